Source: an optimization exercise on an open RTL-to-GDS flow (aim: small area, a short achievable clock period and few clock cycles). Production flows keep margins and buffers that such runs may drop. Where RTL was checked, it was by simulation tests only, not by an equivalence proof against the original. The runs stand in the order in which they began. Some may have run side by side, so a run need not build on the results above it, and the first need not be the original design. Not every run is shown, and edits may drop behaviour that the tests do not exercise. For runs 3 to 12, 14 to 16, 19 to 21, 34, 35, 37 and 38, only the layout was checked, not whether the RTL still works.

==> flow/design.v <==
module comparator_9(
	output	[7:0]		out, 
	input					clk, 
	input					ldFilter, 
	input		[1:0]		selFilter, 
	input		[7:0]		in1, 
	input		[7:0]		in2, 
	input		[7:0]		in3, 
	input		[7:0]		in4, 
	input		[7:0]		in5, 
	input		[7:0]		in6, 
	input		[7:0]		in7, 
	input		[7:0]		in8, 
	input		[7:0]		in9
); 
wire	[7:0] max11, max12, max13, max21, max22, max23, max3; 
wire 	[7:0] med11, med12, med13, med21, med22, med23, med3; 
wire	[7:0]	min11, min12, min13, min21, min22, min23, min3; 
wire			en1, en2, en3; 
assign en1 = (ldFilter == 1) && (selFilter == 1); 
assign en2 = (ldFilter == 1) && (selFilter == 2); 
assign en3 = (ldFilter == 1) && (selFilter == 3); 
comparator comp11(.max (max11), .med (med11), .min (min11), .clk (clk), .en (en1), .in_1 (in1), .in_2 (in2), .in_3 (in3)); 
comparator comp12(.max (max12), .med (med12), .min (min12), .clk (clk), .en (en1), .in_1 (in4), .in_2 (in5), .in_3 (in6));
comparator comp13(.max (max13), .med (med13), .min (min13), .clk (clk), .en (en1), .in_1 (in7), .in_2 (in8), .in_3 (in9));
comparator comp21(.max (max21), .med (med21), .min (min21), .clk (clk), .en (en2), .in_1 (max11), .in_2 (max12), .in_3 (max13));
comparator comp22(.max (max22), .med (med22), .min (min22), .clk (clk), .en (en2), .in_1 (med11), .in_2 (med12), .in_3 (med13));
comparator comp23(.max (max23), .med (med23), .min (min23), .clk (clk), .en (en2), .in_1 (min11), .in_2 (min12), .in_3 (min13));
comparator comp3(.max (max3), .med (med3), .min (min3), .clk (clk), .en (en3), .in_1 (min21), .in_2 (med22), .in_3 (max23));
assign out = med3; 
endmodule
module comparator(
	output reg	[7:0]	max, 
	output reg	[7:0]	med, 
	output reg	[7:0]	min,
	input					clk, 
	input					en, 
	input			[7:0]	in_1, 
	input			[7:0]	in_2, 
	input			[7:0]	in_3
);
always@(posedge clk)
begin
	if(en)
	begin
	  if((in_1 >= in_2) && (in_1 >= in_3) && (in_2 >= in_3)) begin max <= in_1; med <= in_2; min <= in_3; end 
	  else if((in_1 >= in_2) && (in_1 >= in_3) && (in_3 >= in_2)) begin max <= in_1; med <= in_3; min <= in_2; end
	  else if((in_2 >= in_1) && (in_2 >= in_3) && (in_1 >= in_3)) begin max <= in_2; med <= in_1; min <= in_3; end
	  else if((in_2 >= in_1) && (in_2 >= in_3) && (in_3 >= in_1)) begin max <= in_2; med <= in_3; min <= in_1; end
	  else if((in_3 >= in_1) && (in_3 >= in_2) && (in_1 >= in_2)) begin max <= in_3; med <= in_1; min <= in_2; end
	  else if((in_3 >= in_1) && (in_3 >= in_2) && (in_2 >= in_1)) begin max <= in_3; med <= in_2; min <= in_1; end
	end
end
endmodule
module CU(
	output reg				ldAddr, 
	output reg	[2:0]		selAddr, 
	output reg				ldImage, 
	output reg	[2:0]		selImage, 
	output reg				ldFilter, 
	output reg 	[1:0]		selFilter, 
	output reg				done,
	input						clk, 
	input						rst
); 
reg	[3:0]	state; 
parameter S0 = 4'b0000, S1 = 4'b0001, S2 = 4'b0010, S3 = 4'b0011, S4 = 4'b0100, 
  S5 = 4'b0101, S6 = 4'b0110, S7 = 4'b0111, S8 = 4'b1000; 
parameter LENGTH = 640, WIDTH = 480; 
always@(posedge clk or negedge rst)
begin 
	if(!rst)	begin 
	  state <= 0;
	  ldAddr <= 0;			selAddr <= 0; 
	  ldImage <= 0;		selImage <= 0; 
	  ldFilter <= 0;		selFilter <= 0;  
	  done <= 0;  
	end
	else
	begin
		  ldAddr <= 0;			selAddr <= 0; 
		  ldImage <= 0;		selImage <= 0; 
		  ldFilter <= 0;		selFilter <= 0;  
		  done <= 0; 
		  case(state)
		  S0: 	begin state <= S1; 	ldAddr <= 1; 	selAddr <= 1; 		end 
		  S1: 	begin state <= S2; 	ldAddr <= 1; 	selAddr <= 2;  ldImage <= 1; 	selImage <= 1; end
		  S2: 	begin state <= S3; 	ldAddr <= 1; 	selAddr <= 3;  ldImage <= 1; 	selImage <= 2; end
		  S3: 	begin state <= S4; 	ldAddr <= 1; 	selAddr <= 4;  ldImage <= 1; 	selImage <= 3; end
		  S4: 	begin state <= S5; 	ldAddr <= 1; 	selAddr <= 5;  ldImage <= 1; 	selImage <= 4; end
		  S5: 	begin state <= S6;   ldImage <= 1; 	selImage <= 5; end		  
		  S6: 	begin state <= S7; 	ldFilter <= 1; 	selFilter <= 1; 	end 
		  S7: 	begin state <= S8; 	ldFilter <= 1; 	selFilter <= 2; 	end
		  S8: 	begin state <= S0; 	ldFilter <= 1; 	selFilter <= 3;   done <= 1; 	end
        default: begin state <= S0; end
        endcase
	end
end
endmodule 
module DU(
	output 		[7:0]		out, 
	output reg	[18:0]	out_address, 
	output reg				out_valid, 
	output		[18:0]	address_a, 
	output		[18:0]	address_b, 
	input			[7:0]		q_a, 
	input			[7:0]		q_b, 
	input 					clk, 
	input						rst, 
	input						ldAddr, 
	input			[2:0]		selAddr, 
	input 					ldImage,  
	input 		[2:0] 	selImage, 
	input 					ldFilter, 
	input 		[1:0]		selFilter, 
	input                done 
); 
reg 	[18:0]	addr_a; 
reg	[18:0]	addr_b; 
reg 	[7:0] 	in1;  
reg 	[7:0] 	in2; 
reg 	[7:0] 	in3;
reg 	[7:0] 	in4;  
reg 	[7:0] 	in5;  
reg 	[7:0] 	in6;  
reg 	[7:0] 	in7;  
reg 	[7:0] 	in8;  
reg 	[7:0] 	in9;
reg [10:0] column;
reg [9:0] row;
reg [1:0] extra_bits;
reg				ldImage_d; 
reg	[2:0]		selImage_d; 
reg				ldFilter_d; 
reg	[1:0]		selFilter_d; 
parameter LENGTH = 480, WIDTH = 640; 
always@(posedge clk or negedge rst)
begin 
  if(!rst) begin 
    ldImage_d <= 0; selImage_d <= 0; 
    ldFilter_d <= 0; selFilter_d <= 0; 
    out_valid <= 0; 
  end 
  else begin 
    ldImage_d <= ldImage; selImage_d <= selImage; 
    ldFilter_d <= ldFilter; selFilter_d <= selFilter; 
    out_valid <= ldFilter_d && (selFilter_d == 3); 
  end 
end
always@(posedge clk or negedge rst)
begin 
  if(!rst) begin 
    column <= 0; row <= 0; 
  end 
  else if(done) begin 
    if(column == LENGTH - 1) 
	   begin column <= 0; row <= (row == WIDTH - 1) ? 10'd0 : row + 1; end 
	 else column <= column + 1; 
  end
end
always@(posedge clk)
begin 
  if(done) out_address <= LENGTH * row + column; 
end
always@(posedge clk or negedge rst) begin
  if(!rst) begin
    addr_a <= 0; addr_b <= 0;
  end
  else if(ldAddr) begin
  if(row > 0 && row < (WIDTH - 1) && column > 0 && column < (LENGTH - 1) ) begin
    case(selAddr)
    1: begin 	{extra_bits, addr_a} <= LENGTH * (row - 1) + column - 1 ; 	
	  			   {extra_bits, addr_b} <= LENGTH * (row - 1) + column; 	
		 end 
    2: begin 	{extra_bits, addr_a} <= LENGTH * (row - 1) + column + 1; 	
				   {extra_bits, addr_b} <= LENGTH * row + column - 1; 			
		 end
    3: begin 	{extra_bits, addr_a} <= LENGTH * row + column; 	
				   {extra_bits, addr_b} <= LENGTH * row + column + 1; 	
		 end
    4: begin 	{extra_bits, addr_a} <= LENGTH * (row + 1) + column - 1; 	
				   {extra_bits, addr_b} <= LENGTH * (row + 1) + column; 	
		 end
    5: begin 	{extra_bits, addr_a} <= LENGTH * (row + 1) + column + 1;
		 end
  endcase
  end
  else if ((row == 0) || (column == 0) || (column == (LENGTH-1)) || (row == (WIDTH-1) )) begin
    if(selAddr != 0)
    begin  {extra_bits, addr_a} <= LENGTH * row + column; 
			  {extra_bits, addr_b} <= LENGTH * row + column;
			  end
  end 
  end  
  end  
assign address_a = addr_a; 
assign address_b = addr_b; 
always@(posedge clk)
begin 
  if(ldImage_d) 
  begin 
    case(selImage_d)
	 1: begin in1 <= q_a; in2 <= q_b; end 
	 2: begin in3 <= q_a; in4 <= q_b; end
	 3: begin in5 <= q_a; in6 <= q_b; end
	 4: begin in7 <= q_a; in8 <= q_b; end
	 5: begin in9 <= q_a; end
    endcase 
  end 
end
comparator_9 comp(	
	.out				(out), 
	.clk				(clk), 
	.ldFilter		(ldFilter_d), 
	.selFilter		(selFilter_d), 
	.in1				(in1), 
	.in2				(in2), 
	.in3				(in3), 
	.in4				(in4), 
	.in5				(in5), 
	.in6				(in6), 
	.in7				(in7), 
	.in8				(in8), 
	.in9				(in9)
);
endmodule 
module medianFilter(
	output	[7:0]		out, 
	output 	[18:0]	out_address, 
	output				out_valid, 
	output	[18:0]	address_a, 
	output	[18:0]	address_b, 
	input		[7:0]		q_a, 
	input		[7:0]		q_b, 
	input					clk, 
	input 				rst
); 
wire 			ldAddr; 
wire			ldImage; 
wire 			ldFilter; 
wire 			done; 
wire	[2:0]	selAddr; 
wire 	[1:0]	selFilter; 
wire 	[2:0]	selImage; 
DU du(
	.out					(out), 
	.out_address		(out_address), 
	.out_valid			(out_valid), 
	.address_a			(address_a), 
	.address_b			(address_b), 
	.q_a					(q_a), 
	.q_b					(q_b), 
	.clk					(clk), 
	.rst					(rst), 
	.ldAddr				(ldAddr), 
	.selAddr				(selAddr), 
	.ldImage				(ldImage), 
	.selImage			(selImage), 
	.ldFilter			(ldFilter), 
	.selFilter			(selFilter), 
	.done             (done)
); 
CU	cu(
	.ldAddr				(ldAddr), 
	.selAddr				(selAddr), 
	.ldImage				(ldImage), 
	.selImage			(selImage), 
	.ldFilter			(ldFilter), 
	.selFilter			(selFilter), 
	.done					(done), 
	.clk					(clk), 
	.rst					(rst)
); 
endmodule 
==> flow/run.sh <==
#!/bin/bash
# synth_recipe.tcl (not shown) runs the flow's synth.tcl, then flattens the netlist and writes it again
# the make line also repeats each setting of config.mk as NAME=value (left out here)
make -C /OpenROAD-flow-scripts/flow DESIGN_CONFIG=/design/flow/config.mk WORK_HOME=/design/flow/orfs CLKGATE_MAP_FILE= SYNTH_SCRIPT=/design/flow/synth_recipe.tcl finish
==> flow/config.mk <==
export PLATFORM = sky130hd
export DESIGN_NAME = medianFilter
export DESIGN_NICKNAME = medianFilter
export VERILOG_FILES = /design/flow/design.v
export SDC_FILE = /design/flow/constraint.sdc
export NUM_CORES = 4
export LEC_CHECK = 0
export CAP_MARGIN = 20
export CORE_MARGIN = 2
export CORE_UTILIZATION = 40
export PLACE_DENSITY = 0.6
export SLEW_MARGIN = 20
==> flow/constraint.sdc <==
create_clock -name core_clock -period 7.0 [get_ports {clk}]
set_input_delay 1.4000 -clock core_clock [delete_from_list [all_inputs] [get_ports {clk}]]
set_output_delay 1.4000 -clock core_clock [all_outputs]
set_load 0.01 [all_outputs]
==> impl_metrics.py, run 1 <==
metrics = {
    "cells_and_area": {
        "final_nets": 3058,
        "fillers": 5547,
        "layout_common_cells": "295 x ha_1, 264 x inv_1, 205 x nor2_1",
        "diodes": 0,
        "drive_gt1_share_pct": 5.31,
        "final_cell_count_no_fill": 3502,
        "mostFrequentLayoutCell": "ha_1",
        "area_delta_synth_final_pct": 12.6,
    },
    "sta": {
        "clock_skew_ns": 0.0306,
        "rsz0062_at_grt": "false",
        "finalSetupViolCount": 0,
        "holdWs_ns": 0.348,
        "max_slew.worst_pin.slew_ns": 1.11,
        "hold_viol": 0,
        "fin_crit_ns": 6.55,
        "fmax_mhz": 153,
        "finalMaxSlewViolations": 0,
        "fin_crit_sh_pct": 93.5,
        "relSlewSlack_pct": 25.6,
        "tns_ns": 0,
    },
    "synth": {
        "async_flop_share_pct": 29.9,
        "synth_area_um2": 24000,
        "yosysUniqueCellTypes": 91,
        "syn_area_per_cell_um2": 9.13,
        "synth_seq_cells": 278,
        "synth_edf_count": 195,
        "synth_flop_cell": "edfxtp_1",
        "yosysWarnings": 3,
        "syn_inst": 2625,
        "yosysSeqAreaShare_pct": 33.1,
    },
    "critical_path": {
        "crit_required_ns": 7.46,
        "crit_path_frequent_cell": "ha_1",
        "start_kind": "flip-flop",
        "cp_slowest_cell": "or4_1",
        "worstPathArrival_ns": 7.00,
        "worst_path_largest_cell_delay_ns": 0.65,
        "crit_type": "reg -> reg",
        "path_cells": "inv_1 > ha_1 > xnor2_1 > inv_1 > ha_1 > xor2_1 > fa_1 > inv_1 > ha_1 > o21a_1 > a21oi_1 > ha_1 > or2_2 > o22ai_2 > xnor2_1 > mux2_2 > or4_1 > nor3_1 > nand4_1 > o211a_1 > a311oi_1 > a21oi_1",
        "critPathMaxFanout": 7,
        "critPathCaptureType": "flip-flop",
    },
    "drt": {
        "drc_errors": 0,
        "antenna_left": 0,
        "dr.pass1.iters": 6,
        "met1_length_um": 33100,
        "vias_per_cell": 5.84,
        "wl_um": 71500,
        "top_layer": "met5",
        "drtIter0Drc": 1769,
        "vias": 20455,
        "route.met3.wl_um": 4390,
        "met2_length_um": 32700,
        "avgRoutedWirePerCell_um": 20.4,
    },
    "clocking": {
        "cts_tree": "built",
        "cts_made_buffers": 35,
        "clk_pin_slew_ns": 0.07,
        "cts_sinks": 278,
        "cts_max_level": 2,
        "cts_setup_buffers": 0,
        "ctsResizeCount": 0,
        "cts_buffer_depth": 3,
        "clockRootBuffer": "clkbuf_16",
        "cts_hold_buf": 0,
        "clock_latency_ns": 0.58,
    },
    "global_routing": {
        "antenna_found_initial": 1,
        "grt_max_degree": 50,
        "grt_usage_pct": 22.9,
        "grt_pass1_vias": 19848,
        "grt_overflow": 0,
        "grt_pass1_wl_um": 113000,
    },
    "die": {
        "num_rows": 89,
        "die_y_um": 249,
        "io_pins": 84,
        "coreArea_um2": 59100,
        "die_area_um2": 61900,
        "initial_core_util_pct": 40.6,
        "die_x_um": 249,
    },
    "status": {
        "status": "timing/DRC/antenna clean",
    },
    "placed_design": {
        "place.gp.congestion": 0.908,
        "dp_cells": 3438,
        "hpwlAfterDp_um": 55500,
        "portBuffers": 83,
    },
    "run": {
        "cap_violations": 0,
    },
    "worst_hold_path": {
        "hold_path.class": "reg -> reg",
    },
}
## per-stage QoR
| step | util (%) | area, um2 | setup WS [ns] |
|---|---|---|---|
| final | 45.7 | 27000 | 0.455 |
| after global routing | 45.7 | 27000 | 0.101 |
| after CTS | 45.6 | 27000 | 0.388 |
| after detailed placement | 43.6 | 25800 | 0.389 |
| after global placement | 43.5 | 25700 | 0.534 |
| after floorplan | - | 24000 | 0.793 |
## area by class of cell
class / count / area [um2] / share of cell area (%)
sequential: 278 / 7930 / 29.4
multi-input combinational: 2008 / 14800 / 54.9
tap: 773 / 967 / 3.58
timing repair buffer: 115 / 1080 / 3.99
clock inverter: 24 / 300 / 1.11
inverter: 264 / 991 / 3.67
clock buffer: 40 / 905 / 3.35
## sequential cells by signal, indices dropped and copies added, names as in the netlist, 10 cells and up
| register | cells |
|---|---|
| du.addr_a | 19 |
| du.addr_b | 19 |
| du.column | 11 |
| du.row | 10 |
| du.out_address | 19 |
## worst max-delay path, delay by kind of cell (launching register included)
| family | cells | cell delay, ns |
|---|---|---|
| fa+ha+maj | 5 | 1.82 |
| simple gates | 4 | 1.55 |
| compound gates | 6 | 1.13 |
| xor+xnor | 3 | 0.73 |
| flops | 1 | 0.50 |
| buf+inv | 3 | 0.39 |
| mux | 1 | 0.32 |
## Yosys cell counts (45+ instances only)
cell type / n / area [um2]
a21o_1: 57 / 428
a21oi_1: 184 / 921
clkbuf_1: 67 / 251
dfrtp_1: 83 / 2080
edfxtp_1: 195 / 5860
ha_1: 295 / 3690
inv_1: 264 / 991
nand2_1: 157 / 589
nand3_1: 45 / 225
nand4_1: 47 / 294
nor2_1: 208 / 781
nor2b_1: 50 / 313
nor3_1: 57 / 285
o21ai_0: 179 / 896
o22ai_1: 58 / 363
xnor2_1: 85 / 744
## final timing paths
path / depth (start not counted) / to / startpoint / slack, ns
setup / recovery: 22 / du.addr_a[18] / du.row[1] / 0.45
max in group asynchronous: 2 / du.row[9] / rst / 5.15
setup reg to reg: 22 / du.addr_a[18] / du.row[1] / 0.45
hold / removal: 0 / du.selFilter_d[1] / cu.selFilter[1] / 0.35
hold reg to reg: 0 / du.selFilter_d[1] / cu.selFilter[1] / 0.35
min in group asynchronous: 1 / du.addr_b[7] / rst / 0.79
## per-layer routing
layer | vias up | track usage [%]
met1 | 9923 | 32.3
met4 | 2 | 5.13
met2 | 643 | 37.0
met5 | - | 0
li1 | 9786 | -
met3 | 101 | 3.42
## kinds of logic (layout without fill, tap and decap cells)
| family | after synthesis | count (layout) | synth area share (%) |
|---|---|---|---|
| AOI/OAI and AO/OA | 776 | 776 | 21.2 |
| xor gates and xnor gates | 129 | 129 | 4.74 |
| DFF | 278 | 278 | 33.1 |
| buffers and inverters | 339 | 443 | 5.32 |
| muxes | 36 | 36 | 1.54 |
| and+or+nand+nor | 725 | 725 | 15.0 |
| adders and majority gates | 342 | 342 | 19.1 |
Testbench counts, summed over its fixed seeds: cycles 11,059,212.
Power of run 1 is not shown: the default activity estimate is doubtful for this run.
==> run 2: changes to the inputs <==
==> flow/design.v (replaced) <==
module comparator_9(
	input	[7:0]	l_lo, l_md, l_hi,
	input	[7:0]	c_lo, c_md, c_hi,
	input	[7:0]	r_lo, r_md, r_hi,
	output	[7:0]	x, y, z
);
max3 u_x(.a(l_lo), .b(c_lo), .c(r_lo), .y(x));
med3 u_y(.a(l_md), .b(c_md), .c(r_md), .y(y));
min3 u_z(.a(l_hi), .b(c_hi), .c(r_hi), .y(z));
endmodule
module max3(input [7:0] a, b, c, output [7:0] y);
wire ab = a >= b, ac = a >= c, bc = b >= c;
assign y = (ab & ac) ? a : (!ab & bc) ? b : c;
endmodule
module min3(input [7:0] a, b, c, output [7:0] y);
wire ab = a >= b, ac = a >= c, bc = b >= c;
assign y = (!ab & !ac) ? a : (ab & !bc) ? b : c;
endmodule
module med3(input [7:0] a, b, c, output [7:0] y);
wire ab = a >= b, ac = a >= c, bc = b >= c;
assign y = (ab ^ ac) ? a : (ab ^ bc) ? c : b;
endmodule
module sort3(
	input	[7:0]	a, m, b,
	output	[7:0]	lo, md, hi,
	output			m_lo, m_hi
);
wire am = a >= m, ab = a >= b, mb = m >= b;
assign hi = (am & ab) ? a : (!am & mb) ? m : b;
assign lo = (!am & !ab) ? a : (am & !mb) ? m : b;
assign md = (am ^ ab) ? a : (am ^ mb) ? b : m;
assign m_hi = !am & mb;
assign m_lo = am & !mb;
endmodule
module CU(
	input						clk,
	input						rst,
	output reg	[1:0]		ph,
	output reg	[17:0]	rd_pair,		 
	output reg				border,		 
	output reg	[18:0]	out_address,
	output reg				out_valid
);
localparam NPAIR = 153600;            
localparam RD_START = 18'd261904;     
localparam RD_LAST  = 18'd153839;     
reg	[1:0]	warm;                       
reg	[7:0]	col_pair;                   
wire [17:0] opair = out_address[18:1];
wire row_border = (opair <= 18'd238) || (opair >= 18'd153359);
wire rd_wrap = &(rd_pair | ~RD_LAST);
wire op_wrap = &(opair | ~(NPAIR - 1));
always @(posedge clk or negedge rst) begin
	if (!rst) begin
		ph <= 2'd0;
		warm <= 2'd0;
		rd_pair <= RD_START;
		out_address[18:1] <= 18'd0;
		col_pair <= 8'd0;
		out_valid <= 1'b0;
	end else begin
		ph <= (ph == 2'd2) ? 2'd0 : ph + 2'd1;
		if (ph == 2'd2 && warm != 2'd3) warm <= warm + 2'd1;
		if (ph == 2'd2)
			rd_pair <= rd_wrap ? RD_START : rd_pair - 18'd479;
		else
			rd_pair <= rd_pair + 18'd240;
		if (ph == 2'd1 && warm == 2'd3) begin
			out_address[18:1] <= op_wrap ? 18'd0 : opair + 18'd1;
			col_pair <= (col_pair == 8'd239) ? 8'd0 : col_pair + 8'd1;
		end
		out_valid <= (ph == 2'd1 && warm[1]) || (ph == 2'd0 && warm == 2'd3);
	end
end
always @(posedge clk) begin
	out_address[0] <= (ph == 2'd0);
	border <= row_border || (ph == 2'd2 ? col_pair == 8'd239 : col_pair == 8'd238);
end
endmodule
module DU(
	input						clk,
	input			[1:0]		ph,
	input						border,
	input			[7:0]		q_a,
	input			[7:0]		q_b,
	output reg	[7:0]		out
);
reg [7:0] ra, a1, a2;
reg [7:0] rb, b1, b2, b3;
always @(posedge clk) begin
	ra <= q_a; a1 <= ra; a2 <= a1;
	rb <= q_b; b1 <= rb; b2 <= b1; b3 <= b2;
end
wire sel_b = (ph == 2'd2);
wire [7:0] st = sel_b ? b3 : a2;
wire [7:0] sm = sel_b ? b2 : a1;
wire [7:0] sb = sel_b ? b1 : ra;
wire [7:0] s_lo, s_md, s_hi;
wire       s_tlo, s_thi;
sort3 srt(.a(st), .m(sm), .b(sb), .lo(s_lo), .md(s_md), .hi(s_hi), .m_lo(s_tlo), .m_hi(s_thi));
reg [7:0] l_lo, l_md, l_hi;
reg [7:0] c_lo, c_md, c_hi;
reg       c_tlo, c_thi;
reg [7:0] r_lo, r_md, r_hi;
reg       r_tlo, r_thi;
always @(posedge clk) begin
	if (ph != 2'd0) begin
		l_lo <= c_lo; l_md <= c_md; l_hi <= c_hi;
		c_lo <= r_lo; c_md <= r_md; c_hi <= r_hi; c_tlo <= r_tlo; c_thi <= r_thi;
		r_lo <= s_lo; r_md <= s_md; r_hi <= s_hi; r_tlo <= s_tlo; r_thi <= s_thi;
	end
end
wire [7:0] c_mid = c_tlo ? c_lo : c_thi ? c_hi : c_md;
wire [7:0] mx_lo, md_md, mn_hi;
comparator_9 cmp(
	.l_lo(l_lo), .l_md(l_md), .l_hi(l_hi),
	.c_lo(c_lo), .c_md(c_md), .c_hi(c_hi),
	.r_lo(r_lo), .r_md(r_md), .r_hi(r_hi),
	.x(mx_lo), .y(md_md), .z(mn_hi)
);
reg [7:0] x, y, z;
always @(posedge clk) begin
	x <= border ? c_mid : mx_lo;
	y <= border ? c_mid : md_md;
	z <= border ? c_mid : mn_hi;
end
wire [7:0] med;
med3 m3(.a(x), .b(y), .c(z), .y(med));
always @(posedge clk) out <= med;
endmodule
module medianFilter(
	output	[7:0]		out,
	output 	[18:0]	out_address,
	output				out_valid,
	output	[18:0]	address_a,
	output	[18:0]	address_b,
	input		[7:0]		q_a,
	input		[7:0]		q_b,
	input					clk,
	input 				rst
);
wire	[1:0]	ph;
wire			border;
wire	[17:0]	rd_pair;
CU cu(
	.clk				(clk),
	.rst				(rst),
	.ph				(ph),
	.rd_pair			(rd_pair),
	.border			(border),
	.out_address	(out_address),
	.out_valid		(out_valid)
);
assign address_a = {rd_pair, 1'b0};
assign address_b = {rd_pair, 1'b1};
DU du(
	.clk				(clk),
	.ph				(ph),
	.border			(border),
	.q_a				(q_a),
	.q_b				(q_b),
	.out				(out)
);
endmodule
==> impl_metrics.py, run 2 <==
metrics = {
    "synth": {
        "synth_common_cells": "122 x ha_1, 115 x inv_1, 90 x dfxtp_1, 82 x nand2_1, 76 x edfxtp_1",
        "syn_inst": 1196,
        "ys_top_cells_by_area": "edfxtp_1 19%, dfxtp_1 15%, ha_1 13%",
        "yosys.area.top_type": "edfxtp_1",
        "syn_area_per_cell_um2": 10.2,
        "synth_area_um2": 12200,
        "synth_seq_cells": 215,
        "yosysSeqAreaShare_pct": 43.7,
        "synth_flop_cell": "dfxtp_1",
        "async_flop_share_pct": 22.8,
        "synth_top_area_share_pct": 18.7,
        "synth_edf_count": 76,
        "yosysMostFrequentCell": "ha_1",
        "yosysUniqueCellTypes": 90,
        "yosysWarnings": 2,
    },
    "sta": {
        "finalMaxSlewViolations": 0,
        "finalSetupViolCount": 0,
        "max_slew.worst_pin.slew_ns": 0.933,
        "fmax_mhz": 234,
        "setup_slack_ns": 2.74,
        "tns_ns": 0,
        "fin_crit_ns": 4.26,
        "fin_crit_sh_pct": 60.9,
        "clock_skew_ns": 0.0138,
        "relSlewSlack_pct": 37.8,
        "rsz0062_at_grt": "false",
        "hold_viol": 0,
    },
    "placed_design": {
        "portBuffers": 81,
        "hpwlAfterDp_um": 20900,
        "dp_cells": 1614,
        "place.gp.congestion": 0.852,
        "place_ws_ns": 2.80,
    },
    "die": {
        "num_rows": 63,
        "die_y_um": 179,
        "coreArea_um2": 29800,
        "die_x_um": 179,
        "die_area_um2": 31900,
        "io_pins": 84,
        "initial_core_util_pct": 40.9,
    },
    "critical_path": {
        "critPathMaxFanout": 43,
        "r2r_start": "cu.ph[0]",
        "start_kind": "flip-flop",
        "cp.depth": 9,
        "cp_slowest_cell": "nor2_1",
        "cp-startpoint": "cu.ph[0]",
        "endpoint": "du.r_hi[4]",
        "worst_path_dominant_cell_family": "simple AND/OR/NAND/NOR gates",
        "critPathBufInv": 0,
        "r2r_slack_ns": 2.74,
        "worstPathArrival_ns": 4.55,
        "worst_r2r_endpoint": "du.r_hi[4]",
        "path_cells": "and2b_4 > mux2i_1 > ha_1 > a2111oi_0 > a21oi_1 > nor2_1 > nor2_2 > a22o_1 > or2_1",
        "crit_type": "reg -> reg",
        "critPathCaptureType": "flip-flop",
        "worst_path_largest_cell_delay_ns": 0.70,
        "crit_required_ns": 7.29,
        "rr_worst_depth": 9,
    },
    "global_routing": {
        "grt_overflow": 0,
        "grt_pass1_wl_um": 46400,
        "grt_usage_pct": 18.0,
        "grt_pass1_vias": 8916,
        "antenna_found_initial": 0,
        "grt_max_degree": 72,
    },
    "clocking": {
        "cts_tree": "built",
        "cts_hold_buf": 0,
        "cts_made_buffers": 25,
        "ctsResizeCount": 0,
        "clock_latency_ns": 0.54,
        "cts_max_level": 1,
        "clk_pin_slew_ns": 0.06,
        "cts_sinks": 215,
        "cts_buffer_depth": 3,
        "cts_setup_buffers": 0,
        "clockRootBuffer": "clkbuf_16",
    },
    "drt": {
        "drc_errors": 0,
        "vias_per_cell": 5.55,
        "antenna_left": 0,
        "wl_um": 28700,
        "dr.pass1.iters": 5,
        "drtIter0Drc": 604,
        "avgRoutedWirePerCell_um": 17.3,
        "vias": 9203,
    },
    "cells_and_area": {
        "largest-register": "cu.out_address",
        "final_core_util_pct": 47.3,
        "final_nets": 1391,
        "drive_gt1_share_pct": 8.12,
        "layout_common_cells": "122 x ha_1, 115 x inv_1, 90 x dfxtp_1",
        "area_delta_synth_final_pct": 15.7,
        "mostFrequentLayoutCell": "ha_1",
        "final_cell_count_no_fill": 1659,
        "diodes": 0,
        "largest_register_ffs": 19,
        "largestRegisters": "cu.out_address: 19 flops, cu.rd_pair: 18 flops",
    },
    "worst_hold_path": {
        "hold_path.class": "reg -> reg",
        "worstHoldStart": "du.rb[0]",
    },
    "run": {
        "cap_violations": 0,
    },
    "status": {
        "status": "timing/DRC/antenna clean",
    },
}
run 2: area by class of cell:
type,instances,area [um2]
Multi-Input combinational cell,805,6060
Sequential cell,215,5320
Timing Repair Buffer,89,866
Clock inverter,13,210
Tap cell,390,488
Inverter,115,432
Fill cell,2809,15700
Clock buffer,32,726
run 2: kinds of logic after synthesis:
logic type | synth area share (%)
XOR/XNOR | 1.80
flip-flops | 43.7
other | 0.0616
multiplexers | 3.97
buffers and inverters | 6.65
AND/OR/NAND/NOR | 12.4
adder cells (fa/ha/maj) | 12.7
AO/OA/AOI/OAI | 18.7
run 2: layer usage:
layer	global-route usage, %	wire length, um
met1	24.3	13100
met2	29.3	13100
met4	7.01	1070
met3	2.60	1370
met5	0	0
run 2: metrics by stage:
step | hold slack (ns) | instance area [um2]
global route | 0.328 | 14100
global placement | 0.310 | 13200
CTS | 0.327 | 14100
floorplan | 0.310 | 12200
detailed placement | 0.313 | 13200
finish | 0.326 | 14100
run 2: worst min path at each step:
stage / end / slack (ns) / cells past startpoint
after floorplan: du.b1[0] / 0.31 / 0
after global placement: du.b1[6] / 0.31 / 0
after detailed placement: du.b1[0] / 0.31 / 0
after CTS: du.b1[0] / 0.33 / 0
after global routing: du.b1[3] / 0.33 / 0
final: du.b1[0] / 0.33 / 0
Testbench counts for the RTL of run 2, summed over its fixed seeds: cycles 1,843,232.
Power of run 2 is not shown: the default activity estimate is doubtful for this run.
==> run 3: changes to the inputs <==
--- a/flow/design.v
+++ b/flow/design.v
@@ -1,2 +1,7 @@
+module ge8(input [7:0] a, b, output y);
+wire [7:0] g = a & ~b;
+wire [7:0] e = ~(a ^ b);
+assign y = g[7] | e[7] & (g[6] | e[6] & (g[5] | e[5] & (g[4] | e[4] & (g[3] | e[3] & (g[2] | e[2] & (g[1] | e[1] & (g[0] | e[0])))))));
+endmodule
 module comparator_9(
 	input	[7:0]	l_lo, l_md, l_hi,
@@ -10,13 +15,22 @@
 endmodule
 module max3(input [7:0] a, b, c, output [7:0] y);
-wire ab = a >= b, ac = a >= c, bc = b >= c;
+wire ab, ac, bc;
+ge8 g0(.a(a), .b(b), .y(ab));
+ge8 g1(.a(a), .b(c), .y(ac));
+ge8 g2(.a(b), .b(c), .y(bc));
 assign y = (ab & ac) ? a : (!ab & bc) ? b : c;
 endmodule
 module min3(input [7:0] a, b, c, output [7:0] y);
-wire ab = a >= b, ac = a >= c, bc = b >= c;
+wire ab, ac, bc;
+ge8 g0(.a(a), .b(b), .y(ab));
+ge8 g1(.a(a), .b(c), .y(ac));
+ge8 g2(.a(b), .b(c), .y(bc));
 assign y = (!ab & !ac) ? a : (ab & !bc) ? b : c;
 endmodule
 module med3(input [7:0] a, b, c, output [7:0] y);
-wire ab = a >= b, ac = a >= c, bc = b >= c;
+wire ab, ac, bc;
+ge8 g0(.a(a), .b(b), .y(ab));
+ge8 g1(.a(a), .b(c), .y(ac));
+ge8 g2(.a(b), .b(c), .y(bc));
 assign y = (ab ^ ac) ? a : (ab ^ bc) ? c : b;
 endmodule
@@ -26,5 +40,8 @@
 	output			m_lo, m_hi
 );
-wire am = a >= m, ab = a >= b, mb = m >= b;
+wire am, ab, mb;
+ge8 g0(.a(a), .b(m), .y(am));
+ge8 g1(.a(a), .b(b), .y(ab));
+ge8 g2(.a(m), .b(b), .y(mb));
 assign hi = (am & ab) ? a : (!am & mb) ? m : b;
 assign lo = (!am & !ab) ? a : (am & !mb) ? m : b;
@@ -92,5 +109,9 @@
 	rb <= q_b; b1 <= rb; b2 <= b1; b3 <= b2;
 end
-wire sel_b = (ph == 2'd2);
+reg sel_b, shift;
+always @(posedge clk) begin
+	sel_b <= (ph == 2'd1);
+	shift <= (ph != 2'd2);
+end
 wire [7:0] st = sel_b ? b3 : a2;
 wire [7:0] sm = sel_b ? b2 : a1;
@@ -105,5 +126,5 @@
 reg       r_tlo, r_thi;
 always @(posedge clk) begin
-	if (ph != 2'd0) begin
+	if (shift) begin
 		l_lo <= c_lo; l_md <= c_md; l_hi <= c_hi;
 		c_lo <= r_lo; c_md <= r_md; c_hi <= r_hi; c_tlo <= r_tlo; c_thi <= r_thi;
--- a/flow/config.mk
+++ b/flow/config.mk
@@ -10,3 +10,4 @@
 export CORE_UTILIZATION = 40
 export PLACE_DENSITY = 0.6
+export SETUP_SLACK_MARGIN = 4.0
 export SLEW_MARGIN = 20
==> impl_metrics.py, run 3 <==
metrics = {
    "placed_design": {
        "place_ws_ns": 3.52,
        "hpwlAfterDp_um": 18400,
        "portBuffers": 81,
        "place.gp.congestion": 0.853,
        "placed_cell_area_um2": 12500,
    },
    "drt": {
        "antenna_left": 0,
        "vias": 8317,
        "avgRoutedWirePerCell_um": 16.7,
        "drtIter0Drc": 483,
        "drc_errors": 0,
        "vias_per_cell": 5.31,
        "dr.pass1.iters": 5,
        "wl_um": 26200,
    },
    "cells_and_area": {
        "layout_common_cells": "109 x ha_1, 90 x dfxtp_1, 87 x inv_1",
        "area_delta_synth_final_pct": 21.1,
        "largest-register": "cu.out_address",
        "drive_gt1_share_pct": 16.1,
        "fillers": 2580,
        "final_nets": 1295,
        "mostFrequentLayoutCell": "ha_1",
        "diodes": 0,
        "largestRegisters": "cu.out_address: 19 flops, cu.rd_pair: 18 flops",
        "fin_area_um2": 13900,
        "largest_register_ffs": 19,
    },
    "synth": {
        "syn_area_per_cell_um2": 10.8,
        "yosysMostFrequentCell": "ha_1",
        "yosys.area.top_type": "edfxtp_1",
        "synth_area_um2": 11500,
        "ys_top_cells_by_area": "edfxtp_1 20%, dfxtp_1 16%, ha_1 12%",
        "syn_inst": 1063,
        "synth_common_cells": "113 x ha_1, 92 x dfxtp_1, 89 x inv_1, 78 x nand2_1, 76 x edfxtp_1",
        "yosysWarnings": 2,
        "async_flop_share_pct": 22.6,
        "synth_top_area_share_pct": 19.9,
        "synth_flop_cell": "dfxtp_1",
        "yosysUniqueCellTypes": 82,
        "yosysSeqAreaShare_pct": 46.7,
        "synth_edf_count": 76,
        "synth_seq_cells": 217,
    },
    "clocking": {
        "cts_buffer_depth": 3,
        "cts_made_buffers": 23,
        "clk_pin_slew_ns": 0.07,
        "cts_hold_buf": 0,
        "cts_tree": "built",
        "clock_latency_ns": 0.52,
        "cts_sinks": 217,
        "clockRootBuffer": "clkbuf_16",
        "cts_max_level": 1,
    },
    "critical_path": {
        "crit_type": "reg -> reg",
        "worstPathArrival_ns": 3.35,
        "r2r_start": "du.sel_b",
        "start_kind": "flip-flop",
        "crit_required_ns": 7.36,
        "critPathMaxFanout": 8,
        "rr_worst_depth": 10,
        "r2r_slack_ns": 4.01,
        "worst_r2r_endpoint": "du.r_md[5]",
        "critPathCaptureType": "flip-flop",
    },
    "global_routing": {
        "antenna_found_initial": 0,
        "grt_pass1_vias": 8024,
        "grt_max_degree": 77,
        "grt_overflow": 0,
        "grt_usage_pct": 16.9,
        "grt_pass1_wl_um": 41700,
    },
    "sta": {
        "setup_slack_ns": 4.01,
        "rsz0062_at_grt": "true",
        "max_slew.worst_pin.slew_ns": 0.965,
        "tns_ns": 0,
        "relSlewSlack_pct": 35.6,
        "finalMaxSlewViolations": 0,
        "fin_crit_sh_pct": 42.8,
        "fin_crit_ns": 2.99,
        "hold_viol": 0,
        "finalSetupViolCount": 0,
        "clock_skew_ns": 0.0175,
        "fmax_mhz": 334,
    },
    "die": {
        "die_x_um": 173,
        "coreArea_um2": 28500,
        "die_area_um2": 30100,
        "io_pins": 84,
        "num_rows": 62,
        "initial_core_util_pct": 40.3,
        "die_y_um": 173,
    },
    "worst_hold_path": {
        "whs_endpoint": "du.b1[7]",
        "worstHoldStart": "du.rb[7]",
        "hold_path.class": "reg -> reg",
        "holdPathStages": 0,
    },
    "run": {
        "cap_violations": 0,
    },
    "status": {
        "status": "timing/DRC/antenna clean",
    },
}
run 3: worst max path at each step:
stage,from,to,slack [ns],depth (start not counted)
floorplan,du.sel_b,du.r_md[0],4.01,11
global placement,du.sel_b,du.r_md[2],3.61,10
detailed placement,du.sel_b,du.r_md[2],3.52,8
CTS,du.sel_b,du.r_md[5],4.00,10
global route,du.sel_b,du.r_md[5],3.94,11
finish,du.sel_b,du.r_md[5],4.01,10
run 3: final cells by class:
class,count,area (um2),area share [%]
clock buffer,31,646,4.64
clock inverter,11,72.6,0.522
inverter,90,338,2.43
multi-input combinational,712,5840,42.0
sequential,217,5390,38.7
tap,384,480,3.45
timing repair buffer,120,1150,8.28
run 3: cell families after synthesis:
family	after synthesis	share of synthesized area [%]
AOI/OAI and AO/OA	240	14.9
xor gates and xnor gates	25	2.07
buffers and inverters	135	5.27
DFF	217	46.7
adders and majority gates	113	12.3
and+or+nand+nor	241	10.5
muxes	90	8.17
other	2	0.0654
run 3: critical path: stages, from the launching register on:
cell	delay [ns]
dfxtp_4	0.38
buf_12	0.16
mux2i_4	0.38
ha_4	0.27
a21oi_4	0.15
nand2_1	0.09
o221a_4	0.33
or3_4	0.45
nand2_8	0.14
mux2_4	0.31
o21ai_2	0.15
run 3: metal layers:
metal	up-vias	GRT usage, %	wire (um)
met1	3989	23.6	12000
met3	46	2.41	1260
met5	-	0	0
li1	4091	-	-
met2	191	26.9	12100
met4	0	5.93	783
run 3: what timing repair did:
item                                    in CTS  in global routing
endpoints found under the setup margin      53                 35
pin swaps                                    7                 12
setup buffers                               12                 21
cloned                                       2                  1
gates resized for setup                     60                 48
run 3: stage by stage:
step                      cells  hold slack, ns  util [%]
final                      1565           0.320      48.9
after global routing       1565           0.331      48.9
after CTS                  1543           0.319      47.6
after detailed placement   1487           0.312      44.0
after global placement     1487           0.312      44.0
after floorplan            1063           0.310         -
Power of run 3 is not shown: the default activity estimate is doubtful for this run.
==> run 4: changes to the inputs <==
--- a/flow/config.mk
+++ b/flow/config.mk
@@ -10,4 +10,3 @@
 export CORE_UTILIZATION = 40
 export PLACE_DENSITY = 0.6
-export SETUP_SLACK_MARGIN = 4.0
 export SLEW_MARGIN = 20
==> impl_metrics.py, run 4 <==
metrics = {
    "drt": {
        "dr.pass1.iters": 5,
        "drc_errors": 0,
        "avgRoutedWirePerCell_um": 16.4,
        "drtIter0Drc": 581,
        "antenna_left": 0,
        "vias_per_cell": 5.32,
        "wl_um": 25100,
        "vias": 8146,
    },
    "sta": {
        "finalSetupViolCount": 0,
        "hold_viol": 0,
        "rsz0062_at_grt": "false",
        "fin_crit_ns": 3.52,
        "finalMaxSlewViolations": 0,
        "fmax_mhz": 284,
        "fin_crit_sh_pct": 50.3,
        "relSlewSlack_pct": 34.6,
        "tns_ns": 0,
        "clock_skew_ns": 0.0159,
        "max_slew.worst_pin.slew_ns": 0.981,
    },
    "critical_path": {
        "crit_required_ns": 7.24,
        "crit_type": "reg -> reg",
        "critPathCaptureType": "flip-flop",
        "path_cells": "buf_4 > mux2i_1 > ha_1 > a41oi_1 > o21ai_0 > o31ai_2 > and2_1 > or2_1 > o221ai_1",
        "worst_path_largest_cell_delay_ns": 0.52,
        "worstPathArrival_ns": 3.76,
        "start_kind": "flip-flop",
        "rr_worst_depth": 9,
        "critPathMaxFanout": 29,
        "cp_slowest_cell": "mux2i_1",
    },
    "synth": {
        "syn_inst": 1063,
        "synth_flop_cell": "dfxtp_1",
        "yosysUniqueCellTypes": 82,
        "ys_top_cells_by_area": "edfxtp_1 20%, dfxtp_1 16%, ha_1 12%",
        "yosys.area.top_type": "edfxtp_1",
        "yosysMostFrequentCell": "ha_1",
        "synth_top_area_share_pct": 19.9,
        "synth_edf_count": 76,
        "syn_area_per_cell_um2": 10.8,
        "yosysWarnings": 2,
        "async_flop_share_pct": 22.6,
        "yosysSeqAreaShare_pct": 46.7,
        "synth_common_cells": "113 x ha_1, 92 x dfxtp_1, 89 x inv_1, 78 x nand2_1, 76 x edfxtp_1",
        "synth_area_um2": 11500,
        "synth_seq_cells": 217,
    },
    "global_routing": {
        "grt_pass1_vias": 7980,
        "grt_usage_pct": 16.6,
        "grt_max_degree": 77,
        "grt_pass1_wl_um": 41200,
        "antenna_found_initial": 0,
        "grt_overflow": 0,
    },
    "worst_hold_path": {
        "hold_path.class": "reg -> reg",
        "holdPathStages": 0,
    },
    "cells_and_area": {
        "largest_register_ffs": 19,
        "area_delta_synth_final_pct": 15.8,
        "final_nets": 1260,
        "layout_common_cells": "113 x ha_1, 91 x dfxtp_1, 89 x inv_1",
        "diodes": 0,
        "final_cell_count_no_fill": 1531,
        "mostFrequentLayoutCell": "ha_1",
        "largest-register": "cu.out_address",
        "largestRegisters": "cu.out_address: 19 flops, cu.rd_pair: 18 flops",
        "drive_gt1_share_pct": 9.15,
        "final_core_util_pct": 46.7,
    },
    "run": {
        "cap_violations": 0,
    },
    "placed_design": {
        "place.gp.congestion": 0.850,
        "hpwlAfterDp_um": 18400,
        "portBuffers": 81,
        "dp_cells": 1487,
    },
    "clocking": {
        "clockRootBuffer": "clkbuf_16",
        "cts_sinks": 217,
        "cts_setup_buffers": 0,
        "cts_buffer_depth": 3,
        "cts_tree": "built",
        "cts_hold_buf": 0,
        "cts_max_level": 1,
        "clk_pin_slew_ns": 0.06,
        "ctsResizeCount": 0,
        "cts_made_buffers": 24,
        "clock_latency_ns": 0.53,
    },
    "status": {
        "status": "timing/DRC/antenna clean",
    },
    "die": {
        "num_rows": 62,
        "die_y_um": 173,
        "initial_core_util_pct": 40.3,
        "io_pins": 84,
        "coreArea_um2": 28500,
        "die_area_um2": 30100,
        "die_x_um": 173,
    },
}
## run 4: cell count changes in the layout (fill, tap and decap cells not counted), moves of 4 or more
cell,previous run,this run
buf_4,33,4
mux2_2,15,24
mux2i_4,9,0
ha_1,109,113
dfrtp_1,24,38
mux2_4,12,1
a21oi_1,35,40
mux2i_1,52,63
a21oi_2,7,3
dlygate4sd2_1,22,0
dfrtp_2,14,0
clkdlybuf4s50_1,58,80
## run 4: final timing paths
path                          start                 to  slack (ns)
max reg2reg                du.sel_b         du.r_lo[6]        3.48
min                        du.rb[2]           du.b1[2]        0.33
min reg2reg                du.rb[2]           du.b1[2]        0.33
min in group asynchronous       rst  cu.out_address[9]        0.97
max in group asynchronous       rst      cu.rd_pair[3]        5.58
max                        du.sel_b         du.r_lo[6]        3.48
## run 4: final cells by class
| class | count | area (um2) |
|---|---|---|
| Fill cell | 2686 | 15200 |
| Multi-Input combinational cell | 711 | 5530 |
| Sequential cell | 217 | 5370 |
| Timing Repair Buffer | 85 | 836 |
| Clock buffer | 32 | 661 |
| Tap cell | 384 | 480 |
| Inverter | 90 | 338 |
| Clock inverter | 12 | 98.8 |
## run 4: logic make-up after synthesis
kind of cell    share of synthesized area, %
simple gates                            10.5
compound gates                          14.9
flops                                   46.7
buf+inv                                 5.27
fa+ha+maj                               12.3
mux                                     8.17
xor+xnor                                2.07
other cells                           0.0654
## run 4: worst max-delay path, delay by kind of cell, from the launching register on
kind	cells	cell delay (ns)
AOI/OAI and AO/OA	4	0.95
adders and majority gates	1	0.36
buffers and inverters	1	0.35
DFF	1	0.31
muxes	1	0.52
and+or+nand+nor	2	0.70
## run 4: per-layer routing
layer	share of wire [%]	vias to the layer above	global-route usage, %
met4	2.3	0	4.87
met2	46	168	26.8
met5	0	-	0
met3	4.3	39	2.52
met1	48	3911	23.1
li1	-	4028	-
## run 4: per-stage QoR
step                      cell area, um2  hold WS [ns]  worst slack [ns]
after floorplan                    11500         0.310              3.78
after global placement             12500         0.311              3.62
after detailed placement           12500         0.313              3.45
after CTS                          13300         0.328              3.43
after global routing               13300         0.333              3.28
final                              13300         0.325              3.48
Power of run 4 is not shown: the default activity estimate is doubtful for this run.
==> run 5: changes to the inputs <==
--- a/flow/config.mk
+++ b/flow/config.mk
@@ -10,3 +10,4 @@
 export CORE_UTILIZATION = 40
 export PLACE_DENSITY = 0.6
+export SETUP_SLACK_MARGIN = 5.0
 export SLEW_MARGIN = 20
==> impl_metrics.py, run 5 <==
metrics = {
    "sta": {
        "finalSetupViolCount": 0,
        "holdWs_ns": 0.324,
        "finalMaxSlewViolations": 0,
        "max_slew.worst_pin.slew_ns": 1.00,
        "relSlewSlack_pct": 33.2,
        "fmax_mhz": 344,
        "fin_crit_sh_pct": 41.6,
        "fin_crit_ns": 2.91,
        "clock_skew_ns": 0.0111,
        "rsz0062_at_grt": "true",
        "tns_ns": 0,
        "hold_viol": 0,
    },
    "clocking": {
        "clock_latency_ns": 0.53,
        "cts_max_level": 1,
        "clockRootBuffer": "clkbuf_16",
        "cts_made_buffers": 25,
        "cts_buffer_depth": 3,
        "clk_pin_slew_ns": 0.06,
        "cts_sinks": 217,
        "cts_tree": "built",
    },
    "global_routing": {
        "grt_max_degree": 77,
        "grt_usage_pct": 18.8,
        "grt_pass1_vias": 8810,
        "antenna_found_initial": 0,
        "grt_overflow": 0,
        "grt_pass1_wl_um": 46100,
    },
    "synth": {
        "yosys.area.top_type": "edfxtp_1",
        "ys_top_cells_by_area": "edfxtp_1 20%, dfxtp_1 16%, ha_1 12%",
        "syn_area_per_cell_um2": 10.8,
        "synth_common_cells": "113 x ha_1, 92 x dfxtp_1, 89 x inv_1, 78 x nand2_1, 76 x edfxtp_1",
        "yosysMostFrequentCell": "ha_1",
        "synth_edf_count": 76,
        "async_flop_share_pct": 22.6,
        "yosysSeqAreaShare_pct": 46.7,
        "synth_seq_cells": 217,
        "yosysWarnings": 2,
        "synth_flop_cell": "dfxtp_1",
        "syn_inst": 1063,
        "yosysUniqueCellTypes": 82,
        "synth_top_area_share_pct": 19.9,
        "synth_area_um2": 11500,
    },
    "critical_path": {
        "crit_type": "reg -> reg",
        "crit_required_ns": 7.26,
        "r2r_slack_ns": 4.09,
        "cp_slowest_cell": "dfxtp_4",
        "start_kind": "flip-flop",
        "worst_path_largest_cell_delay_ns": 0.45,
        "worstPathArrival_ns": 3.17,
        "path_cells": "mux2_2 > inv_2 > ha_4 > a21oi_2 > nand3_1 > o221a_4 > or3_4 > buf_6 > mux2i_1 > nor2_1 > a21oi_2",
        "critPathMaxFanout": 8,
        "crit_path_frequent_cell": "a21oi_2",
        "critPathCaptureType": "flip-flop",
    },
    "cells_and_area": {
        "largest-register": "cu.out_address",
        "final_core_util_pct": 56.6,
        "largest_register_ffs": 19,
        "mostFrequentLayoutCell": "buf_4",
        "layout_common_cells": "119 x buf_4, 89 x ha_1, 83 x dfxtp_1",
        "drive_gt1_share_pct": 40.4,
        "largestRegisters": "cu.out_address: 19 flops, cu.rd_pair: 18 flops",
        "final_nets": 1419,
        "diodes": 0,
        "area_delta_synth_final_pct": 40.4,
    },
    "die": {
        "io_pins": 84,
        "die_area_um2": 30100,
        "initial_core_util_pct": 40.3,
        "die_x_um": 173,
        "coreArea_um2": 28500,
        "die_y_um": 173,
        "num_rows": 62,
    },
    "drt": {
        "drtIter0Drc": 450,
        "vias": 8948,
        "avgRoutedWirePerCell_um": 17.6,
        "antenna_left": 0,
        "drc_errors": 0,
        "dr.pass1.iters": 5,
        "wl_um": 29700,
        "vias_per_cell": 5.29,
    },
    "placed_design": {
        "portBuffers": 81,
        "place.gp.congestion": 0.831,
        "hpwlAfterDp_um": 19000,
    },
    "worst_hold_path": {
        "hold_path.class": "reg -> reg",
    },
    "status": {
        "status": "timing/DRC/antenna clean",
    },
    "run": {
        "cap_violations": 0,
    },
}
==> run 5: cell counts after synthesis <==
Identical to the previous run, type by type.
==> run 5: area by class of cell <==
| cell class | count | area, um2 |
|---|---|---|
| Fill cell | 2401 | 12300 |
| Multi-Input combinational cell | 712 | 6880 |
| Sequential cell | 217 | 5390 |
| Timing Repair Buffer | 242 | 2210 |
| Clock buffer | 37 | 733 |
| Tap cell | 384 | 480 |
| Inverter | 90 | 344 |
| Clock inverter | 9 | 82.6 |
==> run 5: cells by family after synthesis <==
logic type,synth area share [%]
and+or+nand+nor,10.5
muxes,8.17
xor gates and xnor gates,2.07
buffers and inverters,5.27
adders and majority gates,12.3
DFF,46.7
AOI/OAI and AO/OA,14.9
other,0.0654
==> run 5: layer usage <==
layer	track usage, %	vias to the layer above	routed length [um]
met1	24.9	4316	13000
met5	0	-	0
met2	31.2	210	14400
li1	-	4350	-
met4	7.31	0	1110
met3	2.70	72	1220
==> run 5: path summary, 6_finish.rpt <==
kind,start,end,cells past startpoint
max,du.sel_b,du.r_hi[3],11
min,du.rb[4],du.b1[4],0
max reg2reg,du.sel_b,du.r_hi[3],11
min reg2reg,du.rb[4],du.b1[4],0
max in group asynchronous,rst,cu.rd_pair[7],2
min in group asynchronous,rst,cu.out_address[6],2
==> run 5: timing repair <==
action | 4_1_cts | 5_1_grt
hold buffers | 0 | 0
setup endpoints to repair | 151 | 148
cloned | 2 | 0
buffers inserted | 107 | 50
gates resized for setup | 427 | 129
pin swaps | 42 | 47
==> run 5: critical path, delay by kind of cell, from the launching register on <==
family | cells | cell delay (ns)
adders and majority gates | 1 | 0.22
AOI/OAI and AO/OA | 3 | 0.49
muxes | 2 | 0.53
buffers and inverters | 2 | 0.29
DFF | 1 | 0.45
and+or+nand+nor | 3 | 0.65
==> run 5: stage by stage <==
step / cells / instance area, um2 / setup slack (ns)
final: 1691 / 16100 / 4.09
after global placement: 1486 / 12800 / 3.45
after global routing: 1691 / 16100 / 4.04
after detailed placement: 1486 / 12800 / 3.24
after floorplan: 1063 / 11900 / 4.22
after CTS: 1641 / 15100 / 4.19
Power of run 5 is not shown: the default activity estimate is doubtful for this run.
==> run 6: changes to the inputs <==
--- a/flow/design.v
+++ b/flow/design.v
@@ -103,18 +103,21 @@
 	output reg	[7:0]		out
 );
-reg [7:0] ra, a1, a2;
-reg [7:0] rb, b1, b2, b3;
+reg [7:0] ra, a1;
+reg [7:0] rb, b1, b2;
 always @(posedge clk) begin
-	ra <= q_a; a1 <= ra; a2 <= a1;
-	rb <= q_b; b1 <= rb; b2 <= b1; b3 <= b2;
+	ra <= q_a; a1 <= ra;
+	rb <= q_b; b1 <= rb; b2 <= b1;
 end
-reg sel_b, shift;
+reg sel_a, shift;
 always @(posedge clk) begin
-	sel_b <= (ph == 2'd1);
+	sel_a <= (ph == 2'd2);
 	shift <= (ph != 2'd2);
 end
-wire [7:0] st = sel_b ? b3 : a2;
-wire [7:0] sm = sel_b ? b2 : a1;
-wire [7:0] sb = sel_b ? b1 : ra;
+reg [7:0] st, sm, sb;
+always @(posedge clk) begin
+	st <= sel_a ? a1 : b2;
+	sm <= sel_a ? ra : b1;
+	sb <= sel_a ? q_a : rb;
+end
 wire [7:0] s_lo, s_md, s_hi;
 wire       s_tlo, s_thi;
--- a/flow/config.mk
+++ b/flow/config.mk
@@ -10,4 +10,4 @@
 export CORE_UTILIZATION = 40
 export PLACE_DENSITY = 0.6
-export SETUP_SLACK_MARGIN = 5.0
+export SETUP_SLACK_MARGIN = 4.0
 export SLEW_MARGIN = 20
==> impl_metrics.py, run 6 <==
metrics = {
    "status": {
        "status": "timing/DRC/antenna clean",
    },
    "die": {
        "coreArea_um2": 28600,
        "die_area_um2": 30300,
        "io_pins": 84,
        "initial_core_util_pct": 40.5,
        "die_x_um": 174,
        "die_y_um": 174,
        "num_rows": 62,
    },
    "sta": {
        "finalMaxSlewViolations": 0,
        "fmax_mhz": 341,
        "rsz0062_at_grt": "false",
        "hold_viol": 0,
        "fin_crit_ns": 2.93,
        "tns_ns": 0,
        "clock_skew_ns": 0.0178,
        "fin_crit_sh_pct": 41.9,
        "relSlewSlack_pct": 32.1,
        "finalSetupViolCount": 0,
        "max_slew.worst_pin.slew_ns": 1.02,
        "holdWs_ns": 0.347,
    },
    "synth": {
        "syn_inst": 1083,
        "synth_xor_area_share_pct": 1.72,
        "synth_top_family_by_area": "compound AO/OA/AOI/OAI gates",
        "synth_edf_count": 76,
        "ys_top_cells_by_area": "edfxtp_1 20%, dfxtp_1 17%, ha_1 13%",
        "synth_common_cells": "117 x ha_1, 106 x inv_1, 100 x dfxtp_1, 92 x o21ai_0, 89 x nand2_1",
        "syn_area_per_cell_um2": 10.7,
        "yosys.area_share.simple_pct": 10.5,
        "muxShareOfSynthArea_pct": 6.84,
        "yosysUniqueCellTypes": 80,
        "yosys.area_share.adder_pct": 12.6,
        "yosysMostFrequentCell": "ha_1",
        "synth-compound-area-share_pct": 14.8,
        "yosysWarnings": 2,
        "yosysSeqAreaShare_pct": 47.7,
        "synth_top_area_share_pct": 19.7,
        "synth_area_um2": 11600,
        "synth_flop_cell": "dfxtp_1",
        "synth_seq_cells": 225,
        "yosys.area.top_type": "edfxtp_1",
        "async_flop_share_pct": 21.8,
    },
    "clocking": {
        "clock_latency_ns": 0.54,
        "cts_sinks": 225,
        "cts_buffer_depth": 3,
        "clk_pin_slew_ns": 0.06,
        "cts_hold_buf": 0,
        "cts_made_buffers": 25,
        "cts_tree": "built",
        "clockRootBuffer": "clkbuf_16",
        "cts_max_level": 1,
    },
    "global_routing": {
        "antenna_found_initial": 0,
        "grt_pass1_wl_um": 41500,
        "grt_usage_pct": 16.7,
        "grt_pass1_vias": 7857,
        "grt_max_degree": 77,
        "grt_overflow": 0,
    },
    "drt": {
        "antenna_left": 0,
        "drc_errors": 0,
        "drtIter0Drc": 413,
        "vias_per_cell": 5.19,
        "avgRoutedWirePerCell_um": 16.1,
        "vias": 8116,
        "wl_um": 25100,
        "dr.pass1.iters": 7,
    },
    "critical_path": {
        "worstPathArrival_ns": 1.53,
        "crit_required_ns": 5.60,
        "critPathMaxFanout": 6,
        "critPathCaptureType": "primary output",
        "crit_type": "reg -> out",
        "critPathBufInv": 1,
        "path_cells": "clkdlybuf4s50_1",
        "worst_path_dominant_cell_family": "buffers and inverters",
        "r2r_start": "du.sm[1]",
        "worst_path_largest_cell_delay_ns": 0.57,
        "start_kind": "flip-flop",
        "cp_slowest_cell": "clkdlybuf4s50_1",
        "cp-startpoint": "cu.out_address[6]",
    },
    "cells_and_area": {
        "largest_register_ffs": 19,
        "register_area_um2": 5540,
        "largest-register": "cu.out_address",
        "final_cell_count_no_fill": 1563,
        "fillers": 2631,
        "multi_input_area_um2": 5400,
        "final_nets": 1295,
        "mostFrequentLayoutCell": "ha_1",
        "diodes": 0,
        "largestRegisters": "cu.out_address: 19 flops, cu.rd_pair: 18 flops",
        "area_delta_synth_final_pct": 17.0,
        "layout_common_cells": "117 x ha_1, 106 x inv_1, 98 x dfxtp_1",
        "drive_gt1_share_pct": 11.8,
        "final_core_util_pct": 47.3,
    },
    "worst_hold_path": {
        "worstHoldStart": "du.rb[1]",
        "hold_path.class": "reg -> reg",
    },
    "placed_design": {
        "place.gp.congestion": 0.832,
        "portBuffers": 81,
        "hpwlAfterDp_um": 18000,
        "dp_cells": 1504,
    },
    "run": {
        "cap_violations": 0,
    },
}
run 6: cell count changes in the layout (fill, tap and decap cells not counted), moves of 18 or more:
cell and change:
ha_4 -18, o21ai_0 +49, buf_2 -24, buf_6 -70, mux2i_4 -19, mux2i_1 +19
buf_4 -104, dlygate4sd2_1 +22, ha_1 +28, o221ai_2 -21, inv_2 -20, inv_1 +38
clkdlybuf4s50_1 +41
run 6: routing by layer:
metal  vias to the layer above  track usage (%)  part of all wire (%)
met2                       138             27.0                    46
met5                         -                0                     0
met1                      3897             23.5                    49
met4                         0             4.10                   2.2
met3                        39             2.56                   3.2
li1                       4042                -                     -
run 6: logic make-up (layout without fill, tap and decap cells):
group / after synthesis / after routing
simple gates: 240 / 240
compound gates: 249 / 249
mux: 76 / 76
xor+xnor: 21 / 21
flops: 225 / 225
other cells: 2 / 2
fa+ha+maj: 117 / 117
buf+inv: 153 / 249
run 6: through the flow:
stage | cell area, um2 | setup slack, ns
floorplan | 11600 | 4.52
global placement | 12600 | 4.32
detailed placement | 12600 | 4.29
CTS | 13500 | 4.00
global route | 13600 | 4.01
finish | 13600 | 4.07
run 6: repair_timing:
item | CTS | global route
gates resized for setup | 30 | 5
setup endpoints to repair | 32 | 10
buffers inserted | 8 | 5
run 6: cell type report:
class	count	share of cell area [%]
flip-flops and latches	225	40.9
multi-input cells	705	39.8
repair buffers	96	6.59
clock buffers	37	5.64
well taps	384	3.55
inverters	107	2.96
clock inverters	9	0.517
run 6: path summary, 6_finish.rpt:
kind | to | slack, ns | cells past startpoint
setup / recovery | out_address[6] | 4.07 | 1
max in group asynchronous | cu.out_address[1] | 5.53 | 2
hold / removal | du.b1[1] | 0.35 | 0
min in group asynchronous | cu.rd_pair[1] | 0.98 | 2
hold reg to reg | du.b1[1] | 0.35 | 0
setup reg to reg | du.r_hi[3] | 4.29 | 11
Power of run 6 is not shown: the default activity estimate is doubtful for this run.
==> run 7: changes to the inputs <==
--- a/flow/design.v
+++ b/flow/design.v
@@ -63,5 +63,5 @@
 localparam RD_LAST  = 18'd153839;     
 reg	[1:0]	warm;                       
-reg	[7:0]	col_pair;                   
+reg	[3:0]	m15;                        
 wire [17:0] opair = out_address[18:1];
 wire row_border = (opair <= 18'd238) || (opair >= 18'd153359);
@@ -70,9 +70,9 @@
 always @(posedge clk or negedge rst) begin
 	if (!rst) begin
-		ph <= 2'd0;
+		ph <= 2'd1;           
 		warm <= 2'd0;
-		rd_pair <= RD_START;
+		rd_pair <= 18'd0;
 		out_address[18:1] <= 18'd0;
-		col_pair <= 8'd0;
+		m15 <= 4'd0;
 		out_valid <= 1'b0;
 	end else begin
@@ -85,5 +85,5 @@
 		if (ph == 2'd1 && warm == 2'd3) begin
 			out_address[18:1] <= op_wrap ? 18'd0 : opair + 18'd1;
-			col_pair <= (col_pair == 8'd239) ? 8'd0 : col_pair + 8'd1;
+			if (&opair[3:0]) m15 <= (m15 == 4'd14) ? 4'd0 : m15 + 4'd1;
 		end
 		out_valid <= (ph == 2'd1 && warm[1]) || (ph == 2'd0 && warm == 2'd3);
@@ -92,5 +92,5 @@
 always @(posedge clk) begin
 	out_address[0] <= (ph == 2'd0);
-	border <= row_border || (ph == 2'd2 ? col_pair == 8'd239 : col_pair == 8'd238);
+	border <= row_border || (m15 == 4'd14 && opair[3:1] == 3'b111 && (opair[0] == (ph == 2'd2)));
 end
 endmodule
--- a/flow/config.mk
+++ b/flow/config.mk
@@ -8,6 +8,9 @@
 export CAP_MARGIN = 20
 export CORE_MARGIN = 2
-export CORE_UTILIZATION = 40
-export PLACE_DENSITY = 0.6
-export SETUP_SLACK_MARGIN = 4.0
+export CORE_UTILIZATION = 60
+export CTS_BUF_LIST = sky130_fd_sc_hd__clkbuf_16
+export CTS_CLUSTER_DIAMETER = 100
+export CTS_CLUSTER_SIZE = 30
+export PLACE_DENSITY = 0.75
+export SETUP_SLACK_MARGIN = 4.5
 export SLEW_MARGIN = 20
==> impl_metrics.py, run 7 <==
metrics = {
    "status": {
        "status": "timing/DRC/antenna clean",
    },
    "worst_hold_path": {
        "whs_endpoint": "du.a1[3]",
        "worstHoldStart": "du.ra[3]",
        "holdPathStages": 0,
        "hold_path.class": "reg -> reg",
    },
    "placed_design": {
        "hpwlAfterDp_um": 17000,
        "portBuffers": 81,
        "place.gp.congestion": 0.888,
        "dp_cells": 1328,
    },
    "global_routing": {
        "grt_pass1_wl_um": 39800,
        "grt_usage_pct": 24.4,
        "grt_max_degree": 77,
        "antenna_found_initial": 0,
        "grt_overflow": 0,
        "grt_pass1_vias": 7927,
    },
    "cells_and_area": {
        "largestRegisters": "cu.out_address: 19 flops, cu.rd_pair: 18 flops",
        "final_nets": 1302,
        "final_core_util_pct": 70.2,
        "drive_gt1_share_pct": 20.8,
        "final_cell_count_no_fill": 1407,
        "diodes": 0,
        "largest-register": "cu.out_address",
        "largest_register_ffs": 19,
        "mostFrequentLayoutCell": "ha_1",
        "layout_common_cells": "108 x ha_1, 102 x inv_1, 95 x dfxtp_1",
        "area_delta_synth_final_pct": 15.3,
    },
    "drt": {
        "antenna_left": 0,
        "route.met3.wl_um": 1120,
        "avgRoutedWirePerCell_um": 17.7,
        "drtIter0Drc": 470,
        "vias_per_cell": 5.92,
        "wl_um": 24900,
        "dr.pass1.iters": 5,
        "vias": 8330,
        "top_layer": "met4",
        "drc_errors": 0,
        "met1_length_um": 10800,
        "met2_length_um": 12300,
    },
    "sta": {
        "relSlewSlack_pct": 36.5,
        "hold_viol": 0,
        "fin_crit_sh_pct": 37.5,
        "rsz0062_at_grt": "true",
        "clock_skew_ns": 0.0101,
        "finalSetupViolCount": 0,
        "tns_ns": 0,
        "fin_crit_ns": 2.63,
        "max_slew.worst_pin.slew_ns": 0.953,
        "fmax_mhz": 381,
        "finalMaxSlewViolations": 0,
    },
    "clocking": {
        "cts_tree": "built",
        "cts_buffer_depth": 3,
        "cts_sinks": 221,
        "cts_made_buffers": 11,
        "cts_max_level": 1,
        "clock_latency_ns": 0.47,
        "cts_hold_buf": 0,
        "clk_pin_slew_ns": 0.11,
        "clockRootBuffer": "clkbuf_16",
    },
    "critical_path": {
        "crit_path_frequent_cell": "buf_6",
        "path_cells": "buf_6 > buf_6 > buf_6",
        "critPathCaptureType": "primary output",
        "rr_worst_depth": 9,
        "crit_type": "reg -> out",
        "critPathMaxFanout": 3,
        "r2r_slack_ns": 4.56,
        "start_kind": "flip-flop",
        "worst_path_largest_cell_delay_ns": 0.42,
        "worst_r2r_endpoint": "du.z[7]",
        "worstPathArrival_ns": 1.23,
        "r2r_start": "du.c_hi[5]",
        "crit_required_ns": 5.60,
        "cp_slowest_cell": "dfrtp_1",
    },
    "synth": {
        "ys_top_cells_by_area": "edfxtp_1 20%, dfxtp_1 18%, ha_1 13%",
        "synth_flop_cell": "dfxtp_1",
        "synth_top_area_share_pct": 20.1,
        "synth_edf_count": 76,
        "synth_area_um2": 11300,
        "async_flop_share_pct": 20.4,
        "synth_seq_cells": 221,
        "yosysMostFrequentCell": "ha_1",
        "syn_area_per_cell_um2": 10.7,
        "yosysSeqAreaShare_pct": 47.7,
        "yosysUniqueCellTypes": 73,
        "yosysWarnings": 2,
        "synth_common_cells": "115 x ha_1, 101 x inv_1, 100 x dfxtp_1, 87 x o21ai_0, 81 x nand2_1",
        "syn_inst": 1061,
        "yosys.area.top_type": "edfxtp_1",
    },
    "die": {
        "num_rows": 50,
        "io_pins": 84,
        "die_y_um": 142,
        "die_x_um": 142,
        "coreArea_um2": 18600,
        "die_area_um2": 20000,
        "initial_core_util_pct": 60.9,
    },
    "run": {
        "cap_violations": 0,
    },
}
run 7: worst max path at each step:
stage	start	endpoint	slack (ns)	cells after the start
4_1_cts	cu.rd_pair[17]	address_a[18]	4.36	3
6_report	cu.rd_pair[17]	address_a[18]	4.37	3
2_1_floorplan	du.sm[1]	du.r_md[5]	4.52	12
5_1_grt	cu.rd_pair[17]	address_a[18]	4.33	3
3_5_place_dp	du.sm[1]	du.r_md[4]	4.27	11
3_3_place_gp	cu.ph[0]	cu.rd_pair[7]	4.32	6
run 7: final cells by class:
class / instances / area (um2)
Inverter: 102 / 384
Clock inverter: 5 / 27.5
Multi-Input combinational cell: 688 / 5540
Timing Repair Buffer: 145 / 1080
Fill cell: 1384 / 5560
Sequential cell: 221 / 5450
Tap cell: 234 / 293
Clock buffer: 12 / 300
run 7: worst max-delay path, delay by kind of cell (launching register included):
kind	cells	cell delay (ns)
buf+inv	3	0.34
flops	1	0.42
run 7: repair_timing:
item	CTS	global route
cloned	0	0
resized for setup	264	56
setup buffers	46	15
pin swaps	3	16
endpoints found under the setup margin	119	81
run 7: cell families (layout without fill, tap and decap cells):
kind of cell	after synthesis	in the layout	share of synthesized area, %
compound gates	247	247	15.1
simple gates	230	230	10.1
flops	221	221	47.7
buf+inv	152	264	5.79
fa+ha+maj	115	115	12.7
mux	77	77	7.08
xor+xnor	17	17	1.44
other cells	2	2	0.0662
run 7: routing by layer:
metal	GRT usage, %	up-vias
met5	0	-
met4	6.32	0
met3	2.80	48
met2	42.2	247
met1	32.7	4012
li1	-	4023
run 7: per-stage QoR:
| stage | setup slack [ns] | instance area [um2] | hold WS [ns] |
|---|---|---|---|
| after floorplan | 4.52 | 11300 | 0.326 |
| after global placement | 4.32 | 12200 | 0.328 |
| after detailed placement | 4.27 | 12200 | 0.331 |
| after CTS | 4.36 | 12700 | 0.351 |
| after global routing | 4.33 | 13100 | 0.359 |
| final | 4.37 | 13100 | 0.351 |
Power of run 7 is not shown: the default activity estimate is doubtful for this run.
==> run 8: changes to the inputs <==
--- a/flow/config.mk
+++ b/flow/config.mk
@@ -9,7 +9,4 @@
 export CORE_MARGIN = 2
 export CORE_UTILIZATION = 60
-export CTS_BUF_LIST = sky130_fd_sc_hd__clkbuf_16
-export CTS_CLUSTER_DIAMETER = 100
-export CTS_CLUSTER_SIZE = 30
 export PLACE_DENSITY = 0.75
 export SETUP_SLACK_MARGIN = 4.5
==> impl_metrics.py, run 8 <==
metrics = {
    "synth": {
        "synth_edf_count": 76,
        "syn_inst": 1061,
        "syn_area_per_cell_um2": 10.7,
        "yosysSeqAreaShare_pct": 47.7,
        "async_flop_share_pct": 20.4,
        "synth_top_area_share_pct": 20.1,
        "yosysWarnings": 2,
        "synth_common_cells": "115 x ha_1, 101 x inv_1, 100 x dfxtp_1, 87 x o21ai_0, 81 x nand2_1",
        "synth_seq_cells": 221,
        "synth_area_um2": 11300,
        "ys_top_cells_by_area": "edfxtp_1 20%, dfxtp_1 18%, ha_1 13%",
        "yosys.area.top_type": "edfxtp_1",
        "yosysMostFrequentCell": "ha_1",
        "yosysUniqueCellTypes": 73,
        "synth_flop_cell": "dfxtp_1",
    },
    "placed_design": {
        "portBuffers": 81,
        "placed_cell_area_um2": 12200,
        "hpwlAfterDp_um": 17000,
        "place.gp.congestion": 0.888,
    },
    "cells_and_area": {
        "mostFrequentLayoutCell": "ha_1",
        "register_area_um2": 5450,
        "layout_common_cells": "108 x ha_1, 99 x inv_1, 96 x dfxtp_1",
        "fin_area_um2": 13700,
        "largest-register": "cu.out_address",
        "final_nets": 1314,
        "largest_register_ffs": 19,
        "area_delta_synth_final_pct": 20.5,
        "fillers": 1285,
        "diodes": 0,
        "largestRegisters": "cu.out_address: 19 flops, cu.rd_pair: 18 flops",
        "multi_input_area_um2": 5520,
        "drive_gt1_share_pct": 22.4,
    },
    "clocking": {
        "cts_max_level": 1,
        "cts_made_buffers": 24,
        "cts_tree": "built",
        "clk_pin_slew_ns": 0.06,
        "cts_sinks": 221,
        "clock_latency_ns": 0.52,
        "clockRootBuffer": "clkbuf_16",
        "cts_buffer_depth": 3,
    },
    "drt": {
        "vias_per_cell": 5.89,
        "drtIter0Drc": 517,
        "vias": 8441,
        "avgRoutedWirePerCell_um": 18.0,
        "antenna_left": 0,
        "wl_um": 25800,
        "dr.pass1.iters": 5,
        "drc_errors": 0,
    },
    "critical_path": {
        "crit_path_frequent_cell": "buf_6",
        "cp-startpoint": "cu.rd_pair[17]",
        "worst_path_largest_cell_delay_ns": 0.40,
        "start_kind": "flip-flop",
        "critPathCaptureType": "primary output",
        "crit_type": "reg -> out",
        "critPathMaxFanout": 3,
        "path_cells": "buf_6 > buf_6 > buf_6",
        "cp_slowest_cell": "dfrtp_1",
        "r2r_start": "du.sb[2]",
        "crit_required_ns": 5.60,
        "critPathBufInv": 3,
        "worst_path_dominant_cell_family": "flip-flops",
        "worstPathArrival_ns": 1.25,
    },
    "global_routing": {
        "grt_pass1_vias": 8236,
        "antenna_found_initial": 0,
        "grt_pass1_wl_um": 41200,
        "grt_overflow": 0,
        "grt_usage_pct": 25.4,
        "grt_max_degree": 77,
    },
    "die": {
        "die_y_um": 142,
        "coreArea_um2": 18600,
        "num_rows": 50,
        "initial_core_util_pct": 60.9,
        "io_pins": 84,
        "die_x_um": 142,
        "die_area_um2": 20000,
    },
    "sta": {
        "hold_viol": 0,
        "max_slew.worst_pin.slew_ns": 0.963,
        "finalMaxSlewViolations": 0,
        "fin_crit_sh_pct": 37.9,
        "finalSetupViolCount": 0,
        "tns_ns": 0,
        "relSlewSlack_pct": 35.8,
        "fin_crit_ns": 2.65,
        "rsz0062_at_grt": "true",
        "clock_skew_ns": 0.0125,
        "holdWs_ns": 0.346,
        "fmax_mhz": 377,
    },
    "run": {
        "cap_violations": 0,
    },
    "worst_hold_path": {
        "worstHoldStart": "du.b1[3]",
        "hold_path.class": "reg -> reg",
    },
    "status": {
        "status": "timing/DRC/antenna clean",
    },
}
-- run 8: changes by cell type in the layout (fill, tap and decap cells not counted), sizes merged --
cell	before	now
buf	116	117
bufinv	0	5
dlygate4sd2	8	4
inv	104	101
clkdlybuf4s15	1	4
clkinv	2	11
clkbuf	16	30
-- run 8: logic make-up after synthesis --
kind of cell / count (synthesis) / share of synthesized area (%)
multiplexers: 77 / 7.08
other: 2 / 0.0662
AND/OR/NAND/NOR: 230 / 10.1
AO/OA/AOI/OAI: 247 / 15.1
adder cells (fa/ha/maj): 115 / 12.7
buffers and inverters: 152 / 5.79
flip-flops: 221 / 47.7
XOR/XNOR: 17 / 1.44
-- run 8: layer usage --
layer	routed length [um]	part of all wire, %	vias up	track usage, %
li1	-	-	4068	-
met1	11000	42	4038	33.6
met2	12600	49	265	42.5
met3	1390	5.4	70	4.08
met4	853	3.3	0	9.42
met5	0	0	-	0
-- run 8: worst register-to-register path, stage by stage (launching register included) --
cell	delay, ns
dfxtp_1	0.38
inv_1	0.08
ha_1	0.29
nor2b_1	0.13
o21ai_1	0.13
a21oi_1	0.09
o211ai_1	0.19
and2_4	0.19
ha_4	0.15
clkbuf_4	0.18
mux2i_1	0.24
o21ai_0	0.13
-- run 8: path summary, 6_finish.rpt --
path	to	slack, ns	cells after the start
setup reg to reg	du.r_lo[4]	4.55	11
hold reg to reg	du.b2[3]	0.35	0
max in group asynchronous	cu.out_address[12]	5.58	2
min in group asynchronous	cu.rd_pair[5]	0.97	2
hold / removal	du.b2[3]	0.35	0
setup / recovery	address_a[18]	4.35	3
-- run 8: through the flow --
| stage | utilization (%) | worst slack, ns | std cells |
|---|---|---|---|
| after detailed placement | 65.4 | 4.27 | 1328 |
| after floorplan | - | 4.52 | 1061 |
| after global placement | 65.4 | 4.32 | 1328 |
| after CTS | 71.0 | 4.33 | 1417 |
| final | 73.4 | 4.35 | 1432 |
| after global routing | 73.4 | 4.30 | 1432 |
-- run 8: what timing repair did --
item / in CTS / in global routing
resized for setup: 268 / 75
setup endpoints to repair: 119 / 99
pin swaps: 4 / 15
setup buffers: 46 / 15
hold buffers: 0 / 0
-- run 8: cell type report --
cell class                 count  share of cell area, %
tap                          234                   2.14
multi-input combinational    688                   40.4
clock buffer                  27                   4.62
clock inverter                16                   1.67
timing repair buffer         144                   8.56
sequential                   221                   39.8
inverter                     102                   2.81
Power of run 8 is not shown: the default activity estimate is doubtful for this run.
==> run 9: changes to the inputs <==
--- a/flow/design.v
+++ b/flow/design.v
@@ -103,20 +103,17 @@
 	output reg	[7:0]		out
 );
-reg [7:0] ra, a1;
+reg [7:0] ra;
 reg [7:0] rb, b1, b2;
+reg [7:0] st, sm, sb;
+reg p1, p2, shift;    
 always @(posedge clk) begin
-	ra <= q_a; a1 <= ra;
+	p1 <= (ph == 2'd0);
+	p2 <= (ph == 2'd1);
+	shift <= (ph != 2'd2);
+	ra <= q_a;
 	rb <= q_b; b1 <= rb; b2 <= b1;
-end
-reg sel_a, shift;
-always @(posedge clk) begin
-	sel_a <= (ph == 2'd2);
-	shift <= (ph != 2'd2);
-end
-reg [7:0] st, sm, sb;
-always @(posedge clk) begin
-	st <= sel_a ? a1 : b2;
-	sm <= sel_a ? ra : b1;
-	sb <= sel_a ? q_a : rb;
+	st <= p1 ? b2 : sm;
+	sm <= p1 ? b1 : p2 ? ra : sb;
+	sb <= p1 ? rb : q_a;
 end
 wire [7:0] s_lo, s_md, s_hi;
--- a/flow/config.mk
+++ b/flow/config.mk
@@ -9,4 +9,7 @@
 export CORE_MARGIN = 2
 export CORE_UTILIZATION = 60
+export CTS_BUF_LIST = sky130_fd_sc_hd__clkbuf_16
+export CTS_CLUSTER_DIAMETER = 100
+export CTS_CLUSTER_SIZE = 30
 export PLACE_DENSITY = 0.75
 export SETUP_SLACK_MARGIN = 4.5
==> impl_metrics.py, run 9 <==
metrics = {
    "status": {
        "status": "timing/DRC/antenna clean",
    },
    "cells_and_area": {
        "layout_common_cells": "109 x ha_1, 100 x nand2_1, 99 x inv_1",
        "drive_gt1_share_pct": 20.8,
        "final_core_util_pct": 70.8,
        "final_nets": 1357,
        "area_delta_synth_final_pct": 15.9,
        "diodes": 0,
        "mostFrequentLayoutCell": "ha_1",
        "largestRegisters": "cu.out_address: 18 flops, cu.rd_pair: 18 flops",
    },
    "critical_path": {
        "r2r_slack_ns": 4.55,
        "rr_worst_depth": 10,
        "crit_path_frequent_cell": "buf_6",
        "crit_type": "reg -> out",
        "critPathCaptureType": "primary output",
        "critPathMaxFanout": 2,
        "worst_path_largest_cell_delay_ns": 0.43,
        "cp-startpoint": "cu.rd_pair[12]",
        "path_cells": "buf_6 > buf_6 > buf_6",
        "start_kind": "flip-flop",
        "cp_slowest_cell": "dfrtp_2",
        "worst_r2r_endpoint": "du.y[0]",
        "crit_required_ns": 5.60,
        "worstPathArrival_ns": 1.24,
        "r2r_start": "du.r_md[4]",
    },
    "sta": {
        "fin_crit_ns": 2.64,
        "finalMaxSlewViolations": 0,
        "tns_ns": 0,
        "finalSetupViolCount": 0,
        "fmax_mhz": 379,
        "clock_skew_ns": 0.0219,
        "rsz0062_at_grt": "true",
        "setup_slack_ns": 4.36,
        "relSlewSlack_pct": 27.8,
        "fin_crit_sh_pct": 37.7,
        "hold_viol": 0,
        "max_slew.worst_pin.slew_ns": 1.07,
    },
    "run": {
        "cap_violations": 0,
    },
    "placed_design": {
        "portBuffers": 81,
        "hpwlAfterDp_um": 17600,
        "place_ws_ns": 4.15,
        "place.gp.congestion": 0.886,
    },
    "drt": {
        "vias": 8781,
        "drc_errors": 0,
        "drtIter0Drc": 683,
        "wl_um": 26000,
        "dr.pass1.iters": 6,
        "avgRoutedWirePerCell_um": 17.8,
        "antenna_left": 0,
        "vias_per_cell": 6.01,
    },
    "die": {
        "initial_core_util_pct": 61.1,
        "io_pins": 84,
        "num_rows": 50,
        "coreArea_um2": 18700,
        "die_area_um2": 20200,
        "die_y_um": 142,
        "die_x_um": 142,
    },
    "global_routing": {
        "grt_pass1_wl_um": 41500,
        "grt_pass1_vias": 8296,
        "grt_max_degree": 77,
        "antenna_found_initial": 0,
        "grt_usage_pct": 25.4,
        "grt_overflow": 0,
    },
    "synth": {
        "yosys.area.top_type": "edfxtp_1",
        "yosysSeqAreaShare_pct": 45.9,
        "synth_common_cells": "115 x ha_1, 101 x nand2_1, 101 x o21ai_0, 100 x inv_1, 92 x dfxtp_1",
        "synth_top_area_share_pct": 20.0,
        "async_flop_share_pct": 21.1,
        "yosysUniqueCellTypes": 80,
        "ys_top_cells_by_area": "edfxtp_1 20%, dfxtp_1 16%, ha_1 13%",
        "synth_seq_cells": 213,
        "synth_edf_count": 76,
        "yosysWarnings": 2,
        "yosysMostFrequentCell": "ha_1",
        "synth_area_um2": 11400,
        "syn_area_per_cell_um2": 10.3,
        "syn_inst": 1114,
        "synth_flop_cell": "dfxtp_1",
    },
    "clocking": {
        "cts_tree": "built",
        "cts_sinks": 213,
        "clk_pin_slew_ns": 0.10,
        "cts_buffer_depth": 3,
        "clockRootBuffer": "clkbuf_16",
        "cts_hold_buf": 0,
        "clock_latency_ns": 0.48,
        "cts_made_buffers": 11,
        "cts_max_level": 1,
    },
    "worst_hold_path": {
        "hold_path.class": "reg -> reg",
        "worstHoldStart": "du.b1[0]",
        "whs_endpoint": "du.b2[0]",
        "holdPathStages": 0,
    },
}
## run 9: cell count changes in the layout (fill, tap and decap cells not counted), sizes merged, moves of 13 or more
cell / previous run / this run
nand2: 81 / 101
mux2: 26 / 12
clkbuf: 30 / 12
nand3: 15 / 30
o21ai: 92 / 106
buf: 117 / 130
## run 9: worst max-delay path by stage
stage	endpoint	cells after the start
after global routing	address_b[13]	3
after detailed placement	du.y[0]	9
after global placement	du.y[0]	9
after floorplan	du.r_md[5]	12
after CTS	out_address[0]	2
final	address_b[13]	3
## run 9: routing by layer
metal | up-vias | wire [um] | GRT usage, %
met5 | - | 0 | 0
met4 | 0 | 579 | 6.21
met3 | 37 | 1160 | 3.03
met2 | 264 | 12700 | 43.9
met1 | 4229 | 11500 | 34.1
li1 | 4251 | - | -
## run 9: kinds of logic after synthesis
group,synth area share (%)
AO/OA/AOI/OAI,15.3
other,0.0657
AND/OR/NAND/NOR,12.4
flip-flops,45.9
XOR/XNOR,1.30
multiplexers,6.26
adder cells (fa/ha/maj),12.6
buffers and inverters,6.23
## run 9: worst max-delay path, delay by kind of cell, from the launching register on
family,cells,cell delay (ns)
DFF,1,0.43
buffers and inverters,3,0.34
## run 9: cell type report
cell class	count	area, um2
multi-input combinational	741	5770
fill	1355	5460
sequential	213	5290
timing repair buffer	156	1190
inverter	101	379
tap	234	293
clock buffer	11	275
clock inverter	6	45.0
## run 9: metrics by stage
step / std cells / hold slack [ns] / cell area [um2]
after global placement: 1375 / 0.328 / 12200
after CTS: 1439 / 0.347 / 12800
after global routing: 1462 / 0.358 / 13200
after detailed placement: 1375 / 0.333 / 12200
final: 1462 / 0.340 / 13200
after floorplan: 1114 / 0.326 / 11400
## run 9: timing repair
item                                    in CTS  in global routing
cloned                                       1                  2
setup buffers                               46                 21
endpoints found under the setup margin     112                 76
endpoints found under the hold margin        0                  0
pin swaps                                    3                 11
gates resized for setup                    284                 51
Power of run 9 is not shown: the default activity estimate is doubtful for this run.
==> run 10: changes to the inputs <==
--- a/flow/design.v
+++ b/flow/design.v
@@ -1,6 +1,7 @@
 module ge8(input [7:0] a, b, output y);
-wire [7:0] g = a & ~b;
-wire [7:0] e = ~(a ^ b);
-assign y = g[7] | e[7] & (g[6] | e[6] & (g[5] | e[5] & (g[4] | e[4] & (g[3] | e[3] & (g[2] | e[2] & (g[1] | e[1] & (g[0] | e[0])))))));
+wire [7:0] g = a & ~b;    
+wire [7:0] l = ~a & b;    
+assign y = g[7] | ~l[7] & (g[6] | ~l[6] & (g[5] | ~l[5] & (g[4] | ~l[4] &
+          (g[3] | ~l[3] & (g[2] | ~l[2] & (g[1] | ~l[1] & (g[0] | ~l[0])))))));
 endmodule
 module comparator_9(
@@ -8,23 +9,18 @@
 	input	[7:0]	c_lo, c_md, c_hi,
 	input	[7:0]	r_lo, r_md, r_hi,
+	input			lc_lo, lc_md, lc_hi,
+	output			cr_lo, cr_md, cr_hi,
 	output	[7:0]	x, y, z
 );
-max3 u_x(.a(l_lo), .b(c_lo), .c(r_lo), .y(x));
-med3 u_y(.a(l_md), .b(c_md), .c(r_md), .y(y));
-min3 u_z(.a(l_hi), .b(c_hi), .c(r_hi), .y(z));
-endmodule
-module max3(input [7:0] a, b, c, output [7:0] y);
-wire ab, ac, bc;
-ge8 g0(.a(a), .b(b), .y(ab));
-ge8 g1(.a(a), .b(c), .y(ac));
-ge8 g2(.a(b), .b(c), .y(bc));
-assign y = (ab & ac) ? a : (!ab & bc) ? b : c;
-endmodule
-module min3(input [7:0] a, b, c, output [7:0] y);
-wire ab, ac, bc;
-ge8 g0(.a(a), .b(b), .y(ab));
-ge8 g1(.a(a), .b(c), .y(ac));
-ge8 g2(.a(b), .b(c), .y(bc));
-assign y = (!ab & !ac) ? a : (ab & !bc) ? b : c;
+wire lr_lo, lr_md, lr_hi;
+ge8 g0(.a(c_lo), .b(r_lo), .y(cr_lo));
+ge8 g1(.a(c_md), .b(r_md), .y(cr_md));
+ge8 g2(.a(c_hi), .b(r_hi), .y(cr_hi));
+ge8 g3(.a(l_lo), .b(r_lo), .y(lr_lo));
+ge8 g4(.a(l_md), .b(r_md), .y(lr_md));
+ge8 g5(.a(l_hi), .b(r_hi), .y(lr_hi));
+assign x = (lc_lo & lr_lo) ? l_lo : (!lc_lo & cr_lo) ? c_lo : r_lo;
+assign y = (lc_md ^ lr_md) ? l_md : (lc_md ^ cr_md) ? r_md : c_md;
+assign z = (!lc_hi & !lr_hi) ? l_hi : (lc_hi & !cr_hi) ? c_hi : r_hi;
 endmodule
 module med3(input [7:0] a, b, c, output [7:0] y);
@@ -121,4 +117,6 @@
 sort3 srt(.a(st), .m(sm), .b(sb), .lo(s_lo), .md(s_md), .hi(s_hi), .m_lo(s_tlo), .m_hi(s_thi));
 reg [7:0] l_lo, l_md, l_hi;
+reg       lc_lo, lc_md, lc_hi;    
+wire      cr_lo, cr_md, cr_hi;    
 reg [7:0] c_lo, c_md, c_hi;
 reg       c_tlo, c_thi;
@@ -128,4 +126,5 @@
 	if (shift) begin
 		l_lo <= c_lo; l_md <= c_md; l_hi <= c_hi;
+		lc_lo <= cr_lo; lc_md <= cr_md; lc_hi <= cr_hi;
 		c_lo <= r_lo; c_md <= r_md; c_hi <= r_hi; c_tlo <= r_tlo; c_thi <= r_thi;
 		r_lo <= s_lo; r_md <= s_md; r_hi <= s_hi; r_tlo <= s_tlo; r_thi <= s_thi;
@@ -138,4 +137,6 @@
 	.c_lo(c_lo), .c_md(c_md), .c_hi(c_hi),
 	.r_lo(r_lo), .r_md(r_md), .r_hi(r_hi),
+	.lc_lo(lc_lo), .lc_md(lc_md), .lc_hi(lc_hi),
+	.cr_lo(cr_lo), .cr_md(cr_md), .cr_hi(cr_hi),
 	.x(mx_lo), .y(md_md), .z(mn_hi)
 );
==> impl_metrics.py, run 10 <==
metrics = {
    "die": {
        "initial_core_util_pct": 61.6,
        "die_x_um": 135,
        "die_y_um": 135,
        "coreArea_um2": 16600,
        "num_rows": 47,
        "io_pins": 84,
        "die_area_um2": 18200,
    },
    "global_routing": {
        "grt_overflow": 0,
        "antenna_found_initial": 0,
        "grt_max_degree": 80,
        "grt_pass1_vias": 7620,
        "grt_pass1_wl_um": 39000,
        "grt_usage_pct": 26.5,
    },
    "critical_path": {
        "crit_path_frequent_cell": "maj3_2",
        "crit_required_ns": 7.22,
        "crit_type": "reg -> reg",
        "path_cells": "nand2_2 > o21ai_2 > a31oi_1 > maj3_2 > maj3_2 > maj3_2 > maj3_2 > a21o_1 > o21ai_2 > ha_4 > buf_6 > mux2i_1 > o21ai_1",
        "critPathMaxFanout": 4,
        "worstPathArrival_ns": 3.22,
        "cp_slowest_cell": "dfxtp_4",
        "worst_path_largest_cell_delay_ns": 0.38,
        "critPathCaptureType": "flip-flop",
        "start_kind": "flip-flop",
        "critPathBufInv": 1,
        "worst_path_dominant_cell_family": "adder cells",
    },
    "synth": {
        "synth_common_cells": "96 x nand2_1, 92 x dfxtp_1, 80 x o21ai_0, 79 x edfxtp_1, 73 x nor2_1",
        "synth_top_area_share_pct": 23.1,
        "yosysMostFrequentCell": "nand2_1",
        "synth_seq_cells": 216,
        "yosysSeqAreaShare_pct": 52.1,
        "yosys.area.top_type": "edfxtp_1",
        "synth_edf_count": 79,
        "async_flop_share_pct": 20.8,
        "yosysUniqueCellTypes": 79,
        "ys_top_cells_by_area": "edfxtp_1 23%, dfxtp_1 18%, dfrtp_1 11%",
        "syn_inst": 1007,
        "yosysWarnings": 2,
        "synth_flop_cell": "dfxtp_1",
        "synth_area_um2": 10300,
        "syn_area_per_cell_um2": 10.2,
    },
    "clocking": {
        "cts_tree": "built",
        "clockRootBuffer": "clkbuf_16",
        "clk_pin_slew_ns": 0.11,
        "cts_sinks": 216,
        "cts_max_level": 1,
        "cts_buffer_depth": 3,
        "cts_made_buffers": 11,
        "cts_hold_buf": 0,
        "clock_latency_ns": 0.47,
    },
    "cells_and_area": {
        "fillers": 1091,
        "largestRegisters": "cu.out_address: 18 flops, cu.rd_pair: 18 flops",
        "final_nets": 1189,
        "drive_gt1_share_pct": 29.5,
        "layout_common_cells": "93 x nand2_1, 80 x dfxtp_1, 79 x edfxtp_1",
        "area_delta_synth_final_pct": 25.0,
        "mostFrequentLayoutCell": "nand2_1",
        "diodes": 0,
    },
    "sta": {
        "fmax_mhz": 334,
        "fin_crit_sh_pct": 42.8,
        "fin_crit_ns": 3.00,
        "max_slew.worst_pin.slew_ns": 0.993,
        "finalSetupViolCount": 0,
        "tns_ns": 0,
        "clock_skew_ns": 0.0160,
        "rsz0062_at_grt": "true",
        "finalMaxSlewViolations": 0,
        "hold_viol": 0,
        "relSlewSlack_pct": 33.8,
    },
    "drt": {
        "wl_um": 24600,
        "antenna_left": 0,
        "top_layer": "met4",
        "dr.pass1.iters": 6,
        "route.met3.wl_um": 1290,
        "drc_errors": 0,
        "drtIter0Drc": 626,
        "met2_length_um": 12100,
        "avgRoutedWirePerCell_um": 17.8,
        "met1_length_um": 10400,
        "vias_per_cell": 5.93,
        "vias": 8214,
    },
    "run": {
        "cap_violations": 0,
    },
    "status": {
        "status": "timing/DRC/antenna clean",
    },
    "worst_hold_path": {
        "hold_path.class": "reg -> reg",
    },
    "placed_design": {
        "place.gp.congestion": 0.883,
        "portBuffers": 81,
        "hpwlAfterDp_um": 15200,
    },
}
run 10: stage by stage:
step	hold slack (ns)	util [%]	instances	setup WS (ns)	instance area, um2
after floorplan	0.326	-	1007	4.13	10400
after global placement	0.329	67.2	1258	3.81	11200
after detailed placement	0.332	67.2	1258	3.65	11200
after CTS	0.354	74.9	1373	4.08	12500
after global routing	0.361	77.0	1385	3.91	12800
final	0.354	77.0	1385	4.00	12800
run 10: final timing paths:
kind	from	endpoint	slack [ns]	cells after the start
worst max-delay path	du.sb[0]	du.r_lo[2]	4.00	13
worst min-delay path	du.rb[3]	du.b1[3]	0.35	0
worst max register to register	du.sb[0]	du.r_lo[2]	4.00	13
worst min register to register	du.rb[3]	du.b1[3]	0.35	0
max in group asynchronous	rst	cu.rd_pair[11]	5.62	1
min in group asynchronous	rst	cu.rd_pair[12]	0.93	1
run 10: layout make-up:
type                    count  area [um2]  share of cell area, %
clock buffers              11         275                   2.15
flip-flops and latches    216        5400                   42.2
repair buffers            194        1670                   13.0
multi-input cells         669        4890                   38.2
inverters                  69         262                   2.04
well taps                 220         275                   2.15
clock inverters             6        45.0                  0.351
run 10: logic make-up after synthesis:
group	after synthesis	share of synthesized area, %
compound gates	244	15.9
xor+xnor	22	1.88
flops	216	52.1
buf+inv	122	5.26
fa+ha+maj	46	4.82
other cells	2	0.0732
simple gates	289	13.3
mux	66	6.67
run 10: what timing repair did:
item,4_1_cts,5_1_grt
pin swaps,43,35
buffers inserted,97,11
hold endpoints to repair,0,0
resized for setup,355,67
setup endpoints to repair,123,87
gates cloned,1,1
run 10: per-layer routing:
layer	vias up	GRT usage [%]
li1	3913	-
met1	3930	37.0
met2	311	44.0
met3	60	2.89
met4	0	8.07
met5	-	0
Power of run 10 is not shown: the default activity estimate is doubtful for this run.
==> run 11: changes to the inputs <==
--- a/flow/design.v
+++ b/flow/design.v
@@ -1,7 +1,6 @@
 module ge8(input [7:0] a, b, output y);
-wire [7:0] g = a & ~b;    
-wire [7:0] l = ~a & b;    
-assign y = g[7] | ~l[7] & (g[6] | ~l[6] & (g[5] | ~l[5] & (g[4] | ~l[4] &
-          (g[3] | ~l[3] & (g[2] | ~l[2] & (g[1] | ~l[1] & (g[0] | ~l[0])))))));
+wire [7:0] g = a & ~b;
+wire [7:0] e = ~(a ^ b);
+assign y = g[7] | e[7] & (g[6] | e[6] & (g[5] | e[5] & (g[4] | e[4] & (g[3] | e[3] & (g[2] | e[2] & (g[1] | e[1] & (g[0] | e[0])))))));
 endmodule
 module comparator_9(
==> impl_metrics.py, run 11 <==
metrics = {
    "status": {
        "status": "timing/DRC/antenna clean",
    },
    "drt": {
        "vias": 7941,
        "drtIter0Drc": 543,
        "vias_per_cell": 5.83,
        "drc_errors": 0,
        "antenna_left": 0,
        "wl_um": 23400,
        "avgRoutedWirePerCell_um": 17.2,
        "dr.pass1.iters": 5,
    },
    "critical_path": {
        "crit_type": "reg -> out",
        "worst_path_largest_cell_delay_ns": 0.39,
        "rr_worst_depth": 11,
        "r2r_slack_ns": 4.54,
        "crit_path_frequent_cell": "buf_6",
        "r2r_start": "du.sm[2]",
        "start_kind": "flip-flop",
        "worst_r2r_endpoint": "du.r_md[4]",
        "cp-startpoint": "cu.rd_pair[0]",
        "crit_required_ns": 5.60,
        "path_cells": "buf_4 > buf_6 > buf_6",
        "critPathMaxFanout": 4,
        "critPathCaptureType": "primary output",
        "endpoint": "address_a[1]",
        "worstPathArrival_ns": 1.21,
        "cp_slowest_cell": "dfrtp_1",
    },
    "global_routing": {
        "grt_pass1_vias": 7455,
        "grt_pass1_wl_um": 37500,
        "antenna_found_initial": 0,
        "grt_usage_pct": 23.4,
        "grt_max_degree": 80,
        "grt_overflow": 0,
    },
    "cells_and_area": {
        "final_cell_count_no_fill": 1362,
        "drive_gt1_share_pct": 20.4,
        "final_nets": 1241,
        "area_delta_synth_final_pct": 15.6,
        "register_area_um2": 5400,
        "multi_input_area_um2": 5080,
        "diodes": 0,
        "mostFrequentLayoutCell": "nand2_1",
        "layout_common_cells": "103 x nand2_1, 91 x o21ai_0, 88 x ha_1",
        "largestRegisters": "cu.out_address: 18 flops, cu.rd_pair: 18 flops",
        "fillers": 1353,
    },
    "placed_design": {
        "place_ws_ns": 4.26,
        "dp_cells": 1284,
        "portBuffers": 81,
        "place.gp.congestion": 0.865,
        "hpwlAfterDp_um": 15900,
    },
    "synth": {
        "async_flop_share_pct": 20.8,
        "synth_flop_cell": "dfxtp_1",
        "syn_inst": 1023,
        "synth_common_cells": "105 x nand2_1, 94 x ha_1, 94 x o21ai_0, 92 x dfxtp_1, 79 x edfxtp_1",
        "yosys.area.top_type": "edfxtp_1",
        "yosysMostFrequentCell": "nand2_1",
        "yosysUniqueCellTypes": 76,
        "synth_area_um2": 10800,
        "ys_top_cells_by_area": "edfxtp_1 22%, dfxtp_1 17%, ha_1 11%",
        "synth_edf_count": 79,
        "syn_area_per_cell_um2": 10.6,
        "synth_seq_cells": 216,
        "synth_top_area_share_pct": 21.9,
        "yosysWarnings": 2,
        "yosysSeqAreaShare_pct": 49.4,
    },
    "die": {
        "coreArea_um2": 17800,
        "die_area_um2": 19100,
        "die_y_um": 138,
        "initial_core_util_pct": 60.6,
        "die_x_um": 138,
        "num_rows": 49,
        "io_pins": 84,
    },
    "sta": {
        "fmax_mhz": 383,
        "clock_skew_ns": 0.0170,
        "tns_ns": 0,
        "relSlewSlack_pct": 29.3,
        "rsz0062_at_grt": "true",
        "finalSetupViolCount": 0,
        "fin_crit_ns": 2.61,
        "fin_crit_sh_pct": 37.3,
        "setup_slack_ns": 4.39,
        "finalMaxSlewViolations": 0,
        "hold_viol": 0,
        "max_slew.worst_pin.slew_ns": 1.06,
    },
    "worst_hold_path": {
        "hold_path.class": "reg -> reg",
    },
    "clocking": {
        "cts_max_level": 1,
        "cts_tree": "built",
        "clk_pin_slew_ns": 0.11,
        "cts_buffer_depth": 3,
        "cts_sinks": 216,
        "cts_made_buffers": 11,
        "cts_hold_buf": 0,
        "clock_latency_ns": 0.47,
        "clockRootBuffer": "clkbuf_16",
    },
    "run": {
        "cap_violations": 0,
    },
}
## run 11: worst min-delay path by stage
stage          startpoint       end  slack (ns)  cells past startpoint
2_1_floorplan    du.rb[0]  du.b1[0]        0.33                      0
3_3_place_gp     du.rb[5]  du.b1[5]        0.33                      0
3_5_place_dp     du.rb[0]  du.b1[0]        0.33                      0
4_1_cts          du.rb[5]  du.b1[5]        0.36                      0
5_1_grt          du.b1[5]  du.b2[5]        0.36                      0
6_report         du.rb[5]  du.b1[5]        0.35                      0
## run 11: kinds of logic (layout without fill, tap and decap cells)
group | count (synthesis) | count (layout) | synth area share, %
mux | 68 | 68 | 6.41
compound gates | 249 | 249 | 15.4
simple gates | 244 | 244 | 10.9
buf+inv | 132 | 242 | 5.42
xor+xnor | 18 | 18 | 1.63
other cells | 2 | 2 | 0.0694
flops | 216 | 216 | 49.4
fa+ha+maj | 94 | 94 | 10.9
## run 11: final cells by class
class / instances / area share, %
sequential: 216 / 43.2
multi-input combinational: 675 / 40.6
timing repair buffer: 144 / 8.74
inverter: 81 / 2.43
tap: 229 / 2.29
clock buffer: 11 / 2.20
clock inverter: 6 / 0.520
## run 11: critical path: cells and delay by family (launching register included)
family / cells / cell delay [ns]
buf+inv: 3 / 0.36
flops: 1 / 0.39
## run 11: stage by stage
step	instance area (um2)	hold slack, ns	util [%]
CTS	12200	0.356	68.3
global route	12500	0.360	70.1
floorplan	10800	0.326	-
global placement	11600	0.329	65.3
finish	12500	0.355	70.1
detailed placement	11600	0.332	65.3
## run 11: per-layer routing
metal / vias to the layer above / track usage [%] / part of all wire, %
met4: 0 / 5.69 / 1.8
met3: 39 / 2.11 / 4.7
met2: 233 / 38.8 / 49
li1: 3874 / - / -
met1: 3795 / 33.6 / 44
met5: - / 0 / 0
## run 11: repair_timing
item                       in CTS  in global routing
cloned                          1                  0
setup buffers                  41                 19
setup endpoints to repair      94                 59
pin swaps                       0                 12
gates resized for setup       265                 56
Power of run 11 is not shown: the default activity estimate is doubtful for this run.
==> run 12: changes to the inputs <==
--- a/flow/config.mk
+++ b/flow/config.mk
@@ -6,4 +6,5 @@
 export NUM_CORES = 4
 export LEC_CHECK = 0
+export ABC_AREA = 1
 export CAP_MARGIN = 20
 export CORE_MARGIN = 2
==> impl_metrics.py, run 12 <==
metrics = {
    "cells_and_area": {
        "mostFrequentLayoutCell": "nand2_1",
        "drive_gt1_share_pct": 17.4,
        "area_delta_synth_final_pct": 17.6,
        "layout_common_cells": "311 x nand2_1, 229 x inv_1, 100 x nand3_1",
        "fin_area_um2": 13400,
        "diodes": 0,
        "largestRegisters": "cu.out_address: 18 flops, cu.rd_pair: 18 flops",
        "final_nets": 1589,
        "final_cell_count_no_fill": 1715,
    },
    "sta": {
        "fin_crit_ns": 2.81,
        "max_slew.worst_pin.slew_ns": 1.05,
        "fmax_mhz": 356,
        "finalMaxSlewViolations": 0,
        "tns_ns": 0,
        "hold_viol": 0,
        "clock_skew_ns": 0.0239,
        "finalSetupViolCount": 0,
        "relSlewSlack_pct": 29.8,
        "fin_crit_sh_pct": 40.1,
        "rsz0062_at_grt": "true",
    },
    "drt": {
        "wl_um": 25400,
        "avgRoutedWirePerCell_um": 14.8,
        "vias_per_cell": 5.32,
        "drtIter0Drc": 585,
        "antenna_left": 0,
        "vias": 9132,
        "dr.pass1.iters": 5,
        "drc_errors": 0,
    },
    "global_routing": {
        "grt_max_degree": 80,
        "grt_overflow": 0,
        "grt_pass1_vias": 8529,
        "grt_usage_pct": 25.0,
        "grt_pass1_wl_um": 41000,
        "antenna_found_initial": 0,
    },
    "placed_design": {
        "dp_cells": 1617,
        "portBuffers": 81,
        "place.gp.congestion": 0.903,
        "placed_cell_area_um2": 12300,
        "hpwlAfterDp_um": 16800,
    },
    "status": {
        "status": "timing/DRC/antenna clean",
    },
    "critical_path": {
        "critPathMaxFanout": 3,
        "cp.depth": 16,
        "crit_required_ns": 7.22,
        "worst_path_dominant_cell_family": "compound AO/OA/AOI/OAI gates",
        "path_cells": "inv_4 > ha_4 > a21boi_2 > o21a_1 > o21ai_1 > nand2_1 > a21oi_2 > o21bai_1 > a21o_1 > a21oi_2 > buf_4 > ha_4 > clkinvlp_4 > buf_4 > o211ai_1 > o21ai_1",
        "crit_type": "reg -> reg",
        "rr_worst_depth": 16,
        "worstPathArrival_ns": 3.03,
        "critPathBufInv": 4,
        "start_kind": "flip-flop",
        "critPathCaptureType": "flip-flop",
        "worst_path_largest_cell_delay_ns": 0.38,
        "cp_slowest_cell": "dfxtp_4",
    },
    "run": {
        "cap_violations": 0,
    },
    "die": {
        "initial_core_util_pct": 61.0,
        "die_area_um2": 20100,
        "die_x_um": 142,
        "io_pins": 84,
        "coreArea_um2": 18600,
        "num_rows": 50,
        "die_y_um": 142,
    },
    "synth": {
        "yosysMostFrequentCell": "nand2_1",
        "yosysWarnings": 2,
        "yosys.area.top_type": "edfxtp_1",
        "synth_seq_cells": 216,
        "synth_flop_cell": "dfxtp_1",
        "syn_inst": 1348,
        "yosysUniqueCellTypes": 51,
        "async_flop_share_pct": 20.8,
        "synth_edf_count": 79,
        "synth_area_um2": 11400,
        "synth_common_cells": "328 x nand2_1, 235 x inv_1, 104 x nand3_1, 94 x ha_1, 92 x dfxtp_1",
        "yosysSeqAreaShare_pct": 46.9,
        "syn_area_per_cell_um2": 8.44,
        "ys_top_cells_by_area": "edfxtp_1 21%, dfxtp_1 16%, nand2_1 11%",
        "synth_top_area_share_pct": 20.8,
    },
    "worst_hold_path": {
        "holdPathStages": 0,
        "hold_path.class": "reg -> reg",
    },
    "clocking": {
        "cts_tree": "built",
        "cts_sinks": 216,
        "clockRootBuffer": "clkbuf_16",
        "cts_hold_buf": 0,
        "clk_pin_slew_ns": 0.11,
        "clock_latency_ns": 0.48,
        "cts_buffer_depth": 3,
        "cts_made_buffers": 11,
        "cts_max_level": 1,
    },
}
## run 12: cell types whose count changed after synthesis, sizes merged, moves of 6 or more
| cell | previous run | this run |
|---|---|---|
| a211oi | 6 | 0 |
| inv | 80 | 238 |
| mux2i | 58 | 0 |
| nand2 | 106 | 336 |
| nand2b | 19 | 0 |
| nand3 | 19 | 104 |
| nor2 | 45 | 52 |
| o211ai | 14 | 29 |
| o21ai | 100 | 86 |
| o221a | 9 | 0 |
| o221ai | 18 | 0 |
| or3 | 6 | 0 |
## run 12: metrics by stage
stage | setup WS, ns | hold WS, ns | util [%]
2_1_floorplan | 4.37 | 0.331 | -
3_3_place_gp | 4.01 | 0.336 | 65.8
3_5_place_dp | 3.99 | 0.338 | 65.8
4_1_cts | 4.36 | 0.357 | 70.1
5_1_grt | 4.06 | 0.362 | 71.8
6_report | 4.19 | 0.352 | 71.8
## run 12: cell type report
cell class | count | area [um2]
Inverter | 240 | 920
Fill cell | 1442 | 5260
Multi-Input combinational cell | 846 | 5140
Tap cell | 234 | 293
Sequential cell | 216 | 5380
Clock inverter | 4 | 27.5
Clock buffer | 13 | 325
Timing Repair Buffer | 162 | 1290
## run 12: repair_timing
| item | in CTS | in global routing |
|---|---|---|
| setup buffers | 64 | 17 |
| endpoints found under the setup margin | 93 | 80 |
| pin swaps | 19 | 15 |
| gates resized for setup | 283 | 68 |
## run 12: kinds of logic after synthesis
kind of cell    after synthesis  synth area share [%]
buf+inv                     286                  10.1
xor+xnor                     18                  1.39
mux                           8                 0.792
flops                       216                  46.9
compound gates              201                  10.6
simple gates                523                  19.8
other cells                   2                0.0660
fa+ha+maj                    94                  10.3
## run 12: path summary, 6_finish.rpt
check / start / endpoint / slack, ns
setup / recovery: du.sm[1] / du.r_lo[5] / 4.19
hold / removal: du.rb[6] / du.b1[6] / 0.35
setup reg to reg: du.sm[1] / du.r_lo[5] / 4.19
hold reg to reg: du.rb[6] / du.b1[6] / 0.35
max in group asynchronous: rst / cu.rd_pair[11] / 5.63
min in group asynchronous: rst / cu.m15[3] / 0.91
## run 12: per-layer routing
layer / global-route usage (%) / up-vias / share of wire [%]
met5: 0 / - / 0
li1: - / 4636 / -
met4: 8.84 / 0 / 2.9
met2: 42.5 / 244 / 49
met1: 33.4 / 4203 / 44
met3: 2.70 / 49 / 4.5
Power of run 12 is not shown: the default activity estimate is doubtful for this run.
==> run 13: changes to the inputs <==
--- a/flow/design.v
+++ b/flow/design.v
@@ -1,6 +1,16 @@
 module ge8(input [7:0] a, b, output y);
-wire [7:0] g = a & ~b;
-wire [7:0] e = ~(a ^ b);
-assign y = g[7] | e[7] & (g[6] | e[6] & (g[5] | e[5] & (g[4] | e[4] & (g[3] | e[3] & (g[2] | e[2] & (g[1] | e[1] & (g[0] | e[0])))))));
+wire [7:0] g0 = a & ~b, l0 = ~a & b;
+wire [3:0] g1, l1;
+wire [1:0] g2, l2;
+genvar i;
+generate for (i = 0; i < 4; i = i + 1) begin : m1
+	assign g1[i] = g0[2*i+1] | ~l0[2*i+1] & g0[2*i];
+	assign l1[i] = l0[2*i+1] | ~g0[2*i+1] & l0[2*i];
+end endgenerate
+generate for (i = 0; i < 2; i = i + 1) begin : m2
+	assign g2[i] = g1[2*i+1] | ~l1[2*i+1] & g1[2*i];
+	assign l2[i] = l1[2*i+1] | ~g1[2*i+1] & l1[2*i];
+end endgenerate
+assign y = ~(l2[1] | ~g2[1] & l2[0]);
 endmodule
 module comparator_9(
==> impl_metrics.py, run 13 <==
metrics = {
    "status": {
        "status": "timing/DRC/antenna clean",
    },
    "sta": {
        "rsz0062_at_grt": "true",
        "tns_ns": 0,
        "max_slew.worst_pin.slew_ns": 0.980,
        "fmax_mhz": 392,
        "finalMaxSlewViolations": 0,
        "hold_viol": 0,
        "relSlewSlack_pct": 34.7,
        "clock_skew_ns": 0.0311,
        "fin_crit_sh_pct": 36.4,
        "setup_slack_ns": 4.45,
        "finalSetupViolCount": 0,
        "fin_crit_ns": 2.55,
    },
    "critical_path": {
        "crit_path_frequent_cell": "buf_6",
        "worst_r2r_endpoint": "du.r_md[4]",
        "cp.depth": 2,
        "crit_required_ns": 5.60,
        "rr_worst_depth": 10,
        "path_cells": "buf_6 > buf_6",
        "r2r_start": "du.sb[1]",
        "crit_type": "reg -> out",
        "start_kind": "flip-flop",
        "cp-startpoint": "cu.rd_pair[4]",
        "cp_slowest_cell": "dfrtp_2",
        "critPathMaxFanout": 2,
        "critPathCaptureType": "primary output",
        "endpoint": "address_a[5]",
        "worst_path_dominant_cell_family": "flip-flops",
        "r2r_slack_ns": 4.63,
        "worst_path_largest_cell_delay_ns": 0.43,
        "worstPathArrival_ns": 1.15,
        "critPathBufInv": 2,
    },
    "global_routing": {
        "grt_pass1_wl_um": 41300,
        "grt_overflow": 0,
        "grt_pass1_vias": 8624,
        "grt_max_degree": 80,
        "antenna_found_initial": 0,
        "grt_usage_pct": 25.3,
    },
    "synth": {
        "synth_area_um2": 11100,
        "syn_inst": 1443,
        "ys_top_cells_by_area": "edfxtp_1 21%, dfxtp_1 17%, nand2_1 13%",
        "synth_common_cells": "374 x nand2_1, 212 x inv_1, 158 x nand3_1, 98 x o21ai_0, 92 x dfxtp_1",
        "synth_seq_cells": 216,
        "async_flop_share_pct": 20.8,
        "yosysSeqAreaShare_pct": 48.1,
        "synth_edf_count": 79,
        "yosysUniqueCellTypes": 51,
        "syn_area_per_cell_um2": 7.69,
        "synth_top_area_share_pct": 21.4,
        "synth_flop_cell": "dfxtp_1",
        "yosys.area.top_type": "edfxtp_1",
        "yosysWarnings": 2,
        "yosysMostFrequentCell": "nand2_1",
    },
    "clocking": {
        "cts_max_level": 1,
        "clock_latency_ns": 0.48,
        "cts_made_buffers": 12,
        "cts_tree": "built",
        "cts_sinks": 216,
        "clockRootBuffer": "clkbuf_16",
        "cts_buffer_depth": 3,
        "cts_hold_buf": 0,
        "clk_pin_slew_ns": 0.11,
    },
    "placed_design": {
        "placed_cell_area_um2": 11900,
        "place_ws_ns": 3.88,
        "portBuffers": 81,
        "hpwlAfterDp_um": 17800,
        "place.gp.congestion": 0.919,
    },
    "cells_and_area": {
        "diodes": 0,
        "final_nets": 1567,
        "area_delta_synth_final_pct": 13.3,
        "final_core_util_pct": 69.7,
        "drive_gt1_share_pct": 12.4,
        "register_area_um2": 5380,
        "mostFrequentLayoutCell": "nand2_1",
        "layout_common_cells": "374 x nand2_1, 214 x inv_1, 158 x nand3_1",
        "fin_area_um2": 12600,
        "largestRegisters": "cu.out_address: 18 flops, cu.rd_pair: 18 flops",
        "multi_input_area_um2": 4670,
        "fillers": 1512,
    },
    "drt": {
        "vias_per_cell": 5.43,
        "dr.pass1.iters": 5,
        "antenna_left": 0,
        "vias": 9631,
        "wl_um": 25100,
        "drtIter0Drc": 820,
        "avgRoutedWirePerCell_um": 14.2,
        "drc_errors": 0,
    },
    "die": {
        "num_rows": 49,
        "io_pins": 84,
        "die_x_um": 140,
        "coreArea_um2": 18000,
        "initial_core_util_pct": 61.6,
        "die_area_um2": 19600,
        "die_y_um": 140,
    },
    "run": {
        "cap_violations": 0,
    },
    "worst_hold_path": {
        "hold_path.class": "reg -> reg",
    },
}
-- run 13: changes by cell type in the layout (fill, tap and decap cells not counted), moves of 10 or more --
cell | before | now
ha_1 | 87 | 8
nand2_1 | 311 | 374
nand3_1 | 100 | 158
nor2_1 | 44 | 87
o21ai_0 | 59 | 98
a21oi_1 | 38 | 60
o21ai_1 | 25 | 4
buf_4 | 58 | 42
buf_6 | 30 | 15
inv_1 | 229 | 214
nor3_1 | 6 | 17
o22ai_1 | 2 | 12
-- run 13: kinds of logic (layout without fill, tap and decap cells) --
logic type / after synthesis / count (layout) / synth area share [%]
simple gates: 697 / 697 / 27.7
buf+inv: 271 / 373 / 9.93
compound gates: 233 / 233 / 12.0
flops: 216 / 216 / 48.1
xor+xnor: 13 / 13 / 1.03
fa+ha+maj: 10 / 10 / 1.13
other cells: 2 / 2 / 0.0677
mux: 1 / 1 / 0.101
-- run 13: worst min-delay path by stage --
stage             start  endpoint  cells after the start
6_report       du.rb[6]  du.b1[6]                      0
5_1_grt        du.b1[2]  du.b2[2]                      0
4_1_cts        du.b1[2]  du.b2[2]                      0
3_5_place_dp   du.b1[2]  du.b2[2]                      0
3_3_place_gp   du.rb[7]  du.b1[7]                      0
2_1_floorplan  du.rb[2]  du.b1[2]                      0
-- run 13: area by class of cell --
| class | count | area share [%] |
|---|---|---|
| well taps | 229 | 2.28 |
| multi-input cells | 956 | 37.1 |
| clock buffers | 14 | 2.79 |
| clock inverters | 6 | 0.587 |
| flip-flops and latches | 216 | 42.8 |
| inverters | 224 | 6.73 |
| repair buffers | 129 | 7.71 |
-- run 13: metrics by stage --
stage          hold slack, ns  std cells
6_report                0.357       1774
3_3_place_gp            0.336       1707
3_5_place_dp            0.338       1707
2_1_floorplan           0.331       1443
4_1_cts                 0.358       1772
5_1_grt                 0.360       1774
-- run 13: repair_timing --
| action | in CTS | in global routing |
|---|---|---|
| hold endpoints to repair | 0 | 0 |
| endpoints found under the setup margin | 64 | 40 |
| gates cloned | 0 | 0 |
| pin swaps | 0 | 0 |
| buffers inserted | 45 | 2 |
| resized for setup | 256 | 16 |
-- run 13: worst reg2reg max path, stage by stage, from the launching register on --
cell and delay, ns:
dfxtp_1 0.46, inv_1 0.08, o21ai_0 0.13, o21ai_0 0.10, o211ai_1 0.27, nand3_1 0.11, nand3_1 0.14, ha_1 0.25
inv_1 0.32, o211ai_1 0.15, o21ai_0 0.16
-- run 13: metal layers --
layer | global-route usage (%) | up-vias | share of wire (%)
met3 | 2.74 | 41 | 5.9
met1 | 35.5 | 4376 | 45
met4 | 6.63 | 0 | 2.3
met2 | 42.4 | 304 | 47
met5 | 0 | - | 0
li1 | - | 4910 | -
Testbench counts for the RTL of run 13, summed over its fixed seeds: cycles 1,843,228.
Power of run 13 is not shown: the default activity estimate is doubtful for this run.
==> run 14: changes to the inputs <==
--- a/flow/design.v
+++ b/flow/design.v
@@ -84,8 +84,8 @@
 		ph <= (ph == 2'd2) ? 2'd0 : ph + 2'd1;
 		if (ph == 2'd2 && warm != 2'd3) warm <= warm + 2'd1;
-		if (ph == 2'd2)
-			rd_pair <= rd_wrap ? RD_START : rd_pair - 18'd479;
+		if (ph == 2'd2 && rd_wrap)
+			rd_pair <= RD_START;
 		else
-			rd_pair <= rd_pair + 18'd240;
+			rd_pair <= rd_pair + ((ph == 2'd2) ? 18'h3FE21 : 18'd240);    
 		if (ph == 2'd1 && warm == 2'd3) begin
 			out_address[18:1] <= op_wrap ? 18'd0 : opair + 18'd1;
--- a/flow/config.mk
+++ b/flow/config.mk
@@ -6,5 +6,4 @@
 export NUM_CORES = 4
 export LEC_CHECK = 0
-export ABC_AREA = 1
 export CAP_MARGIN = 20
 export CORE_MARGIN = 2
==> impl_metrics.py, run 14 <==
metrics = {
    "synth": {
        "yosys.area.top_type": "edfxtp_1",
        "async_flop_share_pct": 20.8,
        "yosysWarnings": 2,
        "synth_flop_cell": "dfxtp_1",
        "yosysMostFrequentCell": "dfxtp_1",
        "yosysUniqueCellTypes": 63,
        "syn_area_per_cell_um2": 10.7,
        "synth_top_area_share_pct": 23.7,
        "syn_inst": 935,
        "synth_seq_cells": 216,
        "synth_common_cells": "92 x dfxtp_1, 91 x nand2_1, 79 x edfxtp_1, 62 x o21ai_0, 59 x inv_1",
        "synth_edf_count": 79,
        "synth_area_um2": 9990,
        "ys_top_cells_by_area": "edfxtp_1 24%, dfxtp_1 18%, dfrtp_1 11%",
        "yosysSeqAreaShare_pct": 53.4,
    },
    "die": {
        "num_rows": 47,
        "io_pins": 84,
        "coreArea_um2": 16400,
        "die_x_um": 133,
        "die_area_um2": 17700,
        "die_y_um": 133,
        "initial_core_util_pct": 60.9,
    },
    "sta": {
        "relSlewSlack_pct": 31.7,
        "finalSetupViolCount": 0,
        "finalMaxSlewViolations": 0,
        "fin_crit_sh_pct": 49.8,
        "setup_slack_ns": 3.51,
        "fin_crit_ns": 3.49,
        "rsz0062_at_grt": "true",
        "tns_ns": 0,
        "clock_skew_ns": 0.0179,
        "fmax_mhz": 287,
        "max_slew.worst_pin.slew_ns": 1.02,
        "hold_viol": 0,
    },
    "drt": {
        "vias_per_cell": 5.88,
        "drc_errors": 0,
        "antenna_left": 0,
        "dr.pass1.iters": 6,
        "wl_um": 24400,
        "drtIter0Drc": 813,
        "vias": 7751,
        "avgRoutedWirePerCell_um": 18.5,
    },
    "critical_path": {
        "critPathMaxFanout": 8,
        "cp_slowest_cell": "dfxtp_2",
        "path_cells": "nand2b_4 > maj3_2 > maj3_2 > maj3_2 > maj3_2 > maj3_2 > maj3_2 > a21oi_4 > ha_4 > mux2i_1 > o21ai_1",
        "start_kind": "flip-flop",
        "worst_path_largest_cell_delay_ns": 0.36,
        "worstPathArrival_ns": 3.71,
        "crit_type": "reg -> reg",
        "crit_path_frequent_cell": "maj3_2",
        "crit_required_ns": 7.23,
        "critPathCaptureType": "flip-flop",
    },
    "cells_and_area": {
        "mostFrequentLayoutCell": "nand2_1",
        "largestRegisters": "cu.out_address: 18 flops, cu.rd_pair: 18 flops",
        "final_nets": 1123,
        "drive_gt1_share_pct": 26.8,
        "diodes": 0,
        "layout_common_cells": "90 x nand2_1, 86 x dfxtp_1, 83 x buf_4",
        "area_delta_synth_final_pct": 23.2,
    },
    "clocking": {
        "cts_max_level": 1,
        "cts_hold_buf": 0,
        "cts_sinks": 216,
        "clockRootBuffer": "clkbuf_16",
        "cts_made_buffers": 11,
        "cts_tree": "built",
        "cts_buffer_depth": 3,
        "clk_pin_slew_ns": 0.11,
        "clock_latency_ns": 0.47,
    },
    "global_routing": {
        "grt_pass1_wl_um": 37900,
        "grt_usage_pct": 26.4,
        "grt_max_degree": 80,
        "grt_overflow": 0,
        "antenna_found_initial": 0,
        "grt_pass1_vias": 7399,
    },
    "placed_design": {
        "place.gp.congestion": 0.889,
        "hpwlAfterDp_um": 14700,
        "portBuffers": 81,
        "place_ws_ns": 3.57,
    },
    "status": {
        "status": "timing/DRC/antenna clean",
    },
    "worst_hold_path": {
        "hold_path.class": "reg -> reg",
    },
    "run": {
        "cap_violations": 0,
    },
}
run 14: kinds of logic (layout without fill, tap and decap cells):
kind of cell / Yosys count / count (layout) / share of synthesized area, %
other cells: 2 / 2 / 0.0752
fa+ha+maj: 59 / 59 / 6.39
compound gates: 202 / 202 / 13.7
buf+inv: 107 / 270 / 4.92
xor+xnor: 35 / 35 / 3.07
mux: 65 / 65 / 6.65
simple gates: 249 / 249 / 11.7
flops: 216 / 216 / 53.4
run 14: per-stage QoR:
stage,instances,utilization [%],hold slack (ns),area (um2)
3_5_place_dp,1191,66.7,0.333,10900
6_report,1318,75.0,0.335,12300
4_1_cts,1289,72.9,0.332,12000
3_3_place_gp,1191,66.7,0.332,10900
5_1_grt,1318,75.0,0.335,12300
2_1_floorplan,935,-,0.326,10200
run 14: layout make-up:
cell class                 instances  area [um2]
sequential                       216        5390
inverter                          59         226
clock inverter                     6        40.0
clock buffer                      11         275
multi-input combinational        612        4450
timing repair buffer             194        1660
fill                            1081        4090
tap                              220         275
run 14: per-layer routing:
layer / wire, um / part of all wire [%] / GRT usage [%] / up-vias
li1: - / - / - / 3651
met3: 1320 / 5.4 / 3.07 / 58
met5: 0 / 0 / 0 / -
met1: 10100 / 41 / 35.2 / 3749
met4: 755 / 3.1 / 8.66 / 0
met2: 12300 / 50 / 45.3 / 293
run 14: critical path: cells and delay by family, from the launching register on:
family / cells / cell delay, ns
compound gates: 2 / 0.30
fa+ha+maj: 7 / 2.13
flops: 1 / 0.36
mux: 1 / 0.29
simple gates: 1 / 0.14
run 14: final timing paths:
path	slack, ns	endpoint	cells past startpoint	start
setup / recovery	3.51	du.r_md[0]	11	du.st[0]
hold / removal	0.34	du.b2[1]	0	du.b1[1]
setup reg to reg	3.51	du.r_md[0]	11	du.st[0]
hold reg to reg	0.34	du.b2[1]	0	du.b1[1]
max in group asynchronous	5.61	cu.rd_pair[15]	1	rst
min in group asynchronous	0.92	cu.rd_pair[10]	1	rst
run 14: what timing repair did:
item,in CTS,in global routing
cloned,2,0
gates resized for setup,310,43
setup endpoints to repair,120,88
pin swaps,10,12
setup buffers,79,29
Power of run 14 is not shown: the default activity estimate is doubtful for this run.
==> run 15: changes to the inputs <==
--- a/flow/config.mk
+++ b/flow/config.mk
@@ -13,4 +13,4 @@
 export CTS_CLUSTER_SIZE = 30
 export PLACE_DENSITY = 0.75
-export SETUP_SLACK_MARGIN = 4.5
+export SETUP_SLACK_MARGIN = 4.7
 export SLEW_MARGIN = 20
==> impl_metrics.py, run 15 <==
metrics = {
    "status": {
        "status": "timing/DRC/antenna clean",
    },
    "placed_design": {
        "place.gp.congestion": 0.893,
        "portBuffers": 81,
        "hpwlAfterDp_um": 14500,
    },
    "drt": {
        "avgRoutedWirePerCell_um": 18.2,
        "wl_um": 24300,
        "vias": 7776,
        "antenna_left": 0,
        "drc_errors": 0,
        "drtIter0Drc": 588,
        "dr.pass1.iters": 5,
        "vias_per_cell": 5.82,
    },
    "sta": {
        "fmax_mhz": 293,
        "hold_viol": 0,
        "fin_crit_ns": 3.41,
        "rsz0062_at_grt": "true",
        "tns_ns": 0,
        "clock_skew_ns": 0.0148,
        "finalSetupViolCount": 0,
        "relSlewSlack_pct": 30.8,
        "finalMaxSlewViolations": 0,
        "fin_crit_sh_pct": 48.7,
        "max_slew.worst_pin.slew_ns": 1.04,
    },
    "clocking": {
        "clockRootBuffer": "clkbuf_16",
        "cts_sinks": 216,
        "cts_made_buffers": 11,
        "clk_pin_slew_ns": 0.11,
        "cts_tree": "built",
        "cts_max_level": 1,
        "cts_hold_buf": 0,
        "clock_latency_ns": 0.46,
        "cts_buffer_depth": 3,
    },
    "global_routing": {
        "grt_pass1_vias": 7472,
        "grt_overflow": 0,
        "antenna_found_initial": 0,
        "grt_usage_pct": 26.0,
        "grt_max_degree": 80,
        "grt_pass1_wl_um": 37600,
    },
    "cells_and_area": {
        "largestRegisters": "cu.out_address: 18 flops, cu.rd_pair: 18 flops",
        "diodes": 0,
        "mostFrequentLayoutCell": "buf_4",
        "final_nets": 1143,
        "fillers": 1018,
        "drive_gt1_share_pct": 31.9,
        "area_delta_synth_final_pct": 28.0,
        "layout_common_cells": "101 x buf_4, 89 x nand2_1, 85 x dfxtp_1",
    },
    "critical_path": {
        "r2r_start": "du.st[0]",
        "critPathCaptureType": "flip-flop",
        "crit_type": "reg -> reg",
        "path_cells": "nand2b_4 > maj3_2 > maj3_2 > maj3_2 > maj3_2 > maj3_2 > maj3_2 > a21oi_4 > ha_4 > buf_6 > mux2i_1 > o21ai_1",
        "r2r_slack_ns": 3.59,
        "crit_path_frequent_cell": "maj3_2",
        "critPathMaxFanout": 4,
        "rr_worst_depth": 12,
        "worstPathArrival_ns": 3.63,
        "worst_path_largest_cell_delay_ns": 0.35,
        "crit_required_ns": 7.22,
        "worst_r2r_endpoint": "du.r_hi[2]",
        "cp_slowest_cell": "dfxtp_2",
        "start_kind": "flip-flop",
    },
    "synth": {
        "syn_area_per_cell_um2": 10.7,
        "ys_top_cells_by_area": "edfxtp_1 24%, dfxtp_1 18%, dfrtp_1 11%",
        "yosys.area.top_type": "edfxtp_1",
        "synth_common_cells": "92 x dfxtp_1, 91 x nand2_1, 79 x edfxtp_1, 62 x o21ai_0, 59 x inv_1",
        "syn_inst": 935,
        "synth_top_area_share_pct": 23.7,
        "yosysUniqueCellTypes": 63,
        "yosysSeqAreaShare_pct": 53.4,
        "async_flop_share_pct": 20.8,
        "synth_flop_cell": "dfxtp_1",
        "yosysMostFrequentCell": "dfxtp_1",
        "synth_seq_cells": 216,
        "synth_area_um2": 9990,
        "synth_edf_count": 79,
        "yosysWarnings": 2,
    },
    "die": {
        "die_area_um2": 17700,
        "num_rows": 47,
        "die_x_um": 133,
        "initial_core_util_pct": 60.9,
        "io_pins": 84,
        "coreArea_um2": 16400,
        "die_y_um": 133,
    },
    "worst_hold_path": {
        "hold_path.class": "reg -> reg",
        "worstHoldStart": "du.rb[3]",
        "holdPathStages": 0,
        "whs_endpoint": "du.b1[3]",
    },
    "run": {
        "cap_violations": 0,
    },
}
-- run 15: worst max-delay path by stage --
stage / start / to / slack, ns / cells after the start
after floorplan: du.sb[0] / du.r_md[5] / 3.69 / 12
after global placement: du.sm[1] / du.r_hi[0] / 3.63 / 11
after detailed placement: du.sm[1] / du.r_hi[6] / 3.59 / 11
after CTS: du.sb[0] / du.r_hi[3] / 3.63 / 12
after global routing: du.sm[1] / du.r_hi[5] / 3.47 / 12
final: du.st[0] / du.r_hi[2] / 3.59 / 12
-- run 15: final cells by class --
class	instances	area (um2)	area share [%]
Tap cell	220	275	2.15
Clock inverter	5	61.3	0.479
Timing Repair Buffer	214	1930	15.1
Clock buffer	11	275	2.15
Inverter	59	226	1.77
Sequential cell	216	5390	42.1
Multi-Input combinational cell	612	4630	36.2
-- run 15: cells by family after synthesis --
group	share of synthesized area, %
and+or+nand+nor	11.7
DFF	53.4
buffers and inverters	4.92
other	0.0752
muxes	6.65
adders and majority gates	6.39
AOI/OAI and AO/OA	13.7
xor gates and xnor gates	3.07
-- run 15: what timing repair did --
item / in CTS / in global routing
buffers inserted: 93 / 35
cloned: 2 / 0
pin swaps: 24 / 41
endpoints found under the setup margin: 142 / 135
resized for setup: 388 / 47
-- run 15: critical path, delay by kind of cell, from the launching register on --
kind	cells	cell delay, ns
fa+ha+maj	7	2.07
simple gates	1	0.14
flops	1	0.35
mux	1	0.19
buf+inv	1	0.13
compound gates	2	0.28
-- run 15: metal layers --
layer / part of all wire (%) / up-vias / track usage, % / wire length [um]
li1: - / 3688 / - / -
met1: 43 / 3798 / 35.1 / 10400
met2: 50 / 231 / 43.7 / 12100
met3: 4.4 / 59 / 3.18 / 1070
met4: 3.0 / 0 / 9.26 / 737
met5: 0 / - / 0 / 0
-- run 15: per-stage QoR --
stage | utilization [%] | std cells | hold slack, ns | setup slack (ns) | instance area [um2]
floorplan | - | 935 | 0.326 | 3.69 | 10200
global placement | 67.0 | 1191 | 0.331 | 3.63 | 11000
detailed placement | 67.0 | 1191 | 0.334 | 3.59 | 11000
CTS | 75.0 | 1302 | 0.356 | 3.63 | 12300
global route | 77.9 | 1337 | 0.361 | 3.47 | 12800
finish | 77.9 | 1337 | 0.353 | 3.59 | 12800
Power of run 15 is not shown: the default activity estimate is doubtful for this run.
==> run 16: changes to the inputs <==
--- a/flow/design.v
+++ b/flow/design.v
@@ -1,16 +1,4 @@
 module ge8(input [7:0] a, b, output y);
-wire [7:0] g0 = a & ~b, l0 = ~a & b;
-wire [3:0] g1, l1;
-wire [1:0] g2, l2;
-genvar i;
-generate for (i = 0; i < 4; i = i + 1) begin : m1
-	assign g1[i] = g0[2*i+1] | ~l0[2*i+1] & g0[2*i];
-	assign l1[i] = l0[2*i+1] | ~g0[2*i+1] & l0[2*i];
-end endgenerate
-generate for (i = 0; i < 2; i = i + 1) begin : m2
-	assign g2[i] = g1[2*i+1] | ~l1[2*i+1] & g1[2*i];
-	assign l2[i] = l1[2*i+1] | ~g1[2*i+1] & l1[2*i];
-end endgenerate
-assign y = ~(l2[1] | ~g2[1] & l2[0]);
+assign y = a >= b;
 endmodule
 module comparator_9(
@@ -84,8 +72,8 @@
 		ph <= (ph == 2'd2) ? 2'd0 : ph + 2'd1;
 		if (ph == 2'd2 && warm != 2'd3) warm <= warm + 2'd1;
-		if (ph == 2'd2 && rd_wrap)
-			rd_pair <= RD_START;
+		if (ph == 2'd2)
+			rd_pair <= rd_wrap ? RD_START : rd_pair - 18'd479;
 		else
-			rd_pair <= rd_pair + ((ph == 2'd2) ? 18'h3FE21 : 18'd240);    
+			rd_pair <= rd_pair + 18'd240;
 		if (ph == 2'd1 && warm == 2'd3) begin
 			out_address[18:1] <= op_wrap ? 18'd0 : opair + 18'd1;
--- a/flow/config.mk
+++ b/flow/config.mk
@@ -13,4 +13,4 @@
 export CTS_CLUSTER_SIZE = 30
 export PLACE_DENSITY = 0.75
-export SETUP_SLACK_MARGIN = 4.7
+export SETUP_SLACK_MARGIN = 4.5
 export SLEW_MARGIN = 20
==> impl_metrics.py, run 16 <==
metrics = {
    "status": {
        "status": "timing/DRC/antenna clean",
    },
    "cells_and_area": {
        "drive_gt1_share_pct": 20.0,
        "largestRegisters": "cu.out_address: 18 flops, cu.rd_pair: 18 flops",
        "mostFrequentLayoutCell": "nand2_1",
        "diodes": 0,
        "final_nets": 1290,
        "layout_common_cells": "115 x nand2_1, 100 x ha_1, 84 x dfxtp_1",
        "area_delta_synth_final_pct": 16.0,
    },
    "drt": {
        "drtIter0Drc": 649,
        "dr.pass1.iters": 5,
        "route.met3.wl_um": 992,
        "avgRoutedWirePerCell_um": 17.3,
        "vias": 8177,
        "vias_per_cell": 5.84,
        "wl_um": 24300,
        "met1_length_um": 10700,
        "top_layer": "met4",
        "met2_length_um": 11800,
        "antenna_left": 0,
        "drc_errors": 0,
    },
    "run": {
        "cap_violations": 0,
    },
    "critical_path": {
        "crit_required_ns": 7.23,
        "start_kind": "flip-flop",
        "r2r_slack_ns": 4.34,
        "worstPathArrival_ns": 2.90,
        "rr_worst_depth": 12,
        "crit_type": "reg -> reg",
        "worst_r2r_endpoint": "du.r_hi[5]",
        "worst_path_largest_cell_delay_ns": 0.39,
        "critPathCaptureType": "flip-flop",
        "r2r_start": "du.sm[0]",
        "critPathMaxFanout": 4,
        "path_cells": "ha_4 > nand2b_4 > a21o_1 > a21o_1 > a211o_1 > a21oi_2 > buf_4 > o21a_2 > ha_4 > buf_4 > mux2i_1 > o21ai_0",
        "cp_slowest_cell": "dfxtp_4",
    },
    "clocking": {
        "cts_max_level": 1,
        "cts_tree": "built",
        "cts_buffer_depth": 3,
        "clockRootBuffer": "clkbuf_16",
        "clock_latency_ns": 0.47,
        "cts_hold_buf": 0,
        "cts_made_buffers": 11,
        "cts_sinks": 216,
        "clk_pin_slew_ns": 0.11,
    },
    "die": {
        "die_x_um": 140,
        "io_pins": 84,
        "die_y_um": 140,
        "die_area_um2": 19500,
        "num_rows": 49,
        "initial_core_util_pct": 61.4,
        "coreArea_um2": 18000,
    },
    "synth": {
        "synth_top_area_share_pct": 21.5,
        "synth_edf_count": 79,
        "yosys.area.top_type": "edfxtp_1",
        "ys_top_cells_by_area": "edfxtp_1 22%, dfxtp_1 17%, ha_1 12%",
        "yosysUniqueCellTypes": 65,
        "yosysSeqAreaShare_pct": 48.5,
        "yosysMostFrequentCell": "nand2_1",
        "yosysWarnings": 2,
        "async_flop_share_pct": 20.8,
        "synth_flop_cell": "dfxtp_1",
        "synth_seq_cells": 216,
        "syn_area_per_cell_um2": 10.5,
        "syn_inst": 1049,
        "synth_area_um2": 11000,
        "synth_common_cells": "115 x nand2_1, 106 x ha_1, 96 x o21ai_0, 92 x dfxtp_1, 82 x inv_1",
    },
    "worst_hold_path": {
        "worstHoldStart": "du.b1[0]",
        "hold_path.class": "reg -> reg",
        "holdPathStages": 0,
        "whs_endpoint": "du.b2[0]",
    },
    "global_routing": {
        "antenna_found_initial": 0,
        "grt_overflow": 0,
        "grt_pass1_wl_um": 39900,
        "grt_pass1_vias": 8097,
        "grt_max_degree": 80,
        "grt_usage_pct": 24.9,
    },
    "sta": {
        "clock_skew_ns": 0.0199,
        "hold_viol": 0,
        "fin_crit_sh_pct": 38.0,
        "fmax_mhz": 376,
        "max_slew.worst_pin.slew_ns": 1.03,
        "tns_ns": 0,
        "relSlewSlack_pct": 31.3,
        "finalSetupViolCount": 0,
        "finalMaxSlewViolations": 0,
        "fin_crit_ns": 2.66,
        "rsz0062_at_grt": "true",
    },
    "placed_design": {
        "place.gp.congestion": 0.868,
        "hpwlAfterDp_um": 16500,
        "portBuffers": 81,
    },
}
run 16: final cells by class:
class	instances	area, um2
clock buffer	11	275
sequential	216	5390
inverter	82	308
tap	229	287
fill	1376	5180
timing repair buffer	157	1210
multi-input combinational	698	5280
clock inverter	6	41.3
run 16: metal layers:
metal	vias to the layer above	GRT usage, %
met5	-	0
met4	0	7.26
met3	41	2.68
met2	208	43.0
met1	3937	33.6
li1	3991	-
run 16: cells by family (layout without fill, tap and decap cells):
family	after synthesis	in the layout	share of synthesized area (%)
multiplexers	78	78	7.24
adder cells (fa/ha/maj)	106	106	12.0
XOR/XNOR	21	21	1.91
other	2	2	0.0681
AND/OR/NAND/NOR	245	245	10.4
buffers and inverters	135	256	5.35
AO/OA/AOI/OAI	246	246	14.5
flip-flops	216	216	48.5
run 16: critical path, delay by kind of cell (launching register included):
kind | cells | cell delay, ns
adder cells (fa/ha/maj) | 2 | 0.39
AO/OA/AOI/OAI | 6 | 1.03
buffers and inverters | 2 | 0.28
multiplexers | 1 | 0.21
flip-flops | 1 | 0.39
AND/OR/NAND/NOR | 1 | 0.13
run 16: repair_timing:
action	in CTS	in global routing
pin swaps	16	16
gates resized for setup	286	41
setup buffers	65	7
setup endpoints to repair	110	70
cloned	0	0
run 16: how the worst max path moves through the flow:
stage              from         end
2_1_floorplan  du.st[0]  du.r_md[0]
3_3_place_gp   du.sb[0]  du.r_lo[0]
3_5_place_dp   du.st[0]  du.r_hi[4]
4_1_cts        du.sm[0]  du.r_hi[7]
5_1_grt        du.sm[0]  du.r_lo[3]
6_report       du.sm[0]  du.r_hi[5]
run 16: through the flow:
| step | util (%) | cells | hold WS (ns) | worst slack (ns) | cell area [um2] |
|---|---|---|---|---|---|
| after floorplan | - | 1049 | 0.326 | 4.50 | 11100 |
| after global placement | 66.1 | 1310 | 0.330 | 4.15 | 11900 |
| after detailed placement | 66.1 | 1310 | 0.331 | 4.06 | 11900 |
| after CTS | 70.2 | 1392 | 0.340 | 4.34 | 12600 |
| after global routing | 71.2 | 1399 | 0.352 | 4.24 | 12800 |
| final | 71.2 | 1399 | 0.335 | 4.34 | 12800 |
Power of run 16 is not shown: the default activity estimate is doubtful for this run.
==> run 17: changes to the inputs <==
--- a/flow/design.v
+++ b/flow/design.v
@@ -1,4 +1,16 @@
 module ge8(input [7:0] a, b, output y);
-assign y = a >= b;
+wire [7:0] g0 = a & ~b, l0 = ~a & b;
+wire [3:0] g1, l1;
+wire [1:0] g2, l2;
+genvar i;
+generate for (i = 0; i < 4; i = i + 1) begin : m1
+	assign g1[i] = g0[2*i+1] | ~l0[2*i+1] & g0[2*i];
+	assign l1[i] = l0[2*i+1] | ~g0[2*i+1] & l0[2*i];
+end endgenerate
+generate for (i = 0; i < 2; i = i + 1) begin : m2
+	assign g2[i] = g1[2*i+1] | ~l1[2*i+1] & g1[2*i];
+	assign l2[i] = l1[2*i+1] | ~g1[2*i+1] & l1[2*i];
+end endgenerate
+assign y = ~(l2[1] | ~g2[1] & l2[0]);
 endmodule
 module comparator_9(
--- a/flow/config.mk
+++ b/flow/config.mk
@@ -13,4 +13,4 @@
 export CTS_CLUSTER_SIZE = 30
 export PLACE_DENSITY = 0.75
-export SETUP_SLACK_MARGIN = 4.5
+export SETUP_SLACK_MARGIN = 4.7
 export SLEW_MARGIN = 20
==> impl_metrics.py, run 17 <==
metrics = {
    "cells_and_area": {
        "final_nets": 1166,
        "mostFrequentLayoutCell": "nand2_1",
        "layout_common_cells": "111 x nand2_1, 85 x dfxtp_1, 83 x inv_1",
        "area_delta_synth_final_pct": 21.1,
        "fillers": 1191,
        "drive_gt1_share_pct": 25.3,
        "diodes": 0,
        "largestRegisters": "cu.out_address: 18 flops, cu.rd_pair: 18 flops",
    },
    "placed_design": {
        "portBuffers": 81,
        "hpwlAfterDp_um": 15200,
        "place.gp.congestion": 0.872,
    },
    "sta": {
        "tns_ns": 0,
        "finalMaxSlewViolations": 0,
        "rsz0062_at_grt": "true",
        "max_slew.worst_pin.slew_ns": 1.04,
        "fmax_mhz": 386,
        "hold_viol": 0,
        "finalSetupViolCount": 0,
        "clock_skew_ns": 0.0152,
        "relSlewSlack_pct": 30.8,
        "fin_crit_sh_pct": 37.0,
        "fin_crit_ns": 2.59,
    },
    "synth": {
        "synth_top_area_share_pct": 23.0,
        "async_flop_share_pct": 20.8,
        "synth_common_cells": "112 x nand2_1, 95 x o21ai_0, 92 x dfxtp_1, 81 x inv_1, 79 x edfxtp_1",
        "syn_area_per_cell_um2": 10.2,
        "yosysUniqueCellTypes": 77,
        "synth_edf_count": 79,
        "yosys.area.top_type": "edfxtp_1",
        "syn_inst": 1009,
        "ys_top_cells_by_area": "edfxtp_1 23%, dfxtp_1 18%, dfrtp_1 11%",
        "synth_flop_cell": "dfxtp_1",
        "yosysWarnings": 2,
        "yosysMostFrequentCell": "nand2_1",
        "synth_area_um2": 10300,
        "synth_seq_cells": 216,
        "yosysSeqAreaShare_pct": 51.8,
    },
    "die": {
        "coreArea_um2": 16700,
        "die_area_um2": 18200,
        "die_y_um": 135,
        "die_x_um": 135,
        "initial_core_util_pct": 61.7,
        "io_pins": 84,
        "num_rows": 47,
    },
    "clocking": {
        "cts_sinks": 216,
        "cts_max_level": 1,
        "clock_latency_ns": 0.47,
        "clockRootBuffer": "clkbuf_16",
        "cts_buffer_depth": 3,
        "clk_pin_slew_ns": 0.11,
        "cts_hold_buf": 0,
        "cts_made_buffers": 11,
        "cts_tree": "built",
    },
    "drt": {
        "drtIter0Drc": 827,
        "drc_errors": 0,
        "wl_um": 24000,
        "avgRoutedWirePerCell_um": 17.6,
        "antenna_left": 0,
        "vias_per_cell": 6.02,
        "dr.pass1.iters": 7,
        "vias": 8204,
    },
    "critical_path": {
        "worstPathArrival_ns": 2.80,
        "path_cells": "nor2b_4 > maj3_2 > a221o_1 > o221ai_2 > o2111ai_2 > a41oi_2 > a21o_1 > ha_4 > buf_6 > mux2i_1 > o21ai_1",
        "worst_path_largest_cell_delay_ns": 0.36,
        "cp_slowest_cell": "dfxtp_4",
        "critPathCaptureType": "flip-flop",
        "crit_type": "reg -> reg",
        "start_kind": "flip-flop",
        "critPathMaxFanout": 4,
        "crit_required_ns": 7.21,
    },
    "global_routing": {
        "grt_pass1_wl_um": 38500,
        "antenna_found_initial": 0,
        "grt_max_degree": 80,
        "grt_pass1_vias": 7687,
        "grt_usage_pct": 25.9,
        "grt_overflow": 0,
    },
    "run": {
        "cap_violations": 0,
    },
    "status": {
        "status": "timing/DRC/antenna clean",
    },
    "worst_hold_path": {
        "hold_path.class": "reg -> reg",
    },
}
-- run 17: cell count changes after synthesis, moves of 11 or more --
| cell | delta |
|---|---|
| ha_1 | -96 |
| maj3_1 | +23 |
| o221ai_1 | +17 |
| mux2i_1 | -15 |
| a21oi_1 | -11 |
| nand2b_1 | +11 |
| nor2b_1 | +11 |
-- run 17: stage by stage --
stage	cell area [um2]	worst slack, ns	utilization [%]	instances	hold WS, ns
2_1_floorplan	10300	4.56	-	1009	0.326
3_3_place_gp	11100	4.25	66.5	1256	0.330
3_5_place_dp	11100	4.15	66.5	1256	0.333
4_1_cts	12100	4.47	72.5	1340	0.344
5_1_grt	12500	4.29	74.8	1362	0.354
6_report	12500	4.41	74.8	1362	0.344
-- run 17: logic make-up (layout without fill, tap and decap cells) --
kind of cell	count (synthesis)	after routing	synth area share [%]
compound gates	257	257	16.7
fa+ha+maj	40	40	4.21
simple gates	268	268	12.2
flops	216	216	51.8
other cells	2	2	0.0728
mux	66	66	6.75
buf+inv	138	271	5.98
xor+xnor	22	22	2.20
-- run 17: cell type report --
type,instances,area (um2),area share (%)
clock buffers,11,275,2.20
clock inverters,6,42.5,0.341
inverters,82,312,2.50
multi-input cells,655,4660,37.3
flip-flops and latches,216,5390,43.2
well taps,220,275,2.20
repair buffers,171,1530,12.3
repair inverters,1,5.00,0.0401
-- run 17: worst paths after layout --
check / from / end / slack, ns / cells past startpoint
max: du.sb[0] / du.r_hi[4] / 4.41 / 11
min: du.rb[6] / du.b1[6] / 0.34 / 0
max reg2reg: du.sb[0] / du.r_hi[4] / 4.41 / 11
min reg2reg: du.rb[6] / du.b1[6] / 0.34 / 0
max in group asynchronous: rst / cu.out_address[13] / 5.62 / 1
min in group asynchronous: rst / cu.rd_pair[15] / 0.93 / 1
-- run 17: worst max-delay path: cells and delay by family (launching register included) --
kind / cells / cell delay (ns)
AO/OA/AOI/OAI: 6 / 1.02
adder cells (fa/ha/maj): 2 / 0.48
flip-flops: 1 / 0.36
multiplexers: 1 / 0.23
buffers and inverters: 1 / 0.14
AND/OR/NAND/NOR: 1 / 0.12
-- run 17: what timing repair did --
item / 4_1_cts / 5_1_grt
gates resized for setup: 364 / 53
endpoints found under the setup margin: 102 / 133
pin swaps: 8 / 23
gates cloned: 1 / 1
buffers inserted: 66 / 21
-- run 17: layer usage --
| metal | track usage, % | up-vias | part of all wire, % | routed length (um) |
|---|---|---|---|---|
| met1 | 36.1 | 3969 | 43 | 10400 |
| met5 | 0 | - | 0 | 0 |
| met4 | 8.10 | 0 | 2.8 | 683 |
| met2 | 43.0 | 294 | 48 | 11600 |
| li1 | - | 3890 | - | - |
| met3 | 2.82 | 51 | 5.4 | 1290 |
Testbench counts for the RTL of run 17, summed over its fixed seeds: cycles 1,843,228.
Power of run 17 is not shown: the default activity estimate is doubtful for this run.
==> run 18: changes to the inputs <==
--- a/flow/config.mk
+++ b/flow/config.mk
@@ -13,4 +13,4 @@
 export CTS_CLUSTER_SIZE = 30
 export PLACE_DENSITY = 0.75
-export SETUP_SLACK_MARGIN = 4.7
+export SETUP_SLACK_MARGIN = 4.5
 export SLEW_MARGIN = 20
==> impl_metrics.py, run 18 <==
metrics = {
    "die": {
        "io_pins": 84,
        "coreArea_um2": 16700,
        "die_x_um": 135,
        "initial_core_util_pct": 61.7,
        "num_rows": 47,
        "die_y_um": 135,
        "die_area_um2": 18200,
    },
    "clocking": {
        "cts_tree": "built",
        "cts_made_buffers": 11,
        "cts_hold_buf": 0,
        "clk_pin_slew_ns": 0.11,
        "cts_buffer_depth": 3,
        "cts_max_level": 1,
        "clock_latency_ns": 0.47,
        "clockRootBuffer": "clkbuf_16",
        "cts_sinks": 216,
    },
    "synth": {
        "yosys.area.top_type": "edfxtp_1",
        "ys_top_cells_by_area": "edfxtp_1 23%, dfxtp_1 18%, dfrtp_1 11%",
        "synth_edf_count": 79,
        "synth_top_area_share_pct": 23.0,
        "synth_seq_cells": 216,
        "async_flop_share_pct": 20.8,
        "yosysMostFrequentCell": "nand2_1",
        "yosysSeqAreaShare_pct": 51.8,
        "syn_area_per_cell_um2": 10.2,
        "yosysWarnings": 2,
        "yosysUniqueCellTypes": 77,
        "synth_area_um2": 10300,
        "synth_common_cells": "112 x nand2_1, 95 x o21ai_0, 92 x dfxtp_1, 81 x inv_1, 79 x edfxtp_1",
        "syn_inst": 1009,
        "synth_flop_cell": "dfxtp_1",
    },
    "sta": {
        "fmax_mhz": 376,
        "setup_slack_ns": 4.34,
        "rsz0062_at_grt": "true",
        "finalSetupViolCount": 0,
        "finalMaxSlewViolations": 0,
        "hold_viol": 0,
        "tns_ns": 0,
        "max_slew.worst_pin.slew_ns": 1.01,
        "relSlewSlack_pct": 32.6,
        "clock_skew_ns": 0.0193,
        "fin_crit_sh_pct": 37.9,
        "fin_crit_ns": 2.66,
    },
    "worst_hold_path": {
        "worstHoldStart": "du.rb[4]",
        "hold_path.class": "reg -> reg",
    },
    "critical_path": {
        "crit_type": "reg -> out",
        "r2r_start": "du.sb[0]",
        "start_kind": "flip-flop",
        "crit_required_ns": 5.60,
        "critPathMaxFanout": 4,
        "r2r_slack_ns": 4.42,
        "critPathCaptureType": "primary output",
        "cp-startpoint": "cu.rd_pair[4]",
        "worstPathArrival_ns": 1.26,
    },
    "global_routing": {
        "grt_overflow": 0,
        "grt_max_degree": 80,
        "grt_pass1_vias": 7450,
        "grt_usage_pct": 25.1,
        "antenna_found_initial": 0,
        "grt_pass1_wl_um": 37100,
    },
    "drt": {
        "dr.pass1.iters": 5,
        "drtIter0Drc": 628,
        "avgRoutedWirePerCell_um": 17.3,
        "vias": 7965,
        "vias_per_cell": 5.93,
        "antenna_left": 0,
        "wl_um": 23300,
        "drc_errors": 0,
    },
    "placed_design": {
        "portBuffers": 81,
        "hpwlAfterDp_um": 15100,
        "place.gp.congestion": 0.878,
        "place_ws_ns": 4.04,
    },
    "cells_and_area": {
        "mostFrequentLayoutCell": "nand2_1",
        "area_delta_synth_final_pct": 16.6,
        "fillers": 1287,
        "final_nets": 1148,
        "largestRegisters": "cu.out_address: 18 flops, cu.rd_pair: 18 flops",
        "drive_gt1_share_pct": 20.5,
        "layout_common_cells": "112 x nand2_1, 86 x dfxtp_1, 84 x inv_1",
        "diodes": 0,
    },
    "run": {
        "cap_violations": 0,
    },
    "status": {
        "status": "timing/DRC/antenna clean",
    },
}
-- run 18: area by class of cell --
| cell class | count | area (um2) | share of cell area (%) |
|---|---|---|---|
| flip-flops and latches | 216 | 5390 | 44.8 |
| multi-input cells | 655 | 4520 | 37.6 |
| repair buffers | 154 | 1190 | 9.91 |
| well taps | 220 | 275 | 2.29 |
| clock buffers | 11 | 275 | 2.29 |
| clock inverters | 6 | 65.1 | 0.541 |
| inverters | 82 | 312 | 2.59 |
-- run 18: metrics by stage --
stage | cells | area [um2] | hold WS, ns | utilization [%]
2_1_floorplan | 1009 | 10300 | 0.326 | -
3_3_place_gp | 1256 | 11100 | 0.332 | 66.5
3_5_place_dp | 1256 | 11100 | 0.333 | 66.5
4_1_cts | 1327 | 11800 | 0.355 | 70.9
5_1_grt | 1344 | 12000 | 0.360 | 72.0
6_report | 1344 | 12000 | 0.354 | 72.0
-- run 18: path summary, 6_finish.rpt --
check	endpoint	cells past startpoint
setup / recovery	address_b[5]	3
hold / removal	du.b1[4]	0
setup reg to reg	du.r_hi[5]	11
hold reg to reg	du.b1[4]	0
max in group asynchronous	cu.rd_pair[3]	1
min in group asynchronous	cu.warm[1]	1
-- run 18: layer usage --
| layer | track usage, % | vias up | wire length, um |
|---|---|---|---|
| li1 | - | 3853 | - |
| met1 | 34.3 | 3829 | 10200 |
| met2 | 42.2 | 244 | 11300 |
| met3 | 3.08 | 39 | 1180 |
| met4 | 7.93 | 0 | 599 |
| met5 | 0 | - | 0 |
-- run 18: cells by family (layout without fill, tap and decap cells) --
kind of cell             after synthesis  in the layout  share of synthesized area [%]
AND/OR/NAND/NOR                      268            268                           12.2
AO/OA/AOI/OAI                        257            257                           16.7
flip-flops                           216            216                           51.8
buffers and inverters                138            253                           5.98
multiplexers                          66             66                           6.75
adder cells (fa/ha/maj)               40             40                           4.21
XOR/XNOR                              22             22                           2.20
other                                  2              2                         0.0728
-- run 18: what timing repair did --
item / in CTS / in global routing
gates cloned: 1 / 0
buffers inserted: 53 / 17
resized for setup: 268 / 60
pin swaps: 10 / 7
setup endpoints to repair: 90 / 68
-- run 18: critical path, cell delays in order, from the launching register on --
cell and delay [ns]:
dfrtp_2 0.44, buf_6 0.12, buf_6 0.11, buf_6 0.11
Power of run 18 is not shown: the default activity estimate is doubtful for this run.
==> run 19: changes to the inputs <==
--- a/flow/design.v
+++ b/flow/design.v
@@ -70,5 +70,7 @@
 reg	[3:0]	m15;                        
 wire [17:0] opair = out_address[18:1];
-wire row_border = (opair <= 18'd238) || (opair >= 18'd153359);
+wire row_first = ~|opair[17:8] & ~&opair[7:4] & ~(opair[7:4] == 4'hE & &opair[3:0]);
+wire row_last = (opair[17:8] == 10'h257) & (|opair[7:4] | &opair[3:0]);
+wire row_border = row_first | row_last;
 wire rd_wrap = &(rd_pair | ~RD_LAST);
 wire op_wrap = &(opair | ~(NPAIR - 1));
==> impl_metrics.py, run 19 <==
metrics = {
    "status": {
        "status": "timing/DRC/antenna clean",
    },
    "worst_hold_path": {
        "holdPathStages": 0,
        "worstHoldStart": "du.rb[0]",
        "whs_endpoint": "du.b1[0]",
        "hold_path.class": "reg -> reg",
    },
    "critical_path": {
        "rr_worst_depth": 11,
        "worst_r2r_endpoint": "du.r_md[0]",
        "r2r_slack_ns": 3.36,
        "worst_path_largest_cell_delay_ns": 0.38,
        "critPathMaxFanout": 8,
        "r2r_start": "du.sm[0]",
        "path_cells": "nor2b_4 > maj3_2 > maj3_2 > maj3_2 > maj3_2 > maj3_2 > maj3_2 > maj3_2 > ha_4 > mux2i_1 > o21ai_1",
        "critPathBufInv": 0,
        "worstPathArrival_ns": 3.87,
        "crit_path_frequent_cell": "maj3_2",
        "cp.depth": 11,
        "worst_path_dominant_cell_family": "adder cells",
        "crit_type": "reg -> reg",
        "crit_required_ns": 7.23,
        "cp_slowest_cell": "ha_4",
        "start_kind": "flip-flop",
        "critPathCaptureType": "flip-flop",
    },
    "drt": {
        "dr.pass1.iters": 5,
        "avgRoutedWirePerCell_um": 19.5,
        "wl_um": 27900,
        "vias": 8781,
        "drc_errors": 0,
        "drtIter0Drc": 858,
        "vias_per_cell": 6.13,
        "antenna_left": 0,
    },
    "global_routing": {
        "grt_max_degree": 80,
        "grt_usage_pct": 28.6,
        "antenna_found_initial": 0,
        "grt_pass1_vias": 8300,
        "grt_pass1_wl_um": 42000,
        "grt_overflow": 0,
    },
    "sta": {
        "hold_viol": 0,
        "holdWs_ns": 0.353,
        "relSlewSlack_pct": 31.3,
        "tns_ns": 0,
        "fmax_mhz": 274,
        "finalMaxSlewViolations": 0,
        "fin_crit_ns": 3.64,
        "finalSetupViolCount": 0,
        "max_slew.worst_pin.slew_ns": 1.03,
        "rsz0062_at_grt": "true",
        "clock_skew_ns": 0.0180,
        "setup_slack_ns": 3.36,
        "fin_crit_sh_pct": 52.1,
    },
    "placed_design": {
        "place.gp.congestion": 0.895,
        "portBuffers": 81,
        "hpwlAfterDp_um": 15300,
        "place_ws_ns": 3.31,
    },
    "clocking": {
        "clock_latency_ns": 0.47,
        "clockRootBuffer": "clkbuf_16",
        "cts_made_buffers": 11,
        "cts_hold_buf": 0,
        "cts_tree": "built",
        "clk_pin_slew_ns": 0.10,
        "cts_max_level": 1,
        "cts_buffer_depth": 3,
        "cts_sinks": 216,
    },
    "synth": {
        "synth_edf_count": 79,
        "synth_area_um2": 10300,
        "yosysSeqAreaShare_pct": 52.0,
        "async_flop_share_pct": 20.8,
        "synth_flop_cell": "dfxtp_1",
        "synth_top_area_share_pct": 23.1,
        "yosysMostFrequentCell": "nand2_1",
        "synth_seq_cells": 216,
        "yosysWarnings": 2,
        "synth_common_cells": "109 x nand2_1, 92 x dfxtp_1, 84 x o21ai_0, 79 x edfxtp_1, 71 x nor2_1",
        "yosys.area.top_type": "edfxtp_1",
        "syn_area_per_cell_um2": 10.2,
        "ys_top_cells_by_area": "edfxtp_1 23%, dfxtp_1 18%, dfrtp_1 11%",
        "syn_inst": 1011,
        "yosysUniqueCellTypes": 65,
    },
    "cells_and_area": {
        "final_nets": 1236,
        "drive_gt1_share_pct": 31.5,
        "diodes": 0,
        "largestRegisters": "cu.out_address: 18 flops, cu.rd_pair: 18 flops",
        "area_delta_synth_final_pct": 31.2,
        "layout_common_cells": "108 x nand2_1, 90 x buf_4, 86 x dfxtp_1",
        "mostFrequentLayoutCell": "nand2_1",
    },
    "die": {
        "coreArea_um2": 16600,
        "io_pins": 84,
        "initial_core_util_pct": 61.8,
        "die_area_um2": 18200,
        "die_x_um": 135,
        "die_y_um": 135,
        "num_rows": 47,
    },
    "run": {
        "cap_violations": 0,
    },
}
## run 19: cell types whose count changed in the layout (fill, tap and decap cells not counted), sizes merged, moves of 9 or more
cell	delta
buf	+84
nor2	+28
maj3	+24
o21ai	-19
inv	-15
o221ai	-14
nor2b	+13
or3	+13
a31o	+12
nand2b	-12
a222oi	-9
## run 19: metrics by stage
step	util [%]	instance area (um2)	instances
6_report	81.0	13500	1433
5_1_grt	81.0	13500	1433
4_1_cts	78.2	13000	1410
3_5_place_dp	67.0	11200	1267
3_3_place_gp	67.0	11200	1267
2_1_floorplan	-	10400	1011
## run 19: cell families (layout without fill, tap and decap cells)
group / after synthesis / count (layout) / share of synthesized area, %
and+or+nand+nor: 299 / 299 / 13.7
AOI/OAI and AO/OA: 226 / 226 / 14.2
DFF: 216 / 216 / 52.0
buffers and inverters: 116 / 318 / 5.03
adders and majority gates: 63 / 63 / 6.52
muxes: 63 / 63 / 6.28
xor gates and xnor gates: 26 / 26 / 2.22
other: 2 / 2 / 0.0731
## run 19: layer usage
metal / vias up / track usage, % / share of wire [%]
li1: 4015 / - / -
met1: 4198 / 37.8 / 40
met2: 464 / 48.7 / 49
met3: 104 / 3.45 / 6.4
met4: 0 / 10.4 / 4.4
met5: - / 0 / 0
## run 19: repair_timing
action | 4_1_cts | 5_1_grt
pin swaps | 44 | 34
cloned | 2 | 0
buffers inserted | 124 | 23
gates resized for setup | 400 | 72
setup endpoints to repair | 122 | 101
## run 19: worst max-delay path by stage
stage | startpoint | end | slack (ns)
2_1_floorplan | du.sm[0] | du.r_md[5] | 3.47
3_3_place_gp | du.sm[0] | du.r_lo[0] | 3.41
3_5_place_dp | du.sm[0] | du.r_lo[3] | 3.31
4_1_cts | du.sm[0] | du.r_md[1] | 3.40
5_1_grt | du.sm[0] | du.r_md[1] | 3.25
6_report | du.sm[0] | du.r_md[0] | 3.36
## run 19: area by class of cell
class | count | area (um2)
clock inverter | 5 | 57.6
fill | 964 | 3160
timing repair buffer | 233 | 2130
inverter | 68 | 255
tap | 220 | 275
clock buffer | 12 | 300
multi-input combinational | 679 | 5090
sequential | 216 | 5380
Power of run 19 is not shown: the default activity estimate is doubtful for this run.
==> run 20: changes to the inputs <==
--- a/flow/design.v
+++ b/flow/design.v
@@ -42,11 +42,8 @@
 module sort3(
 	input	[7:0]	a, m, b,
+	input			am, ab, mb,
 	output	[7:0]	lo, md, hi,
 	output			m_lo, m_hi
 );
-wire am, ab, mb;
-ge8 g0(.a(a), .b(m), .y(am));
-ge8 g1(.a(a), .b(b), .y(ab));
-ge8 g2(.a(m), .b(b), .y(mb));
 assign hi = (am & ab) ? a : (!am & mb) ? m : b;
 assign lo = (!am & !ab) ? a : (am & !mb) ? m : b;
@@ -113,5 +110,13 @@
 reg [7:0] rb, b1, b2;
 reg [7:0] st, sm, sb;
-reg p1, p2, shift;    
+reg p1, p2, shift;
+reg s_am, s_ab, s_mb;
+wire [7:0] st_n = p1 ? b2 : sm;
+wire [7:0] sm_n = p1 ? b1 : p2 ? ra : sb;
+wire [7:0] sb_n = p1 ? rb : q_a;
+wire am_n, ab_n, mb_n;
+ge8 c0(.a(st_n), .b(sm_n), .y(am_n));
+ge8 c1(.a(st_n), .b(sb_n), .y(ab_n));
+ge8 c2(.a(sm_n), .b(sb_n), .y(mb_n));    
 always @(posedge clk) begin
 	p1 <= (ph == 2'd0);
@@ -120,11 +125,14 @@
 	ra <= q_a;
 	rb <= q_b; b1 <= rb; b2 <= b1;
-	st <= p1 ? b2 : sm;
-	sm <= p1 ? b1 : p2 ? ra : sb;
-	sb <= p1 ? rb : q_a;
+	st <= st_n;
+	sm <= sm_n;
+	sb <= sb_n;
+	s_am <= am_n;
+	s_ab <= ab_n;
+	s_mb <= mb_n;
 end
 wire [7:0] s_lo, s_md, s_hi;
 wire       s_tlo, s_thi;
-sort3 srt(.a(st), .m(sm), .b(sb), .lo(s_lo), .md(s_md), .hi(s_hi), .m_lo(s_tlo), .m_hi(s_thi));
+sort3 srt(.a(st), .m(sm), .b(sb), .am(s_am), .ab(s_ab), .mb(s_mb), .lo(s_lo), .md(s_md), .hi(s_hi), .m_lo(s_tlo), .m_hi(s_thi));
 reg [7:0] l_lo, l_md, l_hi;
 reg       lc_lo, lc_md, lc_hi;    
==> impl_metrics.py, run 20 <==
metrics = {
    "sta": {
        "finalSetupViolCount": 0,
        "finalMaxSlewViolations": 0,
        "max_slew.worst_pin.slew_ns": 1.02,
        "fin_crit_sh_pct": 37.7,
        "fmax_mhz": 379,
        "clock_skew_ns": 0.0139,
        "hold_viol": 0,
        "fin_crit_ns": 2.64,
        "relSlewSlack_pct": 32.0,
        "tns_ns": 0,
        "rsz0062_at_grt": "true",
    },
    "placed_design": {
        "placed_cell_area_um2": 11400,
        "place.gp.congestion": 0.878,
        "hpwlAfterDp_um": 15900,
        "portBuffers": 81,
    },
    "cells_and_area": {
        "fin_area_um2": 12300,
        "final_nets": 1174,
        "layout_common_cells": "117 x nand2_1, 92 x dfxtp_1, 79 x edfxtp_1",
        "drive_gt1_share_pct": 21.1,
        "area_delta_synth_final_pct": 17.0,
        "mostFrequentLayoutCell": "nand2_1",
        "largestRegisters": "cu.out_address: 18 flops, cu.rd_pair: 18 flops",
        "diodes": 0,
        "final_core_util_pct": 71.6,
        "fillers": 1264,
    },
    "die": {
        "initial_core_util_pct": 61.2,
        "die_area_um2": 18700,
        "die_y_um": 137,
        "io_pins": 84,
        "coreArea_um2": 17200,
        "num_rows": 48,
        "die_x_um": 137,
    },
    "synth": {
        "yosys.area.top_type": "edfxtp_1",
        "yosysMostFrequentCell": "nand2_1",
        "yosysWarnings": 2,
        "yosysUniqueCellTypes": 79,
        "ys_top_cells_by_area": "edfxtp_1 22%, dfxtp_1 18%, dfrtp_1 10%",
        "synth_flop_cell": "dfxtp_1",
        "syn_area_per_cell_um2": 10.2,
        "syn_inst": 1032,
        "synth_top_area_share_pct": 22.5,
        "synth_area_um2": 10500,
        "yosysSeqAreaShare_pct": 51.2,
        "synth_edf_count": 79,
        "synth_common_cells": "118 x nand2_1, 95 x dfxtp_1, 79 x edfxtp_1, 67 x inv_1, 59 x mux2i_1",
        "async_flop_share_pct": 20.5,
        "synth_seq_cells": 219,
    },
    "critical_path": {
        "critPathMaxFanout": 3,
        "cp_slowest_cell": "dfrtp_2",
        "crit_required_ns": 5.60,
        "r2r_start": "du.r_md[5]",
        "worstPathArrival_ns": 1.24,
        "critPathCaptureType": "primary output",
        "worst_path_largest_cell_delay_ns": 0.43,
        "cp-startpoint": "cu.rd_pair[8]",
        "start_kind": "flip-flop",
        "crit_type": "reg -> out",
        "crit_path_frequent_cell": "buf_6",
        "path_cells": "buf_6 > buf_6 > buf_6",
    },
    "drt": {
        "avgRoutedWirePerCell_um": 17.3,
        "wl_um": 23800,
        "antenna_left": 0,
        "drtIter0Drc": 758,
        "dr.pass1.iters": 7,
        "vias": 8139,
        "drc_errors": 0,
        "vias_per_cell": 5.91,
    },
    "worst_hold_path": {
        "worstHoldStart": "du.b1[3]",
        "hold_path.class": "reg -> reg",
    },
    "clocking": {
        "clock_latency_ns": 0.47,
        "cts_sinks": 219,
        "cts_made_buffers": 11,
        "clk_pin_slew_ns": 0.11,
        "clockRootBuffer": "clkbuf_16",
        "cts_max_level": 1,
        "cts_buffer_depth": 3,
        "cts_tree": "built",
    },
    "global_routing": {
        "grt_max_degree": 80,
        "antenna_found_initial": 0,
        "grt_pass1_wl_um": 37900,
        "grt_pass1_vias": 7587,
        "grt_usage_pct": 25.2,
        "grt_overflow": 0,
    },
    "status": {
        "status": "timing/DRC/antenna clean",
    },
    "run": {
        "cap_violations": 0,
    },
}
-- run 20: cell count changes after synthesis, sizes merged, moves of 12 or more --
| cell | delta |
|---|---|
| maj3 | -14 |
| nor2 | -22 |
| o31ai | +16 |
| o21ai | -14 |
| a21oi | +12 |
| nand3 | +16 |
-- run 20: cell type report --
cell class	count	area, um2	area share [%]
Timing Repair Buffer	154	1190	9.63
Clock buffer	11	275	2.23
Inverter	71	270	2.19
Sequential cell	219	5440	44.1
Timing Repair inverter	1	5.00	0.0406
Multi-Input combinational cell	689	4830	39.1
Tap cell	225	282	2.28
Clock inverter	6	48.8	0.396
-- run 20: logic make-up after synthesis --
kind of cell / share of synthesized area, %
other: 0.0712
DFF: 51.2
AOI/OAI and AO/OA: 15.6
adders and majority gates: 4.97
muxes: 6.70
xor gates and xnor gates: 1.74
buffers and inverters: 5.30
and+or+nand+nor: 14.4
-- run 20: critical path: cells and delay by family (launching register included) --
| kind | cells | cell delay (ns) |
|---|---|---|
| buffers and inverters | 3 | 0.34 |
| DFF | 1 | 0.43 |
-- run 20: path summary, 6_finish.rpt --
path / endpoint / slack, ns / depth (start not counted)
setup / recovery: address_b[9] / 4.36 / 3
hold / removal: du.b2[3] / 0.35 / 0
setup reg to reg: du.y[0] / 4.58 / 7
hold reg to reg: du.b2[3] / 0.35 / 0
max in group asynchronous: cu.rd_pair[11] / 5.64 / 1
min in group asynchronous: cu.rd_pair[8] / 0.93 / 1
-- run 20: layer usage --
metal  global-route usage [%]  wire [um]
met1                     34.0      10400
met2                     42.7      11600
met3                     3.04       1160
met4                     7.81        648
met5                        0          0
-- run 20: timing repair --
item                       CTS  global route
pin swaps                    8            24
gates resized for setup    278            60
hold buffers                 0             0
gates cloned                 2             0
setup buffers               50            20
setup endpoints to repair   98            49
-- run 20: metrics by stage --
stage | hold slack [ns] | setup slack, ns | cells
floorplan | 0.326 | 4.18 | 1032
global placement | 0.334 | 3.51 | 1287
detailed placement | 0.338 | 3.51 | 1287
CTS | 0.354 | 4.26 | 1356
global route | 0.353 | 4.32 | 1376
finish | 0.351 | 4.36 | 1376
Power of run 20 is not shown: the default activity estimate is doubtful for this run.
==> run 21: changes to the inputs <==
--- a/flow/config.mk
+++ b/flow/config.mk
@@ -8,9 +8,9 @@
 export CAP_MARGIN = 20
 export CORE_MARGIN = 2
-export CORE_UTILIZATION = 60
+export CORE_UTILIZATION = 70
 export CTS_BUF_LIST = sky130_fd_sc_hd__clkbuf_16
 export CTS_CLUSTER_DIAMETER = 100
 export CTS_CLUSTER_SIZE = 30
-export PLACE_DENSITY = 0.75
+export PLACE_DENSITY = 0.85
 export SETUP_SLACK_MARGIN = 4.5
 export SLEW_MARGIN = 20
==> impl_metrics.py, run 21 <==
metrics = {
    "status": {
        "status": "timing/DRC/antenna clean",
    },
    "drt": {
        "avgRoutedWirePerCell_um": 21.3,
        "drc_errors": 0,
        "vias": 8936,
        "antenna_left": 0,
        "drtIter0Drc": 1006,
        "vias_per_cell": 6.61,
        "wl_um": 28800,
        "dr.pass1.iters": 6,
    },
    "critical_path": {
        "worst_path_largest_cell_delay_ns": 0.47,
        "critPathMaxFanout": 3,
        "critPathCaptureType": "primary output",
        "crit_path_frequent_cell": "buf_6",
        "path_cells": "buf_6 > buf_6",
        "start_kind": "flip-flop",
        "cp_slowest_cell": "dfrtp_2",
        "worstPathArrival_ns": 1.20,
        "crit_type": "reg -> out",
        "crit_required_ns": 5.60,
    },
    "clocking": {
        "cts_buffer_depth": 3,
        "cts_tree": "built",
        "cts_max_level": 1,
        "cts_hold_buf": 0,
        "cts_made_buffers": 11,
        "clk_pin_slew_ns": 0.11,
        "clock_latency_ns": 0.47,
        "cts_sinks": 219,
        "clockRootBuffer": "clkbuf_16",
    },
    "synth": {
        "synth_area_um2": 10500,
        "synth_edf_count": 79,
        "yosysMostFrequentCell": "nand2_1",
        "synth_top_area_share_pct": 22.5,
        "syn_inst": 1032,
        "yosysSeqAreaShare_pct": 51.2,
        "yosys.area.top_type": "edfxtp_1",
        "synth_seq_cells": 219,
        "ys_top_cells_by_area": "edfxtp_1 22%, dfxtp_1 18%, dfrtp_1 10%",
        "yosysUniqueCellTypes": 79,
        "synth_common_cells": "118 x nand2_1, 95 x dfxtp_1, 79 x edfxtp_1, 67 x inv_1, 59 x mux2i_1",
        "yosysWarnings": 2,
        "async_flop_share_pct": 20.5,
        "syn_area_per_cell_um2": 10.2,
        "synth_flop_cell": "dfxtp_1",
    },
    "cells_and_area": {
        "mostFrequentLayoutCell": "nand2_1",
        "largestRegisters": "cu.out_address: 18 flops, cu.rd_pair: 18 flops",
        "layout_common_cells": "117 x nand2_1, 93 x dfxtp_1, 79 x edfxtp_1",
        "area_delta_synth_final_pct": 19.7,
        "fin_area_um2": 12600,
        "final_cell_count_no_fill": 1352,
        "register_area_um2": 5430,
        "final_nets": 1190,
        "multi_input_area_um2": 4920,
        "fillers": 720,
        "drive_gt1_share_pct": 22.7,
    },
    "die": {
        "die_x_um": 127,
        "num_rows": 44,
        "io_pins": 84,
        "coreArea_um2": 14600,
        "die_area_um2": 16100,
        "die_y_um": 127,
        "initial_core_util_pct": 72.0,
    },
    "global_routing": {
        "antenna_found_initial": 0,
        "grt_usage_pct": 32.8,
        "grt_max_degree": 80,
        "grt_pass1_vias": 8073,
        "grt_pass1_wl_um": 42700,
        "grt_overflow": 0,
    },
    "sta": {
        "relSlewSlack_pct": 32.4,
        "finalSetupViolCount": 0,
        "fmax_mhz": 385,
        "clock_skew_ns": 0.0158,
        "finalMaxSlewViolations": 0,
        "hold_viol": 0,
        "fin_crit_sh_pct": 37.1,
        "rsz0062_at_grt": "true",
        "tns_ns": 0,
        "max_slew.worst_pin.slew_ns": 1.01,
        "fin_crit_ns": 2.60,
    },
    "run": {
        "cap_violations": 0,
    },
    "placed_design": {
        "portBuffers": 81,
        "place.gp.congestion": 0.909,
        "dp_cells": 1247,
        "hpwlAfterDp_um": 16000,
        "placed_cell_area_um2": 11300,
    },
    "worst_hold_path": {
        "hold_path.class": "reg -> reg",
    },
}
## run 21: cell type report
cell class / instances / share of cell area (%)
flip-flops and latches: 219 / 43.0
multi-input cells: 689 / 39.0
repair buffers: 170 / 11.3
clock buffers: 12 / 2.38
inverters: 71 / 2.14
well taps: 184 / 1.82
clock inverters: 5 / 0.278
repair inverters: 1 / 0.0396
diodes: 1 / 0.0198
## run 21: stage by stage
| step | utilization (%) | setup slack [ns] | hold slack (ns) |
|---|---|---|---|
| after floorplan | - | 4.18 | 0.326 |
| after global placement | 77.4 | 3.54 | 0.334 |
| after detailed placement | 77.4 | 3.52 | 0.336 |
| after CTS | 83.6 | 4.27 | 0.346 |
| after global routing | 86.2 | 4.38 | 0.346 |
| final | 86.2 | 4.40 | 0.355 |
## run 21: cells by family (layout without fill, tap and decap cells)
| kind of cell | Yosys count | in the layout | synth area share, % |
|---|---|---|---|
| compound gates | 237 | 237 | 15.6 |
| xor+xnor | 21 | 21 | 1.74 |
| buf+inv | 124 | 259 | 5.30 |
| fa+ha+maj | 49 | 49 | 4.97 |
| simple gates | 311 | 311 | 14.4 |
| mux | 69 | 69 | 6.70 |
| other cells | 2 | 3 | 0.0712 |
| flops | 219 | 219 | 51.2 |
## run 21: what timing repair did
action,in CTS,in global routing
gates resized for setup,308,58
setup endpoints to repair,102,70
pin swaps,21,11
gates cloned,1,1
buffers inserted,62,23
## run 21: worst paths after layout
kind | endpoint | slack (ns) | start | cells after the start
max reg2reg | cu.rd_pair[16] | 4.49 | cu.rd_pair[10] | 8
min reg2reg | du.b2[0] | 0.36 | du.b1[0] | 0
max | address_a[15] | 4.40 | cu.rd_pair[14] | 2
max in group asynchronous | cu.out_address[13] | 5.61 | rst | 1
min | du.b2[0] | 0.36 | du.b1[0] | 0
min in group asynchronous | cu.warm[0] | 0.94 | rst | 1
## run 21: worst max-delay path, delay by kind of cell, from the launching register on
family                 cells  cell delay (ns)
flip-flops                 1             0.47
buffers and inverters      2             0.26
## run 21: metal layers
| metal | wire length [um] | up-vias | GRT usage, % |
|---|---|---|---|
| met1 | 10900 | 4221 | 44.2 |
| li1 | - | 3974 | - |
| met3 | 2350 | 161 | 3.75 |
| met5 | 0 | - | 0 |
| met4 | 1550 | 0 | 11.2 |
| met2 | 14000 | 580 | 55.9 |
Power of run 21 is not shown: the default activity estimate is doubtful for this run.
==> run 22: changes to the inputs <==
--- a/flow/design.v
+++ b/flow/design.v
@@ -72,27 +72,32 @@
 wire rd_wrap = &(rd_pair | ~RD_LAST);
 wire op_wrap = &(opair | ~(NPAIR - 1));
+reg first;
 always @(posedge clk or negedge rst) begin
 	if (!rst) begin
-		ph <= 2'd1;           
+		first <= 1'b1;
+		ph <= 2'd0;
 		warm <= 2'd0;
-		rd_pair <= 18'd0;
-		out_address[18:1] <= 18'd0;
 		m15 <= 4'd0;
 		out_valid <= 1'b0;
 	end else begin
+		first <= 1'b0;
 		ph <= (ph == 2'd2) ? 2'd0 : ph + 2'd1;
 		if (ph == 2'd2 && warm != 2'd3) warm <= warm + 2'd1;
-		if (ph == 2'd2)
-			rd_pair <= rd_wrap ? RD_START : rd_pair - 18'd479;
-		else
-			rd_pair <= rd_pair + 18'd240;
-		if (ph == 2'd1 && warm == 2'd3) begin
-			out_address[18:1] <= op_wrap ? 18'd0 : opair + 18'd1;
-			if (&opair[3:0]) m15 <= (m15 == 4'd14) ? 4'd0 : m15 + 4'd1;
-		end
+		if (ph == 2'd1 && warm == 2'd3 && &opair[3:0])
+			m15 <= (m15 == 4'd14) ? 4'd0 : m15 + 4'd1;
 		out_valid <= (ph == 2'd1 && warm[1]) || (ph == 2'd0 && warm == 2'd3);
 	end
 end
 always @(posedge clk) begin
+	if (first)
+		rd_pair <= 18'd0;
+	else if (ph == 2'd2)
+		rd_pair <= rd_wrap ? RD_START : rd_pair - 18'd479;
+	else
+		rd_pair <= rd_pair + 18'd240;
+	if (first)
+		out_address[18:1] <= 18'd0;
+	else if (ph == 2'd1 && warm == 2'd3)
+		out_address[18:1] <= op_wrap ? 18'd0 : opair + 18'd1;
 	out_address[0] <= (ph == 2'd0);
 	border <= row_border || (m15 == 4'd14 && opair[3:1] == 3'b111 && (opair[0] == (ph == 2'd2)));
--- a/flow/config.mk
+++ b/flow/config.mk
@@ -8,9 +8,9 @@
 export CAP_MARGIN = 20
 export CORE_MARGIN = 2
-export CORE_UTILIZATION = 70
+export CORE_UTILIZATION = 60
 export CTS_BUF_LIST = sky130_fd_sc_hd__clkbuf_16
 export CTS_CLUSTER_DIAMETER = 100
 export CTS_CLUSTER_SIZE = 30
-export PLACE_DENSITY = 0.85
+export PLACE_DENSITY = 0.75
 export SETUP_SLACK_MARGIN = 4.5
 export SLEW_MARGIN = 20
==> impl_metrics.py, run 22 <==
metrics = {
    "status": {
        "status": "timing/DRC/antenna clean",
    },
    "synth": {
        "yosysUniqueCellTypes": 83,
        "async_flop_share_pct": 4.55,
        "yosysSeqAreaShare_pct": 50.3,
        "synth_flop_cell": "dfxtp_1",
        "yosys.area.top_type": "dfxtp_1",
        "syn_area_per_cell_um2": 10.1,
        "yosysWarnings": 2,
        "synth_area_um2": 10400,
        "synth_edf_count": 79,
        "syn_inst": 1036,
        "synth_common_cells": "131 x dfxtp_1, 84 x nand2_1, 81 x inv_1, 79 x edfxtp_1, 79 x nor2_1",
        "synth_top_area_share_pct": 25.1,
        "yosysMostFrequentCell": "dfxtp_1",
        "synth_seq_cells": 220,
        "ys_top_cells_by_area": "dfxtp_1 25%, edfxtp_1 23%, mux2i_1 4.3%",
    },
    "critical_path": {
        "crit_required_ns": 5.60,
        "critPathMaxFanout": 6,
        "crit_type": "reg -> out",
        "start_kind": "flip-flop",
        "worst_path_dominant_cell_family": "flip-flops",
        "critPathCaptureType": "primary output",
        "worst_path_largest_cell_delay_ns": 0.39,
        "rr_worst_depth": 5,
        "cp_slowest_cell": "dfxtp_4",
        "path_cells": "clkdlybuf4s15_2",
        "critPathBufInv": 1,
        "cp.depth": 1,
        "worstPathArrival_ns": 1.07,
    },
    "drt": {
        "vias": 8059,
        "drtIter0Drc": 651,
        "vias_per_cell": 5.96,
        "wl_um": 23700,
        "avgRoutedWirePerCell_um": 17.5,
        "dr.pass1.iters": 5,
        "drc_errors": 0,
        "antenna_left": 0,
    },
    "cells_and_area": {
        "multi_input_area_um2": 4710,
        "layout_common_cells": "93 x dfxtp_1, 84 x nand2_1, 84 x inv_1",
        "final_nets": 1150,
        "register_area_um2": 5380,
        "largest_register_ffs": 19,
        "mostFrequentLayoutCell": "dfxtp_1",
        "diodes": 0,
        "drive_gt1_share_pct": 17.1,
        "fillers": 1335,
        "area_delta_synth_final_pct": 16.3,
        "largest-register": "cu.out_address",
        "largestRegisters": "cu.out_address: 19 flops, cu.rd_pair: 18 flops",
    },
    "sta": {
        "rsz0062_at_grt": "true",
        "clock_skew_ns": 0.0169,
        "relSlewSlack_pct": 29.6,
        "fin_crit_ns": 2.47,
        "hold_viol": 0,
        "max_slew.worst_pin.slew_ns": 1.06,
        "finalSetupViolCount": 0,
        "tns_ns": 0,
        "fmax_mhz": 404,
        "fin_crit_sh_pct": 35.3,
        "finalMaxSlewViolations": 0,
    },
    "die": {
        "io_pins": 84,
        "initial_core_util_pct": 60.7,
        "die_x_um": 136,
        "die_y_um": 136,
        "die_area_um2": 18500,
        "num_rows": 48,
        "coreArea_um2": 17200,
    },
    "global_routing": {
        "grt_pass1_wl_um": 37700,
        "grt_max_degree": 80,
        "grt_pass1_vias": 7523,
        "grt_usage_pct": 25.3,
        "grt_overflow": 0,
        "antenna_found_initial": 0,
    },
    "placed_design": {
        "portBuffers": 81,
        "hpwlAfterDp_um": 16000,
        "place.gp.congestion": 0.936,
    },
    "clocking": {
        "cts_max_level": 1,
        "clock_latency_ns": 0.47,
        "cts_sinks": 220,
        "clk_pin_slew_ns": 0.11,
        "cts_tree": "built",
        "cts_buffer_depth": 3,
        "clockRootBuffer": "clkbuf_16",
        "cts_hold_buf": 0,
        "cts_made_buffers": 11,
    },
    "worst_hold_path": {
        "holdPathStages": 0,
        "hold_path.class": "reg -> reg",
    },
    "run": {
        "cap_violations": 0,
    },
}
-- run 22: cell count changes after synthesis, moves of 8 or more --
cell	before	now
inv_1	67	81
dfxtp_1	95	131
nor2_1	49	79
nor2b_1	22	32
a221o_1	9	17
nand2_1	118	84
o31ai_1	19	5
mux2i_1	59	45
dfrtp_1	44	9
a211oi_1	0	13
-- run 22: cells by family after synthesis --
logic type | synth area share [%]
multiplexers | 5.86
buffers and inverters | 5.85
other | 0.0720
XOR/XNOR | 2.59
AO/OA/AOI/OAI | 16.4
adder cells (fa/ha/maj) | 4.96
flip-flops | 50.3
AND/OR/NAND/NOR | 14.0
-- run 22: worst paths after layout --
| path | startpoint | endpoint | slack [ns] |
|---|---|---|---|
| setup / recovery | cu.rd_pair[12] | address_a[13] | 4.53 |
| hold / removal | du.rb[6] | du.b1[6] | 0.36 |
| setup reg to reg | cu.border | du.z[4] | 4.55 |
| hold reg to reg | du.rb[6] | du.b1[6] | 0.36 |
| max in group asynchronous | rst | cu.first | 5.39 |
| min in group asynchronous | rst | cu.m15[1] | 1.25 |
-- run 22: per-layer routing --
| layer | share of wire (%) | up-vias | global-route usage (%) |
|---|---|---|---|
| li1 | - | 3892 | - |
| met1 | 45 | 3864 | 34.4 |
| met2 | 49 | 246 | 42.8 |
| met3 | 4.0 | 57 | 2.50 |
| met4 | 2.8 | 0 | 8.16 |
| met5 | 0 | - | 0 |
-- run 22: cell type report --
class / instances / area share, %
Clock buffer: 11 / 2.27
Clock inverter: 6 / 0.330
Inverter: 83 / 2.68
Multi-Input combinational cell: 683 / 38.9
Sequential cell: 220 / 44.4
Tap cell: 225 / 2.32
Timing Repair Buffer: 124 / 9.17
-- run 22: repair_timing --
| action | in CTS | in global routing |
|---|---|---|
| buffers inserted | 27 | 13 |
| setup endpoints to repair | 70 | 68 |
| cloned | 1 | 0 |
| gates resized for setup | 220 | 46 |
| pin swaps | 6 | 10 |
-- run 22: metrics by stage --
stage                     std cells  worst slack, ns  hold slack (ns)  utilization (%)  cell area [um2]
after detailed placement       1294             3.76            0.335             65.6            11300
after global routing           1352             4.40            0.364             70.6            12100
after CTS                      1339             4.36            0.356             69.8            12000
after floorplan                1037             4.29            0.326                -            10400
after global placement         1294             3.76            0.334             65.6            11300
final                          1352             4.53            0.356             70.6            12100
Testbench counts for the RTL of run 22, summed over its fixed seeds: cycles 1,843,232.
Power of run 22 is not shown: the default activity estimate is doubtful for this run.
==> run 23: changes to the inputs <==
--- a/flow/design.v
+++ b/flow/design.v
@@ -55,5 +55,5 @@
 	input						clk,
 	input						rst,
-	output reg	[1:0]		ph,
+	output reg	[2:0]		ph,			 
 	output reg	[17:0]	rd_pair,		 
 	output reg				border,		 
@@ -76,5 +76,5 @@
 	if (!rst) begin
 		first <= 1'b1;
-		ph <= 2'd0;
+		ph <= 3'b001;
 		warm <= 2'd0;
 		m15 <= 4'd0;
@@ -82,9 +82,9 @@
 	end else begin
 		first <= 1'b0;
-		ph <= (ph == 2'd2) ? 2'd0 : ph + 2'd1;
-		if (ph == 2'd2 && warm != 2'd3) warm <= warm + 2'd1;
-		if (ph == 2'd1 && warm == 2'd3 && &opair[3:0])
+		ph <= {ph[1:0], ph[2]};
+		if (ph[2] && warm != 2'd3) warm <= warm + 2'd1;
+		if (ph[1] && warm == 2'd3 && &opair[3:0])
 			m15 <= (m15 == 4'd14) ? 4'd0 : m15 + 4'd1;
-		out_valid <= (ph == 2'd1 && warm[1]) || (ph == 2'd0 && warm == 2'd3);
+		out_valid <= (ph[1] && warm[1]) || (ph[0] && warm == 2'd3);
 	end
 end
@@ -92,5 +92,5 @@
 	if (first)
 		rd_pair <= 18'd0;
-	else if (ph == 2'd2)
+	else if (ph[2])
 		rd_pair <= rd_wrap ? RD_START : rd_pair - 18'd479;
 	else
@@ -98,13 +98,13 @@
 	if (first)
 		out_address[18:1] <= 18'd0;
-	else if (ph == 2'd1 && warm == 2'd3)
+	else if (ph[1] && warm == 2'd3)
 		out_address[18:1] <= op_wrap ? 18'd0 : opair + 18'd1;
-	out_address[0] <= (ph == 2'd0);
-	border <= row_border || (m15 == 4'd14 && opair[3:1] == 3'b111 && (opair[0] == (ph == 2'd2)));
+	out_address[0] <= (ph[0]);
+	border <= row_border || (m15 == 4'd14 && opair[3:1] == 3'b111 && (opair[0] == ph[2]));
 end
 endmodule
 module DU(
 	input						clk,
-	input			[1:0]		ph,
+	input			[2:0]		ph,			 
 	input						border,
 	input			[7:0]		q_a,
@@ -115,5 +115,7 @@
 reg [7:0] rb, b1, b2;
 reg [7:0] st, sm, sb;
-reg p1, p2, shift;
+wire p1 = ph[1];         
+wire p2 = ph[2];         
+wire shift = !ph[0];     
 reg s_am, s_ab, s_mb;
 wire [7:0] st_n = p1 ? b2 : sm;
@@ -123,9 +125,6 @@
 ge8 c0(.a(st_n), .b(sm_n), .y(am_n));
 ge8 c1(.a(st_n), .b(sb_n), .y(ab_n));
-ge8 c2(.a(sm_n), .b(sb_n), .y(mb_n));    
-always @(posedge clk) begin
-	p1 <= (ph == 2'd0);
-	p2 <= (ph == 2'd1);
-	shift <= (ph != 2'd2);
+ge8 c2(.a(sm_n), .b(sb_n), .y(mb_n));
+always @(posedge clk) begin
 	ra <= q_a;
 	rb <= q_b; b1 <= rb; b2 <= b1;
@@ -186,5 +185,5 @@
 	input 				rst
 );
-wire	[1:0]	ph;
+wire	[2:0]	ph;
 wire			border;
 wire	[17:0]	rd_pair;
==> impl_metrics.py, run 23 <==
metrics = {
    "run": {
        "cap_violations": 0,
    },
    "placed_design": {
        "hpwlAfterDp_um": 15900,
        "dp_cells": 1302,
        "portBuffers": 81,
        "place.gp.congestion": 0.911,
    },
    "global_routing": {
        "antenna_found_initial": 0,
        "grt_usage_pct": 24.8,
        "grt_max_degree": 80,
        "grt_overflow": 0,
        "grt_pass1_wl_um": 36600,
        "grt_pass1_vias": 7272,
    },
    "drt": {
        "vias_per_cell": 5.82,
        "drtIter0Drc": 691,
        "dr.pass1.iters": 5,
        "vias": 7944,
        "avgRoutedWirePerCell_um": 16.7,
        "antenna_left": 0,
        "wl_um": 22800,
        "drc_errors": 0,
    },
    "clocking": {
        "clock_latency_ns": 0.47,
        "clockRootBuffer": "clkbuf_16",
        "cts_sinks": 219,
        "clk_pin_slew_ns": 0.11,
        "cts_max_level": 1,
        "cts_made_buffers": 11,
        "cts_tree": "built",
        "cts_buffer_depth": 3,
    },
    "cells_and_area": {
        "largestRegisters": "cu.out_address: 19 flops, cu.rd_pair: 18 flops",
        "area_delta_synth_final_pct": 16.0,
        "largest-register": "cu.out_address",
        "mostFrequentLayoutCell": "nand2_1",
        "final_cell_count_no_fill": 1364,
        "diodes": 0,
        "final_nets": 1162,
        "register_area_um2": 5360,
        "multi_input_area_um2": 4600,
        "fillers": 1274,
        "largest_register_ffs": 19,
        "drive_gt1_share_pct": 15.6,
        "layout_common_cells": "102 x nand2_1, 93 x dfxtp_1, 81 x inv_1",
    },
    "critical_path": {
        "worstPathArrival_ns": 2.92,
        "start_kind": "primary input",
        "crit_type": "in -> reg",
        "critPathMaxFanout": 3,
        "crit_required_ns": 7.39,
        "critPathCaptureType": "flip-flop",
    },
    "die": {
        "die_area_um2": 18300,
        "initial_core_util_pct": 60.6,
        "die_x_um": 135,
        "io_pins": 84,
        "coreArea_um2": 17100,
        "num_rows": 48,
        "die_y_um": 135,
    },
    "synth": {
        "synth_common_cells": "129 x dfxtp_1, 102 x nand2_1, 79 x edfxtp_1, 79 x inv_1, 74 x nor2_1",
        "yosysWarnings": 2,
        "yosys.area.top_type": "dfxtp_1",
        "syn_area_per_cell_um2": 9.91,
        "yosysSeqAreaShare_pct": 50.6,
        "synth_edf_count": 79,
        "ys_top_cells_by_area": "dfxtp_1 25%, edfxtp_1 23%, mux2i_1 6.0%",
        "async_flop_share_pct": 5.02,
        "synth_seq_cells": 219,
        "synth_top_area_share_pct": 25.0,
        "yosysUniqueCellTypes": 77,
        "syn_inst": 1044,
        "synth_area_um2": 10300,
        "synth_flop_cell": "dfxtp_1",
        "yosysMostFrequentCell": "dfxtp_1",
    },
    "sta": {
        "rsz0062_at_grt": "true",
        "holdWs_ns": 0.356,
        "hold_viol": 0,
        "finalMaxSlewViolations": 0,
        "fmax_mhz": 395,
        "finalSetupViolCount": 0,
        "tns_ns": 0,
        "fin_crit_ns": 2.53,
        "fin_crit_sh_pct": 36.1,
        "clock_skew_ns": 0.0170,
        "max_slew.worst_pin.slew_ns": 0.980,
        "relSlewSlack_pct": 34.6,
    },
    "worst_hold_path": {
        "hold_path.class": "reg -> reg",
    },
    "status": {
        "status": "timing/DRC/antenna clean",
    },
}
-- run 23: area by class of cell --
cell class | count | share of cell area [%]
flip-flops and latches | 219 | 44.7
multi-input cells | 691 | 38.4
repair buffers | 129 | 9.33
inverters | 83 | 2.60
well taps | 225 | 2.35
clock buffers | 11 | 2.30
clock inverters | 6 | 0.334
-- run 23: cells by family after synthesis --
| logic type | Yosys count | synth area share (%) |
|---|---|---|
| and+or+nand+nor | 298 | 13.6 |
| AOI/OAI and AO/OA | 249 | 16.2 |
| DFF | 219 | 50.6 |
| buffers and inverters | 135 | 5.80 |
| muxes | 71 | 7.11 |
| xor gates and xnor gates | 37 | 3.13 |
| adders and majority gates | 33 | 3.48 |
| other | 2 | 0.0726 |
-- run 23: timing repair --
item	in CTS	in global routing
setup buffers	30	15
gates cloned	0	0
endpoints found under the setup margin	68	43
hold buffers	0	0
pin swaps	11	4
gates resized for setup	246	32
-- run 23: final timing paths --
check,startpoint,endpoint,slack [ns],depth (start not counted)
setup / recovery,q_a[1],du.s_mb,4.47,8
max in group asynchronous,rst,cu.first,5.39,1
hold reg to reg,du.b1[3],du.b2[3],0.36,0
min in group asynchronous,rst,cu.out_valid,1.25,1
hold / removal,du.b1[3],du.b2[3],0.36,0
setup reg to reg,cu.ph[1],du.s_am,4.60,8
-- run 23: through the flow --
stage	utilization, %	cell area (um2)	setup slack, ns
after floorplan	-	10300	4.25
after global placement	65.5	11200	3.69
after detailed placement	65.5	11200	3.68
after CTS	69.9	11900	4.49
after global routing	70.3	12000	4.42
final	70.3	12000	4.47
-- run 23: worst max-delay path, cell delays in order --
cell	delay (ns)
buf_2	0.11
mux2_4	0.29
a211oi_2	0.19
o21ai_1	0.14
o211ai_1	0.27
a211oi_2	0.13
o31a_1	0.29
o21ai_1	0.12
-- run 23: metal layers --
metal | track usage, % | share of wire, % | vias up
met2 | 41.9 | 48 | 269
met5 | 0 | 0 | -
met3 | 2.62 | 4.9 | 46
li1 | - | - | 3906
met1 | 34.3 | 44 | 3723
met4 | 6.77 | 2.7 | 0
Testbench counts for the RTL of run 23, summed over its fixed seeds: cycles 1,843,232.
Power of run 23 is not shown: the default activity estimate is doubtful for this run.
==> run 24: changes to the inputs <==
--- a/flow/config.mk
+++ b/flow/config.mk
@@ -13,4 +13,4 @@
 export CTS_CLUSTER_SIZE = 30
 export PLACE_DENSITY = 0.75
-export SETUP_SLACK_MARGIN = 4.5
+export SETUP_SLACK_MARGIN = 4.3
 export SLEW_MARGIN = 20
==> impl_metrics.py, run 24 <==
metrics = {
    "sta": {
        "fmax_mhz": 375,
        "tns_ns": 0,
        "clock_skew_ns": 0.0200,
        "rsz0062_at_grt": "true",
        "finalMaxSlewViolations": 0,
        "setup_slack_ns": 4.33,
        "fin_crit_sh_pct": 38.1,
        "relSlewSlack_pct": 34.6,
        "finalSetupViolCount": 0,
        "max_slew.worst_pin.slew_ns": 0.982,
        "fin_crit_ns": 2.67,
        "hold_viol": 0,
    },
    "critical_path": {
        "crit_type": "in -> reg",
        "worst_r2r_endpoint": "du.s_am",
        "start_kind": "primary input",
        "rr_worst_depth": 8,
        "critPathCaptureType": "flip-flop",
        "cp-startpoint": "q_a[2]",
        "worstPathArrival_ns": 3.06,
        "r2r_start": "cu.ph[2]",
        "r2r_slack_ns": 4.46,
        "crit_required_ns": 7.39,
        "critPathMaxFanout": 4,
    },
    "die": {
        "coreArea_um2": 17100,
        "die_area_um2": 18300,
        "io_pins": 84,
        "num_rows": 48,
        "die_x_um": 135,
        "die_y_um": 135,
        "initial_core_util_pct": 60.6,
    },
    "cells_and_area": {
        "drive_gt1_share_pct": 7.50,
        "register_area_um2": 5330,
        "final_core_util_pct": 67.6,
        "area_delta_synth_final_pct": 11.6,
        "largest_register_ffs": 19,
        "multi_input_area_um2": 4540,
        "diodes": 0,
        "mostFrequentLayoutCell": "nand2_1",
        "fillers": 1402,
        "layout_common_cells": "102 x nand2_1, 94 x dfxtp_1, 82 x inv_1",
        "largest-register": "cu.out_address",
        "final_nets": 1117,
        "largestRegisters": "cu.out_address: 19 flops, cu.rd_pair: 18 flops",
    },
    "placed_design": {
        "place.gp.congestion": 0.918,
        "hpwlAfterDp_um": 15900,
        "place_ws_ns": 3.68,
        "portBuffers": 81,
    },
    "clocking": {
        "cts_tree": "built",
        "cts_sinks": 219,
        "cts_setup_buffers": 0,
        "cts_buffer_depth": 3,
        "cts_hold_buf": 0,
        "cts_made_buffers": 11,
        "clock_latency_ns": 0.47,
        "clk_pin_slew_ns": 0.10,
        "clockRootBuffer": "clkbuf_16",
        "cts_max_level": 1,
    },
    "global_routing": {
        "grt_overflow": 0,
        "antenna_found_initial": 0,
        "grt_pass1_wl_um": 35500,
        "grt_pass1_vias": 7137,
        "grt_usage_pct": 24.0,
        "grt_max_degree": 80,
    },
    "drt": {
        "antenna_left": 0,
        "vias": 7687,
        "drc_errors": 0,
        "avgRoutedWirePerCell_um": 16.5,
        "vias_per_cell": 5.83,
        "dr.pass1.iters": 5,
        "drtIter0Drc": 528,
        "wl_um": 21800,
    },
    "synth": {
        "syn_inst": 1044,
        "synth_top_area_share_pct": 25.0,
        "yosysUniqueCellTypes": 77,
        "async_flop_share_pct": 5.02,
        "yosysWarnings": 2,
        "yosys.area.top_type": "dfxtp_1",
        "yosysMostFrequentCell": "dfxtp_1",
        "synth_area_um2": 10300,
        "synth_common_cells": "129 x dfxtp_1, 102 x nand2_1, 79 x edfxtp_1, 79 x inv_1, 74 x nor2_1",
        "synth_flop_cell": "dfxtp_1",
        "synth_seq_cells": 219,
        "synth_edf_count": 79,
        "syn_area_per_cell_um2": 9.91,
        "yosysSeqAreaShare_pct": 50.6,
        "ys_top_cells_by_area": "dfxtp_1 25%, edfxtp_1 23%, mux2i_1 6.0%",
    },
    "worst_hold_path": {
        "hold_path.class": "reg -> reg",
        "holdPathStages": 0,
        "worstHoldStart": "du.rb[4]",
        "whs_endpoint": "du.b1[4]",
    },
    "run": {
        "cap_violations": 0,
    },
    "status": {
        "status": "timing/DRC/antenna clean",
    },
}
[run 24: cell count changes in the layout (fill, tap and decap cells not counted), moves of 6 or more]
cell,before,now
dlygate4sd2_1,10,65
buf_4,45,2
clkdlybuf4s15_2,21,0
clkdlybuf4s15_1,16,0
clkbuf_2,14,0
dfxtp_4,33,22
dfxtp_2,3,13
buf_2,6,0
[run 24: area by class of cell]
type	instances	share of cell area, %
timing repair buffer	84	6.57
tap	225	2.44
multi-input combinational	691	39.3
clock buffer	11	2.39
sequential	219	46.2
clock inverter	6	0.347
inverter	83	2.70
[run 24: how the worst max path moves through the flow]
stage / to / cells past startpoint
3_3_place_gp: du.s_ab / 8
3_5_place_dp: du.s_ab / 8
4_1_cts: address_a[10] / 1
6_report: du.s_mb / 8
5_1_grt: du.s_mb / 8
2_1_floorplan: du.s_ab / 7
[run 24: what timing repair did]
action	CTS	global route
gates resized for setup	127	6
endpoints found under the setup margin	66	4
pin swaps	3	1
hold endpoints to repair	0	0
[run 24: critical path, cell delays in order]
cell and delay (ns):
clkdlybuf4s50_1 0.46, mux2_2 0.32, a211oi_1 0.17, o21ai_1 0.12
o211ai_1 0.11, a211oi_1 0.12, o31a_1 0.25, o21ai_1 0.13
[run 24: cells by family (layout without fill, tap and decap cells)]
family	count (synthesis)	count (layout)	share of synthesized area [%]
flops	219	219	50.6
fa+ha+maj	33	33	3.48
compound gates	249	249	16.2
xor+xnor	37	37	3.13
buf+inv	135	184	5.80
mux	71	71	7.11
simple gates	298	298	13.6
other cells	2	3	0.0726
[run 24: layer usage]
metal  up-vias  track usage (%)  part of all wire [%]
li1       3808                -                     -
met1      3639             32.5                    45
met2       195             40.8                    48
met3        45             2.24                   3.6
met4         0             8.28                   3.5
met5         -                0                     0
[run 24: per-stage QoR]
stage | hold WS, ns | instances | cell area (um2)
5_1_grt | 0.362 | 1319 | 11500
3_5_place_dp | 0.338 | 1302 | 11200
3_3_place_gp | 0.334 | 1302 | 11200
4_1_cts | 0.357 | 1319 | 11500
2_1_floorplan | 0.326 | 1045 | 10300
6_report | 0.354 | 1319 | 11500
Power of run 24 is not shown: the default activity estimate is doubtful for this run.
==> run 25: changes to the inputs <==
--- a/flow/config.mk
+++ b/flow/config.mk
@@ -13,4 +13,4 @@
 export CTS_CLUSTER_SIZE = 30
 export PLACE_DENSITY = 0.75
-export SETUP_SLACK_MARGIN = 4.3
+export SETUP_SLACK_MARGIN = 4.7
 export SLEW_MARGIN = 20
==> impl_metrics.py, run 25 <==
metrics = {
    "status": {
        "status": "timing/DRC/antenna clean",
    },
    "synth": {
        "synth_flop_cell": "dfxtp_1",
        "synth_seq_cells": 219,
        "yosysSeqAreaShare_pct": 50.6,
        "synth_common_cells": "129 x dfxtp_1, 102 x nand2_1, 79 x edfxtp_1, 79 x inv_1, 74 x nor2_1",
        "yosys.area.top_type": "dfxtp_1",
        "syn_inst": 1044,
        "synth_top_area_share_pct": 25.0,
        "synth_area_um2": 10300,
        "yosysWarnings": 2,
        "async_flop_share_pct": 5.02,
        "syn_area_per_cell_um2": 9.91,
        "synth_edf_count": 79,
        "yosysMostFrequentCell": "dfxtp_1",
        "ys_top_cells_by_area": "dfxtp_1 25%, edfxtp_1 23%, mux2i_1 6.0%",
        "yosysUniqueCellTypes": 77,
    },
    "placed_design": {
        "portBuffers": 81,
        "place.gp.congestion": 0.901,
        "hpwlAfterDp_um": 15800,
    },
    "cells_and_area": {
        "largestRegisters": "cu.out_address: 19 flops, cu.rd_pair: 18 flops",
        "layout_common_cells": "101 x nand2_1, 91 x dfxtp_1, 80 x inv_1, 80 x buf_4, 79 x edfxtp_1",
        "largest-register": "cu.out_address",
        "drive_gt1_share_pct": 23.1,
        "largest_register_ffs": 19,
        "mostFrequentLayoutCell": "nand2_1",
        "fillers": 1220,
        "area_delta_synth_final_pct": 21.9,
        "final_nets": 1201,
        "diodes": 0,
        "final_core_util_pct": 73.9,
    },
    "critical_path": {
        "endpoint": "address_b[15]",
        "worst_path_largest_cell_delay_ns": 0.36,
        "path_cells": "buf_6 > buf_6",
        "cp.depth": 2,
        "critPathMaxFanout": 6,
        "crit_type": "reg -> out",
        "worst_path_dominant_cell_family": "flip-flops",
        "start_kind": "flip-flop",
        "cp-startpoint": "cu.rd_pair[14]",
        "r2r_start": "du.r_md[4]",
        "crit_required_ns": 5.60,
        "worstPathArrival_ns": 1.06,
        "crit_path_frequent_cell": "buf_6",
        "critPathCaptureType": "primary output",
        "r2r_slack_ns": 4.73,
        "rr_worst_depth": 7,
        "critPathBufInv": 2,
        "cp_slowest_cell": "dfxtp_4",
        "worst_r2r_endpoint": "du.y[2]",
    },
    "clocking": {
        "cts_sinks": 219,
        "cts_buffer_depth": 3,
        "clock_latency_ns": 0.47,
        "cts_tree": "built",
        "clk_pin_slew_ns": 0.11,
        "cts_max_level": 1,
        "cts_made_buffers": 11,
        "clockRootBuffer": "clkbuf_16",
    },
    "global_routing": {
        "grt_usage_pct": 25.6,
        "grt_max_degree": 80,
        "grt_overflow": 0,
        "grt_pass1_vias": 7597,
        "grt_pass1_wl_um": 37700,
        "antenna_found_initial": 0,
    },
    "sta": {
        "clock_skew_ns": 0.0204,
        "relSlewSlack_pct": 33.3,
        "fin_crit_ns": 2.46,
        "fmax_mhz": 407,
        "finalMaxSlewViolations": 0,
        "hold_viol": 0,
        "fin_crit_sh_pct": 35.1,
        "rsz0062_at_grt": "true",
        "tns_ns": 0,
        "max_slew.worst_pin.slew_ns": 1.00,
        "finalSetupViolCount": 0,
    },
    "die": {
        "num_rows": 48,
        "die_y_um": 135,
        "die_x_um": 135,
        "coreArea_um2": 17100,
        "io_pins": 84,
        "die_area_um2": 18300,
        "initial_core_util_pct": 60.6,
    },
    "drt": {
        "drtIter0Drc": 531,
        "avgRoutedWirePerCell_um": 17.4,
        "drc_errors": 0,
        "wl_um": 24400,
        "antenna_left": 0,
        "vias_per_cell": 5.81,
        "dr.pass1.iters": 5,
        "vias": 8157,
    },
    "run": {
        "cap_violations": 0,
    },
    "worst_hold_path": {
        "hold_path.class": "reg -> reg",
    },
}
-- run 25: changes by cell type in the layout (fill, tap and decap cells not counted), sizes merged --
| cell | change |
|---|---|
| buf | +147 |
| dlygate4sd2 | -63 |
| clkdlybuf4s50 | -4 |
| inv | -3 |
| bufbuf | +2 |
| clkbuf | +2 |
| clkinvlp | +2 |
| clkinv | +1 |
-- run 25: how the worst min path moves through the flow --
stage,startpoint,to,slack [ns],cells past startpoint
3_5_place_dp,du.rb[4],du.b1[4],0.33,0
2_1_floorplan,du.rb[4],du.b1[4],0.33,0
3_3_place_gp,du.b1[6],du.b2[6],0.33,0
5_1_grt,du.b1[3],du.b2[3],0.37,0
6_report,du.b1[3],du.b2[3],0.36,0
4_1_cts,du.b1[3],du.b2[3],0.36,0
-- run 25: cell families after synthesis --
family                     share of synthesized area (%)
xor gates and xnor gates                            3.13
DFF                                                 50.6
muxes                                               7.11
buffers and inverters                               5.80
adders and majority gates                           3.48
other                                             0.0726
AOI/OAI and AO/OA                                   16.2
and+or+nand+nor                                     13.6
-- run 25: cell type report --
class | count | area [um2] | share of cell area (%)
Clock buffer | 11 | 275 | 2.18
Multi-Input combinational cell | 691 | 4730 | 37.5
Sequential cell | 219 | 5370 | 42.6
Tap cell | 225 | 282 | 2.23
Timing Repair Buffer | 168 | 1590 | 12.6
Inverter | 83 | 319 | 2.53
Clock inverter | 6 | 48.8 | 0.387
-- run 25: metrics by stage --
step / std cells / setup WS [ns] / instance area, um2 / hold slack [ns]
after floorplan: 1045 / 4.25 / 10300 / 0.326
after global placement: 1302 / 3.68 / 11200 / 0.335
after detailed placement: 1302 / 3.64 / 11200 / 0.333
after CTS: 1369 / 4.51 / 12200 / 0.356
after global routing: 1403 / 4.49 / 12600 / 0.366
final: 1403 / 4.54 / 12600 / 0.356
-- run 25: timing repair --
action	4_1_cts	5_1_grt
cloned	2	1
endpoints found under the setup margin	82	110
hold buffers	0	0
setup buffers	48	33
pin swaps	12	18
gates resized for setup	419	46
endpoints found under the hold margin	0	0
-- run 25: routing by layer --
layer	part of all wire (%)	GRT usage (%)	routed length [um]
met3	3.8	2.54	932
met2	49	44.3	12000
met1	44	34.0	10800
met4	3.1	8.39	758
met5	0	0	0
Power of run 25 is not shown: the default activity estimate is doubtful for this run.
==> run 26: changes to the inputs <==
--- a/flow/config.mk
+++ b/flow/config.mk
@@ -13,4 +13,4 @@
 export CTS_CLUSTER_SIZE = 30
 export PLACE_DENSITY = 0.75
-export SETUP_SLACK_MARGIN = 4.7
+export SETUP_SLACK_MARGIN = 4.8
 export SLEW_MARGIN = 20
==> impl_metrics.py, run 26 <==
metrics = {
    "drt": {
        "vias": 8187,
        "drc_errors": 0,
        "avgRoutedWirePerCell_um": 17.5,
        "drtIter0Drc": 563,
        "antenna_left": 0,
        "wl_um": 24700,
        "dr.pass1.iters": 7,
        "vias_per_cell": 5.81,
    },
    "global_routing": {
        "grt_pass1_vias": 7672,
        "grt_usage_pct": 26.0,
        "grt_max_degree": 80,
        "grt_overflow": 0,
        "antenna_found_initial": 0,
        "grt_pass1_wl_um": 38200,
    },
    "die": {
        "die_area_um2": 18300,
        "num_rows": 48,
        "io_pins": 84,
        "coreArea_um2": 17100,
        "initial_core_util_pct": 60.6,
        "die_x_um": 135,
        "die_y_um": 135,
    },
    "status": {
        "status": "timing/DRC/antenna clean",
    },
    "critical_path": {
        "crit_required_ns": 7.40,
        "path_cells": "buf_6 > mux2_4 > o221a_4 > o21ai_2 > a22oi_1 > maj3_2 > maj3_2 > a2bb2oi_2",
        "crit_type": "in -> reg",
        "cp.depth": 8,
        "critPathMaxFanout": 3,
        "rr_worst_depth": 8,
        "r2r_slack_ns": 4.75,
        "start_kind": "primary input",
        "critPathBufInv": 1,
        "worst_path_largest_cell_delay_ns": 0.33,
        "endpoint": "du.s_ab",
        "critPathCaptureType": "flip-flop",
        "cp_slowest_cell": "maj3_2",
        "r2r_start": "cu.ph[1]",
        "cp-startpoint": "q_a[1]",
        "crit_path_frequent_cell": "maj3_2",
        "worstPathArrival_ns": 2.90,
        "worst_path_dominant_cell_family": "adder cells",
        "worst_r2r_endpoint": "du.s_am",
    },
    "clocking": {
        "clockRootBuffer": "clkbuf_16",
        "clock_latency_ns": 0.46,
        "clk_pin_slew_ns": 0.11,
        "cts_sinks": 219,
        "cts_hold_buf": 0,
        "cts_tree": "built",
        "cts_max_level": 1,
        "cts_buffer_depth": 3,
        "cts_made_buffers": 11,
    },
    "sta": {
        "fin_crit_ns": 2.50,
        "fmax_mhz": 400,
        "clock_skew_ns": 0.0140,
        "relSlewSlack_pct": 34.0,
        "rsz0062_at_grt": "true",
        "hold_viol": 0,
        "finalMaxSlewViolations": 0,
        "max_slew.worst_pin.slew_ns": 0.990,
        "tns_ns": 0,
        "finalSetupViolCount": 0,
        "fin_crit_sh_pct": 35.7,
    },
    "cells_and_area": {
        "area_delta_synth_final_pct": 23.6,
        "final_nets": 1206,
        "largestRegisters": "cu.out_address: 19 flops, cu.rd_pair: 18 flops",
        "mostFrequentLayoutCell": "nand2_1",
        "largest_register_ffs": 19,
        "drive_gt1_share_pct": 24.5,
        "largest-register": "cu.out_address",
        "layout_common_cells": "100 x nand2_1, 91 x dfxtp_1, 82 x buf_4",
        "diodes": 0,
    },
    "run": {
        "cap_violations": 0,
    },
    "synth": {
        "synth-compound-area-share_pct": 16.2,
        "syn_inst": 1044,
        "yosysSeqAreaShare_pct": 50.6,
        "synth_common_cells": "129 x dfxtp_1, 102 x nand2_1, 79 x edfxtp_1, 79 x inv_1, 74 x nor2_1",
        "synth_area_um2": 10300,
        "yosys.area_share.simple_pct": 13.6,
        "synth_seq_cells": 219,
        "yosysMostFrequentCell": "dfxtp_1",
        "synth_flop_cell": "dfxtp_1",
        "async_flop_share_pct": 5.02,
        "yosys.area_share.adder_pct": 3.48,
        "yosysUniqueCellTypes": 77,
        "syn_area_per_cell_um2": 9.91,
        "synth_top_family_by_area": "compound AO/OA/AOI/OAI gates",
        "synth_xor_area_share_pct": 3.13,
        "yosysWarnings": 2,
        "synth_edf_count": 79,
        "muxShareOfSynthArea_pct": 7.11,
        "yosys.area.top_type": "dfxtp_1",
        "synth_top_area_share_pct": 25.0,
        "ys_top_cells_by_area": "dfxtp_1 25%, edfxtp_1 23%, mux2i_1 6.0%",
    },
    "placed_design": {
        "hpwlAfterDp_um": 15800,
        "place.gp.congestion": 0.901,
        "portBuffers": 81,
    },
    "worst_hold_path": {
        "hold_path.class": "reg -> reg",
    },
}
run 26: layer usage:
| metal | up-vias | wire length, um | global-route usage, % | share of wire (%) |
|---|---|---|---|---|
| met3 | 49 | 978 | 2.58 | 4.0 |
| met5 | - | 0 | 0 | 0 |
| met1 | 3920 | 10600 | 34.1 | 43 |
| li1 | 3981 | - | - | - |
| met4 | 0 | 773 | 8.80 | 3.1 |
| met2 | 237 | 12400 | 45.3 | 50 |
run 26: timing repair:
| item | in CTS | in global routing |
|---|---|---|
| endpoints found under the hold margin | 0 | 0 |
| resized for setup | 434 | 52 |
| setup buffers | 56 | 31 |
| pin swaps | 15 | 21 |
| endpoints found under the setup margin | 90 | 117 |
| gates cloned | 2 | 0 |
run 26: how the worst min path moves through the flow:
stage                   from  endpoint  depth (start not counted)  slack [ns]
floorplan           du.rb[4]  du.b1[4]                          0        0.33
global placement    du.b1[6]  du.b2[6]                          0        0.33
detailed placement  du.rb[4]  du.b1[4]                          0        0.33
CTS                 du.b1[3]  du.b2[3]                          0        0.36
global route        du.b1[3]  du.b2[3]                          0        0.37
finish              du.b1[3]  du.b2[3]                          0        0.36
run 26: final cells by class:
class                      count  area [um2]
clock buffer                  11         275
multi-input combinational    691        4850
tap                          225         282
timing repair buffer         173        1640
inverter                      83         315
fill                        1210        4280
sequential                   219        5370
clock inverter                 6        48.8
run 26: kinds of logic (layout without fill, tap and decap cells):
kind of cell / Yosys count / count (layout)
flops: 219 / 219
mux: 71 / 71
compound gates: 249 / 249
simple gates: 298 / 298
other cells: 2 / 3
buf+inv: 135 / 273
fa+ha+maj: 33 / 33
xor+xnor: 37 / 37
run 26: stage by stage:
| step | cell area (um2) | hold WS, ns | cells | utilization [%] | worst slack (ns) |
|---|---|---|---|---|---|
| after floorplan | 10300 | 0.326 | 1045 | - | 4.25 |
| after detailed placement | 11200 | 0.333 | 1302 | 65.5 | 3.64 |
| after global routing | 12800 | 0.366 | 1408 | 74.9 | 4.48 |
| after CTS | 12300 | 0.356 | 1377 | 72.2 | 4.51 |
| after global placement | 11200 | 0.335 | 1302 | 65.5 | 3.68 |
| final | 12800 | 0.356 | 1408 | 74.9 | 4.50 |
run 26: worst register-to-register path, delay by kind of cell (launching register included):
kind | cells | cell delay, ns
adders and majority gates | 4 | 1.13
DFF | 1 | 0.45
buffers and inverters | 2 | 0.36
AOI/OAI and AO/OA | 2 | 0.27
Power of run 26 is not shown: the default activity estimate is doubtful for this run.
==> run 27: changes to the inputs <==
--- a/flow/config.mk
+++ b/flow/config.mk
@@ -13,4 +13,4 @@
 export CTS_CLUSTER_SIZE = 30
 export PLACE_DENSITY = 0.75
-export SETUP_SLACK_MARGIN = 4.8
+export SETUP_SLACK_MARGIN = 4.6
 export SLEW_MARGIN = 20
==> impl_metrics.py, run 27 <==
metrics = {
    "die": {
        "die_y_um": 135,
        "num_rows": 48,
        "coreArea_um2": 17100,
        "initial_core_util_pct": 60.6,
        "io_pins": 84,
        "die_area_um2": 18300,
        "die_x_um": 135,
    },
    "global_routing": {
        "grt_max_degree": 80,
        "grt_usage_pct": 25.2,
        "antenna_found_initial": 0,
        "grt_overflow": 0,
        "grt_pass1_vias": 7336,
        "grt_pass1_wl_um": 37100,
    },
    "clocking": {
        "cts_buffer_depth": 3,
        "cts_max_level": 1,
        "cts_sinks": 219,
        "cts_made_buffers": 11,
        "clock_latency_ns": 0.47,
        "clockRootBuffer": "clkbuf_16",
        "clk_pin_slew_ns": 0.10,
        "cts_tree": "built",
    },
    "synth": {
        "yosysUniqueCellTypes": 77,
        "synth_edf_count": 79,
        "synth_top_area_share_pct": 25.0,
        "yosys.area.top_type": "dfxtp_1",
        "syn_inst": 1044,
        "synth_flop_cell": "dfxtp_1",
        "synth_seq_cells": 219,
        "yosysSeqAreaShare_pct": 50.6,
        "synth_common_cells": "129 x dfxtp_1, 102 x nand2_1, 79 x edfxtp_1, 79 x inv_1, 74 x nor2_1",
        "yosysWarnings": 2,
        "synth_area_um2": 10300,
        "yosysMostFrequentCell": "dfxtp_1",
        "ys_top_cells_by_area": "dfxtp_1 25%, edfxtp_1 23%, mux2i_1 6.0%",
        "async_flop_share_pct": 5.02,
        "syn_area_per_cell_um2": 9.91,
    },
    "cells_and_area": {
        "area_delta_synth_final_pct": 15.9,
        "fillers": 1291,
        "mostFrequentLayoutCell": "nand2_1",
        "largest-register": "cu.out_address",
        "drive_gt1_share_pct": 19.7,
        "layout_common_cells": "102 x nand2_1, 92 x dfxtp_1, 80 x inv_1",
        "largestRegisters": "cu.out_address: 19 flops, cu.rd_pair: 18 flops",
        "fin_area_um2": 12000,
        "final_nets": 1174,
        "largest_register_ffs": 19,
        "diodes": 0,
    },
    "critical_path": {
        "worstPathArrival_ns": 2.86,
        "worst_r2r_endpoint": "du.s_am",
        "r2r_start": "cu.ph[1]",
        "critPathCaptureType": "flip-flop",
        "endpoint": "du.s_ab",
        "cp-startpoint": "q_a[1]",
        "rr_worst_depth": 8,
        "start_kind": "primary input",
        "crit_required_ns": 7.39,
        "critPathMaxFanout": 3,
        "r2r_slack_ns": 4.66,
        "crit_type": "in -> reg",
    },
    "sta": {
        "hold_viol": 0,
        "fin_crit_ns": 2.47,
        "rsz0062_at_grt": "true",
        "finalMaxSlewViolations": 0,
        "clock_skew_ns": 0.0143,
        "finalSetupViolCount": 0,
        "relSlewSlack_pct": 34.5,
        "fmax_mhz": 405,
        "fin_crit_sh_pct": 35.3,
        "tns_ns": 0,
        "max_slew.worst_pin.slew_ns": 0.983,
    },
    "drt": {
        "wl_um": 23600,
        "vias_per_cell": 5.85,
        "dr.pass1.iters": 5,
        "drc_errors": 0,
        "avgRoutedWirePerCell_um": 17.2,
        "drtIter0Drc": 700,
        "antenna_left": 0,
        "vias": 8054,
    },
    "placed_design": {
        "place.gp.congestion": 0.911,
        "hpwlAfterDp_um": 15900,
        "placed_cell_area_um2": 11200,
        "portBuffers": 81,
    },
    "status": {
        "status": "timing/DRC/antenna clean",
    },
    "worst_hold_path": {
        "hold_path.class": "reg -> reg",
    },
    "run": {
        "cap_violations": 0,
    },
}
## run 27: cell families (layout without fill, tap and decap cells)
family	count (synthesis)	count (layout)	share of synthesized area (%)
and+or+nand+nor	298	298	13.6
AOI/OAI and AO/OA	249	249	16.2
DFF	219	219	50.6
buffers and inverters	135	241	5.80
muxes	71	71	7.11
xor gates and xnor gates	37	37	3.13
adders and majority gates	33	33	3.48
other	2	3	0.0726
## run 27: worst min path at each step
stage | start | slack [ns] | depth (start not counted) | endpoint
2_1_floorplan | du.rb[4] | 0.33 | 0 | du.b1[4]
3_3_place_gp | du.b1[7] | 0.33 | 0 | du.b2[7]
3_5_place_dp | du.rb[4] | 0.34 | 0 | du.b1[4]
4_1_cts | du.b1[3] | 0.36 | 0 | du.b2[3]
5_1_grt | du.b1[7] | 0.36 | 0 | du.b2[7]
6_report | du.b1[3] | 0.36 | 0 | du.b2[3]
## run 27: what timing repair did
item	in CTS	in global routing
hold buffers	0	0
endpoints found under the hold margin	0	0
gates resized for setup	366	25
cloned	1	1
buffers inserted	43	12
setup endpoints to repair	75	34
pin swaps	10	5
## run 27: per-layer routing
| metal | GRT usage (%) | wire length, um | up-vias | share of wire, % |
|---|---|---|---|---|
| li1 | - | - | 3923 | - |
| met1 | 34.4 | 10200 | 3780 | 43 |
| met2 | 43.0 | 11500 | 307 | 49 |
| met3 | 2.62 | 1320 | 44 | 5.6 |
| met4 | 7.18 | 639 | 0 | 2.7 |
| met5 | 0 | 0 | - | 0 |
## run 27: critical path, cell delays in order
cell and delay (ns):
buf_6 0.09, mux2_4 0.30, o221a_4 0.13, o21ai_4 0.14
a22oi_2 0.07, maj3_2 0.31, maj3_2 0.30, a2bb2oi_1 0.12
## run 27: area by class of cell
| cell class | count | area, um2 | area share, % |
|---|---|---|---|
| clock inverter | 6 | 40.0 | 0.334 |
| tap | 225 | 282 | 2.35 |
| multi-input combinational | 691 | 4670 | 38.9 |
| clock buffer | 11 | 275 | 2.30 |
| timing repair buffer | 141 | 1050 | 8.78 |
| inverter | 83 | 315 | 2.63 |
| sequential | 219 | 5360 | 44.7 |
## run 27: per-stage QoR
step | instances | hold WS [ns] | util [%] | setup slack (ns)
floorplan | 1045 | 0.326 | - | 4.25
global placement | 1302 | 0.334 | 65.5 | 3.69
detailed placement | 1302 | 0.336 | 65.5 | 3.68
CTS | 1363 | 0.358 | 69.0 | 4.49
global route | 1376 | 0.359 | 70.3 | 4.51
finish | 1376 | 0.356 | 70.3 | 4.53
Power of run 27 is not shown: the default activity estimate is doubtful for this run.
==> run 28: changes to the inputs <==
--- a/flow/config.mk
+++ b/flow/config.mk
@@ -9,7 +9,7 @@
 export CORE_MARGIN = 2
 export CORE_UTILIZATION = 60
-export CTS_BUF_LIST = sky130_fd_sc_hd__clkbuf_16
-export CTS_CLUSTER_DIAMETER = 100
-export CTS_CLUSTER_SIZE = 30
+export CTS_BUF_LIST = sky130_fd_sc_hd__clkbuf_8
+export CTS_CLUSTER_DIAMETER = 80
+export CTS_CLUSTER_SIZE = 20
 export PLACE_DENSITY = 0.75
 export SETUP_SLACK_MARGIN = 4.6
==> impl_metrics.py, run 28 <==
metrics = {
    "global_routing": {
        "grt_max_degree": 80,
        "grt_usage_pct": 25.5,
        "grt_pass1_wl_um": 37400,
        "antenna_found_initial": 0,
        "grt_overflow": 0,
        "grt_pass1_vias": 7365,
        "grt_use_met3_pct": 3.40,
        "grtUsageMet1_pct": 34.5,
        "top_usage_layer": "met2",
        "grt_use_met2_pct": 42.6,
    },
    "cells_and_area": {
        "diodes": 0,
        "layout_common_cells": "102 x nand2_1, 92 x dfxtp_1, 84 x inv_1",
        "final_nets": 1177,
        "largest_register_ffs": 19,
        "mostFrequentLayoutCell": "nand2_1",
        "fillers": 1269,
        "area_delta_synth_final_pct": 18.1,
        "largest-register": "cu.out_address",
        "largestRegisters": "cu.out_address: 19 flops, cu.rd_pair: 18 flops",
        "drive_gt1_share_pct": 19.8,
    },
    "clocking": {
        "cts_sinks": 219,
        "clock_latency_ns": 0.54,
        "cts_tree": "built",
        "cts_buffer_depth": 3,
        "cts_made_buffers": 15,
        "clockRootBuffer": "clkbuf_8",
        "cts_max_level": 1,
        "clk_pin_slew_ns": 0.12,
    },
    "sta": {
        "finalMaxSlewViolations": 0,
        "hold_viol": 0,
        "fin_crit_ns": 2.54,
        "tns_ns": 0,
        "holdWs_ns": 0.347,
        "clock_skew_ns": 0.0219,
        "rsz0062_at_grt": "true",
        "max_slew.worst_pin.slew_ns": 0.973,
        "relSlewSlack_pct": 35.1,
        "setup_slack_ns": 4.46,
        "fin_crit_sh_pct": 36.2,
        "fmax_mhz": 394,
        "finalSetupViolCount": 0,
    },
    "die": {
        "coreArea_um2": 17100,
        "num_rows": 48,
        "io_pins": 84,
        "initial_core_util_pct": 60.6,
        "die_area_um2": 18300,
        "die_y_um": 135,
        "die_x_um": 135,
    },
    "critical_path": {
        "crit_path_frequent_cell": "buf_6",
        "critPathMaxFanout": 2,
        "start_kind": "flip-flop",
        "critPathCaptureType": "primary output",
        "cp_slowest_cell": "dfxtp_4",
        "worstPathArrival_ns": 1.14,
        "crit_required_ns": 5.60,
        "path_cells": "buf_6 > buf_6",
        "crit_type": "reg -> out",
        "worst_path_largest_cell_delay_ns": 0.37,
    },
    "placed_design": {
        "portBuffers": 81,
        "hpwlAfterDp_um": 15900,
        "place_ws_ns": 3.68,
        "place.gp.congestion": 0.911,
    },
    "synth": {
        "yosysSeqAreaShare_pct": 50.6,
        "ys_top_cells_by_area": "dfxtp_1 25%, edfxtp_1 23%, mux2i_1 6.0%",
        "yosysUniqueCellTypes": 77,
        "synth_common_cells": "129 x dfxtp_1, 102 x nand2_1, 79 x edfxtp_1, 79 x inv_1, 74 x nor2_1",
        "syn_area_per_cell_um2": 9.91,
        "synth_flop_cell": "dfxtp_1",
        "synth_top_area_share_pct": 25.0,
        "synth_seq_cells": 219,
        "yosysMostFrequentCell": "dfxtp_1",
        "async_flop_share_pct": 5.02,
        "yosysWarnings": 2,
        "synth_edf_count": 79,
        "yosys.area.top_type": "dfxtp_1",
        "syn_inst": 1044,
        "synth_area_um2": 10300,
    },
    "drt": {
        "vias_per_cell": 5.84,
        "drtIter0Drc": 668,
        "vias": 8079,
        "avgRoutedWirePerCell_um": 17.2,
        "wl_um": 23900,
        "antenna_left": 0,
        "drc_errors": 0,
        "dr.pass1.iters": 6,
    },
    "status": {
        "status": "timing/DRC/antenna clean",
    },
    "run": {
        "cap_violations": 0,
    },
    "worst_hold_path": {
        "hold_path.class": "reg -> reg",
    },
}
[run 28: changes by cell type in the layout (fill, tap and decap cells not counted), sizes merged]
cell	delta
inv	+5
clkbuf	+3
clkdlybuf4s50	+1
clkinv	-1
[run 28: cells by family after synthesis]
family | after synthesis | synth area share [%]
XOR/XNOR | 37 | 3.13
flip-flops | 219 | 50.6
AO/OA/AOI/OAI | 249 | 16.2
multiplexers | 71 | 7.11
other | 2 | 0.0726
adder cells (fa/ha/maj) | 33 | 3.48
buffers and inverters | 135 | 5.80
AND/OR/NAND/NOR | 298 | 13.6
[run 28: routing by layer]
| layer | vias up | part of all wire [%] |
|---|---|---|
| li1 | 3923 | - |
| met1 | 3830 | 44 |
| met4 | 0 | 2.9 |
| met2 | 277 | 48 |
| met5 | - | 0 |
| met3 | 49 | 4.9 |
[run 28: stage by stage]
step	area (um2)	instances	utilization, %
finish	12200	1384	71.6
global route	12200	1384	71.6
CTS	12000	1373	70.3
detailed placement	11200	1302	65.5
global placement	11200	1302	65.5
floorplan	10300	1045	-
[run 28: critical path, delay by kind of cell (launching register included)]
kind | cells | cell delay, ns
buf+inv | 2 | 0.23
flops | 1 | 0.37
[run 28: final cells by class]
type	count	area, um2	share of cell area (%)
Sequential cell	219	5360	43.9
Clock buffer	16	220	1.80
Timing Repair Buffer	140	1340	11.0
Tap cell	225	282	2.31
Inverter	83	312	2.55
Multi-Input combinational cell	691	4650	38.0
Clock inverter	10	56.3	0.461
[run 28: timing repair]
item / in CTS / in global routing
pin swaps: 13 / 6
hold buffers: 0 / 0
buffers inserted: 44 / 10
endpoints found under the setup margin: 79 / 85
cloned: 1 / 1
resized for setup: 410 / 21
[run 28: path summary, 6_finish.rpt]
kind	cells after the start	end	start	slack, ns
worst max register to register	8	du.s_am	cu.ph[1]	4.69
max in group asynchronous	1	cu.ph[2]	rst	5.44
worst max-delay path	2	address_b[15]	cu.rd_pair[14]	4.46
worst min register to register	0	du.b2[7]	du.b1[7]	0.35
min in group asynchronous	1	cu.m15[2]	rst	1.18
worst min-delay path	0	du.b2[7]	du.b1[7]	0.35
Power of run 28 is not shown: the default activity estimate is doubtful for this run.
==> run 29: changes to the inputs <==
==> flow/config.mk (replaced) <==
export PLATFORM = sky130hd
export DESIGN_NAME = medianFilter
export DESIGN_NICKNAME = medianFilter
export VERILOG_FILES = /design/flow/design.v
export SDC_FILE = /design/flow/constraint.sdc
export NUM_CORES = 4
export LEC_CHECK = 0
export CAP_MARGIN = 20
export CORE_MARGIN = 2
export CORE_UTILIZATION = 50
export CTS_BUF_LIST = sky130_fd_sc_hd__clkbuf_16
export CTS_CLUSTER_DIAMETER = 100
export CTS_CLUSTER_SIZE = 30
export PLACE_DENSITY = 0.7
export SETUP_SLACK_MARGIN = 4.6
export SLEW_MARGIN = 20
==> impl_metrics.py, run 29 <==
metrics = {
    "clocking": {
        "cts_sinks": 219,
        "clk_pin_slew_ns": 0.11,
        "cts_tree": "built",
        "cts_max_level": 1,
        "clockRootBuffer": "clkbuf_16",
        "cts_buffer_depth": 3,
        "cts_hold_buf": 0,
        "clock_latency_ns": 0.47,
        "cts_made_buffers": 11,
    },
    "global_routing": {
        "grt_overflow": 0,
        "grt_pass1_vias": 7474,
        "grt_pass1_wl_um": 37300,
        "antenna_found_initial": 0,
        "grt_usage_pct": 20.8,
        "grt_max_degree": 80,
    },
    "synth": {
        "yosysUniqueCellTypes": 77,
        "synth_seq_cells": 219,
        "syn_inst": 1044,
        "yosysWarnings": 2,
        "synth_flop_cell": "dfxtp_1",
        "async_flop_share_pct": 5.02,
        "synth_area_um2": 10300,
        "synth_edf_count": 79,
        "yosysSeqAreaShare_pct": 50.6,
        "yosys.area.top_type": "dfxtp_1",
        "synth_common_cells": "129 x dfxtp_1, 102 x nand2_1, 79 x edfxtp_1, 79 x inv_1, 74 x nor2_1",
        "ys_top_cells_by_area": "dfxtp_1 25%, edfxtp_1 23%, mux2i_1 6.0%",
        "synth_top_area_share_pct": 25.0,
        "yosysMostFrequentCell": "dfxtp_1",
        "syn_area_per_cell_um2": 9.91,
    },
    "cells_and_area": {
        "area_delta_synth_final_pct": 17.2,
        "largest_register_ffs": 19,
        "layout_common_cells": "102 x nand2_1, 92 x dfxtp_1, 80 x inv_1",
        "final_cell_count_no_fill": 1422,
        "diodes": 0,
        "mostFrequentLayoutCell": "nand2_1",
        "multi_input_area_um2": 4680,
        "register_area_um2": 5360,
        "fillers": 1690,
        "final_nets": 1175,
        "largestRegisters": "cu.out_address: 19 flops, cu.rd_pair: 18 flops",
        "largest-register": "cu.out_address",
        "drive_gt1_share_pct": 19.9,
    },
    "placed_design": {
        "place.gp.congestion": 0.877,
        "hpwlAfterDp_um": 15800,
        "dp_cells": 1347,
        "portBuffers": 81,
        "place_ws_ns": 3.61,
    },
    "status": {
        "status": "timing/DRC/antenna clean",
    },
    "critical_path": {
        "worstPathArrival_ns": 2.87,
        "r2r_slack_ns": 4.70,
        "crit_type": "in -> reg",
        "critPathCaptureType": "flip-flop",
        "critPathMaxFanout": 3,
        "worst_path_dominant_cell_family": "adder cells",
        "cp_slowest_cell": "maj3_2",
        "crit_required_ns": 7.41,
        "path_cells": "buf_6 > mux2_4 > o221a_4 > o21ai_4 > a22oi_2 > maj3_2 > maj3_2 > a2bb2oi_2",
        "critPathBufInv": 1,
        "worst_path_largest_cell_delay_ns": 0.31,
        "start_kind": "primary input",
        "crit_path_frequent_cell": "maj3_2",
        "rr_worst_depth": 8,
        "cp.depth": 8,
    },
    "worst_hold_path": {
        "holdPathStages": 0,
        "hold_path.class": "reg -> reg",
    },
    "drt": {
        "wl_um": 23400,
        "avgRoutedWirePerCell_um": 16.5,
        "dr.pass1.iters": 5,
        "vias_per_cell": 5.54,
        "drc_errors": 0,
        "antenna_left": 0,
        "vias": 7872,
        "drtIter0Drc": 640,
    },
    "sta": {
        "finalSetupViolCount": 0,
        "fmax_mhz": 406,
        "holdWs_ns": 0.355,
        "max_slew.worst_pin.slew_ns": 0.979,
        "finalMaxSlewViolations": 0,
        "clock_skew_ns": 0.0161,
        "setup_slack_ns": 4.54,
        "tns_ns": 0,
        "relSlewSlack_pct": 34.7,
        "hold_viol": 0,
        "fin_crit_ns": 2.46,
        "fin_crit_sh_pct": 35.2,
        "rsz0062_at_grt": "true",
    },
    "die": {
        "num_rows": 52,
        "coreArea_um2": 20200,
        "die_x_um": 148,
        "initial_core_util_pct": 51.1,
        "die_y_um": 148,
        "io_pins": 84,
        "die_area_um2": 21800,
    },
    "run": {
        "cap_violations": 0,
    },
}
-- run 29: path summary, 6_finish.rpt --
path | from | endpoint
min in group asynchronous | rst | cu.m15[1]
max in group asynchronous | rst | cu.ph[1]
max | q_a[1] | du.s_ab
min reg2reg | du.b1[2] | du.b2[2]
max reg2reg | cu.ph[1] | du.s_am
min | du.b1[2] | du.b2[2]
-- run 29: cells by family (layout without fill, tap and decap cells) --
family | Yosys count | count (layout) | share of synthesized area [%]
buffers and inverters | 135 | 242 | 5.80
XOR/XNOR | 37 | 37 | 3.13
other | 2 | 3 | 0.0726
multiplexers | 71 | 71 | 7.11
AO/OA/AOI/OAI | 249 | 249 | 16.2
flip-flops | 219 | 219 | 50.6
adder cells (fa/ha/maj) | 33 | 33 | 3.48
AND/OR/NAND/NOR | 298 | 298 | 13.6
-- run 29: per-layer routing --
| metal | wire [um] | GRT usage, % | vias up |
|---|---|---|---|
| met3 | 978 | 2.81 | 42 |
| met2 | 11500 | 36.1 | 203 |
| met4 | 625 | 5.71 | 0 |
| met1 | 10300 | 27.6 | 3705 |
| met5 | 0 | 0 | - |
| li1 | - | - | 3922 |
-- run 29: per-stage QoR --
step | util [%] | area [um2]
floorplan | - | 10300
global placement | 55.5 | 11200
detailed placement | 55.5 | 11200
CTS | 58.6 | 11900
global route | 59.9 | 12100
finish | 59.9 | 12100
-- run 29: area by class of cell --
cell class,instances,area share (%)
clock buffers,11,2.27
well taps,270,2.79
clock inverters,6,0.351
multi-input cells,691,38.6
repair buffers,142,9.18
flip-flops and latches,219,44.2
inverters,83,2.60
-- run 29: what timing repair did --
action | in CTS | in global routing
pin swaps | 13 | 4
cloned | 1 | 1
endpoints found under the setup margin | 69 | 46
gates resized for setup | 372 | 27
buffers inserted | 43 | 13
-- run 29: worst register-to-register path, cell delays in order (launching register included) --
cell      delay [ns]
dfrtp_2         0.45
buf_12          0.17
nand2b_1        0.19
and2_1          0.18
maj3_2          0.31
maj3_2          0.31
maj3_2          0.30
a21oi_1         0.16
maj3_1          0.18
Power of run 29 is not shown: the default activity estimate is doubtful for this run.
==> run 30: changes to the inputs <==
--- a/flow/config.mk
+++ b/flow/config.mk
@@ -8,9 +8,9 @@
 export CAP_MARGIN = 20
 export CORE_MARGIN = 2
-export CORE_UTILIZATION = 50
+export CORE_UTILIZATION = 70
 export CTS_BUF_LIST = sky130_fd_sc_hd__clkbuf_16
 export CTS_CLUSTER_DIAMETER = 100
 export CTS_CLUSTER_SIZE = 30
-export PLACE_DENSITY = 0.7
+export PLACE_DENSITY = 0.8
 export SETUP_SLACK_MARGIN = 4.6
 export SLEW_MARGIN = 20
==> impl_metrics.py, run 30 <==
metrics = {
    "clocking": {
        "cts_max_level": 1,
        "clockRootBuffer": "clkbuf_16",
        "cts_hold_buf": 0,
        "clk_pin_slew_ns": 0.11,
        "cts_tree": "built",
        "cts_buffer_depth": 3,
        "cts_sinks": 219,
        "cts_made_buffers": 11,
        "clock_latency_ns": 0.46,
    },
    "drt": {
        "antenna_left": 0,
        "vias_per_cell": 6.20,
        "drc_errors": 0,
        "vias": 8302,
        "dr.pass1.iters": 5,
        "avgRoutedWirePerCell_um": 18.7,
        "drtIter0Drc": 711,
        "wl_um": 25100,
    },
    "sta": {
        "finalSetupViolCount": 0,
        "relSlewSlack_pct": 34.7,
        "clock_skew_ns": 0.0103,
        "setup_slack_ns": 4.50,
        "fin_crit_ns": 2.50,
        "finalMaxSlewViolations": 0,
        "tns_ns": 0,
        "holdWs_ns": 0.360,
        "max_slew.worst_pin.slew_ns": 0.979,
        "rsz0062_at_grt": "true",
        "fin_crit_sh_pct": 35.7,
        "fmax_mhz": 400,
        "hold_viol": 0,
    },
    "synth": {
        "yosysUniqueCellTypes": 77,
        "syn_inst": 1044,
        "synth_common_cells": "129 x dfxtp_1, 102 x nand2_1, 79 x edfxtp_1, 79 x inv_1, 74 x nor2_1",
        "async_flop_share_pct": 5.02,
        "yosysMostFrequentCell": "dfxtp_1",
        "yosysWarnings": 2,
        "yosysSeqAreaShare_pct": 50.6,
        "yosys.area.top_type": "dfxtp_1",
        "ys_top_cells_by_area": "dfxtp_1 25%, edfxtp_1 23%, mux2i_1 6.0%",
        "synth_flop_cell": "dfxtp_1",
        "synth_area_um2": 10300,
        "synth_seq_cells": 219,
        "syn_area_per_cell_um2": 9.91,
        "synth_top_area_share_pct": 25.0,
        "synth_edf_count": 79,
    },
    "critical_path": {
        "critPathCaptureType": "flip-flop",
        "r2r_start": "du.r_md[4]",
        "start_kind": "flip-flop",
        "crit_required_ns": 7.36,
        "critPathBufInv": 1,
        "worst_path_dominant_cell_family": "compound AO/OA/AOI/OAI gates",
        "cp_slowest_cell": "edfxtp_1",
        "rr_worst_depth": 8,
        "cp.depth": 8,
        "r2r_slack_ns": 4.50,
        "worst_r2r_endpoint": "du.y[2]",
        "crit_type": "reg -> reg",
        "endpoint": "du.y[2]",
        "worstPathArrival_ns": 2.86,
        "worst_path_largest_cell_delay_ns": 0.47,
        "critPathMaxFanout": 7,
        "path_cells": "buf_4 > nand2b_4 > maj3_2 > o221a_1 > or3_1 > o211ai_1 > nand2_2 > o221ai_2",
        "cp-startpoint": "du.r_md[4]",
    },
    "cells_and_area": {
        "area_delta_synth_final_pct": 16.3,
        "diodes": 0,
        "fillers": 825,
        "mostFrequentLayoutCell": "nand2_1",
        "largest_register_ffs": 19,
        "largestRegisters": "cu.out_address: 19 flops, cu.rd_pair: 18 flops",
        "final_nets": 1177,
        "largest-register": "cu.out_address",
        "final_core_util_pct": 83.0,
        "drive_gt1_share_pct": 21.3,
        "layout_common_cells": "101 x nand2_1, 92 x dfxtp_1, 81 x inv_1",
    },
    "status": {
        "status": "timing/DRC/antenna clean",
    },
    "die": {
        "die_x_um": 126,
        "initial_core_util_pct": 71.4,
        "die_area_um2": 15800,
        "coreArea_um2": 14500,
        "die_y_um": 126,
        "num_rows": 44,
        "io_pins": 84,
    },
    "global_routing": {
        "grt_usage_pct": 29.3,
        "grt_max_degree": 80,
        "grt_pass1_vias": 7764,
        "grt_pass1_wl_um": 38400,
        "antenna_found_initial": 0,
        "grt_overflow": 0,
    },
    "worst_hold_path": {
        "hold_path.class": "reg -> reg",
        "worstHoldStart": "du.b1[2]",
    },
    "placed_design": {
        "portBuffers": 81,
        "hpwlAfterDp_um": 16100,
        "place.gp.congestion": 0.944,
        "place_ws_ns": 3.67,
    },
    "run": {
        "cap_violations": 0,
    },
}
==> run 30: worst min-delay path by stage <==
stage / endpoint / slack [ns] / depth (start not counted)
3_5_place_dp: du.b2[3] / 0.34 / 0
4_1_cts: du.b2[3] / 0.35 / 0
3_3_place_gp: du.b1[7] / 0.33 / 0
5_1_grt: du.b1[7] / 0.36 / 0
6_report: du.b2[2] / 0.36 / 0
2_1_floorplan: du.b1[4] / 0.33 / 0
==> run 30: worst register-to-register path: cells and delay by family, from the launching register on <==
| family | cells | cell delay, ns |
|---|---|---|
| AO/OA/AOI/OAI | 3 | 0.78 |
| AND/OR/NAND/NOR | 3 | 0.68 |
| flip-flops | 1 | 0.47 |
| adder cells (fa/ha/maj) | 1 | 0.30 |
| buffers and inverters | 1 | 0.18 |
==> run 30: area by class of cell <==
cell class / instances / area [um2] / area share [%]
clock inverter: 6 / 40.0 / 0.333
clock buffer: 11 / 275 / 2.29
sequential: 219 / 5350 / 44.5
inverter: 83 / 315 / 2.62
tap: 184 / 230 / 1.91
timing repair buffer: 144 / 1030 / 8.61
multi-input combinational: 691 / 4770 / 39.7
==> run 30: layer usage <==
layer,share of wire [%],vias to the layer above,GRT usage [%]
li1,-,3927,-
met1,40,3946,39.8
met2,50,371,49.6
met3,6.2,58,2.74
met4,3.4,0,10.4
met5,0,-,0
==> run 30: cells by family (layout without fill, tap and decap cells) <==
kind of cell               Yosys count  count (layout)  synth area share (%)
AOI/OAI and AO/OA                  249             249                  16.2
adders and majority gates           33              33                  3.48
and+or+nand+nor                    298             298                  13.6
muxes                               71              71                  7.11
other                                2               3                0.0726
buffers and inverters              135             244                  5.80
xor gates and xnor gates            37              37                  3.13
DFF                                219             219                  50.6
==> run 30: per-stage QoR <==
step,std cells,instance area (um2)
6_report,1338,12000
4_1_cts,1322,11700
3_3_place_gp,1261,11100
5_1_grt,1338,12000
2_1_floorplan,1045,10300
3_5_place_dp,1261,11100
==> run 30: repair_timing <==
| action | CTS | global route |
|---|---|---|
| cloned | 0 | 2 |
| setup buffers | 44 | 14 |
| gates resized for setup | 357 | 46 |
| setup endpoints to repair | 81 | 30 |
| pin swaps | 12 | 14 |
Power of run 30 is not shown: the default activity estimate is doubtful for this run.
==> run 31: changes to the inputs <==
==> flow/flow/run.sh (new file) <==
#!/bin/bash
# The standard layout, with the resizer free to swap a cell for one of another
# footprint (the platform otherwise only allows same-footprint swaps), so the
# port buffers and the logic on the critical paths can take faster cells.
set -euo pipefail
bash standard.sh MATCH_CELL_FOOTPRINT=0 finish > standard.log 2>&1
==> flow/standard.sh (new file) <==
#!/bin/bash
# synth_recipe.tcl (not shown) runs the flow's synth.tcl, then flattens the netlist and writes it again
# the make line also repeats each setting of config.mk as NAME=value (left out here)
make -C /OpenROAD-flow-scripts/flow DESIGN_CONFIG=/design/flow/config.mk WORK_HOME=/design/flow/orfs CLKGATE_MAP_FILE= SYNTH_SCRIPT=/design/flow/synth_recipe.tcl "${@:-finish}"
--- a/flow/config.mk
+++ b/flow/config.mk
@@ -8,9 +8,9 @@
 export CAP_MARGIN = 20
 export CORE_MARGIN = 2
-export CORE_UTILIZATION = 70
+export CORE_UTILIZATION = 60
 export CTS_BUF_LIST = sky130_fd_sc_hd__clkbuf_16
 export CTS_CLUSTER_DIAMETER = 100
 export CTS_CLUSTER_SIZE = 30
-export PLACE_DENSITY = 0.8
+export PLACE_DENSITY = 0.75
 export SETUP_SLACK_MARGIN = 4.6
 export SLEW_MARGIN = 20
removed: flow/run.sh
==> impl_metrics.py, run 31 <==
metrics = {
    "status": {
        "status": "timing/DRC/antenna clean",
    },
    "synth": {
        "yosysUniqueCellTypes": 77,
        "syn_area_per_cell_um2": 9.91,
        "yosys.area.top_type": "dfxtp_1",
        "synth_flop_cell": "dfxtp_1",
        "synth_edf_count": 79,
        "yosysMostFrequentCell": "dfxtp_1",
        "yosysSeqAreaShare_pct": 50.6,
        "synth_seq_cells": 219,
        "synth_common_cells": "129 x dfxtp_1, 102 x nand2_1, 79 x edfxtp_1, 79 x inv_1, 74 x nor2_1",
        "syn_inst": 1044,
        "synth_top_area_share_pct": 25.0,
        "synth_area_um2": 10300,
        "yosysWarnings": 2,
        "async_flop_share_pct": 5.02,
        "ys_top_cells_by_area": "dfxtp_1 25%, edfxtp_1 23%, mux2i_1 6.0%",
    },
    "sta": {
        "finalSetupViolCount": 0,
        "fin_crit_sh_pct": 35.8,
        "clock_skew_ns": 0.0158,
        "holdWs_ns": 0.352,
        "rsz0062_at_grt": "true",
        "hold_viol": 0,
        "fin_crit_ns": 2.51,
        "relSlewSlack_pct": 35.5,
        "max_slew.worst_pin.slew_ns": 0.968,
        "finalMaxSlewViolations": 0,
        "fmax_mhz": 399,
        "tns_ns": 0,
    },
    "cells_and_area": {
        "largestRegisters": "cu.out_address: 19 flops, cu.rd_pair: 18 flops",
        "largest-register": "cu.out_address",
        "layout_common_cells": "102 x nand2_1, 93 x dfxtp_1, 81 x inv_1",
        "diodes": 0,
        "mostFrequentLayoutCell": "nand2_1",
        "drive_gt1_share_pct": 18.0,
        "area_delta_synth_final_pct": 16.0,
        "final_nets": 1171,
        "largest_register_ffs": 19,
    },
    "critical_path": {
        "worst_r2r_endpoint": "du.s_am",
        "r2r_start": "cu.ph[2]",
        "critPathMaxFanout": 3,
        "r2r_slack_ns": 4.62,
        "endpoint": "du.s_mb",
        "cp-startpoint": "q_a[1]",
        "start_kind": "primary input",
        "rr_worst_depth": 8,
        "worst_path_largest_cell_delay_ns": 0.29,
        "crit_required_ns": 7.39,
        "critPathCaptureType": "flip-flop",
        "path_cells": "buf_6 > mux2_4 > a211oi_2 > o21ai_1 > o211ai_1 > a211oi_2 > o31a_1 > o21ai_1",
        "worstPathArrival_ns": 2.90,
        "cp_slowest_cell": "o31a_1",
        "crit_type": "in -> reg",
    },
    "global_routing": {
        "grt_pass1_wl_um": 37200,
        "grt_max_degree": 80,
        "grt_overflow": 0,
        "grt_usage_pct": 25.2,
        "antenna_found_initial": 0,
        "grt_pass1_vias": 7380,
    },
    "clocking": {
        "cts_max_level": 1,
        "clk_pin_slew_ns": 0.11,
        "clock_latency_ns": 0.47,
        "cts_tree": "built",
        "cts_made_buffers": 11,
        "cts_sinks": 219,
        "cts_hold_buf": 0,
        "clockRootBuffer": "clkbuf_16",
        "cts_buffer_depth": 3,
    },
    "drt": {
        "antenna_left": 0,
        "wl_um": 23300,
        "vias_per_cell": 5.83,
        "vias": 7999,
        "drtIter0Drc": 619,
        "avgRoutedWirePerCell_um": 17.0,
        "drc_errors": 0,
        "dr.pass1.iters": 6,
    },
    "die": {
        "die_area_um2": 18300,
        "initial_core_util_pct": 60.6,
        "io_pins": 84,
        "die_x_um": 135,
        "coreArea_um2": 17100,
        "die_y_um": 135,
        "num_rows": 48,
    },
    "placed_design": {
        "portBuffers": 81,
        "hpwlAfterDp_um": 15900,
        "place.gp.congestion": 0.911,
    },
    "worst_hold_path": {
        "hold_path.class": "reg -> reg",
    },
    "run": {
        "cap_violations": 0,
    },
}
==> run 31: cell types whose count changed in the layout (fill, tap and decap cells not counted), sizes merged <==
| cell | previous run | this run |
|---|---|---|
| clkbuf | 14 | 50 |
| buf | 127 | 75 |
| dlymetal6s2s | 1 | 13 |
| clkinv | 1 | 3 |
| clkinvlp | 1 | 0 |
| inv | 87 | 86 |
| dlygate4sd2 | 2 | 0 |
==> run 31: cells by family (layout without fill, tap and decap cells) <==
| kind of cell | after synthesis | in the layout | synth area share [%] |
|---|---|---|---|
| AO/OA/AOI/OAI | 249 | 249 | 16.2 |
| XOR/XNOR | 37 | 37 | 3.13 |
| adder cells (fa/ha/maj) | 33 | 33 | 3.48 |
| buffers and inverters | 135 | 238 | 5.80 |
| flip-flops | 219 | 219 | 50.6 |
| multiplexers | 71 | 71 | 7.11 |
| other | 2 | 3 | 0.0726 |
| AND/OR/NAND/NOR | 298 | 298 | 13.6 |
==> run 31: critical path: cells and delay by family <==
kind                   cells  cell delay, ns
AOI/OAI and AO/OA          6            1.12
muxes                      1            0.28
buffers and inverters      1            0.09
==> run 31: routing by layer <==
layer	share of wire [%]	global-route usage, %	wire, um
met1	44	34.4	10200
met5	0	0	0
met4	2.8	7.35	659
met2	49	42.9	11300
met3	4.7	2.66	1100
==> run 31: through the flow <==
| stage | area (um2) | setup slack, ns | utilization, % | std cells |
|---|---|---|---|---|
| 2_1_floorplan | 10300 | 4.25 | - | 1045 |
| 3_3_place_gp | 11200 | 3.69 | 65.5 | 1302 |
| 3_5_place_dp | 11200 | 3.68 | 65.5 | 1302 |
| 4_1_cts | 11900 | 4.54 | 69.6 | 1357 |
| 5_1_grt | 12000 | 4.46 | 70.3 | 1373 |
| 6_report | 12000 | 4.49 | 70.3 | 1373 |
==> run 31: area by class of cell <==
cell class                      count  area [um2]
Clock buffer                       11         275
Clock inverter                      6        40.0
Fill cell                        1280        5060
Inverter                           83         312
Multi-Input combinational cell    691        4620
Sequential cell                   219        5360
Tap cell                          225         282
Timing Repair Buffer              138        1110
==> run 31: worst min-delay path by stage <==
stage	startpoint	endpoint	slack, ns	cells past startpoint
2_1_floorplan	du.rb[4]	du.b1[4]	0.33	0
3_3_place_gp	du.b1[7]	du.b2[7]	0.33	0
3_5_place_dp	du.rb[4]	du.b1[4]	0.34	0
4_1_cts	du.b1[3]	du.b2[3]	0.36	0
5_1_grt	du.b1[7]	du.b2[7]	0.36	0
6_report	du.b1[7]	du.b2[7]	0.35	0
==> run 31: what timing repair did <==
action / CTS / global route
gates cloned: 1 / 1
resized for setup: 218 / 44
setup endpoints to repair: 75 / 59
buffers inserted: 37 / 15
pin swaps: 11 / 1
Power of run 31 is not shown: the default activity estimate is doubtful for this run.
==> run 32: changes to the inputs <==
--- a/flow/design.v
+++ b/flow/design.v
@@ -112,5 +112,4 @@
 	output reg	[7:0]		out
 );
-reg [7:0] ra;
 reg [7:0] rb, b1, b2;
 reg [7:0] st, sm, sb;
@@ -120,6 +119,6 @@
 reg s_am, s_ab, s_mb;
 wire [7:0] st_n = p1 ? b2 : sm;
-wire [7:0] sm_n = p1 ? b1 : p2 ? ra : sb;
-wire [7:0] sb_n = p1 ? rb : q_a;
+wire [7:0] sm_n = p1 ? b1 : sb;
+wire [7:0] sb_n = p1 ? rb : q_a;    
 wire am_n, ab_n, mb_n;
 ge8 c0(.a(st_n), .b(sm_n), .y(am_n));
@@ -127,16 +126,16 @@
 ge8 c2(.a(sm_n), .b(sb_n), .y(mb_n));
 always @(posedge clk) begin
-	ra <= q_a;
 	rb <= q_b; b1 <= rb; b2 <= b1;
 	st <= st_n;
 	sm <= sm_n;
-	sb <= sb_n;
+	sb <= q_a;
 	s_am <= am_n;
 	s_ab <= ab_n;
 	s_mb <= mb_n;
 end
+wire [7:0] s_b = p2 ? b1 : sb;
 wire [7:0] s_lo, s_md, s_hi;
 wire       s_tlo, s_thi;
-sort3 srt(.a(st), .m(sm), .b(sb), .am(s_am), .ab(s_ab), .mb(s_mb), .lo(s_lo), .md(s_md), .hi(s_hi), .m_lo(s_tlo), .m_hi(s_thi));
+sort3 srt(.a(st), .m(sm), .b(s_b), .am(s_am), .ab(s_ab), .mb(s_mb), .lo(s_lo), .md(s_md), .hi(s_hi), .m_lo(s_tlo), .m_hi(s_thi));
 reg [7:0] l_lo, l_md, l_hi;
 reg       lc_lo, lc_md, lc_hi;    
==> flow/run.sh (new file) <==
#!/bin/bash
# synth_recipe.tcl (not shown) runs the flow's synth.tcl, then flattens the netlist and writes it again
# the make line also repeats each setting of config.mk as NAME=value (left out here)
make -C /OpenROAD-flow-scripts/flow DESIGN_CONFIG=/design/flow/config.mk WORK_HOME=/design/flow/orfs CLKGATE_MAP_FILE= SYNTH_SCRIPT=/design/flow/synth_recipe.tcl finish
removed: flow/flow/run.sh
removed: flow/standard.sh
==> impl_metrics.py, run 32 <==
metrics = {
    "status": {
        "status": "timing/DRC/antenna clean",
    },
    "drt": {
        "antenna_left": 0,
        "avgRoutedWirePerCell_um": 17.0,
        "drtIter0Drc": 714,
        "vias": 8120,
        "dr.pass1.iters": 4,
        "drc_errors": 0,
        "vias_per_cell": 5.88,
        "wl_um": 23500,
    },
    "critical_path": {
        "r2r_slack_ns": 4.65,
        "crit_type": "reg -> out",
        "worst_path_dominant_cell_family": "flip-flops",
        "critPathBufInv": 1,
        "worst_r2r_endpoint": "du.s_mb",
        "start_kind": "flip-flop",
        "critPathCaptureType": "primary output",
        "critPathMaxFanout": 3,
        "worstPathArrival_ns": 0.97,
        "cp_slowest_cell": "dfxtp_4",
        "path_cells": "buf_2",
        "endpoint": "out_address[1]",
        "cp-startpoint": "cu.out_address[1]",
        "rr_worst_depth": 7,
        "cp.depth": 1,
        "crit_required_ns": 5.60,
        "r2r_start": "cu.ph[1]",
        "worst_path_largest_cell_delay_ns": 0.37,
    },
    "synth": {
        "yosysUniqueCellTypes": 72,
        "syn_area_per_cell_um2": 9.83,
        "synth_edf_count": 79,
        "ys_top_cells_by_area": "dfxtp_1 23%, edfxtp_1 23%, mux2i_1 6.0%",
        "synth_top_area_share_pct": 23.3,
        "synth_flop_cell": "dfxtp_1",
        "async_flop_share_pct": 5.21,
        "syn_inst": 1057,
        "yosysWarnings": 2,
        "synth_area_um2": 10400,
        "yosys.area.top_type": "dfxtp_1",
        "yosysSeqAreaShare_pct": 48.8,
        "synth_common_cells": "121 x dfxtp_1, 102 x nand2_1, 95 x inv_1, 79 x edfxtp_1, 77 x nor2_1",
        "yosysMostFrequentCell": "dfxtp_1",
        "synth_seq_cells": 211,
    },
    "global_routing": {
        "grt_pass1_wl_um": 37300,
        "grt_overflow": 0,
        "top_usage_layer": "met2",
        "grt_use_met2_pct": 42.9,
        "grt_max_degree": 80,
        "grt_use_met3_pct": 2.10,
        "grt_pass1_vias": 7679,
        "grtUsageMet1_pct": 33.8,
        "grt_usage_pct": 24.9,
        "antenna_found_initial": 0,
    },
    "cells_and_area": {
        "mostFrequentLayoutCell": "nand2_1",
        "drive_gt1_share_pct": 22.9,
        "final_nets": 1178,
        "largest-register": "cu.out_address",
        "largest_register_ffs": 19,
        "fin_area_um2": 12100,
        "area_delta_synth_final_pct": 16.3,
        "diodes": 0,
        "layout_common_cells": "102 x nand2_1, 95 x inv_1, 83 x dfxtp_1",
        "largestRegisters": "cu.out_address: 19 flops, cu.rd_pair: 18 flops",
    },
    "sta": {
        "finalSetupViolCount": 0,
        "hold_viol": 0,
        "max_slew.worst_pin.slew_ns": 0.981,
        "fin_crit_sh_pct": 33.9,
        "rsz0062_at_grt": "true",
        "fmax_mhz": 422,
        "relSlewSlack_pct": 34.6,
        "holdWs_ns": 0.361,
        "finalMaxSlewViolations": 0,
        "clock_skew_ns": 0.00847,
        "fin_crit_ns": 2.37,
        "tns_ns": 0,
    },
    "worst_hold_path": {
        "hold_path.class": "reg -> reg",
    },
    "die": {
        "die_area_um2": 18400,
        "io_pins": 84,
        "num_rows": 48,
        "die_y_um": 136,
        "coreArea_um2": 17100,
        "die_x_um": 136,
        "initial_core_util_pct": 60.7,
    },
    "run": {
        "cap_violations": 0,
    },
    "clocking": {
        "cts_tree": "built",
        "cts_max_level": 1,
        "cts_made_buffers": 11,
        "clockRootBuffer": "clkbuf_16",
        "cts_buffer_depth": 3,
        "clock_latency_ns": 0.46,
        "cts_sinks": 211,
        "clk_pin_slew_ns": 0.11,
    },
    "placed_design": {
        "placed_cell_area_um2": 11200,
        "hpwlAfterDp_um": 15800,
        "portBuffers": 81,
        "place.gp.congestion": 0.957,
    },
}
[run 32: cells by family after synthesis]
group           count (synthesis)  share of synthesized area, %
other cells                     2                        0.0723
compound gates                225                          15.2
simple gates                  305                          13.9
fa+ha+maj                      46                          4.68
flops                         211                          48.8
xor+xnor                       37                          3.19
buf+inv                       152                          6.26
mux                            79                          7.81
[run 32: repair_timing]
action / 4_1_cts / 5_1_grt
hold buffers: 0 / 0
buffers inserted: 44 / 8
pin swaps: 20 / 12
hold endpoints to repair: 0 / 0
gates resized for setup: 362 / 46
gates cloned: 0 / 0
setup endpoints to repair: 108 / 42
[run 32: per-stage QoR]
step	util, %	std cells	setup WS [ns]
floorplan	-	1058	4.36
global placement	65.6	1311	3.77
detailed placement	65.6	1311	3.77
CTS	69.0	1372	4.53
global route	70.6	1380	4.52
finish	70.6	1380	4.63
[run 32: layer usage]
metal	up-vias	wire length (um)
met3	49	939
met1	3894	10300
met5	-	0
met2	224	11600
met4	0	667
li1	3953	-
[run 32: how the worst min path moves through the flow]
stage	startpoint	cells after the start	endpoint	slack (ns)
6_report	du.b1[6]	0	du.b2[6]	0.36
5_1_grt	du.b1[6]	0	du.b2[6]	0.37
4_1_cts	du.b1[6]	0	du.b2[6]	0.36
3_5_place_dp	du.rb[4]	0	du.b1[4]	0.34
3_3_place_gp	du.rb[2]	0	du.b1[2]	0.34
2_1_floorplan	du.rb[2]	0	du.b1[2]	0.33
[run 32: layout make-up]
class	count	area [um2]
flip-flops and latches	211	5190
fillers	1316	5030
multi-input cells	695	5020
repair buffers	137	918
inverters	95	357
well taps	225	282
clock buffers	11	275
clock inverters	6	46.3
Testbench counts for the RTL of run 32, summed over its fixed seeds: cycles 1,843,232.
Power of run 32 is not shown: the default activity estimate is doubtful for this run.
==> run 33: changes to the inputs <==
--- a/flow/config.mk
+++ b/flow/config.mk
@@ -13,4 +13,4 @@
 export CTS_CLUSTER_SIZE = 30
 export PLACE_DENSITY = 0.75
-export SETUP_SLACK_MARGIN = 4.6
+export SETUP_SLACK_MARGIN = 4.7
 export SLEW_MARGIN = 20
==> impl_metrics.py, run 33 <==
metrics = {
    "synth": {
        "syn_inst": 1057,
        "synth_common_cells": "121 x dfxtp_1, 102 x nand2_1, 95 x inv_1, 79 x edfxtp_1, 77 x nor2_1",
        "yosysUniqueCellTypes": 72,
        "synth_area_um2": 10400,
        "muxShareOfSynthArea_pct": 7.81,
        "syn_area_per_cell_um2": 9.83,
        "synth_edf_count": 79,
        "synth_flop_cell": "dfxtp_1",
        "synth-compound-area-share_pct": 15.2,
        "yosys.area_share.simple_pct": 13.9,
        "synth_top_area_share_pct": 23.3,
        "synth_xor_area_share_pct": 3.19,
        "synth_top_family_by_area": "compound AO/OA/AOI/OAI gates",
        "yosys.area.top_type": "dfxtp_1",
        "yosysWarnings": 2,
        "ys_top_cells_by_area": "dfxtp_1 23%, edfxtp_1 23%, mux2i_1 6.0%",
        "yosys.area_share.adder_pct": 4.68,
        "synth_seq_cells": 211,
        "async_flop_share_pct": 5.21,
        "yosysSeqAreaShare_pct": 48.8,
        "yosysMostFrequentCell": "dfxtp_1",
    },
    "cells_and_area": {
        "largest_register_ffs": 19,
        "diodes": 0,
        "register_area_um2": 5190,
        "area_delta_synth_final_pct": 22.5,
        "multi_input_area_um2": 5070,
        "fillers": 1182,
        "final_nets": 1203,
        "mostFrequentLayoutCell": "nand2_1",
        "largestRegisters": "cu.out_address: 19 flops, cu.rd_pair: 18 flops",
        "layout_common_cells": "102 x nand2_1, 95 x inv_1, 80 x dfxtp_1",
        "largest-register": "cu.out_address",
        "drive_gt1_share_pct": 25.9,
    },
    "critical_path": {
        "critPathCaptureType": "primary output",
        "crit_path_frequent_cell": "buf_6",
        "crit_required_ns": 5.60,
        "worstPathArrival_ns": 1.06,
        "worst_path_largest_cell_delay_ns": 0.37,
        "start_kind": "flip-flop",
        "cp_slowest_cell": "dfxtp_4",
        "critPathMaxFanout": 2,
        "crit_type": "reg -> out",
        "path_cells": "buf_6 > buf_6",
    },
    "global_routing": {
        "grt_pass1_vias": 7494,
        "antenna_found_initial": 0,
        "grt_max_degree": 80,
        "grt_usage_pct": 25.8,
        "grt_overflow": 0,
        "grt_pass1_wl_um": 38200,
    },
    "sta": {
        "clock_skew_ns": 0.0163,
        "tns_ns": 0,
        "fmax_mhz": 407,
        "finalSetupViolCount": 0,
        "hold_viol": 0,
        "fin_crit_sh_pct": 35.1,
        "rsz0062_at_grt": "true",
        "max_slew.worst_pin.slew_ns": 0.976,
        "relSlewSlack_pct": 34.9,
        "fin_crit_ns": 2.46,
        "finalMaxSlewViolations": 0,
    },
    "drt": {
        "drc_errors": 0,
        "vias": 8344,
        "route.met3.wl_um": 1350,
        "top_layer": "met4",
        "wl_um": 25000,
        "drtIter0Drc": 745,
        "vias_per_cell": 5.94,
        "antenna_left": 0,
        "avgRoutedWirePerCell_um": 17.8,
        "met1_length_um": 10700,
        "met2_length_um": 12200,
        "dr.pass1.iters": 5,
    },
    "clocking": {
        "cts_hold_buf": 0,
        "cts_sinks": 211,
        "clockRootBuffer": "clkbuf_16",
        "cts_tree": "built",
        "clk_pin_slew_ns": 0.11,
        "cts_made_buffers": 11,
        "cts_buffer_depth": 3,
        "clock_latency_ns": 0.47,
        "cts_max_level": 1,
    },
    "die": {
        "die_y_um": 136,
        "die_x_um": 136,
        "num_rows": 48,
        "io_pins": 84,
        "coreArea_um2": 17100,
        "die_area_um2": 18400,
        "initial_core_util_pct": 60.7,
    },
    "status": {
        "status": "timing/DRC/antenna clean",
    },
    "worst_hold_path": {
        "hold_path.class": "reg -> reg",
    },
    "run": {
        "cap_violations": 0,
    },
    "placed_design": {
        "hpwlAfterDp_um": 16300,
        "portBuffers": 81,
        "place.gp.congestion": 0.910,
    },
}
==> run 33: cell counts after synthesis <==
Identical to the previous run, type by type.
==> run 33: area by class of cell <==
| class | count | area share [%] |
|---|---|---|
| multi-input cells | 696 | 39.8 |
| inverters | 95 | 2.83 |
| clock inverters | 6 | 0.374 |
| well taps | 225 | 2.21 |
| repair buffers | 161 | 11.7 |
| clock buffers | 11 | 2.16 |
| flip-flops and latches | 211 | 40.8 |
==> run 33: metal layers <==
layer / GRT usage (%) / vias to the layer above
met4: 8.91 / 0
met5: 0 / -
met2: 43.0 / 282
li1: - / 4005
met1: 35.0 / 4005
met3: 3.25 / 52
==> run 33: logic make-up after synthesis <==
logic type	Yosys count
buf+inv	152
mux	79
fa+ha+maj	46
simple gates	305
xor+xnor	37
compound gates	225
other cells	2
flops	211
==> run 33: timing repair <==
action | in CTS | in global routing
resized for setup | 421 | 73
setup buffers | 55 | 20
cloned | 0 | 2
pin swaps | 19 | 18
setup endpoints to repair | 109 | 118
==> run 33: path summary, 6_finish.rpt <==
check                         startpoint            to  slack, ns  cells past startpoint
setup reg to reg              du.r_lo[0]       du.x[7]       4.68                      8
setup / recovery           cu.rd_pair[6]  address_b[7]       4.54                      2
hold / removal                  du.rb[7]      du.b1[7]       0.36                      0
max in group asynchronous            rst      cu.ph[1]       5.38                      1
min in group asynchronous            rst    cu.warm[0]       1.25                      1
hold reg to reg                 du.rb[7]      du.b1[7]       0.36                      0
==> run 33: metrics by stage <==
step / hold slack, ns / util, % / instances / setup WS [ns] / area (um2)
6_report: 0.359 / 74.3 / 1405 / 4.54 / 12700
5_1_grt: 0.366 / 74.3 / 1405 / 4.52 / 12700
4_1_cts: 0.361 / 71.4 / 1383 / 4.52 / 12200
3_5_place_dp: 0.341 / 65.7 / 1311 / 3.80 / 11200
3_3_place_gp: 0.339 / 65.7 / 1311 / 3.79 / 11200
2_1_floorplan: 0.326 / - / 1058 / 4.36 / 10400
==> run 33: worst max-delay path, delay by kind of cell (launching register included) <==
| kind | cells | cell delay, ns |
|---|---|---|
| DFF | 1 | 0.37 |
| buffers and inverters | 2 | 0.22 |
Power of run 33 is not shown: the default activity estimate is doubtful for this run.
==> run 34: changes to the inputs <==
--- a/flow/design.v
+++ b/flow/design.v
@@ -146,7 +146,7 @@
 reg       r_tlo, r_thi;
 always @(posedge clk) begin
+	l_lo <= c_lo; l_md <= c_md; l_hi <= c_hi;
+	lc_lo <= cr_lo; lc_md <= cr_md; lc_hi <= cr_hi;
 	if (shift) begin
-		l_lo <= c_lo; l_md <= c_md; l_hi <= c_hi;
-		lc_lo <= cr_lo; lc_md <= cr_md; lc_hi <= cr_hi;
 		c_lo <= r_lo; c_md <= r_md; c_hi <= r_hi; c_tlo <= r_tlo; c_thi <= r_thi;
 		r_lo <= s_lo; r_md <= s_md; r_hi <= s_hi; r_tlo <= s_tlo; r_thi <= s_thi;
--- a/flow/config.mk
+++ b/flow/config.mk
@@ -13,4 +13,4 @@
 export CTS_CLUSTER_SIZE = 30
 export PLACE_DENSITY = 0.75
-export SETUP_SLACK_MARGIN = 4.7
+export SETUP_SLACK_MARGIN = 4.6
 export SLEW_MARGIN = 20
==> impl_metrics.py, run 34 <==
metrics = {
    "status": {
        "status": "timing/DRC/antenna clean",
    },
    "die": {
        "num_rows": 47,
        "io_pins": 84,
        "die_x_um": 133,
        "die_area_um2": 17600,
        "initial_core_util_pct": 60.7,
        "die_y_um": 133,
        "coreArea_um2": 16400,
    },
    "cells_and_area": {
        "mostFrequentLayoutCell": "dfxtp_1",
        "largestRegisters": "cu.out_address: 19 flops, cu.rd_pair: 18 flops",
        "area_delta_synth_final_pct": 24.0,
        "final_nets": 1177,
        "fin_area_um2": 12300,
        "layout_common_cells": "107 x dfxtp_1, 85 x buf_4, 81 x nand2_1",
        "drive_gt1_share_pct": 29.4,
        "final_core_util_pct": 75.3,
        "largest_register_ffs": 19,
        "largest-register": "cu.out_address",
        "diodes": 0,
    },
    "drt": {
        "vias": 7799,
        "antenna_left": 0,
        "dr.pass1.iters": 6,
        "avgRoutedWirePerCell_um": 16.6,
        "vias_per_cell": 5.68,
        "drtIter0Drc": 549,
        "drc_errors": 0,
        "wl_um": 22700,
    },
    "sta": {
        "finalMaxSlewViolations": 0,
        "max_slew.worst_pin.slew_ns": 0.626,
        "hold_viol": 0,
        "fin_crit_ns": 2.91,
        "fmax_mhz": 344,
        "fin_crit_sh_pct": 41.6,
        "tns_ns": 0,
        "finalSetupViolCount": 0,
        "clock_skew_ns": 0.0151,
        "rsz0062_at_grt": "true",
        "relSlewSlack_pct": 58.3,
    },
    "synth": {
        "synth_flop_cell": "dfxtp_1",
        "yosysSeqAreaShare_pct": 48.2,
        "yosysWarnings": 2,
        "syn_inst": 997,
        "synth_area_um2": 9950,
        "yosys.area.top_type": "dfxtp_1",
        "synth_top_area_share_pct": 29.8,
        "synth_common_cells": "148 x dfxtp_1, 82 x nand2_1, 73 x o21ai_0, 69 x mux2i_1, 66 x inv_1",
        "ys_top_cells_by_area": "dfxtp_1 30%, edfxtp_1 16%, mux2i_1 6.9%",
        "syn_area_per_cell_um2": 9.98,
        "yosysUniqueCellTypes": 70,
        "yosysMostFrequentCell": "dfxtp_1",
        "synth_edf_count": 52,
        "async_flop_share_pct": 5.21,
        "synth_seq_cells": 211,
    },
    "critical_path": {
        "cp_slowest_cell": "maj3_2",
        "rr_worst_depth": 8,
        "worst_path_largest_cell_delay_ns": 0.31,
        "crit_type": "in -> reg",
        "critPathMaxFanout": 2,
        "critPathCaptureType": "flip-flop",
        "path_cells": "buf_8 > nor2b_4 > o21bai_1 > a222oi_1 > o2bb2ai_1 > maj3_2 > maj3_2 > maj3_2 > maj3_2",
        "worstPathArrival_ns": 3.27,
        "crit_required_ns": 7.36,
        "crit_path_frequent_cell": "maj3_2",
        "worst_r2r_endpoint": "du.s_ab",
        "start_kind": "primary input",
        "r2r_slack_ns": 4.29,
        "r2r_start": "cu.ph[1]",
    },
    "worst_hold_path": {
        "whs_endpoint": "du.b1[4]",
        "hold_path.class": "reg -> reg",
        "holdPathStages": 0,
        "worstHoldStart": "du.rb[4]",
    },
    "run": {
        "cap_violations": 0,
    },
    "global_routing": {
        "grt_overflow": 0,
        "grt_usage_pct": 24.5,
        "grt_pass1_wl_um": 35900,
        "grt_max_degree": 53,
        "grt_pass1_vias": 7317,
        "antenna_found_initial": 0,
    },
    "clocking": {
        "cts_sinks": 211,
        "cts_buffer_depth": 3,
        "clockRootBuffer": "clkbuf_16",
        "cts_made_buffers": 11,
        "clock_latency_ns": 0.46,
        "cts_tree": "built",
        "clk_pin_slew_ns": 0.11,
        "cts_max_level": 1,
    },
    "placed_design": {
        "placed_cell_area_um2": 10900,
        "portBuffers": 81,
        "hpwlAfterDp_um": 14400,
        "place.gp.congestion": 0.870,
    },
}
## run 34: critical path: cells and delay by family
kind	cells	cell delay, ns
simple gates	1	0.15
buf+inv	1	0.07
compound gates	3	0.46
fa+ha+maj	4	1.20
## run 34: metrics by stage
step                instances  hold slack [ns]  setup WS [ns]
floorplan                 998            0.326           3.80
detailed placement       1247            0.332           3.17
CTS                      1332            0.353           4.10
finish                   1374            0.352           4.09
global placement         1247            0.332           3.20
global route             1374            0.352           4.04
## run 34: layout make-up
cell class	instances	area, um2
Timing Repair Buffer	193	1610
Clock inverter	6	45.0
Sequential cell	211	4920
Clock buffer	11	275
Fill cell	1126	4060
Inverter	66	248
Multi-Input combinational cell	667	4980
Tap cell	220	275
## run 34: cells by family after synthesis
group	synth area share, %
flops	48.2
simple gates	14.0
compound gates	12.6
xor+xnor	3.51
other cells	0.0755
mux	10.8
fa+ha+maj	5.42
buf+inv	5.33
## run 34: per-layer routing
layer	up-vias	track usage, %	share of wire [%]
li1	3830	-	-
met1	3697	32.3	43
met2	219	42.8	50
met3	53	2.03	3.8
met4	0	7.89	3.3
met5	-	0	0
## run 34: how the worst max path moves through the flow
stage,start,to,cells after the start
floorplan,q_a[0],du.s_ab,8
global placement,q_a[0],du.s_ab,9
detailed placement,q_a[0],du.s_ab,9
CTS,q_a[0],du.s_ab,9
global route,q_a[3],du.s_ab,9
finish,q_a[0],du.s_ab,9
## run 34: what timing repair did
item | 4_1_cts | 5_1_grt
gates cloned | 0 | 1
hold buffers | 0 | 0
buffers inserted | 68 | 40
endpoints found under the setup margin | 112 | 67
pin swaps | 34 | 33
resized for setup | 393 | 31
Power of run 34 is not shown: the default activity estimate is doubtful for this run.
==> run 35: changes to the inputs <==
--- a/flow/config.mk
+++ b/flow/config.mk
@@ -15,2 +15,3 @@
 export SETUP_SLACK_MARGIN = 4.6
 export SLEW_MARGIN = 20
+export SYNTH_HIERARCHICAL = 1
==> impl_metrics.py, run 35 <==
metrics = {
    "drt": {
        "vias_per_cell": 5.99,
        "avgRoutedWirePerCell_um": 17.4,
        "dr.pass1.iters": 5,
        "drtIter0Drc": 657,
        "vias": 9160,
        "antenna_left": 0,
        "wl_um": 26600,
        "drc_errors": 0,
    },
    "critical_path": {
        "worst_r2r_endpoint": "cu.rd_pair[17]",
        "critPathMaxFanout": 2,
        "critPathCaptureType": "primary output",
        "start_kind": "flip-flop",
        "rr_worst_depth": 6,
        "crit_required_ns": 5.60,
        "cp-startpoint": "cu.rd_pair[11]",
        "r2r_slack_ns": 4.56,
        "crit_type": "reg -> out",
        "endpoint": "address_b[12]",
        "worstPathArrival_ns": 1.06,
        "r2r_start": "cu.rd_pair[11]",
    },
    "cells_and_area": {
        "largest_register_ffs": 19,
        "layout_common_cells": "106 x dfxtp_1, 76 x buf_4, 66 x nand2_1",
        "mostFrequentLayoutCell": "dfxtp_1",
        "diodes": 0,
        "area_delta_synth_final_pct": 15.5,
        "drive_gt1_share_pct": 29.9,
        "fillers": 1403,
        "final_nets": 1318,
        "largestRegisters": "cu.out_address: 19 flops, cu.rd_pair: 18 flops",
        "largest-register": "cu.out_address",
    },
    "global_routing": {
        "grt_usage_pct": 25.2,
        "grt_overflow": 0,
        "grt_pass1_vias": 8595,
        "antenna_found_initial": 0,
        "grt_max_degree": 53,
        "grt_pass1_wl_um": 42500,
    },
    "sta": {
        "max_slew.worst_pin.slew_ns": 0.877,
        "relSlewSlack_pct": 41.5,
        "finalSetupViolCount": 0,
        "rsz0062_at_grt": "true",
        "hold_viol": 0,
        "tns_ns": 0,
        "fin_crit_ns": 2.46,
        "finalMaxSlewViolations": 0,
        "fin_crit_sh_pct": 35.2,
        "clock_skew_ns": 0.0129,
        "fmax_mhz": 406,
    },
    "synth": {
        "synth_edf_count": 52,
        "synth_area_um2": 11500,
        "yosys.area.top_type": "dfxtp_1",
        "synth_seq_cells": 211,
        "syn_inst": 1186,
        "yosysWarnings": 8,
        "yosysSeqAreaShare_pct": 41.7,
        "yosysMostFrequentCell": "dfxtp_1",
        "synth_common_cells": "148 x dfxtp_1, 66 x nand2_1, 61 x inv_1, 59 x a21oi_1, 54 x nor2_1",
        "synth_top_area_share_pct": 25.7,
        "yosysUniqueCellTypes": 70,
        "ys_top_cells_by_area": "dfxtp_1 26%, edfxtp_1 14%, mux2i_1 4.3%",
        "synth_flop_cell": "dfxtp_1",
        "syn_area_per_cell_um2": 9.71,
        "async_flop_share_pct": 5.21,
    },
    "die": {
        "io_pins": 84,
        "initial_core_util_pct": 61.3,
        "die_area_um2": 20300,
        "die_x_um": 143,
        "die_y_um": 143,
        "num_rows": 50,
        "coreArea_um2": 18800,
    },
    "clocking": {
        "clk_pin_slew_ns": 0.11,
        "cts_sinks": 211,
        "clockRootBuffer": "clkbuf_16",
        "cts_tree": "built",
        "cts_made_buffers": 11,
        "cts_buffer_depth": 3,
        "cts_max_level": 1,
        "cts_hold_buf": 0,
        "clock_latency_ns": 0.46,
    },
    "placed_design": {
        "hpwlAfterDp_um": 17500,
        "portBuffers": 81,
        "place.gp.congestion": 0.854,
    },
    "status": {
        "status": "timing/DRC/antenna clean",
    },
    "run": {
        "cap_violations": 0,
    },
    "worst_hold_path": {
        "holdPathStages": 0,
        "hold_path.class": "reg -> reg",
    },
}
## run 35: cell types whose count changed in the layout (fill, tap and decap cells not counted), sizes merged, moves of 17 or more
| cell | previous run | this run |
|---|---|---|
| o31ai | 3 | 20 |
| o41ai | 2 | 25 |
| maj3 | 42 | 12 |
| a21oi | 28 | 59 |
| mux2i | 69 | 49 |
| or3 | 5 | 29 |
| a211oi | 4 | 57 |
| nand3b | 10 | 34 |
| nor2b | 16 | 57 |
## run 35: per-stage QoR
stage          hold WS (ns)  cells  worst slack, ns  utilization [%]  area, um2
2_1_floorplan         0.326   1186             4.67                -      11500
3_3_place_gp          0.329   1422             4.12             64.3      12100
6_report              0.348   1529             4.54             70.8      13300
5_1_grt               0.358   1529             4.43             70.8      13300
3_5_place_dp          0.333   1425             4.07             64.5      12100
4_1_cts               0.350   1499             4.48             68.4      12800
## run 35: area by class of cell
class | instances | area [um2] | area share (%)
Tap cell | 234 | 293 | 2.20
Clock inverter | 5 | 36.3 | 0.273
Inverter | 74 | 278 | 2.09
Sequential cell | 211 | 4930 | 37.1
Clock buffer | 12 | 300 | 2.26
Timing Repair Buffer | 174 | 1310 | 9.88
Multi-Input combinational cell | 819 | 6150 | 46.2
## run 35: logic make-up after synthesis
family,after synthesis,synth area share (%)
flip-flops,211,41.7
AO/OA/AOI/OAI,327,19.9
multiplexers,85,7.78
other,3,0.0978
adder cells (fa/ha/maj),21,2.15
AND/OR/NAND/NOR,359,18.7
buffers and inverters,156,7.56
XOR/XNOR,24,2.15
## run 35: worst min-delay path by stage
stage                         from  slack (ns)       end
after floorplan           du.rb[0]        0.33  du.b1[0]
after global placement    du.rb[1]        0.33  du.b1[1]
after detailed placement  du.rb[5]        0.33  du.b1[5]
after CTS                 du.rb[1]        0.35  du.b1[1]
after global routing      du.rb[1]        0.36  du.b1[1]
final                     du.rb[1]        0.35  du.b1[1]
## run 35: layer usage
layer,wire length [um],track usage [%],up-vias
li1,-,-,4509
met1,12000,34.1,4397
met2,12800,43.0,208
met3,1040,2.49,46
met4,729,7.82,0
met5,0,0,-
## run 35: worst max-delay path, cell delays in order, from the launching register on
cell and delay [ns]:
dfxtp_4 0.37, buf_6 0.12, buf_6 0.11
## run 35: Yosys stat by module (local to each module, per instance)
module,times used,flops+latches
comparator_9,1,0
ge8,12,0
medianFilter,1,0
CU,1,49
DU,1,162
med3,1,0
sort3,1,0
## run 35: timing repair
item / CTS / global route
cloned: 0 / 1
pin swaps: 7 / 23
setup buffers: 57 / 28
setup endpoints to repair: 110 / 51
resized for setup: 337 / 53
Power of run 35 is not shown: the default activity estimate is doubtful for this run.
==> run 36: changes to the inputs <==
--- a/flow/design.v
+++ b/flow/design.v
@@ -146,7 +146,7 @@
 reg       r_tlo, r_thi;
 always @(posedge clk) begin
-	l_lo <= c_lo; l_md <= c_md; l_hi <= c_hi;
-	lc_lo <= cr_lo; lc_md <= cr_md; lc_hi <= cr_hi;
 	if (shift) begin
+		l_lo <= c_lo; l_md <= c_md; l_hi <= c_hi;
+		lc_lo <= cr_lo; lc_md <= cr_md; lc_hi <= cr_hi;
 		c_lo <= r_lo; c_md <= r_md; c_hi <= r_hi; c_tlo <= r_tlo; c_thi <= r_thi;
 		r_lo <= s_lo; r_md <= s_md; r_hi <= s_hi; r_tlo <= s_tlo; r_thi <= s_thi;
--- a/flow/config.mk
+++ b/flow/config.mk
@@ -6,4 +6,5 @@
 export NUM_CORES = 4
 export LEC_CHECK = 0
+export ABC_AREA = 1
 export CAP_MARGIN = 20
 export CORE_MARGIN = 2
@@ -15,3 +16,2 @@
 export SETUP_SLACK_MARGIN = 4.6
 export SLEW_MARGIN = 20
-export SYNTH_HIERARCHICAL = 1
==> impl_metrics.py, run 36 <==
metrics = {
    "critical_path": {
        "rr_worst_depth": 10,
        "critPathCaptureType": "primary output",
        "critPathMaxFanout": 1,
        "worst_r2r_endpoint": "cu.out_address[17]",
        "critPathBufInv": 1,
        "path_cells": "buf_6",
        "worst_path_largest_cell_delay_ns": 0.41,
        "crit_type": "reg -> out",
        "worst_path_dominant_cell_family": "flip-flops",
        "r2r_slack_ns": 4.79,
        "cp_slowest_cell": "dfrtp_1",
        "crit_required_ns": 5.60,
        "worstPathArrival_ns": 1.00,
        "start_kind": "flip-flop",
        "r2r_start": "cu.ph[1]",
    },
    "clocking": {
        "clockRootBuffer": "clkbuf_16",
        "cts_tree": "built",
        "cts_made_buffers": 11,
        "clock_latency_ns": 0.47,
        "clk_pin_slew_ns": 0.11,
        "cts_buffer_depth": 3,
        "cts_sinks": 211,
        "cts_max_level": 1,
    },
    "global_routing": {
        "grt_usage_pct": 25.7,
        "grt_pass1_wl_um": 41500,
        "grt_max_degree": 81,
        "antenna_found_initial": 0,
        "grt_overflow": 0,
        "grt_pass1_vias": 8755,
    },
    "cells_and_area": {
        "mostFrequentLayoutCell": "nand2_1",
        "final_nets": 1572,
        "diodes": 0,
        "layout_common_cells": "412 x nand2_1, 204 x inv_1, 132 x nand3_1",
        "largestRegisters": "cu.out_address: 19 flops, cu.rd_pair: 18 flops",
        "largest_register_ffs": 19,
        "fin_area_um2": 12200,
        "largest-register": "cu.out_address",
        "drive_gt1_share_pct": 13.4,
        "area_delta_synth_final_pct": 12.4,
        "fillers": 1552,
    },
    "sta": {
        "finalSetupViolCount": 0,
        "clock_skew_ns": 0.00937,
        "fin_crit_sh_pct": 34.3,
        "fin_crit_ns": 2.40,
        "relSlewSlack_pct": 33.3,
        "fmax_mhz": 416,
        "hold_viol": 0,
        "max_slew.worst_pin.slew_ns": 1.00,
        "tns_ns": 0,
        "rsz0062_at_grt": "true",
        "finalMaxSlewViolations": 0,
    },
    "synth": {
        "synth_flop_cell": "dfxtp_1",
        "syn_inst": 1454,
        "async_flop_share_pct": 5.21,
        "ys_top_cells_by_area": "dfxtp_1 22%, edfxtp_1 22%, nand2_1 14%",
        "synth_common_cells": "412 x nand2_1, 203 x inv_1, 132 x nand3_1, 128 x o21ai_0, 121 x dfxtp_1",
        "yosysMostFrequentCell": "nand2_1",
        "syn_area_per_cell_um2": 7.47,
        "yosys.area.top_type": "dfxtp_1",
        "synth_seq_cells": 211,
        "yosysUniqueCellTypes": 54,
        "synth_edf_count": 79,
        "synth_area_um2": 10900,
        "synth_top_area_share_pct": 22.3,
        "yosysWarnings": 2,
        "yosysSeqAreaShare_pct": 46.7,
    },
    "die": {
        "coreArea_um2": 17800,
        "die_y_um": 139,
        "initial_core_util_pct": 60.9,
        "die_area_um2": 19200,
        "io_pins": 84,
        "num_rows": 49,
        "die_x_um": 139,
    },
    "drt": {
        "drtIter0Drc": 705,
        "vias_per_cell": 5.39,
        "avgRoutedWirePerCell_um": 14.1,
        "antenna_left": 0,
        "dr.pass1.iters": 5,
        "wl_um": 25100,
        "vias": 9589,
        "drc_errors": 0,
    },
    "worst_hold_path": {
        "whs_endpoint": "du.b1[3]",
        "holdPathStages": 0,
        "worstHoldStart": "du.rb[3]",
        "hold_path.class": "reg -> reg",
    },
    "placed_design": {
        "placed_cell_area_um2": 11700,
        "portBuffers": 81,
        "place.gp.congestion": 0.936,
        "hpwlAfterDp_um": 18200,
    },
    "status": {
        "status": "timing/DRC/antenna clean",
    },
    "run": {
        "cap_violations": 0,
    },
}
[run 36: cell count changes after synthesis, moves of 49 or more]
cell / change
inv_1: +142
mux2i_1: -49
nand2_1: +346
nand3_1: +110
o21ai_0: +86
[run 36: layer usage]
layer  part of all wire [%]  global-route usage (%)
met3                    4.9                    3.00
met5                      0                       0
met2                     48                    43.4
met4                    2.7                    8.38
met1                     44                    34.7
[run 36: how the worst max path moves through the flow]
stage | end | from | slack (ns) | depth (start not counted)
3_3_place_gp | du.s_ab | q_a[7] | 4.29 | 7
6_report | out_valid | cu.out_valid | 4.60 | 1
4_1_cts | address_b[9] | cu.rd_pair[8] | 4.53 | 1
5_1_grt | out_valid | cu.out_valid | 4.55 | 1
2_1_floorplan | du.c_hi[0] | cu.ph[0] | 4.67 | 1
3_5_place_dp | du.s_ab | q_a[7] | 4.24 | 7
[run 36: kinds of logic after synthesis]
logic type                 synth area share (%)
other                                    0.0692
xor gates and xnor gates                   1.29
and+or+nand+nor                            28.5
DFF                                        46.7
adders and majority gates                  1.04
muxes                                     0.104
AOI/OAI and AO/OA                          12.3
buffers and inverters                      10.0
[run 36: per-stage QoR]
| stage | hold WS (ns) | utilization [%] | worst slack [ns] | cells |
|---|---|---|---|---|
| floorplan | 0.326 | - | 4.67 | 1455 |
| global placement | 0.334 | 65.5 | 4.29 | 1721 |
| detailed placement | 0.335 | 65.5 | 4.24 | 1721 |
| CTS | 0.356 | 68.0 | 4.53 | 1777 |
| global route | 0.361 | 68.4 | 4.55 | 1778 |
| finish | 0.355 | 68.4 | 4.60 | 1778 |
[run 36: final cells by class]
class | instances | area [um2] | share of cell area (%)
repair inverters | 1 | 5.00 | 0.0410
flip-flops and latches | 211 | 5190 | 42.5
multi-input cells | 986 | 4710 | 38.6
repair buffers | 123 | 868 | 7.11
well taps | 229 | 287 | 2.35
inverters | 211 | 796 | 6.52
clock buffers | 11 | 275 | 2.26
clock inverters | 6 | 72.6 | 0.595
[run 36: timing repair]
action	in CTS	in global routing
hold buffers	0	0
setup buffers	39	0
cloned	0	1
setup endpoints to repair	64	15
resized for setup	320	15
pin swaps	0	0
Testbench counts for the RTL of run 36, summed over its fixed seeds: cycles 1,843,232.
Power of run 36 is not shown: the default activity estimate is doubtful for this run.
==> run 37: changes to the inputs <==
--- a/flow/design.v
+++ b/flow/design.v
@@ -146,7 +146,7 @@
 reg       r_tlo, r_thi;
 always @(posedge clk) begin
+	l_lo <= c_lo; l_md <= c_md; l_hi <= c_hi;
+	lc_lo <= cr_lo; lc_md <= cr_md; lc_hi <= cr_hi;
 	if (shift) begin
-		l_lo <= c_lo; l_md <= c_md; l_hi <= c_hi;
-		lc_lo <= cr_lo; lc_md <= cr_md; lc_hi <= cr_hi;
 		c_lo <= r_lo; c_md <= r_md; c_hi <= r_hi; c_tlo <= r_tlo; c_thi <= r_thi;
 		r_lo <= s_lo; r_md <= s_md; r_hi <= s_hi; r_tlo <= s_tlo; r_thi <= s_thi;
==> impl_metrics.py, run 37 <==
metrics = {
    "status": {
        "status": "timing/DRC/antenna clean",
    },
    "clocking": {
        "cts_max_level": 1,
        "cts_made_buffers": 11,
        "clock_latency_ns": 0.46,
        "clk_pin_slew_ns": 0.11,
        "cts_buffer_depth": 3,
        "clockRootBuffer": "clkbuf_16",
        "cts_tree": "built",
        "cts_sinks": 211,
    },
    "cells_and_area": {
        "diodes": 0,
        "layout_common_cells": "426 x nand2_1, 210 x inv_1, 143 x nand3_1",
        "final_core_util_pct": 69.1,
        "mostFrequentLayoutCell": "nand2_1",
        "final_nets": 1595,
        "fillers": 1487,
        "largest_register_ffs": 19,
        "largestRegisters": "cu.out_address: 19 flops, cu.rd_pair: 18 flops",
        "drive_gt1_share_pct": 13.4,
        "largest-register": "cu.out_address",
        "area_delta_synth_final_pct": 12.3,
        "fin_area_um2": 12000,
    },
    "die": {
        "die_x_um": 137,
        "num_rows": 48,
        "die_area_um2": 18800,
        "io_pins": 84,
        "initial_core_util_pct": 61.6,
        "coreArea_um2": 17300,
        "die_y_um": 137,
    },
    "drt": {
        "antenna_left": 0,
        "met1_length_um": 11300,
        "dr.pass1.iters": 5,
        "avgRoutedWirePerCell_um": 14.0,
        "drc_errors": 0,
        "top_layer": "met4",
        "met2_length_um": 11900,
        "route.met3.wl_um": 1270,
        "vias": 9615,
        "wl_um": 25100,
        "vias_per_cell": 5.35,
        "drtIter0Drc": 787,
    },
    "synth": {
        "synth_common_cells": "426 x nand2_1, 208 x inv_1, 148 x dfxtp_1, 143 x nand3_1, 129 x o21ai_0",
        "ys_top_cells_by_area": "dfxtp_1 28%, nand2_1 15%, edfxtp_1 15%",
        "yosysUniqueCellTypes": 54,
        "synth_seq_cells": 211,
        "syn_area_per_cell_um2": 7.22,
        "yosys.area.top_type": "dfxtp_1",
        "async_flop_share_pct": 5.21,
        "synth-compound-area-share_pct": 12.1,
        "synth_top_area_share_pct": 27.8,
        "synth_top_family_by_area": "simple AND/OR/NAND/NOR gates",
        "yosysWarnings": 2,
        "yosys.area_share.simple_pct": 29.6,
        "synth_xor_area_share_pct": 1.65,
        "syn_inst": 1475,
        "yosysSeqAreaShare_pct": 45.1,
        "yosys.area_share.adder_pct": 1.06,
        "synth_area_um2": 10600,
        "synth_flop_cell": "dfxtp_1",
        "synth_edf_count": 52,
        "yosysMostFrequentCell": "nand2_1",
        "muxShareOfSynthArea_pct": 0.106,
    },
    "placed_design": {
        "hpwlAfterDp_um": 18000,
        "portBuffers": 81,
        "placed_cell_area_um2": 11500,
        "place.gp.congestion": 0.913,
    },
    "critical_path": {
        "critPathCaptureType": "primary output",
        "cp_slowest_cell": "dfxtp_4",
        "crit_type": "reg -> out",
        "path_cells": "buf_6 > buf_6",
        "worst_path_largest_cell_delay_ns": 0.37,
        "crit_required_ns": 5.60,
        "crit_path_frequent_cell": "buf_6",
        "critPathMaxFanout": 2,
        "start_kind": "flip-flop",
        "worstPathArrival_ns": 1.05,
    },
    "worst_hold_path": {
        "hold_path.class": "reg -> reg",
    },
    "global_routing": {
        "grt_usage_pct": 26.5,
        "grt_overflow": 0,
        "grt_max_degree": 54,
        "grt_pass1_wl_um": 40800,
        "grt_pass1_vias": 8575,
        "antenna_found_initial": 0,
    },
    "sta": {
        "relSlewSlack_pct": 37.3,
        "clock_skew_ns": 0.0122,
        "tns_ns": 0,
        "fin_crit_sh_pct": 35.0,
        "rsz0062_at_grt": "true",
        "fin_crit_ns": 2.45,
        "hold_viol": 0,
        "finalSetupViolCount": 0,
        "fmax_mhz": 408,
        "max_slew.worst_pin.slew_ns": 0.940,
        "finalMaxSlewViolations": 0,
    },
    "run": {
        "cap_violations": 0,
    },
}
-- run 37: cells by family after synthesis --
family | after synthesis
AOI/OAI and AO/OA | 234
xor gates and xnor gates | 20
adders and majority gates | 9
buffers and inverters | 261
DFF | 211
muxes | 1
other | 2
and+or+nand+nor | 737
-- run 37: metrics by stage --
stage	hold slack, ns	setup WS, ns	instances
global route	0.367	4.52	1797
CTS	0.358	4.54	1796
floorplan	0.326	4.68	1476
detailed placement	0.336	4.11	1738
finish	0.358	4.55	1797
global placement	0.335	4.17	1738
-- run 37: worst paths after layout --
kind,startpoint,to,slack [ns],cells past startpoint
setup / recovery,cu.rd_pair[11],address_b[12],4.55,2
hold / removal,du.b1[5],du.b2[5],0.36,0
setup reg to reg,cu.rd_pair[0],cu.rd_pair[14],4.84,10
hold reg to reg,du.b1[5],du.b2[5],0.36,0
max in group asynchronous,rst,cu.first,5.40,1
min in group asynchronous,rst,cu.warm[1],1.25,1
-- run 37: layout make-up --
| type | count | area, um2 | area share [%] |
|---|---|---|---|
| inverters | 215 | 808 | 6.76 |
| repair buffers | 125 | 856 | 7.16 |
| clock buffers | 11 | 275 | 2.30 |
| flip-flops and latches | 211 | 4920 | 41.1 |
| clock inverters | 6 | 47.5 | 0.398 |
| well taps | 225 | 282 | 2.35 |
| multi-input cells | 1004 | 4770 | 39.9 |
-- run 37: per-layer routing --
metal	up-vias	global-route usage, %
met1	4366	36.3
met4	0	7.04
li1	4923	-
met3	43	3.09
met5	-	0
met2	283	44.6
-- run 37: timing repair --
| action | in CTS | in global routing |
|---|---|---|
| hold buffers | 0 | 0 |
| setup endpoints to repair | 65 | 8 |
| buffers inserted | 41 | 1 |
| resized for setup | 328 | 6 |
-- run 37: worst max-delay path, delay by kind of cell, from the launching register on --
kind                   cells  cell delay (ns)
DFF                        1             0.37
buffers and inverters      2             0.23
Power of run 37 is not shown: the default activity estimate is doubtful for this run.
==> run 38: changes to the inputs <==
--- a/flow/config.mk
+++ b/flow/config.mk
@@ -14,4 +14,4 @@
 export CTS_CLUSTER_SIZE = 30
 export PLACE_DENSITY = 0.75
-export SETUP_SLACK_MARGIN = 4.6
+export SETUP_SLACK_MARGIN = 4.7
 export SLEW_MARGIN = 20
==> impl_metrics.py, run 38 <==
metrics = {
    "critical_path": {
        "path_cells": "buf_6 > buf_6",
        "worstPathArrival_ns": 1.06,
        "cp_slowest_cell": "dfxtp_4",
        "critPathCaptureType": "primary output",
        "r2r_start": "cu.rd_pair[5]",
        "critPathMaxFanout": 2,
        "crit_path_frequent_cell": "buf_6",
        "start_kind": "flip-flop",
        "crit_required_ns": 5.60,
        "worst_path_largest_cell_delay_ns": 0.37,
        "critPathBufInv": 2,
        "cp-startpoint": "cu.rd_pair[11]",
        "crit_type": "reg -> out",
        "worst_path_dominant_cell_family": "flip-flops",
    },
    "drt": {
        "drtIter0Drc": 843,
        "vias_per_cell": 5.30,
        "drc_errors": 0,
        "wl_um": 24600,
        "avgRoutedWirePerCell_um": 13.7,
        "top_layer": "met4",
        "route.met3.wl_um": 1250,
        "met2_length_um": 11900,
        "dr.pass1.iters": 8,
        "met1_length_um": 10900,
        "antenna_left": 0,
        "vias": 9531,
    },
    "sta": {
        "rsz0062_at_grt": "true",
        "hold_viol": 0,
        "finalMaxSlewViolations": 0,
        "relSlewSlack_pct": 29.8,
        "fin_crit_ns": 2.46,
        "max_slew.worst_pin.slew_ns": 1.05,
        "clock_skew_ns": 0.0132,
        "finalSetupViolCount": 0,
        "fin_crit_sh_pct": 35.2,
        "fmax_mhz": 406,
        "tns_ns": 0,
    },
    "synth": {
        "synth_common_cells": "426 x nand2_1, 208 x inv_1, 148 x dfxtp_1, 143 x nand3_1, 129 x o21ai_0",
        "yosysWarnings": 2,
        "synth_top_area_share_pct": 27.8,
        "ys_top_cells_by_area": "dfxtp_1 28%, nand2_1 15%, edfxtp_1 15%",
        "yosys.area.top_type": "dfxtp_1",
        "yosysUniqueCellTypes": 54,
        "synth_seq_cells": 211,
        "synth_edf_count": 52,
        "synth_area_um2": 10600,
        "async_flop_share_pct": 5.21,
        "synth_flop_cell": "dfxtp_1",
        "yosysSeqAreaShare_pct": 45.1,
        "yosysMostFrequentCell": "nand2_1",
        "syn_area_per_cell_um2": 7.22,
        "syn_inst": 1475,
    },
    "cells_and_area": {
        "layout_common_cells": "424 x nand2_1, 209 x inv_1, 143 x nand3_1",
        "mostFrequentLayoutCell": "nand2_1",
        "largest-register": "cu.out_address",
        "area_delta_synth_final_pct": 15.7,
        "largestRegisters": "cu.out_address: 19 flops, cu.rd_pair: 18 flops",
        "largest_register_ffs": 19,
        "diodes": 0,
        "fillers": 1427,
        "final_nets": 1596,
        "drive_gt1_share_pct": 14.0,
    },
    "global_routing": {
        "grt_max_degree": 54,
        "antenna_found_initial": 0,
        "grt_pass1_vias": 8365,
        "grt_usage_pct": 25.9,
        "grt_overflow": 0,
        "grt_pass1_wl_um": 39600,
    },
    "clocking": {
        "cts_hold_buf": 0,
        "cts_max_level": 1,
        "clock_latency_ns": 0.47,
        "cts_sinks": 211,
        "cts_made_buffers": 11,
        "clk_pin_slew_ns": 0.11,
        "cts_buffer_depth": 3,
        "cts_tree": "built",
        "clockRootBuffer": "clkbuf_16",
    },
    "worst_hold_path": {
        "hold_path.class": "reg -> reg",
        "worstHoldStart": "du.rb[1]",
    },
    "die": {
        "coreArea_um2": 17300,
        "die_y_um": 137,
        "die_area_um2": 18800,
        "num_rows": 48,
        "die_x_um": 137,
        "io_pins": 84,
        "initial_core_util_pct": 61.6,
    },
    "placed_design": {
        "portBuffers": 81,
        "place.gp.congestion": 0.903,
        "hpwlAfterDp_um": 17800,
    },
    "status": {
        "status": "timing/DRC/antenna clean",
    },
    "run": {
        "cap_violations": 0,
    },
}
## run 38: kinds of logic after synthesis
group / after synthesis / synth area share [%]
other: 2 / 0.0705
DFF: 211 / 45.1
xor gates and xnor gates: 20 / 1.65
muxes: 1 / 0.106
buffers and inverters: 261 / 10.3
adders and majority gates: 9 / 1.06
AOI/OAI and AO/OA: 234 / 12.1
and+or+nand+nor: 737 / 29.6
## run 38: worst reg2reg max path, cell delays in order (launching register included)
cell and delay [ns]:
dfxtp_4 0.38, buf_4 0.13, inv_1 0.09, ha_1 0.21, inv_1 0.05, nor2_1 0.04
nand2_1 0.12, nand2_1 0.06, nor2_1 0.17, nand2_1 0.09, nor2_1 0.22, nand2_1 0.12
nand2_1 0.08, nand2_1 0.05, o21ai_1 0.13, nor2_1 0.05
## run 38: cell type report
type / count / area, um2 / area share, %
clock buffer: 11 / 275 / 2.23
clock inverter: 6 / 42.5 / 0.345
inverter: 215 / 807 / 6.55
multi-input combinational: 1004 / 4810 / 39.0
sequential: 211 / 4910 / 39.9
tap: 225 / 282 / 2.28
timing repair buffer: 126 / 1190 / 9.67
## run 38: path summary, 6_finish.rpt
path                                   to  cells after the start  slack, ns
hold reg to reg                  du.b1[1]                      0       0.35
setup / recovery            address_b[12]                      2       4.54
min in group asynchronous       cu.m15[0]                      1       1.24
setup reg to reg           cu.rd_pair[14]                     15       4.89
hold / removal                   du.b1[1]                      0       0.35
max in group asynchronous        cu.ph[0]                      1       5.41
## run 38: per-stage QoR
step           utilization [%]  hold slack [ns]  cells  worst slack (ns)  area, um2
3_5_place_dp              66.3            0.336   1738              4.15      11500
5_1_grt                   71.2            0.366   1798              4.50      12300
3_3_place_gp              66.3            0.334   1738              4.17      11500
2_1_floorplan                -            0.326   1476              4.70      10700
6_report                  71.2            0.354   1798              4.54      12300
4_1_cts                   70.5            0.356   1795              4.52      12200
## run 38: what timing repair did
| action | in CTS | in global routing |
|---|---|---|
| endpoints found under the setup margin | 66 | 67 |
| gates resized for setup | 368 | 32 |
| pin swaps | 2 | 7 |
| buffers inserted | 40 | 3 |
## run 38: routing by layer
layer / vias up / GRT usage (%)
met3: 42 / 2.80
met4: 0 / 6.93
met5: - / 0
met1: 4246 / 35.1
met2: 303 / 44.2
li1: 4940 / -
Power of run 38 is not shown: the default activity estimate is doubtful for this run.

## re-timing with driven ports
How much do the figures lean on ideal ports? The routed layouts below were timed once more, with nothing changed but the port constraints.
Step 1 sets driving cells, clkbuf_16 on the clock port and buf_2 on the other inputs (assumed; they add their load-dependent delay and slew).
Step 2 also shifts input and output timing later by t, the mid clock arrival at the registers, as if the neighbouring blocks saw the same clock.
Three values: ideal ports, drivers, drivers and shift; two values: the first two.
run	t, ns	setup slack, ns	worst hold slack (ns)	clock arrival spread, ns	worst register clock-pin slew, ns
run 1	0.625	0.455 / 0.455 / 0.455	0.348 / 0.348 / 0.348	0.034 / 0.033	0.07 / 0.07
run 2	0.582	2.735 / 2.735 / 2.735	0.326 / 0.326 / 0.326	0.018 / 0.018	0.06 / 0.06
run 3	0.565	4.007 / 3.998 / 4.007	0.320 / 0.320 / 0.320	0.021 / 0.021	0.07 / 0.07
run 4	0.564	3.482 / 3.482 / 3.482	0.325 / 0.325 / 0.325	0.017 / 0.017	0.06 / 0.06
run 5	0.579	4.090 / 4.090 / 4.090	0.324 / 0.324 / 0.324	0.013 / 0.013	0.06 / 0.06
run 6	0.577	4.067 / 4.018 / 4.287	0.347 / 0.347 / 0.347	0.020 / 0.019	0.06 / 0.06
run 7	0.503	4.373 / 4.333 / 4.561	0.351 / 0.351 / 0.351	0.012 / 0.012	0.11 / 0.11
run 8	0.554	4.350 / 4.307 / 4.551	0.346 / 0.346 / 0.346	0.014 / 0.014	0.07 / 0.07
run 9	0.515	4.359 / 4.312 / 4.547	0.340 / 0.340 / 0.340	0.027 / 0.028	0.12 / 0.12
run 10	0.506	4.003 / 4.003 / 4.003	0.354 / 0.354 / 0.354	0.017 / 0.017	0.11 / 0.11
run 11	0.502	4.391 / 4.347 / 4.537	0.355 / 0.355 / 0.355	0.017 / 0.017	0.11 / 0.11
run 12	0.512	4.191 / 4.191 / 4.191	0.352 / 0.352 / 0.352	0.024 / 0.025	0.12 / 0.12
run 13	0.506	4.450 / 4.408 / 4.626	0.357 / 0.357 / 0.357	0.035 / 0.035	0.11 / 0.11
run 14	0.503	3.515 / 3.515 / 3.515	0.335 / 0.335 / 0.335	0.026 / 0.026	0.12 / 0.12
run 15	0.504	3.590 / 3.590 / 3.590	0.353 / 0.353 / 0.353	0.018 / 0.018	0.11 / 0.11
run 16	0.504	4.339 / 4.331 / 4.339	0.335 / 0.335 / 0.335	0.027 / 0.028	0.12 / 0.12
run 17	0.506	4.408 / 4.408 / 4.408	0.344 / 0.344 / 0.344	0.021 / 0.021	0.11 / 0.11
run 18	0.508	4.344 / 4.297 / 4.423	0.354 / 0.354 / 0.354	0.030 / 0.030	0.12 / 0.12
run 19	0.514	3.356 / 3.356 / 3.356	0.353 / 0.353 / 0.353	0.019 / 0.019	0.11 / 0.11
run 20	0.506	4.364 / 4.319 / 3.969	0.351 / 0.351 / 0.351	0.019 / 0.020	0.11 / 0.11
run 21	0.506	4.404 / 4.363 / 3.988	0.355 / 0.355 / 0.355	0.021 / 0.021	0.12 / 0.12
run 22	0.504	4.526 / 4.484 / 4.072	0.356 / 0.356 / 0.356	0.017 / 0.017	0.12 / 0.12
run 23	0.498	4.471 / 4.485 / 3.997	0.356 / 0.356 / 0.356	0.021 / 0.021	0.11 / 0.11
run 24	0.498	4.335 / 4.354 / 3.856	0.354 / 0.354 / 0.354	0.021 / 0.022	0.12 / 0.12
run 25	0.497	4.542 / 4.502 / 4.057	0.356 / 0.356 / 0.356	0.021 / 0.021	0.12 / 0.12
run 26	0.497	4.499 / 4.496 / 4.010	0.356 / 0.356 / 0.356	0.021 / 0.021	0.12 / 0.12
run 27	0.499	4.532 / 4.519 / 4.045	0.356 / 0.356 / 0.356	0.017 / 0.018	0.11 / 0.11
run 28	0.563	4.464 / 4.426 / 3.952	0.347 / 0.347 / 0.347	0.023 / 0.022	0.12 / 0.12
run 29	0.509	4.537 / 4.509 / 4.039	0.355 / 0.355 / 0.355	0.022 / 0.022	0.11 / 0.11
run 30	0.502	4.501 / 4.501 / 4.007	0.360 / 0.360 / 0.360	0.012 / 0.011	0.11 / 0.11
run 31	0.499	4.491 / 4.502 / 4.003	0.352 / 0.352 / 0.352	0.016 / 0.016	0.11 / 0.11
run 32	0.496	4.630 / 4.588 / 4.170	0.361 / 0.361 / 0.361	0.011 / 0.011	0.11 / 0.11
run 33	0.508	4.544 / 4.501 / 4.116	0.359 / 0.359 / 0.359	0.024 / 0.025	0.12 / 0.12
run 34	0.504	4.091 / 4.055 / 3.580	0.352 / 0.352 / 0.352	0.018 / 0.018	0.11 / 0.11
run 35	0.500	4.538 / 4.494 / 4.164	0.348 / 0.348 / 0.348	0.018 / 0.019	0.11 / 0.11
run 36	0.506	4.597 / 4.553 / 4.242	0.355 / 0.355 / 0.355	0.009 / 0.010	0.11 / 0.11
run 37	0.501	4.548 / 4.507 / 4.169	0.358 / 0.358 / 0.358	0.018 / 0.018	0.11 / 0.11
run 38	0.507	4.539 / 4.498 / 4.271	0.354 / 0.354 / 0.354	0.014 / 0.014	0.11 / 0.11
After both steps every run listed still meets setup and hold. The setup slack of run 28, which loses most, moves by -0.038 ns with the drivers and by -0.512 ns with both steps.
